Background: an optimization exercise with open tools, aiming at small area and a short achievable clock period. Do not read the settings as production practice. At most, simulation tests tie the RTL to the original design; equivalence was not proved. The runs stand in the order in which they began. Some may have run side by side, so a run need not build on the results above it, and the first need not be the original design. Not every run is shown, and edits may drop behaviour that the tests do not exercise. The RTL of runs 6 to 18, 27, 35 to 43, 47, 48, 59, 60 and 68 was laid out without a check of its function. Power and IR drop assume default switching activity.

## design/flow/design.v

```verilog
module fir_gen
    #(parameter W1 = 8,  
                W2 = 16,  
                W3 = 17,  
                W4 = 8,  
                L = 3)  
            (input clk,  
             input reset,  
             input Load_x,  
             input signed [W1-1:0] x_in,  
             input signed [W1-1:0] c_in,  
             output signed [W4-1:0] y_out);  
reg signed [W1-1:0] x;
wire signed [W3-1:0] y;
reg signed [W1-1:0] c [0:2];  
wire signed [W2-1:0] p [0:2];  
reg signed [W3-1:0] a [0:2];  
always @(posedge clk or posedge reset) begin: Load
        integer k;  
        if (reset) begin  
            for (k=0; k<=L-1; k=k+1) c[k] <= 0;
            x <= 0;
        end else if (!Load_x) begin
            c[2] <= c_in;  
            c[1] <= c[2];  
            c[0] <= c[1];
        end else
            x <= x_in;  
        end
always @(posedge clk or posedge reset)begin: SOP
    integer k;  
    if (reset)  
        for (k=0; k<=2; k=k+1) a[k] <= 0;
    else begin
        a[0] <= p[0] + a[1];
        a[1] <= p[1] + a[2];
        a[2] <= p[2];
    end
end
     assign y = a[0];
     genvar I;  
generate
        for (I=0; I<L; I=I+1) begin : MulGen
        assign p[I] = x * c[I];
    end
endgenerate
        assign y_out = y[W3-1:W3-W4];
endmodule
```

## design/flow/run.sh

```bash
#!/bin/bash
# synth_recipe.tcl (not shown) runs the flow's synth.tcl, then flattens the netlist and writes it again
# the make line also repeats each setting of config.mk as NAME=value (left out here)
make -C /OpenROAD-flow-scripts/flow DESIGN_CONFIG=/design/flow/config.mk WORK_HOME=/design/flow/orfs CLKGATE_MAP_FILE= SYNTH_SCRIPT=/design/flow/synth_recipe.tcl finish
```

## design/flow/config.mk

```make
export PLATFORM = sky130hd
export DESIGN_NAME = fir_gen
export DESIGN_NICKNAME = fir_gen
export VERILOG_FILES = /design/flow/design.v
export SDC_FILE = /design/flow/constraint.sdc
export NUM_CORES = 4
export LEC_CHECK = 0
export CAP_MARGIN = 20
export CORE_MARGIN = 2
export CORE_UTILIZATION = 40
export SLEW_MARGIN = 20
```

## design/flow/constraint.sdc

```tcl
create_clock -name core_clock -period 5.5 [get_ports {clk}]
set_input_delay 1.1000 -clock core_clock [delete_from_list [all_inputs] [get_ports {clk}]]
set_output_delay 1.1000 -clock core_clock [all_outputs]
set_load 0.01 [all_outputs]
```

==> results of run 1 <==
[sequential cells by signal (all words and copies together) (netlist names)]
signal  cells
a          41
c          24
x           8
[cell type report]
| cell class | instances | area [um2] |
|---|---|---|
| clock buffer | 12 | 256 |
| timing repair buffer | 41 | 368 |
| tap | 335 | 419 |
| fill | 2498 | 14500 |
| sequential | 73 | 1830 |
| multi-input combinational | 695 | 7860 |
| clock inverter | 4 | 98.8 |
| inverter | 223 | 838 |
[through the flow]
step	worst slack, ns	utilization
floorplan	0.371	-
detailed placement	0.390	0.433
global route	0.0707	0.447
CTS	0.392	0.447
global placement	0.485	0.433
finish	0.365	0.447
[worst max-delay path, delay by kind of cell, from the launching register on]
family / cells / cell delay [ns]
AOI/OAI and AO/OA: 4 / 0.87
buffers and inverters: 2 / 0.21
adders and majority gates: 6 / 2.81
DFF: 1 / 0.75
xor gates and xnor gates: 1 / 0.17
and+or+nand+nor: 2 / 0.23
[layout by cell type (no fill, tap or decap), types with 5 or more instances in the layout]
master and instances:
a21oi_1 12, clkdlybuf4s50_1 25, clkbuf_16 9, mux2_2 30
xnor2_1 38, nand2_1 81, buf_4 15, inv_1 219
nor2_1 33, and2_1 102, a31oi_1 5, dfrtp_1 73
nand2b_1 8, o21ai_0 14, ha_1 102, fa_1 206
nor3_1 9, o21a_1 5
[metal layers]
layer,track usage,vias to the layer above,part of all wire
met2,0.297,70,0.52
met4,0.0363,0,0.010
li1,-,3110,-
met5,0,-,0
met3,0.0194,17,0.023
met1,0.211,3419,0.45
[worst min path at each step]
stage / slack, ns / to / from / depth (start not counted)
global placement: 0.49 / a[1][0] / a[2][0] / 1
global route: 0.52 / a[1][0] / a[2][0] / 1
CTS: 0.50 / a[1][0] / a[2][0] / 1
finish: 0.49 / a[1][0] / a[2][0] / 1
floorplan: 0.46 / a[1][0] / a[2][0] / 1
detailed placement: 0.49 / a[1][0] / a[2][0] / 1
[logic make-up after synthesis]
family / share of synthesized area
adders and majority gates: 0.507
buffers and inverters: 0.0899
and+or+nand+nor: 0.122
DFF: 0.172
AOI/OAI and AO/OA: 0.0375
xor gates and xnor gates: 0.0397
muxes: 0.0317
[Yosys cell counts, types with 2 or more instances]
| cell type | instances | share of area |
|---|---|---|
| o21ai_0 | 14 | 0.0066 |
| mux2_2 | 30 | 0.032 |
| dfrtp_1 | 73 | 0.17 |
| and2_1 | 102 | 0.060 |
| clkbuf_1 | 30 | 0.011 |
| a31oi_1 | 5 | 0.0029 |
| nand2b_1 | 8 | 0.0047 |
| xor2_1 | 4 | 0.0033 |
| fa_1 | 206 | 0.39 |
| a21o_1 | 2 | 0.0014 |
| a211oi_1 | 3 | 0.0021 |
| nand3_1 | 3 | 0.0014 |
| or2_2 | 2 | 0.0012 |
| inv_1 | 220 | 0.078 |
| o21bai_1 | 3 | 0.0021 |
| ha_1 | 102 | 0.12 |
| nor4_1 | 2 | 0.0012 |
| nor2b_1 | 4 | 0.0024 |
| xnor2_2 | 2 | 0.0031 |
| clkinv_1 | 3 | 0.0011 |
| nor3_1 | 9 | 0.0042 |
| a21oi_2 | 2 | 0.0016 |
| xnor2_1 | 38 | 0.031 |
| o21a_1 | 5 | 0.0035 |
| o211ai_1 | 2 | 0.0014 |
| a21boi_0 | 2 | 0.0014 |
| nor2_1 | 33 | 0.012 |
| and3_1 | 4 | 0.0024 |
| a21oi_1 | 12 | 0.0056 |
| nand2_1 | 81 | 0.029 |
| nand3b_1 | 2 | 0.0014 |
==> run_results.csv, run 1 <==
group,metric,value,unit
synth,async_flop_share,1.00,
setup_path,startpoint,"x[5]",
clocking,htreeDepth,3,
timing,finalSetupViolations,0,
placement,dp_hpwl,16.7,mm
grt,grt_pass1_vias,7443,
setup_path,crit_path_end_kind,"register",
setup_path,crit_path_end,"a[1][15]",
setup_path,worstPathMaxFanout,17,
grt,antenna_found_initial,0,
synth,mappedNetlistArea,10600,um2
synth,synth-edff-count,0,
die,core,26100,um2
setup_path,r2r_slack,0.37,ns
routing,first_pass_iters,23,
timing,whs,0.492,ns
setup_path,arrival,5.39,ns
routing,wirelength,20.4,mm
clocking,cts.path.max_buffers,2,
placement,portBuffers,26,
timing,min_period,5.13,ns
setup_path,timing.rr.end,"a[1][15]",
routing,drc,0,
clocking,cts_sinks,73,
clocking,path_clk_slew,0.06,ns
setup_path,cp-start-kind,"register",
routing,via_per_inst,4.78,
timing,hold_viol,0,
timing,rsz0062_at_grt,"false",
setup_path,cp_slowest_cell,"dfrtp_1",
setup_path,path_class,"reg -> reg",
synth,synth_seq_area_share,0.172,
timing,max_freq,195,MHz
grt,grt_max_degree,46,
timing,worst_slew_pin_slew,0.963,ns
timing,relSlewSlack,0.358,
clocking,cts_root_buffer,"clkbuf_16",
final_layout,final_layout_size_suffix_gt1_frac,0.0687,
routing,drt-wirelength-per-cell,14.8,um
placement,dp.cells,1367,
timing,fin_skew,0.0111,ns
placement,gp_congestion,0.813,
setup_path,regToRegStartpoint,"x[5]",
timing,maxSlewViolCount,0,
routing,drtIter0Drc,252,
setup_path,cpPeakStageDelay,0.75,ns
timing,timing.setup.tns,0,ns
timing,min_period_over_period,0.934,
setup_path,r2r_cells,15,
grt,grt_pass1_wl,36.6,mm
outcome,status,"timing/DRC/antenna clean",
placement,placed_area,11300,um2
synth,synth_seq_cells,73,
synth,synth_flop_cell,"dfrtp_1",
die,ios,27,
final_layout,nets,1370,
die,die_w,167,um
clocking,cts_tree,"done",
die,die_y,167,um
clocking,post_cts_buffers,0,
final_layout,post_layout_nonfiller_instances,1383,
setup_path,worst_path_most_repeated_cell,"fa_1",
clocking,cts_buffers,9,
setup_path,worstPathRequired,5.76,ns
final_layout,antenna_cells,0,
synth,yosys_warnings,3,
synth,syn_avg_cell_area,10.4,um2
final_layout,syn_to_final_growth,9.61,%
grt,grt.total_usage,0.164,
die,num_rows,59,
clocking,hold_buffers,0,
clocking,cts_resized,0,
routing,antenna_left,0,
setup_path,worstPathCellList,"nand2_1 -> fa_1 -> fa_1 -> inv_1 -> fa_1 -> fa_1 -> fa_1 -> ha_1 -> nand2_1 -> o21ai_0 -> o41ai_1 -> buf_4 -> o211ai_1 -> o311a_1 -> xor2_1",
routing,vias,6616,
die,fp.dieArea,27900,um2
synth,synthCells,1022,
clocking,clkLatencyLatePin,0.35,ns
synth,yosys.cell_types.count,45,
grt,overflow,0,
die,initial_core_util,0.407,
min_path,hold_path.class,"reg -> reg",
flow_run,drv_cap,0,
final_layout,design_area,11700,um2
Power of run 1 is not shown: default switching activity piles up to over one toggle a cycle in this logic, so the estimate is an artifact.
## Run 2: large edit since run 1, in outline
design/flow/design.v: 48 -> 1052 lines; modules unchanged: 0
  fir_gen: edited, 48 -> 1046 lines, shown in part
  fa_cell: new, 3 lines
  ha_cell: new, 3 lines
==> module fir_gen, changes in run 2, first 30 of 1094 lines <==
@@ -1,48 +1,1046 @@
-module fir_gen
-    #(parameter W1 = 8,  
-                W2 = 16,  
-                W3 = 17,  
-                W4 = 8,  
-                L = 3)  
-            (input clk,  
-             input reset,  
-             input Load_x,  
-             input signed [W1-1:0] x_in,  
-             input signed [W1-1:0] c_in,  
-             output signed [W4-1:0] y_out);  
-reg signed [W1-1:0] x;
-wire signed [W3-1:0] y;
-reg signed [W1-1:0] c [0:2];  
-wire signed [W2-1:0] p [0:2];  
-reg signed [W3-1:0] a [0:2];  
-always @(posedge clk or posedge reset) begin: Load
-        integer k;  
-        if (reset) begin  
-            for (k=0; k<=L-1; k=k+1) c[k] <= 0;
-            x <= 0;
-        end else if (!Load_x) begin
-            c[2] <= c_in;  
-            c[1] <= c[2];  
-            c[0] <= c[1];
-        end else
-            x <= x_in;  
-        end
==> module fa_cell as of run 2 <==
module fa_cell (input a, input b, input c, output s, output co);
assign {co, s} = a + b + c;
endmodule
==> module ha_cell as of run 2 <==
module ha_cell (input a, input b, output s, output co);
assign {co, s} = a + b;
endmodule
--- a/design/flow/config.mk
+++ b/design/flow/config.mk
@@ -10,2 +10,4 @@
 export CORE_UTILIZATION = 40
 export SLEW_MARGIN = 20
+export SYNTH_HIERARCHICAL = 1
+export SYNTH_MINIMUM_KEEP_SIZE = 0
==> run_results.csv, run 2 <==
group,metric,value,unit
flow_run,drv_cap,0,
grt,grt_max_degree,75,
routing,drt-wirelength-per-cell,18.3,um
final_layout,antenna_cells,0,
routing,first_pass_iters,4,
clocking,cts_resized,0,
setup_path,path_class,"reg -> reg",
final_layout,layout_commonest_cell,"fa_1",
synth,synth-edff-count,0,
placement,gp_congestion,0.796,
setup_path,r2r_slack,1.56,ns
placement,dp_hpwl,11.8,mm
final_layout,reg_top3,"a1c x16, a1s x16, a2s x15",
min_path,holdPathEnd,"a1c[0]",
setup_path,critical-path-top-delay-family,"adder cells",
setup_path,crit_buf_inv,0,
setup_path,worstPathRequired,5.75,ns
setup_path,cp-start-kind,"register",
die,core,20800,um2
synth,synth_seq_cells,110,
min_path,hold_path.class,"reg -> reg",
timing,layout_setup_ws,1.56,ns
setup_path,r2r_cells,9,
synth,post-synth-top-count-cell,"fa_1",
timing,relSlewSlack,0.358,
final_layout,final_layout_size_suffix_gt1_frac,0.107,
synth,syn_avg_cell_area,13.7,um2
setup_path,arrival,4.19,ns
die,ios,27,
synth,synth_seq_area_share,0.329,
clocking,hold_buffers,0,
synth,yosys_warnings,7,
outcome,status,"timing/DRC/antenna clean",
clocking,cts_sinks,110,
die,die_y,149,um
min_path,hold_depth,0,
routing,routed.top_layer,"met4",
min_path,worstHoldStart,"a2s[0]",
synth,synthCells,613,
final_layout,final_cell_mix,"fa_1 (161), and2_1 (150), dfrtp_1 (96)",
setup_path,worstPathCellList,"and2_1 -> fa_1 -> fa_1 -> fa_1 -> fa_1 -> ha_1 -> a211oi_1 -> o21ai_0 -> a21o_1",
grt,overflow,0,
routing,dr_wl_met3,517,um
synth,yosys-top-cells-count,"fa_1 (161), and2_1 (150), dfrtp_1 (96)",
grt,grt.total_usage,0.165,
final_layout,n_fill_cell,1910,
grt,antenna_found_initial,0,
setup_path,crit_path_end_kind,"register",
timing,worst_slew_pin_slew,0.963,ns
timing,max_freq,254,MHz
setup_path,cpPeakStageDelay,0.92,ns
clocking,post_cts_buffers,0,
timing,min_period,3.94,ns
routing,drc,0,
setup_path,worst_path_most_repeated_cell,"fa_1",
routing,wl_met2,8.53,mm
clocking,path_clk_slew,0.08,ns
timing,fin_skew,0.00991,ns
timing,min_period_over_period,0.716,
routing,wirelength_met1,7.41,mm
synth,async_flop_share,1.00,
clocking,htreeDepth,3,
grt,grt_pass1_vias,5379,
timing,hold_viol,0,
final_layout,nets,855,
final_layout,syn_to_final_growth,9.82,%
die,fp.dieArea,22200,um2
clocking,cts_buffers,9,
clocking,cts_tree,"done",
clocking,cts.path.max_buffers,2,
grt,grt_pass1_wl,28.3,mm
## run 2: layer usage
metal,global-route usage,up-vias
met5,0,-
met4,0.0362,0
met3,0.0275,13
met2,0.278,82
met1,0.229,2479
li1,-,1974
## run 2: worst max-delay path by stage
stage	start	endpoint	slack (ns)
final	x[2]	a0k	1.56
after detailed placement	x[2]	a0k	1.54
after floorplan	reset	a0c[0]	1.52
after global placement	x[2]	a0k	1.71
after CTS	x[2]	a0k	1.54
after global routing	x[2]	a0k	1.33
## run 2: per-stage QoR
| step | cells | total power, W | util | area, um2 |
|---|---|---|---|---|
| after floorplan | 613 | 0.00379 | - | 8410 |
| after global placement | 894 | 0.00472 | 0.430 | 8940 |
| after detailed placement | 894 | 0.00483 | 0.430 | 8940 |
| after CTS | 910 | 0.00549 | 0.444 | 9240 |
| after global routing | 910 | 0.00604 | 0.444 | 9240 |
| final | 910 | 0.00537 | 0.444 | 9240 |
## run 2: area by class of cell
| class | count | area, um2 | area share |
|---|---|---|---|
| timing repair buffer | 29 | 278 | 0.0301 |
| sequential | 110 | 2770 | 0.300 |
| multi-input combinational | 466 | 5500 | 0.595 |
| clock inverter | 6 | 52.6 | 0.00569 |
| clock buffer | 10 | 239 | 0.0259 |
| inverter | 14 | 55.1 | 0.00596 |
| tap | 275 | 344 | 0.0373 |
## run 2: logic make-up (layout without fill, tap and decap cells)
family / after synthesis / count (layout) / share of synthesized area
DFF: 110 / 110 / 0.329
AOI/OAI and AO/OA: 21 / 21 / 0.0180
adders and majority gates: 206 / 206 / 0.450
and+or+nand+nor: 201 / 201 / 0.136
xor gates and xnor gates: 5 / 5 / 0.00521
buffers and inverters: 37 / 59 / 0.0170
muxes: 33 / 33 / 0.0440
--- run 3: outline of the changes from run 2 ---
design/flow/design.v: 1052 -> 1709 lines; modules unchanged: 2
  fir_gen: edited, 1046 -> 1703 lines, shown in part
==> module fir_gen as of run 3, first 121 of 1703 lines <==
module fir_gen (input clk, input reset, input Load_x,
    input signed [7:0] x_in, input signed [7:0] c_in, output signed [7:0] y_out);
reg [7:0] x, c0, c1, c2;
reg [15:0] a2;
reg [16:0] a1;
reg [7:0] a0h;
wire p1;
wire p2;
wire p3;
wire p4;
wire p5;
wire p6;
wire p7;
wire p8;
wire p9;
wire p10;
wire p11;
wire p12;
wire p13;
wire p14;
wire p15;
wire p16;
wire p17;
wire p18;
wire p19;
wire p20;
wire p21;
wire p22;
wire p23;
wire p24;
wire p25;
wire p26;
wire p27;
wire p28;
wire p29;
wire p30;
wire p31;
wire p32;
wire p33;
wire p34;
wire p35;
wire p36;
wire p37;
wire p38;
wire p39;
wire p40;
wire p41;
wire p42;
wire p43;
wire p44;
wire p45;
wire p46;
wire p47;
wire p48;
wire p49;
wire p50;
wire p51;
wire p52;
wire p53;
wire p54;
wire p55;
wire p56;
wire p57;
wire p58;
wire p59;
wire p60;
wire p61;
wire p62;
wire p63;
wire p64;
wire s65;
wire c66;
wire s67;
wire c68;
wire s69;
wire c70;
wire s71;
wire c72;
wire s73;
wire c74;
wire s75;
wire c76;
wire s77;
wire c78;
wire s79;
wire c80;
wire s81;
wire c82;
wire s83;
wire c84;
wire s85;
wire c86;
wire s87;
wire c88;
wire s89;
wire c90;
wire s91;
wire c92;
wire s93;
wire c94;
wire s95;
wire c96;
wire s97;
wire c98;
wire s99;
wire c100;
wire s101;
wire c102;
wire s103;
wire c104;
wire s105;
wire c106;
wire s107;
wire c108;
wire s109;
wire c110;
wire s111;
wire c112;
wire s113;
wire c114;
wire s115;
==> run_results.csv, run 3 <==
group,metric,value,unit
outcome,status,"timing/DRC/antenna clean",
setup_path,path_class,"reg -> reg",
placement,portBuffers,26,
final_layout,syn_to_final_growth,10.8,%
synth,yosys_warnings,7,
grt,grt_pass1_wl,29.1,mm
synth,synth_top_area_frac,0.340,
synth,synth_seq_cells,73,
synth,synth.area.top_cells,"fa_1 (34%), dfrtp_1 (18%), ha_1 (12%)",
setup_path,startpoint,"x[1]",
flow_run,drv_cap,0,
final_layout,final_util,0.456,
setup_path,crit_path_end_kind,"register",
routing,drc,0,
final_layout,final_layout_size_suffix_gt1_frac,0.0910,
synth,synth_seq_area_share,0.229,
setup_path,regToRegStartpoint,"x[1]",
setup_path,cp-start-kind,"register",
final_layout,nets,940,
synth,mappedNetlistArea,8060,um2
synth,yosys.cell_types.count,49,
placement,dp.cells,963,
die,num_rows,51,
timing,fin_skew,0.00699,ns
routing,wirelength,17.0,mm
die,die_y,146,um
clocking,clkLatencyLatePin,0.35,ns
setup_path,r2r_cells,12,
timing,max_freq,208,MHz
setup_path,r2r_slack,0.70,ns
placement,dp_hpwl,13.3,mm
routing,via_per_inst,5.22,
timing,rsz0062_at_grt,"false",
routing,first_pass_iters,4,
final_layout,post_layout_nonfiller_instances,979,
grt,overflow,0,
setup_path,critical-path-top-delay-family,"adder cells",
min_path,hold_path.class,"reg -> reg",
timing,timing.setup.tns,0,ns
grt,grt_pass1_vias,5802,
grt,grt_max_degree,39,
die,initial_core_util,0.411,
timing,worst_slew_pin_slew,0.741,ns
clocking,hold_buffers,0,
timing,hold_viol,0,
setup_path,worst_path_most_repeated_cell,"fa_1",
synth,yosysTopAreaCell,"fa_1",
clocking,cts_tree,"done",
timing,finalSetupViolations,0,
timing,maxSlewViolCount,0,
synth,synth-edff-count,0,
final_layout,top_register,"a1",
die,core,19600,um2
setup_path,worstPathCellList,"nand2_1 -> fa_1 -> fa_1 -> fa_1 -> fa_1 -> ha_1 -> a21o_1 -> or3_1 -> nor4_2 -> o21ai_1 -> a2111oi_0 -> or3b_1",
clocking,htreeDepth,3,
routing,antenna_left,0,
setup_path,cpPeakStageDelay,0.70,ns
final_layout,largest_reg_flops,17,
final_layout,final_cell_mix,"and2_1 (148), fa_1 (137), ha_1 (75)",
min_path,holdPathEnd,"a1[0]",
clocking,cts_root_buffer,"clkbuf_16",
grt,grt.total_usage,0.173,
clocking,cts_resized,0,
clocking,cts_buffers,9,
timing,whs,0.502,ns
synth,synthCells,685,
timing,min_period,4.80,ns
grt,antenna_found_initial,0,
synth,synth_flop_cell,"dfrtp_1",
synth,yosys-top-cells-count,"and2_1 (148), fa_1 (137), ha_1 (75)",
final_layout,layout_commonest_cell,"and2_1",
final_layout,reg_top3,"a1 x17, a2 x16",
clocking,cts.path.max_buffers,2,
min_path,hold_depth,1,
setup_path,crit_buf_inv,0,
min_path,worstHoldStart,"a2[0]",
final_layout,antenna_cells,0,
setup_path,worstPathRequired,5.79,ns
routing,drtIter0Drc,175,
setup_path,arrival,5.09,ns
die,fp.dieArea,21300,um2
die,ios,27,
clocking,cts_sinks,73,
synth,async_flop_share,1.00,
setup_path,worstPathMaxFanout,16,
synth,syn_avg_cell_area,11.8,um2
clocking,post_cts_buffers,0,
setup_path,cp_slowest_cell,"dfrtp_1",
die,die_w,146,um
timing,relSlewSlack,0.506,
clocking,path_clk_slew,0.06,ns
placement,gp_congestion,0.840,
timing,min_period_over_period,0.872,
routing,vias,5111,
setup_path,timing.rr.end,"a1[15]",
routing,drt-wirelength-per-cell,17.4,um
synth,post-synth-top-count-cell,"and2_1",
## run 3: changes by cell type after synthesis, moves of 11 or more
cell     change
fa_1        -24
xnor2_1     +11
dfrtp_1     -37
ha_1        +30
mux2_2      -14
xor2_1      +12
a21oi_1     +14
mux2_1      +14
## run 3: cells by family after synthesis
group	Yosys count	share of synthesized area
simple gates	233	0.163
fa+ha+maj	212	0.457
flops	73	0.229
compound gates	62	0.0551
buf+inv	45	0.0210
mux	32	0.0447
xor+xnor	28	0.0304
## run 3: layout make-up
class                           instances  area (um2)
Clock buffer                           10         229
Clock inverter                          6        58.8
Fill cell                            1820       10700
Inverter                               22        83.8
Multi-Input combinational cell        567        6040
Sequential cell                        73        1840
Tap cell                              265         332
Timing Repair Buffer                   36         335
## run 3: Yosys stat by module, one instance, submodules excluded
module   cells inside  flops+latches
fa_cell             1              0
ha_cell             1              0
fir_gen           527             73
## run 3: layer usage
layer,GRT usage,share of wire,vias to the layer above
li1,-,-,2297
met3,0.0226,0.027,20
met4,0.0667,0.019,0
met5,0,0,-
met1,0.221,0.44,2708
met2,0.299,0.51,86
## run 3: worst max path at each step
stage / endpoint / slack [ns] / cells after the start
after detailed placement: a1[15] / 0.74 / 12
after global routing: a1[15] / 0.44 / 12
after floorplan: a1[15] / 1.27 / 13
after CTS: a1[15] / 0.73 / 12
final: a1[15] / 0.70 / 12
after global placement: a1[15] / 0.90 / 12
## run 3: metrics by stage
step / worst slack, ns / instance area, um2
global placement: 0.897 / 8640
global route: 0.444 / 8920
finish: 0.702 / 8920
detailed placement: 0.743 / 8640
floorplan: 1.27 / 8060
CTS: 0.732 / 8920
Power of run 3 is not shown: default switching activity piles up to over one toggle a cycle in this logic, so the estimate is an artifact.
==> run 4: changes to the inputs <==
==> design/flow/design.v: back to that of run 2 <==
--- a/design/flow/config.mk
+++ b/design/flow/config.mk
@@ -9,4 +9,5 @@
 export CORE_MARGIN = 2
 export CORE_UTILIZATION = 40
+export SETUP_SLACK_MARGIN = 2.5
 export SLEW_MARGIN = 20
 export SYNTH_HIERARCHICAL = 1
==> run_results.csv, run 4 <==
group,metric,value,unit
die,fp.dieArea,22200,um2
final_layout,layout_commonest_cell,"and2_1",
final_layout,nets,897,
setup_path,path_class,"reg -> reg",
synth,post-synth-top-count-cell,"fa_1",
final_layout,reg_top3,"a1c x16, a1s x16, a2s x15",
timing,rsz0062_at_grt,"true",
placement,gp_congestion,0.807,
clocking,hold_buffers,0,
routing,antenna_left,0,
placement,pre_cts_slack,1.62,ns
final_layout,final_cell_mix,"and2_1 (145), fa_1 (109), dfrtp_1 (83)",
grt,globalRouteMet1Util,0.238,
synth,syn_avg_cell_area,13.7,um2
setup_path,worstPathMaxFanout,6,
clocking,cts_buffers,9,
routing,dr_wl_met3,701,um
routing,vias,4785,
timing,whs,0.366,ns
synth,synth.area.top_cells,"fa_1 (38%), dfrtp_1 (29%), and2_1 (11%)",
setup_path,cp_slowest_cell,"fa_1",
setup_path,regToRegStartpoint,"x[1]",
setup_path,r2r_cells,11,
timing,min_period,3.39,ns
synth,synth_seq_area_share,0.329,
timing,finalSetupViolations,0,
timing,max_freq,295,MHz
clocking,path_clk_slew,0.08,ns
synth,synth_top_area_frac,0.383,
setup_path,crit_buf_inv,3,
setup_path,timing.rr.end,"a0k",
clocking,cts.path.max_buffers,2,
routing,drtIter0Drc,186,
setup_path,startpoint,"x[1]",
timing,layout_setup_ws,2.11,ns
setup_path,worstPathCellList,"buf_4 -> buf_6 -> and2_1 -> ha_1 -> inv_1 -> fa_2 -> fa_2 -> fa_1 -> ha_1 -> o21a_1 -> a21o_1",
routing,first_pass_iters,4,
routing,via_per_inst,5.03,
synth,synth_seq_cells,110,
die,die_w,149,um
synth,synthCells,613,
timing,fin_skew,0.0118,ns
timing,relSlewSlack,0.401,
routing,wl_met2,9.20,mm
timing,min_period_over_period,0.617,
synth,synth-edff-count,0,
setup_path,cpPeakStageDelay,0.57,ns
grt,grt_busiest_layer,"met2",
timing,hold_viol,0,
grt,antenna_found_initial,0,
die,core,20800,um2
die,die_y,149,um
outcome,status,"timing/DRC/antenna clean",
grt,grt_pass1_vias,5748,
setup_path,crit_path_end,"a0k",
flow_run,drv_cap,0,
placement,portBuffers,26,
grt,overflow,0,
setup_path,r2r_slack,2.11,ns
synth,yosysTopAreaCell,"fa_1",
final_layout,final_layout_size_suffix_gt1_frac,0.300,
synth,yosys_warnings,7,
routing,drc,0,
clocking,cts_root_buffer,"clkbuf_16",
clocking,clkLatencyLatePin,0.36,ns
grt,grtUsageMet3,0.0303,
min_path,worstHoldStart,"a2s[0]",
timing,maxSlewViolCount,0,
synth,synth_flop_cell,"dfrtp_1",
routing,routed.top_layer,"met4",
synth,async_flop_share,1.00,
-- run 4: cell types whose count changed after synthesis, sizes merged, moves of 4 or more --
cell   before  now
dfrtp      59   96
o21ai      11    3
a21o       11    3
nand2      50   44
inv        22   14
a21oi      17    3
ha         75   45
fa        137  161
nand3       6    0
nor2       11    1
xor2       14    2
or3         4    0
xnor2      14    3
-- run 4: per-stage QoR --
step	instance area, um2	instances
after floorplan	8440	613
after global placement	8950	893
after detailed placement	8950	893
after CTS	9680	944
after global routing	9880	952
final	9880	952
-- run 4: cell families (layout without fill, tap and decap cells) --
group,Yosys count,in the layout,synth area share
muxes,33,33,0.0440
xor gates and xnor gates,5,5,0.00521
adders and majority gates,206,206,0.450
buffers and inverters,37,101,0.0170
AOI/OAI and AO/OA,21,21,0.0180
DFF,110,110,0.329
and+or+nand+nor,201,201,0.136
-- run 4: power by group --
group	switching [W]	internal, W	total [W]
Sequential	0.000216	0.00120	0.00141
Clock	0.000329	0.000333	0.000662
Combinational	0.00180	0.00193	0.00373
Total	0.00235	0.00346	0.00580
-- run 4: worst reg2reg max path: cells and delay by family, from the launching register on --
kind / cells / cell delay, ns
simple gates: 1 / 0.14
fa+ha+maj: 5 / 2.07
flops: 1 / 0.52
compound gates: 2 / 0.25
buf+inv: 3 / 0.32
-- run 4: what timing repair did --
item | CTS | global route
endpoints found under the setup margin | 43 | 27
setup buffers | 35 | 8
resized for setup | 97 | 41
pin swaps | 28 | 34
-- run 4: layout make-up --
cell class	instances	area [um2]	share of cell area
clock buffers	10	239	0.0242
clock inverters	6	62.6	0.00633
inverters	14	56.3	0.00570
multi-input cells	466	5730	0.580
flip-flops and latches	110	2810	0.284
well taps	275	344	0.0348
repair buffers	71	638	0.0646
==> run 5: changes to the inputs <==
--- a/design/flow/config.mk
+++ b/design/flow/config.mk
@@ -9,5 +9,5 @@
 export CORE_MARGIN = 2
 export CORE_UTILIZATION = 40
-export SETUP_SLACK_MARGIN = 2.5
+export SETUP_SLACK_MARGIN = 1.5
 export SLEW_MARGIN = 20
 export SYNTH_HIERARCHICAL = 1
==> run_results.csv, run 5 <==
group,metric,value,unit
grt,grt_pass1_vias,5379,
die,die_w,149,um
placement,portBuffers,26,
routing,wl_met2,8.49,mm
min_path,worstHoldStart,"a2s[0]",
pwr,combPwrFrac,0.614,
timing,maxSlewViolCount,0,
clocking,cts_root_buffer,"clkbuf_16",
pwr,seq_power_share,0.266,
synth,synth_flop_cell,"dfrtp_1",
clocking,path_clk_slew,0.08,ns
routing,drtIter0Drc,145,
setup_path,cp_slowest_cell,"clkdlybuf4s50_1",
clocking,clkLatencyLatePin,0.35,ns
setup_path,worstPathMaxFanout,3,
synth,synth_compound_area_frac,0.0180,
synth,yosysTopAreaCell,"fa_1",
placement,gp_congestion,0.796,
setup_path,r2r_cells,8,
routing,drc,0,
synth,synth_seq_area_share,0.329,
timing,min_period_over_period,0.686,
setup_path,crit_path_end,"y_out[6]",
timing,hold_viol,0,
synth,synth_seq_cells,110,
synth,yosys_warnings,7,
flow_run,drv_cap,0,
pwr,power.share.clock,0.120,
grt,globalRouteMet1Util,0.229,
clocking,cts.path.max_buffers,2,
synth,synth_top_area_frac,0.383,
routing,routed.top_layer,"met4",
synth,synth.area.mux_share,0.0440,
routing,first_pass_iters,4,
clocking,post_cts_buffers,0,
synth,post-synth-top-count-cell,"fa_1",
final_layout,layout_commonest_cell,"fa_1",
setup_path,path_class,"reg -> out",
clocking,cts_resized,0,
synth,synthCells,613,
setup_path,regToRegStartpoint,"x[6]",
timing,fin_skew,0.00909,ns
setup_path,timing.rr.end,"a0k",
outcome,status,"timing/DRC/antenna clean",
die,die_y,149,um
synth,synthSimpleGateAreaFrac,0.136,
routing,antenna_left,0,
timing,rsz0062_at_grt,"false",
routing,via_per_inst,4.98,
synth,syn_avg_cell_area,13.7,um2
synth,async_flop_share,1.00,
grt,overflow,0,
timing,max_freq,265,MHz
synth,synth-edff-count,0,
pwr,power.internal,0.00321,W
synth,synth_fa_ha_area_frac,0.450,
final_layout,final_layout_size_suffix_gt1_frac,0.117,
synth,synth-xor-area-share,0.00521,
routing,dr_wl_met3,446,um
timing,finalSetupViolations,0,
die,core,20800,um2
timing,relSlewSlack,0.375,
setup_path,cpPeakStageDelay,0.55,ns
grt,antenna_found_initial,0,
final_layout,final_cell_mix,"fa_1 (161), and2_1 (150), dfrtp_1 (91)",
synth,synth.area.top_cells,"fa_1 (38%), dfrtp_1 (29%), and2_1 (11%)",
final_layout,reg_top3,"a1c x16, a1s x16, a2s x15",
final_layout,nets,855,
grt,grtUsageMet3,0.0275,
timing,min_period,3.77,ns
timing,whs,0.361,ns
## run 5: cell types whose count changed in the layout (fill, tap and decap cells not counted), moves of 8 or more
cell     change
dfrtp_4      -8
dfrtp_1      +8
buf_4       -25
fa_1        +52
fa_2        -52
buf_6       -14
## run 5: area by class of cell
cell class / count / area [um2] / share of cell area
clock buffers: 10 / 239 / 0.0258
clock inverters: 6 / 52.6 / 0.00568
inverters: 14 / 55.1 / 0.00595
multi-input cells: 466 / 5500 / 0.595
flip-flops and latches: 110 / 2780 / 0.300
well taps: 275 / 344 / 0.0372
repair buffers: 29 / 278 / 0.0300
## run 5: metrics by stage
stage / setup slack (ns) / cells / total power [W] / cell area, um2
floorplan: 1.52 / 613 / 0.00379 / 8410
global placement: 1.71 / 894 / 0.00472 / 8940
detailed placement: 1.54 / 894 / 0.00483 / 8940
CTS: 1.54 / 910 / 0.00549 / 9240
global route: 1.54 / 910 / 0.00605 / 9250
finish: 1.73 / 910 / 0.00538 / 9250
## run 5: power by group through the flow
stage	combinational, W	clock [W]	sequential [W]
2_1_floorplan	0.00246	0	0.00133
3_3_place_gp	0.00327	0	0.00145
3_5_place_dp	0.00337	0	0.00145
4_1_cts	0.00339	0.000665	0.00144
5_1_grt	0.00388	0.000701	0.00147
6_report	0.00330	0.000646	0.00143
## run 5: modules after synthesis, one instance, submodules excluded
module | cells | cell area [um2] | times used
fir_gen | 425 | 4860 | 1
fa_cell | 1 | 20.0 | 159
ha_cell | 1 | 12.5 | 29
## run 5: cells by family (layout without fill, tap and decap cells)
group | Yosys count | in the layout
xor+xnor | 5 | 5
buf+inv | 37 | 59
mux | 33 | 33
simple gates | 201 | 201
flops | 110 | 110
fa+ha+maj | 206 | 206
compound gates | 21 | 21
## Run 6: large edit since run 5, in outline
design/flow/design.v: 1052 -> 693 lines; modules unchanged: 2
  fir_gen: edited, 1046 -> 687 lines, not shown
--- a/design/flow/config.mk
+++ b/design/flow/config.mk
@@ -9,5 +9,5 @@
 export CORE_MARGIN = 2
 export CORE_UTILIZATION = 40
-export SETUP_SLACK_MARGIN = 1.5
+export SETUP_SLACK_MARGIN = 2.5
 export SLEW_MARGIN = 20
 export SYNTH_HIERARCHICAL = 1
==> run_results.csv, run 6 <==
group,metric,value,unit
timing,rsz0062_at_grt,"true",
final_layout,design_area,8980,um2
grt,overflow,0,
die,ios,27,
timing,relSlewSlack,0.361,
routing,wirelength,16.8,mm
final_layout,syn_to_final_growth,13.2,%
synth,syn_avg_cell_area,12.5,um2
setup_path,regToRegStartpoint,"xo[0]",
routing,drc,0,
final_layout,reg_top3,"a1s x16, a1c x15, a2s x15",
placement,portBuffers,26,
clocking,cts_tree,"done",
synth,yosys-top-cells-count,"dfrtp_1 (104), xnor2_1 (104), fa_1 (89)",
timing,timing.setup.tns,0,ns
final_layout,final_cell_mix,"xnor2_1 (101), dfrtp_1 (96), fa_1 (84)",
clocking,cts_sinks,112,
timing,worst_slew_pin_slew,0.958,ns
timing,layout_setup_ws,2.26,ns
synth,synth-xor-area-share,0.128,
die,fp.dieArea,21000,um2
synth,yosysTopAreaCell,"dfrtp_1",
clocking,path_clk_slew,0.08,ns
routing,vias,4861,
grt,grt_pass1_wl,28.7,mm
setup_path,r2r_cells,12,
setup_path,arrival,2.14,ns
synth,synth_seq_cells,112,
timing,maxSlewViolCount,0,
setup_path,path_class,"reg -> out",
placement,placed_area,8400,um2
synth,synth.area.mux_share,0.0410,
setup_path,timing.rr.end,"a0k",
synth,synth-edff-count,0,
synth,synth_top_family_by_area,"adder cells",
clocking,cts.path.max_buffers,2,
timing,max_freq,309,MHz
routing,via_per_inst,5.34,
min_path,holdPathEnd,"a1c[0]",
final_layout,final_layout_size_suffix_gt1_frac,0.204,
synth,async_flop_share,1.00,
clocking,clkLatencyLatePin,0.36,ns
final_layout,top_register,"a1s",
min_path,worstHoldStart,"a2c[0]",
placement,dp_hpwl,11.8,mm
flow_run,drv_cap,0,
routing,antenna_left,0,
synth,mappedNetlistArea,7930,um2
clocking,htreeDepth,3,
timing,min_period,3.24,ns
routing,first_pass_iters,5,
synth,synth_top_area_frac,0.328,
clocking,cts_root_buffer,"clkbuf_16",
timing,finalSetupViolations,0,
synth,synth.area.top_cells,"dfrtp_1 (33%), fa_1 (22%), xnor2_1 (11%)",
setup_path,cp-start-kind,"register",
final_layout,final_util,0.461,
clocking,cts_resized,59,
timing,fin_skew,0.00444,ns
setup_path,worstPathMaxFanout,3,
final_layout,nets,798,
grt,grt_pass1_vias,5606,
die,die_y,145,um
min_path,hold_depth,1,
synth,synth_compound_area_frac,0.110,
grt,antenna_found_initial,0,
final_layout,largest_reg_flops,16,
final_layout,antenna_cells,0,
clocking,cts_buffers,9,
synth,synth_flop_cell,"dfrtp_1",
clocking,hold_buffers,0,
setup_path,crit_path_end_kind,"output pin",
die,initial_core_util,0.408,
outcome,status,"timing/DRC/antenna clean",
timing,hold_viol,0,
die,core,19500,um2
min_path,hold_path.class,"reg -> reg",
synth,synthCells,637,
synth,yosys.cell_types.count,31,
die,num_rows,51,
final_layout,post_layout_nonfiller_instances,911,
grt,grt.total_usage,0.177,
placement,dp.cells,882,
timing,whs,0.487,ns
synth,synthSimpleGateAreaFrac,0.0230,
synth,yosys_warnings,7,
clocking,post_cts_buffers,10,
setup_path,worstPathRequired,4.40,ns
routing,drtIter0Drc,239,
die,die_w,145,um
grt,grt_max_degree,57,
setup_path,r2r_slack,2.27,ns
synth,synth_fa_ha_area_frac,0.302,
routing,drt-wirelength-per-cell,18.5,um
synth,synth_seq_area_share,0.355,
placement,gp_congestion,0.826,
timing,min_period_over_period,0.588,
placement,pre_cts_slack,2.00,ns
final_layout,layout_commonest_cell,"xnor2_1",
run 6: changes by cell type in the layout (fill, tap and decap cells not counted), sizes merged, moves of 6 or more:
cell,before,now
dfrtp,96,104
fa,161,89
xor2,2,12
o21ai,3,16
a21oi,3,15
nor2,1,13
and2,150,0
nand2,44,19
dfstp,14,8
clkdlybuf4s50,25,18
buf,4,34
xnor2,3,104
a22oi,0,84
run 6: worst max path at each step:
stage                start        to  slack [ns]
floorplan            xo[2]       a0k        2.32
global placement     xt[0]       a0k        2.07
detailed placement   xt[0]       a0k        2.00
CTS                 a0s[0]  y_out[6]        2.21
global route         xo[1]       a0k        2.12
finish              a0s[0]  y_out[6]        2.26
run 6: per-layer routing:
| layer | vias up | track usage | wire, um |
|---|---|---|---|
| met5 | - | 0 | 0 |
| li1 | 2175 | - | - |
| met3 | 23 | 0.0257 | 568 |
| met2 | 117 | 0.308 | 8570 |
| met4 | 0 | 0.0588 | 302 |
| met1 | 2546 | 0.226 | 7390 |
run 6: cell type report:
class                           instances  area [um2]
Clock inverter                          7        65.1
Sequential cell                       112        2830
Tap cell                              265         332
Inverter                               12        48.8
Timing Repair Buffer                   54         524
Multi-Input combinational cell        452        4960
Clock buffer                            9         225
Fill cell                            1749       10500
run 6: critical path, stage by stage, from the launching register on:
cell,delay [ns]
dfrtp_1,0.37
inv_2,0.06
fa_2,0.21
inv_2,0.04
fa_2,0.36
a211oi_2,0.19
o21bai_1,0.10
a21oi_1,0.16
xnor2_1,0.13
buf_2,0.15
run 6: per-module statistics from Yosys (local to each module, per instance):
module	cells inside	times used	flops+latches
ha_cell	1	34	0
fir_gen	516	1	112
fa_cell	1	87	0
Power of run 6 is not shown: the default activity estimate is doubtful for this run.
==> run 7: changes to the inputs <==
--- a/design/flow/config.mk
+++ b/design/flow/config.mk
@@ -9,5 +9,5 @@
 export CORE_MARGIN = 2
 export CORE_UTILIZATION = 40
-export SETUP_SLACK_MARGIN = 2.5
+export SETUP_SLACK_MARGIN = 3.0
 export SLEW_MARGIN = 20
 export SYNTH_HIERARCHICAL = 1
==> run_results.csv, run 7 <==
group,metric,value,unit
outcome,status,"timing/DRC/antenna clean",
die,num_rows,51,
grt,grt_pass1_wl,29.5,mm
grt,antenna_found_initial,0,
final_layout,syn_to_final_growth,20.6,%
grt,globalRouteMet1Util,0.232,
synth,synth-edff-count,0,
final_layout,top_register,"a1s",
timing,min_period,3.27,ns
setup_path,crit_path_end_kind,"register",
grt,grt_pass1_vias,5601,
placement,portBuffers,26,
routing,vias,4886,
setup_path,path_class,"reg -> reg",
final_layout,design_area,9570,um2
setup_path,cp_slowest_cell,"fa_1",
synth,yosys-top-cells-count,"dfrtp_1 (104), xnor2_1 (104), fa_1 (89)",
placement,dp_hpwl,12.1,mm
clocking,cts.path.max_buffers,2,
routing,drc,0,
placement,placed_area,8470,um2
timing,layout_setup_ws,2.23,ns
final_layout,largest_reg_flops,16,
final_layout,nets,817,
final_layout,antenna_cells,0,
min_path,hold_path.class,"reg -> reg",
clocking,clkLatencyLatePin,0.36,ns
placement,pre_cts_slack,1.88,ns
routing,antenna_left,0,
grt,grt_busiest_layer,"met2",
setup_path,arrival,3.52,ns
timing,finalSetupViolations,0,
final_layout,post_layout_nonfiller_instances,930,
routing,first_pass_iters,5,
die,die_y,145,um
clocking,hold_buffers,0,
setup_path,worstPathCellList,"buf_12 -> a22oi_2 -> xnor2_2 -> fa_1 -> fa_1 -> fa_1 -> ha_4 -> nand4_1 -> a21oi_2 -> a211oi_2 -> a21oi_1",
synth,synth.area.top_cells,"dfrtp_1 (33%), fa_1 (22%), xnor2_1 (11%)",
synth,synth-xor-area-share,0.128,
synth,yosysTopAreaCell,"dfrtp_1",
timing,timing.setup.tns,0,ns
placement,dp.cells,881,
die,ios,27,
setup_path,cpPeakStageDelay,0.59,ns
synth,synth_top_area_frac,0.328,
synth,synth_fa_ha_area_frac,0.302,
die,core,19500,um2
timing,maxSlewViolCount,0,
synth,yosys_warnings,7,
die,initial_core_util,0.408,
timing,min_period_over_period,0.595,
clocking,cts_tree,"done",
setup_path,worstPathMaxFanout,27,
synth,synthSimpleGateAreaFrac,0.0230,
die,die_w,145,um
clocking,htreeDepth,3,
synth,async_flop_share,1.00,
final_layout,layout_commonest_cell,"xnor2_1",
routing,via_per_inst,5.25,
flow_run,drv_cap,0,
final_layout,n_fill_cell,1689,
synth,syn_avg_cell_area,12.5,um2
synth,synth_seq_cells,112,
synth,synth_flop_cell,"dfrtp_1",
final_layout,final_util,0.491,
grt,overflow,0,
clocking,cts_buffers,9,
synth,synth_top_family_by_area,"adder cells",
clocking,cts_root_buffer,"clkbuf_16",
grt,grtUsageMet3,0.0332,
synth,synthCells,637,
## run 7: area by class of cell
cell class	instances	area (um2)	share of cell area
Tap cell	265	332	0.0347
Inverter	12	48.8	0.00510
Multi-Input combinational cell	452	5250	0.549
Clock inverter	6	47.5	0.00497
Sequential cell	112	2840	0.296
Timing Repair Buffer	73	811	0.0848
Clock buffer	10	239	0.0250
## run 7: final timing paths
kind,from,to,depth (start not counted)
setup / recovery,xo[2],a0k,11
hold / removal,a2c[0],a1c[0],1
setup reg to reg,xo[2],a0k,11
hold reg to reg,a2c[0],a1c[0],1
max in group asynchronous,reset,xn[1],3
min in group asynchronous,reset,c1[6],2
## run 7: timing repair
item                       in CTS  in global routing
pin swaps                      48                 22
buffers inserted               25                  6
cloned                          2                  0
gates resized for setup       149                 28
setup endpoints to repair      48                 42
## run 7: layer usage
layer  share of wire  vias up
li1                -     2221
met1            0.43     2548
met2            0.52      101
met3           0.034       16
met4           0.014        0
met5               0        -
## run 7: cells by family after synthesis
kind of cell,count (synthesis)
AOI/OAI and AO/OA,126
xor gates and xnor gates,116
adders and majority gates,138
buffers and inverters,73
DFF,112
muxes,29
other,1
and+or+nand+nor,42
## run 7: critical path, delay by kind of cell (launching register included)
family	cells	cell delay, ns
AND/OR/NAND/NOR	1	0.10
AO/OA/AOI/OAI	4	0.56
buffers and inverters	1	0.18
flip-flops	1	0.41
adder cells (fa/ha/maj)	4	1.78
XOR/XNOR	1	0.11
## run 7: modules after synthesis (local to each module, per instance)
| module | times used | cell area, um2 |
|---|---|---|
| fa_cell | 87 | 20.0 |
| fir_gen | 1 | 5760 |
| ha_cell | 34 | 12.5 |
Power of run 7 is not shown: the default activity estimate is doubtful for this run.
==> run 8: changes to the inputs <==
==> design/flow/design.v (replaced) <==
module fir_gen (input clk, input reset, input Load_x,
    input signed [7:0] x_in, input signed [7:0] c_in, output signed [7:0] y_out);
reg [7:0] c0, c1, c2;
reg [3:0] xo, xt, xn;
reg [15:0] a2r0;
reg [15:0] a2r1;
reg [15:0] a2r2;
reg [16:0] a1r0;
reg [16:0] a1r1;
reg [16:0] a1r2;
reg [7:0] a0s;
reg [7:0] a0c;
reg [0:0] a0k;
wire [8:0] xe = {x_in, 1'b0};
wire [3:0] bo, bt, bn;
genvar gi;
generate for (gi = 0; gi < 4; gi = gi + 1) begin : rec
  assign bo[gi] = xe[2*gi+1] ^ xe[2*gi];
  assign bt[gi] = (xe[2*gi+2] & ~xe[2*gi+1] & ~xe[2*gi]) | (~xe[2*gi+2] & xe[2*gi+1] & xe[2*gi]);
  assign bn[gi] = xe[2*gi+2];
end endgenerate
wire p1;
wire p2;
wire p3;
wire p4;
wire p5;
wire p6;
wire p7;
wire p8;
wire p9;
wire p10;
wire p11;
wire p12;
wire p13;
wire p14;
wire p15;
wire p16;
wire p17;
wire p18;
wire p19;
wire p20;
wire p21;
wire p22;
wire p23;
wire p24;
wire p25;
wire p26;
wire p27;
wire p28;
wire p29;
wire p30;
wire p31;
wire p32;
wire p33;
wire p34;
wire p35;
wire p36;
wire s37;
wire c38;
wire s39;
wire c40;
wire s41;
wire c42;
wire s43;
wire c44;
wire s45;
wire c46;
wire s47;
wire c48;
wire s49;
wire c50;
wire s51;
wire c52;
wire s53;
wire c54;
wire s55;
wire c56;
wire s57;
wire c58;
wire s59;
wire c60;
wire s61;
wire c62;
wire s63;
wire c64;
wire s65;
wire c66;
wire s67;
wire c68;
wire s69;
wire c70;
wire s71;
wire c72;
wire s73;
wire c74;
wire p75;
wire p76;
wire p77;
wire p78;
wire p79;
wire p80;
wire p81;
wire p82;
wire p83;
wire p84;
wire p85;
wire p86;
wire p87;
wire p88;
wire p89;
wire p90;
wire p91;
wire p92;
wire p93;
wire p94;
wire p95;
wire p96;
wire p97;
wire p98;
wire p99;
wire p100;
wire p101;
wire p102;
wire p103;
wire p104;
wire p105;
wire p106;
wire p107;
wire p108;
wire p109;
wire p110;
wire s111;
wire c112;
wire s113;
wire c114;
wire s115;
wire c116;
wire s117;
wire c118;
wire s119;
wire c120;
wire s121;
wire c122;
wire s123;
wire c124;
wire s125;
wire c126;
wire s127;
wire c128;
wire s129;
wire c130;
wire s131;
wire c132;
wire s133;
wire c134;
wire s135;
wire c136;
wire s137;
wire c138;
wire s139;
wire c140;
wire s141;
wire c142;
wire s143;
wire c144;
wire s145;
wire c146;
wire s147;
wire c148;
wire s149;
wire c150;
wire s151;
wire c152;
wire s153;
wire c154;
wire s155;
wire c156;
wire s157;
wire c158;
wire s159;
wire c160;
wire s161;
wire c162;
wire s163;
wire c164;
wire s165;
wire c166;
wire s167;
wire c168;
wire s169;
wire c170;
wire s171;
wire c172;
wire s173;
wire c174;
wire s175;
wire c176;
wire s177;
wire c178;
wire s179;
wire c180;
wire p181;
wire p182;
wire p183;
wire p184;
wire p185;
wire p186;
wire p187;
wire p188;
wire p189;
wire p190;
wire p191;
wire p192;
wire p193;
wire p194;
wire p195;
wire p196;
wire p197;
wire p198;
wire p199;
wire p200;
wire p201;
wire p202;
wire p203;
wire p204;
wire p205;
wire p206;
wire p207;
wire p208;
wire p209;
wire p210;
wire p211;
wire p212;
wire p213;
wire p214;
wire p215;
wire p216;
wire s217;
wire c218;
wire s219;
wire c220;
wire s221;
wire c222;
wire s223;
wire c224;
wire s225;
wire c226;
wire s227;
wire c228;
wire s229;
wire c230;
wire s231;
wire c232;
wire s233;
wire c234;
wire s235;
wire c236;
wire s237;
wire c238;
wire s239;
wire c240;
wire s241;
wire c242;
wire s243;
wire c244;
wire s245;
wire c246;
wire s247;
wire c248;
wire s249;
wire c250;
wire s251;
wire c252;
wire s253;
wire c254;
wire s255;
wire c256;
wire s257;
wire c258;
wire s259;
wire c260;
wire s261;
wire c262;
wire s263;
wire c264;
wire s265;
wire c266;
wire s267;
wire c268;
wire s269;
wire c270;
wire s271;
wire c272;
wire s273;
wire c274;
wire s275;
wire c276;
wire s277;
wire c278;
wire s279;
wire c280;
wire s281;
wire c282;
wire s283;
wire c284;
wire s285;
wire c286;
wire s287;
wire c288;
wire s289;
wire c290;
wire s291;
wire c292;
wire s293;
wire c294;
wire s295;
wire c296;
wire s297;
wire c298;
wire s299;
wire c300;
wire s301;
wire c302;
wire g303;
wire g304;
wire g305;
wire g306;
wire g307;
wire g308;
wire g309;
wire g310;
wire g311;
wire x312;
wire x313;
wire x314;
wire x315;
wire x316;
wire x317;
wire x318;
wire x319;
wire x320;
wire g321;
wire o322;
wire g323;
wire o324;
wire g325;
wire o326;
wire g327;
wire o328;
wire g329;
wire o330;
wire g331;
wire o332;
wire g333;
wire o334;
wire g335;
wire o336;
assign p1 = (xo[0] & c2[0]) ^ xn[0];
assign p2 = ((xo[0] & c2[1]) | (xt[0] & c2[0])) ^ xn[0];
assign p3 = ((xo[0] & c2[2]) | (xt[0] & c2[1])) ^ xn[0];
assign p4 = ((xo[0] & c2[3]) | (xt[0] & c2[2])) ^ xn[0];
assign p5 = ((xo[0] & c2[4]) | (xt[0] & c2[3])) ^ xn[0];
assign p6 = ((xo[0] & c2[5]) | (xt[0] & c2[4])) ^ xn[0];
assign p7 = ((xo[0] & c2[6]) | (xt[0] & c2[5])) ^ xn[0];
assign p8 = ((xo[0] & c2[7]) | (xt[0] & c2[6])) ^ xn[0];
assign p9 = ~(((xo[0] & c2[7]) | (xt[0] & c2[7])) ^ xn[0]);
assign p10 = (xo[1] & c2[0]) ^ xn[1];
assign p11 = ((xo[1] & c2[1]) | (xt[1] & c2[0])) ^ xn[1];
assign p12 = ((xo[1] & c2[2]) | (xt[1] & c2[1])) ^ xn[1];
assign p13 = ((xo[1] & c2[3]) | (xt[1] & c2[2])) ^ xn[1];
assign p14 = ((xo[1] & c2[4]) | (xt[1] & c2[3])) ^ xn[1];
assign p15 = ((xo[1] & c2[5]) | (xt[1] & c2[4])) ^ xn[1];
assign p16 = ((xo[1] & c2[6]) | (xt[1] & c2[5])) ^ xn[1];
assign p17 = ((xo[1] & c2[7]) | (xt[1] & c2[6])) ^ xn[1];
assign p18 = ~(((xo[1] & c2[7]) | (xt[1] & c2[7])) ^ xn[1]);
assign p19 = (xo[2] & c2[0]) ^ xn[2];
assign p20 = ((xo[2] & c2[1]) | (xt[2] & c2[0])) ^ xn[2];
assign p21 = ((xo[2] & c2[2]) | (xt[2] & c2[1])) ^ xn[2];
assign p22 = ((xo[2] & c2[3]) | (xt[2] & c2[2])) ^ xn[2];
assign p23 = ((xo[2] & c2[4]) | (xt[2] & c2[3])) ^ xn[2];
assign p24 = ((xo[2] & c2[5]) | (xt[2] & c2[4])) ^ xn[2];
assign p25 = ((xo[2] & c2[6]) | (xt[2] & c2[5])) ^ xn[2];
assign p26 = ((xo[2] & c2[7]) | (xt[2] & c2[6])) ^ xn[2];
assign p27 = ~(((xo[2] & c2[7]) | (xt[2] & c2[7])) ^ xn[2]);
assign p28 = (xo[3] & c2[0]) ^ xn[3];
assign p29 = ((xo[3] & c2[1]) | (xt[3] & c2[0])) ^ xn[3];
assign p30 = ((xo[3] & c2[2]) | (xt[3] & c2[1])) ^ xn[3];
assign p31 = ((xo[3] & c2[3]) | (xt[3] & c2[2])) ^ xn[3];
assign p32 = ((xo[3] & c2[4]) | (xt[3] & c2[3])) ^ xn[3];
assign p33 = ((xo[3] & c2[5]) | (xt[3] & c2[4])) ^ xn[3];
assign p34 = ((xo[3] & c2[6]) | (xt[3] & c2[5])) ^ xn[3];
assign p35 = ((xo[3] & c2[7]) | (xt[3] & c2[6])) ^ xn[3];
assign p36 = ~(((xo[3] & c2[7]) | (xt[3] & c2[7])) ^ xn[3]);
fa_cell us37 (.a(xn[1]), .b(p3), .c(p10), .s(s37), .co(c38));
fa_cell us39 (.a(xn[2]), .b(p5), .c(p12), .s(s39), .co(c40));
fa_cell us41 (.a(p6), .b(p13), .c(p20), .s(s41), .co(c42));
fa_cell us43 (.a(xn[3]), .b(p7), .c(p14), .s(s43), .co(c44));
fa_cell us45 (.a(p8), .b(p15), .c(p22), .s(s45), .co(c46));
assign s47 = ~(p9 ^ p16);
assign c48 = p9 | p16;
fa_cell us49 (.a(p17), .b(p24), .c(p31), .s(s49), .co(c50));
fa_cell us51 (.a(p18), .b(p25), .c(p32), .s(s51), .co(c52));
fa_cell us53 (.a(p4), .b(p11), .c(c38), .s(s53), .co(c54));
fa_cell us55 (.a(p21), .b(p28), .c(c42), .s(s55), .co(c56));
fa_cell us57 (.a(p29), .b(c44), .c(s45), .s(s57), .co(c58));
fa_cell us59 (.a(p23), .b(p30), .c(s47), .s(s59), .co(c60));
fa_cell us61 (.a(p26), .b(p33), .c(c52), .s(s61), .co(c62));
fa_cell us63 (.a(p19), .b(s39), .c(c54), .s(s63), .co(c64));
fa_cell us65 (.a(c46), .b(s59), .c(c58), .s(s65), .co(c66));
fa_cell us67 (.a(c48), .b(s49), .c(c60), .s(s67), .co(c68));
fa_cell us69 (.a(p27), .b(p34), .c(c62), .s(s69), .co(c70));
fa_cell us71 (.a(c40), .b(s41), .c(c64), .s(s71), .co(c72));
fa_cell us73 (.a(c50), .b(s51), .c(c68), .s(s73), .co(c74));
assign p75 = (xo[0] & c1[0]) ^ xn[0];
assign p76 = ((xo[0] & c1[1]) | (xt[0] & c1[0])) ^ xn[0];
assign p77 = ((xo[0] & c1[2]) | (xt[0] & c1[1])) ^ xn[0];
assign p78 = ((xo[0] & c1[3]) | (xt[0] & c1[2])) ^ xn[0];
assign p79 = ((xo[0] & c1[4]) | (xt[0] & c1[3])) ^ xn[0];
assign p80 = ((xo[0] & c1[5]) | (xt[0] & c1[4])) ^ xn[0];
assign p81 = ((xo[0] & c1[6]) | (xt[0] & c1[5])) ^ xn[0];
assign p82 = ((xo[0] & c1[7]) | (xt[0] & c1[6])) ^ xn[0];
assign p83 = ~(((xo[0] & c1[7]) | (xt[0] & c1[7])) ^ xn[0]);
assign p84 = (xo[1] & c1[0]) ^ xn[1];
assign p85 = ((xo[1] & c1[1]) | (xt[1] & c1[0])) ^ xn[1];
assign p86 = ((xo[1] & c1[2]) | (xt[1] & c1[1])) ^ xn[1];
assign p87 = ((xo[1] & c1[3]) | (xt[1] & c1[2])) ^ xn[1];
assign p88 = ((xo[1] & c1[4]) | (xt[1] & c1[3])) ^ xn[1];
assign p89 = ((xo[1] & c1[5]) | (xt[1] & c1[4])) ^ xn[1];
assign p90 = ((xo[1] & c1[6]) | (xt[1] & c1[5])) ^ xn[1];
assign p91 = ((xo[1] & c1[7]) | (xt[1] & c1[6])) ^ xn[1];
assign p92 = ~(((xo[1] & c1[7]) | (xt[1] & c1[7])) ^ xn[1]);
assign p93 = (xo[2] & c1[0]) ^ xn[2];
assign p94 = ((xo[2] & c1[1]) | (xt[2] & c1[0])) ^ xn[2];
assign p95 = ((xo[2] & c1[2]) | (xt[2] & c1[1])) ^ xn[2];
assign p96 = ((xo[2] & c1[3]) | (xt[2] & c1[2])) ^ xn[2];
assign p97 = ((xo[2] & c1[4]) | (xt[2] & c1[3])) ^ xn[2];
assign p98 = ((xo[2] & c1[5]) | (xt[2] & c1[4])) ^ xn[2];
assign p99 = ((xo[2] & c1[6]) | (xt[2] & c1[5])) ^ xn[2];
assign p100 = ((xo[2] & c1[7]) | (xt[2] & c1[6])) ^ xn[2];
assign p101 = ~(((xo[2] & c1[7]) | (xt[2] & c1[7])) ^ xn[2]);
assign p102 = (xo[3] & c1[0]) ^ xn[3];
assign p103 = ((xo[3] & c1[1]) | (xt[3] & c1[0])) ^ xn[3];
assign p104 = ((xo[3] & c1[2]) | (xt[3] & c1[1])) ^ xn[3];
assign p105 = ((xo[3] & c1[3]) | (xt[3] & c1[2])) ^ xn[3];
assign p106 = ((xo[3] & c1[4]) | (xt[3] & c1[3])) ^ xn[3];
assign p107 = ((xo[3] & c1[5]) | (xt[3] & c1[4])) ^ xn[3];
assign p108 = ((xo[3] & c1[6]) | (xt[3] & c1[5])) ^ xn[3];
assign p109 = ((xo[3] & c1[7]) | (xt[3] & c1[6])) ^ xn[3];
assign p110 = ~(((xo[3] & c1[7]) | (xt[3] & c1[7])) ^ xn[3]);
fa_cell us111 (.a(xn[0]), .b(a2r0[0]), .c(a2r1[0]), .s(s111), .co(c112));
fa_cell us113 (.a(xn[1]), .b(a2r0[2]), .c(p77), .s(s113), .co(c114));
fa_cell us115 (.a(a2r0[3]), .b(p78), .c(p85), .s(s115), .co(c116));
fa_cell us117 (.a(xn[2]), .b(a2r0[4]), .c(p79), .s(s117), .co(c118));
fa_cell us119 (.a(a2r0[5]), .b(p80), .c(p87), .s(s119), .co(c120));
fa_cell us121 (.a(xn[3]), .b(a2r0[6]), .c(a2r1[6]), .s(s121), .co(c122));
fa_cell us123 (.a(a2r2[6]), .b(p81), .c(p88), .s(s123), .co(c124));
fa_cell us125 (.a(a2r0[7]), .b(a2r1[7]), .c(p82), .s(s125), .co(c126));
fa_cell us127 (.a(p89), .b(p96), .c(p103), .s(s127), .co(c128));
fa_cell us129 (.a(a2r0[8]), .b(p83), .c(p90), .s(s129), .co(c130));
fa_cell us131 (.a(a2r0[9]), .b(a2r1[9]), .c(p91), .s(s131), .co(c132));
fa_cell us133 (.a(a2r0[10]), .b(p92), .c(p99), .s(s133), .co(c134));
fa_cell us135 (.a(a2r0[11]), .b(a2r1[11]), .c(p100), .s(s135), .co(c136));
fa_cell us137 (.a(a2r0[12]), .b(p101), .c(p108), .s(s137), .co(c138));
fa_cell us139 (.a(a2r0[13]), .b(a2r1[13]), .c(p109), .s(s139), .co(c140));
fa_cell us141 (.a(a2r0[1]), .b(c112), .c(p76), .s(s141), .co(c142));
fa_cell us143 (.a(p86), .b(p93), .c(c116), .s(s143), .co(c144));
fa_cell us145 (.a(p94), .b(c118), .c(s119), .s(s145), .co(c146));
fa_cell us147 (.a(s121), .b(p95), .c(p102), .s(s147), .co(c148));
fa_cell us149 (.a(c122), .b(c124), .c(s125), .s(s149), .co(c150));
fa_cell us151 (.a(p97), .b(p104), .c(c126), .s(s151), .co(c152));
fa_cell us153 (.a(p98), .b(p105), .c(c130), .s(s153), .co(c154));
fa_cell us155 (.a(p106), .b(c132), .c(s133), .s(s155), .co(c156));
fa_cell us157 (.a(p107), .b(c134), .c(s135), .s(s157), .co(c158));
fa_cell us159 (.a(a2r0[14]), .b(p110), .c(c140), .s(s159), .co(c160));
fa_cell us161 (.a(p84), .b(c142), .c(s113), .s(s161), .co(c162));
fa_cell us163 (.a(c120), .b(s147), .c(s123), .s(s163), .co(c164));
fa_cell us165 (.a(c148), .b(s127), .c(s149), .s(s165), .co(c166));
fa_cell us167 (.a(c128), .b(s129), .c(c150), .s(s167), .co(c168));
fa_cell us169 (.a(s131), .b(c152), .c(s153), .s(s169), .co(c170));
fa_cell us171 (.a(c136), .b(s137), .c(c158), .s(s171), .co(c172));
fa_cell us173 (.a(c114), .b(s115), .c(c162), .s(s173), .co(c174));
fa_cell us175 (.a(s151), .b(c166), .c(s167), .s(s175), .co(c176));
fa_cell us177 (.a(c154), .b(s155), .c(c170), .s(s177), .co(c178));
fa_cell us179 (.a(c138), .b(s139), .c(c172), .s(s179), .co(c180));
assign p181 = (xo[0] & c0[0]) ^ xn[0];
assign p182 = ((xo[0] & c0[1]) | (xt[0] & c0[0])) ^ xn[0];
assign p183 = ((xo[0] & c0[2]) | (xt[0] & c0[1])) ^ xn[0];
assign p184 = ((xo[0] & c0[3]) | (xt[0] & c0[2])) ^ xn[0];
assign p185 = ((xo[0] & c0[4]) | (xt[0] & c0[3])) ^ xn[0];
assign p186 = ((xo[0] & c0[5]) | (xt[0] & c0[4])) ^ xn[0];
assign p187 = ((xo[0] & c0[6]) | (xt[0] & c0[5])) ^ xn[0];
assign p188 = ((xo[0] & c0[7]) | (xt[0] & c0[6])) ^ xn[0];
assign p189 = ~(((xo[0] & c0[7]) | (xt[0] & c0[7])) ^ xn[0]);
assign p190 = (xo[1] & c0[0]) ^ xn[1];
assign p191 = ((xo[1] & c0[1]) | (xt[1] & c0[0])) ^ xn[1];
assign p192 = ((xo[1] & c0[2]) | (xt[1] & c0[1])) ^ xn[1];
assign p193 = ((xo[1] & c0[3]) | (xt[1] & c0[2])) ^ xn[1];
assign p194 = ((xo[1] & c0[4]) | (xt[1] & c0[3])) ^ xn[1];
assign p195 = ((xo[1] & c0[5]) | (xt[1] & c0[4])) ^ xn[1];
assign p196 = ((xo[1] & c0[6]) | (xt[1] & c0[5])) ^ xn[1];
assign p197 = ((xo[1] & c0[7]) | (xt[1] & c0[6])) ^ xn[1];
assign p198 = ~(((xo[1] & c0[7]) | (xt[1] & c0[7])) ^ xn[1]);
assign p199 = (xo[2] & c0[0]) ^ xn[2];
assign p200 = ((xo[2] & c0[1]) | (xt[2] & c0[0])) ^ xn[2];
assign p201 = ((xo[2] & c0[2]) | (xt[2] & c0[1])) ^ xn[2];
assign p202 = ((xo[2] & c0[3]) | (xt[2] & c0[2])) ^ xn[2];
assign p203 = ((xo[2] & c0[4]) | (xt[2] & c0[3])) ^ xn[2];
assign p204 = ((xo[2] & c0[5]) | (xt[2] & c0[4])) ^ xn[2];
assign p205 = ((xo[2] & c0[6]) | (xt[2] & c0[5])) ^ xn[2];
assign p206 = ((xo[2] & c0[7]) | (xt[2] & c0[6])) ^ xn[2];
assign p207 = ~(((xo[2] & c0[7]) | (xt[2] & c0[7])) ^ xn[2]);
assign p208 = (xo[3] & c0[0]) ^ xn[3];
assign p209 = ((xo[3] & c0[1]) | (xt[3] & c0[0])) ^ xn[3];
assign p210 = ((xo[3] & c0[2]) | (xt[3] & c0[1])) ^ xn[3];
assign p211 = ((xo[3] & c0[3]) | (xt[3] & c0[2])) ^ xn[3];
assign p212 = ((xo[3] & c0[4]) | (xt[3] & c0[3])) ^ xn[3];
assign p213 = ((xo[3] & c0[5]) | (xt[3] & c0[4])) ^ xn[3];
assign p214 = ((xo[3] & c0[6]) | (xt[3] & c0[5])) ^ xn[3];
assign p215 = ((xo[3] & c0[7]) | (xt[3] & c0[6])) ^ xn[3];
assign p216 = ~(((xo[3] & c0[7]) | (xt[3] & c0[7])) ^ xn[3]);
ha_cell us217 (.a(p185), .b(p192), .s(s217), .co(c218));
ha_cell us219 (.a(p187), .b(p194), .s(s219), .co(c220));
ha_cell us221 (.a(p188), .b(p195), .s(s221), .co(c222));
fa_cell us223 (.a(xn[2]), .b(a1r0[4]), .c(p199), .s(s223), .co(c224));
fa_cell us225 (.a(p186), .b(p193), .c(p200), .s(s225), .co(c226));
ha_cell us227 (.a(a1r0[5]), .b(a1r1[5]), .s(s227), .co(c228));
fa_cell us229 (.a(xn[3]), .b(p201), .c(p208), .s(s229), .co(c230));
fa_cell us231 (.a(a1r0[6]), .b(a1r1[6]), .c(s219), .s(s231), .co(c232));
fa_cell us233 (.a(a1r0[7]), .b(p202), .c(p209), .s(s233), .co(c234));
fa_cell us235 (.a(a1r1[7]), .b(c220), .c(s221), .s(s235), .co(c236));
fa_cell us237 (.a(p189), .b(p196), .c(p203), .s(s237), .co(c238));
fa_cell us239 (.a(a1r0[8]), .b(p210), .c(c222), .s(s239), .co(c240));
fa_cell us241 (.a(p197), .b(p204), .c(p211), .s(s241), .co(c242));
fa_cell us243 (.a(a1r0[9]), .b(a1r1[9]), .c(a1r2[9]), .s(s243), .co(c244));
fa_cell us245 (.a(p198), .b(p205), .c(p212), .s(s245), .co(c246));
fa_cell us247 (.a(a1r0[11]), .b(p206), .c(p213), .s(s247), .co(c248));
ha_cell us249 (.a(p181), .b(xn[0]), .s(s249), .co(c250));
ha_cell us251 (.a(p183), .b(p190), .s(s251), .co(c252));
ha_cell us253 (.a(p184), .b(p191), .s(s253), .co(c254));
fa_cell us255 (.a(a1r1[4]), .b(a1r2[4]), .c(s217), .s(s255), .co(c256));
fa_cell us257 (.a(c218), .b(c224), .c(s225), .s(s257), .co(c258));
fa_cell us259 (.a(c228), .b(c226), .c(s229), .s(s259), .co(c260));
fa_cell us261 (.a(c230), .b(s233), .c(c232), .s(s261), .co(c262));
fa_cell us263 (.a(c234), .b(s237), .c(c236), .s(s263), .co(c264));
fa_cell us265 (.a(c238), .b(s241), .c(c240), .s(s265), .co(c266));
fa_cell us267 (.a(a1r0[10]), .b(c244), .c(c242), .s(s267), .co(c268));
fa_cell us269 (.a(a1r1[11]), .b(a1r2[11]), .c(c246), .s(s269), .co(c270));
fa_cell us271 (.a(a1r0[12]), .b(p207), .c(p214), .s(s271), .co(c272));
ha_cell us273 (.a(a1r0[0]), .b(a1r1[0]), .s(s273), .co(c274));
fa_cell us275 (.a(a1r0[1]), .b(p182), .c(c250), .s(s275), .co(c276));
fa_cell us277 (.a(xn[1]), .b(a1r0[2]), .c(s251), .s(s277), .co(c278));
fa_cell us279 (.a(a1r0[3]), .b(c252), .c(s253), .s(s279), .co(c280));
fa_cell us281 (.a(c254), .b(s223), .c(s255), .s(s281), .co(c282));
fa_cell us283 (.a(s227), .b(c256), .c(s257), .s(s283), .co(c284));
fa_cell us285 (.a(s231), .b(c258), .c(s259), .s(s285), .co(c286));
fa_cell us287 (.a(s235), .b(c260), .c(s261), .s(s287), .co(c288));
fa_cell us289 (.a(s239), .b(c262), .c(s263), .s(s289), .co(c290));
fa_cell us291 (.a(s243), .b(s265), .c(c264), .s(s291), .co(c292));
fa_cell us293 (.a(s245), .b(s267), .c(c266), .s(s293), .co(c294));
fa_cell us295 (.a(s247), .b(c268), .c(s269), .s(s295), .co(c296));
fa_cell us297 (.a(c248), .b(s271), .c(c270), .s(s297), .co(c298));
fa_cell us299 (.a(a1r0[13]), .b(p215), .c(c272), .s(s299), .co(c300));
fa_cell us301 (.a(a1r0[14]), .b(a1r1[14]), .c(p216), .s(s301), .co(c302));
assign g303 = s249 & s273;
assign g304 = c274 & s275;
assign g305 = c276 & s277;
assign g306 = c278 & s279;
assign g307 = c280 & s281;
assign g308 = c282 & s283;
assign g309 = c284 & s285;
assign g310 = c286 & s287;
assign g311 = c288 & s289;
assign x312 = s249 ^ s273;
assign x313 = c274 ^ s275;
assign x314 = c276 ^ s277;
assign x315 = c278 ^ s279;
assign x316 = c280 ^ s281;
assign x317 = c282 ^ s283;
assign x318 = c284 ^ s285;
assign x319 = c286 ^ s287;
assign x320 = c288 ^ s289;
assign g321 = x313 & g303;
assign o322 = g304 | g321;
assign g323 = x314 & o322;
assign o324 = g305 | g323;
assign g325 = x315 & o324;
assign o326 = g306 | g325;
assign g327 = x316 & o326;
assign o328 = g307 | g327;
assign g329 = x317 & o328;
assign o330 = g308 | g329;
assign g331 = x318 & o330;
assign o332 = g309 | g331;
assign g333 = x319 & o332;
assign o334 = g310 | g333;
assign g335 = x320 & o334;
assign o336 = g311 | g335;
always @(posedge clk or posedge reset)
  if (reset) begin
    xo <= 4'd0; xt <= 4'd0; xn <= 4'd0; c0 <= 8'd0; c1 <= 8'd0; c2 <= 8'd0;
    a2r0 <= 16'd22016; a2r1 <= 16'd0; a2r2 <= 16'd0; a1r0 <= 17'd43776; a1r1 <= 17'd0; a1r2 <= 17'd0; a0s <= 8'd0; a0c <= 8'd0; a0k <= 1'd0;
  end else begin
    if (Load_x) begin xo <= bo; xt <= bt; xn <= bn; end
    if (!Load_x) begin c2 <= c_in; c1 <= c2; c0 <= c1; end
        a2r0 <= {1'b0,p36,p35,s69,c74,s73,s67,s65,c56,c72,s71,s63,s53,s37,p2,xn[0]};
    a2r1 <= {1'b0,1'b0,c70,1'b0,s61,1'b0,c66,1'b0,s57,s43,1'b0,1'b0,1'b0,1'b0,1'b0,p1};
    a2r2 <= {1'b0,1'b0,1'b0,1'b0,1'b0,1'b0,1'b0,1'b0,1'b0,s55,1'b0,1'b0,1'b0,1'b0,1'b0,1'b0};
    a1r0 <= {1'b0,c160,c180,s179,s171,c178,s177,c176,s175,c164,c146,c144,c174,s173,s161,s141,s111};
    a1r1 <= {1'b0,1'b0,s159,1'b0,1'b0,c156,1'b0,c168,1'b0,s165,s163,s145,s117,1'b0,1'b0,1'b0,p75};
    a1r2 <= {1'b0,1'b0,1'b0,1'b0,1'b0,s157,1'b0,s169,1'b0,1'b0,1'b0,1'b0,s143,1'b0,1'b0,1'b0,1'b0};
    a0s <= {1'b1,a1r0[15],c300,c298,c296,c294,c292,c290};
    a0c <= {1'b0,c302,s301,s299,s297,s295,s293,s291};
    a0k <= {o336};
  end
assign y_out = {a0s[7],a0s[6],a0s[5],a0s[4],a0s[3],a0s[2],a0s[1],a0s[0]} + {1'b0,a0c[6],a0c[5],a0c[4],a0c[3],a0c[2],a0c[1],a0c[0]} + {7'd0, a0k[0]};
endmodule
module fa_cell (input a, input b, input c, output s, output co);
assign {co, s} = a + b + c;
endmodule
module ha_cell (input a, input b, output s, output co);
assign {co, s} = a + b;
endmodule
--- a/design/flow/config.mk
+++ b/design/flow/config.mk
@@ -9,5 +9,5 @@
 export CORE_MARGIN = 2
 export CORE_UTILIZATION = 40
-export SETUP_SLACK_MARGIN = 3.0
+export SETUP_SLACK_MARGIN = 2.5
 export SLEW_MARGIN = 20
 export SYNTH_HIERARCHICAL = 1
==> run_results.csv, run 8 <==
group,metric,value,unit
outcome,status,"timing/DRC/antenna clean",
placement,dp_hpwl,10.7,mm
grt,grt_pass1_wl,27.2,mm
synth,synth_flop_cell,"dfrtp_1",
placement,portBuffers,26,
final_layout,largest_reg_flops,16,
timing,timing.setup.tns,0,ns
grt,overflow,0,
final_layout,syn_to_final_growth,15.2,%
timing,fin_skew,0.00773,ns
timing,layout_setup_ws,2.24,ns
setup_path,worstPathMaxFanout,2,
routing,vias,4582,
placement,dp.cells,805,
grt,grt.total_usage,0.178,
timing,maxSlewViolCount,0,
clocking,cts.path.max_buffers,2,
routing,routed.top_layer,"met4",
setup_path,path_class,"reg -> out",
synth,synthCells,598,
final_layout,antenna_cells,0,
timing,min_period,3.26,ns
synth,synth_top_area_frac,0.314,
placement,pre_cts_slack,1.78,ns
final_layout,post_layout_nonfiller_instances,844,
synth,yosys_warnings,7,
routing,via_per_inst,5.43,
pwr,p_sw_frac,0.409,
grt,globalRouteMet1Util,0.244,
synth,synth_seq_cells,101,
setup_path,crit_path_end_kind,"output pin",
clocking,cts_sinks,101,
final_layout,design_area,8440,um2
die,die_w,139,um
clocking,cts_buffers,9,
final_layout,final_util,0.470,
die,core,18000,um2
routing,drc,0,
synth,synth-edff-count,0,
routing,wl_met2,8.21,mm
setup_path,cp_slowest_cell,"fa_2",
routing,first_pass_iters,4,
final_layout,nets,742,
clocking,cts_tree,"done",
final_layout,top_register,"a1r0",
clocking,cts_root_buffer,"clkbuf_16",
grt,grtUsageMet3,0.0292,
synth,yosysTopAreaCell,"dfrtp_1",
routing,dr_wl_met3,877,um
grt,grt_pass1_vias,5092,
routing,antenna_left,0,
routing,wirelength_met1,6.95,mm
timing,min_period_over_period,0.592,
synth,synth.area.top_cells,"dfrtp_1 (31%), fa_1 (25%), xnor2_1 (13%)",
final_layout,layout_commonest_cell,"xnor2_1",
clocking,htreeDepth,3,
placement,placed_area,7750,um2
grt,grt_busiest_layer,"met2",
timing,finalSetupViolations,0,
clocking,hold_buffers,0,
setup_path,critical-path-top-delay-family,"adder cells",
setup_path,arrival,2.16,ns
setup_path,crit_buf_inv,3,
grt,antenna_found_initial,0,
die,num_rows,49,
min_path,hold_path.class,"reg -> reg",
setup_path,worstPathCellList,"inv_1 -> fa_2 -> inv_2 -> fa_2 -> a21oi_2 -> o211ai_1 -> a21oi_1 -> xnor2_1 -> buf_2",
die,ios,27,
synth,yosys-top-cells-count,"xnor2_1 (105), dfrtp_1 (92), fa_1 (90)",
setup_path,cpPeakStageDelay,0.37,ns
die,die_y,139,um
-- run 8: cell types whose count changed after synthesis, sizes merged, moves of 2 or more --
| cell | previous run | this run |
|---|---|---|
| ha | 49 | 23 |
| buf | 37 | 25 |
| clkbuf | 24 | 36 |
| dfrtp | 104 | 92 |
| a21oi | 15 | 11 |
| nand3b | 0 | 3 |
| nor3 | 4 | 1 |
| a31oi | 0 | 2 |
| nor2 | 13 | 11 |
| or3b | 0 | 2 |
-- run 8: timing repair --
item	4_1_cts	5_1_grt
endpoints found under the setup margin	22	12
pin swaps	20	9
gates cloned	2	0
resized for setup	65	17
setup buffers	19	2
-- run 8: cells by family after synthesis --
family | Yosys count | synth area share
AOI/OAI and AO/OA | 122 | 0.115
xor gates and xnor gates | 116 | 0.139
adders and majority gates | 113 | 0.285
buffers and inverters | 74 | 0.0419
DFF | 101 | 0.347
muxes | 28 | 0.0431
other | 1 | 0.000512
and+or+nand+nor | 43 | 0.0284
-- run 8: area by class of cell --
cell class | instances | area (um2)
clock inverters | 6 | 72.6
fillers | 1584 | 9530
inverters | 13 | 52.6
repair buffers | 62 | 614
multi-input cells | 423 | 4620
flip-flops and latches | 101 | 2560
clock buffers | 10 | 229
well taps | 229 | 287
-- run 8: worst paths after layout --
kind / from / to / slack (ns) / cells past startpoint
max in group asynchronous: reset / xn[0] / 3.25 / 3
hold / removal: a1r0[15] / a0s[6] / 0.39 / 0
min in group asynchronous: reset / a0c[6] / 1.26 / 2
setup reg to reg: xt[2] / a0k / 2.33 / 11
hold reg to reg: a1r0[15] / a0s[6] / 0.39 / 0
setup / recovery: a0s[0] / y_out[6] / 2.24 / 9
==> run 9: changes to the inputs <==
--- a/design/flow/config.mk
+++ b/design/flow/config.mk
@@ -9,5 +9,5 @@
 export CORE_MARGIN = 2
 export CORE_UTILIZATION = 40
-export SETUP_SLACK_MARGIN = 2.5
+export SETUP_SLACK_MARGIN = 2.0
 export SLEW_MARGIN = 20
 export SYNTH_HIERARCHICAL = 1
==> run_results.csv, run 9 <==
group,metric,value,unit
outcome,status,"timing/DRC/antenna clean",
setup_path,crit_path_end_kind,"output pin",
final_layout,design_area,8070,um2
setup_path,cp_slowest_cell,"or4b_1",
setup_path,worstPathRequired,4.40,ns
routing,antenna_left,0,
final_layout,largest_reg_flops,16,
setup_path,path_class,"reg -> out",
routing,via_per_inst,5.36,
routing,drc,0,
final_layout,post_layout_nonfiller_instances,831,
clocking,cts_sinks,101,
final_layout,layout_commonest_cell,"xnor2_1",
clocking,cts.path.max_buffers,2,
grt,overflow,0,
timing,min_period_over_period,0.618,
setup_path,r2r_cells,12,
die,ios,27,
placement,placed_area,7720,um2
setup_path,cp_num_cells,6,
synth,yosys-top-cells-count,"xnor2_1 (105), dfrtp_1 (92), fa_1 (90)",
synth,yosysTopAreaCell,"dfrtp_1",
timing,timing.setup.tns,0,ns
final_layout,top_register,"a1r0",
routing,vias,4454,
die,die_w,139,um
final_layout,final_util,0.449,
clocking,cts_tree,"done",
min_path,hold_path.class,"reg -> reg",
placement,gp_congestion,0.837,
setup_path,cpPeakStageDelay,0.50,ns
clocking,cts_resized,11,
final_layout,nets,729,
clocking,hold_buffers,0,
clocking,path_clk_slew,0.06,ns
synth,yosys_warnings,7,
synth,synthCells,598,
grt,antenna_found_initial,0,
pwr,p_sw_frac,0.413,
grt,grt.total_usage,0.168,
die,core,18000,um2
flow_run,drv_cap,0,
final_layout,antenna_cells,0,
grt,grt_pass1_wl,25.8,mm
synth,synth_top_area_frac,0.314,
min_path,hold_depth,0,
final_layout,syn_to_final_growth,10.3,%
synth,synth_flop_cell,"dfrtp_1",
setup_path,worstPathCellList,"ha_1 -> nor2b_1 -> o211a_1 -> or4b_1 -> o2111ai_1 -> clkdlybuf4s15_1",
placement,dp_hpwl,10.7,mm
die,die_y,139,um
setup_path,arrival,2.30,ns
setup_path,crit_buf_inv,1,
synth,synth_seq_cells,101,
timing,maxSlewViolCount,0,
placement,dp.cells,806,
timing,finalSetupViolations,0,
routing,first_pass_iters,5,
setup_path,critical-path-top-delay-family,"simple AND/OR/NAND/NOR gates",
clocking,cts_buffers,9,
timing,min_period,3.40,ns
timing,fin_skew,0.0124,ns
synth,synth.area.top_cells,"dfrtp_1 (31%), fa_1 (25%), xnor2_1 (13%)",
clocking,htreeDepth,3,
die,num_rows,49,
clocking,cts_root_buffer,"clkbuf_16",
grt,grt_pass1_vias,4879,
synth,synth-edff-count,0,
setup_path,worstPathMaxFanout,3,
placement,portBuffers,26,
clocking,post_cts_buffers,0,
run 9: cell counts after synthesis:
No cell type changed its count.
run 9: cell type report:
class,instances,area [um2]
Fill cell,1630,9890
Tap cell,229,287
Clock inverter,5,35.0
Clock buffer,11,233
Multi-Input combinational cell,423,4490
Timing Repair Buffer,49,429
Inverter,13,52.6
Sequential cell,101,2550
run 9: per-module statistics from Yosys, one instance, submodules excluded:
module,cells inside,area (um2)
fir_gen,502,5460
fa_cell,1,20.0
ha_cell,1,12.5
run 9: kinds of logic (layout without fill, tap and decap cells):
kind of cell | after synthesis | after routing | share of synthesized area
multiplexers | 28 | 28 | 0.0431
AO/OA/AOI/OAI | 122 | 122 | 0.115
flip-flops | 101 | 101 | 0.347
AND/OR/NAND/NOR | 43 | 43 | 0.0284
XOR/XNOR | 116 | 116 | 0.139
other | 1 | 1 | 0.000512
adder cells (fa/ha/maj) | 113 | 113 | 0.285
buffers and inverters | 74 | 78 | 0.0419
run 9: final timing paths:
path	from	end	slack, ns
min reg2reg	a1r0[15]	a0s[6]	0.39
max	a0s[1]	y_out[5]	2.10
min	a1r0[15]	a0s[6]	0.39
min in group asynchronous	reset	a1r1[14]	1.29
max reg2reg	xt[1]	a0k	2.11
max in group asynchronous	reset	a1r0[8]	3.24
run 9: stage by stage:
stage               power (W)  worst slack (ns)  hold slack (ns)
floorplan             0.00350              2.09            0.379
global placement      0.00430              1.93            0.387
detailed placement    0.00443              1.82            0.386
CTS                   0.00501              2.01            0.396
global route          0.00549              1.94            0.400
finish                0.00493              2.10            0.394
run 9: per-layer routing:
layer	routed length (um)	GRT usage
met5	0	0
met4	167	0.0436
met3	674	0.0231
met2	8000	0.285
met1	6640	0.228
==> run 10: changes to the inputs <==
--- a/design/flow/design.v
+++ b/design/flow/design.v
@@ -9,7 +9,7 @@
 reg [16:0] a1r1;
 reg [16:0] a1r2;
-reg [7:0] a0s;
-reg [7:0] a0c;
 reg [0:0] a0k;
+reg [7:0] a0g;
+reg [7:0] a0p;
 wire [8:0] xe = {x_in, 1'b0};
 wire [3:0] bo, bt, bn;
@@ -356,4 +356,56 @@
 wire g335;
 wire o336;
+wire s337;
+wire c338;
+wire s339;
+wire c340;
+wire s341;
+wire c342;
+wire s343;
+wire c344;
+wire s345;
+wire c346;
+wire s347;
+wire c348;
+wire s349;
+wire c350;
+wire g351;
+wire o352;
+wire g353;
+wire o354;
+wire g355;
+wire g356;
+wire o357;
+wire g358;
+wire g359;
+wire o360;
+wire g361;
+wire g362;
+wire o363;
+wire g364;
+wire o365;
+wire g366;
+wire o367;
+wire g368;
+wire g369;
+wire o370;
+wire g371;
+wire g372;
+wire o373;
+wire g374;
+wire o375;
+wire g376;
+wire o377;
+wire g378;
+wire o379;
+wire g380;
+wire x381;
+wire x382;
+wire x383;
+wire x384;
+wire x385;
+wire x386;
+wire x387;
+wire x388;
 assign p1 = (xo[0] & c2[0]) ^ xn[0];
 assign p2 = ((xo[0] & c2[1]) | (xt[0] & c2[0])) ^ xn[0];
@@ -596,8 +648,53 @@
 assign g335 = x320 & o334;
 assign o336 = g311 | g335;
+ha_cell us337 (.a(c290), .b(s291), .s(s337), .co(c338));
+ha_cell us339 (.a(c292), .b(s293), .s(s339), .co(c340));
+ha_cell us341 (.a(c294), .b(s295), .s(s341), .co(c342));
+ha_cell us343 (.a(c296), .b(s297), .s(s343), .co(c344));
+ha_cell us345 (.a(c298), .b(s299), .s(s345), .co(c346));
+ha_cell us347 (.a(c300), .b(s301), .s(s347), .co(c348));
+ha_cell us349 (.a(a1r0[15]), .b(c302), .s(s349), .co(c350));
+assign g351 = a0p[0] & a0k[0];
+assign o352 = a0g[0] | g351;
+assign g353 = a0p[2] & a0g[1];
+assign o354 = a0g[2] | g353;
+assign g355 = a0p[2] & a0p[1];
+assign g356 = a0p[4] & a0g[3];
+assign o357 = a0g[4] | g356;
+assign g358 = a0p[4] & a0p[3];
+assign g359 = a0p[6] & a0g[5];
+assign o360 = a0g[6] | g359;
+assign g361 = a0p[6] & a0p[5];
+assign g362 = a0p[1] & o352;
+assign o363 = a0g[1] | g362;
+assign g364 = g355 & o352;
+assign o365 = o354 | g364;
+assign g366 = a0p[5] & o357;
+assign o367 = a0g[5] | g366;
+assign g368 = a0p[5] & g358;
+assign g369 = g361 & o357;
+assign o370 = o360 | g369;
+assign g371 = g361 & g358;
+assign g372 = a0p[3] & o365;
+assign o373 = a0g[3] | g372;
+assign g374 = g358 & o365;
+assign o375 = o357 | g374;
+assign g376 = g368 & o365;
+assign o377 = o367 | g376;
+assign g378 = g371 & o365;
+assign o379 = o370 | g378;
+assign g380 = a0p[7] & o379;
+assign x381 = a0p[0] ^ a0k[0];
+assign x382 = a0p[1] ^ o352;
+assign x383 = a0p[2] ^ o363;
+assign x384 = a0p[3] ^ o365;
+assign x385 = a0p[4] ^ o373;
+assign x386 = a0p[5] ^ o375;
+assign x387 = a0p[6] ^ o377;
+assign x388 = a0p[7] ^ o379;
 always @(posedge clk or posedge reset)
   if (reset) begin
     xo <= 4'd0; xt <= 4'd0; xn <= 4'd0; c0 <= 8'd0; c1 <= 8'd0; c2 <= 8'd0;
-    a2r0 <= 16'd22016; a2r1 <= 16'd0; a2r2 <= 16'd0; a1r0 <= 17'd43776; a1r1 <= 17'd0; a1r2 <= 17'd0; a0s <= 8'd0; a0c <= 8'd0; a0k <= 1'd0;
+    a2r0 <= 16'd22016; a2r1 <= 16'd0; a2r2 <= 16'd0; a1r0 <= 17'd43776; a1r1 <= 17'd0; a1r2 <= 17'd0; a0k <= 1'd0; a0g <= 8'd0; a0p <= 8'd0;
   end else begin
     if (Load_x) begin xo <= bo; xt <= bt; xn <= bn; end
@@ -609,9 +706,9 @@
     a1r1 <= {1'b0,1'b0,s159,1'b0,1'b0,c156,1'b0,c168,1'b0,s165,s163,s145,s117,1'b0,1'b0,1'b0,p75};
     a1r2 <= {1'b0,1'b0,1'b0,1'b0,1'b0,s157,1'b0,s169,1'b0,1'b0,1'b0,1'b0,s143,1'b0,1'b0,1'b0,1'b0};
-    a0s <= {1'b1,a1r0[15],c300,c298,c296,c294,c292,c290};
-    a0c <= {1'b0,c302,s301,s299,s297,s295,s293,s291};
     a0k <= {o336};
+    a0g <= {1'b0,c350,c348,c346,c344,c342,c340,c338};
+    a0p <= {1'b1,s349,s347,s345,s343,s341,s339,s337};
   end
-assign y_out = {a0s[7],a0s[6],a0s[5],a0s[4],a0s[3],a0s[2],a0s[1],a0s[0]} + {1'b0,a0c[6],a0c[5],a0c[4],a0c[3],a0c[2],a0c[1],a0c[0]} + {7'd0, a0k[0]};
+assign y_out = {x388,x387,x386,x385,x384,x383,x382,x381};
 endmodule
 module fa_cell (input a, input b, input c, output s, output co);
--- a/design/flow/config.mk
+++ b/design/flow/config.mk
@@ -9,5 +9,5 @@
 export CORE_MARGIN = 2
 export CORE_UTILIZATION = 40
-export SETUP_SLACK_MARGIN = 2.0
+export SETUP_SLACK_MARGIN = 2.5
 export SLEW_MARGIN = 20
 export SYNTH_HIERARCHICAL = 1
==> run_results.csv, run 10 <==
group,metric,value,unit
outcome,status,"timing/DRC/antenna clean",
setup_path,crit_path_end_kind,"register",
flow_run,drv_cap,0,
setup_path,path_class,"reg -> reg",
routing,wl_met2,8.20,mm
setup_path,worstPathCellList,"a22oi_2 -> xnor2_2 -> fa_1 -> fa_1 -> fa_1 -> ha_4 -> a21o_1 -> a211oi_2 -> a31oi_1 -> or2_1",
setup_path,worstPathMaxFanout,8,
synth,synth.area.top_cells,"dfrtp_1 (31%), fa_1 (24%), xnor2_1 (12%)",
routing,drc,0,
grt,grtUsageMet3,0.0258,
die,die_w,140,um
synth,synth_flop_cell,"dfrtp_1",
clocking,htreeDepth,3,
min_path,hold_path.class,"reg -> reg",
timing,finalSetupViolations,0,
synth,synthCells,599,
clocking,hold_buffers,0,
setup_path,cpPeakStageDelay,0.56,ns
routing,via_per_inst,5.44,
routing,vias,4523,
setup_path,cp_slowest_cell,"fa_1",
setup_path,crit_buf_inv,0,
die,die_y,140,um
setup_path,regToRegStartpoint,"xt[2]",
grt,grt_pass1_vias,4942,
placement,portBuffers,26,
grt,grt_busiest_layer,"met2",
placement,gp_congestion,0.857,
routing,wirelength_met1,7.14,mm
grt,use_met2,0.291,
pwr,total_power,0.00513,W
final_layout,syn_to_final_growth,14.0,%
clocking,cts_root_buffer,"clkbuf_16",
clocking,cts_tree,"done",
timing,timing.setup.tns,0,ns
setup_path,arrival,3.61,ns
min_path,hold_depth,1,
routing,routed.top_layer,"met4",
synth,yosys-top-cells-count,"xnor2_1 (104), dfrtp_1 (92), fa_1 (88)",
routing,dr_wl_met3,655,um
synth,yosys_warnings,7,
routing,drt-wirelength-per-cell,19.5,um
setup_path,timing.rr.end,"a0k",
die,core,18000,um2
timing,fin_skew,0.0119,ns
timing,maxSlewViolCount,0,
final_layout,top_register,"a1r0",
placement,dp_hpwl,11.0,mm
clocking,cts_sinks,101,
clocking,cts_buffers,9,
min_path,holdPathEnd,"a1r0[0]",
setup_path,r2r_cells,10,
die,num_rows,49,
clocking,path_clk_slew,0.07,ns
clocking,cts.path.max_buffers,2,
grt,overflow,0,
synth,yosysTopAreaCell,"dfrtp_1",
grt,grt_pass1_wl,27.2,mm
timing,min_period_over_period,0.611,
setup_path,critical-path-top-delay-family,"adder cells",
routing,first_pass_iters,4,
setup_path,worstPathRequired,5.75,ns
setup_path,r2r_slack,2.14,ns
routing,antenna_left,0,
die,ios,27,
final_layout,largest_reg_flops,16,
grt,globalRouteMet1Util,0.249,
final_layout,n_fill_cell,1647,
final_layout,antenna_cells,0,
grt,antenna_found_initial,0,
setup_path,startpoint,"xt[2]",
==> run 10: cell types whose count changed after synthesis, sizes merged, moves of 2 or more <==
cell	change
clkbuf	-2
or2	+3
o21ai	-2
inv	-7
nor2b	-3
nand3	+2
ha	+4
fa	-2
a21oi	-2
buf	+11
nor3	+2
==> run 10: cell families after synthesis <==
family	count (synthesis)	share of synthesized area
AOI/OAI and AO/OA	119	0.115
adders and majority gates	115	0.285
xor gates and xnor gates	114	0.136
DFF	101	0.345
buffers and inverters	76	0.0464
and+or+nand+nor	45	0.0289
muxes	28	0.0429
other	1	0.000510
==> run 10: layout make-up <==
class	instances	area (um2)	area share
Multi-Input combinational cell	422	4660	0.556
Sequential cell	101	2570	0.306
Timing Repair Buffer	58	536	0.0639
Tap cell	229	287	0.0342
Clock buffer	11	243	0.0290
Clock inverter	5	60.1	0.00717
Inverter	6	26.3	0.00314
==> run 10: Yosys stat by module (local to each module, per instance) <==
module	area [um2]	copies in the design
fa_cell	20.0	88
fir_gen	5410	1
ha_cell	12.5	15
==> run 10: worst max-delay path by stage <==
stage | to | slack, ns | depth (start not counted)
2_1_floorplan | a0k | 2.09 | 12
3_3_place_gp | a0k | 1.84 | 10
3_5_place_dp | a0k | 1.76 | 10
4_1_cts | a0k | 2.10 | 11
5_1_grt | a0k | 2.00 | 12
6_report | a0k | 2.14 | 10
==> run 10: metrics by stage <==
stage	instances	utilization	worst slack (ns)	instance area [um2]	hold slack, ns
floorplan	599	-	2.09	7430	0.428
global route	832	0.465	2.00	8380	0.563
global placement	798	0.428	1.84	7720	0.512
finish	832	0.465	2.14	8380	0.551
detailed placement	798	0.428	1.76	7720	0.541
CTS	828	0.457	2.10	8240	0.557
==> run 11: changes to the inputs <==
--- a/design/flow/config.mk
+++ b/design/flow/config.mk
@@ -9,5 +9,5 @@
 export CORE_MARGIN = 2
 export CORE_UTILIZATION = 40
-export SETUP_SLACK_MARGIN = 2.5
+export SETUP_SLACK_MARGIN = 3.0
 export SLEW_MARGIN = 20
 export SYNTH_HIERARCHICAL = 1
==> run_results.csv, run 11 <==
group,metric,value,unit
outcome,status,"timing/DRC/antenna clean",
synth,synth_seq_area_share,0.345,
timing,min_period_over_period,0.628,
setup_path,timing.rr.end,"a0k",
clocking,cts_root_buffer,"clkbuf_16",
min_path,hold_path.class,"reg -> reg",
synth,yosysTopAreaCell,"dfrtp_1",
synth,synth_top_family_by_area,"adder cells",
grt,overflow,0,
grt,grt_pass1_wl,28.0,mm
synth,synth-xor-area-share,0.136,
placement,dp.cells,798,
final_layout,top_register,"a1r0",
routing,drc,0,
min_path,hold_depth,1,
clocking,hold_buffers,0,
setup_path,startpoint,"xt[1]",
setup_path,crit_path_end_kind,"register",
die,die_y,140,um
final_layout,largest_reg_flops,16,
final_layout,syn_to_final_growth,22.2,%
clocking,cts.path.max_buffers,2,
clocking,cts_tree,"done",
final_layout,final_util,0.499,
final_layout,design_area,8990,um2
grt,antenna_found_initial,0,
clocking,path_clk_slew,0.08,ns
placement,portBuffers,26,
pwr,p_per_area,611,nW/um2
die,core,18000,um2
pwr,total_power,0.00549,W
synth,yosys-top-cells-count,"xnor2_1 (104), dfrtp_1 (92), fa_1 (88)",
timing,layout_setup_ws,2.05,ns
die,die_w,140,um
setup_path,arrival,3.71,ns
grt,grt.total_usage,0.183,
grt,grt_pass1_vias,5174,
die,ios,27,
min_path,holdPathEnd,"a1r0[0]",
clocking,htreeDepth,3,
synth,synthCells,599,
setup_path,worstPathRequired,5.75,ns
clocking,cts_sinks,101,
synth,synth_fa_ha_area_frac,0.285,
setup_path,regToRegStartpoint,"xt[1]",
placement,dp_hpwl,10.8,mm
routing,first_pass_iters,5,
synth,synth_flop_cell,"dfrtp_1",
setup_path,r2r_slack,2.05,ns
routing,drt-wirelength-per-cell,20.0,um
timing,fin_skew,0.00955,ns
setup_path,path_class,"reg -> reg",
routing,antenna_left,0,
synth,synthSimpleGateAreaFrac,0.0289,
synth,synth.area.top_cells,"dfrtp_1 (31%), fa_1 (24%), xnor2_1 (12%)",
final_layout,post_layout_nonfiller_instances,851,
synth,yosys_warnings,7,
final_layout,antenna_cells,0,
setup_path,cp-start-kind,"register",
timing,maxSlewViolCount,0,
flow_run,drv_cap,0,
timing,timing.setup.tns,0,ns
clocking,cts_buffers,9,
synth,synth.area.mux_share,0.0429,
setup_path,worstPathMaxFanout,25,
placement,pre_cts_slack,1.75,ns
synth,synth_compound_area_frac,0.115,
die,num_rows,49,
pwr,power.share.clock,0.114,
placement,placed_area,7800,um2
routing,via_per_inst,5.51,
run 11: changes by cell type in the layout (fill, tap and decap cells not counted), sizes merged:
| cell | delta |
|---|---|
| buf | +19 |
| bufinv | -1 |
| clkbuf | +1 |
| clkdlybuf4s50 | -1 |
| clkinv | -1 |
| clkinvlp | +1 |
| inv | +1 |
run 11: modules after synthesis, one instance, submodules excluded:
module / flops+latches / times used / cell area, um2 / cells inside
fa_cell: 0 / 88 / 20.0 / 1
fir_gen: 101 / 1 / 5410 / 496
ha_cell: 0 / 15 / 12.5 / 1
run 11: kinds of logic (layout without fill, tap and decap cells):
group,after synthesis,count (layout)
compound gates,119,119
xor+xnor,114,114
fa+ha+maj,115,115
buf+inv,76,99
flops,101,101
mux,28,28
other cells,1,1
simple gates,45,45
run 11: final cells by class:
type	count	area [um2]
Sequential cell	101	2560
Multi-Input combinational cell	422	4970
Inverter	6	26.3
Clock inverter	5	33.8
Timing Repair Buffer	77	862
Tap cell	229	287
Fill cell	1547	9040
Clock buffer	11	253
run 11: how the worst max path moves through the flow:
| stage | to |
|---|---|
| 6_report | a0k |
| 3_3_place_gp | a0k |
| 3_5_place_dp | a0k |
| 2_1_floorplan | a0k |
| 5_1_grt | a0k |
| 4_1_cts | a0k |
run 11: critical path: stages, from the launching register on:
cell	delay, ns
dfrtp_1	0.40
buf_12	0.17
a22oi_2	0.22
xnor2_2	0.15
fa_1	0.46
fa_1	0.49
fa_1	0.57
ha_4	0.22
a21o_1	0.18
a211oi_2	0.16
a31oi_1	0.11
or2_1	0.21
run 11: layer usage:
layer / GRT usage / wire (um) / vias up
met3: 0.0272 / 735 / 24
li1: - / - / 2058
met2: 0.303 / 8700 / 122
met4: 0.0795 / 385 / 0
met5: 0 / 0 / -
met1: 0.241 / 7220 / 2488
## Run 12: large edit since run 11, in outline
design/flow/design.v: 719 -> 869 lines; modules unchanged: 2
  fir_gen: edited, 713 -> 863 lines, not shown
--- a/design/flow/config.mk
+++ b/design/flow/config.mk
@@ -9,5 +9,5 @@
 export CORE_MARGIN = 2
 export CORE_UTILIZATION = 40
-export SETUP_SLACK_MARGIN = 3.0
+export SETUP_SLACK_MARGIN = 2.5
 export SLEW_MARGIN = 20
 export SYNTH_HIERARCHICAL = 1
==> run_results.csv, run 12 <==
group,metric,value,unit
final_layout,layout_commonest_cell,"xnor2_1",
flow_run,drv_cap,0,
synth,yosysTopAreaCell,"dfrtp_1",
clocking,hold_buffers,0,
synth,synthCells,629,
clocking,path_clk_slew,0.07,ns
routing,vias,4845,
timing,maxSlewViolCount,0,
routing,drt-wirelength-per-cell,20.3,um
setup_path,crit_path_end_kind,"register",
placement,dp.cells,841,
die,die_w,142,um
routing,antenna_left,0,
grt,grt.total_usage,0.189,
grt,grt_pass1_vias,5395,
timing,timing.setup.tns,0,ns
routing,dr_wl_met3,621,um
grt,grtUsageMet3,0.0313,
setup_path,crit_buf_inv,1,
synth,synth_flop_cell,"dfrtp_1",
setup_path,worstPathRequired,5.78,ns
setup_path,cp_slowest_cell,"fa_1",
clocking,cts.path.max_buffers,2,
final_layout,antenna_cells,0,
grt,grt_busiest_layer,"met2",
clocking,cts_buffers,9,
grt,globalRouteMet1Util,0.252,
final_layout,reg_top3,"a1r0 x15, a1r1 x15, a2r1 x14",
placement,dp_hpwl,12.3,mm
grt,antenna_found_initial,0,
placement,placed_area,8140,um2
timing,min_period_over_period,0.669,
setup_path,regToRegStartpoint,"xt[0]",
die,ios,27,
clocking,cts_root_buffer,"clkbuf_16",
placement,portBuffers,26,
routing,via_per_inst,5.59,
setup_path,arrival,3.96,ns
final_layout,post_layout_nonfiller_instances,866,
die,num_rows,50,
routing,wirelength_met1,7.73,mm
setup_path,startpoint,"xt[0]",
die,core,18800,um2
outcome,status,"timing/DRC/antenna clean",
final_layout,final_layout_size_suffix_gt1_frac,0.187,
synth,synth_seq_area_share,0.332,
setup_path,cp-start-kind,"register",
setup_path,cp_num_cells,12,
clocking,htreeDepth,3,
final_layout,syn_to_final_growth,13.1,%
setup_path,critical-path-top-delay-family,"adder cells",
die,die_y,142,um
grt,use_met2,0.322,
final_layout,final_cell_mix,"xnor2_1 (101), fa_1 (85), a22oi_1 (82)",
min_path,hold_path.class,"reg -> reg",
synth,yosys_warnings,7,
die,initial_core_util,0.408,
setup_path,crit_path_end,"yh[1]",
setup_path,worst_path_most_repeated_cell,"fa_1",
synth,yosys-top-cells-count,"xnor2_1 (102), dfrtp_1 (92), fa_1 (87)",
clocking,cts_tree,"done",
routing,drc,0,
routing,routed.top_layer,"met4",
synth,synth.area.top_cells,"dfrtp_1 (30%), fa_1 (23%), xnor2_1 (12%)",
final_layout,design_area,8650,um2
clocking,cts_sinks,101,
routing,first_pass_iters,5,
setup_path,worstPathCellList,"buf_12 -> a22oi_2 -> xnor2_1 -> fa_1 -> fa_1 -> fa_1 -> ha_4 -> nand4_1 -> nor2_2 -> a221oi_4 -> o21bai_1 -> xor2_1",
timing,fin_skew,0.0104,ns
grt,overflow,0,
grt,grt_pass1_wl,29.5,mm
-- run 12: logic make-up after synthesis --
logic type / share of synthesized area
flip-flops: 0.332
buffers and inverters: 0.0366
multiplexers: 0.0425
adder cells (fa/ha/maj): 0.303
AO/OA/AOI/OAI: 0.118
XOR/XNOR: 0.135
AND/OR/NAND/NOR: 0.0338
-- run 12: worst min path at each step --
stage	startpoint	endpoint	slack [ns]	cells past startpoint
2_1_floorplan	xn[0]	a2r1[0]	0.53	1
3_3_place_gp	a2r1[0]	a1r1[0]	0.58	2
3_5_place_dp	a2r1[0]	a1r1[0]	0.59	2
4_1_cts	a2r1[0]	a1r1[0]	0.61	2
5_1_grt	a2r1[0]	a1r1[0]	0.64	2
6_report	a2r1[0]	a1r0[1]	0.61	2
-- run 12: layout make-up --
type / count / area (um2) / area share
Timing Repair Buffer: 49 / 508 / 0.0587
Multi-Input combinational cell: 458 / 4980 / 0.575
Inverter: 8 / 33.8 / 0.00390
Clock inverter: 5 / 41.3 / 0.00477
Tap cell: 234 / 293 / 0.0338
Sequential cell: 101 / 2560 / 0.295
Clock buffer: 11 / 243 / 0.0281
-- run 12: per-stage QoR --
step	worst slack (ns)	hold slack, ns	utilization
after floorplan	1.96	0.533	-
after global placement	1.57	0.582	0.434
after detailed placement	1.48	0.594	0.434
after CTS	1.83	0.615	0.457
after global routing	1.72	0.635	0.461
final	1.82	0.611	0.461
-- run 12: timing repair --
item / 4_1_cts / 5_1_grt
setup buffers: 7 / 1
endpoints found under the hold margin: 0 / 0
endpoints found under the setup margin: 8 / 9
cloned: 1 / 0
resized for setup: 23 / 19
pin swaps: 9 / 5
Power of run 12 is left out: the tool's default activity adds up to more than one toggle a clock period on the data nets, which glitch-free logic cannot reach.
==> run 13: too many edits to list; what changed since run 12 <==
design/flow/design.v: 869 -> 826 lines; modules unchanged: 2
  fir_gen: edited, 863 -> 820 lines, shown in part
==> module fir_gen, changes in run 13, first 105 of 1021 lines <==
@@ -5,7 +5,10 @@
 reg [15:0] a2r0;
 reg [15:0] a2r1;
+reg [15:0] a2r2;
 reg [16:0] a1r0;
 reg [16:0] a1r1;
-reg [7:0] yh;
+reg [7:0] y0;
+reg [7:0] y1;
+reg [0:0] yk;
 wire [8:0] xe = {x_in, 1'b0};
 wire [3:0] bo, bt, bn;
@@ -97,10 +100,10 @@
 wire s77;
 wire c78;
-wire s79;
-wire c80;
-wire s81;
-wire c82;
-wire s83;
-wire c84;
+wire p79;
+wire p80;
+wire p81;
+wire p82;
+wire p83;
+wire p84;
 wire p85;
 wire p86;
@@ -133,10 +136,10 @@
 wire p113;
 wire p114;
-wire p115;
-wire p116;
-wire p117;
-wire p118;
-wire p119;
-wire p120;
+wire s115;
+wire c116;
+wire s117;
+wire c118;
+wire s119;
+wire c120;
 wire s121;
 wire c122;
@@ -217,26 +220,26 @@
 wire s197;
 wire c198;
-wire s199;
-wire c200;
-wire s201;
-wire c202;
-wire s203;
-wire c204;
-wire s205;
-wire c206;
-wire s207;
-wire c208;
-wire s209;
-wire c210;
-wire s211;
-wire c212;
-wire s213;
-wire c214;
-wire s215;
-wire c216;
-wire s217;
-wire c218;
-wire s219;
-wire c220;
+wire p199;
+wire p200;
+wire p201;
+wire p202;
+wire p203;
+wire p204;
+wire p205;
+wire p206;
+wire p207;
+wire p208;
+wire p209;
+wire p210;
+wire p211;
+wire p212;
+wire p213;
+wire p214;
+wire p215;
+wire p216;
+wire p217;
+wire p218;
+wire p219;
+wire p220;
 wire p221;
 wire p222;
@@ -253,26 +256,26 @@
 wire p233;
 wire p234;
-wire p235;
-wire p236;
-wire p237;
-wire p238;
-wire p239;
-wire p240;
-wire p241;
==> run_results.csv, run 13 <==
group,metric,value,unit
min_path,worstHoldStart,"a2r0[0]",
die,core,18800,um2
synth,syn_avg_cell_area,12.3,um2
grt,antenna_found_initial,0,
synth,yosysTopAreaCell,"dfrtp_1",
clocking,cts_sinks,106,
clocking,cts_tree,"done",
clocking,cts_buffers,9,
placement,gp_congestion,0.810,
die,die_w,143,um
timing,timing.setup.tns,0,ns
synth,synth_seq_area_share,0.345,
final_layout,final_cell_mix,"xnor2_1 (104), dfrtp_1 (87), fa_1 (77)",
setup_path,regToRegStartpoint,"xt[1]",
setup_path,crit_path_end_kind,"register",
timing,rsz0062_at_grt,"true",
flow_run,drv_cap,0,
final_layout,n_fill_cell,1657,
setup_path,crit_path_end,"y1[5]",
timing,worst_slew_pin_slew,0.667,ns
die,initial_core_util,0.410,
min_path,hold_path.class,"reg -> reg",
grt,overflow,0,
synth,yosys_warnings,7,
setup_path,r2r_cells,14,
grt,grt.total_usage,0.178,
setup_path,worstPathMaxFanout,5,
setup_path,arrival,3.89,ns
synth,synthSimpleGateAreaFrac,0.0295,
synth,async_flop_share,1.00,
setup_path,path_class,"reg -> reg",
setup_path,startpoint,"xt[1]",
final_layout,layout_commonest_cell,"xnor2_1",
timing,fin_skew,0.00827,ns
timing,layout_setup_ws,1.89,ns
timing,finalSetupViolations,0,
clocking,htreeDepth,3,
synth,synth_seq_cells,106,
die,num_rows,50,
synth,synth-edff-count,0,
synth,synth_top_family_by_area,"adder cells",
clocking,path_clk_slew,0.07,ns
timing,relSlewSlack,0.555,
synth,synth_flop_cell,"dfrtp_1",
synth,synth_compound_area_frac,0.115,
placement,pre_cts_slack,1.51,ns
outcome,status,"timing/DRC/antenna clean",
timing,max_freq,277,MHz
final_layout,post_layout_nonfiller_instances,908,
final_layout,final_util,0.479,
routing,drc,0,
synth,synth.area.mux_share,0.0524,
min_path,holdPathEnd,"a1r1[0]",
synth,synthCells,631,
setup_path,r2r_slack,1.89,ns
synth,mappedNetlistArea,7730,um2
placement,portBuffers,26,
synth,post-synth-top-count-cell,"xnor2_1",
die,die_y,143,um
routing,antenna_left,0,
clocking,hold_buffers,0,
timing,hold_viol,0,
setup_path,worstPathRequired,5.78,ns
final_layout,syn_to_final_growth,16.6,%
clocking,cts_root_buffer,"clkbuf_16",
final_layout,nets,787,
grt,grt_pass1_wl,28.2,mm
die,ios,27,
timing,min_period_over_period,0.656,
grt,grt_max_degree,51,
clocking,cts.path.max_buffers,2,
routing,via_per_inst,5.28,
routing,vias,4797,
synth,yosys.cell_types.count,40,
routing,wirelength,16.9,mm
routing,first_pass_iters,5,
synth,synth.area.top_cells,"dfrtp_1 (31%), fa_1 (23%), xnor2_1 (12%)",
synth,synth_top_area_frac,0.314,
placement,dp_hpwl,11.6,mm
min_path,hold_depth,1,
die,fp.dieArea,20500,um2
final_layout,final_layout_size_suffix_gt1_frac,0.242,
final_layout,reg_top3,"a1r0 x15, a1r1 x15, a2r0 x15",
timing,min_period,3.61,ns
routing,drtIter0Drc,276,
placement,dp.cells,870,
routing,drt-wirelength-per-cell,18.6,um
clocking,clkLatencyLatePin,0.36,ns
grt,grt_pass1_vias,5281,
synth,yosys-top-cells-count,"xnor2_1 (108), dfrtp_1 (97), fa_1 (87)",
final_layout,antenna_cells,0,
timing,maxSlewViolCount,0,
synth,synth_fa_ha_area_frac,0.287,
synth,synth-xor-area-share,0.135,
setup_path,cp-start-kind,"register",
setup_path,timing.rr.end,"y1[5]",
==> run 13: cell type report <==
type | count | area (um2) | share of cell area
Multi-Input combinational cell | 454 | 5030 | 0.558
Tap cell | 260 | 325 | 0.0361
Sequential cell | 106 | 2680 | 0.298
Timing Repair Buffer | 64 | 639 | 0.0709
Clock inverter | 5 | 60.1 | 0.00666
Clock buffer | 11 | 243 | 0.0269
Inverter | 8 | 33.8 | 0.00375
==> run 13: per-module statistics from Yosys, one instance, submodules excluded <==
module	flops+latches	cells inside	copies in the design	cell area (um2)
ha_cell	0	1	34	12.5
fa_cell	0	1	87	20.0
fir_gen	106	510	1	5560
==> run 13: through the flow <==
step	cell area, um2	hold WS (ns)
floorplan	7930	0.456
global placement	8290	0.482
detailed placement	8290	0.486
CTS	8910	0.503
global route	9020	0.544
finish	9020	0.499
==> run 13: kinds of logic after synthesis <==
logic type	count (synthesis)
AO/OA/AOI/OAI	127
XOR/XNOR	119
adder cells (fa/ha/maj)	125
buffers and inverters	71
flip-flops	106
multiplexers	36
AND/OR/NAND/NOR	47
==> run 13: what timing repair did <==
action                     4_1_cts  5_1_grt
setup buffers                   13        7
cloned                           2        0
resized for setup               42       12
setup endpoints to repair       19       14
pin swaps                       10        6
==> run 13: critical path, stage by stage, from the launching register on <==
cell and delay, ns:
dfrtp_4 0.54, a22oi_2 0.22, xnor2_2 0.10, fa_2 0.40, fa_2 0.54, fa_2 0.45
ha_4 0.19, ha_4 0.16, o211ai_1 0.20, and2_4 0.20, inv_2 0.04, ha_4 0.15
nor2_4 0.07, a21boi_2 0.17, xnor2_1 0.12
==> run 13: routing by layer <==
layer,wire [um],global-route usage,vias up
met2,8450,0.298,90
met3,564,0.0262,21
met1,7540,0.237,2503
met4,301,0.0573,0
li1,-,-,2183
met5,0,0,-
Power of run 13 is left out for the same reason.
==> run 14: changes to the inputs <==
==> design/flow/design.v: back to that of run 8 <==
--- a/design/flow/config.mk
+++ b/design/flow/config.mk
@@ -9,4 +9,5 @@
 export CORE_MARGIN = 2
 export CORE_UTILIZATION = 40
+export CTS_BUF_LIST = sky130_fd_sc_hd__clkbuf_8
 export SETUP_SLACK_MARGIN = 2.5
 export SLEW_MARGIN = 20
==> run_results.csv, run 14 <==
group,metric,value,unit
setup_path,crit_path_end_kind,"output pin",
die,initial_core_util,0.408,
setup_path,timing.rr.end,"a0k",
placement,portBuffers,26,
grt,grt_busiest_layer,"met2",
setup_path,cp_slowest_cell,"dfrtp_1",
setup_path,crit_buf_inv,3,
final_layout,n_fill_cell,1574,
synth,yosysTopAreaCell,"dfrtp_1",
grt,overflow,0,
outcome,status,"timing/DRC/antenna clean",
timing,worst_slew_pin_slew,0.960,ns
min_path,holdPathEnd,"a0s[6]",
synth,synth-edff-count,0,
setup_path,r2r_cells,11,
synth,synth_top_family_by_area,"adder cells",
die,fp.dieArea,19400,um2
clocking,cts.path.max_buffers,2,
setup_path,cp_num_cells,9,
clocking,htreeDepth,3,
min_path,worstHoldStart,"a1r0[15]",
routing,wirelength,16.4,mm
setup_path,r2r_slack,2.33,ns
timing,hold_viol,0,
synth,synth_fa_ha_area_frac,0.285,
routing,antenna_left,0,
synth,yosys_warnings,7,
routing,vias,4537,
die,num_rows,49,
grt,grt_max_degree,44,
timing,timing.setup.tns,0,ns
flow_run,drv_cap,0,
synth,mappedNetlistArea,7320,um2
setup_path,worstPathMaxFanout,2,
grt,grt.total_usage,0.178,
timing,relSlewSlack,0.360,
setup_path,startpoint,"a0k",
clocking,path_clk_slew,0.10,ns
final_layout,antenna_cells,0,
timing,max_freq,303,MHz
setup_path,worstPathRequired,4.40,ns
final_layout,final_cell_mix,"xnor2_1 (102), fa_1 (81), dfrtp_1 (79)",
die,die_y,139,um
setup_path,path_class,"reg -> out",
synth,synthSimpleGateAreaFrac,0.0284,
synth,post-synth-top-count-cell,"xnor2_1",
setup_path,cp-start-kind,"register",
setup_path,crit_path_end,"y_out[6]",
final_layout,syn_to_final_growth,14.7,%
setup_path,critical-path-top-delay-family,"adder cells",
grt,grtUsageMet3,0.0196,
clocking,cts_sinks,101,
clocking,hold_buffers,0,
synth,synth_top_area_frac,0.314,
setup_path,worstPathCellList,"inv_2 -> fa_2 -> inv_2 -> fa_2 -> a21oi_2 -> o211ai_1 -> a21oi_1 -> xnor2_1 -> buf_2",
final_layout,final_util,0.468,
synth,synth_seq_area_share,0.347,
timing,min_period_over_period,0.599,
timing,maxSlewViolCount,0,
clocking,cts_tree,"done",
die,core,18000,um2
min_path,hold_path.class,"reg -> reg",
placement,dp_hpwl,10.7,mm
routing,drc,0,
timing,min_period,3.30,ns
synth,yosys-top-cells-count,"xnor2_1 (105), dfrtp_1 (92), fa_1 (90)",
synth,synth.area.top_cells,"dfrtp_1 (31%), fa_1 (25%), xnor2_1 (13%)",
grt,grt_pass1_wl,27.2,mm
setup_path,regToRegStartpoint,"xt[2]",
timing,fin_skew,0.0138,ns
routing,drtIter0Drc,260,
## run 14: cell count changes in the layout (fill, tap and decap cells not counted), moves of 3 or more
cell             delta
mux2_2              -7
nand4_1             +3
clkbuf_16           -8
ha_4                -5
inv_1               +4
dfrtp_1             -8
clkbuf_8            +8
fa_1                +4
buf_4               -6
buf_2               +7
buf_6               +5
clkinv_4            +3
clkdlybuf4s50_1     -8
ha_1               -11
## run 14: metrics by stage
step	cell area, um2	worst slack (ns)	hold WS [ns]	std cells
3_5_place_dp	7750	1.78	0.383	805
3_3_place_gp	7750	1.86	0.388	805
4_1_cts	8280	2.15	0.399	842
6_report	8400	2.20	0.396	847
5_1_grt	8400	2.09	0.408	847
2_1_floorplan	7450	2.33	0.379	598
## run 14: worst register-to-register path, stage by stage (launching register included)
cell and delay [ns]:
dfrtp_2 0.47, buf_12 0.15, a22oi_1 0.19, xnor2_1 0.16, fa_1 0.45, fa_1 0.51
fa_1 0.45, ha_4 0.30, nand4_1 0.11, a21oi_2 0.14, a211oi_2 0.06, o21bai_1 0.11
## run 14: repair_timing
action	CTS	global route
buffers inserted	19	4
gates resized for setup	67	23
setup endpoints to repair	24	11
cloned	2	1
pin swaps	21	7
## run 14: area by class of cell
class / count / area, um2 / area share
Clock buffer: 9 / 124 / 0.0147
Timing Repair Buffer: 65 / 659 / 0.0785
Clock inverter: 7 / 76.3 / 0.00909
Tap cell: 229 / 287 / 0.0341
Sequential cell: 101 / 2560 / 0.305
Inverter: 13 / 52.6 / 0.00626
Multi-Input combinational cell: 423 / 4640 / 0.552
## run 14: modules after synthesis (local to each module, per instance)
module,times used,flops+latches,cells inside
ha_cell,8,0,1
fir_gen,1,101,502
fa_cell,88,0,1
==> run 15: changes to the inputs <==
--- a/design/flow/config.mk
+++ b/design/flow/config.mk
@@ -6,8 +6,8 @@
 export NUM_CORES = 4
 export LEC_CHECK = 0
+export ABC_AREA = 1
 export CAP_MARGIN = 20
 export CORE_MARGIN = 2
 export CORE_UTILIZATION = 40
-export CTS_BUF_LIST = sky130_fd_sc_hd__clkbuf_8
 export SETUP_SLACK_MARGIN = 2.5
 export SLEW_MARGIN = 20
==> run_results.csv, run 15 <==
group,metric,value,unit
final_layout,final_util,0.490,
timing,relSlewSlack,0.637,
synth,mappedNetlistArea,7160,um2
setup_path,r2r_cells,12,
setup_path,worstPathMaxFanout,4,
pwr,p_sw_frac,0.407,
routing,via_per_inst,5.50,
setup_path,critical-path-top-delay-family,"adder cells",
final_layout,design_area,8540,um2
synth,yosys_warnings,7,
timing,finalSetupViolations,0,
timing,min_period,3.25,ns
final_layout,final_cell_mix,"xor2_1 (109), dfrtp_1 (82), fa_1 (81)",
clocking,path_clk_slew,0.07,ns
placement,dp_hpwl,11.4,mm
setup_path,timing.rr.end,"a0k",
grt,grt_pass1_wl,28.3,mm
min_path,holdPathEnd,"a0s[6]",
routing,vias,5097,
timing,fin_skew,0.00591,ns
timing,worst_slew_pin_slew,0.541,ns
grt,grt_max_degree,60,
clocking,cts.path.max_buffers,2,
routing,antenna_left,0,
timing,layout_setup_ws,2.25,ns
final_layout,reg_top3,"a1r0 x16, a2r0 x15",
placement,placed_area,7630,um2
setup_path,regToRegStartpoint,"xo[0]",
final_layout,post_layout_nonfiller_instances,926,
final_layout,syn_to_final_growth,19.3,%
clocking,cts_sinks,101,
timing,hold_viol,0,
placement,dp.cells,863,
flow_run,drv_cap,0,
setup_path,worstPathRequired,5.75,ns
synth,synth_top_area_frac,0.322,
die,initial_core_util,0.411,
synth,synth_seq_area_share,0.355,
synth,yosysTopAreaCell,"dfrtp_1",
final_layout,antenna_cells,0,
die,core,17400,um2
min_path,hold_path.class,"reg -> reg",
timing,max_freq,307,MHz
setup_path,r2r_slack,2.25,ns
routing,drc,0,
timing,maxSlewViolCount,0,
clocking,cts_tree,"done",
clocking,post_cts_buffers,18,
min_path,worstHoldStart,"a1r0[15]",
timing,min_period_over_period,0.592,
setup_path,crit_path_end_kind,"register",
timing,timing.setup.tns,0,ns
setup_path,startpoint,"xo[0]",
setup_path,crit_buf_inv,3,
routing,wirelength,17.9,mm
synth,synth_seq_cells,101,
final_layout,top_register,"a1r0",
setup_path,worstPathCellList,"clkinvlp_4 -> buf_4 -> buf_4 -> o22ai_1 -> xor2_1 -> ha_1 -> fa_1 -> fa_1 -> fa_1 -> ha_1 -> nand2_1 -> nand2_1",
grt,overflow,0,
synth,synth-edff-count,0,
outcome,status,"timing/DRC/antenna clean",
die,die_y,138,um
placement,pre_cts_slack,1.84,ns
clocking,hold_buffers,0,
routing,drtIter0Drc,375,
synth,yosys-top-cells-count,"xor2_1 (113), dfrtp_1 (92), fa_1 (90)",
synth,synth.area.top_cells,"dfrtp_1 (32%), fa_1 (25%), xor2_1 (14%)",
grt,grt.total_usage,0.199,
die,num_rows,48,
clocking,cts_resized,51,
placement,portBuffers,26,
[run 15: cell types whose count changed after synthesis, sizes merged, moves of 5 or more]
cell | before | now
a21oi | 11 | 6
a22oi | 84 | 3
clkbuf | 36 | 10
clkinv | 0 | 12
inv | 13 | 51
mux2 | 28 | 0
nand2 | 18 | 66
nor2 | 11 | 1
o21ai | 17 | 46
o22ai | 1 | 85
xnor2 | 105 | 1
xor2 | 11 | 113
[run 15: cells by family after synthesis]
logic type | synth area share
XOR/XNOR | 0.140
adder cells (fa/ha/maj) | 0.292
AND/OR/NAND/NOR | 0.0365
AO/OA/AOI/OAI | 0.121
flip-flops | 0.355
other | 0.000524
buffers and inverters | 0.0558
[run 15: how the worst max path moves through the flow]
stage	cells past startpoint	end
global placement	15	a0k
floorplan	16	a0k
global route	15	a0k
CTS	10	y_out[6]
detailed placement	15	a0k
finish	12	a0k
[run 15: per-module statistics from Yosys (local to each module, per instance)]
module | copies in the design | cell area, um2 | cells inside | flops+latches
fa_cell | 88 | 20.0 | 1 | 0
fir_gen | 1 | 5300 | 545 | 101
ha_cell | 8 | 12.5 | 1 | 0
[run 15: per-layer routing]
layer / share of wire / vias to the layer above / track usage
met3: 0.063 / 46 / 0.0324
met1: 0.40 / 2603 / 0.263
met5: 0 / - / 0
li1: - / 2228 / -
met2: 0.50 / 220 / 0.324
met4: 0.031 / 0 / 0.0873
[run 15: layout make-up]
cell class | count | area [um2] | share of cell area
Multi-Input combinational cell | 442 | 4400 | 0.515
Sequential cell | 101 | 2560 | 0.300
Timing Repair Buffer | 73 | 648 | 0.0759
Tap cell | 225 | 282 | 0.0330
Inverter | 63 | 279 | 0.0327
Clock buffer | 11 | 253 | 0.0296
Clock inverter | 5 | 81.3 | 0.00952
Timing Repair inverter | 6 | 42.5 | 0.00498
==> run 16: changes to the inputs <==
--- a/design/flow/config.mk
+++ b/design/flow/config.mk
@@ -6,9 +6,8 @@
 export NUM_CORES = 4
 export LEC_CHECK = 0
-export ABC_AREA = 1
 export CAP_MARGIN = 20
 export CORE_MARGIN = 2
 export CORE_UTILIZATION = 40
-export SETUP_SLACK_MARGIN = 2.5
+export SETUP_SLACK_MARGIN = 2.75
 export SLEW_MARGIN = 20
 export SYNTH_HIERARCHICAL = 1
==> run_results.csv, run 16 <==
group,metric,value,unit
synth,synth-edff-count,0,
timing,maxSlewViolCount,0,
synth,mappedNetlistArea,7320,um2
placement,dp.cells,805,
setup_path,worstPathRequired,4.40,ns
timing,finalSetupViolations,0,
clocking,cts_root_buffer,"clkbuf_16",
final_layout,top_register,"a1r0",
flow_run,drv_cap,0,
timing,min_period,3.27,ns
pwr,power.share.clock,0.122,
setup_path,worstPathCellList,"inv_2 -> fa_2 -> inv_2 -> fa_2 -> a21oi_2 -> o211ai_1 -> a21oi_1 -> xnor2_1 -> buf_2",
timing,min_period_over_period,0.594,
routing,vias,4764,
timing,max_freq,306,MHz
routing,drc,0,
setup_path,cp-start-kind,"register",
die,initial_core_util,0.408,
routing,drtIter0Drc,275,
timing,layout_setup_ws,2.23,ns
final_layout,nets,757,
grt,grt_pass1_wl,28.5,mm
routing,wirelength,17.3,mm
setup_path,crit_path_end_kind,"output pin",
clocking,cts.path.max_buffers,2,
grt,grt.total_usage,0.187,
grt,grt_max_degree,44,
timing,timing.setup.tns,0,ns
timing,worst_slew_pin_slew,0.962,ns
pwr,p_sw_frac,0.408,
synth,yosys_warnings,7,
pwr,total_power,0.00542,W
clocking,cts_sinks,101,
setup_path,critical-path-top-delay-family,"adder cells",
min_path,hold_path.class,"reg -> reg",
clocking,hold_buffers,0,
synth,synth_top_area_frac,0.314,
clocking,cts_tree,"done",
final_layout,final_util,0.489,
final_layout,post_layout_nonfiller_instances,859,
synth,yosys.cell_types.count,34,
setup_path,crit_buf_inv,3,
placement,pre_cts_slack,1.81,ns
synth,synth.area.top_cells,"dfrtp_1 (31%), fa_1 (25%), xnor2_1 (13%)",
die,core,18000,um2
timing,whs,0.396,ns
die,num_rows,49,
synth,synth_seq_cells,101,
clocking,path_clk_slew,0.07,ns
pwr,seq-power,0.00134,W
setup_path,worstPathMaxFanout,2,
final_layout,antenna_cells,0,
placement,portBuffers,26,
grt,overflow,0,
synth,synth_seq_area_share,0.347,
synth,yosysTopAreaCell,"dfrtp_1",
placement,placed_area,7760,um2
routing,via_per_inst,5.55,
die,die_y,139,um
final_layout,design_area,8780,um2
outcome,status,"timing/DRC/antenna clean",
timing,hold_viol,0,
timing,fin_skew,0.0101,ns
final_layout,syn_to_final_growth,19.9,%
synth,yosys-top-cells-count,"xnor2_1 (105), dfrtp_1 (92), fa_1 (90)",
final_layout,reg_top3,"a1r0 x16, a2r0 x15",
placement,dp_hpwl,10.9,mm
final_layout,largest_reg_flops,16,
final_layout,final_cell_mix,"xnor2_1 (94), dfrtp_1 (77), a22oi_1 (63)",
timing,relSlewSlack,0.359,
routing,antenna_left,0,
==> run 16: Yosys stat by module (local to each module, per instance) <==
module	copies in the design	area, um2
ha_cell	8	12.5
fir_gen	1	5460
fa_cell	88	20.0
==> run 16: repair_timing <==
item                                    in CTS  in global routing
resized for setup                          108                 42
cloned                                       1                  0
endpoints found under the setup margin      37                 30
pin swaps                                   41                 33
setup buffers                               31                  6
==> run 16: kinds of logic (layout without fill, tap and decap cells) <==
logic type               Yosys count  count (layout)  synth area share
multiplexers                      28              28            0.0431
buffers and inverters             74             106            0.0419
AO/OA/AOI/OAI                    122             122             0.115
XOR/XNOR                         116             116             0.139
adder cells (fa/ha/maj)          113             113             0.285
flip-flops                       101             101             0.347
other                              1               1          0.000512
AND/OR/NAND/NOR                   43              43            0.0284
==> run 16: worst paths after layout <==
path                            endpoint  slack, ns  startpoint  cells after the start
worst max register to register       a0k       2.32       xt[1]                      9
worst min-delay path              a0s[6]       0.40    a1r0[15]                      0
worst max-delay path            y_out[6]       2.23         a0k                      9
max in group asynchronous        a1r0[8]       3.24       reset                      3
min in group asynchronous         a0s[6]       1.29       reset                      2
worst min register to register    a0s[6]       0.40    a1r0[15]                      0
==> run 16: area by class of cell <==
| type | count | area (um2) |
|---|---|---|
| fill | 1565 | 9190 |
| multi-input combinational | 423 | 4810 |
| sequential | 101 | 2560 |
| timing repair buffer | 77 | 766 |
| tap | 229 | 287 |
| clock buffer | 11 | 243 |
| clock inverter | 5 | 58.8 |
| inverter | 13 | 52.6 |
==> run 16: layer usage <==
layer / up-vias / share of wire / GRT usage
li1: 2075 / - / -
met1: 2504 / 0.41 / 0.246
met2: 150 / 0.50 / 0.308
met3: 35 / 0.061 / 0.0440
met4: 0 / 0.021 / 0.0611
met5: - / 0 / 0
--- run 17: outline of the changes from run 16 ---
design/flow/design.v: 622 -> 908 lines; modules unchanged: 2
  fir_gen: edited, 616 -> 902 lines, not shown
--- a/design/flow/config.mk
+++ b/design/flow/config.mk
@@ -9,5 +9,5 @@
 export CORE_MARGIN = 2
 export CORE_UTILIZATION = 40
-export SETUP_SLACK_MARGIN = 2.75
+export SETUP_SLACK_MARGIN = 2.5
 export SLEW_MARGIN = 20
 export SYNTH_HIERARCHICAL = 1
==> run_results.csv, run 17 <==
group,metric,value,unit
placement,pre_cts_slack,2.06,ns
grt,grt_pass1_wl,25.9,mm
synth,yosys_warnings,7,
flow_run,drv_cap,0,
die,num_rows,50,
final_layout,syn_to_final_growth,10.8,%
setup_path,crit_buf_inv,1,
synth,synth.area.mux_share,0.0415,
min_path,hold_path.class,"reg -> reg",
synth,synth.area.top_cells,"dfrtp_1 (32%), fa_1 (23%), xnor2_1 (12%)",
timing,min_period,3.17,ns
synth,synthSimpleGateAreaFrac,0.0262,
setup_path,cp-start-kind,"register",
synth,synth-xor-area-share,0.131,
die,initial_core_util,0.408,
placement,portBuffers,26,
setup_path,crit_path_end_kind,"output pin",
grt,grt_pass1_vias,5130,
clocking,cts_sinks,106,
grt,grt_max_degree,49,
final_layout,nets,759,
die,core,18600,um2
grt,use_met2,0.296,
synth,yosys.cell_types.count,34,
timing,finalSetupViolations,0,
timing,worst_slew_pin_slew,0.905,ns
grt,antenna_found_initial,0,
final_layout,reg_top3,"a1r0 x15, a1r1 x15, a2r0 x15",
die,die_y,142,um
final_layout,post_layout_nonfiller_instances,854,
timing,relSlewSlack,0.395,
timing,timing.setup.tns,0,ns
synth,synth-edff-count,0,
die,ios,27,
outcome,status,"timing/DRC/antenna clean",
routing,dr_wl_met3,669,um
setup_path,worstPathRequired,4.40,ns
routing,vias,4685,
final_layout,final_util,0.451,
routing,antenna_left,0,
clocking,hold_buffers,0,
routing,routed.top_layer,"met4",
setup_path,worstPathCellList,"a21o_1 -> ha_4 -> o211ai_4 -> a21oi_2 -> or2_1 -> a311o_1 -> buf_2",
grt,globalRouteMet1Util,0.205,
routing,wirelength,16.1,mm
timing,layout_setup_ws,2.33,ns
routing,wirelength_met1,6.87,mm
timing,whs,0.500,ns
setup_path,worstPathMaxFanout,2,
clocking,cts_tree,"done",
synth,synth_top_family_by_area,"adder cells",
synth,synth_seq_cells,106,
timing,maxSlewViolCount,0,
setup_path,critical-path-top-delay-family,"compound AO/OA/AOI/OAI gates",
synth,synth_seq_area_share,0.351,
timing,fin_skew,0.0120,ns
final_layout,antenna_cells,0,
synth,synth_top_area_frac,0.319,
synth,yosys-top-cells-count,"xnor2_1 (104), dfrtp_1 (97), fa_1 (87)",
routing,via_per_inst,5.49,
synth,synth_fa_ha_area_frac,0.292,
timing,hold_viol,0,
setup_path,r2r_slack,2.59,ns
synth,mappedNetlistArea,7600,um2
grt,overflow,0,
grt,grt_busiest_layer,"met2",
final_layout,n_fill_cell,1688,
clocking,path_clk_slew,0.07,ns
routing,drc,0,
timing,max_freq,316,MHz
clocking,cts_buffers,9,
[run 17: per-stage QoR]
stage / instance area (um2) / total power [W]
floorplan: 7600 / 0.00369
global placement: 7920 / 0.00434
detailed placement: 7920 / 0.00449
CTS: 8310 / 0.00519
global route: 8410 / 0.00570
finish: 8410 / 0.00510
[run 17: final cells by class]
type / instances / area (um2) / share of cell area
Clock inverter: 2 / 35.0 / 0.00416
Sequential cell: 106 / 2690 / 0.320
Inverter: 7 / 30.0 / 0.00357
Clock buffer: 14 / 264 / 0.0314
Timing Repair Buffer: 55 / 462 / 0.0549
Multi-Input combinational cell: 436 / 4640 / 0.552
Tap cell: 234 / 293 / 0.0348
[run 17: cell families after synthesis]
logic type | count (synthesis)
buffers and inverters | 77
AOI/OAI and AO/OA | 122
xor gates and xnor gates | 114
adders and majority gates | 125
muxes | 28
DFF | 106
and+or+nand+nor | 47
[run 17: power by group]
group	switching, W	internal, W	leakage, nW
sequential	0.000257	0.00117	1.24
combinational	0.00149	0.00153	2.02
clock	0.000275	0.000378	0.147
total	0.00202	0.00308	3.40
[run 17: final timing paths]
path | from | to | cells after the start
min in group asynchronous | reset | a2r1[11] | 2
worst min-delay path | a2r0[0] | a1r1[0] | 1
worst max register to register | xt[3] | yq[1] | 8
max in group asynchronous | reset | a1r0[12] | 3
worst max-delay path | yq[0] | y_out[7] | 7
worst min register to register | a2r0[0] | a1r1[0] | 1
[run 17: what timing repair did]
item	4_1_cts	5_1_grt
setup buffers	6	11
gates resized for setup	53	4
gates cloned	0	0
setup endpoints to repair	36	10
pin swaps	12	5
[run 17: modules after synthesis (local to each module, per instance)]
module	times used	flops+latches	cells
fir_gen	1	106	498
ha_cell	34	0	1
fa_cell	87	0	1
==> run 18: changes to the inputs <==
--- a/design/flow/config.mk
+++ b/design/flow/config.mk
@@ -9,5 +9,5 @@
 export CORE_MARGIN = 2
 export CORE_UTILIZATION = 40
-export SETUP_SLACK_MARGIN = 2.5
+export SETUP_SLACK_MARGIN = 2.8
 export SLEW_MARGIN = 20
 export SYNTH_HIERARCHICAL = 1
==> run_results.csv, run 18 <==
group,metric,value,unit
outcome,status,"timing/DRC/antenna clean",
final_layout,n_fill_cell,1638,
synth,synth_fa_ha_area_frac,0.292,
die,die_y,142,um
grt,antenna_found_initial,0,
synth,synth.area.top_cells,"dfrtp_1 (32%), fa_1 (23%), xnor2_1 (12%)",
grt,globalRouteMet1Util,0.220,
pwr,total_power,0.00557,W
setup_path,worstPathCellList,"a21o_1 -> ha_2 -> o211ai_2 -> a21oi_2 -> or2_1 -> a311o_1 -> buf_2",
grt,grt_pass1_vias,5321,
clocking,cts_tree,"done",
setup_path,cp-start-kind,"register",
timing,relSlewSlack,0.552,
final_layout,syn_to_final_growth,20.2,%
final_layout,nets,785,
routing,vias,4771,
synth,mappedNetlistArea,7600,um2
clocking,cts_sinks,106,
synth,yosys-top-cells-count,"xnor2_1 (104), dfrtp_1 (97), fa_1 (87)",
setup_path,worstPathMaxFanout,2,
setup_path,critical-path-top-delay-family,"compound AO/OA/AOI/OAI gates",
timing,min_period_over_period,0.563,
routing,wirelength_met1,7.08,mm
pwr,power_switching,0.00217,W
synth,synth.area.mux_share,0.0415,
grt,overflow,0,
synth,synth_top_area_frac,0.319,
final_layout,post_layout_nonfiller_instances,880,
synth,yosys_warnings,7,
clocking,path_clk_slew,0.07,ns
timing,worst_slew_pin_slew,0.672,ns
pwr,combPwrFrac,0.620,
timing,whs,0.487,ns
grt,use_met2,0.306,
synth,synth-edff-count,0,
synth,synth_compound_area_frac,0.113,
setup_path,crit_path_end_kind,"output pin",
pwr,p_sw_frac,0.390,
grt,grt_max_degree,56,
final_layout,reg_top3,"a1r0 x15, a1r1 x15, a2r0 x15",
setup_path,cp_slowest_cell,"dfrtp_1",
timing,maxSlewViolCount,0,
pwr,seq_power_share,0.257,
synth,synth_seq_area_share,0.351,
min_path,hold_path.class,"reg -> reg",
synth,synth_top_family_by_area,"adder cells",
timing,min_period,3.10,ns
synth,synth-xor-area-share,0.131,
timing,finalSetupViolations,0,
synth,synthSimpleGateAreaFrac,0.0262,
final_layout,design_area,9140,um2
final_layout,antenna_cells,0,
setup_path,worstPathRequired,4.40,ns
routing,wirelength,16.7,mm
routing,dr_wl_met3,599,um
synth,yosys.cell_types.count,34,
grt,grt_pass1_wl,27.6,mm
setup_path,crit_buf_inv,1,
die,ios,27,
pwr,power.internal,0.00339,W
timing,hold_viol,0,
clocking,cts_buffers,9,
timing,max_freq,323,MHz
final_layout,seq_area,2710,um2
die,initial_core_util,0.408,
grt,grt_busiest_layer,"met2",
pwr,power.share.clock,0.123,
placement,placed_area,7940,um2
routing,antenna_left,0,
synth,synth_seq_cells,106,
die,num_rows,50,
## run 18: through the flow
step / setup WS [ns] / util
2_1_floorplan: 2.67 / -
3_3_place_gp: 2.18 / 0.426
3_5_place_dp: 2.06 / 0.426
4_1_cts: 2.32 / 0.477
5_1_grt: 2.30 / 0.490
6_report: 2.40 / 0.490
## run 18: cell type report
type                       count  share of cell area
tap                          234              0.0321
multi-input combinational    436               0.548
clock inverter                 5             0.00863
sequential                   106               0.296
timing repair buffer          81              0.0864
inverter                       7             0.00370
clock buffer                  11              0.0255
## run 18: final timing paths
| check | start | slack (ns) | depth (start not counted) | endpoint |
|---|---|---|---|---|
| max in group asynchronous | reset | 3.67 | 3 | xo[0] |
| max | yq[0] | 2.40 | 7 | y_out[7] |
| min reg2reg | a2r0[0] | 0.49 | 1 | a1r1[0] |
| min in group asynchronous | reset | 1.31 | 3 | a2r1[13] |
| min | a2r0[0] | 0.49 | 1 | a1r1[0] |
| max reg2reg | xt[0] | 2.65 | 7 | yq[2] |
## run 18: what timing repair did
| action | 4_1_cts | 5_1_grt |
|---|---|---|
| hold endpoints to repair | 0 | 0 |
| pin swaps | 36 | 32 |
| gates cloned | 1 | 0 |
| hold buffers | 0 | 0 |
| resized for setup | 129 | 39 |
| setup endpoints to repair | 47 | 29 |
| buffers inserted | 34 | 9 |
## run 18: power groups by stage
| stage | Clock, W | Sequential [W] | Combinational [W] |
|---|---|---|---|
| 2_1_floorplan | 0 | 0.00130 | 0.00242 |
| 3_3_place_gp | 0 | 0.00144 | 0.00292 |
| 3_5_place_dp | 0 | 0.00145 | 0.00307 |
| 4_1_cts | 0.000699 | 0.00143 | 0.00335 |
| 5_1_grt | 0.000734 | 0.00147 | 0.00402 |
| 6_report | 0.000682 | 0.00143 | 0.00345 |
==> run 19: changes to the inputs <==
--- a/design/flow/design.v
+++ b/design/flow/design.v
@@ -479,16 +479,16 @@
 wire o457;
 wire g458;
-wire o459;
-wire g460;
+wire g459;
+wire o460;
 wire g461;
-wire o462;
-wire g463;
+wire g462;
+wire o463;
 wire g464;
-wire o465;
-wire g466;
+wire g465;
+wire o466;
 wire g467;
-wire o468;
-wire g469;
-wire o470;
+wire g468;
+wire o469;
+wire g470;
 wire g471;
 wire o472;
@@ -500,17 +500,29 @@
 wire o478;
 wire g479;
-wire o480;
-wire g481;
-wire o482;
-wire g483;
-wire o484;
-wire x485;
+wire g480;
+wire o481;
+wire g482;
+wire x483;
+wire g484;
+wire o485;
 wire x486;
-wire x487;
-wire x488;
+wire g487;
+wire o488;
 wire x489;
-wire x490;
-wire x491;
+wire g490;
+wire o491;
 wire x492;
+wire g493;
+wire o494;
+wire x495;
+wire g496;
+wire o497;
+wire x498;
+wire g499;
+wire o500;
+wire x501;
+wire g502;
+wire o503;
+wire x504;
 assign p1 = (xo[0] & c2[0]) ^ xn[0];
 assign p2 = ((xo[0] & c2[1]) | (xt[0] & c2[0])) ^ xn[0];
@@ -847,41 +859,53 @@
 assign g454 = yq[2] & yq[0];
 assign o455 = yq[1] | g454;
-assign g456 = yp[0] & o455;
-assign o457 = yg[0] | g456;
-assign g458 = yp[2] & yg[1];
-assign o459 = yg[2] | g458;
-assign g460 = yp[2] & yp[1];
-assign g461 = yp[4] & yg[3];
-assign o462 = yg[4] | g461;
-assign g463 = yp[4] & yp[3];
-assign g464 = yp[6] & yg[5];
-assign o465 = yg[6] | g464;
-assign g466 = yp[6] & yp[5];
-assign g467 = yp[1] & o457;
-assign o468 = yg[1] | g467;
-assign g469 = g460 & o457;
-assign o470 = o459 | g469;
-assign g471 = yp[5] & o462;
-assign o472 = yg[5] | g471;
-assign g473 = yp[5] & g463;
-assign g474 = g466 & o462;
-assign o475 = o465 | g474;
-assign g476 = g466 & g463;
-assign g477 = yp[3] & o470;
-assign o478 = yg[3] | g477;
-assign g479 = g463 & o470;
-assign o480 = o462 | g479;
-assign g481 = g473 & o470;
-assign o482 = o472 | g481;
-assign g483 = g476 & o470;
-assign o484 = o475 | g483;
-assign x485 = yp[0] ^ o455;
-assign x486 = yp[1] ^ o457;
-assign x487 = yp[2] ^ o468;
-assign x488 = yp[3] ^ o470;
-assign x489 = yp[4] ^ o478;
-assign x490 = yp[5] ^ o480;
-assign x491 = yp[6] ^ o482;
-assign x492 = yp[7] ^ o484;
+assign g456 = yp[1] & yg[0];
+assign o457 = yg[1] | g456;
+assign g458 = yp[1] & yp[0];
+assign g459 = yp[3] & yg[2];
+assign o460 = yg[3] | g459;
+assign g461 = yp[3] & yp[2];
+assign g462 = yp[5] & yg[4];
+assign o463 = yg[5] | g462;
+assign g464 = yp[5] & yp[4];
+assign g465 = yp[2] & o457;
+assign o466 = yg[2] | g465;
+assign g467 = yp[2] & g458;
+assign g468 = g461 & o457;
+assign o469 = o460 | g468;
+assign g470 = g461 & g458;
+assign g471 = yp[6] & o463;
+assign o472 = yg[6] | g471;
+assign g473 = yp[6] & g464;
+assign g474 = yp[4] & o469;
+assign o475 = yg[4] | g474;
+assign g476 = yp[4] & g470;
+assign g477 = g464 & o469;
+assign o478 = o463 | g477;
+assign g479 = g464 & g470;
+assign g480 = g473 & o469;
+assign o481 = o472 | g480;
+assign g482 = g473 & g470;
+assign x483 = yp[0] ^ o455;
+assign g484 = yp[0] & o455;
+assign o485 = yg[0] | g484;
+assign x486 = yp[1] ^ o485;
+assign g487 = g458 & o455;
+assign o488 = o457 | g487;
+assign x489 = yp[2] ^ o488;
+assign g490 = g467 & o455;
+assign o491 = o466 | g490;
+assign x492 = yp[3] ^ o491;
+assign g493 = g470 & o455;
+assign o494 = o469 | g493;
+assign x495 = yp[4] ^ o494;
+assign g496 = g476 & o455;
+assign o497 = o475 | g496;
+assign x498 = yp[5] ^ o497;
+assign g499 = g479 & o455;
+assign o500 = o478 | g499;
+assign x501 = yp[6] ^ o500;
+assign g502 = g482 & o455;
+assign o503 = o481 | g502;
+assign x504 = yp[7] ^ o503;
 always @(posedge clk or posedge reset)
   if (reset) begin
@@ -899,5 +923,5 @@
     yp <= {n392,s390,s388,s386,s384,s382,s380,s378};
   end
-assign y_out = {x492,x491,x490,x489,x488,x487,x486,x485};
+assign y_out = {x504,x501,x498,x495,x492,x489,x486,x483};
 endmodule
 module fa_cell (input a, input b, input c, output s, output co);
--- a/design/flow/config.mk
+++ b/design/flow/config.mk
@@ -9,5 +9,5 @@
 export CORE_MARGIN = 2
 export CORE_UTILIZATION = 40
-export SETUP_SLACK_MARGIN = 2.8
+export SETUP_SLACK_MARGIN = 2.5
 export SLEW_MARGIN = 20
 export SYNTH_HIERARCHICAL = 1
==> run_results.csv, run 19 <==
group,metric,value,unit
outcome,status,"timing/DRC/antenna clean",
grt,grt_pass1_wl,26.6,mm
setup_path,regToRegStartpoint,"xt[1]",
synth,synth_compound_area_frac,0.116,
routing,vias,4668,
timing,maxSlewViolCount,0,
setup_path,arrival,1.97,ns
setup_path,cp-start-kind,"register",
clocking,cts_sinks,106,
synth,synth_top_family_by_area,"adder cells",
synth,synth_fa_ha_area_frac,0.288,
final_layout,layout_commonest_cell,"xnor2_1",
grt,antenna_found_initial,0,
final_layout,antenna_cells,0,
routing,drtIter0Drc,205,
die,num_rows,50,
clocking,cts_tree,"done",
clocking,cts_buffers,9,
final_layout,reg_top3,"a1r0 x15, a1r1 x15, a2r0 x15",
synth,synth-xor-area-share,0.132,
grt,grt_max_degree,57,
synth,synth_seq_area_share,0.350,
setup_path,worstPathCellList,"a21o_1 -> o2bb2ai_4 -> or4_4 -> o211a_1 -> clkdlybuf4s15_1",
final_layout,nets,751,
timing,min_period,3.07,ns
setup_path,cp_slowest_cell,"or4_4",
final_layout,design_area,8460,um2
final_layout,post_layout_nonfiller_instances,848,
pwr,total_power,0.00520,W
timing,finalSetupViolations,0,
synth,yosys-top-cells-count,"xnor2_1 (104), dfrtp_1 (97), fa_1 (87)",
setup_path,worstPathMaxFanout,5,
timing,whs,0.490,ns
clocking,hold_buffers,0,
synth,synthSimpleGateAreaFrac,0.0260,
setup_path,timing.rr.end,"yq[1]",
setup_path,worstPathRequired,4.40,ns
min_path,holdPathEnd,"a1r1[0]",
die,initial_core_util,0.407,
final_layout,n_fill_cell,1699,
setup_path,critical-path-top-delay-family,"simple AND/OR/NAND/NOR gates",
synth,mappedNetlistArea,7610,um2
clocking,clkLatencyLatePin,0.35,ns
timing,relSlewSlack,0.396,
grt,overflow,0,
grt,grt_pass1_vias,5192,
timing,max_freq,325,MHz
synth,synth.area.top_cells,"dfrtp_1 (32%), fa_1 (23%), xnor2_1 (12%)",
final_layout,seq_area,2690,um2
synth,yosys_warnings,7,
die,ios,27,
timing,worst_slew_pin_slew,0.906,ns
timing,hold_viol,0,
routing,antenna_left,0,
synth,synth_top_area_frac,0.319,
placement,dp_hpwl,10.9,mm
timing,min_period_over_period,0.559,
routing,drt-wirelength-per-cell,19.0,um
setup_path,crit_buf_inv,1,
min_path,hold_depth,1,
synth,synth_seq_cells,106,
pwr,p_per_area,615,nW/um2
synth,yosys.cell_types.count,33,
min_path,hold_path.class,"reg -> reg",
routing,wirelength,16.1,mm
min_path,worstHoldStart,"a2r0[0]",
final_layout,final_util,0.452,
die,die_y,142,um
clocking,path_clk_slew,0.07,ns
synth,synth-edff-count,0,
timing,layout_setup_ws,2.43,ns
## run 19: area by class of cell
| type | count | share of cell area |
|---|---|---|
| clock inverter | 2 | 0.00710 |
| multi-input combinational | 438 | 0.553 |
| timing repair buffer | 46 | 0.0516 |
| inverter | 8 | 0.00399 |
| tap | 234 | 0.0346 |
| sequential | 106 | 0.318 |
| clock buffer | 14 | 0.0312 |
## run 19: cell families (layout without fill, tap and decap cells)
| group | after synthesis | count (layout) |
|---|---|---|
| AOI/OAI and AO/OA | 125 | 125 |
| xor gates and xnor gates | 115 | 115 |
| adders and majority gates | 123 | 123 |
| buffers and inverters | 78 | 70 |
| DFF | 106 | 106 |
| muxes | 29 | 29 |
| and+or+nand+nor | 46 | 46 |
## run 19: what timing repair did
action	4_1_cts	5_1_grt
setup buffers	4	7
resized for setup	22	27
endpoints found under the setup margin	25	10
pin swaps	0	5
## run 19: worst max path at each step
stage / cells after the start / from / endpoint
global route: 5 / yp[3] / y_out[6]
CTS: 5 / yp[3] / y_out[6]
floorplan: 5 / Load_x / a2r0[7]
global placement: 7 / xo[1] / yq[2]
detailed placement: 7 / xo[1] / yq[2]
finish: 5 / yp[3] / y_out[6]
## run 19: power breakdown
group / leakage [nW] / switching, W / internal (W)
registers: 1.23 / 0.000285 / 0.00117
clock network: 0.157 / 0.000280 / 0.000425
logic: 2.02 / 0.00150 / 0.00154
## run 19: worst register-to-register path: cells and delay by family (launching register included)
| kind | cells | cell delay, ns |
|---|---|---|
| flops | 1 | 0.59 |
| xor+xnor | 1 | 0.11 |
| compound gates | 2 | 0.38 |
| fa+ha+maj | 4 | 1.73 |
## run 19: layer usage
metal  share of wire  track usage
met5               0            0
met4           0.024       0.0658
met3           0.040       0.0310
met2            0.51        0.292
met1            0.43        0.215
==> run 20: changes to the inputs <==
--- a/design/flow/config.mk
+++ b/design/flow/config.mk
@@ -9,5 +9,5 @@
 export CORE_MARGIN = 2
 export CORE_UTILIZATION = 40
-export SETUP_SLACK_MARGIN = 2.5
+export SETUP_SLACK_MARGIN = 2.7
 export SLEW_MARGIN = 20
 export SYNTH_HIERARCHICAL = 1
==> run_results.csv, run 20 <==
group,metric,value,unit
synth,synth-edff-count,0,
synth,synth-xor-area-share,0.132,
timing,whs,0.494,ns
synth,synth_compound_area_frac,0.116,
grt,use_met2,0.314,
setup_path,critical-path-top-delay-family,"compound AO/OA/AOI/OAI gates",
setup_path,worstPathCellList,"a21o_1 -> o2bb2ai_4 -> or4_4 -> o311ai_4 -> buf_2",
timing,layout_setup_ws,2.54,ns
setup_path,arrival,1.86,ns
timing,worst_slew_pin_slew,0.570,ns
setup_path,worstPathRequired,4.40,ns
synth,yosys_warnings,7,
placement,pre_cts_slack,2.03,ns
grt,overflow,0,
die,ios,27,
setup_path,cp-start-kind,"register",
clocking,cts_buffers,9,
routing,dr_wl_met3,671,um
routing,drt-wirelength-per-cell,19.7,um
routing,drtIter0Drc,280,
die,initial_core_util,0.407,
routing,wirelength_met1,7.10,mm
timing,min_period,2.96,ns
setup_path,cp_num_cells,5,
setup_path,worstPathMaxFanout,5,
grt,grtUsageMet3,0.0296,
placement,dp_hpwl,11.3,mm
setup_path,timing.rr.end,"yq[2]",
final_layout,nets,768,
pwr,p_per_area,632,nW/um2
final_layout,antenna_cells,0,
setup_path,cp_slowest_cell,"or4_4",
routing,routed.top_layer,"met4",
clocking,clkLatencyLatePin,0.35,ns
grt,grt_max_degree,47,
grt,antenna_found_initial,0,
die,die_y,142,um
final_layout,reg_top3,"a1r0 x15, a1r1 x15, a2r0 x15",
clocking,cts_tree,"done",
clocking,post_cts_buffers,24,
final_layout,final_cell_mix,"xnor2_1 (98), dfrtp_1 (85), a22oi_1 (75)",
timing,max_freq,338,MHz
grt,grt_pass1_wl,27.7,mm
routing,wl_met2,8.88,mm
routing,antenna_left,0,
synth,synth.area.top_cells,"dfrtp_1 (32%), fa_1 (23%), xnor2_1 (12%)",
setup_path,regToRegStartpoint,"xo[0]",
final_layout,n_fill_cell,1644,
setup_path,crit_buf_inv,1,
synth,synth_top_family_by_area,"adder cells",
timing,hold_viol,0,
setup_path,startpoint,"yp[3]",
final_layout,final_util,0.468,
clocking,cts_sinks,106,
synth,synth_fa_ha_area_frac,0.288,
grt,grt_pass1_vias,5209,
outcome,status,"timing/DRC/antenna clean",
synth,mappedNetlistArea,7610,um2
timing,min_period_over_period,0.538,
timing,relSlewSlack,0.620,
synth,yosys.cell_types.count,33,
grt,globalRouteMet1Util,0.227,
routing,drc,0,
synth,yosys-top-cells-count,"xnor2_1 (104), dfrtp_1 (97), fa_1 (87)",
routing,vias,4769,
synth,synth_seq_cells,106,
synth,synth_seq_area_share,0.350,
clocking,cts_resized,83,
synth,synthSimpleGateAreaFrac,0.0260,
synth,synth_top_area_frac,0.319,
setup_path,crit_path_end,"y_out[7]",
## run 20: worst min-delay path by stage
stage                  from      end  cells past startpoint  slack (ns)
global route        a2r0[0]  a1r0[1]                      1        0.51
floorplan           a2r0[0]  a1r1[0]                      1        0.46
finish              a2r0[0]  a1r0[1]                      1        0.49
global placement    a2r0[0]  a1r1[0]                      1        0.47
CTS                 a2r0[0]  a1r1[0]                      1        0.50
detailed placement  a2r0[0]  a1r1[0]                      1        0.48
## run 20: power by group
part,internal [W],leakage (nW),switching [W],total [W]
Clock,0.000354,0.139,0.000290,0.000644
Sequential,0.00117,1.23,0.000281,0.00145
Combinational,0.00176,2.12,0.00167,0.00344
## run 20: cell type report
| type | instances | area, um2 | area share |
|---|---|---|---|
| clock buffers | 10 | 229 | 0.0262 |
| well taps | 234 | 293 | 0.0334 |
| flip-flops and latches | 106 | 2700 | 0.308 |
| inverters | 8 | 33.8 | 0.00386 |
| clock inverters | 6 | 67.6 | 0.00772 |
| multi-input cells | 438 | 4880 | 0.557 |
| repair buffers | 63 | 553 | 0.0632 |
## run 20: worst reg2reg max path: cells and delay by family (launching register included)
kind / cells / cell delay, ns
simple gates: 1 / 0.13
xor+xnor: 1 / 0.11
compound gates: 1 / 0.26
flops: 1 / 0.55
fa+ha+maj: 4 / 1.79
## run 20: stage by stage
stage	instances	total power [W]	cell area (um2)
final	865	0.00553	8750
after global routing	865	0.00619	8750
after CTS	861	0.00554	8600
after detailed placement	821	0.00458	7940
after global placement	821	0.00442	7940
after floorplan	622	0.00374	7710
## run 20: per-module statistics from Yosys (local to each module, per instance)
module   cells inside  area [um2]
fir_gen           501        5440
fa_cell             1        20.0
ha_cell             1        12.5
==> run 21: changes to the inputs <==
--- a/design/flow/config.mk
+++ b/design/flow/config.mk
@@ -8,5 +8,5 @@
 export CAP_MARGIN = 20
 export CORE_MARGIN = 2
-export CORE_UTILIZATION = 40
+export CORE_UTILIZATION = 60
 export SETUP_SLACK_MARGIN = 2.7
 export SLEW_MARGIN = 20
==> run_results.csv, run 21 <==
group,metric,value,unit
synth,mappedNetlistArea,7610,um2
grt,grt_pass1_wl,26.9,mm
pwr,p_per_area,615,nW/um2
setup_path,worstPathRequired,5.75,ns
timing,whs,0.487,ns
setup_path,worstPathMaxFanout,5,
timing,hold_viol,0,
routing,vias,4821,
grt,use_met2,0.427,
setup_path,cpPeakStageDelay,0.54,ns
routing,routed.top_layer,"met4",
timing,worst_slew_pin_slew,0.864,ns
synth,yosys_warnings,7,
final_layout,reg_top3,"a1r0 x15, a1r1 x15, a2r0 x15",
setup_path,regToRegStartpoint,"xo[0]",
grt,grtUsageMet3,0.0368,
routing,drc,0,
timing,relSlewSlack,0.424,
setup_path,worst_path_most_repeated_cell,"fa_2",
clocking,cts_tree,"done",
setup_path,arrival,3.18,ns
grt,antenna_found_initial,0,
min_path,worstHoldStart,"a2r0[0]",
grt,overflow,0,
grt,globalRouteMet1Util,0.375,
final_layout,antenna_cells,0,
grt,grt_pass1_vias,4967,
final_layout,multiInputGateArea,4880,um2
synth,synth-edff-count,0,
placement,placed_area,7890,um2
routing,wl_met2,8.45,mm
pwr,power.internal,0.00323,W
clocking,cts_buffers,9,
pwr,power_switching,0.00217,W
routing,drtIter0Drc,303,
setup_path,cp-start-kind,"register",
synth,yosys-top-cells-count,"xnor2_1 (104), dfrtp_1 (97), fa_1 (87)",
final_layout,nets,777,
placement,dp_hpwl,11.0,mm
setup_path,startpoint,"xo[0]",
die,ios,27,
routing,wirelength_met1,7.42,mm
pwr,total_power,0.00540,W
synth,synth_seq_area_share,0.350,
outcome,status,"timing/DRC/antenna clean",
placement,dp.cells,762,
routing,dr_wl_met3,935,um
clocking,clkLatencyLatePin,0.35,ns
routing,drt-wirelength-per-cell,21.1,um
final_layout,final_cell_mix,"xnor2_1 (98), dfrtp_1 (84), fa_1 (70)",
grt,grt_busiest_layer,"met2",
clocking,cts_sinks,106,
placement,pre_cts_slack,2.11,ns
final_layout,seq_area,2700,um2
final_layout,post_layout_nonfiller_instances,812,
timing,min_period_over_period,0.533,
setup_path,cp_slowest_cell,"fa_2",
die,initial_core_util,0.608,
grt,grt.total_usage,0.265,
synth,synth_seq_cells,106,
final_layout,design_area,8770,um2
final_layout,final_util,0.701,
pwr,seq_power_share,0.271,
timing,min_period,2.93,ns
pwr,power.share.clock,0.129,
final_layout,n_fill_cell,954,
setup_path,worstPathCellList,"buf_6 -> a22oi_2 -> xnor2_2 -> fa_2 -> fa_2 -> fa_1 -> ha_2 -> and2_1",
timing,layout_setup_ws,2.57,ns
timing,max_freq,341,MHz
synth,synth.area.top_cells,"dfrtp_1 (32%), fa_1 (23%), xnor2_1 (12%)",
die,die_y,117,um
-- run 21: Yosys stat by module (local to each module, per instance) --
module,flops+latches,cells inside,area [um2],times used
fa_cell,0,1,20.0,87
fir_gen,106,501,5440,1
ha_cell,0,1,12.5,34
-- run 21: area by class of cell --
type,instances,area share
repair buffers,72,0.0718
inverters,8,0.00385
clock inverters,3,0.00742
clock buffers,13,0.0285
well taps,172,0.0245
flip-flops and latches,106,0.308
multi-input cells,438,0.556
-- run 21: worst paths after layout --
check                                 to  depth (start not counted)
worst max-delay path               yq[2]                          8
min in group asynchronous       a2r1[13]                          3
worst max register to register     yq[2]                          8
max in group asynchronous          xn[3]                          3
worst min register to register   a1r1[0]                          1
worst min-delay path             a1r1[0]                          1
-- run 21: power by group through the flow --
stage	Sequential, W	Combinational, W	Clock (W)
final	0.00146	0.00324	0.000698
after global placement	0.00146	0.00290	0
after global routing	0.00150	0.00377	0.000744
after detailed placement	0.00147	0.00310	0
after CTS	0.00146	0.00325	0.000712
after floorplan	0.00130	0.00244	0
-- run 21: critical path, delay by kind of cell, from the launching register on --
kind	cells	cell delay [ns]
and+or+nand+nor	1	0.13
adders and majority gates	4	1.72
AOI/OAI and AO/OA	1	0.21
xor gates and xnor gates	1	0.09
DFF	1	0.52
buffers and inverters	1	0.15
-- run 21: kinds of logic after synthesis --
logic type                 count (synthesis)  share of synthesized area
AOI/OAI and AO/OA                        125                      0.116
adders and majority gates                123                      0.288
xor gates and xnor gates                 115                      0.132
DFF                                      106                      0.350
buffers and inverters                     78                     0.0449
and+or+nand+nor                           46                     0.0260
muxes                                     29                     0.0429
-- run 21: what timing repair did --
action / CTS / global route
endpoints found under the setup margin: 47 / 25
hold endpoints to repair: 0 / 0
pin swaps: 16 / 19
setup buffers: 18 / 16
gates resized for setup: 67 / 47
==> run 22: changes to the inputs <==
--- a/design/flow/config.mk
+++ b/design/flow/config.mk
@@ -9,5 +9,5 @@
 export CORE_MARGIN = 2
 export CORE_UTILIZATION = 60
-export SETUP_SLACK_MARGIN = 2.7
+export SETUP_SLACK_MARGIN = 2.6
 export SLEW_MARGIN = 20
 export SYNTH_HIERARCHICAL = 1
==> run_results.csv, run 22 <==
group,metric,value,unit
synth,mappedNetlistArea,7610,um2
placement,dp.cells,761,
clocking,cts_buffers,9,
placement,placed_area,7860,um2
synth,yosysTopAreaCell,"dfrtp_1",
clocking,htreeDepth,3,
timing,finalSetupViolations,0,
final_layout,sh_seq_area,0.315,
grt,antenna_found_initial,0,
final_layout,layout_commonest_cell,"xnor2_1",
clocking,cts.path.max_buffers,2,
setup_path,worstPathRequired,4.40,ns
routing,first_pass_iters,5,
setup_path,regToRegStartpoint,"xo[0]",
synth,yosys.cell_types.count,33,
final_layout,final_layout_size_suffix_gt1_frac,0.207,
final_layout,multi_input_area_share,0.551,
pwr,p_per_area,614,nW/um2
final_layout,multiInputGateArea,4720,um2
min_path,hold_depth,1,
synth,synth_seq_cells,106,
final_layout,largest_cell_class,"multi-input combinational cells",
final_layout,seq_area,2700,um2
final_layout,post_layout_nonfiller_instances,809,
pwr,p_leak,3.50,nW
synth,syn_avg_cell_area,12.2,um2
timing,maxSlewViolCount,0,
pwr,max-vdd-ir-drop,236,uV
timing,whs,0.493,ns
die,die_y,117,um
routing,wirelength,16.6,mm
min_path,worstHoldStart,"a2r0[0]",
grt,overflow,0,
synth,synth-edff-count,0,
final_layout,n_fill_cell,972,
setup_path,crit_path_end_kind,"output pin",
synth,yosys_warnings,7,
die,die_w,117,um
clocking,cts_tree,"done",
final_layout,seq_cells,106,
timing,layout_setup_ws,2.42,ns
final_layout,nets,774,
setup_path,arrival,1.98,ns
grt,grt.total_usage,0.263,
outcome,status,"timing/DRC/antenna clean",
timing,min_period_over_period,0.559,
synth,synth_seq_area_share,0.350,
synth,yosys-top-cells-count,"xnor2_1 (104), dfrtp_1 (97), fa_1 (87)",
placement,dp_hpwl,11.0,mm
placement,pre_cts_slack,2.20,ns
routing,drt-wirelength-per-cell,20.6,um
flow_run,drv_cap,0,
final_layout,nonClkBufAreaFrac,0.0683,
timing,hold_viol,0,
die,num_rows,41,
synth,async_flop_share,1.00,
routing,vias,4870,
final_layout,n_all_inverters,8,
routing,drc,0,
timing,min_period,3.08,ns
pwr,total_power,0.00525,W
timing,timing.setup.tns,0,ns
synth,synthCells,622,
routing,antenna_left,0,
synth,synth_top_area_frac,0.319,
timing,relSlewSlack,0.570,
die,ios,27,
final_layout,nonClockBufferCount,69,
final_layout,nClkBuffers,14,
setup_path,cp-start-kind,"register",
min_path,hold_path.class,"reg -> reg",
final_layout,multi_input_gates,438,
grt,grt_pass1_vias,5049,
clocking,path_clk_slew,0.07,ns
final_layout,reg_top3,"a1r0 x15, a1r1 x15, a2r0 x15",
grt,grt_pass1_wl,26.6,mm
routing,drtIter0Drc,308,
die,core,12500,um2
setup_path,timing.rr.end,"yq[2]",
clocking,clkLatencyLatePin,0.35,ns
clocking,cts_root_buffer,"clkbuf_16",
die,taps,172,
synth,synth.area.top_cells,"dfrtp_1 (32%), fa_1 (23%), xnor2_1 (12%)",
synth,synth_flop_cell,"dfrtp_1",
min_path,holdPathEnd,"a1r1[0]",
setup_path,r2r_slack,2.57,ns
grt,grt_max_degree,52,
final_layout,antenna_cells,0,
placement,gp_congestion,0.849,
setup_path,worstPathMaxFanout,5,
final_layout,syn_to_final_growth,12.4,%
clocking,cts_sinks,106,
synth,post-synth-top-count-cell,"xnor2_1",
setup_path,r2r_cells,8,
final_layout,final_util,0.683,
final_layout,area_share_clock_buf_inv,0.0361,
timing,worst_slew_pin_slew,0.645,ns
final_layout,design_area,8550,um2
final_layout,final_cell_mix,"xnor2_1 (104), dfrtp_1 (86), fa_1 (85)",
timing,rsz0062_at_grt,"true",
die,initial_core_util,0.608,
timing,max_freq,325,MHz
[run 22: how the worst max path moves through the flow]
stage / from / end / slack (ns)
2_1_floorplan: xt[0] / yq[2] / 2.61
3_3_place_gp: xn[1] / yq[2] / 2.26
3_5_place_dp: xt[0] / yq[2] / 2.20
4_1_cts: yp[3] / y_out[7] / 2.37
5_1_grt: yp[3] / y_out[5] / 2.37
6_report: yp[3] / y_out[5] / 2.42
[run 22: repair_timing]
action,CTS,global route
buffers inserted,9,23
endpoints found under the hold margin,0,0
gates resized for setup,27,32
hold buffers,0,0
cloned,0,0
endpoints found under the setup margin,40,12
pin swaps,3,8
[run 22: critical path: stages, from the launching register on]
cell and delay (ns):
dfrtp_1 0.40, a21o_1 0.22, o2bb2ai_4 0.15, nor3_2 0.18, xnor2_1 0.13, clkdlybuf4s50_1 0.55
[run 22: modules after synthesis (local to each module, per instance)]
| module | cells | area, um2 |
|---|---|---|
| fa_cell | 1 | 20.0 |
| ha_cell | 1 | 12.5 |
| fir_gen | 501 | 5440 |
[run 22: routing by layer]
metal,part of all wire,GRT usage
met1,0.45,0.371
met2,0.49,0.425
met3,0.046,0.0348
met4,0.017,0.0886
met5,0,0
[run 22: kinds of logic after synthesis]
kind of cell,share of synthesized area
AND/OR/NAND/NOR,0.0260
adder cells (fa/ha/maj),0.288
XOR/XNOR,0.132
multiplexers,0.0429
buffers and inverters,0.0449
flip-flops,0.350
AO/OA/AOI/OAI,0.116
[run 22: power by group]
part	total, W	internal, W	switching (W)
sequential	0.00145	0.00117	0.000278
combinational	0.00312	0.00159	0.00154
clock	0.000672	0.000390	0.000282
==> run 23: changes to the inputs <==
==> design/flow/flow/run.sh (new file) <==
#!/bin/bash
# Own layout flow: the standard flow (standard.sh), with two changes after synthesis:
#  - the input and output port buffers are buf_1 cells (buffer_ports -buffer_cell)
#  - clock tree synthesis without dummy loads
# Each step's full output goes to its own log file in this folder.
set -euo pipefail
bash standard.sh synth > synth.log 2>&1
export BUFFER_PORTS_ARGS="-buffer_cell sky130_fd_sc_hd__buf_1"
export CTS_ARGS="-sink_clustering_enable -repair_clock_nets -dont_use_dummy_load"
bash standard.sh floorplan > floorplan.log 2>&1
bash standard.sh place > place.log 2>&1
bash standard.sh cts > cts.log 2>&1
bash standard.sh route > route.log 2>&1
bash standard.sh finish > finish.log 2>&1
test -f out/final.def
==> design/flow/standard.sh (new file) <==
#!/bin/bash
# synth_recipe.tcl (not shown) runs the flow's synth.tcl, then flattens the netlist and writes it again
# the make line also repeats each setting of config.mk as NAME=value (left out here)
make -C /OpenROAD-flow-scripts/flow DESIGN_CONFIG=/design/flow/config.mk WORK_HOME=/design/flow/orfs CLKGATE_MAP_FILE= SYNTH_SCRIPT=/design/flow/synth_recipe.tcl "${@:-finish}"
--- a/design/flow/config.mk
+++ b/design/flow/config.mk
@@ -8,6 +8,6 @@
 export CAP_MARGIN = 20
 export CORE_MARGIN = 2
-export CORE_UTILIZATION = 60
-export SETUP_SLACK_MARGIN = 2.6
+export CORE_UTILIZATION = 40
+export SETUP_SLACK_MARGIN = 2.7
 export SLEW_MARGIN = 20
 export SYNTH_HIERARCHICAL = 1
removed: design/flow/run.sh
==> run_results.csv, run 23 <==
group,metric,value,unit
timing,min_period_over_period,0.534,
timing,relSlewSlack,0.486,
setup_path,cpPeakStageDelay,0.53,ns
min_path,hold_depth,1,
final_layout,syn_to_final_growth,13.3,%
routing,wirelength,16.2,mm
routing,first_pass_iters,4,
clocking,cts_buffers,9,
routing,vias,4718,
routing,wirelength_met1,6.83,mm
timing,worst_slew_pin_slew,0.771,ns
final_layout,post_layout_nonfiller_instances,864,
final_layout,final_util,0.461,
grt,grt_pass1_vias,5190,
grt,grt_pass1_wl,26.3,mm
timing,whs,0.494,ns
setup_path,worstPathCellList,"a21oi_4 -> nor3_4 -> or4_4 -> o311ai_4 -> buf_2",
routing,drtIter0Drc,263,
setup_path,cp_slowest_cell,"or4_4",
die,ios,27,
timing,timing.setup.tns,0,ns
die,num_rows,50,
synth,synth_top_area_frac,0.319,
synth,yosys.cell_types.count,33,
final_layout,seq_area,2700,um2
flow_run,drv_cap,0,
placement,dp.cells,824,
min_path,worstHoldStart,"a2r0[0]",
timing,min_period,2.94,ns
routing,wl_met2,8.28,mm
pwr,p_per_area,599,nW/um2
final_layout,nets,774,
outcome,status,"timing/DRC/antenna clean",
clocking,hold_buffers,0,
die,initial_core_util,0.407,
synth,synth_seq_cells,106,
clocking,cts_root_buffer,"clkbuf_16",
timing,finalSetupViolations,0,
final_layout,design_area,8620,um2
grt,globalRouteMet1Util,0.214,
synth,synth_seq_area_share,0.350,
routing,antenna_left,0,
synth,synthCells,622,
synth,yosys-top-cells-count,"xnor2_1 (104), dfrtp_1 (97), fa_1 (87)",
grt,grtUsageMet3,0.0246,
synth,yosys_warnings,7,
timing,layout_setup_ws,2.56,ns
grt,grt_busiest_layer,"met2",
timing,maxSlewViolCount,0,
setup_path,r2r_cells,7,
setup_path,worstPathRequired,4.40,ns
synth,synth.area.top_cells,"dfrtp_1 (32%), fa_1 (23%), xnor2_1 (12%)",
synth,async_flop_share,1.00,
final_layout,n_fill_cell,1625,
min_path,hold_path.class,"reg -> reg",
clocking,cts_tree,"done",
die,die_y,142,um
placement,pre_cts_slack,2.15,ns
clocking,htreeDepth,3,
routing,dr_wl_met3,721,um
routing,drc,0,
setup_path,crit_path_end_kind,"output pin",
grt,grt_max_degree,61,
synth,synth-edff-count,0,
routing,routed.top_layer,"met4",
final_layout,final_layout_size_suffix_gt1_frac,0.270,
timing,hold_viol,0,
final_layout,final_cell_mix,"xnor2_1 (96), dfrtp_1 (84), fa_1 (74)",
timing,rsz0062_at_grt,"true",
timing,max_freq,341,MHz
pwr,max-vdd-ir-drop,190,uV
## run 23: repair_timing
action,in CTS,in global routing
endpoints found under the setup margin,42,25
pin swaps,14,27
gates resized for setup,50,47
buffers inserted,22,9
## run 23: layout make-up
| type | count | area share |
|---|---|---|
| clock buffers | 9 | 0.0261 |
| multi-input cells | 438 | 0.568 |
| inverters | 8 | 0.00436 |
| flip-flops and latches | 106 | 0.313 |
| well taps | 234 | 0.0340 |
| repair buffers | 69 | 0.0544 |
## run 23: path summary, 6_finish.rpt
path	endpoint	slack, ns
min in group asynchronous	a1r0[14]	0.91
max reg2reg	yq[2]	2.61
max in group asynchronous	xn[2]	3.92
min reg2reg	a1r1[0]	0.49
min	a1r1[0]	0.49
max	y_out[7]	2.56
## run 23: modules after synthesis, one instance, submodules excluded
module   cell area [um2]  times used  flops+latches
fa_cell             20.0          87              0
fir_gen             5440           1            106
ha_cell             12.5          34              0
## run 23: cell families (layout without fill, tap and decap cells)
logic type | Yosys count | after routing | share of synthesized area
AOI/OAI and AO/OA | 125 | 125 | 0.116
adders and majority gates | 123 | 123 | 0.288
xor gates and xnor gates | 115 | 115 | 0.132
DFF | 106 | 106 | 0.350
buffers and inverters | 78 | 86 | 0.0449
and+or+nand+nor | 46 | 46 | 0.0260
muxes | 29 | 29 | 0.0429
## run 23: worst max-delay path, delay by kind of cell, from the launching register on
family | cells | cell delay, ns
and+or+nand+nor | 2 | 0.61
DFF | 1 | 0.40
AOI/OAI and AO/OA | 2 | 0.30
buffers and inverters | 1 | 0.17
## run 23: power breakdown
part | switching (W) | leakage (nW) | internal (W)
Clock | 0.000254 | 0.111 | 0.000289
Combinational | 0.00156 | 2.10 | 0.00161
Sequential | 0.000274 | 1.23 | 0.00117
==> run 24: changes to the inputs <==
--- a/design/flow/flow/run.sh
+++ b/design/flow/flow/run.sh
@@ -3,8 +3,10 @@
 #  - the input and output port buffers are buf_1 cells (buffer_ports -buffer_cell)
 #  - clock tree synthesis without dummy loads
+#  - power recovery (downsizing of gates off the critical paths) after global routing
 # Each step's full output goes to its own log file in this folder.
 set -euo pipefail
 bash standard.sh synth > synth.log 2>&1
 export BUFFER_PORTS_ARGS="-buffer_cell sky130_fd_sc_hd__buf_1"
+export RECOVER_POWER=100
 export CTS_ARGS="-sink_clustering_enable -repair_clock_nets -dont_use_dummy_load"
 bash standard.sh floorplan > floorplan.log 2>&1
==> run_results.csv, run 24 <==
group,metric,value,unit
die,die_y,142,um
setup_path,crit_buf_inv,1,
timing,maxSlewViolCount,70,
routing,drc,0,
synth,synth-edff-count,0,
outcome,failed_checks,"capacitance limit, slew limit",
timing,worst_slew_pin_slew,2.32,ns
timing,whs,0.492,ns
setup_path,worstPathRequired,5.74,ns
timing,max_freq,261,MHz
pwr,p_per_area,595,nW/um2
final_layout,final_layout_size_suffix_gt1_frac,0.227,
final_layout,design_area,8520,um2
clocking,cts_tree,"done",
pwr,p_sw_frac,0.405,
timing,finalSetupViolations,0,
min_path,worstHoldStart,"a2r0[0]",
synth,synth.area.top_cells,"dfrtp_1 (32%), fa_1 (23%), xnor2_1 (12%)",
flow_run,drv_cap,2,
clocking,cts_buffers,9,
grt,grt_pass1_vias,5190,
pwr,power.share.clock,0.107,
synth,async_flop_share,1.00,
synth,yosys_warnings,7,
synth,yosys.cell_types.count,33,
min_path,hold_depth,1,
setup_path,r2r_cells,7,
timing,min_period,3.84,ns
grt,grtUsageMet3,0.0246,
routing,first_pass_iters,4,
clocking,cts_resized,50,
clocking,path_clk_slew,0.06,ns
final_layout,final_util,0.456,
pwr,combPwrFrac,0.609,
pwr,power.internal,0.00302,W
outcome,status,"failed layout checks",
pwr,power_switching,0.00205,W
setup_path,crit_path_end_kind,"register",
timing,relSlewSlack,-0.549,
timing,hold_viol,0,
timing,layout_setup_ws,1.67,ns
final_layout,n_fill_cell,1637,
synth,synth_top_area_frac,0.319,
synth,synthCells,622,
min_path,holdPathEnd,"a1r1[0]",
grt,globalRouteMet1Util,0.214,
die,ios,27,
timing,min_period_over_period,0.697,
timing,timing.setup.tns,0,ns
setup_path,worstPathCellList,"clkbuf_1 -> xnor2_1 -> fa_1 -> fa_1 -> ha_1 -> a21oi_1 -> a21oi_1",
synth,synth_seq_cells,106,
synth,yosys-top-cells-count,"xnor2_1 (104), dfrtp_1 (97), fa_1 (87)",
placement,pre_cts_slack,2.15,ns
grt,grt_max_degree,61,
final_layout,seq_area,2690,um2
timing,rsz0062_at_grt,"true",
placement,dp.cells,824,
setup_path,cp_slowest_cell,"clkbuf_1",
synth,synth_seq_area_share,0.350,
min_path,hold_path.class,"reg -> reg",
setup_path,timing.rr.end,"yq[0]",
clocking,htreeDepth,3,
pwr,max-vdd-ir-drop,189,uV
routing,antenna_left,0,
grt,grt_busiest_layer,"met2",
final_layout,nets,774,
final_layout,final_cell_mix,"xnor2_1 (97), dfrtp_1 (86), fa_1 (78)",
routing,drtIter0Drc,190,
die,num_rows,50,
die,initial_core_util,0.407,
clocking,cts_root_buffer,"clkbuf_16",
[run 24: changes by cell type in the layout (fill, tap and decap cells not counted), moves of 3 or more]
cell | previous run | this run
fa_1 | 74 | 78
mux2_2 | 29 | 26
buf_4 | 31 | 27
clkbuf_1 | 0 | 10
clkbuf_2 | 4 | 1
mux2_1 | 0 | 3
fa_2 | 13 | 9
[run 24: layout make-up]
type / count / area share
multi-input combinational: 438 / 0.568
inverter: 8 / 0.00440
sequential: 106 / 0.316
timing repair buffer: 69 / 0.0515
tap: 234 / 0.0344
clock buffer: 9 / 0.0264
[run 24: power by group through the flow]
stage / sequential [W] / combinational (W) / clock [W]
6_report: 0.00144 / 0.00309 / 0.000543
5_1_grt: 0.00148 / 0.00367 / 0.000588
4_1_cts: 0.00145 / 0.00314 / 0.000563
3_3_place_gp: 0.00146 / 0.00282 / 0
3_5_place_dp: 0.00147 / 0.00297 / 0
2_1_floorplan: 0.00130 / 0.00244 / 0
[run 24: kinds of logic (layout without fill, tap and decap cells)]
family | after synthesis | after routing | share of synthesized area
flops | 106 | 106 | 0.350
xor+xnor | 115 | 115 | 0.132
fa+ha+maj | 123 | 123 | 0.288
compound gates | 125 | 125 | 0.116
simple gates | 46 | 46 | 0.0260
mux | 29 | 29 | 0.0429
buf+inv | 78 | 86 | 0.0449
[run 24: worst max-delay path by stage]
stage / from / to / slack [ns]
global route: xn[3] / yq[0] / 1.43
global placement: xo[0] / yq[2] / 2.19
finish: xn[3] / yq[0] / 1.67
CTS: yq[0] / y_out[7] / 2.52
detailed placement: xo[0] / yq[1] / 2.15
floorplan: xt[0] / yq[2] / 2.65
[run 24: metal layers]
layer	part of all wire	vias up
met3	0.049	28
li1	-	2124
met2	0.51	105
met4	0.024	0
met1	0.42	2468
met5	0	-
==> run 25: changes to the inputs <==
--- a/design/flow/flow/run.sh
+++ b/design/flow/flow/run.sh
@@ -3,10 +3,8 @@
 #  - the input and output port buffers are buf_1 cells (buffer_ports -buffer_cell)
 #  - clock tree synthesis without dummy loads
-#  - power recovery (downsizing of gates off the critical paths) after global routing
 # Each step's full output goes to its own log file in this folder.
 set -euo pipefail
 bash standard.sh synth > synth.log 2>&1
 export BUFFER_PORTS_ARGS="-buffer_cell sky130_fd_sc_hd__buf_1"
-export RECOVER_POWER=100
 export CTS_ARGS="-sink_clustering_enable -repair_clock_nets -dont_use_dummy_load"
 bash standard.sh floorplan > floorplan.log 2>&1
--- a/design/flow/config.mk
+++ b/design/flow/config.mk
@@ -9,5 +9,5 @@
 export CORE_MARGIN = 2
 export CORE_UTILIZATION = 40
-export SETUP_SLACK_MARGIN = 2.7
+export SETUP_SLACK_MARGIN = 2.9
 export SLEW_MARGIN = 20
 export SYNTH_HIERARCHICAL = 1
==> run_results.csv, run 25 <==
group,metric,value,unit
synth,synth_top_area_frac,0.319,
placement,dp.cells,824,
setup_path,crit_path_end_kind,"output pin",
pwr,combPwrFrac,0.647,
pwr,power.internal,0.00337,W
routing,drtIter0Drc,213,
timing,hold_viol,0,
pwr,p_clk,0.000548,W
die,ios,27,
pwr,p_sw_frac,0.404,
synth,async_flop_share,1.00,
final_layout,final_util,0.484,
grt,grt_max_degree,55,
routing,first_pass_iters,4,
final_layout,nets,788,
synth,synth-edff-count,0,
pwr,power_switching,0.00229,W
synth,synth.area.top_cells,"dfrtp_1 (32%), fa_1 (23%), xnor2_1 (12%)",
synth,yosys.cell_types.count,33,
setup_path,cp_slowest_cell,"dfrtp_1",
final_layout,design_area,9060,um2
pwr,p_per_area,625,nW/um2
pwr,power_leader,"combinational logic",
final_layout,antenna_cells,0,
setup_path,worstPathRequired,4.40,ns
synth,synth_seq_area_share,0.350,
die,die_y,142,um
timing,rsz0062_at_grt,"true",
timing,layout_setup_ws,2.56,ns
routing,antenna_left,0,
timing,maxSlewViolCount,0,
timing,whs,0.516,ns
synth,synthCells,622,
clocking,cts_resized,114,
clocking,htreeDepth,3,
routing,drc,0,
synth,yosys_warnings,7,
timing,worst_slew_pin_slew,0.670,ns
clocking,cts_root_buffer,"clkbuf_16",
synth,yosys-top-cells-count,"xnor2_1 (104), dfrtp_1 (97), fa_1 (87)",
pwr,power.share.clock,0.097,
timing,max_freq,340,MHz
outcome,status,"timing/DRC/antenna clean",
die,initial_core_util,0.407,
setup_path,path_class,"reg -> out",
setup_path,worstPathCellList,"a21o_1 -> o2bb2ai_4 -> or4_1 -> o311ai_1 -> buf_2",
min_path,hold_path.class,"reg -> reg",
die,num_rows,50,
placement,pre_cts_slack,2.15,ns
timing,timing.setup.tns,0,ns
grt,grt_pass1_vias,5186,
setup_path,crit_buf_inv,1,
final_layout,final_cell_mix,"xnor2_1 (90), dfrtp_1 (80), a22oi_1 (60)",
routing,drt-wirelength-per-cell,19.1,um
timing,relSlewSlack,0.554,
grt,grt_pass1_wl,27.0,mm
clocking,cts_tree,"done",
timing,finalSetupViolations,0,
final_layout,final_layout_size_suffix_gt1_frac,0.360,
die,fp.dieArea,20100,um2
pwr,comb-power,0.00366,W
timing,min_period,2.94,ns
synth,synth_seq_cells,106,
routing,via_per_inst,5.41,
grt,antenna_found_initial,0,
pwr,seq-power,0.00145,W
pwr,max-vdd-ir-drop,215,uV
timing,min_period_over_period,0.535,
clocking,cts_buffers,9,
flow_run,drv_cap,0,
clocking,path_clk_slew,0.07,ns
run 25: cell types whose count changed in the layout (fill, tap and decap cells not counted), moves of 7 or more:
cell | previous run | this run
fa_2 | 9 | 34
buf_4 | 27 | 36
clkbuf_1 | 10 | 0
fa_1 | 78 | 53
a22oi_1 | 67 | 60
xnor2_1 | 97 | 90
xnor2_2 | 7 | 14
a22oi_2 | 17 | 24
run 25: metal layers:
| metal | GRT usage | up-vias | part of all wire |
|---|---|---|---|
| met5 | 0 | - | 0 |
| met4 | 0.0605 | 0 | 0.018 |
| li1 | - | 2147 | - |
| met1 | 0.229 | 2464 | 0.43 |
| met3 | 0.0340 | 25 | 0.038 |
| met2 | 0.290 | 115 | 0.51 |
run 25: Yosys stat by module, one instance, submodules excluded:
module	copies in the design	flip-flops and latches
fir_gen	1	106
fa_cell	87	0
ha_cell	34	0
run 25: kinds of logic (layout without fill, tap and decap cells):
kind of cell,after synthesis,count (layout),share of synthesized area
XOR/XNOR,115,115,0.132
AND/OR/NAND/NOR,46,46,0.0260
multiplexers,29,29,0.0429
AO/OA/AOI/OAI,125,125,0.116
buffers and inverters,78,100,0.0449
adder cells (fa/ha/maj),123,123,0.288
flip-flops,106,106,0.350
run 25: final timing paths:
kind                       startpoint  depth (start not counted)        to
max                             yp[3]                          5  y_out[7]
min                           a2r0[0]                          1   a1r0[1]
max reg2reg                     xo[0]                          7     yq[1]
min reg2reg                   a2r0[0]                          1   a1r0[1]
max in group asynchronous       reset                          3     xt[0]
min in group asynchronous       reset                          3  a2r1[13]
run 25: layout make-up:
type | instances | area (um2)
fill | 1582 | 9650
sequential | 106 | 2700
clock buffer | 9 | 225
tap | 234 | 293
timing repair buffer | 83 | 673
multi-input combinational | 438 | 5130
inverter | 8 | 37.5
==> run 26: changes to the inputs <==
--- a/design/flow/config.mk
+++ b/design/flow/config.mk
@@ -9,5 +9,5 @@
 export CORE_MARGIN = 2
 export CORE_UTILIZATION = 40
-export SETUP_SLACK_MARGIN = 2.9
+export SETUP_SLACK_MARGIN = 2.3
 export SLEW_MARGIN = 20
 export SYNTH_HIERARCHICAL = 1
==> run_results.csv, run 26 <==
group,metric,value,unit
setup_path,cp-start-kind,"register",
final_layout,post_layout_nonfiller_instances,833,
routing,wirelength_met1,6.68,mm
final_layout,final_util,0.429,
timing,max_freq,325,MHz
synth,yosys.cell_types.count,33,
final_layout,antenna_cells,0,
setup_path,timing.rr.end,"yq[2]",
die,die_w,142,um
timing,finalSetupViolations,0,
flow_run,drv_cap,0,
grt,overflow,0,
pwr,power.share.clock,0.112,
final_layout,final_cell_mix,"xnor2_1 (104), dfrtp_1 (88), fa_1 (87)",
die,ios,27,
pwr,seq_power_share,0.300,
routing,drt-wirelength-per-cell,18.3,um
setup_path,worstPathMaxFanout,25,
routing,wirelength,15.2,mm
final_layout,design_area,8030,um2
synth,yosys_warnings,7,
grt,grt_busiest_layer,"met2",
placement,gp_congestion,0.820,
grt,use_met2,0.274,
routing,drc,0,
routing,drtIter0Drc,200,
die,initial_core_util,0.407,
timing,maxSlewViolCount,0,
synth,synth_top_area_frac,0.319,
placement,pre_cts_slack,2.10,ns
synth,post-synth-top-count-cell,"xnor2_1",
final_layout,n_fill_cell,1703,
placement,portBuffers,26,
setup_path,crit_path_end,"yq[2]",
synth,mappedNetlistArea,7610,um2
timing,worst_slew_pin_slew,0.786,ns
placement,dp.cells,822,
pwr,power_switching,0.00196,W
pwr,total_power,0.00484,W
pwr,power.internal,0.00288,W
outcome,status,"timing/DRC/antenna clean",
routing,wl_met2,7.60,mm
clocking,cts_tree,"done",
clocking,path_clk_slew,0.07,ns
die,fp.dieArea,20100,um2
timing,min_period,3.07,ns
setup_path,arrival,3.31,ns
clocking,cts_root_buffer,"clkbuf_16",
routing,via_per_inst,5.47,
timing,hold_viol,0,
grt,grt_pass1_wl,25.5,mm
die,core,18700,um2
synth,synth.area.top_cells,"dfrtp_1 (32%), fa_1 (23%), xnor2_1 (12%)",
setup_path,path_class,"reg -> reg",
final_layout,seq_area,2680,um2
setup_path,r2r_cells,7,
die,die_y,142,um
timing,layout_setup_ws,2.43,ns
clocking,cts_buffers,9,
routing,routed.top_layer,"met4",
min_path,worstHoldStart,"a2r0[0]",
synth,yosysTopAreaCell,"dfrtp_1",
clocking,htreeDepth,3,
synth,async_flop_share,1.00,
routing,first_pass_iters,5,
min_path,holdPathEnd,"a1r0[1]",
synth,synth_seq_area_share,0.350,
setup_path,crit_path_end_kind,"register",
synth,yosys-top-cells-count,"xnor2_1 (104), dfrtp_1 (97), fa_1 (87)",
timing,timing.setup.tns,0,ns
synth,synth-edff-count,0,
min_path,hold_depth,1,
pwr,combPwrFrac,0.587,
timing,rsz0062_at_grt,"false",
die,num_rows,50,
final_layout,final_layout_size_suffix_gt1_frac,0.125,
timing,relSlewSlack,0.476,
final_layout,multiInputGateArea,4610,um2
synth,synthCells,622,
grt,grt_max_degree,62,
pwr,p_sw_frac,0.405,
grt,grt.total_usage,0.164,
synth,synth_seq_cells,106,
routing,vias,4556,
setup_path,startpoint,"xt[0]",
clocking,cts.path.max_buffers,2,
placement,dp_hpwl,10.8,mm
grt,globalRouteMet1Util,0.208,
pwr,max-vdd-ir-drop,200,uV
final_layout,nets,743,
pwr,p_per_area,603,nW/um2
routing,dr_wl_met3,553,um
timing,min_period_over_period,0.559,
setup_path,regToRegStartpoint,"xt[0]",
grt,grt_pass1_vias,5055,
setup_path,worstPathRequired,5.74,ns
timing,whs,0.494,ns
grt,grtUsageMet3,0.0259,
min_path,hold_path.class,"reg -> reg",
routing,antenna_left,0,
grt,antenna_found_initial,0,
final_layout,reg_top3,"a1r0 x15, a1r1 x15, a2r0 x15",
[run 26: cell counts after synthesis]
No cell type changed its count.
[run 26: power groups by stage]
| stage | Sequential, W | Combinational [W] | Clock (W) |
|---|---|---|---|
| after floorplan | 0.00130 | 0.00241 | 0 |
| after global placement | 0.00146 | 0.00281 | 0 |
| after detailed placement | 0.00147 | 0.00291 | 0 |
| after CTS | 0.00146 | 0.00293 | 0.000566 |
| after global routing | 0.00150 | 0.00340 | 0.000589 |
| final | 0.00145 | 0.00284 | 0.000544 |
[run 26: Yosys stat by module, one instance, submodules excluded]
module | cells | times used | flip-flops and latches
fa_cell | 1 | 87 | 0
ha_cell | 1 | 34 | 0
fir_gen | 501 | 1 | 106
[run 26: final cells by class]
cell class | count | share of cell area
clock buffers | 9 | 0.0280
inverters | 8 | 0.00420
multi-input cells | 438 | 0.574
flip-flops and latches | 106 | 0.334
well taps | 234 | 0.0364
repair buffers | 38 | 0.0235
[run 26: what timing repair did]
action / in CTS / in global routing
endpoints found under the setup margin: 8 / 4
gates cloned: 0 / 0
hold buffers: 0 / 0
setup buffers: 0 / 2
gates resized for setup: 9 / 4
[run 26: worst max-delay path, cell delays in order, from the launching register on]
cell     delay, ns
dfrtp_2       0.71
o21ai_0       0.18
xnor2_1       0.20
fa_1          0.46
fa_1          0.51
fa_1          0.42
ha_1          0.30
and2_1        0.16
[run 26: logic make-up after synthesis]
family                     count (synthesis)  synth area share
AOI/OAI and AO/OA                        125             0.116
adders and majority gates                123             0.288
xor gates and xnor gates                 115             0.132
DFF                                      106             0.350
buffers and inverters                     78            0.0449
and+or+nand+nor                           46            0.0260
muxes                                     29            0.0429
==> run 27: changes to the inputs <==
--- a/design/flow/design.v
+++ b/design/flow/design.v
@@ -3,4 +3,5 @@
 reg [7:0] c0, c1, c2;
 reg [3:0] xo, xt, xn;
+reg [3:0] xob, xtb, xnb;
 reg [15:0] a2r0;
 reg [15:0] a2r1;
@@ -661,40 +662,40 @@
 fa_cell us195 (.a(s167), .b(p115), .c(c166), .s(s195), .co(c196));
 fa_cell us197 (.a(a2r0[14]), .b(c168), .c(p116), .s(s197), .co(c198));
-assign p199 = (xo[0] & c0[0]) ^ xn[0];
-assign p200 = ((xo[0] & c0[1]) | (xt[0] & c0[0])) ^ xn[0];
-assign p201 = ((xo[0] & c0[2]) | (xt[0] & c0[1])) ^ xn[0];
-assign p202 = ((xo[0] & c0[3]) | (xt[0] & c0[2])) ^ xn[0];
-assign p203 = ((xo[0] & c0[4]) | (xt[0] & c0[3])) ^ xn[0];
-assign p204 = ((xo[0] & c0[5]) | (xt[0] & c0[4])) ^ xn[0];
-assign p205 = ((xo[0] & c0[6]) | (xt[0] & c0[5])) ^ xn[0];
-assign p206 = ((xo[0] & c0[7]) | (xt[0] & c0[6])) ^ xn[0];
-assign p207 = ~(((xo[0] & c0[7]) | (xt[0] & c0[7])) ^ xn[0]);
-assign p208 = (xo[1] & c0[0]) ^ xn[1];
-assign p209 = ((xo[1] & c0[1]) | (xt[1] & c0[0])) ^ xn[1];
-assign p210 = ((xo[1] & c0[2]) | (xt[1] & c0[1])) ^ xn[1];
-assign p211 = ((xo[1] & c0[3]) | (xt[1] & c0[2])) ^ xn[1];
-assign p212 = ((xo[1] & c0[4]) | (xt[1] & c0[3])) ^ xn[1];
-assign p213 = ((xo[1] & c0[5]) | (xt[1] & c0[4])) ^ xn[1];
-assign p214 = ((xo[1] & c0[6]) | (xt[1] & c0[5])) ^ xn[1];
-assign p215 = ((xo[1] & c0[7]) | (xt[1] & c0[6])) ^ xn[1];
-assign p216 = ~(((xo[1] & c0[7]) | (xt[1] & c0[7])) ^ xn[1]);
-assign p217 = (xo[2] & c0[0]) ^ xn[2];
-assign p218 = ((xo[2] & c0[1]) | (xt[2] & c0[0])) ^ xn[2];
-assign p219 = ((xo[2] & c0[2]) | (xt[2] & c0[1])) ^ xn[2];
-assign p220 = ((xo[2] & c0[3]) | (xt[2] & c0[2])) ^ xn[2];
-assign p221 = ((xo[2] & c0[4]) | (xt[2] & c0[3])) ^ xn[2];
-assign p222 = ((xo[2] & c0[5]) | (xt[2] & c0[4])) ^ xn[2];
-assign p223 = ((xo[2] & c0[6]) | (xt[2] & c0[5])) ^ xn[2];
-assign p224 = ((xo[2] & c0[7]) | (xt[2] & c0[6])) ^ xn[2];
-assign p225 = ~(((xo[2] & c0[7]) | (xt[2] & c0[7])) ^ xn[2]);
-assign p226 = (xo[3] & c0[0]) ^ xn[3];
-assign p227 = ((xo[3] & c0[1]) | (xt[3] & c0[0])) ^ xn[3];
-assign p228 = ((xo[3] & c0[2]) | (xt[3] & c0[1])) ^ xn[3];
-assign p229 = ((xo[3] & c0[3]) | (xt[3] & c0[2])) ^ xn[3];
-assign p230 = ((xo[3] & c0[4]) | (xt[3] & c0[3])) ^ xn[3];
-assign p231 = ((xo[3] & c0[5]) | (xt[3] & c0[4])) ^ xn[3];
-assign p232 = ((xo[3] & c0[6]) | (xt[3] & c0[5])) ^ xn[3];
-assign p233 = ((xo[3] & c0[7]) | (xt[3] & c0[6])) ^ xn[3];
-assign p234 = ~(((xo[3] & c0[7]) | (xt[3] & c0[7])) ^ xn[3]);
+assign p199 = (~xob[0] & c0[0]) ^ ~xnb[0];
+assign p200 = ((~xob[0] & c0[1]) | (~xtb[0] & c0[0])) ^ ~xnb[0];
+assign p201 = ((~xob[0] & c0[2]) | (~xtb[0] & c0[1])) ^ ~xnb[0];
+assign p202 = ((~xob[0] & c0[3]) | (~xtb[0] & c0[2])) ^ ~xnb[0];
+assign p203 = ((~xob[0] & c0[4]) | (~xtb[0] & c0[3])) ^ ~xnb[0];
+assign p204 = ((~xob[0] & c0[5]) | (~xtb[0] & c0[4])) ^ ~xnb[0];
+assign p205 = ((~xob[0] & c0[6]) | (~xtb[0] & c0[5])) ^ ~xnb[0];
+assign p206 = ((~xob[0] & c0[7]) | (~xtb[0] & c0[6])) ^ ~xnb[0];
+assign p207 = ~(((~xob[0] & c0[7]) | (~xtb[0] & c0[7])) ^ ~xnb[0]);
+assign p208 = (~xob[1] & c0[0]) ^ ~xnb[1];
+assign p209 = ((~xob[1] & c0[1]) | (~xtb[1] & c0[0])) ^ ~xnb[1];
+assign p210 = ((~xob[1] & c0[2]) | (~xtb[1] & c0[1])) ^ ~xnb[1];
+assign p211 = ((~xob[1] & c0[3]) | (~xtb[1] & c0[2])) ^ ~xnb[1];
+assign p212 = ((~xob[1] & c0[4]) | (~xtb[1] & c0[3])) ^ ~xnb[1];
+assign p213 = ((~xob[1] & c0[5]) | (~xtb[1] & c0[4])) ^ ~xnb[1];
+assign p214 = ((~xob[1] & c0[6]) | (~xtb[1] & c0[5])) ^ ~xnb[1];
+assign p215 = ((~xob[1] & c0[7]) | (~xtb[1] & c0[6])) ^ ~xnb[1];
+assign p216 = ~(((~xob[1] & c0[7]) | (~xtb[1] & c0[7])) ^ ~xnb[1]);
+assign p217 = (~xob[2] & c0[0]) ^ ~xnb[2];
+assign p218 = ((~xob[2] & c0[1]) | (~xtb[2] & c0[0])) ^ ~xnb[2];
+assign p219 = ((~xob[2] & c0[2]) | (~xtb[2] & c0[1])) ^ ~xnb[2];
+assign p220 = ((~xob[2] & c0[3]) | (~xtb[2] & c0[2])) ^ ~xnb[2];
+assign p221 = ((~xob[2] & c0[4]) | (~xtb[2] & c0[3])) ^ ~xnb[2];
+assign p222 = ((~xob[2] & c0[5]) | (~xtb[2] & c0[4])) ^ ~xnb[2];
+assign p223 = ((~xob[2] & c0[6]) | (~xtb[2] & c0[5])) ^ ~xnb[2];
+assign p224 = ((~xob[2] & c0[7]) | (~xtb[2] & c0[6])) ^ ~xnb[2];
+assign p225 = ~(((~xob[2] & c0[7]) | (~xtb[2] & c0[7])) ^ ~xnb[2]);
+assign p226 = (~xob[3] & c0[0]) ^ ~xnb[3];
+assign p227 = ((~xob[3] & c0[1]) | (~xtb[3] & c0[0])) ^ ~xnb[3];
+assign p228 = ((~xob[3] & c0[2]) | (~xtb[3] & c0[1])) ^ ~xnb[3];
+assign p229 = ((~xob[3] & c0[3]) | (~xtb[3] & c0[2])) ^ ~xnb[3];
+assign p230 = ((~xob[3] & c0[4]) | (~xtb[3] & c0[3])) ^ ~xnb[3];
+assign p231 = ((~xob[3] & c0[5]) | (~xtb[3] & c0[4])) ^ ~xnb[3];
+assign p232 = ((~xob[3] & c0[6]) | (~xtb[3] & c0[5])) ^ ~xnb[3];
+assign p233 = ((~xob[3] & c0[7]) | (~xtb[3] & c0[6])) ^ ~xnb[3];
+assign p234 = ~(((~xob[3] & c0[7]) | (~xtb[3] & c0[7])) ^ ~xnb[3]);
 ha_cell us235 (.a(a1r0[4]), .b(a1r1[4]), .s(s235), .co(c236));
 fa_cell us237 (.a(a1r0[5]), .b(a1r1[5]), .c(p204), .s(s237), .co(c238));
@@ -910,8 +911,9 @@
 always @(posedge clk or posedge reset)
   if (reset) begin
-    xo <= 4'd0; xt <= 4'd0; xn <= 4'd0; c0 <= 8'd0; c1 <= 8'd0; c2 <= 8'd0;
+    xo <= 4'd0; xt <= 4'd0; xn <= 4'd0; xob <= 4'hf; xtb <= 4'hf; xnb <= 4'hf; c0 <= 8'd0; c1 <= 8'd0; c2 <= 8'd0;
     a2r0 <= 16'd22016; a2r1 <= 16'd0; a1r0 <= 17'd43776; a1r1 <= 17'd0; yq <= 3'd0; yg <= 8'd0; yp <= 8'd0;
   end else begin
     xo <= xon; xt <= xtn; xn <= xnn;
+    xob <= ~xon; xtb <= ~xtn; xnb <= ~xnn;
     if (!Load_x) begin c2 <= c_in; c1 <= c2; c0 <= c1; end
     a2r0 <= {1'b0,p36,p35,s73,c80,s79,s71,c78,s77,c76,s75,c54,s53,s37,p2,s63};
--- a/design/flow/config.mk
+++ b/design/flow/config.mk
@@ -9,5 +9,5 @@
 export CORE_MARGIN = 2
 export CORE_UTILIZATION = 40
-export SETUP_SLACK_MARGIN = 2.3
+export SETUP_SLACK_MARGIN = 2.5
 export SLEW_MARGIN = 20
 export SYNTH_HIERARCHICAL = 1
==> run_results.csv, run 27 <==
group,metric,value,unit
synth,async_flop_share,1.00,
timing,layout_setup_ws,2.52,ns
clocking,post_cts_buffers,2,
final_layout,final_util,0.444,
grt,use_met2,0.267,
placement,pre_cts_slack,2.07,ns
final_layout,nets,779,
setup_path,cpPeakStageDelay,0.53,ns
synth,synth_seq_cells,118,
placement,gp_congestion,0.870,
pwr,seq_power_share,0.293,
routing,antenna_left,0,
die,initial_core_util,0.408,
routing,vias,4816,
placement,portBuffers,26,
final_layout,n_all_inverters,27,
routing,drt-wirelength-per-cell,17.9,um
clocking,path_clk_slew,0.05,ns
synth,synth_top_area_frac,0.305,
timing,relSlewSlack,0.246,
pwr,total_power,0.00540,W
routing,drtIter0Drc,331,
synth,mappedNetlistArea,7970,um2
clocking,hold_buffers,0,
setup_path,crit_buf_inv,1,
setup_path,crit_path_end_kind,"output pin",
final_layout,nClkBuffers,17,
pwr,p_sw_frac,0.391,
die,taps,265,
final_layout,antenna_cells,0,
setup_path,cp-start-kind,"register",
routing,via_per_inst,5.35,
final_layout,largest_cell_class,"multi-input combinational cells",
synth,synth.area.top_cells,"dfrtp_1 (30%), fa_1 (22%), xnor2_1 (12%)",
timing,hold_viol,0,
grt,grt_pass1_vias,5321,
final_layout,nonClkBufAreaFrac,0.0172,
setup_path,crit_path_end,"y_out[7]",
setup_path,cp_num_cells,5,
setup_path,startpoint,"yq[2]",
die,die_y,145,um
final_layout,final_cell_mix,"xnor2_1 (107), dfrtp_1 (90), fa_1 (87)",
routing,drc,0,
die,core,19500,um2
routing,wirelength,16.1,mm
flow_run,drv_cap,0,
final_layout,area_share_clock_buf_inv,0.0491,
grt,grtUsageMet3,0.0390,
setup_path,critical-path-top-delay-family,"simple AND/OR/NAND/NOR gates",
final_layout,nonClockBufferCount,32,
setup_path,path_class,"reg -> out",
die,fp.dieArea,21100,um2
timing,min_period,2.98,ns
timing,maxSlewViolCount,0,
setup_path,regToRegStartpoint,"c0[7]",
pwr,power_switching,0.00211,W
setup_path,worstPathMaxFanout,5,
pwr,combPwrFrac,0.549,
die,die_w,145,um
outcome,status,"timing/DRC/antenna clean",
die,num_rows,51,
setup_path,arrival,1.88,ns
routing,first_pass_iters,5,
synth,post-synth-top-count-cell,"xnor2_1",
final_layout,seq_cells,118,
clocking,cts.path.max_buffers,2,
final_layout,reg_top3,"a1r0 x15, a1r1 x15, a2r0 x15",
synth,synthCells,651,
setup_path,cp_slowest_cell,"or4_4",
synth,synth_seq_area_share,0.374,
min_path,worstHoldStart,"a2r0[0]",
==> run 27: cell count changes in the layout (fill, tap and decap cells not counted), sizes merged, moves of 3 or more <==
cell,delta
a22oi,-28
clkbuf,+8
xor2,-3
dfstp,+12
inv,+19
buf,-6
o21ai,-4
a21o,+3
o22ai,+27
xnor2,+3
==> run 27: metrics by stage <==
stage	instances	area, um2	hold WS [ns]
3_5_place_dp	881	8140	0.466
3_3_place_gp	881	8140	0.486
2_1_floorplan	651	7970	0.456
5_1_grt	900	8660	0.511
4_1_cts	900	8650	0.491
6_report	900	8660	0.487
==> run 27: power groups by stage <==
| stage | clock network [W] | registers (W) | logic, W |
|---|---|---|---|
| finish | 0.000852 | 0.00158 | 0.00297 |
| detailed placement | 0 | 0.00159 | 0.00295 |
| global route | 0.000916 | 0.00162 | 0.00351 |
| floorplan | 0 | 0.00141 | 0.00242 |
| global placement | 0 | 0.00157 | 0.00284 |
| CTS | 0.000877 | 0.00158 | 0.00304 |
==> run 27: per-layer routing <==
| layer | vias up | part of all wire |
|---|---|---|
| li1 | 2144 | - |
| met1 | 2509 | 0.44 |
| met2 | 132 | 0.50 |
| met3 | 31 | 0.043 |
| met4 | 0 | 0.021 |
| met5 | - | 0 |
==> run 27: how the worst min path moves through the flow <==
stage | slack (ns) | endpoint
floorplan | 0.46 | a1r1[0]
global placement | 0.49 | a1r1[0]
detailed placement | 0.47 | a1r1[0]
CTS | 0.49 | a1r1[0]
global route | 0.51 | a1r1[0]
finish | 0.49 | a1r1[0]
==> run 27: cell families after synthesis <==
group,count (synthesis),share of synthesized area
xor gates and xnor gates,115,0.126
buffers and inverters,92,0.0489
and+or+nand+nor,52,0.0292
muxes,29,0.0407
DFF,118,0.374
adders and majority gates,123,0.275
AOI/OAI and AO/OA,122,0.106
==> run 28: changes to the inputs <==
==> design/flow/design.v: back to that of run 19 <==
--- a/design/flow/config.mk
+++ b/design/flow/config.mk
@@ -9,5 +9,5 @@
 export CORE_MARGIN = 2
 export CORE_UTILIZATION = 40
-export SETUP_SLACK_MARGIN = 2.5
+export SETUP_SLACK_MARGIN = 2.4
 export SLEW_MARGIN = 20
 export SYNTH_HIERARCHICAL = 1
==> run_results.csv, run 28 <==
group,metric,value,unit
setup_path,cpPeakStageDelay,0.53,ns
synth,yosys-top-cells-count,"xnor2_1 (104), dfrtp_1 (97), fa_1 (87)",
setup_path,worstPathMaxFanout,5,
synth,synth.area.top_cells,"dfrtp_1 (32%), fa_1 (23%), xnor2_1 (12%)",
pwr,combPwrFrac,0.590,
timing,layout_setup_ws,2.47,ns
final_layout,final_util,0.432,
placement,gp_congestion,0.820,
timing,maxSlewViolCount,0,
pwr,seq_power_share,0.298,
synth,synth-edff-count,0,
timing,whs,0.492,ns
synth,synthCells,622,
routing,drtIter0Drc,203,
timing,fin_skew,0.0140,ns
routing,drt-wirelength-per-cell,18.4,um
die,fp.dieArea,20100,um2
synth,synth_seq_cells,106,
timing,min_period,3.03,ns
setup_path,arrival,1.93,ns
routing,first_pass_iters,4,
routing,vias,4558,
routing,wirelength,15.4,mm
final_layout,design_area,8080,um2
pwr,power_switching,0.00196,W
final_layout,final_cell_mix,"xnor2_1 (104), dfrtp_1 (88), fa_1 (87)",
final_layout,post_layout_nonfiller_instances,836,
placement,pre_cts_slack,2.10,ns
final_layout,reg_top3,"a1r0 x15, a1r1 x15, a2r0 x15",
setup_path,path_class,"reg -> out",
clocking,path_clk_slew,0.06,ns
setup_path,cp_slowest_cell,"or4_1",
timing,hold_viol,0,
outcome,status,"timing/DRC/antenna clean",
pwr,total_power,0.00486,W
setup_path,cp-start-kind,"register",
die,die_y,142,um
die,num_rows,50,
routing,via_per_inst,5.45,
routing,antenna_left,0,
die,ios,27,
timing,rsz0062_at_grt,"true",
die,core,18700,um2
timing,relSlewSlack,0.477,
die,die_w,142,um
synth,synth_top_area_frac,0.319,
synth,async_flop_share,1.00,
flow_run,drv_cap,0,
setup_path,cp_num_cells,5,
clocking,cts.path.max_buffers,2,
setup_path,crit_path_end_kind,"output pin",
synth,post-synth-top-count-cell,"xnor2_1",
synth,mappedNetlistArea,7610,um2
routing,drc,0,
synth,synth_seq_area_share,0.350,
final_layout,antenna_cells,0,
timing,min_period_over_period,0.551,
setup_path,critical-path-top-delay-family,"simple AND/OR/NAND/NOR gates",
clocking,cts_root_buffer,"clkbuf_16",
final_layout,nets,746,
placement,dp.cells,822,
placement,portBuffers,26,
grt,grt_pass1_wl,25.6,mm
setup_path,r2r_cells,8,
grt,grt_pass1_vias,5057,
clocking,hold_buffers,0,
setup_path,crit_buf_inv,1,
clocking,cts_tree,"done",
placement,placed_area,7770,um2
die,initial_core_util,0.407,
pwr,p_sw_frac,0.404,
==> run 28: area by class of cell <==
cell class / instances / area [um2]
repair buffers: 41 / 220
clock buffers: 9 / 225
inverters: 8 / 33.8
well taps: 234 / 293
multi-input cells: 438 / 4610
fillers: 1700 / 10600
flip-flops and latches: 106 / 2690
==> run 28: layer usage <==
layer	share of wire	track usage	up-vias
met5	0	0	-
met4	0.024	0.0858	0
met3	0.040	0.0259	25
met2	0.51	0.274	101
met1	0.43	0.209	2368
li1	-	-	2064
==> run 28: final timing paths <==
check	startpoint	slack [ns]	endpoint
max	yp[3]	2.47	y_out[7]
min	a2r0[0]	0.49	a1r1[0]
max reg2reg	xo[0]	2.55	yq[2]
min reg2reg	a2r0[0]	0.49	a1r1[0]
max in group asynchronous	reset	3.90	xn[2]
min in group asynchronous	reset	0.91	a1r1[14]
==> run 28: what timing repair did <==
item,in CTS,in global routing
gates resized for setup,10,9
buffers inserted,1,4
setup endpoints to repair,17,6
==> run 28: modules after synthesis, one instance, submodules excluded <==
| module | cells inside | cell area, um2 |
|---|---|---|
| fir_gen | 501 | 5440 |
| ha_cell | 1 | 12.5 |
| fa_cell | 1 | 20.0 |
==> run 28: cell families after synthesis <==
family,Yosys count,synth area share
fa+ha+maj,123,0.288
compound gates,125,0.116
simple gates,46,0.0260
xor+xnor,115,0.132
buf+inv,78,0.0449
flops,106,0.350
mux,29,0.0429
==> run 28: power groups by stage <==
stage	registers [W]	logic [W]	clock network, W
CTS	0.00146	0.00293	0.000566
global placement	0.00146	0.00281	0
finish	0.00145	0.00286	0.000544
global route	0.00149	0.00342	0.000589
floorplan	0.00130	0.00241	0
detailed placement	0.00147	0.00291	0
==> run 29: changes to the inputs <==
--- a/design/flow/config.mk
+++ b/design/flow/config.mk
@@ -9,5 +9,5 @@
 export CORE_MARGIN = 2
 export CORE_UTILIZATION = 40
-export SETUP_SLACK_MARGIN = 2.4
+export SETUP_SLACK_MARGIN = 2.6
 export SLEW_MARGIN = 20
 export SYNTH_HIERARCHICAL = 1
==> run_results.csv, run 29 <==
group,metric,value,unit
clocking,path_clk_slew,0.06,ns
min_path,worstHoldStart,"a2r0[0]",
synth,yosys-top-cells-count,"xnor2_1 (104), dfrtp_1 (97), fa_1 (87)",
placement,pre_cts_slack,2.10,ns
min_path,hold_depth,1,
timing,whs,0.479,ns
clocking,cts_buffers,9,
grt,grt.total_usage,0.169,
pwr,p_per_area,598,nW/um2
min_path,holdPathEnd,"a1r1[0]",
die,initial_core_util,0.407,
pwr,p_leak,3.40,nW
setup_path,cp-start-kind,"register",
timing,worst_slew_pin_slew,0.771,ns
synth,synth_top_area_frac,0.319,
placement,portBuffers,26,
setup_path,worstPathMaxFanout,4,
synth,post-synth-top-count-cell,"xnor2_1",
grt,grt_pass1_wl,26.5,mm
grt,grt_max_degree,62,
routing,via_per_inst,5.59,
routing,wirelength,16.4,mm
final_layout,final_layout_size_suffix_gt1_frac,0.199,
timing,fin_skew,0.0148,ns
synth,yosysTopAreaCell,"dfrtp_1",
placement,gp_congestion,0.823,
die,fp.dieArea,20100,um2
die,die_y,142,um
setup_path,arrival,1.80,ns
synth,synth_seq_area_share,0.350,
setup_path,worstPathRequired,4.40,ns
placement,dp.cells,821,
final_layout,post_layout_nonfiller_instances,866,
placement,placed_area,7760,um2
final_layout,reg_top3,"a1r0 x15, a1r1 x15, a2r0 x15",
clocking,clkLatencyLatePin,0.36,ns
synth,yosys.cell_types.count,33,
setup_path,path_class,"reg -> out",
clocking,post_cts_buffers,15,
final_layout,nets,776,
grt,antenna_found_initial,0,
grt,overflow,0,
timing,finalSetupViolations,0,
synth,syn_avg_cell_area,12.2,um2
clocking,cts_root_buffer,"clkbuf_16",
final_layout,layout_commonest_cell,"xnor2_1",
routing,drtIter0Drc,276,
routing,drc,0,
synth,yosys_warnings,7,
timing,layout_setup_ws,2.60,ns
timing,maxSlewViolCount,0,
synth,mappedNetlistArea,7610,um2
clocking,cts_sinks,106,
setup_path,startpoint,"yq[2]",
clocking,htreeDepth,3,
synth,synth-edff-count,0,
synth,async_flop_share,1.00,
flow_run,drv_cap,0,
final_layout,final_cell_mix,"xnor2_1 (102), fa_1 (86), dfrtp_1 (86)",
final_layout,n_fill_cell,1672,
routing,drt-wirelength-per-cell,18.9,um
pwr,total_power,0.00503,W
setup_path,crit_path_end_kind,"output pin",
routing,first_pass_iters,7,
clocking,cts_resized,26,
die,core,18700,um2
timing,max_freq,345,MHz
die,num_rows,50,
setup_path,r2r_slack,2.64,ns
timing,hold_viol,0,
clocking,cts_tree,"done",
synth,synth_flop_cell,"dfrtp_1",
min_path,hold_path.class,"reg -> reg",
synth,synth_seq_cells,106,
final_layout,final_util,0.450,
final_layout,design_area,8420,um2
timing,min_period_over_period,0.528,
timing,timing.setup.tns,0,ns
synth,synth.area.top_cells,"dfrtp_1 (32%), fa_1 (23%), xnor2_1 (12%)",
routing,vias,4839,
setup_path,timing.rr.end,"yq[2]",
clocking,hold_buffers,0,
setup_path,regToRegStartpoint,"xo[0]",
clocking,cts.path.max_buffers,2,
die,die_w,142,um
timing,relSlewSlack,0.486,
synth,synthCells,622,
timing,rsz0062_at_grt,"true",
outcome,status,"timing/DRC/antenna clean",
timing,min_period,2.90,ns
final_layout,syn_to_final_growth,10.6,%
placement,dp_hpwl,10.8,mm
grt,grt_pass1_vias,5179,
final_layout,antenna_cells,0,
die,ios,27,
pwr,max-vdd-ir-drop,240,uV
routing,antenna_left,0,
setup_path,r2r_cells,8,
==> run 29: power by group <==
part | internal (W) | switching, W | leakage [nW]
Sequential | 0.00117 | 0.000262 | 1.23
Clock | 0.000289 | 0.000258 | 0.111
Combinational | 0.00152 | 0.00153 | 2.05
==> run 29: critical path: stages, from the launching register on <==
cell,delay [ns]
dfrtp_1,0.40
a21oi_4,0.21
nor3_4,0.07
or4_1,0.50
o311ai_1,0.10
buf_2,0.17
==> run 29: per-module statistics from Yosys (local to each module, per instance) <==
module | cells inside | area, um2
ha_cell | 1 | 12.5
fir_gen | 501 | 5440
fa_cell | 1 | 20.0
==> run 29: final cells by class <==
| type | count | area, um2 | share of cell area |
|---|---|---|---|
| inverters | 8 | 33.8 | 0.00401 |
| multi-input cells | 438 | 4710 | 0.559 |
| repair buffers | 71 | 462 | 0.0548 |
| flip-flops and latches | 106 | 2700 | 0.320 |
| clock buffers | 9 | 225 | 0.0268 |
| well taps | 234 | 293 | 0.0348 |
==> run 29: worst max-delay path by stage <==
stage	end	slack (ns)
finish	y_out[7]	2.60
global route	y_out[3]	2.48
CTS	y_out[7]	2.56
detailed placement	yq[2]	2.10
global placement	yq[1]	2.17
floorplan	yq[2]	2.61
==> run 29: kinds of logic after synthesis <==
group,synth area share
AOI/OAI and AO/OA,0.116
xor gates and xnor gates,0.132
adders and majority gates,0.288
buffers and inverters,0.0449
DFF,0.350
muxes,0.0429
and+or+nand+nor,0.0260
==> run 29: metal layers <==
metal | GRT usage | part of all wire | up-vias
li1 | - | - | 2122
met1 | 0.227 | 0.42 | 2536
met2 | 0.283 | 0.50 | 148
met3 | 0.0256 | 0.050 | 33
met4 | 0.0600 | 0.023 | 0
met5 | 0 | 0 | -
==> run 30: changes to the inputs <==
--- a/design/flow/config.mk
+++ b/design/flow/config.mk
@@ -9,5 +9,5 @@
 export CORE_MARGIN = 2
 export CORE_UTILIZATION = 40
-export SETUP_SLACK_MARGIN = 2.6
+export SETUP_SLACK_MARGIN = 2.5
 export SLEW_MARGIN = 20
 export SYNTH_HIERARCHICAL = 1
==> run_results.csv, run 30 <==
group,metric,value,unit
die,die_w,142,um
timing,hold_viol,0,
pwr,seq-power,0.00145,W
synth,synth_top_area_frac,0.319,
routing,antenna_left,0,
routing,wl_met2,7.96,mm
die,core,18700,um2
pwr,p_clk,0.000545,W
routing,vias,4653,
grt,use_met2,0.277,
synth,synthCells,622,
placement,placed_area,7760,um2
pwr,comb-power,0.00296,W
clocking,path_clk_slew,0.06,ns
pwr,max-vdd-ir-drop,210,uV
clocking,cts_tree,"done",
timing,rsz0062_at_grt,"true",
setup_path,worstPathRequired,5.74,ns
timing,min_period,2.95,ns
timing,max_freq,339,MHz
clocking,post_cts_buffers,2,
grt,grt_pass1_vias,5058,
synth,synth.area.top_cells,"dfrtp_1 (32%), fa_1 (23%), xnor2_1 (12%)",
setup_path,crit_path_end_kind,"register",
final_layout,final_cell_mix,"xnor2_1 (104), dfrtp_1 (88), fa_1 (87)",
placement,gp_congestion,0.821,
setup_path,crit_path_end,"yq[2]",
clocking,cts_resized,19,
synth,syn_avg_cell_area,12.2,um2
outcome,status,"timing/DRC/antenna clean",
setup_path,arrival,3.19,ns
final_layout,reg_top3,"a1r0 x15, a1r1 x15, a2r0 x15",
final_layout,nets,751,
final_layout,layout_commonest_cell,"xnor2_1",
synth,yosys.cell_types.count,33,
routing,routed.top_layer,"met4",
pwr,p_per_area,606,nW/um2
synth,synth_seq_cells,106,
pwr,power_leader,"combinational logic",
timing,timing.setup.tns,0,ns
final_layout,final_util,0.437,
die,num_rows,50,
flow_run,drv_cap,0,
pwr,power.internal,0.00294,W
clocking,cts_sinks,106,
synth,post-synth-top-count-cell,"xnor2_1",
routing,wirelength_met1,7.01,mm
clocking,cts_root_buffer,"clkbuf_16",
die,initial_core_util,0.407,
placement,dp_hpwl,10.8,mm
setup_path,r2r_cells,7,
final_layout,syn_to_final_growth,7.46,%
setup_path,worstPathMaxFanout,25,
clocking,hold_buffers,0,
setup_path,r2r_slack,2.55,ns
routing,first_pass_iters,4,
setup_path,regToRegStartpoint,"xt[2]",
clocking,clkLatencyLatePin,0.35,ns
timing,maxSlewViolCount,0,
routing,drtIter0Drc,185,
synth,synth_flop_cell,"dfrtp_1",
die,fp.dieArea,20100,um2
final_layout,final_layout_size_suffix_gt1_frac,0.148,
routing,wirelength,15.8,mm
pwr,p_leak,3.26,nW
pwr,seq_power_share,0.293,
grt,grt_pass1_wl,25.9,mm
routing,drc,0,
grt,globalRouteMet1Util,0.211,
synth,synth-edff-count,0,
grt,antenna_found_initial,0,
timing,layout_setup_ws,2.55,ns
timing,worst_slew_pin_slew,0.776,ns
routing,dr_wl_met3,531,um
grt,grt_max_degree,62,
pwr,power.share.clock,0.110,
timing,relSlewSlack,0.482,
die,die_y,142,um
min_path,hold_path.class,"reg -> reg",
grt,grt_busiest_layer,"met2",
clocking,htreeDepth,3,
routing,via_per_inst,5.53,
routing,drt-wirelength-per-cell,18.7,um
placement,pre_cts_slack,2.09,ns
grt,overflow,0,
synth,async_flop_share,1.00,
pwr,combPwrFrac,0.597,
placement,portBuffers,26,
clocking,cts_buffers,9,
setup_path,timing.rr.end,"yq[2]",
setup_path,startpoint,"xt[2]",
pwr,p_sw_frac,0.406,
synth,yosys_warnings,7,
final_layout,design_area,8180,um2
synth,yosysTopAreaCell,"dfrtp_1",
grt,grt.total_usage,0.164,
synth,synth_seq_area_share,0.350,
final_layout,antenna_cells,0,
pwr,power_switching,0.00201,W
die,ios,27,
synth,mappedNetlistArea,7610,um2
setup_path,path_class,"reg -> reg",
-- run 30: cell counts after synthesis --
Identical to the previous run, type by type.
-- run 30: cell families after synthesis --
family | count (synthesis) | share of synthesized area
compound gates | 125 | 0.116
fa+ha+maj | 123 | 0.288
xor+xnor | 115 | 0.132
flops | 106 | 0.350
buf+inv | 78 | 0.0449
simple gates | 46 | 0.0260
mux | 29 | 0.0429
-- run 30: worst min path at each step --
| stage | startpoint | end | slack, ns | depth (start not counted) |
|---|---|---|---|---|
| CTS | a2r0[0] | a1r1[0] | 0.49 | 1 |
| global route | a2r0[0] | a1r0[1] | 0.51 | 1 |
| finish | a2r0[0] | a1r1[0] | 0.48 | 1 |
| floorplan | a2r0[0] | a1r1[0] | 0.46 | 1 |
| detailed placement | a2r0[0] | a1r1[0] | 0.47 | 1 |
| global placement | a2r0[0] | a1r1[0] | 0.47 | 1 |
-- run 30: per-module statistics from Yosys (local to each module, per instance) --
module / cell area (um2) / copies in the design
fa_cell: 20.0 / 87
ha_cell: 12.5 / 34
fir_gen: 5440 / 1
-- run 30: cell type report --
cell class              instances  area [um2]
flip-flops and latches        106        2690
multi-input cells             438        4660
fillers                      1673       10500
inverters                       8        33.8
clock buffers                   9         225
well taps                     234         293
repair buffers                 46         269
-- run 30: critical path: stages, from the launching register on --
cell and delay (ns):
dfrtp_4 0.63, a22oi_1 0.26, xnor2_1 0.12, fa_1 0.43, fa_1 0.53, fa_1 0.41
ha_1 0.30, and2_1 0.16
-- run 30: metrics by stage --
step	std cells	total power, W	hold WS [ns]
finish	841	0.00495	0.483
global route	841	0.00560	0.509
CTS	832	0.00501	0.487
detailed placement	821	0.00442	0.472
global placement	821	0.00428	0.466
floorplan	622	0.00372	0.456
==> run 31: changes to the inputs <==
--- a/design/flow/config.mk
+++ b/design/flow/config.mk
@@ -9,4 +9,5 @@
 export CORE_MARGIN = 2
 export CORE_UTILIZATION = 40
+export GPL_TIMING_DRIVEN = 1
 export SETUP_SLACK_MARGIN = 2.5
 export SLEW_MARGIN = 20
==> run_results.csv, run 31 <==
group,metric,value,unit
setup_path,worstPathMaxFanout,25,
placement,gp_congestion,0.821,
synth,synth_fa_ha_area_frac,0.288,
pwr,p_leak,3.26,nW
die,initial_core_util,0.407,
synth,synth_seq_area_share,0.350,
grt,overflow,0,
final_layout,syn_to_final_growth,7.46,%
final_layout,layout_commonest_cell,"xnor2_1",
die,fp.dieArea,20100,um2
final_layout,antenna_cells,0,
setup_path,critical-path-top-delay-family,"adder cells",
clocking,htreeDepth,3,
final_layout,post_layout_nonfiller_instances,841,
min_path,hold_path.class,"reg -> reg",
grt,grt_pass1_wl,25.9,mm
timing,hold_viol,0,
setup_path,cp_slowest_cell,"dfrtp_4",
routing,drtIter0Drc,185,
grt,grt.total_usage,0.164,
timing,worst_slew_pin_slew,0.776,ns
routing,drc,0,
clocking,hold_buffers,0,
routing,wl_met2,7.96,mm
grt,use_met2,0.277,
clocking,post_cts_buffers,2,
placement,dp.cells,821,
setup_path,path_class,"reg -> reg",
synth,synthSimpleGateAreaFrac,0.0260,
synth,syn_avg_cell_area,12.2,um2
synth,post-synth-top-count-cell,"xnor2_1",
routing,drt-wirelength-per-cell,18.7,um
timing,timing.setup.tns,0,ns
grt,grt_max_degree,62,
routing,antenna_left,0,
final_layout,nets,751,
grt,grt_busiest_layer,"met2",
synth,synth_top_family_by_area,"adder cells",
timing,min_period,2.95,ns
die,die_w,142,um
synth,yosys_warnings,7,
synth,synth.area.top_cells,"dfrtp_1 (32%), fa_1 (23%), xnor2_1 (12%)",
die,core,18700,um2
final_layout,final_util,0.437,
synth,synth_flop_cell,"dfrtp_1",
clocking,path_clk_slew,0.06,ns
routing,wirelength,15.8,mm
setup_path,crit_path_end_kind,"register",
synth,yosys.cell_types.count,33,
setup_path,worstPathCellList,"a22oi_1 -> xnor2_1 -> fa_1 -> fa_1 -> fa_1 -> ha_1 -> and2_1",
synth,synth_top_area_frac,0.319,
synth,synth_seq_cells,106,
routing,first_pass_iters,4,
outcome,status,"timing/DRC/antenna clean",
routing,dr_wl_met3,531,um
final_layout,final_layout_size_suffix_gt1_frac,0.148,
flow_run,drv_cap,0,
grt,grt_pass1_vias,5058,
synth,yosysTopAreaCell,"dfrtp_1",
synth,mappedNetlistArea,7610,um2
timing,rsz0062_at_grt,"true",
timing,max_freq,339,MHz
final_layout,reg_top3,"a1r0 x15, a1r1 x15, a2r0 x15",
setup_path,cpPeakStageDelay,0.63,ns
pwr,max-vdd-ir-drop,210,uV
setup_path,worst_path_most_repeated_cell,"fa_1",
synth,synth_compound_area_frac,0.116,
routing,routed.top_layer,"met4",
synth,async_flop_share,1.00,
die,die_y,142,um
final_layout,final_cell_mix,"xnor2_1 (104), dfrtp_1 (88), fa_1 (87)",
## run 31: cell counts after synthesis
No cell type changed its count.
## run 31: Yosys stat by module (local to each module, per instance)
module | flops+latches | cells | cell area (um2)
ha_cell | 0 | 1 | 12.5
fa_cell | 0 | 1 | 20.0
fir_gen | 106 | 501 | 5440
## run 31: metrics by stage
stage	total power (W)	setup WS (ns)	area (um2)
finish	0.00495	2.55	8180
detailed placement	0.00442	2.09	7760
global placement	0.00428	2.15	7760
global route	0.00560	2.50	8180
floorplan	0.00372	2.50	7620
CTS	0.00501	2.50	8060
## run 31: final cells by class
class	count	area (um2)
multi-input cells	438	4660
fillers	1673	10500
well taps	234	293
flip-flops and latches	106	2690
repair buffers	46	269
clock buffers	9	225
inverters	8	33.8
## run 31: power by group
| part | switching, W | internal [W] |
|---|---|---|
| clock | 0.000256 | 0.000289 |
| sequential | 0.000281 | 0.00117 |
| combinational | 0.00148 | 0.00148 |
## run 31: logic make-up (layout without fill, tap and decap cells)
family | count (synthesis) | after routing
AO/OA/AOI/OAI | 125 | 125
XOR/XNOR | 115 | 115
adder cells (fa/ha/maj) | 123 | 123
buffers and inverters | 78 | 63
flip-flops | 106 | 106
multiplexers | 29 | 29
AND/OR/NAND/NOR | 46 | 46
## run 31: final timing paths
| path | startpoint | end | slack [ns] | depth (start not counted) |
|---|---|---|---|---|
| max in group asynchronous | reset | xn[0] | 3.90 | 3 |
| min in group asynchronous | reset | yp[7] | 0.92 | 3 |
| hold / removal | a2r0[0] | a1r1[0] | 0.48 | 1 |
| setup reg to reg | xt[2] | yq[2] | 2.55 | 7 |
| setup / recovery | xt[2] | yq[2] | 2.55 | 7 |
| hold reg to reg | a2r0[0] | a1r1[0] | 0.48 | 1 |
==> run 32: changes to the inputs <==
--- a/design/flow/config.mk
+++ b/design/flow/config.mk
@@ -8,6 +8,5 @@
 export CAP_MARGIN = 20
 export CORE_MARGIN = 2
-export CORE_UTILIZATION = 40
-export GPL_TIMING_DRIVEN = 1
+export CORE_UTILIZATION = 50
 export SETUP_SLACK_MARGIN = 2.5
 export SLEW_MARGIN = 20
==> run_results.csv, run 32 <==
group,metric,value,unit
die,fp.dieArea,16200,um2
setup_path,startpoint,"xn[2]",
routing,dr_wl_met3,701,um
synth,post-synth-top-count-cell,"xnor2_1",
min_path,worstHoldStart,"a2r0[0]",
routing,routed.top_layer,"met4",
final_layout,layout_commonest_cell,"xnor2_1",
final_layout,final_layout_size_suffix_gt1_frac,0.150,
synth,synth_flop_cell,"dfrtp_1",
final_layout,reg_top3,"a1r0 x15, a1r1 x15, a2r0 x15",
setup_path,cp_num_cells,6,
routing,drt-wirelength-per-cell,20.1,um
routing,drc,0,
setup_path,regToRegStartpoint,"xn[2]",
placement,gp_congestion,0.836,
pwr,p_sw_frac,0.408,
routing,wirelength,16.1,mm
die,initial_core_util,0.506,
die,num_rows,45,
timing,layout_setup_ws,2.56,ns
synth,syn_avg_cell_area,12.2,um2
clocking,path_clk_slew,0.07,ns
final_layout,syn_to_final_growth,7.07,%
synth,synth_seq_cells,106,
outcome,status,"timing/DRC/antenna clean",
pwr,power.internal,0.00295,W
synth,async_flop_share,1.00,
final_layout,final_cell_mix,"xnor2_1 (104), dfrtp_1 (88), fa_1 (87)",
setup_path,path_class,"reg -> reg",
final_layout,nets,756,
setup_path,timing.rr.end,"yq[2]",
final_layout,antenna_cells,0,
setup_path,r2r_slack,2.56,ns
synth,yosys_warnings,7,
setup_path,cpPeakStageDelay,0.77,ns
timing,max_freq,340,MHz
timing,timing.setup.tns,0,ns
routing,first_pass_iters,5,
timing,rsz0062_at_grt,"true",
timing,hold_viol,0,
pwr,max-vdd-ir-drop,213,uV
die,die_w,127,um
routing,wl_met2,7.88,mm
die,core,15000,um2
setup_path,critical-path-top-delay-family,"adder cells",
synth,yosysTopAreaCell,"dfrtp_1",
setup_path,worstPathCellList,"xnor2_1 -> fa_1 -> fa_1 -> fa_1 -> ha_1 -> and2_1",
grt,grt_busiest_layer,"met2",
synth,synth_seq_area_share,0.350,
routing,antenna_left,0,
clocking,htreeDepth,3,
pwr,combPwrFrac,0.602,
synth,synth_top_area_frac,0.319,
synth,yosys.cell_types.count,33,
setup_path,crit_path_end,"yq[2]",
clocking,hold_buffers,0,
setup_path,crit_path_end_kind,"register",
die,die_y,127,um
timing,worst_slew_pin_slew,0.695,ns
setup_path,cp_slowest_cell,"dfrtp_2",
pwr,power_switching,0.00204,W
placement,pre_cts_slack,2.12,ns
synth,synth.area.top_cells,"dfrtp_1 (32%), fa_1 (23%), xnor2_1 (12%)",
synth,mappedNetlistArea,7610,um2
final_layout,n_fill_cell,1257,
pwr,p_leak,3.28,nW
min_path,hold_depth,1,
pwr,power.share.clock,0.110,
pwr,total_power,0.00499,W
grt,overflow,0,
grt,grt_max_degree,54,
run 32: cell families (layout without fill, tap and decap cells):
logic type / after synthesis / in the layout / synth area share
multiplexers: 29 / 29 / 0.0429
flip-flops: 106 / 106 / 0.350
XOR/XNOR: 115 / 115 / 0.132
AND/OR/NAND/NOR: 46 / 46 / 0.0260
adder cells (fa/ha/maj): 123 / 123 / 0.288
AO/OA/AOI/OAI: 125 / 125 / 0.116
buffers and inverters: 78 / 68 / 0.0449
run 32: cell type report:
type / instances / area [um2] / area share
Multi-Input combinational cell: 438 / 4640 / 0.570
Inverter: 8 / 33.8 / 0.00415
Timing Repair Buffer: 51 / 322 / 0.0395
Sequential cell: 106 / 2690 / 0.330
Tap cell: 188 / 235 / 0.0289
Clock buffer: 9 / 225 / 0.0276
run 32: timing repair:
action / in CTS / in global routing
setup endpoints to repair: 22 / 7
resized for setup: 21 / 7
pin swaps: 1 / 3
buffers inserted: 1 / 13
run 32: worst register-to-register path, cell delays in order, from the launching register on:
cell,delay (ns)
dfrtp_2,0.77
xnor2_1,0.19
fa_1,0.45
fa_1,0.54
fa_1,0.42
ha_1,0.29
and2_1,0.16
run 32: per-stage QoR:
stage / cells / area (um2)
detailed placement: 777 / 7720
finish: 800 / 8150
floorplan: 622 / 7620
CTS: 787 / 8010
global placement: 777 / 7720
global route: 800 / 8150
run 32: power groups by stage:
stage	Combinational, W	Clock, W	Sequential, W
after floorplan	0.00241	0	0.00130
after global routing	0.00353	0.000601	0.00148
after global placement	0.00284	0	0.00145
after CTS	0.00301	0.000567	0.00146
after detailed placement	0.00298	0	0.00146
final	0.00300	0.000549	0.00144
==> run 33: changes to the inputs <==
==> design/flow/flow/run.sh (replaced) <==
#!/bin/bash
# Own layout flow: the standard flow (standard.sh), with two changes after synthesis:
#  - the input and output port buffers are buf_1 cells (buffer_ports -buffer_cell)
#  - clock tree synthesis without dummy loads, clkbuf_8 below the root buffer
# Each step's full output goes to its own log file in this folder.
set -euo pipefail
bash standard.sh synth > synth.log 2>&1
export BUFFER_PORTS_ARGS="-buffer_cell sky130_fd_sc_hd__buf_1"
export CTS_ARGS="-sink_clustering_enable -repair_clock_nets -dont_use_dummy_load -root_buf sky130_fd_sc_hd__clkbuf_16 -buf_list {sky130_fd_sc_hd__clkbuf_8}"
bash standard.sh floorplan > floorplan.log 2>&1
bash standard.sh place > place.log 2>&1
bash standard.sh cts > cts.log 2>&1
bash standard.sh route > route.log 2>&1
bash standard.sh finish > finish.log 2>&1
test -f out/final.def
--- a/design/flow/config.mk
+++ b/design/flow/config.mk
@@ -8,5 +8,5 @@
 export CAP_MARGIN = 20
 export CORE_MARGIN = 2
-export CORE_UTILIZATION = 50
+export CORE_UTILIZATION = 40
 export SETUP_SLACK_MARGIN = 2.5
 export SLEW_MARGIN = 20
==> run_results.csv, run 33 <==
group,metric,value,unit
synth,synth_compound_area_frac,0.116,
synth,synth_fa_ha_area_frac,0.288,
placement,pre_cts_slack,2.09,ns
final_layout,antenna_cells,0,
final_layout,syn_to_final_growth,7.46,%
routing,routed.top_layer,"met4",
synth,mappedNetlistArea,7610,um2
final_layout,final_util,0.437,
routing,drtIter0Drc,185,
synth,synth_flop_cell,"dfrtp_1",
final_layout,design_area,8180,um2
placement,gp_congestion,0.821,
final_layout,reg_top3,"a1r0 x15, a1r1 x15, a2r0 x15",
final_layout,final_cell_mix,"xnor2_1 (104), dfrtp_1 (88), fa_1 (87)",
timing,finalSetupViolations,0,
die,core,18700,um2
synth,async_flop_share,1.00,
pwr,total_power,0.00495,W
synth,synth.area.top_cells,"dfrtp_1 (32%), fa_1 (23%), xnor2_1 (12%)",
die,die_w,142,um
timing,min_period,2.95,ns
timing,worst_slew_pin_slew,0.776,ns
die,initial_core_util,0.407,
pwr,power.internal,0.00294,W
routing,antenna_left,0,
synth,yosys.cell_types.count,33,
pwr,p_sw_frac,0.406,
synth,yosysTopAreaCell,"dfrtp_1",
timing,max_freq,339,MHz
timing,rsz0062_at_grt,"true",
outcome,status,"timing/DRC/antenna clean",
final_layout,post_layout_nonfiller_instances,841,
synth,yosys_warnings,7,
synth,synthSimpleGateAreaFrac,0.0260,
die,fp.dieArea,20100,um2
min_path,hold_depth,1,
timing,hold_viol,0,
grt,overflow,0,
routing,wirelength,15.8,mm
final_layout,layout_commonest_cell,"xnor2_1",
setup_path,path_class,"reg -> reg",
synth,synth_seq_area_share,0.350,
routing,drc,0,
final_layout,final_layout_size_suffix_gt1_frac,0.148,
die,die_y,142,um
synth,synth.area.mux_share,0.0429,
setup_path,r2r_slack,2.55,ns
synth,synth_top_family_by_area,"adder cells",
clocking,path_clk_slew,0.06,ns
routing,first_pass_iters,4,
synth,post-synth-top-count-cell,"xnor2_1",
final_layout,nets,751,
placement,dp.cells,821,
pwr,p_leak,3.26,nW
pwr,power_switching,0.00201,W
clocking,cts_buffers,9,
pwr,power.share.clock,0.110,
synth,synth-xor-area-share,0.132,
routing,dr_wl_met3,531,um
synth,synth_top_area_frac,0.319,
timing,layout_setup_ws,2.55,ns
routing,wl_met2,7.96,mm
placement,placed_area,7760,um2
pwr,combPwrFrac,0.597,
die,num_rows,50,
synth,synth_seq_cells,106,
pwr,max-vdd-ir-drop,210,uV
timing,timing.setup.tns,0,ns
synth,syn_avg_cell_area,12.2,um2
clocking,htreeDepth,3,
routing,drt-wirelength-per-cell,18.7,um
## run 33: power groups by stage
| stage | logic (W) | clock network (W) | registers, W |
|---|---|---|---|
| finish | 0.00296 | 0.000545 | 0.00145 |
| global route | 0.00352 | 0.000593 | 0.00149 |
| CTS | 0.00298 | 0.000564 | 0.00146 |
| detailed placement | 0.00295 | 0 | 0.00147 |
| global placement | 0.00282 | 0 | 0.00146 |
| floorplan | 0.00241 | 0 | 0.00130 |
## run 33: Yosys stat by module (local to each module, per instance)
module / times used / cell area [um2] / cells
fa_cell: 87 / 20.0 / 1
ha_cell: 34 / 12.5 / 1
fir_gen: 1 / 5440 / 501
## run 33: metal layers
layer / GRT usage / vias to the layer above
met1: 0.211 / 2463
li1: - / 2072
met2: 0.277 / 97
met5: 0 / -
met4: 0.0689 / 0
met3: 0.0273 / 21
## run 33: area by class of cell
| cell class | instances | area, um2 |
|---|---|---|
| clock buffers | 9 | 225 |
| flip-flops and latches | 106 | 2690 |
| inverters | 8 | 33.8 |
| well taps | 234 | 293 |
| fillers | 1673 | 10500 |
| multi-input cells | 438 | 4660 |
| repair buffers | 46 | 269 |
## run 33: critical path, stage by stage, from the launching register on
cell     delay (ns)
dfrtp_4        0.63
a22oi_1        0.26
xnor2_1        0.12
fa_1           0.43
fa_1           0.53
fa_1           0.41
ha_1           0.30
and2_1         0.16
## run 33: repair_timing
action	4_1_cts	5_1_grt
hold buffers	0	0
endpoints found under the setup margin	29	9
gates resized for setup	19	12
pin swaps	3	5
setup buffers	2	9
## run 33: final timing paths
check                              from      end
worst max-delay path              xt[2]    yq[2]
worst min-delay path            a2r0[0]  a1r1[0]
worst max register to register    xt[2]    yq[2]
worst min register to register  a2r0[0]  a1r1[0]
max in group asynchronous         reset    xn[0]
min in group asynchronous         reset    yp[7]
==> run 34: changes to the inputs <==
==> design/flow/flow/run.sh (replaced) <==
#!/bin/bash
# Own layout flow: the standard flow (standard.sh), with two changes after synthesis:
#  - the input and output port buffers are buf_1 cells (buffer_ports -buffer_cell)
#  - clock tree synthesis without dummy loads, clkbuf_4/8 below the root buffer
# Each step's full output goes to its own log file in this folder.
set -euo pipefail
bash standard.sh synth > synth.log 2>&1
export BUFFER_PORTS_ARGS="-buffer_cell sky130_fd_sc_hd__buf_1"
export CTS_ARGS="-sink_clustering_enable -repair_clock_nets -dont_use_dummy_load -root_buf sky130_fd_sc_hd__clkbuf_16 -buf_list {sky130_fd_sc_hd__clkbuf_4 sky130_fd_sc_hd__clkbuf_8}"
bash standard.sh floorplan > floorplan.log 2>&1
bash standard.sh place > place.log 2>&1
bash standard.sh cts > cts.log 2>&1
bash standard.sh route > route.log 2>&1
bash standard.sh finish > finish.log 2>&1
test -f out/final.def
==> run_results.csv, run 34 <==
group,metric,value,unit
outcome,status,"timing/DRC/antenna clean",
routing,wirelength,15.8,mm
setup_path,path_class,"reg -> reg",
pwr,power.internal,0.00294,W
pwr,comb-power,0.00296,W
setup_path,critical-path-top-delay-family,"adder cells",
pwr,p_clk,0.000545,W
synth,yosysTopAreaCell,"dfrtp_1",
timing,layout_setup_ws,2.55,ns
die,die_w,142,um
die,die_y,142,um
routing,drt-wirelength-per-cell,18.7,um
synth,synth_seq_cells,106,
pwr,power_switching,0.00201,W
timing,worst_slew_pin_slew,0.776,ns
setup_path,cpPeakStageDelay,0.63,ns
synth,syn_avg_cell_area,12.2,um2
synth,synth_top_area_frac,0.319,
final_layout,reg_top3,"a1r0 x15, a1r1 x15, a2r0 x15",
setup_path,regToRegStartpoint,"xt[2]",
final_layout,final_util,0.437,
final_layout,antenna_cells,0,
setup_path,worstPathCellList,"a22oi_1 -> xnor2_1 -> fa_1 -> fa_1 -> fa_1 -> ha_1 -> and2_1",
setup_path,crit_buf_inv,0,
pwr,total_power,0.00495,W
final_layout,syn_to_final_growth,7.46,%
synth,post-synth-top-count-cell,"xnor2_1",
synth,synth_flop_cell,"dfrtp_1",
placement,placed_area,7760,um2
pwr,seq-power,0.00145,W
die,num_rows,50,
pwr,power.share.clock,0.110,
min_path,holdPathEnd,"a1r1[0]",
timing,rsz0062_at_grt,"true",
routing,first_pass_iters,4,
setup_path,worst_path_most_repeated_cell,"fa_1",
setup_path,r2r_slack,2.55,ns
final_layout,final_cell_mix,"xnor2_1 (104), dfrtp_1 (88), fa_1 (87)",
routing,antenna_left,0,
routing,via_per_inst,5.53,
final_layout,post_layout_nonfiller_instances,841,
clocking,htreeDepth,3,
placement,gp_congestion,0.821,
min_path,hold_path.class,"reg -> reg",
synth,mappedNetlistArea,7610,um2
pwr,p_sw_frac,0.406,
routing,drc,0,
timing,hold_viol,0,
min_path,worstHoldStart,"a2r0[0]",
pwr,combPwrFrac,0.597,
min_path,hold_depth,1,
timing,max_freq,339,MHz
setup_path,r2r_cells,7,
timing,min_period,2.95,ns
die,core,18700,um2
final_layout,design_area,8180,um2
synth,synth_seq_area_share,0.350,
synth,synth.area.top_cells,"dfrtp_1 (32%), fa_1 (23%), xnor2_1 (12%)",
placement,pre_cts_slack,2.09,ns
die,fp.dieArea,20100,um2
final_layout,final_layout_size_suffix_gt1_frac,0.148,
final_layout,layout_commonest_cell,"xnor2_1",
pwr,max-vdd-ir-drop,210,uV
grt,overflow,0,
setup_path,cp_slowest_cell,"dfrtp_4",
pwr,p_leak,3.26,nW
timing,timing.setup.tns,0,ns
timing,finalSetupViolations,0,
final_layout,nets,751,
setup_path,timing.rr.end,"yq[2]",
synth,yosys_warnings,7,
-- run 34: cell counts in the layout (fill, tap and decap cells not counted) --
Identical to the previous run, type by type.
-- run 34: what timing repair did --
action / CTS / global route
setup endpoints to repair: 29 / 9
gates resized for setup: 19 / 12
buffers inserted: 2 / 9
hold buffers: 0 / 0
pin swaps: 3 / 5
-- run 34: area by class of cell --
| cell class | count | area, um2 |
|---|---|---|
| multi-input cells | 438 | 4660 |
| inverters | 8 | 33.8 |
| well taps | 234 | 293 |
| clock buffers | 9 | 225 |
| repair buffers | 46 | 269 |
| fillers | 1673 | 10500 |
| flip-flops and latches | 106 | 2690 |
-- run 34: kinds of logic after synthesis --
family | count (synthesis) | share of synthesized area
AND/OR/NAND/NOR | 46 | 0.0260
adder cells (fa/ha/maj) | 123 | 0.288
buffers and inverters | 78 | 0.0449
XOR/XNOR | 115 | 0.132
multiplexers | 29 | 0.0429
flip-flops | 106 | 0.350
AO/OA/AOI/OAI | 125 | 0.116
-- run 34: worst max path at each step --
stage          slack [ns]  endpoint  cells past startpoint   start
3_3_place_gp         2.15   a2r0[7]                      6   xn[2]
6_report             2.55     yq[2]                      7   xt[2]
3_5_place_dp         2.09     yq[2]                      7   xo[1]
2_1_floorplan        2.50   a2r0[7]                      5  Load_x
4_1_cts              2.50     yq[2]                      7   xt[0]
5_1_grt              2.50     yq[2]                      7   xt[2]
-- run 34: per-module statistics from Yosys (local to each module, per instance) --
module,copies in the design,cell area (um2),flip-flops and latches,cells
ha_cell,34,12.5,0,1
fa_cell,87,20.0,0,1
fir_gen,1,5440,106,501
-- run 34: metal layers --
metal,track usage,wire (um),vias to the layer above
met5,0,0,-
met4,0.0689,265,0
met3,0.0273,531,21
met2,0.277,7960,97
met1,0.211,7010,2463
li1,-,-,2072
==> run 35: changes to the inputs <==
--- a/design/flow/design.v
+++ b/design/flow/design.v
@@ -477,6 +477,6 @@
 wire o455;
 wire g456;
-wire o457;
-wire g458;
+wire g457;
+wire o458;
 wire g459;
 wire o460;
@@ -503,7 +503,7 @@
 wire o481;
 wire g482;
-wire x483;
-wire g484;
-wire o485;
+wire g483;
+wire o484;
+wire g485;
 wire x486;
 wire g487;
@@ -525,4 +525,7 @@
 wire o503;
 wire x504;
+wire g505;
+wire o506;
+wire x507;
 assign p1 = (xo[0] & c2[0]) ^ xn[0];
 assign p2 = ((xo[0] & c2[1]) | (xt[0] & c2[0])) ^ xn[0];
@@ -854,58 +857,61 @@
 assign o449 = o424 | g425;
 assign x450 = n392 ^ o449;
-assign g451 = s337 & c336;
-assign o452 = c338 | g451;
-assign g453 = s337 & s335;
-assign g454 = yq[2] & yq[0];
-assign o455 = yq[1] | g454;
-assign g456 = yp[1] & yg[0];
-assign o457 = yg[1] | g456;
-assign g458 = yp[1] & yp[0];
-assign g459 = yp[3] & yg[2];
-assign o460 = yg[3] | g459;
-assign g461 = yp[3] & yp[2];
-assign g462 = yp[5] & yg[4];
-assign o463 = yg[5] | g462;
-assign g464 = yp[5] & yp[4];
-assign g465 = yp[2] & o457;
-assign o466 = yg[2] | g465;
-assign g467 = yp[2] & g458;
-assign g468 = g461 & o457;
-assign o469 = o460 | g468;
-assign g470 = g461 & g458;
-assign g471 = yp[6] & o463;
-assign o472 = yg[6] | g471;
-assign g473 = yp[6] & g464;
-assign g474 = yp[4] & o469;
-assign o475 = yg[4] | g474;
-assign g476 = yp[4] & g470;
-assign g477 = g464 & o469;
-assign o478 = o463 | g477;
-assign g479 = g464 & g470;
-assign g480 = g473 & o469;
-assign o481 = o472 | g480;
-assign g482 = g473 & g470;
-assign x483 = yp[0] ^ o455;
-assign g484 = yp[0] & o455;
-assign o485 = yg[0] | g484;
-assign x486 = yp[1] ^ o485;
-assign g487 = g458 & o455;
-assign o488 = o457 | g487;
-assign x489 = yp[2] ^ o488;
-assign g490 = g467 & o455;
-assign o491 = o466 | g490;
-assign x492 = yp[3] ^ o491;
-assign g493 = g470 & o455;
+assign g451 = s335 & c334;
+assign o452 = c336 | g451;
+assign g453 = s335 & s333;
+assign g454 = s337 & o452;
+assign o455 = c338 | g454;
+assign g456 = s337 & g453;
+assign g457 = yq[2] & yq[0];
+assign o458 = yq[1] | g457;
+assign g459 = yp[1] & yg[0];
+assign o460 = yg[1] | g459;
+assign g461 = yp[1] & yp[0];
+assign g462 = yp[3] & yg[2];
+assign o463 = yg[3] | g462;
+assign g464 = yp[3] & yp[2];
+assign g465 = yp[5] & yg[4];
+assign o466 = yg[5] | g465;
+assign g467 = yp[5] & yp[4];
+assign g468 = yp[2] & o460;
+assign o469 = yg[2] | g468;
+assign g470 = yp[2] & g461;
+assign g471 = g464 & o460;
+assign o472 = o463 | g471;
+assign g473 = g464 & g461;
+assign g474 = yp[6] & o466;
+assign o475 = yg[6] | g474;
+assign g476 = yp[6] & g467;
+assign g477 = yp[4] & o472;
+assign o478 = yg[4] | g477;
+assign g479 = yp[4] & g473;
+assign g480 = g467 & o472;
+assign o481 = o466 | g480;
+assign g482 = g467 & g473;
+assign g483 = g476 & o472;
+assign o484 = o475 | g483;
+assign g485 = g476 & g473;
+assign x486 = yp[0] ^ o458;
+assign g487 = yp[0] & o458;
+assign o488 = yg[0] | g487;
+assign x489 = yp[1] ^ o488;
+assign g490 = g461 & o458;
+assign o491 = o460 | g490;
+assign x492 = yp[2] ^ o491;
+assign g493 = g470 & o458;
 assign o494 = o469 | g493;
-assign x495 = yp[4] ^ o494;
-assign g496 = g476 & o455;
-assign o497 = o475 | g496;
-assign x498 = yp[5] ^ o497;
-assign g499 = g479 & o455;
+assign x495 = yp[3] ^ o494;
+assign g496 = g473 & o458;
+assign o497 = o472 | g496;
+assign x498 = yp[4] ^ o497;
+assign g499 = g479 & o458;
 assign o500 = o478 | g499;
-assign x501 = yp[6] ^ o500;
-assign g502 = g482 & o455;
+assign x501 = yp[5] ^ o500;
+assign g502 = g482 & o458;
 assign o503 = o481 | g502;
-assign x504 = yp[7] ^ o503;
+assign x504 = yp[6] ^ o503;
+assign g505 = g485 & o458;
+assign o506 = o484 | g505;
+assign x507 = yp[7] ^ o506;
 always @(posedge clk or posedge reset)
   if (reset) begin
@@ -919,9 +925,9 @@
     a1r0 <= {1'b0,c198,c196,c194,c192,c190,c188,c186,c184,c182,c180,c178,c176,c174,c172,c170,xnn[0]};
     a1r1 <= {1'b0,1'b0,s197,s195,s193,s191,s189,s187,s185,s183,s181,s179,s177,s175,s173,s171,s169};
-    yq <= {g453,o452,o370};
+    yq <= {g456,o455,o367};
     yg <= {1'b0,c391,c389,c387,c385,c383,c381,c379};
     yp <= {n392,s390,s388,s386,s384,s382,s380,s378};
   end
-assign y_out = {x504,x501,x498,x495,x492,x489,x486,x483};
+assign y_out = {x507,x504,x501,x498,x495,x492,x489,x486};
 endmodule
 module fa_cell (input a, input b, input c, output s, output co);
==> design/flow/flow/run.sh (replaced) <==
#!/bin/bash
# Own layout flow: the standard flow (standard.sh), with two changes after synthesis:
#  - the input and output port buffers are buf_1 cells (buffer_ports -buffer_cell)
#  - clock tree synthesis without dummy loads
# Each step's full output goes to its own log file in this folder.
set -euo pipefail
bash standard.sh synth > synth.log 2>&1
export BUFFER_PORTS_ARGS="-buffer_cell sky130_fd_sc_hd__buf_1"
export CTS_ARGS="-sink_clustering_enable -repair_clock_nets -dont_use_dummy_load"
bash standard.sh floorplan > floorplan.log 2>&1
bash standard.sh place > place.log 2>&1
bash standard.sh cts > cts.log 2>&1
bash standard.sh route > route.log 2>&1
bash standard.sh finish > finish.log 2>&1
test -f out/final.def
--- a/design/flow/config.mk
+++ b/design/flow/config.mk
@@ -8,5 +8,5 @@
 export CAP_MARGIN = 20
 export CORE_MARGIN = 2
-export CORE_UTILIZATION = 40
+export CORE_UTILIZATION = 50
 export SETUP_SLACK_MARGIN = 2.5
 export SLEW_MARGIN = 20
==> run_results.csv, run 35 <==
group,metric,value,unit
final_layout,reg_top3,"a1r0 x15, a1r1 x15, a2r0 x15",
timing,maxSlewViolCount,0,
min_path,worstHoldStart,"a2r0[0]",
final_layout,nets,764,
clocking,cts_sinks,106,
setup_path,worstPathCellList,"a22oi_2 -> xnor2_2 -> fa_2 -> fa_1 -> fa_1 -> ha_4 -> a21o_1 -> a21o_1",
setup_path,crit_path_end,"yq[1]",
synth,synth_seq_cells,106,
clocking,hold_buffers,0,
routing,drt-wirelength-per-cell,20.2,um
grt,overflow,0,
setup_path,startpoint,"xt[0]",
synth,synth_fa_ha_area_frac,0.288,
placement,dp_hpwl,10.9,mm
grt,grt_pass1_vias,5115,
setup_path,cpPeakStageDelay,0.57,ns
synth,post-synth-top-count-cell,"xnor2_1",
die,fp.dieArea,16200,um2
timing,min_period,3.04,ns
setup_path,r2r_slack,2.46,ns
synth,syn_avg_cell_area,12.2,um2
die,die_y,127,um
final_layout,final_cell_mix,"xnor2_1 (103), dfrtp_1 (87), fa_1 (85)",
timing,layout_setup_ws,2.46,ns
pwr,max-vdd-ir-drop,222,uV
clocking,cts_resized,19,
pwr,p_per_area,613,nW/um2
pwr,total_power,0.00506,W
clocking,cts_tree,"done",
routing,wirelength,16.3,mm
final_layout,syn_to_final_growth,8.54,%
final_layout,antenna_cells,0,
timing,finalSetupViolations,0,
final_layout,n_fill_cell,1258,
setup_path,cp_slowest_cell,"dfrtp_4",
synth,synth_top_area_frac,0.319,
routing,via_per_inst,5.80,
synth,synth_compound_area_frac,0.117,
final_layout,final_layout_size_suffix_gt1_frac,0.171,
clocking,post_cts_buffers,8,
synth,synth.area.mux_share,0.0429,
routing,antenna_left,0,
setup_path,timing.rr.end,"yq[1]",
synth,mappedNetlistArea,7600,um2
final_layout,layout_commonest_cell,"xnor2_1",
setup_path,worstPathMaxFanout,14,
timing,worst_slew_pin_slew,0.938,ns
clocking,htreeDepth,3,
routing,drc,0,
die,core,15000,um2
final_layout,post_layout_nonfiller_instances,808,
synth,yosysTopAreaCell,"dfrtp_1",
placement,pre_cts_slack,2.02,ns
synth,synth_seq_area_share,0.350,
synth,synth_top_family_by_area,"adder cells",
final_layout,seq_area,2690,um2
timing,hold_viol,0,
timing,timing.setup.tns,0,ns
synth,yosys_warnings,7,
outcome,status,"timing/DRC/antenna clean",
synth,synth_flop_cell,"dfrtp_1",
pwr,p_leak,3.35,nW
timing,max_freq,329,MHz
routing,first_pass_iters,5,
setup_path,regToRegStartpoint,"xt[0]",
timing,rsz0062_at_grt,"true",
setup_path,path_class,"reg -> reg",
setup_path,r2r_cells,8,
synth,synth.area.top_cells,"dfrtp_1 (32%), fa_1 (23%), xnor2_1 (12%)",
die,die_w,127,um
placement,gp_congestion,0.820,
==> run 35: how the worst min path moves through the flow <==
stage / endpoint / slack, ns / depth (start not counted)
after global placement: a1r1[0] / 0.48 / 1
after CTS: a1r1[0] / 0.51 / 1
after floorplan: a1r1[0] / 0.46 / 1
final: a1r1[0] / 0.51 / 1
after detailed placement: a1r1[0] / 0.48 / 1
after global routing: a1r1[0] / 0.53 / 1
==> run 35: critical path, delay by kind of cell, from the launching register on <==
kind                       cells  cell delay [ns]
xor gates and xnor gates       1             0.14
DFF                            1             0.57
adders and majority gates      4             1.67
AOI/OAI and AO/OA              3             0.54
==> run 35: Yosys stat by module (local to each module, per instance) <==
module	copies in the design	area, um2
ha_cell	34	12.5
fa_cell	87	20.0
fir_gen	1	5440
==> run 35: area by class of cell <==
class                   count  area share
multi-input cells         437       0.566
flip-flops and latches    106       0.326
repair buffers             60      0.0482
well taps                 188      0.0285
clock buffers               9      0.0273
inverters                   8     0.00409
==> run 35: power by group <==
group          internal [W]  switching [W]
Combinational       0.00152        0.00154
Clock              0.000290       0.000273
Sequential          0.00117       0.000267
==> run 35: layer usage <==
metal / GRT usage / part of all wire / vias up
met5: 0 / 0 / -
met4: 0.0892 / 0.016 / 0
met3: 0.0247 / 0.046 / 20
met2: 0.344 / 0.50 / 102
met1: 0.293 / 0.44 / 2463
li1: - / - / 2099
==> run 35: through the flow <==
stage / area [um2] / hold slack (ns) / util
floorplan: 7630 / 0.456 / -
global placement: 7720 / 0.482 / 0.513
detailed placement: 7720 / 0.483 / 0.513
CTS: 8060 / 0.508 / 0.536
global route: 8250 / 0.532 / 0.549
finish: 8250 / 0.510 / 0.549
==> run 36: changes to the inputs <==
--- a/design/flow/design.v
+++ b/design/flow/design.v
@@ -480,9 +480,9 @@
 wire o458;
 wire g459;
-wire o460;
-wire g461;
+wire g460;
+wire o461;
 wire g462;
-wire o463;
-wire g464;
+wire g463;
+wire o464;
 wire g465;
 wire o466;
@@ -506,10 +506,10 @@
 wire o484;
 wire g485;
-wire x486;
-wire g487;
-wire o488;
-wire x489;
-wire g490;
-wire o491;
+wire g486;
+wire o487;
+wire g488;
+wire g489;
+wire o490;
+wire g491;
 wire x492;
 wire g493;
@@ -528,4 +528,10 @@
 wire o506;
 wire x507;
+wire g508;
+wire o509;
+wire x510;
+wire g511;
+wire o512;
+wire x513;
 assign p1 = (xo[0] & c2[0]) ^ xn[0];
 assign p2 = ((xo[0] & c2[1]) | (xt[0] & c2[0])) ^ xn[0];
@@ -857,61 +863,67 @@
 assign o449 = o424 | g425;
 assign x450 = n392 ^ o449;
-assign g451 = s335 & c334;
-assign o452 = c336 | g451;
-assign g453 = s335 & s333;
-assign g454 = s337 & o452;
+assign g451 = s333 & c332;
+assign o452 = c334 | g451;
+assign g453 = s333 & s331;
+assign g454 = s337 & c336;
 assign o455 = c338 | g454;
-assign g456 = s337 & g453;
-assign g457 = yq[2] & yq[0];
-assign o458 = yq[1] | g457;
-assign g459 = yp[1] & yg[0];
-assign o460 = yg[1] | g459;
-assign g461 = yp[1] & yp[0];
-assign g462 = yp[3] & yg[2];
-assign o463 = yg[3] | g462;
-assign g464 = yp[3] & yp[2];
-assign g465 = yp[5] & yg[4];
-assign o466 = yg[5] | g465;
-assign g467 = yp[5] & yp[4];
-assign g468 = yp[2] & o460;
-assign o469 = yg[2] | g468;
-assign g470 = yp[2] & g461;
-assign g471 = g464 & o460;
-assign o472 = o463 | g471;
-assign g473 = g464 & g461;
-assign g474 = yp[6] & o466;
-assign o475 = yg[6] | g474;
-assign g476 = yp[6] & g467;
-assign g477 = yp[4] & o472;
-assign o478 = yg[4] | g477;
-assign g479 = yp[4] & g473;
-assign g480 = g467 & o472;
-assign o481 = o466 | g480;
-assign g482 = g467 & g473;
-assign g483 = g476 & o472;
-assign o484 = o475 | g483;
-assign g485 = g476 & g473;
-assign x486 = yp[0] ^ o458;
-assign g487 = yp[0] & o458;
-assign o488 = yg[0] | g487;
-assign x489 = yp[1] ^ o488;
-assign g490 = g461 & o458;
-assign o491 = o460 | g490;
-assign x492 = yp[2] ^ o491;
-assign g493 = g470 & o458;
-assign o494 = o469 | g493;
-assign x495 = yp[3] ^ o494;
-assign g496 = g473 & o458;
-assign o497 = o472 | g496;
-assign x498 = yp[4] ^ o497;
-assign g499 = g479 & o458;
-assign o500 = o478 | g499;
-assign x501 = yp[5] ^ o500;
-assign g502 = g482 & o458;
-assign o503 = o481 | g502;
-assign x504 = yp[6] ^ o503;
-assign g505 = g485 & o458;
+assign g456 = s337 & s335;
+assign g457 = s335 & o452;
+assign o458 = c336 | g457;
+assign g459 = s335 & g453;
+assign g460 = g456 & o452;
+assign o461 = o455 | g460;
+assign g462 = g456 & g453;
+assign g463 = yq[2] & yq[0];
+assign o464 = yq[1] | g463;
+assign g465 = yp[1] & yg[0];
+assign o466 = yg[1] | g465;
+assign g467 = yp[1] & yp[0];
+assign g468 = yp[3] & yg[2];
+assign o469 = yg[3] | g468;
+assign g470 = yp[3] & yp[2];
+assign g471 = yp[5] & yg[4];
+assign o472 = yg[5] | g471;
+assign g473 = yp[5] & yp[4];
+assign g474 = yp[2] & o466;
+assign o475 = yg[2] | g474;
+assign g476 = yp[2] & g467;
+assign g477 = g470 & o466;
+assign o478 = o469 | g477;
+assign g479 = g470 & g467;
+assign g480 = yp[6] & o472;
+assign o481 = yg[6] | g480;
+assign g482 = yp[6] & g473;
+assign g483 = yp[4] & o478;
+assign o484 = yg[4] | g483;
+assign g485 = yp[4] & g479;
+assign g486 = g473 & o478;
+assign o487 = o472 | g486;
+assign g488 = g473 & g479;
+assign g489 = g482 & o478;
+assign o490 = o481 | g489;
+assign g491 = g482 & g479;
+assign x492 = yp[0] ^ o464;
+assign g493 = yp[0] & o464;
+assign o494 = yg[0] | g493;
+assign x495 = yp[1] ^ o494;
+assign g496 = g467 & o464;
+assign o497 = o466 | g496;
+assign x498 = yp[2] ^ o497;
+assign g499 = g476 & o464;
+assign o500 = o475 | g499;
+assign x501 = yp[3] ^ o500;
+assign g502 = g479 & o464;
+assign o503 = o478 | g502;
+assign x504 = yp[4] ^ o503;
+assign g505 = g485 & o464;
 assign o506 = o484 | g505;
-assign x507 = yp[7] ^ o506;
+assign x507 = yp[5] ^ o506;
+assign g508 = g488 & o464;
+assign o509 = o487 | g508;
+assign x510 = yp[6] ^ o509;
+assign g511 = g491 & o464;
+assign o512 = o490 | g511;
+assign x513 = yp[7] ^ o512;
 always @(posedge clk or posedge reset)
   if (reset) begin
@@ -925,9 +937,9 @@
     a1r0 <= {1'b0,c198,c196,c194,c192,c190,c188,c186,c184,c182,c180,c178,c176,c174,c172,c170,xnn[0]};
     a1r1 <= {1'b0,1'b0,s197,s195,s193,s191,s189,s187,s185,s183,s181,s179,s177,s175,s173,s171,s169};
-    yq <= {g456,o455,o367};
+    yq <= {g462,o461,o364};
     yg <= {1'b0,c391,c389,c387,c385,c383,c381,c379};
     yp <= {n392,s390,s388,s386,s384,s382,s380,s378};
   end
-assign y_out = {x507,x504,x501,x498,x495,x492,x489,x486};
+assign y_out = {x513,x510,x507,x504,x501,x498,x495,x492};
 endmodule
 module fa_cell (input a, input b, input c, output s, output co);
==> run_results.csv, run 36 <==
group,metric,value,unit
die,initial_core_util,0.506,
placement,pre_cts_slack,2.11,ns
routing,drc,0,
routing,antenna_left,0,
grt,grt_pass1_wl,26.6,mm
pwr,p_per_area,595,nW/um2
flow_run,drv_cap,0,
synth,synth_seq_cells,106,
setup_path,cp_slowest_cell,"fa_1",
synth,yosys_warnings,7,
pwr,total_power,0.00490,W
grt,overflow,0,
final_layout,final_cell_mix,"xnor2_1 (102), dfrtp_1 (91), fa_1 (86)",
synth,synth-edff-count,0,
synth,yosysTopAreaCell,"dfrtp_1",
synth,synth_flop_cell,"dfrtp_1",
die,die_w,127,um
grt,grt.total_usage,0.210,
grt,grt_max_degree,65,
final_layout,multiInputGateArea,4710,um2
final_layout,layout_commonest_cell,"xnor2_1",
final_layout,reg_top3,"a1r0 x15, a1r1 x15, a2r0 x15",
placement,placed_area,7750,um2
synth,post-synth-top-count-cell,"xnor2_1",
timing,min_period,3.01,ns
timing,worst_slew_pin_slew,0.920,ns
clocking,hold_buffers,0,
clocking,path_clk_slew,0.06,ns
setup_path,worstPathMaxFanout,9,
synth,async_flop_share,1.00,
clocking,cts_buffers,9,
timing,finalSetupViolations,0,
timing,min_period_over_period,0.546,
setup_path,cpPeakStageDelay,0.52,ns
clocking,cts_root_buffer,"clkbuf_16",
die,fp.dieArea,16200,um2
synth,synthCells,621,
placement,dp_hpwl,10.7,mm
setup_path,path_class,"reg -> reg",
outcome,status,"timing/DRC/antenna clean",
die,ios,27,
pwr,max-vdd-ir-drop,223,uV
timing,relSlewSlack,0.386,
setup_path,worstPathCellList,"a22oi_2 -> xnor2_2 -> fa_1 -> fa_1 -> fa_1 -> ha_1 -> nor2b_1 -> o21ai_1 -> nand2b_1",
final_layout,nets,755,
routing,first_pass_iters,4,
final_layout,syn_to_final_growth,8.12,%
timing,layout_setup_ws,2.49,ns
grt,antenna_found_initial,0,
setup_path,r2r_slack,2.49,ns
final_layout,design_area,8230,um2
final_layout,antenna_cells,0,
timing,max_freq,333,MHz
setup_path,crit_path_end_kind,"register",
setup_path,worst_path_most_repeated_cell,"fa_1",
synth,synth.area.top_cells,"dfrtp_1 (32%), fa_1 (23%), xnor2_1 (12%)",
final_layout,final_layout_size_suffix_gt1_frac,0.157,
placement,dp.cells,779,
routing,drtIter0Drc,230,
synth,synth_seq_area_share,0.350,
setup_path,arrival,3.24,ns
clocking,cts_tree,"done",
routing,vias,4591,
setup_path,crit_buf_inv,0,
clocking,clkLatencyLatePin,0.35,ns
die,die_y,127,um
pwr,p_leak,3.34,nW
grt,grt_pass1_vias,5011,
setup_path,worstPathRequired,5.73,ns
die,core,15000,um2
synth,mappedNetlistArea,7610,um2
routing,drt-wirelength-per-cell,20.0,um
routing,wirelength,16.0,mm
placement,gp_congestion,0.815,
final_layout,post_layout_nonfiller_instances,799,
timing,maxSlewViolCount,0,
clocking,cts_sinks,106,
synth,yosys.cell_types.count,32,
timing,hold_viol,0,
synth,syn_avg_cell_area,12.3,um2
routing,via_per_inst,5.75,
clocking,htreeDepth,3,
synth,synth_top_area_frac,0.319,
final_layout,seq_area,2680,um2
placement,portBuffers,26,
synth,yosys-top-cells-count,"xnor2_1 (104), dfrtp_1 (97), fa_1 (87)",
final_layout,final_util,0.547,
die,num_rows,45,
setup_path,cp-start-kind,"register",
min_path,hold_path.class,"reg -> reg",
timing,timing.setup.tns,0,ns
timing,whs,0.489,ns
timing,fin_skew,0.0132,ns
setup_path,critical-path-top-delay-family,"adder cells",
timing,rsz0062_at_grt,"true",
final_layout,n_fill_cell,1280,
clocking,cts.path.max_buffers,2,
==> run 36: logic make-up after synthesis <==
kind of cell | share of synthesized area
xor+xnor | 0.132
buf+inv | 0.0449
compound gates | 0.116
mux | 0.0429
fa+ha+maj | 0.288
simple gates | 0.0260
flops | 0.350
==> run 36: final timing paths <==
path | startpoint | endpoint | depth (start not counted)
setup / recovery | c0[6] | yq[1] | 9
hold / removal | a2r0[0] | a1r1[0] | 1
setup reg to reg | c0[6] | yq[1] | 9
hold reg to reg | a2r0[0] | a1r1[0] | 1
max in group asynchronous | reset | xn[0] | 3
min in group asynchronous | reset | a2r0[13] | 2
==> run 36: what timing repair did <==
action | 4_1_cts | 5_1_grt
cloned | 1 | 0
endpoints found under the setup margin | 14 | 8
hold endpoints to repair | 0 | 0
gates resized for setup | 19 | 18
pin swaps | 5 | 7
buffers inserted | 3 | 7
==> run 36: worst register-to-register path: stages (launching register included) <==
cell and delay [ns]:
dfrtp_1 0.50, a22oi_2 0.25, xnor2_2 0.14, fa_1 0.46, fa_1 0.52, fa_1 0.42, ha_1 0.29, nor2b_1 0.13
o21ai_1 0.12, nand2b_1 0.07
==> run 36: metal layers <==
metal	wire, um	track usage
met1	7450	0.298
met2	7800	0.342
met3	556	0.0356
met4	144	0.0498
met5	0	0
==> run 36: layout make-up <==
type                    count  share of cell area
multi-input cells         437               0.572
flip-flops and latches    106               0.325
repair buffers             51              0.0429
well taps                 188              0.0286
clock buffers               9              0.0274
inverters                   8             0.00411
==> run 36: report_power, final <==
group	switching, W	total (W)	internal (W)
Clock	0.000262	0.000551	0.000289
Sequential	0.000257	0.00142	0.00116
Combinational	0.00148	0.00293	0.00145
--- run 37: outline of the changes from run 36 ---
design/flow/design.v: 950 -> 931 lines; modules unchanged: 2
  fir_gen: edited, 944 -> 925 lines, shown in part
==> module fir_gen, changes in run 37, first 109 of 976 lines <==
@@ -5,4 +5,5 @@
 reg [15:0] a2r0;
 reg [15:0] a2r1;
+reg [15:0] a2r2;
 reg [16:0] a1r0;
 reg [16:0] a1r1;
@@ -95,10 +96,10 @@
 wire s73;
 wire c74;
-wire s75;
-wire c76;
-wire s77;
-wire c78;
-wire s79;
-wire c80;
+wire p75;
+wire p76;
+wire p77;
+wire p78;
+wire p79;
+wire p80;
 wire p81;
 wire p82;
@@ -131,10 +132,10 @@
 wire p109;
 wire p110;
-wire p111;
-wire p112;
-wire p113;
-wire p114;
-wire p115;
-wire p116;
+wire s111;
+wire c112;
+wire s113;
+wire c114;
+wire s115;
+wire c116;
 wire s117;
 wire c118;
@@ -217,6 +218,6 @@
 wire s195;
 wire c196;
-wire s197;
-wire c198;
+wire p197;
+wire p198;
 wire p199;
 wire p200;
@@ -253,6 +254,6 @@
 wire p231;
 wire p232;
-wire p233;
-wire p234;
+wire s233;
+wire c234;
 wire s235;
 wire c236;
@@ -357,45 +358,45 @@
 wire s335;
 wire c336;
-wire s337;
-wire c338;
+wire g337;
+wire o338;
 wire g339;
-wire o340;
-wire g341;
+wire g340;
+wire o341;
 wire g342;
-wire o343;
-wire g344;
+wire g343;
+wire o344;
 wire g345;
-wire o346;
-wire g347;
+wire g346;
+wire o347;
 wire g348;
-wire o349;
-wire g350;
+wire g349;
+wire o350;
 wire g351;
-wire o352;
-wire g353;
+wire g352;
+wire o353;
 wire g354;
-wire o355;
-wire g356;
+wire g355;
+wire o356;
 wire g357;
-wire o358;
-wire g359;
+wire g358;
+wire o359;
 wire g360;
-wire o361;
-wire g362;
+wire g361;
+wire o362;
 wire g363;
-wire o364;
-wire g365;
+wire g364;
==> run_results.csv, run 37 <==
group,metric,value,unit
timing,min_period,2.92,ns
setup_path,cp_slowest_cell,"or4_1",
grt,grt_max_degree,77,
final_layout,layout_commonest_cell,"xnor2_1",
die,initial_core_util,0.508,
pwr,p_clk,0.000557,W
die,ios,27,
synth,mappedNetlistArea,7670,um2
timing,maxSlewViolCount,0,
synth,synth_seq_area_share,0.357,
synth,synth_flop_cell,"dfrtp_1",
outcome,status,"timing/DRC/antenna clean",
placement,placed_area,7800,um2
setup_path,crit_path_end_kind,"output pin",
routing,drtIter0Drc,238,
die,fp.dieArea,16400,um2
clocking,cts_resized,10,
grt,grt_pass1_wl,26.4,mm
grt,overflow,0,
final_layout,nets,751,
synth,yosys.cell_types.count,33,
routing,wirelength,16.1,mm
synth,synth-xor-area-share,0.131,
clocking,htreeDepth,3,
synth,syn_avg_cell_area,12.3,um2
pwr,p_sw_frac,0.407,
setup_path,arrival,1.82,ns
clocking,cts_root_buffer,"clkbuf_16",
setup_path,cpPeakStageDelay,0.42,ns
setup_path,critical-path-top-delay-family,"compound AO/OA/AOI/OAI gates",
flow_run,drv_cap,0,
synth,synth_top_family_by_area,"adder cells",
synth,synthCells,624,
grt,antenna_found_initial,0,
setup_path,path_class,"reg -> out",
final_layout,antenna_cells,0,
synth,yosys_warnings,7,
synth,async_flop_share,1.00,
pwr,power.internal,0.00296,W
pwr,max-vdd-ir-drop,237,uV
die,die_y,128,um
pwr,p_per_area,613,nW/um2
routing,drt-wirelength-per-cell,20.2,um
synth,yosysTopAreaCell,"dfrtp_1",
routing,drc,0,
synth,yosys-top-cells-count,"xnor2_1 (104), dfrtp_1 (100), fa_1 (87)",
clocking,cts.path.max_buffers,2,
timing,max_freq,343,MHz
setup_path,crit_buf_inv,1,
synth,synth.area.top_cells,"dfrtp_1 (33%), fa_1 (23%), xnor2_1 (12%)",
clocking,path_clk_slew,0.07,ns
pwr,power.share.clock,0.111,
setup_path,worstPathCellList,"a21o_1 -> o2bb2ai_4 -> or4_1 -> o311ai_1 -> buf_2",
timing,whs,0.488,ns
synth,synth_compound_area_frac,0.115,
synth,post-synth-top-count-cell,"xnor2_1",
timing,finalSetupViolations,0,
clocking,post_cts_buffers,3,
timing,timing.setup.tns,0,ns
timing,fin_skew,0.0173,ns
pwr,power_switching,0.00204,W
placement,portBuffers,26,
setup_path,worstPathRequired,4.40,ns
synth,synthSimpleGateAreaFrac,0.0258,
pwr,seq-power,0.00146,W
setup_path,cp-start-kind,"register",
final_layout,post_layout_nonfiller_instances,796,
setup_path,worstPathMaxFanout,5,
clocking,cts_sinks,109,
pwr,total_power,0.00500,W
timing,worst_slew_pin_slew,0.958,ns
-- run 37: cell count changes after synthesis, moves of 2 or more --
cell / before / now
dfrtp_1: 97 / 100
a21o_1: 6 / 4
a21oi_1: 13 / 15
buf_1: 7 / 5
clkbuf_1: 40 / 42
-- run 37: cell families (layout without fill, tap and decap cells) --
| family | Yosys count | after routing |
|---|---|---|
| AO/OA/AOI/OAI | 125 | 125 |
| multiplexers | 29 | 29 |
| XOR/XNOR | 115 | 115 |
| AND/OR/NAND/NOR | 46 | 46 |
| adder cells (fa/ha/maj) | 122 | 122 |
| flip-flops | 109 | 109 |
| buffers and inverters | 78 | 62 |
-- run 37: modules after synthesis, one instance, submodules excluded --
module | cells inside | area, um2 | copies in the design
fa_cell | 1 | 20.0 | 87
fir_gen | 504 | 5520 | 1
ha_cell | 1 | 12.5 | 33
-- run 37: final timing paths --
| kind | slack (ns) | start | cells past startpoint | to |
|---|---|---|---|---|
| max in group asynchronous | 3.16 | reset | 3 | xt[0] |
| min in group asynchronous | 0.86 | reset | 2 | a1r0[14] |
| worst min-delay path | 0.49 | a2r0[0] | 1 | a1r1[0] |
| worst max-delay path | 2.58 | yp[3] | 5 | y_out[7] |
| worst max register to register | 2.59 | xt[2] | 8 | yq[2] |
| worst min register to register | 0.49 | a2r0[0] | 1 | a1r1[0] |
-- run 37: final cells by class --
cell class	instances	area (um2)
clock buffer	9	225
inverter	8	33.8
sequential	109	2750
tap	188	235
multi-input combinational	437	4650
fill	1293	6930
timing repair buffer	45	258
-- run 37: metal layers --
metal | up-vias | track usage
li1 | 2065 | -
met3 | 19 | 0.0234
met5 | - | 0
met2 | 107 | 0.346
met1 | 2440 | 0.287
met4 | 0 | 0.0724
==> run 38: changes to the inputs <==
==> design/flow/design.v: back to that of run 17 <==
==> run_results.csv, run 38 <==
group,metric,value,unit
timing,timing.setup.tns,0,ns
timing,worst_slew_pin_slew,0.978,ns
final_layout,n_fill_cell,1245,
synth,synth_flop_cell,"dfrtp_1",
pwr,max-vdd-ir-drop,256,uV
final_layout,n_all_inverters,7,
timing,max_freq,319,MHz
pwr,p_per_area,611,nW/um2
min_path,worstHoldStart,"a2r0[0]",
synth,synth.area.top_cells,"dfrtp_1 (32%), fa_1 (23%), xnor2_1 (12%)",
synth,yosys.cell_types.count,34,
die,ios,27,
synth,async_flop_share,1.00,
final_layout,multi_input_area_share,0.569,
grt,use_met2,0.333,
die,initial_core_util,0.505,
setup_path,critical-path-top-delay-family,"compound AO/OA/AOI/OAI gates",
synth,mappedNetlistArea,7600,um2
final_layout,nets,758,
outcome,status,"timing/DRC/antenna clean",
final_layout,nClkBuffers,9,
setup_path,cp-start-kind,"register",
setup_path,timing.rr.end,"yq[0]",
clocking,htreeDepth,3,
setup_path,cp_slowest_cell,"dfrtp_1",
final_layout,nonClkBufAreaFrac,0.0432,
setup_path,r2r_slack,2.62,ns
pwr,p_sw_frac,0.406,
synth,yosys_warnings,7,
pwr,power.internal,0.00298,W
final_layout,sh_seq_area,0.328,
pwr,power_switching,0.00204,W
synth,synth_seq_area_share,0.351,
setup_path,arrival,2.04,ns
setup_path,cp_num_cells,7,
pwr,seq-power,0.00144,W
setup_path,crit_buf_inv,1,
setup_path,crit_path_end_kind,"output pin",
clocking,path_clk_slew,0.07,ns
grt,grt_max_degree,75,
timing,min_period,3.14,ns
min_path,holdPathEnd,"a1r1[0]",
placement,portBuffers,26,
setup_path,worstPathCellList,"a21o_1 -> ha_4 -> o211ai_4 -> a21oi_2 -> or2_1 -> a311o_1 -> buf_2",
final_layout,multi_input_gates,436,
timing,finalSetupViolations,0,
final_layout,seq_cells,106,
min_path,hold_depth,1,
pwr,power.share.clock,0.112,
final_layout,layout_commonest_cell,"xnor2_1",
timing,maxSlewViolCount,0,
setup_path,path_class,"reg -> out",
routing,wirelength,16.1,mm
clocking,cts_root_buffer,"clkbuf_16",
timing,fin_skew,0.0130,ns
grt,antenna_found_initial,0,
pwr,p_clk,0.000561,W
pwr,total_power,0.00502,W
setup_path,worstPathRequired,4.40,ns
final_layout,seq_area,2700,um2
placement,placed_area,7700,um2
final_layout,antenna_cells,0,
die,taps,188,
grt,grt_pass1_wl,25.7,mm
setup_path,regToRegStartpoint,"xo[1]",
grt,grtUsageMet3,0.0251,
final_layout,multiInputGateArea,4680,um2
routing,drt-wirelength-per-cell,20.1,um
grt,overflow,0,
synth,yosys-top-cells-count,"xnor2_1 (104), dfrtp_1 (97), fa_1 (87)",
final_layout,nonClockBufferCount,54,
-- run 38: cell count changes after synthesis, sizes merged, moves of 2 or more --
cell / delta
buf: +10
clkbuf: -10
dfrtp: -3
ha: +3
a311oi: -2
or2: +2
or4: -2
-- run 38: worst register-to-register path: cells and delay by family (launching register included) --
kind | cells | cell delay (ns)
adders and majority gates | 3 | 1.27
and+or+nand+nor | 1 | 0.29
AOI/OAI and AO/OA | 3 | 0.36
DFF | 1 | 0.56
buffers and inverters | 1 | 0.18
xor gates and xnor gates | 1 | 0.11
-- run 38: cell families (layout without fill, tap and decap cells) --
family | count (synthesis) | in the layout | share of synthesized area
flops | 106 | 106 | 0.351
fa+ha+maj | 125 | 125 | 0.292
mux | 28 | 28 | 0.0415
xor+xnor | 114 | 114 | 0.131
compound gates | 122 | 122 | 0.113
buf+inv | 77 | 70 | 0.0453
simple gates | 47 | 47 | 0.0262
-- run 38: worst max-delay path by stage --
stage                from        to  slack (ns)
finish              yq[0]  y_out[7]        2.36
global route        yq[0]  y_out[7]        2.28
CTS                 yq[0]  y_out[7]        2.31
detailed placement  xo[1]     yq[0]        2.17
global placement    xo[1]     yq[0]        2.23
floorplan           xo[1]     yq[2]        2.56
-- run 38: metrics by stage --
stage	hold slack [ns]	cells	setup WS [ns]
3_3_place_gp	0.466	774	2.23
2_1_floorplan	0.456	619	2.56
3_5_place_dp	0.481	774	2.17
6_report	0.490	800	2.36
5_1_grt	0.518	800	2.28
4_1_cts	0.496	785	2.31
-- run 38: timing repair --
action | in CTS | in global routing
resized for setup | 21 | 30
buffers inserted | 2 | 15
pin swaps | 11 | 9
hold buffers | 0 | 0
endpoints found under the setup margin | 22 | 11
## Run 39: large edit since run 38, in outline
design/flow/design.v: 908 -> 935 lines; modules unchanged: 2
  fir_gen: edited, 902 -> 929 lines, shown in part
==> module fir_gen, changes in run 39, first 109 of 1118 lines <==
@@ -5,4 +5,5 @@
 reg [15:0] a2r0;
 reg [15:0] a2r1;
+reg [15:0] a2r2;
 reg [16:0] a1r0;
 reg [16:0] a1r1;
@@ -99,6 +100,6 @@
 wire s77;
 wire c78;
-wire s79;
-wire c80;
+wire p79;
+wire p80;
 wire p81;
 wire p82;
@@ -135,6 +136,6 @@
 wire p113;
 wire p114;
-wire p115;
-wire p116;
+wire s115;
+wire c116;
 wire s117;
 wire c118;
@@ -256,198 +257,198 @@
 wire p234;
 wire s235;
-wire c236;
-wire s237;
-wire c238;
-wire s239;
-wire c240;
-wire s241;
-wire c242;
-wire s243;
-wire c244;
-wire s245;
-wire c246;
-wire s247;
-wire c248;
-wire s249;
-wire c250;
-wire s251;
-wire c252;
-wire s253;
-wire c254;
-wire s255;
-wire c256;
-wire s257;
-wire c258;
-wire s259;
-wire c260;
-wire s261;
-wire c262;
-wire s263;
-wire c264;
-wire s265;
-wire c266;
-wire s267;
-wire c268;
-wire s269;
-wire c270;
-wire s271;
-wire c272;
-wire s273;
-wire c274;
-wire s275;
-wire c276;
-wire s277;
-wire c278;
-wire s279;
-wire c280;
-wire s281;
-wire c282;
-wire s283;
-wire c284;
-wire s285;
-wire c286;
-wire s287;
-wire c288;
-wire s289;
-wire c290;
-wire s291;
-wire c292;
-wire s293;
-wire c294;
-wire s295;
-wire c296;
-wire s297;
-wire c298;
-wire s299;
-wire c300;
-wire s301;
-wire c302;
-wire s303;
-wire c304;
-wire s305;
-wire c306;
-wire s307;
-wire c308;
-wire s309;
-wire c310;
-wire s311;
-wire c312;
-wire s313;
-wire c314;
-wire s315;
-wire c316;
-wire s317;
==> run_results.csv, run 39 <==
group,metric,value,unit
timing,worst_slew_pin_slew,0.731,ns
setup_path,worstPathRequired,4.40,ns
final_layout,nonClkBufAreaFrac,0.0369,
grt,grt_pass1_wl,26.9,mm
final_layout,nonClockBufferCount,48,
synth,async_flop_share,1.00,
synth,synth_fa_ha_area_frac,0.289,
final_layout,nClkBuffers,9,
pwr,p_per_area,619,nW/um2
synth,synth_seq_area_share,0.350,
synth,synthSimpleGateAreaFrac,0.0273,
placement,pre_cts_slack,2.09,ns
setup_path,crit_path_end_kind,"output pin",
placement,portBuffers,26,
synth,yosys_warnings,7,
setup_path,cp-start-kind,"register",
final_layout,seq_cells,106,
setup_path,worstPathCellList,"buf_4 -> nand3_4 -> nor3_4 -> or4_4 -> o311ai_2 -> buf_2",
routing,drtIter0Drc,258,
final_layout,final_layout_size_suffix_gt1_frac,0.156,
final_layout,multi_input_gates,434,
synth,synth.area.mux_share,0.0429,
synth,synthCells,617,
final_layout,antenna_cells,0,
synth,synth-xor-area-share,0.132,
final_layout,post_layout_nonfiller_instances,792,
grt,overflow,0,
outcome,status,"timing/DRC/antenna clean",
synth,mappedNetlistArea,7610,um2
final_layout,seq_area,2690,um2
routing,wirelength,16.8,mm
clocking,cts_tree,"done",
final_layout,multiInputGateArea,4690,um2
synth,yosys.cell_types.count,36,
final_layout,layout_commonest_cell,"xnor2_1",
timing,timing.setup.tns,0,ns
setup_path,cp_slowest_cell,"or4_4",
die,ios,27,
timing,min_period,2.95,ns
clocking,cts_root_buffer,"clkbuf_16",
setup_path,arrival,1.85,ns
clocking,path_clk_slew,0.07,ns
timing,max_freq,339,MHz
timing,layout_setup_ws,2.55,ns
final_layout,final_cell_mix,"xnor2_1 (104), dfrtp_1 (89), fa_1 (88)",
timing,maxSlewViolCount,0,
timing,finalSetupViolations,0,
pwr,max-vdd-ir-drop,209,uV
final_layout,largest_cell_class,"multi-input combinational cells",
placement,dp.cells,771,
final_layout,sh_seq_area,0.329,
final_layout,n_all_inverters,7,
final_layout,nets,748,
grt,grt_max_degree,57,
clocking,htreeDepth,3,
synth,synth_top_family_by_area,"adder cells",
timing,fin_skew,0.0215,ns
die,taps,188,
routing,drt-wirelength-per-cell,21.2,um
die,initial_core_util,0.507,
synth,synth_flop_cell,"dfrtp_1",
synth,synth_compound_area_frac,0.115,
placement,gp_congestion,0.847,
synth,yosys-top-cells-count,"xnor2_1 (105), dfrtp_1 (98), fa_1 (88)",
synth,synth.area.top_cells,"dfrtp_1 (32%), fa_1 (23%), xnor2_1 (12%)",
setup_path,crit_buf_inv,2,
grt,antenna_found_initial,0,
setup_path,path_class,"reg -> out",
synth,synth-edff-count,0,
setup_path,critical-path-top-delay-family,"simple AND/OR/NAND/NOR gates",
final_layout,n_fill_cell,1260,
-- run 39: path summary, 6_finish.rpt --
kind                       startpoint        to  slack, ns  cells after the start
max                             yp[3]  y_out[7]       2.55                      6
min                           a2r0[0]   a1r1[0]       0.49                      1
max reg2reg                     xt[0]  a2r0[10]       2.59                      7
min reg2reg                   a2r0[0]   a1r1[0]       0.49                      1
max in group asynchronous       reset     xn[1]       3.31                      4
min in group asynchronous       reset  a1r1[14]       0.93                      3
-- run 39: routing by layer --
metal | vias up | track usage | share of wire
met5 | - | 0.0186 | 0.0014
met4 | 2 | 0.0763 | 0.017
met3 | 20 | 0.0251 | 0.044
met2 | 127 | 0.360 | 0.51
met1 | 2520 | 0.298 | 0.43
li1 | 2064 | - | -
-- run 39: through the flow --
stage / hold slack (ns) / area (um2) / total power (W)
2_1_floorplan: 0.456 / 7620 / 0.00377
3_3_place_gp: 0.475 / 7720 / 0.00435
3_5_place_dp: 0.468 / 7720 / 0.00451
4_1_cts: 0.493 / 8010 / 0.00510
5_1_grt: 0.513 / 8170 / 0.00568
6_report: 0.493 / 8170 / 0.00506
-- run 39: where the power goes --
part / switching, W / leakage, nW / internal [W]
sequential: 0.000278 / 1.24 / 0.00117
combinational: 0.00154 / 1.93 / 0.00152
clock: 0.000256 / 0.111 / 0.000289
-- run 39: what timing repair did --
action / CTS / global route
resized for setup: 17 / 16
pin swaps: 2 / 4
hold buffers: 0 / 0
setup buffers: 3 / 9
setup endpoints to repair: 18 / 6
-- run 39: kinds of logic after synthesis --
| group | count (synthesis) |
|---|---|
| AND/OR/NAND/NOR | 44 |
| flip-flops | 106 |
| multiplexers | 29 |
| AO/OA/AOI/OAI | 123 |
| XOR/XNOR | 115 |
| buffers and inverters | 77 |
| adder cells (fa/ha/maj) | 123 |
==> run 40: too many edits to list; what changed since run 39 <==
design/flow/design.v: 935 -> 896 lines; modules unchanged: 2
  fir_gen: edited, 929 -> 890 lines, shown in part
==> module fir_gen, changes in run 40, first 108 of 1248 lines <==
@@ -5,7 +5,7 @@
 reg [15:0] a2r0;
 reg [15:0] a2r1;
-reg [15:0] a2r2;
 reg [16:0] a1r0;
 reg [16:0] a1r1;
+reg [16:0] a1r2;
 reg [2:0] yq;
 reg [7:0] yg;
@@ -100,6 +100,6 @@
 wire s77;
 wire c78;
-wire p79;
-wire p80;
+wire s79;
+wire c80;
 wire p81;
 wire p82;
@@ -136,6 +136,6 @@
 wire p113;
 wire p114;
-wire s115;
-wire c116;
+wire p115;
+wire p116;
 wire s117;
 wire c118;
@@ -204,20 +204,20 @@
 wire s181;
 wire c182;
-wire s183;
-wire c184;
-wire s185;
-wire c186;
-wire s187;
-wire c188;
-wire s189;
-wire c190;
-wire s191;
-wire c192;
-wire s193;
-wire c194;
-wire s195;
-wire c196;
-wire s197;
-wire c198;
+wire p183;
+wire p184;
+wire p185;
+wire p186;
+wire p187;
+wire p188;
+wire p189;
+wire p190;
+wire p191;
+wire p192;
+wire p193;
+wire p194;
+wire p195;
+wire p196;
+wire p197;
+wire p198;
 wire p199;
 wire p200;
@@ -240,125 +240,125 @@
 wire p217;
 wire p218;
-wire p219;
-wire p220;
-wire p221;
-wire p222;
-wire p223;
-wire p224;
-wire p225;
-wire p226;
-wire p227;
-wire p228;
-wire p229;
-wire p230;
-wire p231;
-wire p232;
-wire p233;
-wire p234;
+wire s219;
+wire c220;
+wire s221;
+wire c222;
+wire s223;
+wire c224;
+wire s225;
+wire c226;
+wire s227;
+wire c228;
+wire s229;
+wire c230;
+wire s231;
+wire c232;
+wire s233;
+wire c234;
 wire s235;
-wire s236;
-wire c237;
-wire s238;
-wire c239;
-wire s240;
-wire c241;
-wire s242;
-wire c243;
==> run_results.csv, run 40 <==
group,metric,value,unit
routing,drt-wirelength-per-cell,20.5,um
synth,synth_top_family_by_area,"adder cells",
setup_path,crit_path_end_kind,"register",
synth,synthSimpleGateAreaFrac,0.0264,
pwr,power.internal,0.00298,W
placement,gp_congestion,0.815,
synth,synth.area.mux_share,0.0436,
routing,vias,4586,
pwr,power_switching,0.00206,W
final_layout,multiInputGateArea,4570,um2
pwr,power_leader,"combinational logic",
routing,routed.top_layer,"met4",
routing,wirelength_met1,7.23,mm
timing,min_period,2.93,ns
setup_path,crit_buf_inv,1,
timing,worst_slew_pin_slew,0.895,ns
timing,maxSlewViolCount,0,
setup_path,critical-path-top-delay-family,"adder cells",
routing,drtIter0Drc,297,
pwr,max-vdd-ir-drop,319,uV
die,initial_core_util,0.514,
clocking,path_clk_slew,0.06,ns
synth,synth-edff-count,0,
synth,synth_fa_ha_area_frac,0.277,
clocking,htreeDepth,3,
timing,max_freq,341,MHz
setup_path,arrival,3.15,ns
setup_path,cp_slowest_cell,"dfrtp_4",
grt,grt_max_degree,74,
synth,synth_seq_area_share,0.356,
timing,layout_setup_ws,2.57,ns
pwr,power.share.clock,0.109,
clocking,cts_root_buffer,"clkbuf_16",
final_layout,nets,742,
synth,mappedNetlistArea,7490,um2
setup_path,worstPathRequired,5.72,ns
outcome,status,"timing/DRC/antenna clean",
clocking,cts_tree,"done",
grt,overflow,0,
final_layout,final_cell_mix,"xnor2_1 (103), fa_1 (88), dfrtp_1 (83)",
final_layout,final_layout_size_suffix_gt1_frac,0.179,
placement,placed_area,7580,um2
routing,wl_met2,7.97,mm
timing,min_period_over_period,0.533,
synth,synth.area.top_cells,"dfrtp_1 (32%), fa_1 (24%), xnor2_1 (12%)",
pwr,combPwrFrac,0.601,
grt,antenna_found_initial,0,
pwr,seq_power_share,0.290,
final_layout,antenna_cells,0,
placement,pre_cts_slack,2.11,ns
clocking,hold_buffers,0,
grt,grt_pass1_wl,25.4,mm
pwr,p_sw_frac,0.409,
synth,synth-xor-area-share,0.134,
synth,yosys.cell_types.count,34,
final_layout,design_area,8150,um2
final_layout,layout_commonest_cell,"xnor2_1",
timing,whs,0.547,ns
setup_path,path_class,"reg -> reg",
clocking,cts.path.max_buffers,2,
die,ios,27,
synth,yosys-top-cells-count,"xnor2_1 (104), dfrtp_1 (97), fa_1 (88)",
synth,synthCells,612,
pwr,p_per_area,618,nW/um2
pwr,seq-power,0.00146,W
final_layout,seq_area,2700,um2
routing,dr_wl_met3,729,um
synth,synth_flop_cell,"dfrtp_1",
routing,wirelength,16.2,mm
setup_path,worstPathCellList,"buf_4 -> xnor2_1 -> fa_1 -> fa_1 -> ha_1 -> or2_2 -> a21oi_1 -> a21oi_1",
final_layout,n_fill_cell,1195,
-- run 40: cells by family (layout without fill, tap and decap cells) --
group,count (synthesis),in the layout
buffers and inverters,77,73
flip-flops,106,106
other,1,1
XOR/XNOR,115,115
AO/OA/AOI/OAI,125,125
multiplexers,29,29
adder cells (fa/ha/maj),113,113
AND/OR/NAND/NOR,46,46
-- run 40: through the flow --
step / instances / total power, W / utilization
CTS: 773 / 0.00506 / 0.541
floorplan: 612 / 0.00371 / -
finish: 792 / 0.00504 / 0.558
detailed placement: 761 / 0.00447 / 0.520
global route: 792 / 0.00562 / 0.558
global placement: 761 / 0.00427 / 0.520
-- run 40: per-module statistics from Yosys, one instance, submodules excluded --
module / copies in the design / area (um2)
fir_gen: 1 / 5440
fa_cell: 88 / 20.0
ha_cell: 23 / 12.5
-- run 40: path summary, 6_finish.rpt --
kind,startpoint,slack (ns),cells after the start,to
worst max-delay path,xn[1],2.57,8,yq[0]
worst min-delay path,a2r1[13],0.55,1,a1r2[13]
worst max register to register,xn[1],2.57,8,yq[0]
worst min register to register,a2r1[13],0.55,1,a1r2[13]
max in group asynchronous,reset,3.19,3,c0[6]
min in group asynchronous,reset,0.88,2,c2[7]
-- run 40: per-layer routing --
| metal | up-vias | track usage |
|---|---|---|
| li1 | 2051 | - |
| met1 | 2373 | 0.279 |
| met2 | 139 | 0.338 |
| met3 | 23 | 0.0253 |
| met4 | 0 | 0.0705 |
| met5 | - | 0 |
-- run 40: area by class of cell --
class                   count  area share
clock buffers               9      0.0276
inverters                   7     0.00415
multi-input cells         429       0.561
flip-flops and latches    106       0.331
well taps                 184      0.0283
repair buffers             57      0.0481
-- run 40: repair_timing --
action	CTS	global route
gates cloned	0	1
gates resized for setup	21	20
setup buffers	3	18
setup endpoints to repair	22	6
pin swaps	2	6
==> run 41: changes to the inputs <==
--- a/design/flow/design.v
+++ b/design/flow/design.v
@@ -7,5 +7,4 @@
 reg [16:0] a1r0;
 reg [16:0] a1r1;
-reg [16:0] a1r2;
 reg [2:0] yq;
 reg [7:0] yg;
@@ -204,18 +203,18 @@
 wire s181;
 wire c182;
-wire p183;
-wire p184;
-wire p185;
-wire p186;
-wire p187;
-wire p188;
-wire p189;
-wire p190;
-wire p191;
-wire p192;
-wire p193;
-wire p194;
-wire p195;
-wire p196;
+wire s183;
+wire c184;
+wire s185;
+wire c186;
+wire s187;
+wire c188;
+wire s189;
+wire c190;
+wire s191;
+wire c192;
+wire s193;
+wire c194;
+wire s195;
+wire c196;
 wire p197;
 wire p198;
@@ -240,18 +239,18 @@
 wire p217;
 wire p218;
-wire s219;
-wire c220;
-wire s221;
-wire c222;
-wire s223;
-wire c224;
-wire s225;
-wire c226;
-wire s227;
-wire c228;
-wire s229;
-wire c230;
-wire s231;
-wire c232;
+wire p219;
+wire p220;
+wire p221;
+wire p222;
+wire p223;
+wire p224;
+wire p225;
+wire p226;
+wire p227;
+wire p228;
+wire p229;
+wire p230;
+wire p231;
+wire p232;
 wire s233;
 wire c234;
@@ -630,83 +629,83 @@
 fa_cell us179 (.a(c138), .b(s139), .c(c160), .s(s179), .co(c180));
 fa_cell us181 (.a(c144), .b(s145), .c(c166), .s(s181), .co(c182));
-assign p183 = (xo[0] & c0[0]) ^ xn[0];
-assign p184 = ((xo[0] & c0[1]) | (xt[0] & c0[0])) ^ xn[0];
-assign p185 = ((xo[0] & c0[2]) | (xt[0] & c0[1])) ^ xn[0];
-assign p186 = ((xo[0] & c0[3]) | (xt[0] & c0[2])) ^ xn[0];
-assign p187 = ((xo[0] & c0[4]) | (xt[0] & c0[3])) ^ xn[0];
-assign p188 = ((xo[0] & c0[5]) | (xt[0] & c0[4])) ^ xn[0];
-assign p189 = ((xo[0] & c0[6]) | (xt[0] & c0[5])) ^ xn[0];
-assign p190 = ((xo[0] & c0[7]) | (xt[0] & c0[6])) ^ xn[0];
-assign p191 = ~(((xo[0] & c0[7]) | (xt[0] & c0[7])) ^ xn[0]);
-assign p192 = (xo[1] & c0[0]) ^ xn[1];
-assign p193 = ((xo[1] & c0[1]) | (xt[1] & c0[0])) ^ xn[1];
-assign p194 = ((xo[1] & c0[2]) | (xt[1] & c0[1])) ^ xn[1];
-assign p195 = ((xo[1] & c0[3]) | (xt[1] & c0[2])) ^ xn[1];
-assign p196 = ((xo[1] & c0[4]) | (xt[1] & c0[3])) ^ xn[1];
-assign p197 = ((xo[1] & c0[5]) | (xt[1] & c0[4])) ^ xn[1];
-assign p198 = ((xo[1] & c0[6]) | (xt[1] & c0[5])) ^ xn[1];
-assign p199 = ((xo[1] & c0[7]) | (xt[1] & c0[6])) ^ xn[1];
-assign p200 = ~(((xo[1] & c0[7]) | (xt[1] & c0[7])) ^ xn[1]);
-assign p201 = (xo[2] & c0[0]) ^ xn[2];
-assign p202 = ((xo[2] & c0[1]) | (xt[2] & c0[0])) ^ xn[2];
-assign p203 = ((xo[2] & c0[2]) | (xt[2] & c0[1])) ^ xn[2];
-assign p204 = ((xo[2] & c0[3]) | (xt[2] & c0[2])) ^ xn[2];
-assign p205 = ((xo[2] & c0[4]) | (xt[2] & c0[3])) ^ xn[2];
-assign p206 = ((xo[2] & c0[5]) | (xt[2] & c0[4])) ^ xn[2];
-assign p207 = ((xo[2] & c0[6]) | (xt[2] & c0[5])) ^ xn[2];
-assign p208 = ((xo[2] & c0[7]) | (xt[2] & c0[6])) ^ xn[2];
-assign p209 = ~(((xo[2] & c0[7]) | (xt[2] & c0[7])) ^ xn[2]);
-assign p210 = (xo[3] & c0[0]) ^ xn[3];
-assign p211 = ((xo[3] & c0[1]) | (xt[3] & c0[0])) ^ xn[3];
-assign p212 = ((xo[3] & c0[2]) | (xt[3] & c0[1])) ^ xn[3];
-assign p213 = ((xo[3] & c0[3]) | (xt[3] & c0[2])) ^ xn[3];
-assign p214 = ((xo[3] & c0[4]) | (xt[3] & c0[3])) ^ xn[3];
-assign p215 = ((xo[3] & c0[5]) | (xt[3] & c0[4])) ^ xn[3];
-assign p216 = ((xo[3] & c0[6]) | (xt[3] & c0[5])) ^ xn[3];
-assign p217 = ((xo[3] & c0[7]) | (xt[3] & c0[6])) ^ xn[3];
-assign p218 = ~(((xo[3] & c0[7]) | (xt[3] & c0[7])) ^ xn[3]);
-ha_cell us219 (.a(a1r0[7]), .b(a1r1[7]), .s(s219), .co(c220));
-ha_cell us221 (.a(a1r0[4]), .b(a1r1[4]), .s(s221), .co(c222));
-fa_cell us223 (.a(a1r0[5]), .b(a1r1[5]), .c(a1r2[5]), .s(s223), .co(c224));
-ha_cell us225 (.a(p188), .b(p195), .s(s225), .co(c226));
-fa_cell us227 (.a(a1r0[6]), .b(a1r1[6]), .c(p189), .s(s227), .co(c228));
-fa_cell us229 (.a(p196), .b(p203), .c(p210), .s(s229), .co(c230));
-fa_cell us231 (.a(a1r2[7]), .b(s219), .c(p190), .s(s231), .co(c232));
-fa_cell us233 (.a(p197), .b(p204), .c(p211), .s(s233), .co(c234));
-fa_cell us235 (.a(a1r0[8]), .b(c220), .c(p191), .s(s235), .co(c236));
-fa_cell us237 (.a(p198), .b(p205), .c(p212), .s(s237), .co(c238));
-fa_cell us239 (.a(a1r0[9]), .b(a1r1[9]), .c(a1r2[9]), .s(s239), .co(c240));
-fa_cell us241 (.a(p199), .b(p206), .c(p213), .s(s241), .co(c242));
-fa_cell us243 (.a(a1r0[10]), .b(a1r1[10]), .c(a1r2[10]), .s(s243), .co(c244));
-fa_cell us245 (.a(p200), .b(p207), .c(p214), .s(s245), .co(c246));
-fa_cell us247 (.a(a1r0[11]), .b(a1r1[11]), .c(p208), .s(s247), .co(c248));
-ha_cell us249 (.a(a1r0[2]), .b(a1r1[2]), .s(s249), .co(c250));
-ha_cell us251 (.a(a1r0[3]), .b(p186), .s(s251), .co(c252));
-fa_cell us253 (.a(s221), .b(p187), .c(p194), .s(s253), .co(c254));
-fa_cell us255 (.a(c222), .b(s223), .c(p202), .s(s255), .co(c256));
-fa_cell us257 (.a(c224), .b(c226), .c(s227), .s(s257), .co(c258));
-fa_cell us259 (.a(c228), .b(c230), .c(s231), .s(s259), .co(c260));
-fa_cell us261 (.a(c232), .b(c234), .c(s235), .s(s261), .co(c262));
-fa_cell us263 (.a(s239), .b(c236), .c(c238), .s(s263), .co(c264));
-fa_cell us265 (.a(c240), .b(s243), .c(c242), .s(s265), .co(c266));
-fa_cell us267 (.a(c244), .b(p215), .c(c246), .s(s267), .co(c268));
-fa_cell us269 (.a(a1r0[12]), .b(p209), .c(p216), .s(s269), .co(c270));
-fa_cell us271 (.a(a1r0[13]), .b(a1r1[13]), .c(a1r2[13]), .s(s271), .co(c272));
+fa_cell us183 (.a(c152), .b(s153), .c(c174), .s(s183), .co(c184));
+fa_cell us185 (.a(c156), .b(s157), .c(c176), .s(s185), .co(c186));
+fa_cell us187 (.a(s161), .b(c178), .c(s179), .s(s187), .co(c188));
+fa_cell us189 (.a(c162), .b(s163), .c(c180), .s(s189), .co(c190));
+fa_cell us191 (.a(c146), .b(s147), .c(c182), .s(s191), .co(c192));
+fa_cell us193 (.a(s155), .b(s175), .c(c184), .s(s193), .co(c194));
+fa_cell us195 (.a(c164), .b(s165), .c(c190), .s(s195), .co(c196));
+assign p197 = (xo[0] & c0[0]) ^ xn[0];
+assign p198 = ((xo[0] & c0[1]) | (xt[0] & c0[0])) ^ xn[0];
+assign p199 = ((xo[0] & c0[2]) | (xt[0] & c0[1])) ^ xn[0];
+assign p200 = ((xo[0] & c0[3]) | (xt[0] & c0[2])) ^ xn[0];
+assign p201 = ((xo[0] & c0[4]) | (xt[0] & c0[3])) ^ xn[0];
+assign p202 = ((xo[0] & c0[5]) | (xt[0] & c0[4])) ^ xn[0];
+assign p203 = ((xo[0] & c0[6]) | (xt[0] & c0[5])) ^ xn[0];
+assign p204 = ((xo[0] & c0[7]) | (xt[0] & c0[6])) ^ xn[0];
+assign p205 = ~(((xo[0] & c0[7]) | (xt[0] & c0[7])) ^ xn[0]);
+assign p206 = (xo[1] & c0[0]) ^ xn[1];
+assign p207 = ((xo[1] & c0[1]) | (xt[1] & c0[0])) ^ xn[1];
+assign p208 = ((xo[1] & c0[2]) | (xt[1] & c0[1])) ^ xn[1];
+assign p209 = ((xo[1] & c0[3]) | (xt[1] & c0[2])) ^ xn[1];
+assign p210 = ((xo[1] & c0[4]) | (xt[1] & c0[3])) ^ xn[1];
+assign p211 = ((xo[1] & c0[5]) | (xt[1] & c0[4])) ^ xn[1];
+assign p212 = ((xo[1] & c0[6]) | (xt[1] & c0[5])) ^ xn[1];
+assign p213 = ((xo[1] & c0[7]) | (xt[1] & c0[6])) ^ xn[1];
+assign p214 = ~(((xo[1] & c0[7]) | (xt[1] & c0[7])) ^ xn[1]);
+assign p215 = (xo[2] & c0[0]) ^ xn[2];
+assign p216 = ((xo[2] & c0[1]) | (xt[2] & c0[0])) ^ xn[2];
+assign p217 = ((xo[2] & c0[2]) | (xt[2] & c0[1])) ^ xn[2];
+assign p218 = ((xo[2] & c0[3]) | (xt[2] & c0[2])) ^ xn[2];
+assign p219 = ((xo[2] & c0[4]) | (xt[2] & c0[3])) ^ xn[2];
+assign p220 = ((xo[2] & c0[5]) | (xt[2] & c0[4])) ^ xn[2];
+assign p221 = ((xo[2] & c0[6]) | (xt[2] & c0[5])) ^ xn[2];
+assign p222 = ((xo[2] & c0[7]) | (xt[2] & c0[6])) ^ xn[2];
+assign p223 = ~(((xo[2] & c0[7]) | (xt[2] & c0[7])) ^ xn[2]);
+assign p224 = (xo[3] & c0[0]) ^ xn[3];
+assign p225 = ((xo[3] & c0[1]) | (xt[3] & c0[0])) ^ xn[3];
+assign p226 = ((xo[3] & c0[2]) | (xt[3] & c0[1])) ^ xn[3];
+assign p227 = ((xo[3] & c0[3]) | (xt[3] & c0[2])) ^ xn[3];
+assign p228 = ((xo[3] & c0[4]) | (xt[3] & c0[3])) ^ xn[3];
+assign p229 = ((xo[3] & c0[5]) | (xt[3] & c0[4])) ^ xn[3];
+assign p230 = ((xo[3] & c0[6]) | (xt[3] & c0[5])) ^ xn[3];
+assign p231 = ((xo[3] & c0[7]) | (xt[3] & c0[6])) ^ xn[3];
+assign p232 = ~(((xo[3] & c0[7]) | (xt[3] & c0[7])) ^ xn[3]);
+ha_cell us233 (.a(a1r0[4]), .b(a1r1[4]), .s(s233), .co(c234));
+ha_cell us235 (.a(a1r0[5]), .b(p202), .s(s235), .co(c236));
+fa_cell us237 (.a(a1r0[6]), .b(p203), .c(p210), .s(s237), .co(c238));
+fa_cell us239 (.a(a1r0[7]), .b(a1r1[7]), .c(p204), .s(s239), .co(c240));
+ha_cell us241 (.a(p211), .b(p218), .s(s241), .co(c242));
+fa_cell us243 (.a(a1r0[8]), .b(a1r1[8]), .c(p205), .s(s243), .co(c244));
+fa_cell us245 (.a(p212), .b(p219), .c(p226), .s(s245), .co(c246));
+fa_cell us247 (.a(a1r0[9]), .b(p213), .c(p220), .s(s247), .co(c248));
+fa_cell us249 (.a(a1r0[10]), .b(a1r1[10]), .c(p214), .s(s249), .co(c250));
+ha_cell us251 (.a(a1r0[2]), .b(a1r1[2]), .s(s251), .co(c252));
+ha_cell us253 (.a(a1r0[3]), .b(p200), .s(s253), .co(c254));
+fa_cell us255 (.a(s233), .b(p201), .c(p208), .s(s255), .co(c256));
+fa_cell us257 (.a(c234), .b(p209), .c(p216), .s(s257), .co(c258));
+fa_cell us259 (.a(p217), .b(p224), .c(c236), .s(s259), .co(c260));
+fa_cell us261 (.a(p225), .b(s241), .c(c238), .s(s261), .co(c262));
+fa_cell us263 (.a(c242), .b(c240), .c(s243), .s(s263), .co(c264));
+fa_cell us265 (.a(p227), .b(c244), .c(c246), .s(s265), .co(c266));
+fa_cell us267 (.a(p221), .b(p228), .c(c248), .s(s267), .co(c268));
+fa_cell us269 (.a(a1r0[11]), .b(p222), .c(p229), .s(s269), .co(c270));
+fa_cell us271 (.a(a1r0[12]), .b(a1r1[12]), .c(p223), .s(s271), .co(c272));
 ha_cell us273 (.a(a1r0[1]), .b(a1r1[1]), .s(s273), .co(c274));
-fa_cell us275 (.a(s249), .b(p185), .c(p192), .s(s275), .co(c276));
-fa_cell us277 (.a(c250), .b(p193), .c(s251), .s(s277), .co(c278));
-fa_cell us279 (.a(p201), .b(c252), .c(s253), .s(s279), .co(c280));
-fa_cell us281 (.a(s225), .b(c254), .c(s255), .s(s281), .co(c282));
-fa_cell us283 (.a(c256), .b(s229), .c(s257), .s(s283), .co(c284));
-fa_cell us285 (.a(s233), .b(c258), .c(s259), .s(s285), .co(c286));
-fa_cell us287 (.a(s237), .b(c260), .c(s261), .s(s287), .co(c288));
-fa_cell us289 (.a(s241), .b(c262), .c(s263), .s(s289), .co(c290));
-fa_cell us291 (.a(s245), .b(c264), .c(s265), .s(s291), .co(c292));
-fa_cell us293 (.a(s247), .b(c266), .c(s267), .s(s293), .co(c294));
-fa_cell us295 (.a(c248), .b(s269), .c(c268), .s(s295), .co(c296));
-fa_cell us297 (.a(s271), .b(p217), .c(c270), .s(s297), .co(c298));
-fa_cell us299 (.a(a1r0[14]), .b(c272), .c(p218), .s(s299), .co(c300));
-ha_cell us301 (.a(a1r0[0]), .b(p183), .s(s301), .co(c302));
-ha_cell us303 (.a(p184), .b(s273), .s(s303), .co(c304));
+fa_cell us275 (.a(s251), .b(p199), .c(p206), .s(s275), .co(c276));
+fa_cell us277 (.a(c252), .b(p207), .c(s253), .s(s277), .co(c278));
+fa_cell us279 (.a(p215), .b(c254), .c(s255), .s(s279), .co(c280));
+fa_cell us281 (.a(s235), .b(c256), .c(s257), .s(s281), .co(c282));
+fa_cell us283 (.a(c258), .b(s237), .c(s259), .s(s283), .co(c284));
+fa_cell us285 (.a(s239), .b(c260), .c(s261), .s(s285), .co(c286));
+fa_cell us287 (.a(s245), .b(c262), .c(s263), .s(s287), .co(c288));
+fa_cell us289 (.a(s247), .b(c264), .c(s265), .s(s289), .co(c290));
+fa_cell us291 (.a(s249), .b(c266), .c(s267), .s(s291), .co(c292));
+fa_cell us293 (.a(c250), .b(s269), .c(c268), .s(s293), .co(c294));
+fa_cell us295 (.a(p230), .b(c270), .c(s271), .s(s295), .co(c296));
+fa_cell us297 (.a(a1r0[13]), .b(p231), .c(c272), .s(s297), .co(c298));
+fa_cell us299 (.a(a1r0[14]), .b(a1r1[14]), .c(p232), .s(s299), .co(c300));
+ha_cell us301 (.a(a1r0[0]), .b(p197), .s(s301), .co(c302));
+ha_cell us303 (.a(p198), .b(s273), .s(s303), .co(c304));
 ha_cell us305 (.a(c274), .b(s275), .s(s305), .co(c306));
 ha_cell us307 (.a(c276), .b(s277), .s(s307), .co(c308));
@@ -874,5 +873,5 @@
   if (reset) begin
     xo <= 4'd0; xt <= 4'd0; xn <= 4'd0; c0 <= 8'd0; c1 <= 8'd0; c2 <= 8'd0;
-    a2r0 <= 16'd22016; a2r1 <= 16'd0; a1r0 <= 17'd43776; a1r1 <= 17'd0; a1r2 <= 17'd0; yq <= 3'd0; yg <= 8'd0; yp <= 8'd0;
+    a2r0 <= 16'd22016; a2r1 <= 16'd0; a1r0 <= 17'd43776; a1r1 <= 17'd0; yq <= 3'd0; yg <= 8'd0; yp <= 8'd0;
   end else begin
     xo <= xon; xt <= xtn; xn <= xnn;
@@ -880,7 +879,6 @@
     a2r0 <= {1'b0,p36,p35,s73,c80,s79,s71,c78,s77,c76,s75,c54,s53,s37,p2,s63};
     a2r1 <= {1'b0,1'b0,c74,1'b0,s61,1'b0,c70,s69,1'b0,s67,1'b0,s65,1'b0,xnn[1],c64,1'b0};
-    a1r0 <= {1'b0,c168,s167,c182,s181,c164,c180,c178,s177,c176,s175,c174,c172,s171,xnn[1],c170,s169};
-    a1r1 <= {1'b0,1'b0,1'b0,c146,1'b0,s165,c162,s179,1'b0,c156,s155,c152,s173,1'b0,s149,s119,1'b0};
-    a1r2 <= {1'b0,1'b0,1'b0,s147,1'b0,1'b0,s163,s161,1'b0,s157,1'b0,s153,1'b0,1'b0,1'b0,1'b0,1'b0};
+    a1r0 <= {1'b0,c168,s167,s191,c196,s195,c188,s187,s177,c194,s193,s183,c172,s171,xnn[1],s119,s169};
+    a1r1 <= {1'b0,1'b0,c192,1'b0,s181,1'b0,s189,1'b0,c186,s185,1'b0,1'b0,s173,1'b0,s149,c170,1'b0};
     yq <= {g429,o428,o350};
     yg <= {1'b0,c371,c369,c367,c365,c363,c361,c359};
==> run_results.csv, run 41 <==
group,metric,value,unit
min_path,holdPathEnd,"a1r0[1]",
synth,yosys-top-cells-count,"xnor2_1 (102), dfrtp_1 (90), fa_1 (88)",
setup_path,path_class,"reg -> reg",
pwr,power_leader,"combinational logic",
placement,dp.cells,755,
pwr,p_clk,0.000537,W
grt,grt_max_degree,56,
clocking,hold_buffers,0,
timing,whs,0.538,ns
clocking,cts.path.max_buffers,2,
setup_path,startpoint,"xo[0]",
pwr,comb-power,0.00297,W
pwr,total_power,0.00486,W
clocking,cts_tree,"done",
synth,synth-edff-count,0,
setup_path,crit_path_end_kind,"register",
timing,finalSetupViolations,0,
final_layout,final_util,0.572,
final_layout,antenna_cells,0,
synth,post-synth-top-count-cell,"xnor2_1",
clocking,cts_buffers,9,
setup_path,crit_path_end,"a1r0[11]",
final_layout,layout_commonest_cell,"xnor2_1",
timing,timing.setup.tns,0,ns
synth,async_flop_share,1.00,
placement,gp_congestion,0.780,
pwr,max-vdd-ir-drop,247,uV
routing,drtIter0Drc,293,
pwr,combPwrFrac,0.610,
pwr,seq-power,0.00136,W
die,initial_core_util,0.508,
final_layout,seq_area,2520,um2
timing,hold_viol,0,
min_path,worstHoldStart,"a2r1[1]",
timing,min_period,2.99,ns
setup_path,cp-start-kind,"register",
timing,maxSlewViolCount,0,
clocking,htreeDepth,3,
grt,antenna_found_initial,0,
pwr,p_leak,3.24,nW
routing,drt-wirelength-per-cell,19.9,um
pwr,p_sw_frac,0.404,
final_layout,syn_to_final_growth,12.6,%
min_path,hold_depth,1,
die,ios,27,
setup_path,timing.rr.end,"a1r0[11]",
grt,grt_pass1_wl,26.0,mm
placement,placed_area,7460,um2
clocking,cts_resized,29,
routing,via_per_inst,5.78,
timing,max_freq,335,MHz
pwr,power.share.clock,0.110,
final_layout,design_area,8250,um2
clocking,post_cts_buffers,13,
routing,vias,4630,
final_layout,multiInputGateArea,4680,um2
setup_path,worstPathMaxFanout,6,
setup_path,arrival,3.27,ns
setup_path,r2r_cells,8,
synth,synth_top_area_frac,0.307,
clocking,cts_root_buffer,"clkbuf_16",
timing,min_period_over_period,0.543,
routing,wirelength,15.9,mm
die,die_y,125,um
pwr,seq_power_share,0.280,
outcome,status,"timing/DRC/antenna clean",
timing,fin_skew,0.0135,ns
grt,grt_pass1_vias,4957,
setup_path,worstPathRequired,5.79,ns
pwr,power.internal,0.00290,W
timing,layout_setup_ws,2.51,ns
clocking,cts_sinks,99,
final_layout,n_fill_cell,1213,
synth,synth.area.top_cells,"dfrtp_1 (31%), fa_1 (24%), xnor2_1 (12%)",
pwr,p_per_area,590,nW/um2
setup_path,regToRegStartpoint,"xo[0]",
die,num_rows,44,
clocking,path_clk_slew,0.07,ns
flow_run,drv_cap,0,
synth,synth_flop_cell,"dfrtp_1",
grt,overflow,0,
clocking,clkLatencyLatePin,0.35,ns
die,fp.dieArea,15600,um2
placement,pre_cts_slack,1.97,ns
synth,synthCells,602,
final_layout,post_layout_nonfiller_instances,801,
die,core,14400,um2
pwr,power_switching,0.00197,W
routing,antenna_left,0,
placement,portBuffers,26,
timing,worst_slew_pin_slew,0.702,ns
synth,synth_seq_cells,99,
synth,yosys.cell_types.count,36,
final_layout,final_layout_size_suffix_gt1_frac,0.251,
final_layout,nets,751,
setup_path,r2r_slack,2.51,ns
synth,synth_seq_area_share,0.340,
timing,rsz0062_at_grt,"true",
routing,drc,0,
final_layout,final_cell_mix,"xnor2_1 (98), a22oi_1 (75), fa_1 (74)",
synth,mappedNetlistArea,7320,um2
die,die_w,125,um
run 41: changes by cell type after synthesis, moves of 2 or more:
| cell | change |
|---|---|
| dfrtp_1 | -7 |
| buf_2 | +2 |
| xnor2_1 | -2 |
| buf_1 | -2 |
| xor2_1 | +2 |
| nor2_1 | -2 |
| a21oi_1 | -2 |
| nand2_1 | -2 |
| nand3b_1 | +2 |
run 41: critical path, cell delays in order (launching register included):
cell	delay (ns)
dfrtp_4	0.54
buf_6	0.16
a22oi_2	0.15
xnor2_1	0.10
fa_2	0.36
fa_2	0.40
fa_2	0.34
fa_1	0.38
fa_1	0.49
run 41: cell type report:
class / count / share of cell area
multi-input cells: 427 / 0.567
flip-flops and latches: 99 / 0.306
inverters: 6 / 0.00318
well taps: 184 / 0.0279
repair buffers: 76 / 0.0682
clock buffers: 9 / 0.0273
run 41: per-layer routing:
| layer | up-vias | share of wire | GRT usage | routed length (um) |
|---|---|---|---|---|
| met5 | - | 0 | 0 | 0 |
| met4 | 0 | 0.020 | 0.0654 | 324 |
| met3 | 19 | 0.039 | 0.0334 | 622 |
| met2 | 104 | 0.50 | 0.350 | 8000 |
| met1 | 2442 | 0.44 | 0.293 | 6980 |
| li1 | 2065 | - | - | - |
run 41: cell families (layout without fill, tap and decap cells):
family | Yosys count | count (layout) | synth area share
AO/OA/AOI/OAI | 123 | 123 | 0.119
XOR/XNOR | 115 | 115 | 0.138
adder cells (fa/ha/maj) | 113 | 113 | 0.283
buffers and inverters | 76 | 91 | 0.0458
flip-flops | 99 | 99 | 0.340
multiplexers | 30 | 30 | 0.0461
other | 1 | 1 | 0.000512
AND/OR/NAND/NOR | 45 | 45 | 0.0282
==> run 42: too many edits to list; what changed since run 41 <==
design/flow/design.v: 894 -> 898 lines; modules unchanged: 2
  fir_gen: edited, 888 -> 892 lines, shown in part
==> module fir_gen, changes in run 42, first 77 of 393 lines <==
@@ -5,6 +5,8 @@
 reg [15:0] a2r0;
 reg [15:0] a2r1;
+reg [15:0] a2r2;
 reg [16:0] a1r0;
 reg [16:0] a1r1;
+reg [16:0] a1r2;
 reg [2:0] yq;
 reg [7:0] yg;
@@ -95,10 +97,10 @@
 wire s73;
 wire c74;
-wire s75;
-wire c76;
-wire s77;
-wire c78;
-wire s79;
-wire c80;
+wire p75;
+wire p76;
+wire p77;
+wire p78;
+wire p79;
+wire p80;
 wire p81;
 wire p82;
@@ -131,10 +133,10 @@
 wire p109;
 wire p110;
-wire p111;
-wire p112;
-wire p113;
-wire p114;
-wire p115;
-wire p116;
+wire s111;
+wire c112;
+wire s113;
+wire c114;
+wire s115;
+wire c116;
 wire s117;
 wire c118;
@@ -213,8 +215,8 @@
 wire s191;
 wire c192;
-wire s193;
-wire c194;
-wire s195;
-wire c196;
+wire p193;
+wire p194;
+wire p195;
+wire p196;
 wire p197;
 wire p198;
@@ -249,8 +251,8 @@
 wire p227;
 wire p228;
-wire p229;
-wire p230;
-wire p231;
-wire p232;
+wire s229;
+wire c230;
+wire s231;
+wire c232;
 wire s233;
 wire c234;
@@ -557,155 +559,155 @@
 fa_cell us71 (.a(c48), .b(s49), .c(c60), .s(s71), .co(c72));
 fa_cell us73 (.a(p27), .b(p34), .c(c62), .s(s73), .co(c74));
-fa_cell us75 (.a(c40), .b(s41), .c(c66), .s(s75), .co(c76));
-fa_cell us77 (.a(c56), .b(s57), .c(c68), .s(s77), .co(c78));
-fa_cell us79 (.a(c50), .b(s51), .c(c72), .s(s79), .co(c80));
-assign p81 = (xo[0] & c1[0]) ^ xn[0];
-assign p82 = ((xo[0] & c1[1]) | (xt[0] & c1[0])) ^ xn[0];
==> run_results.csv, run 42 <==
group,metric,value,unit
clocking,path_clk_slew,0.06,ns
final_layout,layout_commonest_cell,"xnor2_1",
clocking,htreeDepth,3,
timing,layout_setup_ws,2.52,ns
synth,synth.area.mux_share,0.0438,
die,num_rows,44,
placement,pre_cts_slack,2.01,ns
clocking,cts_sinks,104,
grt,grt_pass1_vias,5108,
timing,maxSlewViolCount,0,
clocking,clkLatencyLatePin,0.36,ns
clocking,cts_tree,"done",
final_layout,syn_to_final_growth,10.7,%
final_layout,final_cell_mix,"xnor2_1 (103), fa_1 (86), dfrtp_1 (84)",
setup_path,worstPathCellList,"a21oi_4 -> nor3_4 -> or4_4 -> o311ai_2 -> buf_2",
setup_path,arrival,1.88,ns
pwr,max-vdd-ir-drop,201,uV
final_layout,n_fill_cell,1254,
final_layout,post_layout_nonfiller_instances,810,
synth,synth_seq_cells,104,
synth,synth_seq_area_share,0.351,
placement,portBuffers,26,
synth,post-synth-top-count-cell,"xnor2_1",
synth,synth.area.top_cells,"dfrtp_1 (32%), fa_1 (24%), xnor2_1 (12%)",
synth,synth_top_family_by_area,"adder cells",
timing,hold_viol,0,
grt,overflow,0,
synth,synthSimpleGateAreaFrac,0.0265,
synth,synth_fa_ha_area_frac,0.278,
outcome,status,"timing/DRC/antenna clean",
clocking,cts_buffers,9,
final_layout,nets,760,
placement,gp_congestion,0.810,
routing,antenna_left,0,
synth,synth-xor-area-share,0.135,
timing,max_freq,335,MHz
flow_run,drv_cap,0,
routing,wirelength,16.1,mm
routing,via_per_inst,5.75,
setup_path,worstPathMaxFanout,5,
setup_path,crit_buf_inv,1,
pwr,p_per_area,608,nW/um2
clocking,cts_root_buffer,"clkbuf_16",
timing,fin_skew,0.0187,ns
timing,finalSetupViolations,0,
final_layout,final_layout_size_suffix_gt1_frac,0.206,
setup_path,cp-start-kind,"register",
final_layout,final_util,0.568,
synth,async_flop_share,1.00,
grt,antenna_found_initial,0,
setup_path,cp_slowest_cell,"or4_4",
timing,whs,0.534,ns
routing,drtIter0Drc,227,
timing,min_period,2.98,ns
synth,synth_top_area_frac,0.319,
timing,timing.setup.tns,0,ns
placement,placed_area,7540,um2
routing,vias,4656,
die,core,14500,um2
final_layout,antenna_cells,0,
timing,worst_slew_pin_slew,0.965,ns
routing,drt-wirelength-per-cell,19.8,um
timing,min_period_over_period,0.543,
placement,dp.cells,760,
grt,grt_pass1_wl,26.0,mm
pwr,total_power,0.00502,W
synth,synthCells,612,
clocking,cts.path.max_buffers,2,
synth,synth_flop_cell,"dfrtp_1",
final_layout,design_area,8250,um2
setup_path,path_class,"reg -> out",
==> run 42: cell types whose count changed after synthesis, sizes merged <==
cell    before  now
dfrtp       90   95
a21oi       14   16
clkbuf      41   43
nand2       17   19
nand3b       2    0
nor2        13   15
xnor2      102  104
xor2        13   11
a31oi        1    0
inv          6    7
mux2        30   29
o22ai        0    1
or3b         1    0
==> run 42: logic make-up after synthesis <==
kind of cell / count (synthesis)
buf+inv: 79
compound gates: 125
other cells: 1
simple gates: 46
xor+xnor: 115
flops: 104
mux: 29
fa+ha+maj: 113
==> run 42: metal layers <==
layer | wire length [um] | GRT usage
met1 | 6720 | 0.276
met2 | 8190 | 0.350
met3 | 810 | 0.0221
met4 | 321 | 0.0840
met5 | 0 | 0
==> run 42: area by class of cell <==
cell class	instances	area [um2]	share of cell area
clock buffers	9	225	0.0273
flip-flops and latches	104	2650	0.322
inverters	7	30.0	0.00364
repair buffers	77	519	0.0629
multi-input cells	429	4590	0.557
well taps	184	230	0.0279
==> run 42: path summary, 6_finish.rpt <==
check                           start       end  slack, ns  depth (start not counted)
worst max register to register  xo[0]     yq[1]       2.56                          8
min in group asynchronous       reset     c2[7]       0.82                          2
worst min register to register  xt[3]     xt[3]       0.53                          2
max in group asynchronous       reset     xn[1]       3.22                          3
worst max-delay path            yq[0]  y_out[7]       2.52                          5
worst min-delay path            xt[3]     xt[3]       0.53                          2
==> run 42: power by group <==
group / total, W / leakage (nW) / internal (W) / switching [W]
clock network: 0.000548 / 0.111 / 0.000289 / 0.000259
logic: 0.00305 / 1.99 / 0.00154 / 0.00151
registers: 0.00141 / 1.21 / 0.00115 / 0.000263
==> run 42: what timing repair did <==
item,CTS,global route
endpoints found under the setup margin,32,11
setup buffers,8,33
pin swaps,3,6
hold buffers,0,0
gates resized for setup,24,21
## Run 43: large edit since run 42, in outline
design/flow/design.v: 898 -> 931 lines; modules unchanged: 2
  fir_gen: edited, 892 -> 925 lines, shown in part
==> module fir_gen, changes in run 43, first 113 of 1126 lines <==
@@ -97,8 +97,8 @@
 wire s73;
 wire c74;
-wire p75;
-wire p76;
-wire p77;
-wire p78;
+wire s75;
+wire c76;
+wire s77;
+wire c78;
 wire p79;
 wire p80;
@@ -133,8 +133,8 @@
 wire p109;
 wire p110;
-wire s111;
-wire c112;
-wire s113;
-wire c114;
+wire p111;
+wire p112;
+wire p113;
+wire p114;
 wire s115;
 wire c116;
@@ -254,162 +254,162 @@
 wire c230;
 wire s231;
-wire c232;
-wire s233;
-wire c234;
-wire s235;
-wire c236;
-wire s237;
-wire c238;
-wire s239;
-wire c240;
-wire s241;
-wire c242;
-wire s243;
-wire c244;
-wire s245;
-wire c246;
-wire s247;
-wire c248;
-wire s249;
-wire c250;
-wire s251;
-wire c252;
-wire s253;
-wire c254;
-wire s255;
-wire c256;
-wire s257;
-wire c258;
-wire s259;
-wire c260;
-wire s261;
-wire c262;
-wire s263;
-wire c264;
-wire s265;
-wire c266;
-wire s267;
-wire c268;
-wire s269;
-wire c270;
-wire s271;
-wire c272;
-wire s273;
-wire c274;
-wire s275;
-wire c276;
-wire s277;
-wire c278;
-wire s279;
-wire c280;
-wire s281;
-wire c282;
-wire s283;
-wire c284;
-wire s285;
-wire c286;
-wire s287;
-wire c288;
-wire s289;
-wire c290;
-wire s291;
-wire c292;
-wire s293;
-wire c294;
-wire s295;
-wire c296;
-wire s297;
-wire c298;
-wire s299;
-wire c300;
-wire s301;
-wire c302;
-wire s303;
-wire c304;
-wire s305;
-wire c306;
-wire s307;
-wire c308;
-wire s309;
-wire c310;
-wire s311;
-wire c312;
-wire s313;
-wire c314;
-wire s315;
==> run_results.csv, run 43 <==
group,metric,value,unit
timing,worst_slew_pin_slew,0.637,ns
placement,portBuffers,26,
grt,overflow,0,
setup_path,path_class,"reg -> reg",
synth,post-synth-top-count-cell,"xnor2_1",
final_layout,design_area,8110,um2
timing,fin_skew,0.0181,ns
setup_path,arrival,3.18,ns
grt,grtUsageMet3,0.0242,
placement,pre_cts_slack,2.01,ns
synth,synth.area.mux_share,0.0452,
setup_path,cp-start-kind,"register",
synth,synth-edff-count,0,
clocking,htreeDepth,3,
synth,synth_top_area_frac,0.312,
final_layout,final_layout_size_suffix_gt1_frac,0.201,
synth,synth_seq_cells,101,
final_layout,nets,743,
synth,async_flop_share,1.00,
final_layout,final_cell_mix,"xnor2_1 (100), fa_1 (79), dfrtp_1 (79)",
synth,synth_flop_cell,"dfrtp_1",
timing,hold_viol,0,
clocking,hold_buffers,0,
placement,placed_area,7570,um2
clocking,cts_sinks,101,
setup_path,worstPathMaxFanout,8,
final_layout,post_layout_nonfiller_instances,785,
timing,min_period_over_period,0.539,
routing,vias,4567,
timing,maxSlewViolCount,0,
final_layout,layout_commonest_cell,"xnor2_1",
grt,use_met2,0.351,
synth,synth-xor-area-share,0.135,
timing,finalSetupViolations,0,
timing,timing.setup.tns,0,ns
clocking,cts_resized,23,
clocking,clkLatencyLatePin,0.36,ns
final_layout,n_fill_cell,1181,
final_layout,multiInputGateArea,4700,um2
timing,whs,0.561,ns
routing,drtIter0Drc,243,
timing,layout_setup_ws,2.54,ns
grt,antenna_found_initial,0,
final_layout,syn_to_final_growth,8.56,%
final_layout,final_util,0.556,
clocking,path_clk_slew,0.07,ns
clocking,cts_buffers,9,
synth,synth_top_family_by_area,"adder cells",
final_layout,seq_area,2570,um2
routing,drt-wirelength-per-cell,20.7,um
die,num_rows,44,
clocking,post_cts_buffers,6,
synth,synth_fa_ha_area_frac,0.291,
outcome,status,"timing/DRC/antenna clean",
synth,synthSimpleGateAreaFrac,0.0290,
routing,antenna_left,0,
pwr,max-vdd-ir-drop,232,uV
placement,dp.cells,758,
grt,grt_busiest_layer,"met2",
pwr,p_per_area,629,nW/um2
synth,synth_seq_area_share,0.340,
grt,grt_pass1_wl,26.2,mm
grt,grt_pass1_vias,4883,
placement,gp_congestion,0.826,
synth,synthCells,606,
clocking,cts.path.max_buffers,2,
routing,via_per_inst,5.82,
timing,min_period,2.96,ns
pwr,total_power,0.00510,W
final_layout,antenna_cells,0,
timing,max_freq,337,MHz
[run 43: changes by cell type after synthesis, moves of 3 or more]
| cell | previous run | this run |
|---|---|---|
| a21oi_1 | 15 | 9 |
| or3b_2 | 0 | 3 |
| clkbuf_1 | 41 | 34 |
| a31oi_1 | 0 | 3 |
| nor2_1 | 15 | 9 |
| ha_1 | 25 | 33 |
| nand3b_1 | 0 | 4 |
| nand2_1 | 19 | 15 |
[run 43: power by group]
group,internal [W],switching [W]
logic,0.00158,0.00157
clock network,0.000289,0.000263
registers,0.00113,0.000269
total,0.00299,0.00210
[run 43: layer usage]
layer	share of wire	wire length, um
met1	0.44	7100
met2	0.49	8020
met3	0.043	701
met4	0.027	442
met5	0	0
[run 43: area by class of cell]
cell class	instances	share of cell area
Tap cell	184	0.0284
Inverter	6	0.00324
Clock buffer	9	0.0278
Sequential cell	101	0.318
Multi-Input combinational cell	430	0.580
Timing Repair Buffer	55	0.0429
[run 43: Yosys stat by module, one instance, submodules excluded]
module / times used / cells
fir_gen: 1 / 486
fa_cell: 88 / 1
ha_cell: 32 / 1
[run 43: critical path, cell delays in order, from the launching register on]
cell and delay (ns):
dfrtp_4 0.57, buf_4 0.21, a22oi_1 0.19, xnor2_1 0.11, fa_1 0.44, fa_1 0.46, fa_1 0.39, fa_1 0.44
[run 43: worst paths after layout]
| check | end | cells after the start | startpoint | slack [ns] |
|---|---|---|---|---|
| worst max-delay path | a1r0[5] | 7 | xo[0] | 2.54 |
| worst min-delay path | a1r0[1] | 1 | a2r0[1] | 0.56 |
| worst max register to register | a1r0[5] | 7 | xo[0] | 2.54 |
| worst min register to register | a1r0[1] | 1 | a2r0[1] | 0.56 |
| max in group asynchronous | xn[0] | 3 | reset | 3.65 |
| min in group asynchronous | a1r0[14] | 2 | reset | 0.79 |
--- run 44: outline of the changes from run 43 ---
design/flow/design.v: 931 -> 899 lines; modules unchanged: 2
  fir_gen: edited, 925 -> 893 lines, shown in part
==> module fir_gen, changes in run 44, first 93 of 1073 lines <==
@@ -5,5 +5,4 @@
 reg [15:0] a2r0;
 reg [15:0] a2r1;
-reg [15:0] a2r2;
 reg [16:0] a1r0;
 reg [16:0] a1r1;
@@ -101,6 +100,6 @@
 wire s77;
 wire c78;
-wire p79;
-wire p80;
+wire s79;
+wire c80;
 wire p81;
 wire p82;
@@ -137,6 +136,6 @@
 wire p113;
 wire p114;
-wire s115;
-wire c116;
+wire p115;
+wire p116;
 wire s117;
 wire c118;
@@ -254,108 +253,108 @@
 wire c230;
 wire s231;
-wire s232;
-wire c233;
-wire s234;
-wire c235;
-wire s236;
-wire c237;
-wire s238;
-wire c239;
-wire s240;
-wire c241;
-wire s242;
-wire c243;
-wire s244;
-wire c245;
-wire s246;
-wire c247;
-wire s248;
-wire c249;
-wire s250;
-wire c251;
-wire s252;
-wire c253;
-wire s254;
-wire c255;
-wire s256;
-wire c257;
-wire s258;
-wire c259;
-wire s260;
-wire c261;
-wire s262;
-wire c263;
-wire s264;
-wire c265;
-wire s266;
-wire c267;
-wire s268;
-wire c269;
-wire s270;
-wire c271;
-wire s272;
-wire c273;
-wire s274;
-wire c275;
-wire s276;
-wire c277;
-wire s278;
-wire c279;
-wire s280;
-wire c281;
-wire s282;
-wire c283;
-wire s284;
-wire c285;
-wire s286;
-wire c287;
-wire s288;
-wire c289;
-wire s290;
-wire c291;
-wire s292;
-wire c293;
-wire s294;
-wire c295;
-wire s296;
-wire c297;
--- a/design/flow/config.mk
+++ b/design/flow/config.mk
@@ -6,4 +6,5 @@
 export NUM_CORES = 4
 export LEC_CHECK = 0
+export ABC_CLOCK_PERIOD_IN_PS = 2000
 export CAP_MARGIN = 20
 export CORE_MARGIN = 2
==> run_results.csv, run 44 <==
group,metric,value,unit
pwr,power_leader,"combinational logic",
placement,portBuffers,26,
min_path,hold_path.class,"reg -> reg",
timing,min_period,2.94,ns
clocking,cts_buffers,9,
synth,synth-edff-count,0,
routing,drt-wirelength-per-cell,20.2,um
pwr,comb-power,0.00295,W
timing,rsz0062_at_grt,"true",
clocking,path_clk_slew,0.07,ns
min_path,hold_depth,1,
synth,yosys-top-cells-count,"xnor2_1 (102), dfrtp_1 (92), fa_1 (88)",
timing,relSlewSlack,0.574,
setup_path,cp-start-kind,"register",
timing,worst_slew_pin_slew,0.637,ns
clocking,post_cts_buffers,9,
synth,synth_seq_cells,101,
grt,grt_max_degree,44,
timing,timing.setup.tns,0,ns
setup_path,worstPathMaxFanout,9,
final_layout,multiInputGateArea,4590,um2
routing,first_pass_iters,4,
final_layout,layout_commonest_cell,"xnor2_1",
final_layout,post_layout_nonfiller_instances,790,
final_layout,n_fill_cell,1269,
die,ios,27,
final_layout,final_util,0.555,
final_layout,final_cell_mix,"xnor2_1 (102), fa_1 (87), a22oi_1 (80), dfrtp_1 (80)",
timing,fin_skew,0.0120,ns
grt,overflow,0,
clocking,htreeDepth,3,
synth,yosys_warnings,7,
setup_path,worstPathRequired,5.72,ns
pwr,p_leak,3.18,nW
pwr,p_clk,0.000551,W
timing,min_period_over_period,0.534,
routing,drtIter0Drc,250,
grt,grt_pass1_wl,26.2,mm
placement,dp.cells,756,
timing,layout_setup_ws,2.56,ns
final_layout,nets,741,
synth,async_flop_share,1.00,
pwr,seq_power_share,0.284,
clocking,cts.path.max_buffers,2,
synth,synth_seq_area_share,0.344,
pwr,combPwrFrac,0.603,
synth,yosysTopAreaCell,"dfrtp_1",
die,die_y,126,um
synth,post-synth-top-count-cell,"xnor2_1",
timing,max_freq,340,MHz
clocking,hold_buffers,0,
final_layout,seq_area,2580,um2
flow_run,drv_cap,0,
placement,pre_cts_slack,2.05,ns
die,core,14500,um2
final_layout,antenna_cells,0,
placement,gp_congestion,0.799,
pwr,total_power,0.00489,W
synth,synth_flop_cell,"dfrtp_1",
final_layout,syn_to_final_growth,8.88,%
synth,synth.area.top_cells,"dfrtp_1 (31%), fa_1 (24%), xnor2_1 (12%)",
pwr,p_sw_frac,0.409,
pwr,power_switching,0.00200,W
die,die_w,126,um
routing,vias,4619,
timing,finalSetupViolations,0,
pwr,power.share.clock,0.113,
synth,syn_avg_cell_area,12.2,um2
routing,antenna_left,0,
timing,hold_viol,0,
grt,grt.total_usage,0.212,
routing,wirelength,16.0,mm
routing,drc,0,
die,num_rows,44,
setup_path,crit_path_end_kind,"register",
clocking,cts_resized,23,
outcome,status,"timing/DRC/antenna clean",
timing,maxSlewViolCount,0,
die,fp.dieArea,15800,um2
setup_path,arrival,3.16,ns
clocking,clkLatencyLatePin,0.35,ns
placement,placed_area,7490,um2
clocking,cts_tree,"done",
final_layout,design_area,8040,um2
pwr,power.internal,0.00289,W
timing,whs,0.552,ns
clocking,cts_sinks,101,
grt,antenna_found_initial,0,
placement,dp_hpwl,10.2,mm
grt,grt_pass1_vias,5048,
setup_path,r2r_cells,7,
synth,synth_top_area_frac,0.312,
synth,mappedNetlistArea,7390,um2
clocking,cts_root_buffer,"clkbuf_16",
synth,synthCells,605,
final_layout,reg_top3,"a1r0 x15, a2r0 x15",
final_layout,final_layout_size_suffix_gt1_frac,0.190,
pwr,p_per_area,609,nW/um2
setup_path,path_class,"reg -> reg",
pwr,max-vdd-ir-drop,186,uV
routing,via_per_inst,5.85,
pwr,seq-power,0.00139,W
==> run 44: cell count changes in the layout (fill, tap and decap cells not counted), moves of 4 or more <==
cell / before / now
buf_6: 2 / 6
a21oi_1: 8 / 12
buf_4: 24 / 30
fa_2: 9 / 1
fa_1: 79 / 87
ha_1: 33 / 26
nor2_1: 9 / 13
==> run 44: routing by layer <==
layer,global-route usage,part of all wire
met3,0.0317,0.044
met2,0.345,0.49
met4,0.0732,0.022
met5,0,0
met1,0.292,0.45
==> run 44: worst paths after layout <==
| kind | from | end | slack, ns |
|---|---|---|---|
| max | xo[0] | a2r0[7] | 2.56 |
| min | a2r0[0] | a1r0[0] | 0.55 |
| max reg2reg | xo[0] | a2r0[7] | 2.56 |
| min reg2reg | a2r0[0] | a1r0[0] | 0.55 |
| max in group asynchronous | reset | a1r0[9] | 3.76 |
| min in group asynchronous | reset | a2r1[13] | 0.82 |
==> run 44: kinds of logic (layout without fill, tap and decap cells) <==
group,count (synthesis),after routing,share of synthesized area
AOI/OAI and AO/OA,123,123,0.118
xor gates and xnor gates,115,115,0.136
adders and majority gates,114,114,0.283
buffers and inverters,76,77,0.0454
DFF,101,101,0.344
muxes,30,30,0.0457
other,1,1,0.000508
and+or+nand+nor,45,45,0.0279
==> run 44: area by class of cell <==
| class | count | area share |
|---|---|---|
| multi-input combinational | 428 | 0.571 |
| sequential | 101 | 0.320 |
| tap | 184 | 0.0286 |
| timing repair buffer | 62 | 0.0490 |
| inverter | 6 | 0.00327 |
| clock buffer | 9 | 0.0280 |
==> run 44: critical path, stage by stage, from the launching register on <==
cell and delay (ns):
dfrtp_4 0.55, buf_4 0.21, a22oi_2 0.20, xnor2_1 0.11
fa_1 0.46, fa_1 0.46, fa_1 0.38, fa_1 0.43
==> run 45: changes to the inputs <==
--- a/design/flow/config.mk
+++ b/design/flow/config.mk
@@ -6,9 +6,8 @@
 export NUM_CORES = 4
 export LEC_CHECK = 0
-export ABC_CLOCK_PERIOD_IN_PS = 2000
 export CAP_MARGIN = 20
 export CORE_MARGIN = 2
 export CORE_UTILIZATION = 50
-export SETUP_SLACK_MARGIN = 2.5
+export SETUP_SLACK_MARGIN = 2.4
 export SLEW_MARGIN = 20
 export SYNTH_HIERARCHICAL = 1
==> run_results.csv, run 45 <==
group,metric,value,unit
clocking,clkLatencyLatePin,0.35,ns
synth,synth.area.top_cells,"dfrtp_1 (31%), fa_1 (24%), xnor2_1 (12%)",
die,die_w,126,um
timing,worst_slew_pin_slew,0.646,ns
timing,min_period_over_period,0.555,
routing,via_per_inst,5.82,
synth,synth_flop_cell,"dfrtp_1",
clocking,cts_tree,"done",
grt,grt_pass1_wl,25.3,mm
grt,use_met2,0.338,
grt,grtUsageMet3,0.0295,
timing,min_period,3.05,ns
pwr,max-vdd-ir-drop,211,uV
setup_path,crit_path_end,"y_out[7]",
setup_path,cp-start-kind,"register",
grt,grt_pass1_vias,4920,
clocking,cts_root_buffer,"clkbuf_16",
routing,wl_met2,7.81,mm
timing,hold_viol,0,
setup_path,r2r_cells,7,
synth,yosys-top-cells-count,"xnor2_1 (102), dfrtp_1 (92), fa_1 (88)",
timing,max_freq,328,MHz
clocking,path_clk_slew,0.06,ns
synth,post-synth-top-count-cell,"xnor2_1",
final_layout,design_area,7820,um2
setup_path,worstPathRequired,4.40,ns
routing,drc,0,
placement,pre_cts_slack,2.09,ns
final_layout,layout_commonest_cell,"xnor2_1",
routing,wirelength,15.1,mm
timing,timing.setup.tns,0,ns
setup_path,cp_num_cells,5,
clocking,cts_buffers,9,
routing,antenna_left,0,
final_layout,syn_to_final_growth,5.81,%
final_layout,final_util,0.540,
grt,grt_max_degree,52,
placement,portBuffers,26,
routing,vias,4477,
outcome,status,"timing/DRC/antenna clean",
grt,antenna_found_initial,0,
routing,drt-wirelength-per-cell,19.7,um
clocking,cts_sinks,101,
placement,dp.cells,755,
synth,yosys_warnings,7,
die,fp.dieArea,15800,um2
routing,first_pass_iters,5,
routing,routed.top_layer,"met4",
setup_path,crit_path_end_kind,"output pin",
pwr,total_power,0.00484,W
placement,gp_congestion,0.826,
timing,relSlewSlack,0.569,
setup_path,crit_buf_inv,1,
min_path,hold_depth,1,
grt,grt.total_usage,0.203,
setup_path,critical-path-top-delay-family,"simple AND/OR/NAND/NOR gates",
min_path,worstHoldStart,"a2r1[1]",
final_layout,n_fill_cell,1253,
synth,synth_top_area_frac,0.312,
final_layout,final_layout_size_suffix_gt1_frac,0.144,
synth,synthCells,605,
pwr,p_per_area,620,nW/um2
setup_path,cpPeakStageDelay,0.55,ns
setup_path,arrival,1.95,ns
die,ios,27,
routing,wirelength_met1,6.67,mm
grt,grt_busiest_layer,"met2",
setup_path,worstPathMaxFanout,5,
routing,dr_wl_met3,429,um
setup_path,regToRegStartpoint,"xt[1]",
final_layout,post_layout_nonfiller_instances,769,
[run 45: cell types whose count changed in the layout (fill, tap and decap cells not counted), sizes merged]
cell  before  now
buf       61   40
[run 45: modules after synthesis (local to each module, per instance)]
| module | flops+latches | area, um2 | times used | cells |
|---|---|---|---|---|
| fa_cell | 0 | 20.0 | 88 | 1 |
| fir_gen | 101 | 5330 | 1 | 493 |
| ha_cell | 0 | 12.5 | 24 | 1 |
[run 45: power by group]
part	switching (W)	internal, W	leakage [nW]
Sequential	0.000279	0.00112	1.17
Clock	0.000253	0.000289	0.111
Combinational	0.00146	0.00145	1.78
Total	0.00199	0.00286	3.06
[run 45: area by class of cell]
| type | count | area [um2] | area share |
|---|---|---|---|
| repair buffers | 41 | 233 | 0.0298 |
| flip-flops and latches | 101 | 2570 | 0.329 |
| inverters | 6 | 26.3 | 0.00336 |
| multi-input cells | 428 | 4530 | 0.580 |
| clock buffers | 9 | 225 | 0.0288 |
| well taps | 184 | 230 | 0.0295 |
[run 45: repair_timing]
| item | CTS | global route |
|---|---|---|
| resized for setup | 11 | 14 |
| hold buffers | 0 | 0 |
| cloned | 0 | 0 |
| setup buffers | 0 | 4 |
| endpoints found under the hold margin | 0 | 0 |
| setup endpoints to repair | 24 | 12 |
[run 45: logic make-up after synthesis]
logic type | share of synthesized area
xor gates and xnor gates | 0.136
DFF | 0.344
buffers and inverters | 0.0454
AOI/OAI and AO/OA | 0.118
other | 0.000508
and+or+nand+nor | 0.0279
muxes | 0.0457
adders and majority gates | 0.283
[run 45: worst reg2reg max path: cells and delay by family (launching register included)]
family,cells,cell delay [ns]
AO/OA/AOI/OAI,1,0.30
flip-flops,1,0.62
AND/OR/NAND/NOR,1,0.16
adder cells (fa/ha/maj),4,1.69
XOR/XNOR,1,0.13
==> run 46: changes to the inputs <==
--- a/design/flow/config.mk
+++ b/design/flow/config.mk
@@ -9,5 +9,5 @@
 export CORE_MARGIN = 2
 export CORE_UTILIZATION = 50
-export SETUP_SLACK_MARGIN = 2.4
+export SETUP_SLACK_MARGIN = 2.5
 export SLEW_MARGIN = 20
 export SYNTH_HIERARCHICAL = 1
==> run_results.csv, run 46 <==
group,metric,value,unit
outcome,status,"timing/DRC/antenna clean",
synth,yosys-top-cells-count,"xnor2_1 (102), dfrtp_1 (92), fa_1 (88)",
clocking,cts_tree,"done",
grt,grt_max_degree,44,
setup_path,crit_path_end_kind,"register",
setup_path,worstPathMaxFanout,9,
setup_path,path_class,"reg -> reg",
timing,worst_slew_pin_slew,0.637,ns
pwr,seq_power_share,0.284,
timing,timing.setup.tns,0,ns
clocking,clkLatencyLatePin,0.35,ns
die,ios,27,
die,taps,184,
pwr,p_per_area,609,nW/um2
pwr,max-vdd-ir-drop,186,uV
final_layout,multiInputGateArea,4590,um2
clocking,path_clk_slew,0.07,ns
synth,syn_avg_cell_area,12.2,um2
final_layout,nonClockBufferCount,62,
routing,drt-wirelength-per-cell,20.2,um
clocking,cts_buffers,9,
final_layout,n_all_inverters,6,
final_layout,nClkBuffers,9,
synth,synth-edff-count,0,
grt,antenna_found_initial,0,
final_layout,sh_seq_area,0.320,
synth,synth_flop_cell,"dfrtp_1",
final_layout,seq_cells,101,
pwr,power.share.clock,0.113,
final_layout,area_share_clock_buf_inv,0.0280,
final_layout,nonClkBufAreaFrac,0.0490,
routing,vias,4619,
setup_path,cp-start-kind,"register",
die,fp.dieArea,15800,um2
timing,min_period_over_period,0.534,
synth,synth.area.top_cells,"dfrtp_1 (31%), fa_1 (24%), xnor2_1 (12%)",
routing,antenna_left,0,
setup_path,arrival,3.16,ns
synth,synth_top_area_frac,0.312,
pwr,p_clk,0.000551,W
pwr,comb-power,0.00295,W
pwr,combPwrFrac,0.603,
final_layout,final_layout_size_suffix_gt1_frac,0.190,
timing,hold_viol,0,
synth,post-synth-top-count-cell,"xnor2_1",
routing,first_pass_iters,4,
grt,grt_pass1_wl,26.2,mm
pwr,seq-power,0.00139,W
pwr,power_leader,"combinational logic",
clocking,cts_sinks,101,
final_layout,largest_cell_class,"multi-input combinational cells",
grt,grt_pass1_vias,5048,
final_layout,multi_input_area_share,0.571,
pwr,power.internal,0.00289,W
synth,synthCells,605,
placement,gp_congestion,0.799,
pwr,power_switching,0.00200,W
timing,max_freq,340,MHz
timing,min_period,2.94,ns
timing,relSlewSlack,0.574,
placement,portBuffers,26,
clocking,cts_root_buffer,"clkbuf_16",
routing,drc,0,
pwr,p_sw_frac,0.409,
final_layout,layout_commonest_cell,"xnor2_1",
die,die_w,126,um
final_layout,multi_input_gates,428,
placement,pre_cts_slack,2.05,ns
routing,wirelength,16.0,mm
final_layout,syn_to_final_growth,8.88,%
setup_path,worstPathRequired,5.72,ns
-- run 46: routing by layer --
layer / wire, um / vias up / share of wire / global-route usage
li1: - / 2048 / - / -
met1: 7100 / 2437 / 0.45 / 0.292
met2: 7800 / 107 / 0.49 / 0.345
met3: 704 / 27 / 0.044 / 0.0317
met4: 350 / 0 / 0.022 / 0.0732
met5: 0 / - / 0 / 0
-- run 46: cells by family after synthesis --
group / synth area share
flops: 0.344
mux: 0.0457
fa+ha+maj: 0.283
other cells: 0.000508
xor+xnor: 0.136
simple gates: 0.0279
compound gates: 0.118
buf+inv: 0.0454
-- run 46: worst max-delay path, stage by stage, from the launching register on --
cell and delay [ns]:
dfrtp_4 0.55, buf_4 0.21, a22oi_2 0.20, xnor2_1 0.11
fa_1 0.46, fa_1 0.46, fa_1 0.38, fa_1 0.43
-- run 46: final timing paths --
kind	start	slack, ns	to	cells after the start
hold reg to reg	a2r0[0]	0.55	a1r0[0]	1
min in group asynchronous	reset	0.82	a2r1[13]	2
hold / removal	a2r0[0]	0.55	a1r0[0]	1
setup / recovery	xo[0]	2.56	a2r0[7]	7
max in group asynchronous	reset	3.76	a1r0[9]	3
setup reg to reg	xo[0]	2.56	a2r0[7]	7
-- run 46: what timing repair did --
action | CTS | global route
hold buffers | 0 | 0
setup buffers | 9 | 16
setup endpoints to repair | 34 | 8
endpoints found under the hold margin | 0 | 0
gates resized for setup | 23 | 20
pin swaps | 2 | 6
-- run 46: metrics by stage --
stage	cell area (um2)	instances	power (W)	util	hold slack [ns]
floorplan	7390	605	0.00363	-	0.512
global route	8040	790	0.00556	0.555	0.594
global placement	7490	756	0.00417	0.517	0.535
CTS	7850	774	0.00492	0.542	0.563
detailed placement	7490	756	0.00431	0.517	0.549
finish	8040	790	0.00489	0.555	0.552
==> run 47: too many edits to list; what changed since run 46 <==
design/flow/design.v: 899 -> 903 lines; modules unchanged: 2
  fir_gen: edited, 893 -> 893 lines, not shown
  booth_rec: new, 4 lines
==> module booth_rec as of run 47 <==
module booth_rec (input [2:0] b, output o, output t);
assign o = b[1] ^ b[0];
assign t = (b[2] & ~b[1] & ~b[0]) | (~b[2] & b[1] & b[0]);
endmodule
==> run_results.csv, run 47 <==
group,metric,value,unit
clocking,cts_tree,"done",
setup_path,critical-path-top-delay-family,"adder cells",
setup_path,regToRegStartpoint,"c1[3]",
die,initial_core_util,0.505,
setup_path,cpPeakStageDelay,0.56,ns
grt,overflow,0,
setup_path,timing.rr.end,"a1r0[9]",
timing,rsz0062_at_grt,"true",
clocking,cts.path.max_buffers,2,
routing,drt-wirelength-per-cell,19.0,um
min_path,worstHoldStart,"a2r0[0]",
timing,maxSlewViolCount,0,
routing,drc,0,
routing,via_per_inst,5.57,
final_layout,final_layout_size_suffix_gt1_frac,0.389,
timing,hold_viol,0,
setup_path,r2r_cells,10,
placement,dp_hpwl,10.8,mm
clocking,path_clk_slew,0.06,ns
setup_path,cp_slowest_cell,"fa_2",
grt,grt_max_degree,50,
clocking,cts_root_buffer,"clkbuf_16",
setup_path,worstPathMaxFanout,7,
grt,grt.total_usage,0.215,
synth,synth-edff-count,0,
timing,worst_slew_pin_slew,0.607,ns
synth,yosys_warnings,7,
synth,synthCells,629,
min_path,holdPathEnd,"a1r0[0]",
clocking,cts_buffers,9,
clocking,htreeDepth,3,
synth,yosys-top-cells-count,"xnor2_1 (99), dfrtp_1 (90), fa_1 (88)",
clocking,cts_sinks,99,
die,ios,27,
setup_path,crit_buf_inv,4,
setup_path,cp_num_cells,10,
synth,syn_avg_cell_area,12.1,um2
setup_path,r2r_slack,2.34,ns
die,core,15000,um2
routing,vias,4944,
timing,relSlewSlack,0.595,
die,die_w,127,um
clocking,post_cts_buffers,68,
final_layout,nets,834,
placement,portBuffers,26,
clocking,cts_resized,116,
flow_run,drv_cap,0,
timing,min_period_over_period,0.574,
setup_path,crit_path_end,"a1r0[9]",
timing,min_period,3.16,ns
synth,synth_flop_cell,"dfrtp_1",
timing,fin_skew,0.0107,ns
synth,post-synth-top-count-cell,"xnor2_1",
routing,drtIter0Drc,332,
setup_path,startpoint,"c1[3]",
timing,max_freq,317,MHz
routing,antenna_left,0,
setup_path,arrival,3.43,ns
grt,antenna_found_initial,0,
timing,finalSetupViolations,0,
clocking,hold_buffers,0,
synth,synth_seq_cells,99,
final_layout,largest_reg_flops,16,
synth,mappedNetlistArea,7600,um2
setup_path,worstPathCellList,"buf_6 -> o22ai_4 -> buf_6 -> buf_6 -> buf_4 -> a22oi_1 -> xnor2_1 -> fa_2 -> fa_2 -> fa_2",
outcome,status,"timing/DRC/antenna clean",
synth,yosys.cell_types.count,33,
min_path,hold_depth,1,
synth,yosysTopAreaCell,"dfrtp_1",
synth,synth_top_area_frac,0.296,
grt,grt_pass1_wl,27.0,mm
die,fp.dieArea,16200,um2
grt,grt_pass1_vias,5327,
final_layout,syn_to_final_growth,23.9,%
clocking,clkLatencyLatePin,0.35,ns
synth,synth_seq_area_share,0.328,
final_layout,top_register,"a1r0",
routing,wirelength,16.8,mm
die,num_rows,45,
routing,first_pass_iters,5,
timing,timing.setup.tns,0,ns
die,die_y,127,um
final_layout,antenna_cells,0,
min_path,hold_path.class,"reg -> reg",
final_layout,final_cell_mix,"xnor2_1 (93), buf_4 (83), a22oi_1 (72)",
setup_path,cp-start-kind,"register",
placement,gp_congestion,0.821,
setup_path,worstPathRequired,5.77,ns
final_layout,reg_top3,"a1r0 x16, a2r0 x15",
synth,async_flop_share,1.00,
setup_path,path_class,"reg -> reg",
setup_path,crit_path_end_kind,"register",
final_layout,layout_commonest_cell,"xnor2_1",
synth,synth.area.top_cells,"dfrtp_1 (30%), fa_1 (23%), xnor2_1 (11%)",
[run 47: cell types whose count changed after synthesis, sizes merged, moves of 7 or more]
cell    delta
xor2      +12
a21oi      -7
o22ai     +12
nand2     +10
nand2b    +12
buf       -20
clkbuf    +22
nor2      -10
[run 47: kinds of logic after synthesis]
| logic type | after synthesis | share of synthesized area |
|---|---|---|
| muxes | 33 | 0.0489 |
| xor gates and xnor gates | 124 | 0.143 |
| and+or+nand+nor | 54 | 0.0339 |
| buffers and inverters | 77 | 0.0425 |
| adders and majority gates | 114 | 0.275 |
| other | 2 | 0.000989 |
| DFF | 99 | 0.328 |
| AOI/OAI and AO/OA | 126 | 0.128 |
[run 47: area by class of cell]
type / instances / area, um2
Fill cell: 1121 / 5620
Tap cell: 188 / 235
Sequential cell: 99 / 2560
Clock buffer: 9 / 225
Inverter: 5 / 22.5
Multi-Input combinational cell: 462 / 5440
Timing Repair Buffer: 124 / 937
[run 47: metrics by stage]
stage | hold slack (ns) | area [um2] | setup slack (ns) | cells | utilization
final | 0.561 | 9410 | 2.34 | 887 | 0.626
after floorplan | 0.512 | 7670 | 2.50 | 637 | -
after detailed placement | 0.551 | 7730 | 1.79 | 788 | 0.514
after global placement | 0.548 | 7730 | 1.89 | 788 | 0.514
after global routing | 0.595 | 9410 | 2.28 | 887 | 0.626
after CTS | 0.566 | 9030 | 2.37 | 865 | 0.601
[run 47: routing by layer]
layer,vias to the layer above,track usage,wire length [um]
met4,0,0.0834,457
met2,151,0.385,8780
met1,2499,0.262,6900
met3,42,0.0356,703
li1,2252,-,-
met5,-,0,0
Power of run 47 is not shown: the default activity estimate is doubtful for this run.
==> run 48: changes to the inputs <==
--- a/design/flow/config.mk
+++ b/design/flow/config.mk
@@ -9,5 +9,5 @@
 export CORE_MARGIN = 2
 export CORE_UTILIZATION = 50
-export SETUP_SLACK_MARGIN = 2.5
+export SETUP_SLACK_MARGIN = 2.7
 export SLEW_MARGIN = 20
 export SYNTH_HIERARCHICAL = 1
==> run_results.csv, run 48 <==
group,metric,value,unit
synth,synth.area.mux_share,0.0489,
clocking,cts_buffers,9,
setup_path,r2r_slack,2.37,ns
synth,yosys-top-cells-count,"xnor2_1 (99), dfrtp_1 (90), fa_1 (88)",
timing,min_period,3.13,ns
setup_path,regToRegStartpoint,"c0[0]",
placement,dp_hpwl,11.0,mm
timing,worst_slew_pin_slew,0.733,ns
setup_path,worstPathCellList,"nand2b_4 -> o22ai_4 -> o21ai_2 -> xor2_1 -> fa_1 -> fa_1 -> fa_1 -> ha_1 -> a21o_1",
clocking,clkLatencyLatePin,0.35,ns
outcome,status,"timing/DRC/antenna clean",
die,core,15000,um2
setup_path,cp_num_cells,9,
synth,synth_top_area_frac,0.296,
routing,wirelength,17.1,mm
timing,min_period_over_period,0.569,
routing,drtIter0Drc,270,
synth,syn_avg_cell_area,12.1,um2
min_path,holdPathEnd,"x[7]",
synth,synth_top_family_by_area,"adder cells",
routing,via_per_inst,5.59,
synth,post-synth-top-count-cell,"xnor2_1",
clocking,htreeDepth,3,
grt,antenna_found_initial,0,
grt,overflow,0,
clocking,cts_tree,"done",
grt,grt_pass1_wl,27.6,mm
clocking,path_clk_slew,0.06,ns
final_layout,n_fill_cell,1116,
final_layout,largest_reg_flops,16,
timing,max_freq,319,MHz
final_layout,multiInputGateArea,5490,um2
synth,yosys_warnings,7,
setup_path,path_class,"reg -> reg",
die,die_w,127,um
synth,synth_flop_cell,"dfrtp_1",
final_layout,layout_commonest_cell,"xnor2_1",
synth,synth-xor-area-share,0.143,
final_layout,top_register,"a1r0",
setup_path,worstPathMaxFanout,7,
final_layout,final_cell_mix,"xnor2_1 (91), buf_4 (87), a22oi_1 (71)",
clocking,cts_root_buffer,"clkbuf_16",
synth,synth-edff-count,0,
setup_path,crit_path_end_kind,"register",
timing,finalSetupViolations,0,
setup_path,cp-start-kind,"register",
setup_path,worstPathRequired,5.73,ns
routing,first_pass_iters,5,
setup_path,r2r_cells,9,
synth,synthCells,629,
clocking,cts_sinks,99,
setup_path,cpPeakStageDelay,0.51,ns
synth,synthSimpleGateAreaFrac,0.0339,
die,fp.dieArea,16200,um2
timing,fin_skew,0.0128,ns
setup_path,timing.rr.end,"yq[1]",
synth,yosys.cell_types.count,33,
die,num_rows,45,
synth,synth_seq_cells,99,
final_layout,nets,843,
setup_path,crit_buf_inv,0,
timing,rsz0062_at_grt,"true",
final_layout,syn_to_final_growth,25.9,%
placement,gp_congestion,0.776,
die,die_y,127,um
routing,antenna_left,0,
timing,hold_viol,0,
clocking,cts.path.max_buffers,2,
grt,grt.total_usage,0.222,
timing,timing.setup.tns,0,ns
synth,synth.area.top_cells,"dfrtp_1 (30%), fa_1 (23%), xnor2_1 (11%)",
## run 48: changes by cell type in the layout (fill, tap and decap cells not counted), sizes merged
cell	change
xor2	-1
buf	+11
clkbuf	-1
## run 48: modules after synthesis (local to each module, per instance)
module	flip-flops and latches	copies in the design
fir_gen	99	1
fa_cell	0	88
ha_cell	0	24
booth_rec	0	12
## run 48: logic make-up after synthesis
| group | count (synthesis) |
|---|---|
| AO/OA/AOI/OAI | 126 |
| XOR/XNOR | 124 |
| adder cells (fa/ha/maj) | 114 |
| buffers and inverters | 77 |
| flip-flops | 99 |
| multiplexers | 33 |
| other | 2 |
| AND/OR/NAND/NOR | 54 |
## run 48: routing by layer
metal	vias up	routed length, um	share of wire	global-route usage
met5	-	0	0	0
met4	0	375	0.022	0.0963
met3	30	644	0.038	0.0322
met2	133	9050	0.53	0.389
met1	2580	7030	0.41	0.275
li1	2268	-	-	-
## run 48: worst reg2reg max path, delay by kind of cell, from the launching register on
kind	cells	cell delay, ns
AO/OA/AOI/OAI	3	0.53
XOR/XNOR	1	0.19
adder cells (fa/ha/maj)	4	1.69
flip-flops	1	0.44
AND/OR/NAND/NOR	1	0.16
## run 48: cell type report
cell class	count	share of cell area
clock buffers	9	0.0235
well taps	188	0.0246
flip-flops and latches	99	0.268
multi-input cells	461	0.574
inverters	5	0.00235
repair buffers	134	0.108
## run 48: what timing repair did
item	4_1_cts	5_1_grt
resized for setup	107	36
setup endpoints to repair	48	40
buffers inserted	72	26
pin swaps	37	17
## run 48: through the flow
step	hold WS (ns)	setup WS [ns]	instance area, um2
after floorplan	0.512	2.57	7880
after global placement	0.490	2.01	7850
after detailed placement	0.498	1.91	7850
after CTS	0.513	2.37	9140
after global routing	0.524	2.23	9570
final	0.511	2.37	9570
Power of run 48 is not shown: the default activity estimate is doubtful for this run.
==> run 49: changes to the inputs <==
==> design/flow/design.v: back to that of run 44 <==
--- a/design/flow/config.mk
+++ b/design/flow/config.mk
@@ -9,6 +9,7 @@
 export CORE_MARGIN = 2
 export CORE_UTILIZATION = 50
-export SETUP_SLACK_MARGIN = 2.7
+export SETUP_SLACK_MARGIN = 2.5
 export SLEW_MARGIN = 20
 export SYNTH_HIERARCHICAL = 1
 export SYNTH_MINIMUM_KEEP_SIZE = 0
+export TNS_END_PERCENT = 0
==> run_results.csv, run 49 <==
group,metric,value,unit
outcome,status,"timing/DRC/antenna clean",
placement,gp_congestion,0.826,
routing,vias,4516,
setup_path,cpPeakStageDelay,0.51,ns
placement,dp_hpwl,10.4,mm
setup_path,cp-start-kind,"register",
die,die_y,126,um
timing,finalSetupViolations,0,
timing,min_period_over_period,0.543,
synth,synth_seq_cells,101,
clocking,cts.path.max_buffers,2,
synth,post-synth-top-count-cell,"xnor2_1",
grt,overflow,0,
synth,synth_flop_cell,"dfrtp_1",
final_layout,final_cell_mix,"xnor2_1 (102), fa_1 (87), a22oi_1 (84)",
grt,antenna_found_initial,0,
die,fp.dieArea,15800,um2
synth,yosys-top-cells-count,"xnor2_1 (102), dfrtp_1 (92), fa_1 (88)",
timing,timing.setup.tns,0,ns
clocking,cts_buffers,9,
setup_path,crit_buf_inv,1,
timing,hold_viol,0,
routing,first_pass_iters,7,
min_path,hold_path.class,"reg -> reg",
final_layout,layout_commonest_cell,"xnor2_1",
setup_path,worstPathRequired,4.40,ns
clocking,post_cts_buffers,0,
synth,synth_top_family_by_area,"adder cells",
clocking,path_clk_slew,0.06,ns
final_layout,n_fill_cell,1249,
clocking,clkLatencyLatePin,0.35,ns
timing,rsz0062_at_grt,"true",
clocking,cts_sinks,101,
clocking,cts_root_buffer,"clkbuf_16",
placement,placed_area,7480,um2
synth,synth_top_area_frac,0.312,
grt,grt.total_usage,0.203,
setup_path,crit_path_end_kind,"output pin",
synth,synthCells,605,
setup_path,worstPathMaxFanout,5,
setup_path,regToRegStartpoint,"xt[1]",
setup_path,r2r_slack,2.56,ns
synth,syn_avg_cell_area,12.2,um2
die,num_rows,44,
setup_path,startpoint,"yp[3]",
setup_path,path_class,"reg -> out",
synth,synth.area.top_cells,"dfrtp_1 (31%), fa_1 (24%), xnor2_1 (12%)",
final_layout,nets,726,
clocking,cts_resized,13,
synth,yosys.cell_types.count,37,
synth,synth-xor-area-share,0.136,
synth,synth.area.mux_share,0.0457,
timing,worst_slew_pin_slew,0.651,ns
clocking,htreeDepth,3,
grt,grt_pass1_wl,25.3,mm
setup_path,worstPathCellList,"a21o_1 -> o2bb2ai_4 -> or4_1 -> o211a_1 -> buf_1",
die,die_w,126,um
clocking,cts_tree,"done",
routing,via_per_inst,5.83,
routing,drtIter0Drc,244,
synth,yosys_warnings,7,
final_layout,syn_to_final_growth,6.76,%
routing,antenna_left,0,
timing,fin_skew,0.0130,ns
synth,synthSimpleGateAreaFrac,0.0279,
die,core,14500,um2
setup_path,arrival,1.89,ns
final_layout,multiInputGateArea,4550,um2
routing,wirelength,15.4,mm
timing,max_freq,335,MHz
final_layout,design_area,7890,um2
-- run 49: changes by cell type in the layout (fill, tap and decap cells not counted), moves of 12 or more --
| cell | change |
|---|---|
| o22ai_4 | -12 |
| a22oi_2 | -13 |
| buf_4 | -71 |
| fa_1 | +27 |
| dfrtp_2 | -16 |
| a22oi_1 | +13 |
| dfrtp_1 | +23 |
| fa_2 | -27 |
-- run 49: worst paths after layout --
kind | end | depth (start not counted)
worst max-delay path | y_out[6] | 5
worst min-delay path | a1r0[1] | 1
worst max register to register | yq[2] | 7
worst min register to register | a1r0[1] | 1
max in group asynchronous | xo[2] | 3
min in group asynchronous | a1r1[14] | 2
-- run 49: power breakdown --
group | total (W) | switching, W | internal, W
Clock | 0.000538 | 0.000249 | 0.000289
Combinational | 0.00295 | 0.00148 | 0.00147
Sequential | 0.00139 | 0.000270 | 0.00112
-- run 49: cell type report --
class | count | share of cell area
clock buffers | 9 | 0.0286
inverters | 6 | 0.00333
multi-input cells | 428 | 0.577
flip-flops and latches | 101 | 0.326
well taps | 184 | 0.0292
repair buffers | 47 | 0.0362
-- run 49: stage by stage --
step | total power (W) | hold WS [ns] | utilization | worst slack [ns]
2_1_floorplan | 0.00363 | 0.512 | - | 2.46
3_3_place_gp | 0.00416 | 0.551 | 0.517 | 2.15
3_5_place_dp | 0.00435 | 0.541 | 0.517 | 2.09
4_1_cts | 0.00492 | 0.556 | 0.534 | 2.42
5_1_grt | 0.00547 | 0.576 | 0.545 | 2.43
6_report | 0.00488 | 0.555 | 0.545 | 2.51
-- run 49: per-layer routing --
metal / GRT usage / up-vias / wire length [um]
li1: - / 2013 / -
met1: 0.276 / 2412 / 6780
met2: 0.339 / 78 / 7940
met3: 0.0295 / 13 / 506
met4: 0.0660 / 0 / 193
met5: 0 / - / 0
==> run 50: changes to the inputs <==
--- a/design/flow/config.mk
+++ b/design/flow/config.mk
@@ -13,3 +13,3 @@
 export SYNTH_HIERARCHICAL = 1
 export SYNTH_MINIMUM_KEEP_SIZE = 0
-export TNS_END_PERCENT = 0
+export TNS_END_PERCENT = 60
==> run_results.csv, run 50 <==
group,metric,value,unit
die,num_rows,44,
synth,synthCells,605,
pwr,seq_power_share,0.284,
final_layout,syn_to_final_growth,7.76,%
setup_path,worstPathCellList,"a21o_1 -> o2bb2ai_4 -> or4_1 -> o211a_1 -> buf_1",
timing,whs,0.555,ns
pwr,power_switching,0.00201,W
pwr,comb-power,0.00296,W
die,fp.dieArea,15800,um2
placement,pre_cts_slack,2.09,ns
setup_path,r2r_slack,2.56,ns
pwr,p_clk,0.000541,W
final_layout,n_fill_cell,1249,
grt,overflow,0,
pwr,seq-power,0.00139,W
synth,yosys.cell_types.count,37,
placement,dp_hpwl,10.4,mm
final_layout,nonClkBufAreaFrac,0.0443,
setup_path,crit_path_end_kind,"output pin",
die,die_y,126,um
final_layout,seq_cells,101,
final_layout,multiInputGateArea,4550,um2
clocking,cts_tree,"done",
synth,yosys-top-cells-count,"xnor2_1 (102), dfrtp_1 (92), fa_1 (88)",
setup_path,worstPathMaxFanout,5,
routing,via_per_inst,5.82,
grt,grt_pass1_wl,25.6,mm
final_layout,n_all_inverters,6,
clocking,cts_root_buffer,"clkbuf_16",
final_layout,nonClockBufferCount,56,
final_layout,largest_cell_class,"multi-input combinational cells",
synth,syn_avg_cell_area,12.2,um2
clocking,htreeDepth,3,
die,taps,184,
final_layout,final_util,0.550,
routing,drtIter0Drc,320,
clocking,cts_sinks,101,
synth,synth.area.top_cells,"dfrtp_1 (31%), fa_1 (24%), xnor2_1 (12%)",
clocking,clkLatencyLatePin,0.35,ns
final_layout,design_area,7960,um2
clocking,cts.path.max_buffers,2,
outcome,status,"timing/DRC/antenna clean",
final_layout,nClkBuffers,9,
setup_path,arrival,1.89,ns
final_layout,final_cell_mix,"xnor2_1 (102), fa_1 (85), a22oi_1 (84)",
timing,finalSetupViolations,0,
routing,first_pass_iters,5,
setup_path,cp-start-kind,"register",
timing,fin_skew,0.0122,ns
routing,vias,4562,
synth,synth_seq_cells,101,
synth,synth_flop_cell,"dfrtp_1",
die,die_w,126,um
timing,layout_setup_ws,2.51,ns
final_layout,layout_commonest_cell,"xnor2_1",
setup_path,cpPeakStageDelay,0.51,ns
synth,post-synth-top-count-cell,"xnor2_1",
pwr,combPwrFrac,0.606,
routing,drc,0,
clocking,cts_buffers,9,
synth,synth_top_area_frac,0.312,
synth,yosys_warnings,7,
final_layout,multi_input_gates,428,
grt,antenna_found_initial,0,
setup_path,worstPathRequired,4.40,ns
timing,worst_slew_pin_slew,0.661,ns
placement,gp_congestion,0.826,
timing,timing.setup.tns,0,ns
grt,grt.total_usage,0.206,
final_layout,area_share_clock_buf_inv,0.0283,
timing,max_freq,335,MHz
[run 50: per-module statistics from Yosys (local to each module, per instance)]
module,cell area (um2),copies in the design
fir_gen,5330,1
ha_cell,12.5,24
fa_cell,20.0,88
[run 50: layer usage]
metal / share of wire / routed length (um) / vias to the layer above / global-route usage
met2: 0.51 / 8000 / 97 / 0.342
met1: 0.45 / 7020 / 2415 / 0.281
met3: 0.033 / 519 / 17 / 0.0295
li1: - / - / 2033 / -
met4: 0.015 / 231 / 0 / 0.0673
met5: 0 / 0 / - / 0
[run 50: worst paths after layout]
| check | from | endpoint | cells after the start |
|---|---|---|---|
| max in group asynchronous | reset | xo[2] | 3 |
| min | a2r1[1] | a1r0[1] | 1 |
| max reg2reg | xt[1] | yq[2] | 7 |
| max | yp[3] | y_out[6] | 5 |
| min reg2reg | a2r1[1] | a1r0[1] | 1 |
| min in group asynchronous | reset | a1r1[14] | 2 |
[run 50: what timing repair did]
action                                  CTS  global route
resized for setup                        17            14
setup buffers                             2            17
pin swaps                                 0             3
endpoints found under the setup margin   29            13
hold buffers                              0             0
[run 50: cell families (layout without fill, tap and decap cells)]
| logic type | after synthesis | after routing | share of synthesized area |
|---|---|---|---|
| AOI/OAI and AO/OA | 123 | 123 | 0.118 |
| xor gates and xnor gates | 115 | 115 | 0.136 |
| adders and majority gates | 114 | 114 | 0.283 |
| DFF | 101 | 101 | 0.344 |
| buffers and inverters | 76 | 71 | 0.0454 |
| and+or+nand+nor | 45 | 45 | 0.0279 |
| muxes | 30 | 30 | 0.0457 |
| other | 1 | 1 | 0.000508 |
[run 50: worst max-delay path, delay by kind of cell (launching register included)]
kind	cells	cell delay, ns
simple gates	1	0.51
compound gates	3	0.50
buf+inv	1	0.12
flops	1	0.41
==> run 51: changes to the inputs <==
--- a/design/flow/config.mk
+++ b/design/flow/config.mk
@@ -9,7 +9,7 @@
 export CORE_MARGIN = 2
 export CORE_UTILIZATION = 50
-export SETUP_SLACK_MARGIN = 2.5
+export SETUP_SLACK_MARGIN = 2.7
 export SLEW_MARGIN = 20
 export SYNTH_HIERARCHICAL = 1
 export SYNTH_MINIMUM_KEEP_SIZE = 0
-export TNS_END_PERCENT = 60
+export TNS_END_PERCENT = 0
==> run_results.csv, run 51 <==
group,metric,value,unit
outcome,status,"timing/DRC/antenna clean",
pwr,p_clk,0.000539,W
grt,grt_max_degree,52,
synth,yosysTopAreaCell,"dfrtp_1",
clocking,hold_buffers,0,
timing,rsz0062_at_grt,"true",
pwr,power_switching,0.00205,W
setup_path,worstPathMaxFanout,4,
grt,grt_pass1_wl,26.2,mm
pwr,p_sw_frac,0.411,
setup_path,arrival,1.83,ns
setup_path,worstPathRequired,4.40,ns
grt,antenna_found_initial,0,
routing,drtIter0Drc,242,
routing,first_pass_iters,5,
timing,timing.setup.tns,0,ns
synth,synth_seq_cells,101,
setup_path,cpPeakStageDelay,0.53,ns
routing,antenna_left,0,
final_layout,syn_to_final_growth,11.0,%
synth,synthSimpleGateAreaFrac,0.0279,
setup_path,crit_path_end_kind,"output pin",
synth,synth_top_area_frac,0.312,
placement,gp_congestion,0.826,
pwr,seq-power,0.00140,W
clocking,cts_buffers,9,
pwr,combPwrFrac,0.612,
synth,syn_avg_cell_area,12.2,um2
clocking,htreeDepth,3,
pwr,seq_power_share,0.280,
synth,synth_compound_area_frac,0.118,
synth,synth-xor-area-share,0.136,
grt,grt_pass1_vias,5046,
placement,dp.cells,755,
die,die_y,126,um
synth,synthCells,605,
routing,via_per_inst,5.84,
clocking,cts.path.max_buffers,2,
synth,yosys_warnings,7,
timing,fin_skew,0.0131,ns
clocking,path_clk_slew,0.06,ns
final_layout,layout_commonest_cell,"xnor2_1",
timing,finalSetupViolations,0,
timing,whs,0.554,ns
synth,synth_fa_ha_area_frac,0.283,
die,fp.dieArea,15800,um2
clocking,cts_root_buffer,"clkbuf_16",
synth,synth_top_family_by_area,"adder cells",
synth,synth.area.top_cells,"dfrtp_1 (31%), fa_1 (24%), xnor2_1 (12%)",
timing,worst_slew_pin_slew,0.668,ns
synth,yosys-top-cells-count,"xnor2_1 (102), dfrtp_1 (92), fa_1 (88)",
die,die_w,126,um
setup_path,worstPathCellList,"a21oi_4 -> nor3_4 -> or4_4 -> o311ai_4 -> buf_2",
clocking,clkLatencyLatePin,0.35,ns
final_layout,final_util,0.566,
final_layout,final_cell_mix,"xnor2_1 (100), fa_1 (84), dfrtp_1 (76)",
clocking,cts_tree,"done",
grt,overflow,0,
setup_path,cp-start-kind,"register",
die,num_rows,44,
synth,post-synth-top-count-cell,"xnor2_1",
synth,synth.area.mux_share,0.0457,
routing,vias,4637,
synth,yosys.cell_types.count,37,
clocking,cts_sinks,101,
grt,grt.total_usage,0.213,
placement,dp_hpwl,10.4,mm
pwr,comb-power,0.00306,W
routing,drc,0,
timing,max_freq,341,MHz
synth,synth_flop_cell,"dfrtp_1",
## run 51: cell type report
| type | count | area [um2] |
|---|---|---|
| clock buffers | 9 | 225 |
| repair buffers | 66 | 469 |
| fillers | 1218 | 6280 |
| well taps | 184 | 230 |
| flip-flops and latches | 101 | 2580 |
| multi-input cells | 428 | 4660 |
| inverters | 6 | 26.3 |
## run 51: critical path: cells and delay by family, from the launching register on
kind	cells	cell delay (ns)
and+or+nand+nor	2	0.60
DFF	1	0.39
AOI/OAI and AO/OA	2	0.32
buffers and inverters	1	0.17
## run 51: path summary, 6_finish.rpt
path                            slack [ns]     from  endpoint  cells past startpoint
worst max register to register        2.58    xt[0]   a1r0[5]                      7
worst max-delay path                  2.57    yq[2]  y_out[7]                      5
min in group asynchronous             0.74    reset  a1r1[14]                      2
worst min register to register        0.55  a2r1[1]   a1r0[1]                      1
max in group asynchronous             3.68    reset     xo[2]                      3
worst min-delay path                  0.55  a2r1[1]   a1r0[1]                      1
## run 51: timing repair
item | 4_1_cts | 5_1_grt
pin swaps | 5 | 5
setup buffers | 9 | 20
gates resized for setup | 25 | 39
setup endpoints to repair | 44 | 27
## run 51: metrics by stage
| stage | area (um2) | setup slack [ns] |
|---|---|---|
| global placement | 7480 | 2.15 |
| finish | 8200 | 2.57 |
| CTS | 7870 | 2.53 |
| floorplan | 7390 | 2.46 |
| detailed placement | 7480 | 2.09 |
| global route | 8200 | 2.50 |
## run 51: per-module statistics from Yosys, one instance, submodules excluded
module	copies in the design	cells inside
ha_cell	24	1
fa_cell	88	1
fir_gen	1	493
## run 51: routing by layer
layer	wire (um)	global-route usage	vias up
met1	7100	0.290	2446
li1	-	-	2055
met4	276	0.0712	0
met2	8280	0.353	116
met3	721	0.0300	20
met5	0	0	-
==> run 52: changes to the inputs <==
--- a/design/flow/config.mk
+++ b/design/flow/config.mk
@@ -9,5 +9,5 @@
 export CORE_MARGIN = 2
 export CORE_UTILIZATION = 50
-export SETUP_SLACK_MARGIN = 2.7
+export SETUP_SLACK_MARGIN = 2.9
 export SLEW_MARGIN = 20
 export SYNTH_HIERARCHICAL = 1
==> run_results.csv, run 52 <==
group,metric,value,unit
pwr,combPwrFrac,0.612,
setup_path,crit_path_end_kind,"output pin",
synth,yosys.cell_types.count,37,
final_layout,n_fill_cell,1218,
setup_path,worstPathMaxFanout,4,
routing,dr_wl_met3,721,um
grt,grt.total_usage,0.213,
synth,post-synth-top-count-cell,"xnor2_1",
setup_path,cp-start-kind,"register",
final_layout,final_util,0.566,
pwr,comb-power,0.00306,W
timing,whs,0.554,ns
final_layout,syn_to_final_growth,11.0,%
pwr,p_sw_frac,0.411,
setup_path,worstPathCellList,"a21oi_4 -> nor3_4 -> or4_4 -> o311ai_4 -> buf_2",
placement,dp_hpwl,10.4,mm
synth,syn_avg_cell_area,12.2,um2
clocking,htreeDepth,3,
setup_path,worstPathRequired,4.40,ns
final_layout,layout_commonest_cell,"xnor2_1",
die,die_w,126,um
synth,yosys_warnings,7,
synth,synth_flop_cell,"dfrtp_1",
synth,yosys-top-cells-count,"xnor2_1 (102), dfrtp_1 (92), fa_1 (88)",
grt,antenna_found_initial,0,
clocking,path_clk_slew,0.06,ns
placement,gp_congestion,0.826,
setup_path,critical-path-top-delay-family,"simple AND/OR/NAND/NOR gates",
pwr,seq-power,0.00140,W
die,ios,27,
synth,synthCells,605,
routing,wl_met2,8.28,mm
pwr,seq_power_share,0.280,
grt,use_met2,0.353,
timing,layout_setup_ws,2.57,ns
setup_path,cp_slowest_cell,"or4_4",
timing,finalSetupViolations,0,
clocking,clkLatencyLatePin,0.35,ns
routing,drtIter0Drc,242,
setup_path,cpPeakStageDelay,0.53,ns
timing,worst_slew_pin_slew,0.668,ns
synth,synth.area.top_cells,"dfrtp_1 (31%), fa_1 (24%), xnor2_1 (12%)",
routing,antenna_left,0,
routing,routed.top_layer,"met4",
die,fp.dieArea,15800,um2
routing,via_per_inst,5.84,
placement,pre_cts_slack,2.09,ns
clocking,cts_buffers,9,
synth,synth_seq_cells,101,
clocking,post_cts_buffers,9,
outcome,status,"timing/DRC/antenna clean",
clocking,cts_resized,25,
grt,grt_max_degree,52,
grt,grt_pass1_vias,5046,
clocking,cts_tree,"done",
die,num_rows,44,
setup_path,crit_buf_inv,1,
timing,max_freq,341,MHz
timing,timing.setup.tns,0,ns
pwr,power_switching,0.00205,W
routing,drc,0,
grt,grt_busiest_layer,"met2",
pwr,p_clk,0.000539,W
grt,overflow,0,
routing,first_pass_iters,5,
clocking,hold_buffers,0,
grt,globalRouteMet1Util,0.290,
synth,mappedNetlistArea,7390,um2
clocking,cts_root_buffer,"clkbuf_16",
grt,grtUsageMet3,0.0300,
timing,rsz0062_at_grt,"true",
-- run 52: cell counts in the layout (fill, tap and decap cells not counted) --
Identical to the previous run, type by type.
-- run 52: cell families (layout without fill, tap and decap cells) --
| kind of cell | after synthesis | count (layout) | share of synthesized area |
|---|---|---|---|
| flops | 101 | 101 | 0.344 |
| simple gates | 45 | 45 | 0.0279 |
| fa+ha+maj | 114 | 114 | 0.283 |
| mux | 30 | 30 | 0.0457 |
| other cells | 1 | 1 | 0.000508 |
| xor+xnor | 115 | 115 | 0.136 |
| buf+inv | 76 | 81 | 0.0454 |
| compound gates | 123 | 123 | 0.118 |
-- run 52: area by class of cell --
type                       count  area (um2)  area share
clock buffer                   9         225      0.0275
inverter                       6        26.3     0.00321
multi-input combinational    428        4660       0.569
sequential                   101        2580       0.315
tap                          184         230      0.0281
timing repair buffer          66         469      0.0572
-- run 52: Yosys stat by module, one instance, submodules excluded --
module   cells  copies in the design  flops+latches
ha_cell      1                    24              0
fir_gen    493                     1            101
fa_cell      1                    88              0
-- run 52: final timing paths --
check	startpoint	end	slack [ns]	cells after the start
setup / recovery	yq[2]	y_out[7]	2.57	5
hold / removal	a2r1[1]	a1r0[1]	0.55	1
setup reg to reg	xt[0]	a1r0[5]	2.58	7
hold reg to reg	a2r1[1]	a1r0[1]	0.55	1
max in group asynchronous	reset	xo[2]	3.68	3
min in group asynchronous	reset	a1r1[14]	0.74	2
-- run 52: per-stage QoR --
step	power, W	instance area, um2
2_1_floorplan	0.00363	7390
3_3_place_gp	0.00416	7480
5_1_grt	0.00557	8200
3_5_place_dp	0.00435	7480
4_1_cts	0.00497	7870
6_report	0.00499	8200
==> run 53: changes to the inputs <==
--- a/design/flow/config.mk
+++ b/design/flow/config.mk
@@ -9,7 +9,7 @@
 export CORE_MARGIN = 2
 export CORE_UTILIZATION = 50
-export SETUP_SLACK_MARGIN = 2.9
+export SETUP_SLACK_MARGIN = 2.6
 export SLEW_MARGIN = 20
 export SYNTH_HIERARCHICAL = 1
 export SYNTH_MINIMUM_KEEP_SIZE = 0
-export TNS_END_PERCENT = 0
+export TNS_END_PERCENT = 30
==> run_results.csv, run 53 <==
group,metric,value,unit
setup_path,worstPathMaxFanout,4,
die,die_y,126,um
pwr,seq_power_share,0.278,
synth,yosys_warnings,7,
synth,yosys.cell_types.count,37,
synth,synth.area.top_cells,"dfrtp_1 (31%), fa_1 (24%), xnor2_1 (12%)",
pwr,p_per_area,619,nW/um2
routing,vias,4590,
setup_path,crit_path_end_kind,"output pin",
pwr,power_leader,"combinational logic",
setup_path,startpoint,"yq[2]",
timing,finalSetupViolations,0,
pwr,power_switching,0.00207,W
timing,rsz0062_at_grt,"true",
pwr,power.internal,0.00295,W
clocking,path_clk_slew,0.06,ns
timing,hold_viol,0,
grt,globalRouteMet1Util,0.294,
pwr,p_sw_frac,0.412,
clocking,cts_tree,"done",
grt,grtUsageMet3,0.0312,
setup_path,regToRegStartpoint,"xo[0]",
routing,drt-wirelength-per-cell,20.7,um
grt,use_met2,0.352,
synth,synth_seq_area_share,0.344,
clocking,cts_buffers,9,
grt,grt_max_degree,52,
final_layout,multiInputGateArea,4650,um2
pwr,p_clk,0.000538,W
setup_path,worstPathRequired,4.40,ns
final_layout,seq_area,2580,um2
final_layout,syn_to_final_growth,9.72,%
pwr,combPwrFrac,0.614,
setup_path,r2r_cells,7,
final_layout,design_area,8110,um2
setup_path,path_class,"reg -> out",
placement,placed_area,7480,um2
setup_path,r2r_slack,2.58,ns
clocking,htreeDepth,3,
final_layout,n_fill_cell,1224,
die,num_rows,44,
placement,portBuffers,26,
timing,layout_setup_ws,2.57,ns
grt,grt_busiest_layer,"met2",
routing,antenna_left,0,
placement,pre_cts_slack,2.09,ns
routing,wl_met2,8.37,mm
placement,gp_congestion,0.826,
synth,synthCells,605,
setup_path,cp-start-kind,"register",
setup_path,timing.rr.end,"a1r0[5]",
grt,grt_pass1_vias,5067,
pwr,power.share.clock,0.107,
grt,overflow,0,
pwr,comb-power,0.00308,W
pwr,max-vdd-ir-drop,212,uV
die,ios,27,
synth,synth_flop_cell,"dfrtp_1",
timing,maxSlewViolCount,0,
setup_path,arrival,1.83,ns
timing,worst_slew_pin_slew,0.668,ns
timing,max_freq,341,MHz
routing,wirelength,16.3,mm
clocking,clkLatencyLatePin,0.35,ns
timing,fin_skew,0.0127,ns
clocking,cts_root_buffer,"clkbuf_16",
die,fp.dieArea,15800,um2
pwr,seq-power,0.00140,W
routing,routed.top_layer,"met4",
timing,timing.setup.tns,0,ns
placement,dp_hpwl,10.4,mm
synth,syn_avg_cell_area,12.2,um2
timing,whs,0.554,ns
min_path,hold_path.class,"reg -> reg",
routing,first_pass_iters,5,
timing,min_period_over_period,0.533,
synth,post-synth-top-count-cell,"xnor2_1",
final_layout,nets,737,
pwr,total_power,0.00501,W
grt,grt.total_usage,0.214,
grt,antenna_found_initial,0,
grt,grt_pass1_wl,26.4,mm
routing,via_per_inst,5.84,
clocking,cts.path.max_buffers,2,
final_layout,final_cell_mix,"xnor2_1 (101), fa_1 (84), dfrtp_1 (77)",
die,die_w,126,um
routing,drtIter0Drc,274,
synth,synth_seq_cells,101,
synth,yosys-top-cells-count,"xnor2_1 (102), dfrtp_1 (92), fa_1 (88)",
final_layout,reg_top3,"a1r0 x15, a2r0 x15",
final_layout,final_util,0.560,
clocking,hold_buffers,0,
routing,dr_wl_met3,772,um
die,core,14500,um2
routing,drc,0,
pwr,p_leak,3.18,nW
synth,synth-edff-count,0,
outcome,status,"timing/DRC/antenna clean",
setup_path,crit_path_end,"y_out[7]",
synth,mappedNetlistArea,7390,um2
timing,relSlewSlack,0.555,
final_layout,layout_commonest_cell,"xnor2_1",
-- run 53: cell counts after synthesis --
No cell type changed its count.
-- run 53: how the worst min path moves through the flow --
stage	cells past startpoint	to	slack, ns	startpoint
after floorplan	1	a1r0[1]	0.51	a2r1[1]
after global placement	1	a1r0[0]	0.55	a2r0[0]
after detailed placement	1	a1r0[1]	0.54	a2r1[1]
after CTS	1	a1r0[1]	0.56	a2r1[1]
after global routing	1	a1r0[1]	0.58	a2r1[1]
final	1	a1r0[1]	0.55	a2r1[1]
-- run 53: layout make-up --
class / instances / share of cell area
sequential: 101 / 0.318
inverter: 6 / 0.00324
timing repair buffer: 58 / 0.0485
clock buffer: 9 / 0.0278
tap: 184 / 0.0284
multi-input combinational: 428 / 0.574
-- run 53: timing repair --
item                       4_1_cts  5_1_grt
setup endpoints to repair       41       14
pin swaps                        5        6
gates resized for setup         32       29
buffers inserted                15        6
-- run 53: critical path, cell delays in order (launching register included) --
cell and delay (ns):
dfrtp_1 0.39, a21oi_4 0.22, nor3_4 0.07, or4_4 0.53, o311ai_4 0.10, buf_2 0.17
-- run 53: Yosys stat by module, one instance, submodules excluded --
module   cells  flip-flops and latches  copies in the design
fa_cell      1                       0                    88
fir_gen    493                     101                     1
ha_cell      1                       0                    24
-- run 53: cell families (layout without fill, tap and decap cells) --
family                     after synthesis  after routing  synth area share
buffers and inverters                   76             73            0.0454
other                                    1              1          0.000508
muxes                                   30             30            0.0457
xor gates and xnor gates               115            115             0.136
and+or+nand+nor                         45             45            0.0279
adders and majority gates              114            114             0.283
AOI/OAI and AO/OA                      123            123             0.118
DFF                                    101            101             0.344
==> run 54: changes to the inputs <==
--- a/design/flow/config.mk
+++ b/design/flow/config.mk
@@ -9,5 +9,5 @@
 export CORE_MARGIN = 2
 export CORE_UTILIZATION = 50
-export SETUP_SLACK_MARGIN = 2.6
+export SETUP_SLACK_MARGIN = 2.4
 export SLEW_MARGIN = 20
 export SYNTH_HIERARCHICAL = 1
==> run_results.csv, run 54 <==
group,metric,value,unit
outcome,status,"timing/DRC/antenna clean",
routing,wl_met2,7.81,mm
timing,whs,0.554,ns
routing,vias,4477,
routing,dr_wl_met3,429,um
grt,grtUsageMet3,0.0295,
synth,synth_seq_area_share,0.344,
placement,portBuffers,26,
grt,grt_pass1_vias,4920,
setup_path,timing.rr.end,"yq[2]",
clocking,cts_root_buffer,"clkbuf_16",
die,num_rows,44,
clocking,cts_buffers,9,
grt,globalRouteMet1Util,0.276,
final_layout,reg_top3,"a1r0 x15, a2r0 x15",
pwr,p_per_area,620,nW/um2
routing,drc,0,
synth,synth-edff-count,0,
routing,routed.top_layer,"met4",
min_path,hold_path.class,"reg -> reg",
die,fp.dieArea,15800,um2
setup_path,worstPathMaxFanout,5,
final_layout,n_fill_cell,1253,
grt,use_met2,0.338,
timing,layout_setup_ws,2.45,ns
clocking,cts_tree,"done",
clocking,path_clk_slew,0.06,ns
final_layout,nets,720,
grt,grt_max_degree,52,
clocking,clkLatencyLatePin,0.35,ns
synth,synth_seq_cells,101,
timing,worst_slew_pin_slew,0.646,ns
setup_path,worstPathCellList,"a21o_1 -> o2bb2ai_2 -> or4_4 -> o311ai_2 -> buf_2",
setup_path,critical-path-top-delay-family,"simple AND/OR/NAND/NOR gates",
setup_path,crit_buf_inv,1,
synth,synth_flop_cell,"dfrtp_1",
grt,grt.total_usage,0.203,
setup_path,cpPeakStageDelay,0.55,ns
timing,finalSetupViolations,0,
setup_path,worstPathRequired,4.40,ns
routing,antenna_left,0,
clocking,htreeDepth,3,
timing,max_freq,328,MHz
setup_path,crit_path_end,"y_out[7]",
pwr,p_leak,3.06,nW
final_layout,final_cell_mix,"xnor2_1 (102), fa_1 (88), a22oi_1 (84)",
grt,overflow,0,
synth,synthCells,605,
die,ios,27,
pwr,max-vdd-ir-drop,211,uV
setup_path,startpoint,"yp[3]",
grt,antenna_found_initial,0,
placement,gp_congestion,0.826,
timing,maxSlewViolCount,0,
setup_path,crit_path_end_kind,"output pin",
die,core,14500,um2
routing,wirelength,15.1,mm
routing,first_pass_iters,5,
setup_path,cp_slowest_cell,"or4_4",
placement,placed_area,7480,um2
setup_path,cp-start-kind,"register",
synth,yosys-top-cells-count,"xnor2_1 (102), dfrtp_1 (92), fa_1 (88)",
min_path,hold_depth,1,
setup_path,r2r_slack,2.50,ns
timing,timing.setup.tns,0,ns
routing,drtIter0Drc,242,
routing,drt-wirelength-per-cell,19.7,um
placement,pre_cts_slack,2.09,ns
final_layout,syn_to_final_growth,5.81,%
final_layout,design_area,7820,um2
setup_path,cp_num_cells,5,
[run 54: cell counts after synthesis]
Identical to the previous run, type by type.
[run 54: power breakdown]
group          switching (W)  total, W  internal (W)
Combinational        0.00146   0.00290       0.00145
Clock               0.000253  0.000542      0.000289
Sequential          0.000279   0.00140       0.00112
[run 54: timing repair]
item                                   4_1_cts  5_1_grt
buffers inserted                             0        4
hold buffers                                 0        0
setup endpoints to repair                   24       12
resized for setup                           11       14
endpoints found under the hold margin        0        0
[run 54: kinds of logic after synthesis]
logic type | share of synthesized area
AND/OR/NAND/NOR | 0.0279
flip-flops | 0.344
buffers and inverters | 0.0454
other | 0.000508
AO/OA/AOI/OAI | 0.118
XOR/XNOR | 0.136
multiplexers | 0.0457
adder cells (fa/ha/maj) | 0.283
[run 54: per-module statistics from Yosys (local to each module, per instance)]
| module | flip-flops and latches | cell area [um2] | cells |
|---|---|---|---|
| fa_cell | 0 | 20.0 | 1 |
| fir_gen | 101 | 5330 | 493 |
| ha_cell | 0 | 12.5 | 1 |
[run 54: worst min-delay path by stage]
stage / from / endpoint / slack, ns
after CTS: a2r1[1] / a1r0[1] / 0.56
after floorplan: a2r1[1] / a1r0[1] / 0.51
after global placement: a2r0[0] / a1r0[0] / 0.55
final: a2r1[1] / a1r0[1] / 0.55
after global routing: a2r1[1] / a1r0[1] / 0.58
after detailed placement: a2r1[1] / a1r0[1] / 0.54
[run 54: area by class of cell]
type,count,area [um2],share of cell area
multi-input combinational,428,4530,0.580
sequential,101,2570,0.329
timing repair buffer,41,233,0.0298
tap,184,230,0.0295
clock buffer,9,225,0.0288
inverter,6,26.3,0.00336
==> run 55: changes to the inputs <==
--- a/design/flow/config.mk
+++ b/design/flow/config.mk
@@ -8,6 +8,6 @@
 export CAP_MARGIN = 20
 export CORE_MARGIN = 2
-export CORE_UTILIZATION = 50
-export SETUP_SLACK_MARGIN = 2.4
+export CORE_UTILIZATION = 45
+export SETUP_SLACK_MARGIN = 2.5
 export SLEW_MARGIN = 20
 export SYNTH_HIERARCHICAL = 1
==> run_results.csv, run 55 <==
group,metric,value,unit
pwr,p_sw_frac,0.408,
grt,grt_pass1_vias,5081,
placement,placed_area,7550,um2
synth,synth_seq_cells,101,
pwr,power.internal,0.00290,W
synth,synth_seq_area_share,0.344,
setup_path,cp-start-kind,"register",
synth,synth-edff-count,0,
clocking,cts_buffers,9,
routing,drc,0,
die,die_y,132,um
pwr,p_leak,3.19,nW
routing,first_pass_iters,4,
setup_path,critical-path-top-delay-family,"compound AO/OA/AOI/OAI gates",
setup_path,worstPathMaxFanout,4,
grt,overflow,0,
die,fp.dieArea,17500,um2
clocking,clkLatencyLatePin,0.35,ns
timing,whs,0.561,ns
clocking,hold_buffers,0,
pwr,seq_power_share,0.283,
placement,portBuffers,26,
setup_path,crit_buf_inv,1,
flow_run,drv_cap,0,
routing,drtIter0Drc,199,
grt,grt_max_degree,51,
placement,pre_cts_slack,1.97,ns
final_layout,design_area,8110,um2
timing,max_freq,339,MHz
synth,synth_fa_ha_area_frac,0.283,
synth,synth_top_family_by_area,"adder cells",
clocking,cts_root_buffer,"clkbuf_16",
pwr,power.share.clock,0.112,
synth,yosys-top-cells-count,"xnor2_1 (102), dfrtp_1 (92), fa_1 (88)",
routing,antenna_left,0,
pwr,power_switching,0.00200,W
die,num_rows,46,
synth,synth_compound_area_frac,0.118,
clocking,htreeDepth,3,
synth,synth.area.mux_share,0.0457,
final_layout,nets,739,
setup_path,cp_slowest_cell,"dfrtp_1",
timing,timing.setup.tns,0,ns
routing,drt-wirelength-per-cell,19.3,um
synth,async_flop_share,1.00,
final_layout,syn_to_final_growth,9.72,%
pwr,combPwrFrac,0.605,
placement,gp_congestion,0.801,
final_layout,reg_top3,"a1r0 x15, a2r0 x15",
timing,worst_slew_pin_slew,0.637,ns
min_path,hold_path.class,"reg -> reg",
setup_path,cpPeakStageDelay,0.42,ns
timing,maxSlewViolCount,0,
clocking,cts_tree,"done",
setup_path,worstPathRequired,4.40,ns
die,ios,27,
die,core,15900,um2
clocking,path_clk_slew,0.06,ns
die,die_w,132,um
synth,synthCells,605,
routing,vias,4575,
synth,synth_flop_cell,"dfrtp_1",
routing,via_per_inst,5.58,
routing,wirelength,15.8,mm
synth,synthSimpleGateAreaFrac,0.0279,
timing,layout_setup_ws,2.55,ns
timing,relSlewSlack,0.575,
outcome,status,"timing/DRC/antenna clean",
pwr,p_per_area,604,nW/um2
timing,finalSetupViolations,0,
synth,synth-xor-area-share,0.136,
[run 55: cell counts after synthesis]
No cell type changed its count.
[run 55: worst paths after layout]
kind	from	to	slack [ns]	cells after the start
worst max-delay path	yp[3]	y_out[7]	2.55	5
worst min-delay path	a2r0[0]	a1r0[0]	0.56	1
worst max register to register	xo[2]	a1r0[9]	2.56	6
worst min register to register	a2r0[0]	a1r0[0]	0.56	1
max in group asynchronous	reset	xt[2]	3.46	4
min in group asynchronous	reset	yg[5]	0.77	2
[run 55: cell families (layout without fill, tap and decap cells)]
logic type | Yosys count | after routing
other cells | 1 | 1
flops | 101 | 101
compound gates | 123 | 123
simple gates | 45 | 45
fa+ha+maj | 114 | 114
mux | 30 | 30
xor+xnor | 115 | 115
buf+inv | 76 | 75
[run 55: routing by layer]
metal | track usage | routed length [um]
met1 | 0.245 | 6990
met2 | 0.321 | 7940
met3 | 0.0277 | 549
met4 | 0.0670 | 327
met5 | 0 | 0
[run 55: power groups by stage]
| stage | Clock [W] | Combinational (W) | Sequential [W] |
|---|---|---|---|
| after floorplan | 0 | 0.00238 | 0.00125 |
| final | 0.000548 | 0.00296 | 0.00139 |
| after detailed placement | 0 | 0.00285 | 0.00142 |
| after global routing | 0.000597 | 0.00351 | 0.00142 |
| after CTS | 0.000562 | 0.00291 | 0.00140 |
| after global placement | 0 | 0.00274 | 0.00141 |
[run 55: cell type report]
cell class,count,area (um2)
Timing Repair Buffer,60,415
Sequential cell,101,2570
Fill cell,1404,7840
Clock buffer,9,225
Inverter,6,26.3
Tap cell,216,270
Multi-Input combinational cell,428,4590
[run 55: repair_timing]
item / in CTS / in global routing
buffers inserted: 6 / 16
setup endpoints to repair: 28 / 7
pin swaps: 2 / 3
resized for setup: 25 / 17
==> run 56: changes to the inputs <==
--- a/design/flow/config.mk
+++ b/design/flow/config.mk
@@ -8,5 +8,5 @@
 export CAP_MARGIN = 20
 export CORE_MARGIN = 2
-export CORE_UTILIZATION = 45
+export CORE_UTILIZATION = 60
 export SETUP_SLACK_MARGIN = 2.5
 export SLEW_MARGIN = 20
==> run_results.csv, run 56 <==
group,metric,value,unit
routing,wirelength,15.6,mm
flow_run,drv_cap,0,
final_layout,syn_to_final_growth,7.08,%
clocking,hold_buffers,0,
timing,timing.setup.tns,0,ns
routing,first_pass_iters,5,
setup_path,cp_slowest_cell,"or4_1",
pwr,p_sw_frac,0.407,
grt,grt_max_degree,62,
setup_path,worstPathMaxFanout,5,
setup_path,cpPeakStageDelay,0.53,ns
pwr,p_clk,0.000535,W
clocking,cts_buffers,9,
setup_path,startpoint,"yp[3]",
clocking,cts_tree,"done",
pwr,p_leak,3.15,nW
synth,synth_flop_cell,"dfrtp_1",
setup_path,cp-start-kind,"register",
grt,overflow,0,
final_layout,design_area,7910,um2
routing,dr_wl_met3,781,um
timing,finalSetupViolations,0,
grt,grt_pass1_vias,4739,
die,core,12000,um2
routing,antenna_left,0,
clocking,path_clk_slew,0.06,ns
pwr,power.share.clock,0.111,
routing,wl_met2,7.54,mm
timing,max_freq,333,MHz
setup_path,regToRegStartpoint,"xt[0]",
placement,placed_area,7440,um2
placement,portBuffers,26,
die,die_w,115,um
routing,via_per_inst,6.08,
timing,whs,0.546,ns
pwr,seq-power,0.00139,W
pwr,power.internal,0.00285,W
pwr,p_per_area,607,nW/um2
clocking,clkLatencyLatePin,0.35,ns
setup_path,r2r_cells,7,
routing,drtIter0Drc,252,
outcome,status,"timing/DRC/antenna clean",
routing,routed.top_layer,"met4",
pwr,power_switching,0.00195,W
synth,synth_seq_cells,101,
synth,synthCells,605,
synth,synth-edff-count,0,
timing,layout_setup_ws,2.49,ns
placement,pre_cts_slack,1.98,ns
min_path,holdPathEnd,"a1r0[0]",
min_path,hold_depth,1,
final_layout,nets,737,
die,num_rows,40,
pwr,power_leader,"combinational logic",
die,die_y,115,um
routing,wirelength_met1,6.96,mm
timing,worst_slew_pin_slew,0.881,ns
setup_path,timing.rr.end,"a1r0[9]",
synth,synth_seq_area_share,0.344,
clocking,cts_root_buffer,"clkbuf_16",
synth,async_flop_share,1.00,
die,fp.dieArea,13200,um2
min_path,hold_path.class,"reg -> reg",
routing,drt-wirelength-per-cell,20.8,um
routing,drc,0,
timing,relSlewSlack,0.411,
min_path,worstHoldStart,"a2r0[0]",
setup_path,r2r_slack,2.50,ns
pwr,seq_power_share,0.289,
die,ios,27,
routing,vias,4554,
==> run 56: metrics by stage <==
stage	utilization	total power, W
floorplan	-	0.00363
global placement	0.619	0.00412
detailed placement	0.619	0.00426
CTS	0.645	0.00483
global route	0.659	0.00536
finish	0.659	0.00480
==> run 56: worst max-delay path by stage <==
stage	endpoint	slack [ns]	depth (start not counted)
3_5_place_dp	yq[2]	1.98	7
2_1_floorplan	yq[2]	2.46	9
5_1_grt	y_out[7]	2.42	5
3_3_place_gp	yq[2]	2.03	7
6_report	y_out[7]	2.49	5
4_1_cts	y_out[7]	2.48	5
==> run 56: timing repair <==
action                     CTS  global route
resized for setup           22             5
setup endpoints to repair   30             9
setup buffers                5            17
==> run 56: kinds of logic after synthesis <==
kind of cell | count (synthesis) | share of synthesized area
AO/OA/AOI/OAI | 123 | 0.118
XOR/XNOR | 115 | 0.136
adder cells (fa/ha/maj) | 114 | 0.283
buffers and inverters | 76 | 0.0454
flip-flops | 101 | 0.344
multiplexers | 30 | 0.0457
other | 1 | 0.000508
AND/OR/NAND/NOR | 45 | 0.0279
==> run 56: routing by layer <==
| layer | vias up | track usage |
|---|---|---|
| met1 | 2370 | 0.339 |
| li1 | 2049 | - |
| met3 | 22 | 0.0496 |
| met5 | - | 0 |
| met4 | 0 | 0.0932 |
| met2 | 113 | 0.380 |
==> run 56: area by class of cell <==
class / count / area, um2
Clock buffer: 9 / 225
Fill cell: 934 / 4100
Inverter: 6 / 26.3
Multi-Input combinational cell: 428 / 4530
Sequential cell: 101 / 2570
Tap cell: 147 / 184
Timing Repair Buffer: 58 / 367
==> run 56: critical path, delay by kind of cell, from the launching register on <==
family                 cells  cell delay [ns]
buffers and inverters      1             0.17
AO/OA/AOI/OAI              3             0.48
AND/OR/NAND/NOR            1             0.53
flip-flops                 1             0.38
==> run 57: changes to the inputs <==
--- a/design/flow/config.mk
+++ b/design/flow/config.mk
@@ -8,8 +8,8 @@
 export CAP_MARGIN = 20
 export CORE_MARGIN = 2
-export CORE_UTILIZATION = 60
+export CORE_UTILIZATION = 50
 export SETUP_SLACK_MARGIN = 2.5
 export SLEW_MARGIN = 20
 export SYNTH_HIERARCHICAL = 1
 export SYNTH_MINIMUM_KEEP_SIZE = 0
-export TNS_END_PERCENT = 30
+export TNS_END_PERCENT = 15
==> run_results.csv, run 57 <==
group,metric,value,unit
outcome,status,"timing/DRC/antenna clean",
setup_path,worstPathRequired,4.40,ns
placement,portBuffers,26,
setup_path,r2r_slack,2.55,ns
grt,grt_busiest_layer,"met2",
synth,synth_flop_cell,"dfrtp_1",
timing,worst_slew_pin_slew,0.660,ns
die,die_w,126,um
timing,max_freq,335,MHz
routing,antenna_left,0,
final_layout,design_area,7880,um2
final_layout,n_fill_cell,1253,
pwr,p_leak,3.10,nW
setup_path,cp_slowest_cell,"or4_1",
routing,drtIter0Drc,264,
die,fp.dieArea,15800,um2
routing,via_per_inst,5.82,
timing,fin_skew,0.0131,ns
synth,synthCells,605,
flow_run,drv_cap,0,
synth,synth-edff-count,0,
placement,pre_cts_slack,2.09,ns
routing,drt-wirelength-per-cell,20.0,um
placement,placed_area,7480,um2
pwr,p_per_area,618,nW/um2
grt,globalRouteMet1Util,0.281,
setup_path,startpoint,"yp[3]",
min_path,hold_path.class,"reg -> reg",
final_layout,final_util,0.544,
grt,grt_max_degree,52,
setup_path,cp-start-kind,"register",
clocking,cts_tree,"done",
clocking,cts_buffers,9,
setup_path,regToRegStartpoint,"xt[1]",
synth,synth_seq_area_share,0.344,
setup_path,r2r_cells,7,
setup_path,crit_buf_inv,1,
clocking,clkLatencyLatePin,0.35,ns
min_path,holdPathEnd,"a1r0[1]",
setup_path,crit_path_end,"y_out[6]",
clocking,path_clk_slew,0.06,ns
synth,async_flop_share,1.00,
clocking,cts.path.max_buffers,2,
routing,wirelength,15.5,mm
timing,timing.setup.tns,0,ns
die,die_y,126,um
grt,grtUsageMet3,0.0295,
final_layout,syn_to_final_growth,6.71,%
setup_path,cp_num_cells,5,
grt,grt_pass1_vias,4952,
setup_path,timing.rr.end,"yq[2]",
min_path,hold_depth,1,
grt,use_met2,0.342,
min_path,worstHoldStart,"a2r1[1]",
final_layout,final_layout_size_suffix_gt1_frac,0.154,
synth,mappedNetlistArea,7390,um2
routing,drc,0,
setup_path,critical-path-top-delay-family,"simple AND/OR/NAND/NOR gates",
final_layout,nets,726,
timing,layout_setup_ws,2.51,ns
timing,finalSetupViolations,0,
grt,overflow,0,
routing,first_pass_iters,5,
die,num_rows,44,
placement,dp_hpwl,10.4,mm
synth,synth_seq_cells,101,
timing,relSlewSlack,0.560,
setup_path,worstPathMaxFanout,5,
die,core,14500,um2
clocking,cts_root_buffer,"clkbuf_16",
routing,vias,4508,
-- run 57: changes by cell type in the layout (fill, tap and decap cells not counted), sizes merged --
| cell | delta |
|---|---|
| buf | -9 |
| clkbuf | -2 |
-- run 57: cell type report --
type | count | area [um2] | share of cell area
well taps | 184 | 230 | 0.0292
flip-flops and latches | 101 | 2570 | 0.326
multi-input cells | 428 | 4550 | 0.577
repair buffers | 47 | 282 | 0.0357
inverters | 6 | 26.3 | 0.00333
clock buffers | 9 | 225 | 0.0286
-- run 57: what timing repair did --
item	in CTS	in global routing
setup buffers	2	8
resized for setup	17	11
pin swaps	0	3
hold buffers	0	0
setup endpoints to repair	29	13
-- run 57: logic make-up after synthesis --
logic type / synth area share
compound gates: 0.118
mux: 0.0457
flops: 0.344
xor+xnor: 0.136
simple gates: 0.0279
fa+ha+maj: 0.283
other cells: 0.000508
buf+inv: 0.0454
-- run 57: modules after synthesis, one instance, submodules excluded --
module	cell area [um2]	copies in the design	flip-flops and latches	cells inside
fir_gen	5330	1	101	493
ha_cell	12.5	24	0	1
fa_cell	20.0	88	0	1
-- run 57: power by group --
part	switching [W]	total [W]	internal, W
sequential	0.000269	0.00139	0.00112
combinational	0.00148	0.00294	0.00146
clock	0.000253	0.000542	0.000289
total	0.00200	0.00488	0.00287
-- run 57: per-layer routing --
layer  vias to the layer above  part of all wire
li1                       2010                 -
met1                      2404              0.44
met2                        81              0.51
met3                        13             0.029
met4                         0             0.012
met5                         -                 0
-- run 57: per-stage QoR --
step	hold slack [ns]	power [W]
after detailed placement	0.541	0.00435
after global placement	0.551	0.00416
final	0.556	0.00488
after floorplan	0.512	0.00363
after CTS	0.556	0.00493
after global routing	0.576	0.00547
==> run 58: changes to the inputs <==
--- a/design/flow/config.mk
+++ b/design/flow/config.mk
@@ -13,3 +13,3 @@
 export SYNTH_HIERARCHICAL = 1
 export SYNTH_MINIMUM_KEEP_SIZE = 0
-export TNS_END_PERCENT = 15
+export TNS_END_PERCENT = 30
==> run_results.csv, run 58 <==
group,metric,value,unit
synth,synth_top_family_by_area,"adder cells",
clocking,path_clk_slew,0.06,ns
synth,synth.area.top_cells,"dfrtp_1 (31%), fa_1 (24%), xnor2_1 (12%)",
routing,first_pass_iters,5,
final_layout,syn_to_final_growth,6.71,%
pwr,combPwrFrac,0.604,
synth,yosys.cell_types.count,37,
final_layout,multiInputGateArea,4550,um2
grt,grt_busiest_layer,"met2",
final_layout,sh_seq_area,0.326,
die,ios,27,
final_layout,nClkBuffers,9,
final_layout,area_share_clock_buf_inv,0.0286,
synth,synth_seq_cells,101,
grt,grtUsageMet3,0.0295,
pwr,comb-power,0.00294,W
synth,async_flop_share,1.00,
pwr,seq-power,0.00139,W
min_path,hold_depth,1,
final_layout,nonClockBufferCount,47,
final_layout,layout_commonest_cell,"xnor2_1",
pwr,p_per_area,619,nW/um2
timing,finalSetupViolations,0,
setup_path,cp-start-kind,"register",
clocking,clkLatencyLatePin,0.35,ns
timing,max_freq,335,MHz
timing,whs,0.556,ns
clocking,cts.path.max_buffers,2,
placement,portBuffers,26,
synth,yosys-top-cells-count,"xnor2_1 (102), dfrtp_1 (92), fa_1 (88)",
routing,vias,4534,
routing,via_per_inst,5.85,
pwr,power_switching,0.00200,W
pwr,seq_power_share,0.285,
grt,grt_max_degree,52,
setup_path,arrival,1.89,ns
timing,worst_slew_pin_slew,0.657,ns
routing,antenna_left,0,
synth,synth_compound_area_frac,0.118,
routing,drc,0,
final_layout,reg_top3,"a1r0 x15, a2r0 x15",
die,initial_core_util,0.510,
setup_path,worstPathMaxFanout,5,
synth,mappedNetlistArea,7390,um2
die,die_y,126,um
synth,synth_flop_cell,"dfrtp_1",
clocking,cts_root_buffer,"clkbuf_16",
die,taps,184,
grt,grt.total_usage,0.206,
final_layout,nets,726,
clocking,cts_tree,"done",
placement,dp_hpwl,10.4,mm
final_layout,seq_cells,101,
grt,use_met2,0.342,
final_layout,n_all_inverters,6,
die,core,14500,um2
die,fp.dieArea,15800,um2
final_layout,final_layout_size_suffix_gt1_frac,0.154,
routing,drtIter0Drc,249,
die,num_rows,44,
final_layout,nonClkBufAreaFrac,0.0357,
pwr,p_leak,3.10,nW
synth,synth.area.mux_share,0.0457,
clocking,cts_buffers,9,
routing,wirelength,15.4,mm
final_layout,n_fill_cell,1253,
synth,synth-edff-count,0,
setup_path,worstPathRequired,4.40,ns
placement,gp_congestion,0.826,
grt,antenna_found_initial,0,
synth,post-synth-top-count-cell,"xnor2_1",
pwr,power.share.clock,0.111,
min_path,hold_path.class,"reg -> reg",
final_layout,largest_cell_class,"multi-input combinational cells",
grt,grt_pass1_vias,4952,
pwr,p_sw_frac,0.410,
clocking,hold_buffers,0,
routing,drt-wirelength-per-cell,19.9,um
timing,min_period,2.99,ns
synth,synthCells,605,
outcome,status,"timing/DRC/antenna clean",
die,die_w,126,um
timing,fin_skew,0.0131,ns
final_layout,multi_input_area_share,0.577,
synth,synth_fa_ha_area_frac,0.283,
setup_path,r2r_cells,7,
flow_run,drv_cap,0,
pwr,power_leader,"combinational logic",
synth,synth-xor-area-share,0.136,
grt,globalRouteMet1Util,0.281,
clocking,htreeDepth,3,
pwr,power.internal,0.00288,W
timing,relSlewSlack,0.562,
synth,synth_seq_area_share,0.344,
synth,yosysTopAreaCell,"dfrtp_1",
timing,timing.setup.tns,0,ns
grt,overflow,0,
pwr,p_clk,0.000541,W
final_layout,seq_area,2570,um2
synth,synthSimpleGateAreaFrac,0.0279,
final_layout,multi_input_gates,428,
pwr,max-vdd-ir-drop,211,uV
run 58: cell counts in the layout (fill, tap and decap cells not counted):
Identical to the previous run, type by type.
run 58: what timing repair did:
item,CTS,global route
pin swaps,0,3
endpoints found under the setup margin,29,13
resized for setup,17,11
setup buffers,2,8
run 58: critical path, cell delays in order, from the launching register on:
cell	delay [ns]
dfrtp_1	0.41
a21o_1	0.21
o2bb2ai_4	0.15
or4_1	0.51
o211a_1	0.14
buf_1	0.12
run 58: worst paths after layout:
kind / start / endpoint / slack, ns
worst max register to register: xt[1] / yq[2] / 2.55
worst min-delay path: a2r1[1] / a1r0[1] / 0.56
worst min register to register: a2r1[1] / a1r0[1] / 0.56
worst max-delay path: yp[3] / y_out[6] / 2.51
max in group asynchronous: reset / xo[2] / 3.70
min in group asynchronous: reset / a1r1[14] / 0.74
run 58: Yosys stat by module, one instance, submodules excluded:
| module | cell area (um2) | flip-flops and latches | cells inside |
|---|---|---|---|
| fa_cell | 20.0 | 0 | 1 |
| fir_gen | 5330 | 101 | 493 |
| ha_cell | 12.5 | 0 | 1 |
run 58: through the flow:
| step | instance area, um2 | power [W] | setup slack, ns | utilization | cells |
|---|---|---|---|---|---|
| 2_1_floorplan | 7390 | 0.00363 | 2.46 | - | 605 |
| 3_3_place_gp | 7480 | 0.00416 | 2.15 | 0.517 | 755 |
| 5_1_grt | 7880 | 0.00547 | 2.43 | 0.544 | 775 |
| 4_1_cts | 7750 | 0.00493 | 2.42 | 0.536 | 766 |
| 6_report | 7880 | 0.00488 | 2.51 | 0.544 | 775 |
| 3_5_place_dp | 7480 | 0.00435 | 2.09 | 0.517 | 755 |
run 58: per-layer routing:
layer	up-vias	routed length, um
li1	2012	-
met1	2416	6860
met2	93	7910
met3	13	473
met4	0	191
met5	-	0
==> run 59: changes to the inputs <==
==> design/flow/design.v: back to that of run 42 <==
==> run_results.csv, run 59 <==
group,metric,value,unit
outcome,status,"timing/DRC/antenna clean",
timing,min_period_over_period,0.547,
pwr,power_switching,0.00203,W
grt,antenna_found_initial,0,
final_layout,post_layout_nonfiller_instances,798,
clocking,cts.path.max_buffers,2,
die,die_y,126,um
synth,yosys.cell_types.count,34,
final_layout,nets,748,
grt,overflow,0,
pwr,power.share.clock,0.111,
die,ios,27,
routing,wirelength,16.4,mm
synth,yosysTopAreaCell,"dfrtp_1",
setup_path,worstPathMaxFanout,8,
synth,synth_flop_cell,"dfrtp_1",
clocking,hold_buffers,0,
grt,grt_pass1_wl,26.9,mm
timing,layout_setup_ws,2.49,ns
pwr,p_clk,0.000552,W
clocking,cts_buffers,9,
pwr,max-vdd-ir-drop,228,uV
synth,mappedNetlistArea,7450,um2
pwr,comb-power,0.00300,W
placement,pre_cts_slack,1.98,ns
routing,drc,0,
routing,first_pass_iters,5,
placement,dp.cells,760,
synth,yosys_warnings,7,
pwr,p_per_area,607,nW/um2
final_layout,final_util,0.563,
timing,rsz0062_at_grt,"true",
routing,drtIter0Drc,284,
timing,hold_viol,0,
pwr,power_leader,"combinational logic",
clocking,htreeDepth,3,
placement,gp_congestion,0.806,
clocking,clkLatencyLatePin,0.36,ns
synth,synth-edff-count,0,
flow_run,drv_cap,0,
synth,syn_avg_cell_area,12.2,um2
clocking,cts_root_buffer,"clkbuf_16",
timing,fin_skew,0.0231,ns
final_layout,antenna_cells,0,
final_layout,design_area,8180,um2
die,initial_core_util,0.513,
timing,worst_slew_pin_slew,0.693,ns
synth,async_flop_share,1.00,
timing,whs,0.564,ns
placement,placed_area,7540,um2
min_path,hold_depth,2,
setup_path,r2r_slack,2.49,ns
grt,grt_max_degree,79,
setup_path,r2r_cells,8,
timing,finalSetupViolations,0,
pwr,power.internal,0.00294,W
synth,synth_seq_cells,104,
min_path,hold_path.class,"reg -> reg",
setup_path,cp-start-kind,"register",
final_layout,syn_to_final_growth,9.84,%
timing,min_period,3.01,ns
setup_path,arrival,3.25,ns
clocking,post_cts_buffers,9,
setup_path,worstPathRequired,5.75,ns
synth,synth_seq_area_share,0.351,
synth,yosys-top-cells-count,"xnor2_1 (104), dfrtp_1 (95), fa_1 (88)",
final_layout,final_cell_mix,"xnor2_1 (102), dfrtp_1 (84), fa_1 (83)",
final_layout,n_fill_cell,1232,
die,num_rows,44,
timing,max_freq,332,MHz
setup_path,path_class,"reg -> reg",
routing,via_per_inst,5.82,
pwr,p_leak,3.25,nW
clocking,path_clk_slew,0.08,ns
die,die_w,126,um
die,fp.dieArea,15900,um2
timing,maxSlewViolCount,0,
pwr,p_sw_frac,0.409,
routing,antenna_left,0,
synth,synth_top_area_frac,0.319,
pwr,total_power,0.00497,W
placement,dp_hpwl,10.5,mm
pwr,seq_power_share,0.286,
routing,drt-wirelength-per-cell,20.6,um
routing,vias,4647,
timing,relSlewSlack,0.537,
placement,portBuffers,26,
synth,synth.area.top_cells,"dfrtp_1 (32%), fa_1 (24%), xnor2_1 (12%)",
pwr,seq-power,0.00142,W
clocking,cts_sinks,104,
final_layout,reg_top3,"a1r0 x15, a2r0 x15, a1r1 x9",
clocking,cts_resized,26,
timing,timing.setup.tns,0,ns
synth,post-synth-top-count-cell,"xnor2_1",
synth,synthCells,612,
final_layout,layout_commonest_cell,"xnor2_1",
grt,grt.total_usage,0.218,
setup_path,crit_path_end_kind,"register",
pwr,combPwrFrac,0.603,
final_layout,final_layout_size_suffix_gt1_frac,0.192,
die,core,14500,um2
grt,grt_pass1_vias,5064,
clocking,cts_tree,"done",
==> run 59: changes by cell type in the layout (fill, tap and decap cells not counted), moves of 3 or more <==
cell     previous run  this run
a22oi_2             0         3
fa_2                1         5
buf_4              17        30
fa_1               87        83
a22oi_1            84        81
==> run 59: cell type report <==
class / instances / area, um2 / share of cell area
Tap cell: 184 / 230 / 0.0281
Multi-Input combinational cell: 429 / 4590 / 0.561
Timing Repair Buffer: 65 / 453 / 0.0554
Clock buffer: 9 / 225 / 0.0275
Inverter: 7 / 30.0 / 0.00367
Sequential cell: 104 / 2650 / 0.324
==> run 59: worst max-delay path, cell delays in order (launching register included) <==
cell,delay (ns)
dfrtp_4,0.53
buf_8,0.16
a22oi_2,0.24
xnor2_2,0.16
fa_2,0.47
fa_2,0.54
fa_1,0.41
ha_1,0.27
and2_1,0.13
==> run 59: path summary, 6_finish.rpt <==
path,from,to
hold / removal,xt[3],xt[3]
min in group asynchronous,reset,c2[7]
setup / recovery,xo[0],yq[2]
setup reg to reg,xo[0],yq[2]
hold reg to reg,xt[3],xt[3]
max in group asynchronous,reset,a1r0[8]
==> run 59: cell families (layout without fill, tap and decap cells) <==
family                     count (synthesis)  after routing  synth area share
other                                      1              1          0.000503
xor gates and xnor gates                 115            115             0.135
muxes                                     29             29            0.0438
buffers and inverters                     79             81            0.0464
DFF                                      104            104             0.351
AOI/OAI and AO/OA                        125            125             0.118
and+or+nand+nor                           46             46            0.0265
adders and majority gates                113            113             0.278
==> run 59: layer usage <==
metal | GRT usage | share of wire | routed length [um]
met5 | 0 | 0 | 0
met4 | 0.0814 | 0.020 | 335
met3 | 0.0268 | 0.036 | 594
met2 | 0.363 | 0.50 | 8240
met1 | 0.297 | 0.44 | 7230
==> run 60: changes to the inputs <==
==> design/flow/design.v: back to that of run 40 <==
==> run_results.csv, run 60 <==
group,metric,value,unit
die,num_rows,44,
final_layout,multiInputGateArea,4530,um2
pwr,seq-power,0.00145,W
timing,max_freq,332,MHz
pwr,power_leader,"combinational logic",
pwr,max-vdd-ir-drop,196,uV
outcome,status,"timing/DRC/antenna clean",
pwr,combPwrFrac,0.598,
pwr,comb-power,0.00298,W
timing,finalSetupViolations,0,
final_layout,n_fill_cell,1236,
final_layout,largest_cell_class,"multi-input combinational cells",
setup_path,cp-start-kind,"register",
die,taps,184,
synth,async_flop_share,1.00,
grt,grt.total_usage,0.206,
placement,placed_area,7580,um2
clocking,cts_root_buffer,"clkbuf_16",
routing,via_per_inst,5.89,
synth,synthCells,612,
clocking,cts_buffers,9,
setup_path,arrival,1.91,ns
timing,min_period,3.01,ns
die,fp.dieArea,16000,um2
placement,dp_hpwl,10.5,mm
pwr,p_sw_frac,0.408,
final_layout,antenna_cells,0,
final_layout,design_area,8020,um2
final_layout,final_cell_mix,"xnor2_1 (104), fa_1 (88), dfrtp_1 (87)",
pwr,p_clk,0.000550,W
setup_path,worstPathRequired,4.40,ns
timing,min_period_over_period,0.547,
setup_path,cp_slowest_cell,"or4_1",
timing,worst_slew_pin_slew,0.890,ns
grt,grt_pass1_wl,25.8,mm
final_layout,nonClkBufAreaFrac,0.0379,
final_layout,nClkBuffers,9,
synth,synth_seq_cells,106,
setup_path,cpPeakStageDelay,0.52,ns
setup_path,critical-path-top-delay-family,"simple AND/OR/NAND/NOR gates",
synth,synth_flop_cell,"dfrtp_1",
synth,yosys.cell_types.count,34,
final_layout,layout_commonest_cell,"xnor2_1",
grt,overflow,0,
routing,first_pass_iters,6,
routing,antenna_left,0,
placement,gp_congestion,0.807,
timing,rsz0062_at_grt,"true",
final_layout,seq_cells,106,
pwr,seq_power_share,0.292,
die,core,14600,um2
grt,grt_max_degree,74,
die,ios,27,
final_layout,multi_input_gates,429,
synth,yosysTopAreaCell,"dfrtp_1",
routing,drt-wirelength-per-cell,20.2,um
die,initial_core_util,0.514,
clocking,cts.path.max_buffers,2,
final_layout,reg_top3,"a1r0 x15, a2r0 x15, a1r1 x10",
placement,portBuffers,26,
final_layout,syn_to_final_growth,7.00,%
final_layout,nonClockBufferCount,47,
synth,syn_avg_cell_area,12.2,um2
flow_run,drv_cap,0,
timing,relSlewSlack,0.406,
final_layout,final_layout_size_suffix_gt1_frac,0.151,
timing,hold_viol,0,
min_path,hold_path.class,"reg -> reg",
die,die_y,126,um
routing,drtIter0Drc,243,
clocking,clkLatencyLatePin,0.35,ns
[run 60: changes by cell type in the layout (fill, tap and decap cells not counted), moves of 3 or more]
cell     before  now
buf_4        30   15
dfrtp_1      84   87
dfrtp_4      10    7
fa_1         83   88
fa_2          5    0
[run 60: through the flow]
step / std cells / hold slack [ns] / util / worst slack [ns]
final: 782 / 0.548 / 0.549 / 2.49
after global routing: 782 / 0.569 / 0.549 / 2.43
after CTS: 774 / 0.555 / 0.540 / 2.41
after detailed placement: 761 / 0.541 / 0.520 / 2.05
after global placement: 761 / 0.535 / 0.520 / 2.20
after floorplan: 612 / 0.512 / - / 2.46
[run 60: layer usage]
metal  vias up  share of wire  GRT usage
li1       2034              -          -
met1      2425           0.46      0.288
met2       112           0.48      0.328
met3        37          0.040     0.0316
met4         0          0.026     0.0789
met5         -              0          0
[run 60: final timing paths]
| kind | start | end | cells past startpoint |
|---|---|---|---|
| setup / recovery | yp[3] | y_out[7] | 5 |
| hold / removal | a2r1[13] | a1r2[13] | 1 |
| setup reg to reg | xt[1] | yq[2] | 7 |
| hold reg to reg | a2r1[13] | a1r2[13] | 1 |
| max in group asynchronous | reset | a1r1[4] | 3 |
| min in group asynchronous | reset | c2[7] | 2 |
[run 60: cell families (layout without fill, tap and decap cells)]
group                      count (synthesis)  in the layout  synth area share
AOI/OAI and AO/OA                        125            125             0.118
xor gates and xnor gates                 115            115             0.134
adders and majority gates                113            113             0.277
buffers and inverters                     77             63            0.0451
DFF                                      106            106             0.356
muxes                                     29             29            0.0436
other                                      1              1          0.000501
and+or+nand+nor                           46             46            0.0264
[run 60: what timing repair did]
item,CTS,global route
pin swaps,0,4
setup buffers,4,7
gates cloned,0,1
endpoints found under the setup margin,22,8
gates resized for setup,19,13
==> run 61: changes to the inputs <==
==> design/flow/design.v: back to that of run 44 <==
--- a/design/flow/config.mk
+++ b/design/flow/config.mk
@@ -9,4 +9,5 @@
 export CORE_MARGIN = 2
 export CORE_UTILIZATION = 50
+export GPL_ROUTABILITY_DRIVEN = 0
 export SETUP_SLACK_MARGIN = 2.5
 export SLEW_MARGIN = 20
==> run_results.csv, run 61 <==
group,metric,value,unit
placement,dp.cells,755,
synth,syn_avg_cell_area,12.2,um2
pwr,comb-power,0.00294,W
timing,relSlewSlack,0.562,
synth,synth_seq_area_share,0.344,
final_layout,final_layout_size_suffix_gt1_frac,0.154,
synth,synth_fa_ha_area_frac,0.283,
final_layout,n_fill_cell,1253,
pwr,p_clk,0.000541,W
timing,finalSetupViolations,0,
die,initial_core_util,0.510,
synth,synth_compound_area_frac,0.118,
placement,portBuffers,26,
setup_path,worstPathCellList,"a21o_1 -> o2bb2ai_4 -> or4_1 -> o211a_1 -> buf_1",
grt,grt_max_degree,52,
clocking,clkLatencyLatePin,0.35,ns
routing,wirelength,15.4,mm
final_layout,antenna_cells,0,
pwr,total_power,0.00488,W
synth,synthCells,605,
outcome,status,"timing/DRC/antenna clean",
synth,synthSimpleGateAreaFrac,0.0279,
routing,drt-wirelength-per-cell,19.9,um
final_layout,syn_to_final_growth,6.71,%
timing,whs,0.556,ns
synth,synth_seq_cells,101,
setup_path,path_class,"reg -> out",
setup_path,worstPathRequired,4.40,ns
timing,min_period,2.99,ns
min_path,hold_path.class,"reg -> reg",
routing,via_per_inst,5.85,
die,num_rows,44,
die,fp.dieArea,15800,um2
synth,synth_top_area_frac,0.312,
timing,worst_slew_pin_slew,0.657,ns
setup_path,crit_buf_inv,1,
clocking,hold_buffers,0,
synth,synth_flop_cell,"dfrtp_1",
grt,antenna_found_initial,0,
setup_path,cpPeakStageDelay,0.51,ns
synth,synth-edff-count,0,
final_layout,final_util,0.544,
setup_path,cp_num_cells,5,
pwr,seq-power,0.00139,W
setup_path,critical-path-top-delay-family,"simple AND/OR/NAND/NOR gates",
timing,hold_viol,0,
min_path,hold_depth,1,
final_layout,reg_top3,"a1r0 x15, a2r0 x15",
pwr,combPwrFrac,0.604,
clocking,cts_buffers,9,
pwr,p_sw_frac,0.410,
routing,antenna_left,0,
pwr,power_leader,"combinational logic",
timing,max_freq,335,MHz
final_layout,layout_commonest_cell,"xnor2_1",
clocking,cts.path.max_buffers,2,
grt,grt.total_usage,0.206,
setup_path,cp_slowest_cell,"or4_1",
synth,synth.area.top_cells,"dfrtp_1 (31%), fa_1 (24%), xnor2_1 (12%)",
timing,fin_skew,0.0131,ns
setup_path,worstPathMaxFanout,5,
routing,vias,4534,
routing,first_pass_iters,5,
die,die_y,126,um
pwr,seq_power_share,0.285,
die,die_w,126,um
pwr,p_leak,3.10,nW
synth,yosys_warnings,7,
timing,min_period_over_period,0.543,
placement,placed_area,7480,um2
final_layout,post_layout_nonfiller_instances,775,
flow_run,drv_cap,0,
routing,drc,0,
final_layout,multiInputGateArea,4550,um2
synth,synth_top_family_by_area,"adder cells",
synth,synth.area.mux_share,0.0457,
timing,rsz0062_at_grt,"true",
synth,synth-xor-area-share,0.136,
grt,grt_pass1_wl,25.6,mm
setup_path,r2r_cells,7,
clocking,cts_root_buffer,"clkbuf_16",
timing,maxSlewViolCount,0,
die,ios,27,
routing,drtIter0Drc,249,
clocking,path_clk_slew,0.06,ns
placement,pre_cts_slack,2.09,ns
final_layout,design_area,7880,um2
grt,overflow,0,
synth,post-synth-top-count-cell,"xnor2_1",
die,core,14500,um2
pwr,max-vdd-ir-drop,211,uV
synth,yosys.cell_types.count,37,
pwr,power.internal,0.00288,W
clocking,htreeDepth,3,
synth,yosysTopAreaCell,"dfrtp_1",
final_layout,final_cell_mix,"xnor2_1 (102), fa_1 (87), a22oi_1 (84)",
setup_path,cp-start-kind,"register",
setup_path,arrival,1.89,ns
pwr,power_switching,0.00200,W
timing,layout_setup_ws,2.51,ns
synth,async_flop_share,1.00,
placement,dp_hpwl,10.4,mm
## run 61: logic make-up (layout without fill, tap and decap cells)
kind of cell / count (synthesis) / count (layout)
AOI/OAI and AO/OA: 123 / 123
xor gates and xnor gates: 115 / 115
adders and majority gates: 114 / 114
buffers and inverters: 76 / 62
DFF: 101 / 101
muxes: 30 / 30
other: 1 / 1
and+or+nand+nor: 45 / 45
## run 61: per-layer routing
layer	GRT usage	wire length (um)	up-vias
met5	0	0	-
met3	0.0295	473	13
met1	0.281	6860	2416
met4	0.0673	191	0
met2	0.342	7910	93
li1	-	-	2012
## run 61: path summary, 6_finish.rpt
check                           end  slack, ns  startpoint
setup / recovery           y_out[6]       2.51       yp[3]
hold / removal              a1r0[1]       0.56     a2r1[1]
setup reg to reg              yq[2]       2.55       xt[1]
hold reg to reg             a1r0[1]       0.56     a2r1[1]
max in group asynchronous     xo[2]       3.70       reset
min in group asynchronous  a1r1[14]       0.74       reset
## run 61: repair_timing
item                                    4_1_cts  5_1_grt
pin swaps                                     0        3
setup buffers                                 2        8
resized for setup                            17       11
endpoints found under the hold margin         0        0
endpoints found under the setup margin       29       13
## run 61: worst reg2reg max path: cells and delay by family, from the launching register on
family	cells	cell delay (ns)
compound gates	1	0.28
xor+xnor	1	0.13
fa+ha+maj	4	1.68
flops	1	0.58
simple gates	1	0.16
## run 61: layout make-up
class                   instances  share of cell area
clock buffers                   9              0.0286
inverters                       6             0.00333
multi-input cells             428               0.577
flip-flops and latches        101               0.326
well taps                     184              0.0292
repair buffers                 47              0.0357
## run 61: Yosys stat by module (local to each module, per instance)
module	cells inside	flops+latches
fir_gen	493	101
fa_cell	1	0
ha_cell	1	0
==> run 62: changes to the inputs <==
--- a/design/flow/config.mk
+++ b/design/flow/config.mk
@@ -9,5 +9,5 @@
 export CORE_MARGIN = 2
 export CORE_UTILIZATION = 50
-export GPL_ROUTABILITY_DRIVEN = 0
+export PLACE_DENSITY = 0.5
 export SETUP_SLACK_MARGIN = 2.5
 export SLEW_MARGIN = 20
==> run_results.csv, run 62 <==
group,metric,value,unit
outcome,status,"timing/DRC/antenna clean",
synth,synthCells,605,
final_layout,reg_top3,"a1r0 x15, a2r0 x15",
setup_path,arrival,3.21,ns
synth,synth_compound_area_frac,0.118,
final_layout,syn_to_final_growth,7.18,%
placement,portBuffers,26,
placement,gp_congestion,0.777,
synth,synth_seq_cells,101,
synth,async_flop_share,1.00,
synth,synthSimpleGateAreaFrac,0.0279,
timing,min_period,2.98,ns
clocking,cts_root_buffer,"clkbuf_16",
pwr,power.internal,0.00286,W
grt,grtUsageMet3,0.0274,
pwr,p_leak,3.12,nW
die,ios,27,
routing,antenna_left,0,
synth,synth-edff-count,0,
timing,relSlewSlack,0.528,
die,fp.dieArea,15800,um2
timing,worst_slew_pin_slew,0.708,ns
synth,synth_seq_area_share,0.344,
setup_path,cp-start-kind,"register",
final_layout,antenna_cells,0,
setup_path,worstPathMaxFanout,12,
final_layout,final_layout_size_suffix_gt1_frac,0.162,
pwr,p_sw_frac,0.411,
die,num_rows,44,
timing,finalSetupViolations,0,
synth,yosys_warnings,7,
synth,syn_avg_cell_area,12.2,um2
die,die_w,126,um
setup_path,path_class,"reg -> reg",
routing,drc,0,
routing,routed.top_layer,"met4",
flow_run,drv_cap,0,
setup_path,worstPathRequired,5.73,ns
timing,hold_viol,0,
clocking,cts_sinks,101,
clocking,path_clk_slew,0.07,ns
die,core,14500,um2
timing,min_period_over_period,0.542,
placement,placed_area,7500,um2
timing,layout_setup_ws,2.52,ns
routing,wirelength_met1,7.43,mm
timing,rsz0062_at_grt,"true",
routing,dr_wl_met3,786,um
synth,post-synth-top-count-cell,"xnor2_1",
placement,pre_cts_slack,2.07,ns
final_layout,n_fill_cell,1249,
min_path,hold_path.class,"reg -> reg",
final_layout,post_layout_nonfiller_instances,777,
timing,fin_skew,0.0155,ns
grt,overflow,0,
synth,yosys.cell_types.count,37,
grt,grt_pass1_wl,26.6,mm
placement,dp_hpwl,10.7,mm
routing,wirelength,16.1,mm
synth,synth_flop_cell,"dfrtp_1",
die,initial_core_util,0.510,
routing,wl_met2,7.59,mm
routing,vias,4418,
synth,synth_fa_ha_area_frac,0.283,
synth,synth_top_area_frac,0.312,
grt,grt.total_usage,0.216,
clocking,cts_tree,"done",
grt,grt_busiest_layer,"met2",
setup_path,regToRegStartpoint,"xt[1]",
routing,via_per_inst,5.69,
final_layout,design_area,7920,um2
timing,maxSlewViolCount,0,
pwr,max-vdd-ir-drop,188,uV
timing,max_freq,336,MHz
clocking,cts.path.max_buffers,2,
synth,synth_top_family_by_area,"adder cells",
clocking,cts_buffers,9,
grt,antenna_found_initial,0,
routing,drtIter0Drc,246,
setup_path,crit_path_end_kind,"register",
min_path,worstHoldStart,"a2r0[0]",
final_layout,layout_commonest_cell,"xnor2_1",
grt,globalRouteMet1Util,0.308,
synth,synth.area.top_cells,"dfrtp_1 (31%), fa_1 (24%), xnor2_1 (12%)",
die,die_y,126,um
synth,synth-xor-area-share,0.136,
pwr,power_switching,0.00199,W
timing,whs,0.546,ns
pwr,total_power,0.00485,W
pwr,combPwrFrac,0.601,
routing,first_pass_iters,4,
clocking,clkLatencyLatePin,0.35,ns
final_layout,final_cell_mix,"xnor2_1 (102), fa_1 (88), a22oi_1 (83)",
routing,drt-wirelength-per-cell,20.7,um
timing,timing.setup.tns,0,ns
grt,grt_max_degree,55,
pwr,seq_power_share,0.286,
clocking,htreeDepth,3,
grt,use_met2,0.342,
synth,yosysTopAreaCell,"dfrtp_1",
placement,dp.cells,757,
setup_path,startpoint,"xt[1]",
run 62: final cells by class:
| cell class | count | area [um2] | share of cell area |
|---|---|---|---|
| Sequential cell | 101 | 2570 | 0.324 |
| Inverter | 6 | 26.3 | 0.00332 |
| Tap cell | 184 | 230 | 0.0291 |
| Clock buffer | 9 | 225 | 0.0284 |
| Timing Repair Buffer | 49 | 317 | 0.0400 |
| Multi-Input combinational cell | 428 | 4550 | 0.575 |
run 62: repair_timing:
item,4_1_cts,5_1_grt
endpoints found under the hold margin,0,0
endpoints found under the setup margin,29,8
buffers inserted,5,5
resized for setup,22,8
pin swaps,1,3
run 62: Yosys stat by module (local to each module, per instance):
module / flops+latches / cell area (um2) / times used
ha_cell: 0 / 12.5 / 24
fir_gen: 101 / 5330 / 1
fa_cell: 0 / 20.0 / 88
run 62: power groups by stage:
stage / Combinational [W] / Clock (W) / Sequential (W)
detailed placement: 0.00292 / 0 / 0.00142
finish: 0.00291 / 0.000546 / 0.00139
global route: 0.00347 / 0.000599 / 0.00143
global placement: 0.00281 / 0 / 0.00141
CTS: 0.00296 / 0.000567 / 0.00140
floorplan: 0.00238 / 0 / 0.00125
run 62: worst max-delay path, cell delays in order (launching register included):
cell     delay, ns
dfrtp_2       0.44
buf_4         0.21
a22oi_1       0.21
xnor2_1       0.13
fa_1          0.47
fa_1          0.53
fa_1          0.41
ha_1          0.30
and2_1        0.16
run 62: path summary, 6_finish.rpt:
check                           slack (ns)  cells past startpoint       end
worst max-delay path                  2.52                      8     yq[2]
worst min-delay path                  0.55                      1   a1r0[0]
worst max register to register        2.52                      8     yq[2]
worst min register to register        0.55                      1   a1r0[0]
max in group asynchronous             3.55                      3     xt[2]
min in group asynchronous             0.80                      2  a1r1[14]
==> run 63: changes to the inputs <==
--- a/design/flow/config.mk
+++ b/design/flow/config.mk
@@ -9,5 +9,5 @@
 export CORE_MARGIN = 2
 export CORE_UTILIZATION = 50
-export PLACE_DENSITY = 0.5
+export PLACE_DENSITY = 0.8
 export SETUP_SLACK_MARGIN = 2.5
 export SLEW_MARGIN = 20
==> run_results.csv, run 63 <==
group,metric,value,unit
outcome,status,"timing/DRC/antenna clean",
timing,hold_viol,0,
placement,gp_congestion,0.831,
placement,placed_area,7460,um2
setup_path,arrival,3.17,ns
final_layout,antenna_cells,0,
timing,relSlewSlack,0.376,
pwr,seq_power_share,0.285,
synth,synth_seq_cells,101,
pwr,power.internal,0.00287,W
timing,min_period,2.96,ns
clocking,cts_tree,"done",
clocking,cts_buffers,9,
synth,synth-xor-area-share,0.136,
timing,timing.setup.tns,0,ns
synth,yosys_warnings,7,
die,die_w,126,um
flow_run,drv_cap,0,
setup_path,worstPathRequired,5.72,ns
synth,yosys-top-cells-count,"xnor2_1 (102), dfrtp_1 (92), fa_1 (88)",
synth,synthSimpleGateAreaFrac,0.0279,
clocking,cts_root_buffer,"clkbuf_16",
timing,layout_setup_ws,2.54,ns
routing,first_pass_iters,6,
synth,syn_avg_cell_area,12.2,um2
pwr,total_power,0.00488,W
timing,maxSlewViolCount,0,
routing,wirelength,15.9,mm
final_layout,reg_top3,"a1r0 x15, a2r0 x15",
final_layout,final_cell_mix,"xnor2_1 (102), fa_1 (88), dfrtp_1 (82)",
setup_path,cp-start-kind,"register",
pwr,combPwrFrac,0.606,
timing,fin_skew,0.0179,ns
placement,dp_hpwl,9.99,mm
grt,antenna_found_initial,0,
routing,drtIter0Drc,512,
die,die_y,126,um
die,ios,27,
final_layout,nets,727,
clocking,cts.path.max_buffers,2,
grt,grt_pass1_vias,4990,
synth,post-synth-top-count-cell,"xnor2_1",
synth,yosysTopAreaCell,"dfrtp_1",
timing,min_period_over_period,0.538,
synth,async_flop_share,1.00,
routing,vias,4738,
routing,via_per_inst,6.11,
timing,finalSetupViolations,0,
synth,synth.area.top_cells,"dfrtp_1 (31%), fa_1 (24%), xnor2_1 (12%)",
final_layout,design_area,7950,um2
setup_path,crit_path_end_kind,"register",
die,core,14500,um2
synth,synth_seq_area_share,0.344,
grt,grt_max_degree,60,
placement,dp.cells,752,
synth,synth_fa_ha_area_frac,0.283,
routing,antenna_left,0,
timing,whs,0.560,ns
clocking,htreeDepth,3,
routing,drc,0,
setup_path,path_class,"reg -> reg",
clocking,cts_sinks,101,
pwr,power_switching,0.00201,W
final_layout,syn_to_final_growth,7.55,%
pwr,p_sw_frac,0.412,
placement,portBuffers,26,
die,fp.dieArea,15800,um2
synth,synth_flop_cell,"dfrtp_1",
clocking,clkLatencyLatePin,0.35,ns
pwr,power.share.clock,0.109,
synth,synth_top_family_by_area,"adder cells",
grt,overflow,0,
routing,drt-wirelength-per-cell,20.5,um
die,initial_core_util,0.510,
final_layout,post_layout_nonfiller_instances,776,
setup_path,r2r_slack,2.54,ns
pwr,p_leak,3.12,nW
synth,mappedNetlistArea,7390,um2
pwr,p_per_area,615,nW/um2
synth,synth-edff-count,0,
synth,synth_compound_area_frac,0.118,
synth,synthCells,605,
grt,grt_pass1_wl,25.0,mm
synth,synth.area.mux_share,0.0457,
timing,worst_slew_pin_slew,0.936,ns
final_layout,final_util,0.549,
grt,grt.total_usage,0.199,
final_layout,layout_commonest_cell,"xnor2_1",
final_layout,final_layout_size_suffix_gt1_frac,0.162,
min_path,hold_path.class,"reg -> reg",
synth,synth_top_area_frac,0.312,
setup_path,worstPathMaxFanout,19,
die,num_rows,44,
clocking,hold_buffers,0,
clocking,path_clk_slew,0.07,ns
timing,rsz0062_at_grt,"true",
pwr,max-vdd-ir-drop,217,uV
placement,pre_cts_slack,2.00,ns
timing,max_freq,338,MHz
synth,yosys.cell_types.count,37,
-- run 63: cell count changes in the layout (fill, tap and decap cells not counted), moves of 2 or more --
| cell | delta |
|---|---|
| a22oi_2 | +2 |
| dfrtp_1 | +2 |
| dfrtp_2 | -5 |
| buf_4 | -2 |
| dfrtp_4 | +3 |
| a22oi_1 | -2 |
| o21ai_0 | -2 |
| o21ai_1 | +2 |
| clkbuf_2 | -2 |
-- run 63: final cells by class --
type                            instances  area (um2)
Timing Repair Buffer                   48         294
Sequential cell                       101        2570
Inverter                                6        26.3
Clock buffer                            9         225
Tap cell                              184         230
Fill cell                            1174        6530
Multi-Input combinational cell        428        4600
-- run 63: worst max-delay path, stage by stage, from the launching register on --
cell,delay [ns]
dfrtp_4,0.66
buf_4,0.31
xnor2_1,0.13
fa_1,0.42
fa_1,0.47
fa_1,0.40
fa_1,0.45
-- run 63: path summary, 6_finish.rpt --
check	endpoint	from	cells past startpoint
worst max-delay path	a2r0[7]	xn[2]	6
worst min-delay path	a1r0[0]	a2r0[0]	1
worst max register to register	a2r0[7]	xn[2]	6
worst min register to register	a1r0[0]	a2r0[0]	1
max in group asynchronous	xo[0]	reset	3
min in group asynchronous	c2[7]	reset	2
-- run 63: per-layer routing --
metal,track usage,part of all wire
met2,0.350,0.52
met5,0,0
met1,0.255,0.39
met4,0.0608,0.024
met3,0.0317,0.068
-- run 63: power groups by stage --
stage	Sequential, W	Combinational (W)	Clock, W
final	0.00139	0.00296	0.000531
after global routing	0.00142	0.00345	0.000574
after CTS	0.00140	0.00293	0.000542
after detailed placement	0.00141	0.00287	0
after global placement	0.00139	0.00267	0
after floorplan	0.00125	0.00238	0
-- run 63: what timing repair did --
item,in CTS,in global routing
setup endpoints to repair,32,12
gates resized for setup,24,14
pin swaps,0,4
buffers inserted,4,11
==> run 64: changes to the inputs <==
--- a/design/flow/config.mk
+++ b/design/flow/config.mk
@@ -9,5 +9,5 @@
 export CORE_MARGIN = 2
 export CORE_UTILIZATION = 50
-export PLACE_DENSITY = 0.8
+export PLACE_DENSITY = 0.9
 export SETUP_SLACK_MARGIN = 2.5
 export SLEW_MARGIN = 20
==> run_results.csv, run 64 <==
group,metric,value,unit
final_layout,nets,725,
die,initial_core_util,0.510,
setup_path,path_class,"reg -> reg",
synth,synth_seq_area_share,0.344,
final_layout,design_area,7910,um2
clocking,htreeDepth,3,
placement,pre_cts_slack,2.09,ns
clocking,path_clk_slew,0.06,ns
grt,overflow,0,
die,core,14500,um2
pwr,max-vdd-ir-drop,266,uV
synth,synthCells,605,
setup_path,critical-path-top-delay-family,"adder cells",
pwr,p_per_area,630,nW/um2
synth,yosysTopAreaCell,"dfrtp_1",
timing,layout_setup_ws,2.50,ns
setup_path,arrival,3.28,ns
clocking,cts.path.max_buffers,2,
synth,synth_top_area_frac,0.312,
timing,hold_viol,0,
pwr,p_leak,3.10,nW
timing,rsz0062_at_grt,"true",
grt,grt_max_degree,71,
routing,antenna_left,0,
final_layout,n_fill_cell,1073,
routing,drt-wirelength-per-cell,22.2,um
synth,mappedNetlistArea,7390,um2
setup_path,cp_num_cells,6,
final_layout,syn_to_final_growth,7.13,%
synth,synth_seq_cells,101,
final_layout,final_cell_mix,"xnor2_1 (102), fa_1 (88), a22oi_1 (80), dfrtp_1 (80), mux2_2 (30)",
die,num_rows,44,
clocking,cts_tree,"done",
synth,post-synth-top-count-cell,"xnor2_1",
timing,relSlewSlack,0.394,
timing,maxSlewViolCount,0,
synth,synth.area.top_cells,"dfrtp_1 (31%), fa_1 (24%), xnor2_1 (12%)",
routing,vias,4901,
final_layout,final_util,0.547,
clocking,cts_buffers,9,
min_path,hold_depth,1,
synth,async_flop_share,1.00,
clocking,cts_sinks,101,
setup_path,worstPathRequired,5.78,ns
timing,timing.setup.tns,0,ns
routing,first_pass_iters,5,
die,die_w,126,um
setup_path,crit_path_end_kind,"register",
routing,drc,0,
setup_path,worst_path_most_repeated_cell,"fa_1",
grt,antenna_found_initial,0,
grt,grt.total_usage,0.211,
setup_path,worstPathCellList,"a22oi_2 -> xnor2_1 -> fa_1 -> fa_1 -> fa_1 -> fa_1",
final_layout,reg_top3,"a1r0 x15, a2r0 x15",
routing,wirelength,17.2,mm
timing,min_period,3.00,ns
timing,whs,0.555,ns
grt,grt_pass1_vias,5240,
timing,finalSetupViolations,0,
final_layout,antenna_cells,0,
pwr,total_power,0.00499,W
die,die_y,126,um
placement,dp.cells,751,
setup_path,r2r_cells,6,
flow_run,drv_cap,0,
synth,yosys-top-cells-count,"xnor2_1 (102), dfrtp_1 (92), fa_1 (88)",
setup_path,cpPeakStageDelay,0.63,ns
final_layout,post_layout_nonfiller_instances,774,
routing,drtIter0Drc,446,
min_path,hold_path.class,"reg -> reg",
setup_path,crit_buf_inv,0,
timing,min_period_over_period,0.545,
final_layout,final_layout_size_suffix_gt1_frac,0.158,
clocking,cts_root_buffer,"clkbuf_16",
placement,placed_area,7450,um2
die,ios,27,
setup_path,worstPathMaxFanout,10,
setup_path,cp_slowest_cell,"dfrtp_1",
outcome,status,"timing/DRC/antenna clean",
placement,portBuffers,26,
placement,gp_congestion,0.842,
die,fp.dieArea,15800,um2
synth,syn_avg_cell_area,12.2,um2
synth,synth_flop_cell,"dfrtp_1",
timing,worst_slew_pin_slew,0.909,ns
routing,via_per_inst,6.33,
grt,grt_pass1_wl,26.4,mm
placement,dp_hpwl,10.5,mm
setup_path,cp-start-kind,"register",
timing,max_freq,334,MHz
final_layout,layout_commonest_cell,"xnor2_1",
synth,synth-edff-count,0,
timing,fin_skew,0.0147,ns
synth,yosys_warnings,7,
synth,yosys.cell_types.count,37,
clocking,clkLatencyLatePin,0.34,ns
run 64: layer usage:
layer	global-route usage	wire [um]	vias up	part of all wire
met5	0	0	-	0
met4	0.113	854	0	0.050
met3	0.0381	1280	82	0.074
met2	0.359	8870	306	0.52
met1	0.255	6200	2505	0.36
li1	-	-	2008	-
run 64: final timing paths:
kind,startpoint,to,slack [ns]
setup / recovery,c1[4],a1r0[9],2.50
hold / removal,a2r0[0],a1r0[0],0.56
setup reg to reg,c1[4],a1r0[9],2.50
hold reg to reg,a2r0[0],a1r0[0],0.56
max in group asynchronous,reset,xt[3],3.21
min in group asynchronous,reset,yg[6],0.85
run 64: cell type report:
cell class,instances,area (um2),share of cell area
inverter,6,26.3,0.00332
timing repair buffer,46,304,0.0384
multi-input combinational,428,4550,0.575
sequential,101,2580,0.326
tap,184,230,0.0291
clock buffer,9,225,0.0285
run 64: repair_timing:
action | 4_1_cts | 5_1_grt
pin swaps | 0 | 1
setup buffers | 4 | 10
hold buffers | 0 | 0
endpoints found under the setup margin | 27 | 11
cloned | 0 | 0
gates resized for setup | 31 | 6
run 64: cell families after synthesis:
group | share of synthesized area
AOI/OAI and AO/OA | 0.118
muxes | 0.0457
buffers and inverters | 0.0454
other | 0.000508
and+or+nand+nor | 0.0279
xor gates and xnor gates | 0.136
DFF | 0.344
adders and majority gates | 0.283
run 64: report_power, final:
group | switching [W] | internal, W | leakage, nW | total [W]
logic | 0.00157 | 0.00148 | 1.82 | 0.00305
clock network | 0.000248 | 0.000289 | 0.111 | 0.000537
registers | 0.000277 | 0.00112 | 1.17 | 0.00140
run 64: per-module statistics from Yosys, one instance, submodules excluded:
module	cell area [um2]	flip-flops and latches
ha_cell	12.5	0
fir_gen	5330	101
fa_cell	20.0	0
==> run 65: changes to the inputs <==
--- a/design/flow/config.mk
+++ b/design/flow/config.mk
@@ -8,6 +8,6 @@
 export CAP_MARGIN = 20
 export CORE_MARGIN = 2
-export CORE_UTILIZATION = 50
-export PLACE_DENSITY = 0.9
+export CORE_UTILIZATION = 60
+export PLACE_DENSITY = 0.7
 export SETUP_SLACK_MARGIN = 2.5
 export SLEW_MARGIN = 20
==> run_results.csv, run 65 <==
group,metric,value,unit
pwr,p_per_area,610,nW/um2
timing,fin_skew,0.0126,ns
routing,drtIter0Drc,338,
placement,gp_congestion,0.839,
setup_path,worstPathRequired,4.40,ns
grt,grt_pass1_wl,24.6,mm
timing,finalSetupViolations,0,
setup_path,startpoint,"yp[3]",
grt,grt_busiest_layer,"met2",
final_layout,design_area,7900,um2
timing,hold_viol,0,
die,fp.dieArea,13200,um2
final_layout,layout_commonest_cell,"xnor2_1",
clocking,htreeDepth,3,
synth,synth-edff-count,0,
final_layout,final_cell_mix,"xnor2_1 (102), fa_1 (85), a22oi_1 (82), dfrtp_1 (82), mux2_2 (30)",
setup_path,critical-path-top-delay-family,"simple AND/OR/NAND/NOR gates",
pwr,power_leader,"combinational logic",
routing,vias,4561,
pwr,power_switching,0.00196,W
setup_path,cpPeakStageDelay,0.53,ns
final_layout,syn_to_final_growth,6.89,%
clocking,cts.path.max_buffers,2,
clocking,hold_buffers,0,
clocking,cts_tree,"done",
outcome,status,"timing/DRC/antenna clean",
timing,rsz0062_at_grt,"true",
die,initial_core_util,0.615,
synth,yosys-top-cells-count,"xnor2_1 (102), dfrtp_1 (92), fa_1 (88)",
timing,timing.setup.tns,0,ns
pwr,combPwrFrac,0.602,
setup_path,worstPathMaxFanout,5,
setup_path,arrival,1.90,ns
synth,synthCells,605,
synth,synth.area.top_cells,"dfrtp_1 (31%), fa_1 (24%), xnor2_1 (12%)",
synth,mappedNetlistArea,7390,um2
die,ios,27,
routing,drt-wirelength-per-cell,20.1,um
setup_path,path_class,"reg -> out",
timing,worst_slew_pin_slew,0.710,ns
die,num_rows,40,
pwr,power.internal,0.00286,W
synth,synth_flop_cell,"dfrtp_1",
placement,portBuffers,26,
die,die_w,115,um
setup_path,regToRegStartpoint,"xo[1]",
synth,yosys_warnings,7,
grt,globalRouteMet1Util,0.333,
timing,min_period_over_period,0.545,
routing,wl_met2,7.55,mm
grt,overflow,0,
pwr,p_sw_frac,0.407,
routing,wirelength_met1,6.56,mm
setup_path,crit_buf_inv,1,
synth,post-synth-top-count-cell,"xnor2_1",
pwr,p_clk,0.000535,W
clocking,path_clk_slew,0.07,ns
routing,wirelength,15.0,mm
final_layout,reg_top3,"a1r0 x15, a2r0 x15",
final_layout,antenna_cells,0,
final_layout,final_layout_size_suffix_gt1_frac,0.169,
routing,drc,0,
die,core,12000,um2
grt,grt_pass1_vias,4926,
routing,dr_wl_met3,669,um
pwr,seq-power,0.00138,W
clocking,clkLatencyLatePin,0.35,ns
pwr,max-vdd-ir-drop,242,uV
pwr,comb-power,0.00290,W
timing,maxSlewViolCount,0,
grt,antenna_found_initial,0,
==> run 65: cell counts after synthesis <==
No cell type changed its count.
==> run 65: worst paths after layout <==
| kind | to | slack (ns) | cells after the start |
|---|---|---|---|
| min | a1r0[0] | 0.55 | 1 |
| min in group asynchronous | a2r1[13] | 0.92 | 3 |
| max reg2reg | a1r0[9] | 2.55 | 7 |
| min reg2reg | a1r0[0] | 0.55 | 1 |
| max | y_out[7] | 2.50 | 5 |
| max in group asynchronous | xn[0] | 3.36 | 4 |
==> run 65: repair_timing <==
item / CTS / global route
setup buffers: 8 / 7
gates resized for setup: 18 / 12
endpoints found under the setup margin: 24 / 13
pin swaps: 0 / 5
gates cloned: 0 / 0
==> run 65: stage by stage <==
| step | worst slack (ns) | instances | hold WS, ns | utilization | total power (W) |
|---|---|---|---|---|---|
| after floorplan | 2.46 | 605 | 0.512 | - | 0.00363 |
| after global placement | 2.22 | 721 | 0.527 | 0.621 | 0.00411 |
| after detailed placement | 2.14 | 721 | 0.548 | 0.621 | 0.00429 |
| after CTS | 2.47 | 738 | 0.563 | 0.648 | 0.00486 |
| after global routing | 2.46 | 745 | 0.574 | 0.657 | 0.00543 |
| final | 2.50 | 745 | 0.554 | 0.657 | 0.00482 |
==> run 65: logic make-up after synthesis <==
group | share of synthesized area
muxes | 0.0457
xor gates and xnor gates | 0.136
and+or+nand+nor | 0.0279
AOI/OAI and AO/OA | 0.118
other | 0.000508
buffers and inverters | 0.0454
adders and majority gates | 0.283
DFF | 0.344
==> run 65: area by class of cell <==
cell class	count	area [um2]
Inverter	6	26.3
Timing Repair Buffer	54	334
Fill cell	873	4120
Sequential cell	101	2570
Clock buffer	9	225
Tap cell	147	184
Multi-Input combinational cell	428	4560
==> run 66: changes to the inputs <==
--- a/design/flow/config.mk
+++ b/design/flow/config.mk
@@ -8,6 +8,6 @@
 export CAP_MARGIN = 20
 export CORE_MARGIN = 2
-export CORE_UTILIZATION = 60
-export PLACE_DENSITY = 0.7
+export CORE_UTILIZATION = 50
+export PLACE_DENSITY = 0.75
 export SETUP_SLACK_MARGIN = 2.5
 export SLEW_MARGIN = 20
==> run_results.csv, run 66 <==
group,metric,value,unit
outcome,status,"timing/DRC/antenna clean",
setup_path,crit_path_end,"y_out[7]",
setup_path,cp_num_cells,5,
routing,wirelength,15.8,mm
synth,yosys-top-cells-count,"xnor2_1 (102), dfrtp_1 (92), fa_1 (88)",
setup_path,arrival,1.85,ns
die,initial_core_util,0.510,
synth,synth.area.top_cells,"dfrtp_1 (31%), fa_1 (24%), xnor2_1 (12%)",
routing,vias,4729,
synth,synth_compound_area_frac,0.118,
setup_path,r2r_cells,7,
setup_path,cpPeakStageDelay,0.53,ns
routing,drt-wirelength-per-cell,20.1,um
pwr,p_sw_frac,0.413,
pwr,combPwrFrac,0.607,
synth,synthCells,605,
synth,synth.area.mux_share,0.0457,
die,core,14500,um2
final_layout,syn_to_final_growth,8.74,%
synth,synth_fa_ha_area_frac,0.283,
timing,min_period_over_period,0.537,
setup_path,critical-path-top-delay-family,"simple AND/OR/NAND/NOR gates",
clocking,cts.path.max_buffers,2,
grt,grt_pass1_vias,5020,
synth,synthSimpleGateAreaFrac,0.0279,
setup_path,timing.rr.end,"yq[1]",
synth,post-synth-top-count-cell,"xnor2_1",
final_layout,n_fill_cell,1134,
placement,gp_congestion,0.824,
grt,grt_pass1_wl,25.3,mm
setup_path,worstPathMaxFanout,5,
grt,antenna_found_initial,0,
die,fp.dieArea,15800,um2
synth,synth_top_family_by_area,"adder cells",
timing,fin_skew,0.0126,ns
pwr,power.internal,0.00291,W
final_layout,antenna_cells,0,
synth,yosys_warnings,7,
timing,timing.setup.tns,0,ns
die,ios,27,
final_layout,layout_commonest_cell,"xnor2_1",
pwr,comb-power,0.00301,W
die,die_w,126,um
clocking,cts_tree,"done",
clocking,clkLatencyLatePin,0.36,ns
timing,hold_viol,0,
synth,synth_flop_cell,"dfrtp_1",
synth,mappedNetlistArea,7390,um2
placement,portBuffers,26,
synth,synth_seq_cells,101,
final_layout,final_layout_size_suffix_gt1_frac,0.176,
timing,min_period,2.95,ns
synth,async_flop_share,1.00,
clocking,hold_buffers,0,
setup_path,worstPathRequired,4.40,ns
routing,drc,0,
final_layout,final_util,0.555,
clocking,path_clk_slew,0.07,ns
pwr,max-vdd-ir-drop,202,uV
timing,worst_slew_pin_slew,0.820,ns
setup_path,r2r_slack,2.55,ns
pwr,p_clk,0.000551,W
pwr,total_power,0.00495,W
pwr,p_per_area,617,nW/um2
timing,finalSetupViolations,0,
timing,rsz0062_at_grt,"true",
pwr,power_leader,"combinational logic",
grt,overflow,0,
synth,synth-edff-count,0,
clocking,cts_sinks,101,
synth,synth-xor-area-share,0.136,
==> run 66: area by class of cell <==
cell class              instances  area [um2]  area share
repair buffers                 57         384      0.0478
multi-input cells             428        4600       0.572
clock buffers                   9         225      0.0280
flip-flops and latches        101        2570       0.320
inverters                       6        26.3     0.00327
well taps                     184         230      0.0287
==> run 66: repair_timing <==
action | in CTS | in global routing
pin swaps | 0 | 4
gates resized for setup | 20 | 16
setup buffers | 2 | 21
setup endpoints to repair | 26 | 11
==> run 66: per-layer routing <==
layer | GRT usage | up-vias | share of wire
met5 | 0 | - | 0
li1 | - | 2029 | -
met3 | 0.0347 | 42 | 0.049
met2 | 0.336 | 177 | 0.50
met4 | 0.0778 | 0 | 0.027
met1 | 0.262 | 2481 | 0.42
==> run 66: how the worst min path moves through the flow <==
stage | depth (start not counted) | to | slack (ns)
2_1_floorplan | 1 | a1r0[1] | 0.51
3_3_place_gp | 1 | a1r0[0] | 0.53
3_5_place_dp | 1 | a1r0[1] | 0.54
4_1_cts | 1 | a1r0[1] | 0.56
5_1_grt | 1 | a1r0[0] | 0.58
6_report | 1 | a1r0[1] | 0.55
==> run 66: Yosys stat by module, one instance, submodules excluded <==
module   copies in the design  cells  flip-flops and latches  cell area (um2)
fir_gen                     1    493                     101             5330
fa_cell                    88      1                       0             20.0
ha_cell                    24      1                       0             12.5
==> run 66: per-stage QoR <==
step / cells / setup slack [ns] / hold slack (ns) / cell area [um2]
2_1_floorplan: 605 / 2.46 / 0.512 / 7390
3_3_place_gp: 753 / 2.19 / 0.535 / 7470
3_5_place_dp: 753 / 2.10 / 0.545 / 7470
4_1_cts: 764 / 2.43 / 0.561 / 7740
5_1_grt: 785 / 2.46 / 0.583 / 8030
6_report: 785 / 2.55 / 0.548 / 8030
==> run 67: changes to the inputs <==
--- a/design/flow/config.mk
+++ b/design/flow/config.mk
@@ -9,5 +9,5 @@
 export CORE_MARGIN = 2
 export CORE_UTILIZATION = 50
-export PLACE_DENSITY = 0.75
+export PLACE_DENSITY = 0.7
 export SETUP_SLACK_MARGIN = 2.5
 export SLEW_MARGIN = 20
==> run_results.csv, run 67 <==
group,metric,value,unit
outcome,status,"timing/DRC/antenna clean",
placement,dp_hpwl,9.82,mm
synth,synth.area.top_cells,"dfrtp_1 (31%), fa_1 (24%), xnor2_1 (12%)",
final_layout,syn_to_final_growth,6.67,%
pwr,p_per_area,610,nW/um2
routing,vias,4558,
clocking,cts_sinks,101,
synth,synth_top_area_frac,0.312,
clocking,cts_tree,"done",
setup_path,cpPeakStageDelay,0.51,ns
synth,synthCells,605,
timing,min_period,2.96,ns
pwr,p_clk,0.000534,W
timing,hold_viol,0,
routing,wirelength,14.7,mm
synth,mappedNetlistArea,7390,um2
clocking,cts.path.max_buffers,2,
synth,yosys_warnings,7,
pwr,combPwrFrac,0.598,
final_layout,final_util,0.544,
routing,drtIter0Drc,267,
placement,portBuffers,26,
clocking,cts_buffers,9,
grt,grt_max_degree,102,
routing,via_per_inst,5.90,
setup_path,cp-start-kind,"register",
clocking,hold_buffers,0,
timing,timing.setup.tns,0,ns
pwr,power.share.clock,0.111,
final_layout,final_layout_size_suffix_gt1_frac,0.155,
final_layout,final_cell_mix,"xnor2_1 (102), fa_1 (88), a22oi_1 (83)",
placement,dp.cells,753,
synth,post-synth-top-count-cell,"xnor2_1",
synth,yosys-top-cells-count,"xnor2_1 (102), dfrtp_1 (92), fa_1 (88)",
clocking,path_clk_slew,0.07,ns
routing,drt-wirelength-per-cell,19.1,um
clocking,post_cts_buffers,7,
synth,yosysTopAreaCell,"dfrtp_1",
grt,grt.total_usage,0.192,
timing,whs,0.553,ns
routing,drc,0,
clocking,clkLatencyLatePin,0.34,ns
setup_path,regToRegStartpoint,"xo[0]",
min_path,worstHoldStart,"a2r0[0]",
routing,first_pass_iters,4,
synth,yosys.cell_types.count,37,
pwr,power.internal,0.00284,W
final_layout,antenna_cells,0,
die,num_rows,44,
final_layout,post_layout_nonfiller_instances,772,
grt,grt_pass1_vias,4935,
setup_path,worstPathRequired,4.40,ns
timing,relSlewSlack,0.623,
pwr,max-vdd-ir-drop,224,uV
placement,gp_congestion,0.849,
setup_path,worstPathCellList,"a21o_1 -> o2bb2ai_2 -> or4_1 -> o211a_1 -> buf_1",
setup_path,cp_slowest_cell,"or4_1",
placement,placed_area,7480,um2
clocking,htreeDepth,3,
die,ios,27,
grt,grt_pass1_wl,24.5,mm
die,fp.dieArea,15800,um2
timing,fin_skew,0.0144,ns
timing,rsz0062_at_grt,"true",
setup_path,arrival,1.86,ns
grt,antenna_found_initial,0,
final_layout,nets,723,
die,die_y,126,um
min_path,hold_path.class,"reg -> reg",
timing,worst_slew_pin_slew,0.565,ns
synth,syn_avg_cell_area,12.2,um2
die,die_w,126,um
die,initial_core_util,0.510,
routing,antenna_left,0,
timing,finalSetupViolations,0,
timing,layout_setup_ws,2.54,ns
pwr,p_sw_frac,0.408,
pwr,seq-power,0.00139,W
final_layout,layout_commonest_cell,"xnor2_1",
pwr,seq_power_share,0.290,
pwr,power_leader,"combinational logic",
clocking,cts_resized,25,
flow_run,drv_cap,0,
grt,overflow,0,
setup_path,worstPathMaxFanout,5,
synth,synth_seq_area_share,0.344,
die,core,14500,um2
pwr,total_power,0.00480,W
timing,min_period_over_period,0.538,
setup_path,crit_path_end_kind,"output pin",
pwr,p_leak,3.08,nW
final_layout,reg_top3,"a1r0 x15, a2r0 x15",
timing,maxSlewViolCount,0,
synth,async_flop_share,1.00,
synth,synth-edff-count,0,
synth,synth_flop_cell,"dfrtp_1",
setup_path,path_class,"reg -> out",
synth,synth_seq_cells,101,
final_layout,design_area,7880,um2
pwr,power_switching,0.00196,W
pwr,comb-power,0.00287,W
placement,pre_cts_slack,2.14,ns
==> run 67: path summary, 6_finish.rpt <==
check	to	slack (ns)	depth (start not counted)
min in group asynchronous	a2r1[13]	0.89	3
worst min register to register	a1r0[0]	0.55	1
worst min-delay path	a1r0[0]	0.55	1
worst max register to register	a1r0[9]	2.56	7
worst max-delay path	y_out[6]	2.54	5
max in group asynchronous	xn[0]	4.13	3
==> run 67: per-layer routing <==
layer	global-route usage	routed length, um	share of wire	vias up
li1	-	-	-	2002
met5	0	0	0	-
met1	0.254	6280	0.43	2395
met4	0.0575	190	0.013	0
met2	0.332	7570	0.51	144
met3	0.0278	669	0.045	17
==> run 67: kinds of logic (layout without fill, tap and decap cells) <==
logic type,count (synthesis),in the layout,synth area share
buffers and inverters,76,59,0.0454
AO/OA/AOI/OAI,123,123,0.118
adder cells (fa/ha/maj),114,114,0.283
flip-flops,101,101,0.344
AND/OR/NAND/NOR,45,45,0.0279
multiplexers,30,30,0.0457
other,1,1,0.000508
XOR/XNOR,115,115,0.136
==> run 67: worst max-delay path, delay by kind of cell (launching register included) <==
family | cells | cell delay (ns)
buf+inv | 1 | 0.12
compound gates | 3 | 0.48
simple gates | 1 | 0.51
flops | 1 | 0.40
==> run 67: layout make-up <==
type / count / area (um2)
Sequential cell: 101 / 2580
Fill cell: 1178 / 6600
Inverter: 6 / 26.3
Timing Repair Buffer: 44 / 269
Multi-Input combinational cell: 428 / 4550
Tap cell: 184 / 230
Clock buffer: 9 / 225
==> run 67: Yosys stat by module, one instance, submodules excluded <==
module	copies in the design	flip-flops and latches	cells inside	area [um2]
fir_gen	1	101	493	5330
fa_cell	88	0	1	20.0
ha_cell	24	0	1	12.5
==> run 68: changes to the inputs <==
--- a/design/flow/design.v
+++ b/design/flow/design.v
@@ -453,6 +453,6 @@
 wire o430;
 wire g431;
-wire g432;
-wire o433;
+wire o432;
+wire g433;
 wire g434;
 wire o435;
@@ -479,7 +479,7 @@
 wire o456;
 wire g457;
-wire g458;
-wire o459;
-wire g460;
+wire x458;
+wire g459;
+wire o460;
 wire x461;
 wire g462;
@@ -501,7 +501,4 @@
 wire o478;
 wire x479;
-wire g480;
-wire o481;
-wire x482;
 assign p1 = (xo[0] & c2[0]) ^ xn[0];
 assign p2 = ((xo[0] & c2[1]) | (xt[0] & c2[0])) ^ xn[0];
@@ -820,58 +817,55 @@
 assign o427 = o402 | g403;
 assign n428 = ~o427;
-assign g429 = s319 & c318;
-assign o430 = c320 | g429;
-assign g431 = s319 & s317;
-assign g432 = yq[2] & yq[0];
-assign o433 = yq[1] | g432;
-assign g434 = yp[1] & yg[0];
-assign o435 = yg[1] | g434;
-assign g436 = yp[1] & yp[0];
-assign g437 = yp[3] & yg[2];
-assign o438 = yg[3] | g437;
-assign g439 = yp[3] & yp[2];
-assign g440 = yp[5] & yg[4];
-assign o441 = yg[5] | g440;
-assign g442 = yp[5] & yp[4];
-assign g443 = yp[2] & o435;
-assign o444 = yg[2] | g443;
-assign g445 = yp[2] & g436;
-assign g446 = g439 & o435;
-assign o447 = o438 | g446;
-assign g448 = g439 & g436;
-assign g449 = yp[6] & o441;
-assign o450 = yg[6] | g449;
-assign g451 = yp[6] & g442;
-assign g452 = yp[4] & o447;
-assign o453 = yg[4] | g452;
-assign g454 = yp[4] & g448;
-assign g455 = g442 & o447;
-assign o456 = o441 | g455;
-assign g457 = g442 & g448;
-assign g458 = g451 & o447;
-assign o459 = o450 | g458;
-assign g460 = g451 & g448;
-assign x461 = yp[0] ^ o433;
-assign g462 = yp[0] & o433;
-assign o463 = yg[0] | g462;
-assign x464 = yp[1] ^ o463;
-assign g465 = g436 & o433;
-assign o466 = o435 | g465;
-assign x467 = yp[2] ^ o466;
-assign g468 = g445 & o433;
+assign g429 = yq[2] & yq[0];
+assign o430 = yq[1] | g429;
+assign g431 = yp[1] & yg[0];
+assign o432 = yg[1] | g431;
+assign g433 = yp[1] & yp[0];
+assign g434 = yp[3] & yg[2];
+assign o435 = yg[3] | g434;
+assign g436 = yp[3] & yp[2];
+assign g437 = yp[5] & yg[4];
+assign o438 = yg[5] | g437;
+assign g439 = yp[5] & yp[4];
+assign g440 = yp[2] & o432;
+assign o441 = yg[2] | g440;
+assign g442 = yp[2] & g433;
+assign g443 = g436 & o432;
+assign o444 = o435 | g443;
+assign g445 = g436 & g433;
+assign g446 = yp[6] & o438;
+assign o447 = yg[6] | g446;
+assign g448 = yp[6] & g439;
+assign g449 = yp[4] & o444;
+assign o450 = yg[4] | g449;
+assign g451 = yp[4] & g445;
+assign g452 = g439 & o444;
+assign o453 = o438 | g452;
+assign g454 = g439 & g445;
+assign g455 = g448 & o444;
+assign o456 = o447 | g455;
+assign g457 = g448 & g445;
+assign x458 = yp[0] ^ o430;
+assign g459 = yp[0] & o430;
+assign o460 = yg[0] | g459;
+assign x461 = yp[1] ^ o460;
+assign g462 = g433 & o430;
+assign o463 = o432 | g462;
+assign x464 = yp[2] ^ o463;
+assign g465 = g442 & o430;
+assign o466 = o441 | g465;
+assign x467 = yp[3] ^ o466;
+assign g468 = g445 & o430;
 assign o469 = o444 | g468;
-assign x470 = yp[3] ^ o469;
-assign g471 = g448 & o433;
-assign o472 = o447 | g471;
-assign x473 = yp[4] ^ o472;
-assign g474 = g454 & o433;
+assign x470 = yp[4] ^ o469;
+assign g471 = g451 & o430;
+assign o472 = o450 | g471;
+assign x473 = yp[5] ^ o472;
+assign g474 = g454 & o430;
 assign o475 = o453 | g474;
-assign x476 = yp[5] ^ o475;
-assign g477 = g457 & o433;
+assign x476 = yp[6] ^ o475;
+assign g477 = g457 & o430;
 assign o478 = o456 | g477;
-assign x479 = yp[6] ^ o478;
-assign g480 = g460 & o433;
-assign o481 = o459 | g480;
-assign x482 = yp[7] ^ o481;
+assign x479 = yp[7] ^ o478;
 always @(posedge clk or posedge reset)
   if (reset) begin
@@ -886,9 +880,9 @@
     a1r1 <= {1'b0,1'b0,s167,1'b0,1'b0,c164,s189,1'b0,s177,1'b0,s155,1'b0,s173,1'b0,s149,c170,1'b0};
     a1r2 <= {1'b0,1'b0,1'b0,1'b0,1'b0,s165,1'b0,1'b0,1'b0,1'b0,s175,1'b0,1'b0,1'b0,1'b0,1'b0,1'b0};
-    yq <= {g431,o430,o352};
+    yq <= {s319,c320,o355};
     yg <= {1'b0,c373,c371,c369,c367,c365,c363,c361};
     yp <= {1'b1,s372,s370,s368,s366,s364,s362,s360};
   end
-assign y_out = {x482,x479,x476,x473,x470,x467,x464,x461};
+assign y_out = {x479,x476,x473,x470,x467,x464,x461,x458};
 endmodule
 module fa_cell (input a, input b, input c, output s, output co);
==> run_results.csv, run 68 <==
group,metric,value,unit
grt,overflow,0,
final_layout,design_area,8020,um2
setup_path,worstPathMaxFanout,7,
die,ios,27,
synth,yosys.cell_types.count,35,
timing,min_period_over_period,0.549,
setup_path,worstPathRequired,5.80,ns
clocking,clkLatencyLatePin,0.35,ns
pwr,p_leak,3.16,nW
placement,dp.cells,752,
timing,worst_slew_pin_slew,0.914,ns
synth,synth_seq_cells,101,
flow_run,drv_cap,0,
routing,vias,4685,
routing,first_pass_iters,5,
final_layout,final_util,0.554,
placement,dp_hpwl,10.2,mm
routing,wirelength,15.7,mm
clocking,cts_tree,"done",
pwr,max-vdd-ir-drop,225,uV
die,die_w,125,um
routing,drc,0,
timing,timing.setup.tns,0,ns
final_layout,antenna_cells,0,
pwr,power_switching,0.00204,W
die,core,14500,um2
setup_path,arrival,3.32,ns
synth,yosys-top-cells-count,"xnor2_1 (102), dfrtp_1 (92), fa_1 (88)",
timing,hold_viol,0,
synth,synth_seq_area_share,0.344,
timing,maxSlewViolCount,0,
synth,async_flop_share,1.00,
clocking,path_clk_slew,0.07,ns
die,fp.dieArea,15700,um2
timing,min_period,3.02,ns
setup_path,crit_buf_inv,1,
placement,placed_area,7470,um2
routing,antenna_left,0,
pwr,p_per_area,613,nW/um2
timing,fin_skew,0.0151,ns
timing,finalSetupViolations,0,
placement,gp_congestion,0.852,
final_layout,reg_top3,"a1r0 x15, a2r0 x15",
final_layout,nets,734,
routing,via_per_inst,5.98,
synth,synth.area.top_cells,"dfrtp_1 (31%), fa_1 (24%), xnor2_1 (12%)",
pwr,total_power,0.00492,W
pwr,seq_power_share,0.284,
grt,grt.total_usage,0.200,
final_layout,final_layout_size_suffix_gt1_frac,0.187,
outcome,status,"timing/DRC/antenna clean",
pwr,p_clk,0.000543,W
synth,synth_flop_cell,"dfrtp_1",
setup_path,cpPeakStageDelay,0.54,ns
min_path,hold_path.class,"reg -> reg",
final_layout,post_layout_nonfiller_instances,783,
grt,grt_max_degree,53,
synth,synth_top_area_frac,0.312,
setup_path,cp_slowest_cell,"dfrtp_4",
final_layout,final_cell_mix,"xnor2_1 (102), fa_1 (84), dfrtp_1 (81)",
pwr,combPwrFrac,0.606,
timing,rsz0062_at_grt,"true",
grt,antenna_found_initial,0,
final_layout,n_fill_cell,1173,
pwr,power.internal,0.00288,W
timing,layout_setup_ws,2.48,ns
pwr,power_leader,"combinational logic",
setup_path,crit_path_end_kind,"register",
placement,pre_cts_slack,2.05,ns
final_layout,layout_commonest_cell,"xnor2_1",
die,die_y,125,um
run 68: area by class of cell:
class | instances | area, um2 | area share
Multi-Input combinational cell | 426 | 4600 | 0.574
Sequential cell | 101 | 2570 | 0.320
Inverter | 6 | 26.3 | 0.00328
Timing Repair Buffer | 57 | 369 | 0.0460
Tap cell | 184 | 230 | 0.0287
Clock buffer | 9 | 225 | 0.0281
run 68: path summary, 6_finish.rpt:
path	end	cells after the start	slack, ns	from
worst max-delay path	a1r0[9]	7	2.48	xo[0]
worst min-delay path	a1r0[1]	1	0.55	a2r1[1]
worst max register to register	a1r0[9]	7	2.48	xo[0]
worst min register to register	a1r0[1]	1	0.55	a2r1[1]
max in group asynchronous	xn[0]	3	3.74	reset
min in group asynchronous	yp[0]	2	0.74	reset
run 68: layer usage:
metal | share of wire | up-vias | global-route usage
met2 | 0.52 | 177 | 0.340
met4 | 0.023 | 0 | 0.0902
met3 | 0.052 | 30 | 0.0227
met5 | 0 | - | 0
met1 | 0.41 | 2448 | 0.259
li1 | - | 2030 | -
run 68: logic make-up (layout without fill, tap and decap cells):
kind of cell | count (synthesis) | count (layout) | synth area share
compound gates | 124 | 124 | 0.119
xor+xnor | 115 | 115 | 0.137
fa+ha+maj | 114 | 114 | 0.283
flops | 101 | 101 | 0.344
buf+inv | 76 | 72 | 0.0454
simple gates | 42 | 42 | 0.0259
mux | 30 | 30 | 0.0458
other cells | 1 | 1 | 0.000508
run 68: repair_timing:
action | 4_1_cts | 5_1_grt
hold buffers | 0 | 0
buffers inserted | 2 | 19
setup endpoints to repair | 29 | 10
pin swaps | 0 | 7
gates resized for setup | 18 | 22
run 68: Yosys stat by module (local to each module, per instance):
module	cell area, um2	flip-flops and latches	copies in the design
fa_cell	20.0	0	88
fir_gen	5320	101	1
ha_cell	12.5	0	24

[static timing again, ports no longer ideal]
In the flow no input, the clock included, has a driving cell. The finished layouts below were timed again as built, in two steps.
Step 1: set_driving_cell puts a clkbuf_16 on clk and a buf_2 on each other input, an assumption about the parent block.
Step 2, shift: input delay + t, output delay - t, t = (earliest + latest rising clock arrival at the registers) / 2. This alone moves slack from input paths to output paths.
Three values: ideal ports, drivers, drivers and shift; two values: the first two.
run | t (ns) | setup WS [ns] | hold WS [ns] | clock arrival spread, ns | worst slew at a driven data input, ns
run 1 | 0.392 | 0.365 / 0.365 / 0.365 | 0.492 / 0.492 / 0.492 | 0.011 / 0.012 | 0.03
run 2 | 0.392 | 1.563 / 1.563 / 1.563 | 0.361 / 0.361 / 0.361 | 0.011 / 0.010 | 0.04
run 3 | 0.389 | 0.702 / 0.702 / 0.702 | 0.502 / 0.502 / 0.502 | 0.007 / 0.007 | 0.05
run 4 | 0.397 | 2.108 / 2.108 / 2.108 | 0.366 / 0.366 / 0.366 | 0.012 / 0.012 | 0.04
run 5 | 0.389 | 1.728 / 1.686 / 1.824 | 0.361 / 0.361 / 0.361 | 0.009 / 0.010 | 0.04
run 6 | 0.400 | 2.264 / 2.226 / 2.269 | 0.487 / 0.487 / 0.487 | 0.005 / 0.005 | 0.03
run 7 | 0.397 | 2.227 / 2.220 / 2.227 | 0.489 / 0.489 / 0.489 | 0.012 / 0.012 | 0.03
run 8 | 0.403 | 2.242 / 2.197 / 2.331 | 0.394 / 0.394 / 0.394 | 0.008 / 0.008 | 0.04
run 9 | 0.384 | 2.102 / 2.062 / 2.108 | 0.394 / 0.394 / 0.394 | 0.012 / 0.012 | 0.05
run 10 | 0.399 | 2.141 / 2.141 / 2.141 | 0.551 / 0.551 / 0.551 | 0.012 / 0.012 | 0.04
run 11 | 0.402 | 2.048 / 2.048 / 2.048 | 0.536 / 0.536 / 0.536 | 0.010 / 0.010 | 0.03
run 12 | 0.394 | 1.819 / 1.819 / 1.819 | 0.611 / 0.611 / 0.611 | 0.011 / 0.011 | 0.03
run 13 | 0.399 | 1.891 / 1.891 / 1.891 | 0.499 / 0.499 / 0.499 | 0.009 / 0.009 | 0.04
run 14 | 0.433 | 2.203 / 2.161 / 2.326 | 0.396 / 0.396 / 0.396 | 0.014 / 0.014 | 0.04
run 15 | 0.397 | 2.246 / 2.246 / 2.246 | 0.393 / 0.393 / 0.393 | 0.006 / 0.006 | 0.03
run 16 | 0.392 | 2.232 / 2.189 / 2.320 | 0.396 / 0.396 / 0.396 | 0.010 / 0.010 | 0.04
run 17 | 0.386 | 2.332 / 2.296 / 2.409 | 0.500 / 0.500 / 0.500 | 0.013 / 0.012 | 0.03
run 18 | 0.395 | 2.401 / 2.357 / 2.554 | 0.487 / 0.487 / 0.487 | 0.006 / 0.006 | 0.03
run 19 | 0.392 | 2.427 / 2.383 / 2.240 | 0.490 / 0.490 / 0.490 | 0.007 / 0.008 | 0.03
run 20 | 0.392 | 2.541 / 2.497 / 2.517 | 0.494 / 0.494 / 0.494 | 0.012 / 0.012 | 0.04
run 21 | 0.395 | 2.566 / 2.526 / 2.477 | 0.487 / 0.487 / 0.487 | 0.006 / 0.007 | 0.03
run 22 | 0.393 | 2.425 / 2.382 / 2.480 | 0.493 / 0.493 / 0.493 | 0.010 / 0.011 | 0.03
run 23 | 0.389 | 2.564 / 2.523 / 2.425 | 0.494 / 0.494 / 0.494 | 0.011 / 0.011 | 0.04
run 24 | 0.388 | 1.665 / 1.665 / 1.553 | 0.492 / 0.492 / 0.492 | 0.012 / 0.013 | 0.04
run 25 | 0.389 | 2.559 / 2.515 / 2.613 | 0.516 / 0.516 / 0.516 | 0.008 / 0.008 | 0.03
run 26 | 0.399 | 2.427 / 2.415 / 2.417 | 0.494 / 0.494 / 0.494 | 0.014 / 0.014 | 0.03
run 27 | 0.444 | 2.522 / 2.482 / 2.380 | 0.487 / 0.487 / 0.487 | 0.020 / 0.020 | 0.04
run 28 | 0.401 | 2.472 / 2.426 / 2.423 | 0.492 / 0.492 / 0.492 | 0.015 / 0.014 | 0.03
run 29 | 0.396 | 2.599 / 2.552 / 2.448 | 0.479 / 0.479 / 0.479 | 0.015 / 0.015 | 0.03
run 30 | 0.390 | 2.553 / 2.536 / 2.448 | 0.483 / 0.483 / 0.483 | 0.011 / 0.012 | 0.03
run 31 | 0.390 | 2.553 / 2.536 / 2.448 | 0.483 / 0.483 / 0.483 | 0.011 / 0.012 | 0.03
run 32 | 0.385 | 2.557 / 2.540 / 2.401 | 0.489 / 0.489 / 0.489 | 0.016 / 0.015 | 0.03
run 33 | 0.390 | 2.553 / 2.536 / 2.448 | 0.483 / 0.483 / 0.483 | 0.011 / 0.012 | 0.03
run 34 | 0.390 | 2.553 / 2.536 / 2.448 | 0.483 / 0.483 / 0.483 | 0.011 / 0.012 | 0.03
run 35 | 0.389 | 2.458 / 2.458 / 2.204 | 0.510 / 0.510 / 0.510 | 0.013 / 0.012 | 0.03
run 36 | 0.388 | 2.495 / 2.495 / 2.375 | 0.489 / 0.489 / 0.489 | 0.013 / 0.013 | 0.03
run 37 | 0.383 | 2.583 / 2.544 / 2.594 | 0.488 / 0.488 / 0.488 | 0.017 / 0.018 | 0.03
run 38 | 0.394 | 2.361 / 2.324 / 2.453 | 0.490 / 0.490 / 0.490 | 0.013 / 0.013 | 0.03
run 39 | 0.393 | 2.554 / 2.507 / 2.431 | 0.493 / 0.493 / 0.493 | 0.022 / 0.022 | 0.03
run 40 | 0.380 | 2.567 / 2.548 / 2.229 | 0.547 / 0.547 / 0.547 | 0.014 / 0.014 | 0.03
run 41 | 0.384 | 2.514 / 2.514 / 2.264 | 0.538 / 0.538 / 0.538 | 0.014 / 0.013 | 0.03
run 42 | 0.388 | 2.515 / 2.475 / 2.483 | 0.534 / 0.534 / 0.534 | 0.019 / 0.019 | 0.03
run 43 | 0.396 | 2.535 / 2.522 / 2.342 | 0.561 / 0.561 / 0.561 | 0.018 / 0.019 | 0.03
run 44 | 0.387 | 2.561 / 2.523 / 2.383 | 0.552 / 0.552 / 0.552 | 0.013 / 0.012 | 0.04
run 45 | 0.389 | 2.449 / 2.407 / 2.350 | 0.554 / 0.554 / 0.554 | 0.014 / 0.013 | 0.04
run 46 | 0.387 | 2.561 / 2.523 / 2.383 | 0.552 / 0.552 / 0.552 | 0.013 / 0.012 | 0.04
run 47 | 0.385 | 2.343 / 2.343 / 2.258 | 0.561 / 0.561 / 0.561 | 0.011 / 0.011 | 0.03
run 48 | 0.383 | 2.369 / 2.369 / 2.369 | 0.511 / 0.511 / 0.511 | 0.013 / 0.013 | 0.04
run 49 | 0.387 | 2.514 / 2.472 / 2.346 | 0.555 / 0.555 / 0.555 | 0.013 / 0.013 | 0.04
run 50 | 0.387 | 2.513 / 2.472 / 2.345 | 0.555 / 0.555 / 0.555 | 0.013 / 0.013 | 0.04
run 51 | 0.385 | 2.568 / 2.529 / 2.359 | 0.554 / 0.554 / 0.554 | 0.013 / 0.013 | 0.04
run 52 | 0.385 | 2.568 / 2.529 / 2.359 | 0.554 / 0.554 / 0.554 | 0.013 / 0.013 | 0.04
run 53 | 0.384 | 2.568 / 2.529 / 2.370 | 0.554 / 0.554 / 0.554 | 0.013 / 0.012 | 0.04
run 54 | 0.389 | 2.449 / 2.407 / 2.350 | 0.554 / 0.554 / 0.554 | 0.014 / 0.013 | 0.04
run 55 | 0.383 | 2.554 / 2.517 / 2.383 | 0.561 / 0.561 / 0.561 | 0.018 / 0.018 | 0.03
run 56 | 0.381 | 2.494 / 2.452 / 2.372 | 0.546 / 0.546 / 0.546 | 0.017 / 0.018 | 0.03
run 57 | 0.387 | 2.514 / 2.472 / 2.346 | 0.556 / 0.556 / 0.556 | 0.013 / 0.013 | 0.04
run 58 | 0.386 | 2.514 / 2.473 / 2.341 | 0.556 / 0.556 / 0.556 | 0.013 / 0.013 | 0.04
run 59 | 0.394 | 2.491 / 2.454 / 2.491 | 0.564 / 0.564 / 0.564 | 0.023 / 0.023 | 0.03
run 60 | 0.388 | 2.491 / 2.447 / 2.239 | 0.548 / 0.548 / 0.548 | 0.013 / 0.012 | 0.03
run 61 | 0.386 | 2.514 / 2.473 / 2.341 | 0.556 / 0.556 / 0.556 | 0.013 / 0.013 | 0.04
run 62 | 0.386 | 2.521 / 2.509 / 2.494 | 0.546 / 0.546 / 0.546 | 0.016 / 0.016 | 0.03
run 63 | 0.382 | 2.544 / 2.505 / 2.177 | 0.560 / 0.560 / 0.560 | 0.018 / 0.018 | 0.03
run 64 | 0.377 | 2.503 / 2.493 / 2.396 | 0.555 / 0.555 / 0.555 | 0.015 / 0.015 | 0.05
run 65 | 0.382 | 2.505 / 2.462 / 2.462 | 0.554 / 0.554 / 0.554 | 0.013 / 0.013 | 0.03
run 66 | 0.392 | 2.549 / 2.508 / 2.331 | 0.548 / 0.548 / 0.548 | 0.013 / 0.013 | 0.03
run 67 | 0.375 | 2.541 / 2.502 / 2.440 | 0.553 / 0.553 / 0.553 | 0.014 / 0.014 | 0.04
run 68 | 0.385 | 2.480 / 2.480 / 2.213 | 0.551 / 0.551 / 0.551 | 0.016 / 0.015 | 0.03
For run 63, which loses most, drivers alone change the setup slack by -0.039 ns; drivers and shift together by -0.367 ns.
